From an optimization exercise on the open Yosys and OpenROAD flow, aimed at small area and a short achievable clock period; shortcuts taken in it are not production practice.
The RTL was checked by simulation tests, not by an equivalence proof against the original design.
The runs stand in the order in which they began. Some may have run side by side, so a run need not build on the results above it, and the first need not be the original design.
Some runs may be left out. An edit can pass the tests and still lose a function that they never use.

`design/flow/config.mk`:
```
export PLATFORM = sky130hd
export DESIGN_NAME = pipeline
export DESIGN_NICKNAME = pipeline
export VERILOG_FILES = /design/flow/design.v
export SDC_FILE = /design/flow/constraint.sdc
export NUM_CORES = 8
export LEC_CHECK = 0
export CAP_MARGIN = 20
export CORE_MARGIN = 2
export CORE_UTILIZATION = 40
export SLEW_MARGIN = 20
```
`design/flow/constraint.sdc`:
```
create_clock -name core_clock -period 7.5 [get_ports {CLK}]
set_input_delay 1.5000 -clock core_clock [delete_from_list [all_inputs] [get_ports {CLK}]]
set_output_delay 1.5000 -clock core_clock [all_outputs]
set_load 0.01 [all_outputs]
```
`design/flow/design.v`:
```
module pipeline (
  input  CLK,
  input  [31:0]counter_in,
  input  [127:0]target_hash,
  input  reset,
  output found,
  output reg [31:0]found_word
);
reg [31:0] word00, word01, word02, word03, word04, word05, word06, word07,
           word08, word09, word10, word11, word12, word13, word14, word15,
           word16, word17, word18, word19, word20, word21, word22, word23,
           word24, word25, word26, word27, word28, word29, word30, word31,
           word32, word33, word34, word35, word36, word37, word38, word39,
           word40, word41, word42, word43, word44, word45, word46, word47,
           word48, word49, word50, word51, word52, word53, word54, word55,
           word56, word57, word58, word59, word60, word61, word62, word63,
           word64;
wire [31:0] counter19;
wire [31:0] counter41;
wire [31:0] counter48;
assign counter19[31:0] = {word18[ 7: 0],word18[15: 8],word18[23:16],word18[31:24]};
assign counter41[31:0] = {word40[ 7: 0],word40[15: 8],word40[23:16],word40[31:24]};
assign counter48[31:0] = {word47[ 7: 0],word47[15: 8],word47[23:16],word47[31:24]};
reg [127:0] hash;
reg hash_equal;
reg [31:0] counter00;
reg [31:0] A00, B00, C00, D00, F00;
reg [31:0] A01, B01, C01, D01, F01;
reg [31:0] A02, B02, C02, D02, F02;
reg [31:0] A03, B03, C03, D03, F03;
reg [31:0] A04, B04, C04, D04, F04;
reg [31:0] A05, B05, C05, D05, F05;
reg [31:0] A06, B06, C06, D06, F06;
reg [31:0] A07, B07, C07, D07, F07;
reg [31:0] A08, B08, C08, D08, F08;
reg [31:0] A09, B09, C09, D09, F09;
reg [31:0] A10, B10, C10, D10, F10;
reg [31:0] A11, B11, C11, D11, F11;
reg [31:0] A12, B12, C12, D12, F12;
reg [31:0] A13, B13, C13, D13, F13;
reg [31:0] A14, B14, C14, D14, F14;
reg [31:0] A15, B15, C15, D15, F15;
reg [31:0] A16, B16, C16, D16, F16;
reg [31:0] A17, B17, C17, D17, F17;
reg [31:0] A18, B18, C18, D18, F18;
reg [31:0] A19, B19, C19, D19, F19;
reg [31:0] A20, B20, C20, D20, F20;
reg [31:0] A21, B21, C21, D21, F21;
reg [31:0] A22, B22, C22, D22, F22;
reg [31:0] A23, B23, C23, D23, F23;
reg [31:0] A24, B24, C24, D24, F24;
reg [31:0] A25, B25, C25, D25, F25;
reg [31:0] A26, B26, C26, D26, F26;
reg [31:0] A27, B27, C27, D27, F27;
reg [31:0] A28, B28, C28, D28, F28;
reg [31:0] A29, B29, C29, D29, F29;
reg [31:0] A30, B30, C30, D30, F30;
reg [31:0] A31, B31, C31, D31, F31;
reg [31:0] A32, B32, C32, D32, F32;
reg [31:0] A33, B33, C33, D33, F33;
reg [31:0] A34, B34, C34, D34, F34;
reg [31:0] A35, B35, C35, D35, F35;
reg [31:0] A36, B36, C36, D36, F36;
reg [31:0] A37, B37, C37, D37, F37;
reg [31:0] A38, B38, C38, D38, F38;
reg [31:0] A39, B39, C39, D39, F39;
reg [31:0] A40, B40, C40, D40, F40;
reg [31:0] A41, B41, C41, D41, F41;
reg [31:0] A42, B42, C42, D42, F42;
reg [31:0] A43, B43, C43, D43, F43;
reg [31:0] A44, B44, C44, D44, F44;
reg [31:0] A45, B45, C45, D45, F45;
reg [31:0] A46, B46, C46, D46, F46;
reg [31:0] A47, B47, C47, D47, F47;
reg [31:0] A48, B48, C48, D48, F48;
reg [31:0] A49, B49, C49, D49, F49;
reg [31:0] A50, B50, C50, D50, F50;
reg [31:0] A51, B51, C51, D51, F51;
reg [31:0] A52, B52, C52, D52, F52;
reg [31:0] A53, B53, C53, D53, F53;
reg [31:0] A54, B54, C54, D54, F54;
reg [31:0] A55, B55, C55, D55, F55;
reg [31:0] A56, B56, C56, D56, F56;
reg [31:0] A57, B57, C57, D57, F57;
reg [31:0] A58, B58, C58, D58, F58;
reg [31:0] A59, B59, C59, D59, F59;
reg [31:0] A60, B60, C60, D60, F60;
reg [31:0] A61, B61, C61, D61, F61;
reg [31:0] A62, B62, C62, D62, F62;
reg [31:0] A63, B63, C63, D63, F63;
localparam AValue = 32'h67452301;
localparam BValue = 32'hefcdab89;
localparam CValue = 32'h98badcfe;
localparam DValue = 32'h10325476;
localparam Stage00Value = 32'hd76aa478;
localparam Stage01Value = 32'he8c7b7d6;
localparam Stage02Value = 32'h242070db;
localparam Stage03Value = 32'hc1bdceee;
localparam Stage04Value = 32'hf57c0faf;
localparam Stage05Value = 32'h4787c62a;
localparam Stage06Value = 32'ha8304613;
localparam Stage07Value = 32'hfd469501;
localparam Stage08Value = 32'h698098d8;
localparam Stage09Value = 32'h8b44f7af;
localparam Stage10Value = 32'hffff5bb1;
localparam Stage11Value = 32'h895cd7be;
localparam Stage12Value = 32'h6b901122;
localparam Stage13Value = 32'hfd987193;
localparam Stage14Value = 32'ha67943ae;
localparam Stage15Value = 32'h49b40821;
localparam Stage16Value = 32'hf61e25e2;
localparam Stage17Value = 32'hc040b340;
localparam Stage18Value = 32'h265e5a51;
localparam Stage19Value = 32'he9b6c7aa;
localparam Stage20Value = 32'hd62f105d;
localparam Stage21Value = 32'h2441453;
localparam Stage22Value = 32'hd8a1e681;
localparam Stage23Value = 32'he7d3fbc8;
localparam Stage24Value = 32'h21e1cde6;
localparam Stage25Value = 32'hc33707f6;
localparam Stage26Value = 32'hf4d50d87;
localparam Stage27Value = 32'h455a14ed;
localparam Stage28Value = 32'ha9e3e905;
localparam Stage29Value = 32'hfcefa3f8;
localparam Stage30Value = 32'h676f02d9;
localparam Stage31Value = 32'h8d2a4c8a;
localparam Stage32Value = 32'hfffa3942;
localparam Stage33Value = 32'h8771f681;
localparam Stage34Value = 32'h6d9d6122;
localparam Stage35Value = 32'hfde5382c;
localparam Stage36Value = 32'ha4beeac4;
localparam Stage37Value = 32'h4bdecfa9;
localparam Stage38Value = 32'hf6bb4b60;
localparam Stage39Value = 32'hbebfbc70;
localparam Stage40Value = 32'h289b7ec6;
localparam Stage41Value = 32'heaa127fa;
localparam Stage42Value = 32'hd4ef3085;
localparam Stage43Value = 32'h4881d05;
localparam Stage44Value = 32'hd9d4d039;
localparam Stage45Value = 32'he6db99e5;
localparam Stage46Value = 32'h1fa27cf8;
localparam Stage47Value = 32'hc4ac5665;
localparam Stage48Value = 32'hf4292244;
localparam Stage49Value = 32'h432aff97;
localparam Stage50Value = 32'hab9423c7;
localparam Stage51Value = 32'hfc93a039;
localparam Stage52Value = 32'h655b59c3;
localparam Stage53Value = 32'h8f0ccc92;
localparam Stage54Value = 32'hffeff47d;
localparam Stage55Value = 32'h85845e51;
localparam Stage56Value = 32'h6fa87e4f;
localparam Stage57Value = 32'hfe2ce6e0;
localparam Stage58Value = 32'ha3014314;
localparam Stage59Value = 32'h4e0811a1;
localparam Stage60Value = 32'hf7537e82;
localparam Stage61Value = 32'hbd3af235;
localparam Stage62Value = 32'h2ad7d2bb;
localparam Stage63Value = 32'heb86d391;
always @(posedge CLK)
begin
  word00 <= counter_in;
  counter00[ 7: 0] = counter_in[31:24];
  counter00[15: 8] = counter_in[23:16];
  counter00[23:16] = counter_in[15: 8];
  counter00[31:24] = counter_in[ 7: 0];
  F00 = ( ( BValue & CValue) | (( ~ BValue) & DValue) ) + AValue + Stage00Value + counter00;
  A00 <= DValue;
  D00 <= CValue;
  C00 <= BValue;
  B00 <= BValue + ( (F00 << 7) | (F00 >> ( 32 - 7 ) ) );
end
always @(posedge CLK)
begin
  word01 <= word00;
  F01 = ( ( B00 & C00) | (( ~ B00) & D00) ) + A00 + Stage01Value;
  A01 <= D00;
  D01 <= C00;
  C01 <= B00;
  B01 <= B00 + ( (F01 << 12) | (F01 >> ( 32 - 12 ) ) );
end
always @(posedge CLK)
begin
  word02 <= word01;
  F02 = ( ( B01 & C01) | (( ~ B01) & D01) ) + A01 + Stage02Value;
  A02 <= D01;
  D02 <= C01;
  C02 <= B01;
  B02 <= B01 + ( (F02 << 17) | (F02 >> ( 32 - 17 ) ) );
end
always @(posedge CLK)
begin
  word03 <= word02;
  F03 = ( ( B02 & C02) | (( ~ B02) & D02) ) + A02 + Stage03Value;
  A03 <= D02;
  D03 <= C02;
  C03 <= B02;
  B03 <= B02 + ( (F03 << 22) | (F03 >> ( 32 - 22 ) ) );
end
always @(posedge CLK)
begin
  word04 <= word03;
  F04 = ( ( B03 & C03) | (( ~ B03) & D03) ) + A03 + Stage04Value;
  A04 <= D03;
  D04 <= C03;
  C04 <= B03;
  B04 <= B03 + ( (F04 << 7) | (F04 >> ( 32 - 7 ) ) );
end
always @(posedge CLK)
begin
  word05 <= word04;
  F05 = ( ( B04 & C04) | (( ~ B04) & D04) ) + A04 + Stage05Value;
  A05 <= D04;
  D05 <= C04;
  C05 <= B04;
  B05 <= B04 + ( (F05 << 12) | (F05 >> ( 32 - 12 ) ) );
end
always @(posedge CLK)
begin
  word06 <= word05;
  F06 = ( ( B05 & C05) | (( ~ B05) & D05) ) + A05 + Stage06Value;
  A06 <= D05;
  D06 <= C05;
  C06 <= B05;
  B06 <= B05 + ( (F06 << 17) | (F06 >> ( 32 - 17 ) ) );
end
always @(posedge CLK)
begin
  word07 <= word06;
  F07 = ( ( B06 & C06) | (( ~ B06) & D06) ) + A06 + Stage07Value;
  A07 <= D06;
  D07 <= C06;
  C07 <= B06;
  B07 <= B06 + ( (F07 << 22) | (F07 >> ( 32 - 22 ) ) );
end
always @(posedge CLK)
begin
  word08 <= word07;
  F08 = ( ( B07 & C07) | (( ~ B07) & D07) ) + A07 + Stage08Value;
  A08 <= D07;
  D08 <= C07;
  C08 <= B07;
  B08 <= B07 + ( (F08 << 7) | (F08 >> ( 32 - 7 ) ) );
end
always @(posedge CLK)
begin
  word09 <= word08;
  F09 = ( ( B08 & C08) | (( ~ B08) & D08) ) + A08 + Stage09Value;
  A09 <= D08;
  D09 <= C08;
  C09 <= B08;
  B09 <= B08 + ( (F09 << 12) | (F09 >> ( 32 - 12 ) ) );
end
always @(posedge CLK)
begin
  word10 <= word09;
  F10 = ( ( B09 & C09) | (( ~ B09) & D09) ) + A09 + Stage10Value;
  A10 <= D09;
  D10 <= C09;
  C10 <= B09;
  B10 <= B09 + ( (F10 << 17) | (F10 >> ( 32 - 17 ) ) );
end
always @(posedge CLK)
begin
  word11 <= word10;
  F11 = ( ( B10 & C10) | (( ~ B10) & D10) ) + A10 + Stage11Value;
  A11 <= D10;
  D11 <= C10;
  C11 <= B10;
  B11 <= B10 + ( (F11 << 22) | (F11 >> ( 32 - 22 ) ) );
end
always @(posedge CLK)
begin
  word12 <= word11;
  F12 = ( ( B11 & C11) | (( ~ B11) & D11) ) + A11 + Stage12Value;
  A12 <= D11;
  D12 <= C11;
  C12 <= B11;
  B12 <= B11 + ( (F12 << 7) | (F12 >> ( 32 - 7 ) ) );
end
always @(posedge CLK)
begin
  word13 <= word12;
  F13 = ( ( B12 & C12) | (( ~ B12) & D12) ) + A12 + Stage13Value;
  A13 <= D12;
  D13 <= C12;
  C13 <= B12;
  B13 <= B12 + ( (F13 << 12) | (F13 >> ( 32 - 12 ) ) );
end
always @(posedge CLK)
begin
  word14 <= word13;
  F14 = ( ( B13 & C13) | (( ~ B13) & D13) ) + A13 + Stage14Value;
  A14 <= D13;
  D14 <= C13;
  C14 <= B13;
  B14 <= B13 + ( (F14 << 17) | (F14 >> ( 32 - 17 ) ) );
end
always @(posedge CLK)
begin
  word15 <= word14;
  F15 = ( ( B14 & C14) | (( ~ B14) & D14) ) + A14 + Stage15Value;
  A15 <= D14;
  D15 <= C14;
  C15 <= B14;
  B15 <= B14 + ( (F15 << 22) | (F15 >> ( 32 - 22 ) ) );
end
always @(posedge CLK)
begin
  word16 <= word15;
  F16 = ( ( D15 & B15) | (( ~ D15) & C15) ) + A15 + Stage16Value;
  A16 <= D15;
  D16 <= C15;
  C16 <= B15;
  B16 <= B15 + ( (F16 << 5) | (F16 >> ( 32 - 5 ) ) );
end
always @(posedge CLK)
begin
  word17 <= word16;
  F17 = ( ( D16 & B16) | (( ~ D16) & C16) ) + A16 + Stage17Value;
  A17 <= D16;
  D17 <= C16;
  C17 <= B16;
  B17 <= B16 + ( (F17 << 9) | (F17 >> ( 32 - 9 ) ) );
end
always @(posedge CLK)
begin
  word18 <= word17;
  F18 = ( ( D17 & B17) | (( ~ D17) & C17) ) + A17 + Stage18Value;
  A18 <= D17;
  D18 <= C17;
  C18 <= B17;
  B18 <= B17 + ( (F18 << 14) | (F18 >> ( 32 - 14 ) ) );
end
always @(posedge CLK)
begin
  word19 <= word18;
  F19 = ( ( D18 & B18) | (( ~ D18) & C18) ) + A18 + Stage19Value + counter19;
  A19 <= D18;
  D19 <= C18;
  C19 <= B18;
  B19 <= B18 + ( (F19 << 20) | (F19 >> ( 32 - 20 ) ) );
end
always @(posedge CLK)
begin
  word20 <= word19;
  F20 = ( ( D19 & B19) | (( ~ D19) & C19) ) + A19 + Stage20Value;
  A20 <= D19;
  D20 <= C19;
  C20 <= B19;
  B20 <= B19 + ( (F20 << 5) | (F20 >> ( 32 - 5 ) ) );
end
always @(posedge CLK)
begin
  word21 <= word20;
  F21 = ( ( D20 & B20) | (( ~ D20) & C20) ) + A20 + Stage21Value;
  A21 <= D20;
  D21 <= C20;
  C21 <= B20;
  B21 <= B20 + ( (F21 << 9) | (F21 >> ( 32 - 9 ) ) );
end
always @(posedge CLK)
begin
  word22 <= word21;
  F22 = ( ( D21 & B21) | (( ~ D21) & C21) ) + A21 + Stage22Value;
  A22 <= D21;
  D22 <= C21;
  C22 <= B21;
  B22 <= B21 + ( (F22 << 14) | (F22 >> ( 32 - 14 ) ) );
end
always @(posedge CLK)
begin
  word23 <= word22;
  F23 = ( ( D22 & B22) | (( ~ D22) & C22) ) + A22 + Stage23Value;
  A23 <= D22;
  D23 <= C22;
  C23 <= B22;
  B23 <= B22 + ( (F23 << 20) | (F23 >> ( 32 - 20 ) ) );
end
always @(posedge CLK)
begin
  word24 <= word23;
  F24 = ( ( D23 & B23) | (( ~ D23) & C23) ) + A23 + Stage24Value;
  A24 <= D23;
  D24 <= C23;
  C24 <= B23;
  B24 <= B23 + ( (F24 << 5) | (F24 >> ( 32 - 5 ) ) );
end
always @(posedge CLK)
begin
  word25 <= word24;
  F25 = ( ( D24 & B24) | (( ~ D24) & C24) ) + A24 + Stage25Value;
  A25 <= D24;
  D25 <= C24;
  C25 <= B24;
  B25 <= B24 + ( (F25 << 9) | (F25 >> ( 32 - 9 ) ) );
end
always @(posedge CLK)
begin
  word26 <= word25;
  F26 = ( ( D25 & B25) | (( ~ D25) & C25) ) + A25 + Stage26Value;
  A26 <= D25;
  D26 <= C25;
  C26 <= B25;
  B26 <= B25 + ( (F26 << 14) | (F26 >> ( 32 - 14 ) ) );
end
always @(posedge CLK)
begin
  word27 <= word26;
  F27 = ( ( D26 & B26) | (( ~ D26) & C26) ) + A26 + Stage27Value;
  A27 <= D26;
  D27 <= C26;
  C27 <= B26;
  B27 <= B26 + ( (F27 << 20) | (F27 >> ( 32 - 20 ) ) );
end
always @(posedge CLK)
begin
  word28 <= word27;
  F28 = ( ( D27 & B27) | (( ~ D27) & C27) ) + A27 + Stage28Value;
  A28 <= D27;
  D28 <= C27;
  C28 <= B27;
  B28 <= B27 + ( (F28 << 5) | (F28 >> ( 32 - 5 ) ) );
end
always @(posedge CLK)
begin
  word29 <= word28;
  F29 = ( ( D28 & B28) | (( ~ D28) & C28) ) + A28 + Stage29Value;
  A29 <= D28;
  D29 <= C28;
  C29 <= B28;
  B29 <= B28 + ( (F29 << 9) | (F29 >> ( 32 - 9 ) ) );
end
always @(posedge CLK)
begin
  word30 <= word29;
  F30 = ( ( D29 & B29) | (( ~ D29) & C29) ) + A29 + Stage30Value;
  A30 <= D29;
  D30 <= C29;
  C30 <= B29;
  B30 <= B29 + ( (F30 << 14) | (F30 >> ( 32 - 14 ) ) );
end
always @(posedge CLK)
begin
  word31 <= word30;
  F31 = ( ( D30 & B30) | (( ~ D30) & C30) ) + A30 + Stage31Value;
  A31 <= D30;
  D31 <= C30;
  C31 <= B30;
  B31 <= B30 + ( (F31 << 20) | (F31 >> ( 32 - 20 ) ) );
end
always @(posedge CLK)
begin
  word32 <= word31;
  F32 = ( ( B31 ^ C31) ^ D31 ) +  A31 + Stage32Value;
  A32 <= D31;
  D32 <= C31;
  C32 <= B31;
  B32 <= B31 + ( (F32 << 4) | (F32 >> ( 32 - 4 ) ) );
end
always @(posedge CLK)
begin
  word33 <= word32;
  F33 = ( ( B32 ^ C32) ^ D32 ) +  A32 + Stage33Value;
  A33 <= D32;
  D33 <= C32;
  C33 <= B32;
  B33 <= B32 + ( (F33 << 11) | (F33 >> ( 32 - 11 ) ) );
end
always @(posedge CLK)
begin
  word34 <= word33;
  F34 = ( ( B33 ^ C33) ^ D33 ) +  A33 + Stage34Value;
  A34 <= D33;
  D34 <= C33;
  C34 <= B33;
  B34 <= B33 + ( (F34 << 16) | (F34 >> ( 32 - 16 ) ) );
end
always @(posedge CLK)
begin
  word35 <= word34;
  F35 = ( ( B34 ^ C34) ^ D34 ) +  A34 + Stage35Value;
  A35 <= D34;
  D35 <= C34;
  C35 <= B34;
  B35 <= B34 + ( (F35 << 23) | (F35 >> ( 32 - 23 ) ) );
end
always @(posedge CLK)
begin
  word36 <= word35;
  F36 = ( ( B35 ^ C35) ^ D35 ) +  A35 + Stage36Value;
  A36 <= D35;
  D36 <= C35;
  C36 <= B35;
  B36 <= B35 + ( (F36 << 4) | (F36 >> ( 32 - 4 ) ) );
end
always @(posedge CLK)
begin
  word37 <= word36;
  F37 = ( ( B36 ^ C36) ^ D36 ) +  A36 + Stage37Value;
  A37 <= D36;
  D37 <= C36;
  C37 <= B36;
  B37 <= B36 + ( (F37 << 11) | (F37 >> ( 32 - 11 ) ) );
end
always @(posedge CLK)
begin
  word38 <= word37;
  F38 = ( ( B37 ^ C37) ^ D37 ) +  A37 + Stage38Value;
  A38 <= D37;
  D38 <= C37;
  C38 <= B37;
  B38 <= B37 + ( (F38 << 16) | (F38 >> ( 32 - 16 ) ) );
end
always @(posedge CLK)
begin
  word39 <= word38;
  F39 = ( ( B38 ^ C38) ^ D38 ) +  A38 + Stage39Value;
  A39 <= D38;
  D39 <= C38;
  C39 <= B38;
  B39 <= B38 + ( (F39 << 23) | (F39 >> ( 32 - 23 ) ) );
end
always @(posedge CLK)
begin
  word40 <= word39;
  F40 = ( ( B39 ^ C39) ^ D39 ) +  A39 + Stage40Value;
  A40 <= D39;
  D40 <= C39;
  C40 <= B39;
  B40 <= B39 + ( (F40 << 4) | (F40 >> ( 32 - 4 ) ) );
end
always @(posedge CLK)
begin
  word41 <= word40;
  F41 = ( ( B40 ^ C40) ^ D40 ) +  A40 + Stage41Value + counter41;
  A41 <= D40;
  D41 <= C40;
  C41 <= B40;
  B41 <= B40 + ( (F41 << 11) | (F41 >> ( 32 - 11 ) ) );
end
always @(posedge CLK)
begin
  word42 <= word41;
  F42 = ( ( B41 ^ C41) ^ D41 ) +  A41 + Stage42Value;
  A42 <= D41;
  D42 <= C41;
  C42 <= B41;
  B42 <= B41 + ( (F42 << 16) | (F42 >> ( 32 - 16 ) ) );
end
always @(posedge CLK)
begin
  word43 <= word42;
  F43 = ( ( B42 ^ C42) ^ D42 ) +  A42 + Stage43Value;
  A43 <= D42;
  D43 <= C42;
  C43 <= B42;
  B43 <= B42 + ( (F43 << 23) | (F43 >> ( 32 - 23 ) ) );
end
always @(posedge CLK)
begin
  word44 <= word43;
  F44 = ( ( B43 ^ C43) ^ D43 ) +  A43 + Stage44Value;
  A44 <= D43;
  D44 <= C43;
  C44 <= B43;
  B44 <= B43 + ( (F44 << 4) | (F44 >> ( 32 - 4 ) ) );
end
always @(posedge CLK)
begin
  word45 <= word44;
  F45 = ( ( B44 ^ C44) ^ D44 ) +  A44 + Stage45Value;
  A45 <= D44;
  D45 <= C44;
  C45 <= B44;
  B45 <= B44 + ( (F45 << 11) | (F45 >> ( 32 - 11 ) ) );
end
always @(posedge CLK)
begin
  word46 <= word45;
  F46 = ( ( B45 ^ C45) ^ D45 ) +  A45 + Stage46Value;
  A46 <= D45;
  D46 <= C45;
  C46 <= B45;
  B46 <= B45 + ( (F46 << 16) | (F46 >> ( 32 - 16 ) ) );
end
always @(posedge CLK)
begin
  word47 <= word46;
  F47 = ( ( B46 ^ C46) ^ D46 ) +  A46 + Stage47Value;
  A47 <= D46;
  D47 <= C46;
  C47 <= B46;
  B47 <= B46 + ( (F47 << 23) | (F47 >> ( 32 - 23 ) ) );
end
always @(posedge CLK)
begin
  word48 <= word47;
  F48 = ( C47 ^ (  B47 | ~ D47 ) ) +  A47 + Stage48Value + counter48;
  A48 <= D47;
  D48 <= C47;
  C48 <= B47;
  B48 <= B47 + ( (F48 << 6) | (F48 >> ( 32 - 6 ) ) );
end
always @(posedge CLK)
begin
  word49 <= word48;
  F49 = ( C48 ^ (  B48 | ~ D48 ) ) +  A48 + Stage49Value;
  A49 <= D48;
  D49 <= C48;
  C49 <= B48;
  B49 <= B48 + ( (F49 << 10) | (F49 >> ( 32 - 10 ) ) );
end
always @(posedge CLK)
begin
  word50 <= word49;
  F50 = ( C49 ^ (  B49 | ~ D49 ) ) +  A49 + Stage50Value;
  A50 <= D49;
  D50 <= C49;
  C50 <= B49;
  B50 <= B49 + ( (F50 << 15) | (F50 >> ( 32 - 15 ) ) );
end
always @(posedge CLK)
begin
  word51 <= word50;
  F51 = ( C50 ^ (  B50 | ~ D50 ) ) +  A50 + Stage51Value;
  A51 <= D50;
  D51 <= C50;
  C51 <= B50;
  B51 <= B50 + ( (F51 << 21) | (F51 >> ( 32 - 21 ) ) );
end
always @(posedge CLK)
begin
  word52 <= word51;
  F52 = ( C51 ^ (  B51 | ~ D51 ) ) +  A51 + Stage52Value;
  A52 <= D51;
  D52 <= C51;
  C52 <= B51;
  B52 <= B51 + ( (F52 << 6) | (F52 >> ( 32 - 6 ) ) );
end
always @(posedge CLK)
begin
  word53 <= word52;
  F53 = ( C52 ^ (  B52 | ~ D52 ) ) +  A52 + Stage53Value;
  A53 <= D52;
  D53 <= C52;
  C53 <= B52;
  B53 <= B52 + ( (F53 << 10) | (F53 >> ( 32 - 10 ) ) );
end
always @(posedge CLK)
begin
  word54 <= word53;
  F54 = ( C53 ^ (  B53 | ~ D53 ) ) +  A53 + Stage54Value;
  A54 <= D53;
  D54 <= C53;
  C54 <= B53;
  B54 <= B53 + ( (F54 << 15) | (F54 >> ( 32 - 15 ) ) );
end
always @(posedge CLK)
begin
  word55 <= word54;
  F55 = ( C54 ^ (  B54 | ~ D54 ) ) +  A54 + Stage55Value;
  A55 <= D54;
  D55 <= C54;
  C55 <= B54;
  B55 <= B54 + ( (F55 << 21) | (F55 >> ( 32 - 21 ) ) );
end
always @(posedge CLK)
begin
  word56 <= word55;
  F56 = ( C55 ^ (  B55 | ~ D55 ) ) +  A55 + Stage56Value;
  A56 <= D55;
  D56 <= C55;
  C56 <= B55;
  B56 <= B55 + ( (F56 << 6) | (F56 >> ( 32 - 6 ) ) );
end
always @(posedge CLK)
begin
  word57 <= word56;
  F57 = ( C56 ^ (  B56 | ~ D56 ) ) +  A56 + Stage57Value;
  A57 <= D56;
  D57 <= C56;
  C57 <= B56;
  B57 <= B56 + ( (F57 << 10) | (F57 >> ( 32 - 10 ) ) );
end
always @(posedge CLK)
begin
  word58 <= word57;
  F58 = ( C57 ^ (  B57 | ~ D57 ) ) +  A57 + Stage58Value;
  A58 <= D57;
  D58 <= C57;
  C58 <= B57;
  B58 <= B57 + ( (F58 << 15) | (F58 >> ( 32 - 15 ) ) );
end
always @(posedge CLK)
begin
  word59 <= word58;
  F59 = ( C58 ^ (  B58 | ~ D58 ) ) +  A58 + Stage59Value;
  A59 <= D58;
  D59 <= C58;
  C59 <= B58;
  B59 <= B58 + ( (F59 << 21) | (F59 >> ( 32 - 21 ) ) );
end
always @(posedge CLK)
begin
  word60 <= word59;
  F60 = ( C59 ^ (  B59 | ~ D59 ) ) +  A59 + Stage60Value;
  A60 <= D59;
  D60 <= C59;
  C60 <= B59;
  B60 <= B59 + ( (F60 << 6) | (F60 >> ( 32 - 6 ) ) );
end
always @(posedge CLK)
begin
  word61 <= word60;
  F61 = ( C60 ^ (  B60 | ~ D60 ) ) +  A60 + Stage61Value;
  A61 <= D60;
  D61 <= C60;
  C61 <= B60;
  B61 <= B60 + ( (F61 << 10) | (F61 >> ( 32 - 10 ) ) );
end
always @(posedge CLK)
begin
  word62 <= word61;
  F62 = ( C61 ^ (  B61 | ~ D61 ) ) +  A61 + Stage62Value;
  A62 <= D61;
  D62 <= C61;
  C62 <= B61;
  B62 <= B61 + ( (F62 << 15) | (F62 >> ( 32 - 15 ) ) );
end
always @(posedge CLK)
begin
  word63 <= word62;
  F63 = ( C62 ^ (  B62 | ~ D62 ) ) +  A62 + Stage63Value;
  A63 <= D62 + AValue;
  D63 <= C62 + DValue;
  C63 <= B62 + CValue;
  B63 <= B62 + BValue + ( (F63 << 21) | (F63 >> ( 32 - 21 ) ) );
end
always @(posedge CLK)
begin
  word64 <= word63;
  hash <= {A63[7:0],A63[15:8],A63[23:16],A63[31:24],
           B63[7:0],B63[15:8],B63[23:16],B63[31:24],
           C63[7:0],C63[15:8],C63[23:16],C63[31:24],
           D63[7:0],D63[15:8],D63[23:16],D63[31:24]
          };
end
always @(posedge CLK)
begin
  found_word <= word64;
  if (reset)
    hash_equal <= 1'h0;
  else
    hash_equal <= ( hash == target_hash);
end
assign found = hash_equal;
endmodule
```
`design/flow/run.sh`:
```
#!/bin/bash
# synth_recipe.tcl (not shown) runs the flow's synth.tcl, then flattens the netlist and writes it again
# the make line also repeats each setting of config.mk as NAME=value (left out here)
make -C /OpenROAD-flow-scripts/flow DESIGN_CONFIG=/design/flow/config.mk WORK_HOME=/design/flow/orfs CLKGATE_MAP_FILE= SYNTH_SCRIPT=/design/flow/synth_recipe.tcl finish
```
==> results of run 1 <==
-- metal layers --
layer	routed length (µm)	vias to the layer above
met1	600300	145300
met5	44	-
met2	675800	8396
met4	70290	8
li1	-	149100
met3	63140	2528
-- logic make-up (layout without fill, tap and decap cells) --
| group | Yosys count | count (layout) |
|---|---|---|
| xor+xnor | 5235 | 5235 |
| buf+inv | 4030 | 7094 |
| compound gates | 8582 | 8582 |
| flops | 10240 | 10240 |
| fa+ha+maj | 5868 | 5868 |
| mux | 944 | 944 |
| simple gates | 7153 | 7153 |
| other cells | 1 | 88 |
-- final timing paths --
kind	startpoint	end	slack, ns
worst max-delay path	D37[1]	B38[31]	0.26
worst min-delay path	word07[4]	word08[4]	0.25
worst max register to register	D37[1]	B38[31]	0.26
worst min register to register	word07[4]	word08[4]	0.25
-- worst register-to-register path, delay by kind of cell, from the launching register on --
family                   cells  cell delay [ns]
AO/OA/AOI/OAI               18             3.65
adder cells (fa/ha/maj)      4             1.22
AND/OR/NAND/NOR              5             1.06
XOR/XNOR                     3             0.42
flip-flops                   1             0.41
buffers and inverters        2             0.38
-- placed cells by master (no fill, tap or decap), drive strengths merged, types with 84 or more instances in the layout --
cell,n
diode,86
o21bai,482
nor2b,699
mux2i,494
dfxtp,10240
ha,5651
a31o,93
nand2,1293
nor3,578
o31ai,144
clkinv,214
and2,172
clkdlybuf4s50,194
nand3,548
or3,179
a21boi,101
buf,928
bufinv,114
inv,4031
xor2,1219
nor2,2087
or2,118
nand4,176
o21a,656
a211oi,301
o21ai,1459
fa,216
a31oi,268
clkbuf,1547
o211ai,137
a21oi,2669
a2111oi,84
and3,246
mux2,450
nand2b,760
a21o,1267
xnor2,4015
-- timing repair --
item                                   4_1_cts  5_1_grt
setup endpoints to repair                   57      279
endpoints found under the hold margin        0        0
pin swaps                                   21      120
setup buffers                                3       29
resized for setup                           76      405
-- Yosys cell counts (all sizes together), types with 548 or more instances --
cell,number
nor2b,699
nand2b,760
xor2,1219
nand2,1293
ha,5651
dfxtp,10240
nor2,2087
a21oi,2669
inv,3980
nand3,548
a21o,1267
o21a,656
xnor2,4015
o21ai,1459
nor3,578
-- final cells by class --
class | instances | share of cell area
Clock buffer | 1547 | 0.06484
Inverter | 3980 | 0.02928
Multi-Input combinational cell | 27780 | 0.4386
Tap cell | 14740 | 0.03616
Timing Repair Buffer | 1122 | 0.01756
Antenna cell | 86 | 0.0004218
Clock inverter | 445 | 0.01127
Sequential cell | 10240 | 0.4018
-- through the flow --
step                      TNS [ns]  worst slack, ns
final                            0           0.2588
after global routing       -0.4669         -0.05683
after CTS                        0         0.001005
after detailed placement    -8.880          -0.6771
after global placement      -15.04          -0.9497
after floorplan                  0           0.5260
==> out/metrics.yaml, run 1 <==
global_routing:
  gr-usage-met2: 0.4282
  gr-usage-all-layers: 0.2444
  grt_pass1_wl_um: 2015000
  grt_max_degree: 18
  busiest_layer: "met2"
  globalRouteOverflowTotal: 0
  antenna_found_initial: 128
  grt_pass1_vias: 304700
  met3_usage: 0.02767
  met1_usage: 0.3037
min_path:
  hold_path.class: "flop to flop"
  min_path_cells: 0
sta:
  min_period_ns: 7.241
  rsz0062_at_grt: "yes"
  final_max_slew_viol_count: 0
  holdWs_ns: 0.2515
  fin_crit_sh: 0.9655
  tightestPinTransition_ns: 1.276
  timing.slew.headroom: 0.1468
  fmax_mhz: 138.1
  hold_violations: 0
  setup_viol: 0
  fin_worst_skew_ns: 0.1061
die:
  core_um2: 1103000
  die_w_um: 1055
  io_pins: 195
  rows: 386
  dieArea_um2: 1113000
  initial_core_util: 0.4006
  die_h_um: 1055
worst_setup_path:
  critPathKind: "flop to flop"
  path_max_fanout: 6
  crit_path_end_kind: "flop"
  crit_family: "compound AO/OA/AOI/OAI gates"
  r2r_cells: 32
  required_ns: 8.61
  max_stage_delay_ns: 0.49
  crit_buf_inv: 2
  crit_slowest_cell: "fa_1"
  arrival_ns: 8.35
  cp.depth: 32
  cp-start-kind: "flop"
cts:
  htree_levels: 7
  root_buffer: "clkbuf_16"
  insertion_delay_ns: 1.28
  path_clk_slew_ns: 0.06
  clock_sinks: 10240
  cts_tree: "yes"
  ctsHoldBuffers: 0
  cts_buffers: 1171
  cts_buffer_depth: 6
drt:
  wire_per_inst_um: 23.51
  drtAntennaViolNets: 0
  viasPerCell: 5.092
  dr.pass1.iters: 8
  drt_iter0_drc: 20420
  vias: 305300
  routed_wl_um: 1410000
  drcViolationCount: 0
synth:
  syn-cell-area_um2: 441900
  synth_compound_gate_area_share: 0.1256
  synth_flop_cell: "dfxtp_1"
  synth_area_per_cell_um2: 10.51
  synth.area.top_cells: "dfxtp_1, ha_1, xnor2_1, inv_1, a21oi_1"
  synth_top_area_share: 0.4640
  synth_seq_area_share: 0.4640
  synthCells: 42050
  yosys.area.top_type: "dfxtp_1"
  yosysWarningCount: 1
  synthAdderAreaFrac: 0.1698
  synth_xor_area_frac: 0.1038
  synthArstFlopShare: 0
  synth_cell_types: 101
  synthSimpleGateAreaFrac: 0.07995
  synth_top_family_by_area: "adder cells"
  synthMuxAreaShare: 0.02266
  synth_edf_count: 0
  ys_seq_elements: 10240
layout:
  final_nets: 50330
  drive_gt1_frac: 0.08500
  multi_input_area_um2: 223800
  num-fill-cells: 102800
  largest_reg_flops: 128
  fin_cells: 59950
  final_util: 0.4625
  regMostFlops: "hash"
  seq_area_um2: 205000
  syn_to_final_growth_pct: 15.47
  final_cell_area_um2: 510200
placed_design:
  portBuffers: 194
  gp_congestion: 0.9720
  place_inst: 57840
  dp_hpwl_um: 1178000
  dpl-instance-area_um2: 468900
status:
  status: "timing/DRC/antenna clean"
flow_run:
  drv_cap: 0
Power of run 1 is not shown: default switching activity piles up to over one toggle a cycle in this logic, so the estimate is an artifact.
==> inputs of run 2 (changes only) <==
==> design/flow/design.v (replaced) <==
module pipeline (
  input  CLK,
  input  [31:0]counter_in,
  input  [127:0]target_hash,
  input  reset,
  output reg found,
  output reg [31:0]found_word
);
reg [31:0] w_m1;
reg [31:0] w_00;
reg [31:0] w_01;
reg [31:0] w_02;
reg [31:0] w_03;
reg [31:0] w_04;
reg [31:0] w_05;
reg [31:0] w_06;
reg [31:0] w_07;
reg [31:0] w_08;
reg [31:0] w_09;
reg [31:0] w_10;
reg [31:0] w_11;
reg [31:0] w_12;
reg [31:0] w_13;
reg [31:0] w_14;
reg [31:0] w_15;
reg [31:0] w_16;
reg [31:0] w_17;
reg [31:0] w_18;
reg [31:0] w_19;
reg [31:0] w_20;
reg [31:0] w_21;
reg [31:0] w_22;
reg [31:0] w_23;
reg [31:0] w_24;
reg [31:0] w_25;
reg [31:0] w_26;
reg [31:0] w_27;
reg [31:0] w_28;
reg [31:0] w_29;
reg [31:0] w_30;
reg [31:0] w_31;
reg [31:0] w_32;
reg [31:0] w_33;
reg [31:0] w_34;
reg [31:0] w_35;
reg [31:0] w_36;
reg [31:0] w_37;
reg [31:0] w_38;
reg [31:0] w_39;
reg [31:0] w_40;
reg [31:0] w_41;
reg [31:0] w_42;
reg [31:0] w_43;
reg [31:0] w_44;
always @(posedge CLK) begin
  w_m1 <= counter_in;
  w_00 <= w_m1;
  w_01 <= w_00;
  w_02 <= w_01;
  w_03 <= w_02;
  w_04 <= w_03;
  w_05 <= w_04;
  w_06 <= w_05;
  w_07 <= w_06;
  w_08 <= w_07;
  w_09 <= w_08;
  w_10 <= w_09;
  w_11 <= w_10;
  w_12 <= w_11;
  w_13 <= w_12;
  w_14 <= w_13;
  w_15 <= w_14;
  w_16 <= w_15;
  w_17 <= w_16;
  w_18 <= w_17;
  w_19 <= w_18;
  w_20 <= w_19;
  w_21 <= w_20;
  w_22 <= w_21;
  w_23 <= w_22;
  w_24 <= w_23;
  w_25 <= w_24;
  w_26 <= w_25;
  w_27 <= w_26;
  w_28 <= w_27;
  w_29 <= w_28;
  w_30 <= w_29;
  w_31 <= w_30;
  w_32 <= w_31;
  w_33 <= w_32;
  w_34 <= w_33;
  w_35 <= w_34;
  w_36 <= w_35;
  w_37 <= w_36;
  w_38 <= w_37;
  w_39 <= w_38;
  w_40 <= w_39;
  w_41 <= w_40;
  w_42 <= w_41;
  w_43 <= w_42;
  w_44 <= w_43;
  found_word <= w_44;
end
function [31:0] bswap(input [31:0] x);
  bswap = {x[7:0], x[15:8], x[23:16], x[31:24]};
endfunction
wire [31:0] f_00 = ((32'hefcdab89 & 32'h98badcfe) | (~32'hefcdab89 & 32'h10325476));
wire [31:0] x_00 = bswap(w_m1) + 32'h3eafc779 + f_00;
wire [31:0] r_00 = {x_00[24:0], x_00[31:25]};
reg  [31:0] b_00;
always @(posedge CLK) b_00 <= 32'hefcdab89 + r_00;
wire [31:0] f_01 = ((b_00 & 32'hefcdab89) | (~b_00 & 32'h98badcfe));
wire [31:0] x_01 = 32'hf8fa0c4c + f_01;
wire [31:0] r_01 = {x_01[19:0], x_01[31:20]};
reg  [31:0] b_01;
always @(posedge CLK) b_01 <= b_00 + r_01;
reg  [31:0] c_01;
always @(posedge CLK) c_01 <= b_00;
wire [31:0] f_02 = ((b_01 & c_01) | (~b_01 & 32'hefcdab89));
wire [31:0] x_02 = 32'hbcdb4dd9 + f_02;
wire [31:0] r_02 = {x_02[14:0], x_02[31:15]};
reg  [31:0] b_02;
always @(posedge CLK) b_02 <= b_01 + r_02;
reg  [31:0] c_02;
always @(posedge CLK) c_02 <= b_01;
reg  [31:0] d_02;
always @(posedge CLK) d_02 <= c_01;
wire [31:0] f_03 = ((b_02 & c_02) | (~b_02 & d_02));
wire [31:0] x_03 = 32'hb18b7a77 + f_03;
wire [31:0] r_03 = {x_03[9:0], x_03[31:10]};
reg  [31:0] b_03;
always @(posedge CLK) b_03 <= b_02 + r_03;
reg  [31:0] ap_03;
always @(posedge CLK) ap_03 <= d_02 + 32'hf57c0faf;
reg  [31:0] c_03;
always @(posedge CLK) c_03 <= b_02;
reg  [31:0] d_03;
always @(posedge CLK) d_03 <= c_02;
wire [31:0] f_04 = ((b_03 & c_03) | (~b_03 & d_03));
wire [31:0] x_04 = ap_03 + f_04;
wire [31:0] r_04 = {x_04[24:0], x_04[31:25]};
reg  [31:0] b_04;
always @(posedge CLK) b_04 <= b_03 + r_04;
reg  [31:0] ap_04;
always @(posedge CLK) ap_04 <= d_03 + 32'h4787c62a;
reg  [31:0] c_04;
always @(posedge CLK) c_04 <= b_03;
reg  [31:0] d_04;
always @(posedge CLK) d_04 <= c_03;
wire [31:0] f_05 = ((b_04 & c_04) | (~b_04 & d_04));
wire [31:0] x_05 = ap_04 + f_05;
wire [31:0] r_05 = {x_05[19:0], x_05[31:20]};
reg  [31:0] b_05;
always @(posedge CLK) b_05 <= b_04 + r_05;
reg  [31:0] ap_05;
always @(posedge CLK) ap_05 <= d_04 + 32'ha8304613;
reg  [31:0] c_05;
always @(posedge CLK) c_05 <= b_04;
reg  [31:0] d_05;
always @(posedge CLK) d_05 <= c_04;
wire [31:0] f_06 = ((b_05 & c_05) | (~b_05 & d_05));
wire [31:0] x_06 = ap_05 + f_06;
wire [31:0] r_06 = {x_06[14:0], x_06[31:15]};
reg  [31:0] b_06;
always @(posedge CLK) b_06 <= b_05 + r_06;
reg  [31:0] ap_06;
always @(posedge CLK) ap_06 <= d_05 + 32'hfd469501;
reg  [31:0] c_06;
always @(posedge CLK) c_06 <= b_05;
reg  [31:0] d_06;
always @(posedge CLK) d_06 <= c_05;
wire [31:0] f_07 = ((b_06 & c_06) | (~b_06 & d_06));
wire [31:0] x_07 = ap_06 + f_07;
wire [31:0] r_07 = {x_07[9:0], x_07[31:10]};
reg  [31:0] b_07;
always @(posedge CLK) b_07 <= b_06 + r_07;
reg  [31:0] ap_07;
always @(posedge CLK) ap_07 <= d_06 + 32'h698098d8;
reg  [31:0] c_07;
always @(posedge CLK) c_07 <= b_06;
reg  [31:0] d_07;
always @(posedge CLK) d_07 <= c_06;
wire [31:0] f_08 = ((b_07 & c_07) | (~b_07 & d_07));
wire [31:0] x_08 = ap_07 + f_08;
wire [31:0] r_08 = {x_08[24:0], x_08[31:25]};
reg  [31:0] b_08;
always @(posedge CLK) b_08 <= b_07 + r_08;
reg  [31:0] ap_08;
always @(posedge CLK) ap_08 <= d_07 + 32'h8b44f7af;
reg  [31:0] c_08;
always @(posedge CLK) c_08 <= b_07;
reg  [31:0] d_08;
always @(posedge CLK) d_08 <= c_07;
wire [31:0] f_09 = ((b_08 & c_08) | (~b_08 & d_08));
wire [31:0] x_09 = ap_08 + f_09;
wire [31:0] r_09 = {x_09[19:0], x_09[31:20]};
reg  [31:0] b_09;
always @(posedge CLK) b_09 <= b_08 + r_09;
reg  [31:0] ap_09;
always @(posedge CLK) ap_09 <= d_08 + 32'hffff5bb1;
reg  [31:0] c_09;
always @(posedge CLK) c_09 <= b_08;
reg  [31:0] d_09;
always @(posedge CLK) d_09 <= c_08;
wire [31:0] f_10 = ((b_09 & c_09) | (~b_09 & d_09));
wire [31:0] x_10 = ap_09 + f_10;
wire [31:0] r_10 = {x_10[14:0], x_10[31:15]};
reg  [31:0] b_10;
always @(posedge CLK) b_10 <= b_09 + r_10;
reg  [31:0] ap_10;
always @(posedge CLK) ap_10 <= d_09 + 32'h895cd7be;
reg  [31:0] c_10;
always @(posedge CLK) c_10 <= b_09;
reg  [31:0] d_10;
always @(posedge CLK) d_10 <= c_09;
wire [31:0] f_11 = ((b_10 & c_10) | (~b_10 & d_10));
wire [31:0] x_11 = ap_10 + f_11;
wire [31:0] r_11 = {x_11[9:0], x_11[31:10]};
reg  [31:0] b_11;
always @(posedge CLK) b_11 <= b_10 + r_11;
reg  [31:0] ap_11;
always @(posedge CLK) ap_11 <= d_10 + 32'h6b901122;
reg  [31:0] c_11;
always @(posedge CLK) c_11 <= b_10;
reg  [31:0] d_11;
always @(posedge CLK) d_11 <= c_10;
wire [31:0] f_12 = ((b_11 & c_11) | (~b_11 & d_11));
wire [31:0] x_12 = ap_11 + f_12;
wire [31:0] r_12 = {x_12[24:0], x_12[31:25]};
reg  [31:0] b_12;
always @(posedge CLK) b_12 <= b_11 + r_12;
reg  [31:0] ap_12;
always @(posedge CLK) ap_12 <= d_11 + 32'hfd987193;
reg  [31:0] c_12;
always @(posedge CLK) c_12 <= b_11;
reg  [31:0] d_12;
always @(posedge CLK) d_12 <= c_11;
wire [31:0] f_13 = ((b_12 & c_12) | (~b_12 & d_12));
wire [31:0] x_13 = ap_12 + f_13;
wire [31:0] r_13 = {x_13[19:0], x_13[31:20]};
reg  [31:0] b_13;
always @(posedge CLK) b_13 <= b_12 + r_13;
reg  [31:0] ap_13;
always @(posedge CLK) ap_13 <= d_12 + 32'ha67943ae;
reg  [31:0] c_13;
always @(posedge CLK) c_13 <= b_12;
reg  [31:0] d_13;
always @(posedge CLK) d_13 <= c_12;
wire [31:0] f_14 = ((b_13 & c_13) | (~b_13 & d_13));
wire [31:0] x_14 = ap_13 + f_14;
wire [31:0] r_14 = {x_14[14:0], x_14[31:15]};
reg  [31:0] b_14;
always @(posedge CLK) b_14 <= b_13 + r_14;
reg  [31:0] ap_14;
always @(posedge CLK) ap_14 <= d_13 + 32'h49b40821;
reg  [31:0] c_14;
always @(posedge CLK) c_14 <= b_13;
reg  [31:0] d_14;
always @(posedge CLK) d_14 <= c_13;
wire [31:0] f_15 = ((b_14 & c_14) | (~b_14 & d_14));
wire [31:0] x_15 = ap_14 + f_15;
wire [31:0] r_15 = {x_15[9:0], x_15[31:10]};
reg  [31:0] b_15;
always @(posedge CLK) b_15 <= b_14 + r_15;
reg  [31:0] ap_15;
always @(posedge CLK) ap_15 <= d_14 + 32'hf61e25e2;
reg  [31:0] c_15;
always @(posedge CLK) c_15 <= b_14;
reg  [31:0] d_15;
always @(posedge CLK) d_15 <= c_14;
wire [31:0] f_16 = ((d_15 & b_15) | (c_15 & ~d_15));
wire [31:0] x_16 = ap_15 + f_16;
wire [31:0] r_16 = {x_16[26:0], x_16[31:27]};
reg  [31:0] b_16;
always @(posedge CLK) b_16 <= b_15 + r_16;
reg  [31:0] ap_16;
always @(posedge CLK) ap_16 <= d_15 + 32'hc040b340;
reg  [31:0] c_16;
always @(posedge CLK) c_16 <= b_15;
reg  [31:0] d_16;
always @(posedge CLK) d_16 <= c_15;
wire [31:0] f_17 = ((d_16 & b_16) | (c_16 & ~d_16));
wire [31:0] x_17 = ap_16 + f_17;
wire [31:0] r_17 = {x_17[22:0], x_17[31:23]};
reg  [31:0] b_17;
always @(posedge CLK) b_17 <= b_16 + r_17;
reg  [31:0] ap_17;
always @(posedge CLK) ap_17 <= d_16 + 32'h265e5a51;
reg  [31:0] c_17;
always @(posedge CLK) c_17 <= b_16;
reg  [31:0] d_17;
always @(posedge CLK) d_17 <= c_16;
wire [31:0] f_18 = ((d_17 & b_17) | (c_17 & ~d_17));
wire [31:0] x_18 = ap_17 + f_18;
wire [31:0] r_18 = {x_18[17:0], x_18[31:18]};
reg  [31:0] b_18;
always @(posedge CLK) b_18 <= b_17 + r_18;
reg  [31:0] ap_18;
always @(posedge CLK) ap_18 <= d_17 + 32'he9b6c7aa + bswap(w_17);
reg  [31:0] c_18;
always @(posedge CLK) c_18 <= b_17;
reg  [31:0] d_18;
always @(posedge CLK) d_18 <= c_17;
wire [31:0] f_19 = ((d_18 & b_18) | (c_18 & ~d_18));
wire [31:0] x_19 = ap_18 + f_19;
wire [31:0] r_19 = {x_19[11:0], x_19[31:12]};
reg  [31:0] b_19;
always @(posedge CLK) b_19 <= b_18 + r_19;
reg  [31:0] ap_19;
always @(posedge CLK) ap_19 <= d_18 + 32'hd62f105d;
reg  [31:0] c_19;
always @(posedge CLK) c_19 <= b_18;
reg  [31:0] d_19;
always @(posedge CLK) d_19 <= c_18;
wire [31:0] f_20 = ((d_19 & b_19) | (c_19 & ~d_19));
wire [31:0] x_20 = ap_19 + f_20;
wire [31:0] r_20 = {x_20[26:0], x_20[31:27]};
reg  [31:0] b_20;
always @(posedge CLK) b_20 <= b_19 + r_20;
reg  [31:0] ap_20;
always @(posedge CLK) ap_20 <= d_19 + 32'h02441453;
reg  [31:0] c_20;
always @(posedge CLK) c_20 <= b_19;
reg  [31:0] d_20;
always @(posedge CLK) d_20 <= c_19;
wire [31:0] f_21 = ((d_20 & b_20) | (c_20 & ~d_20));
wire [31:0] x_21 = ap_20 + f_21;
wire [31:0] r_21 = {x_21[22:0], x_21[31:23]};
reg  [31:0] b_21;
always @(posedge CLK) b_21 <= b_20 + r_21;
reg  [31:0] ap_21;
always @(posedge CLK) ap_21 <= d_20 + 32'hd8a1e681;
reg  [31:0] c_21;
always @(posedge CLK) c_21 <= b_20;
reg  [31:0] d_21;
always @(posedge CLK) d_21 <= c_20;
wire [31:0] f_22 = ((d_21 & b_21) | (c_21 & ~d_21));
wire [31:0] x_22 = ap_21 + f_22;
wire [31:0] r_22 = {x_22[17:0], x_22[31:18]};
reg  [31:0] b_22;
always @(posedge CLK) b_22 <= b_21 + r_22;
reg  [31:0] ap_22;
always @(posedge CLK) ap_22 <= d_21 + 32'he7d3fbc8;
reg  [31:0] c_22;
always @(posedge CLK) c_22 <= b_21;
reg  [31:0] d_22;
always @(posedge CLK) d_22 <= c_21;
wire [31:0] f_23 = ((d_22 & b_22) | (c_22 & ~d_22));
wire [31:0] x_23 = ap_22 + f_23;
wire [31:0] r_23 = {x_23[11:0], x_23[31:12]};
reg  [31:0] b_23;
always @(posedge CLK) b_23 <= b_22 + r_23;
reg  [31:0] ap_23;
always @(posedge CLK) ap_23 <= d_22 + 32'h21e1cde6;
reg  [31:0] c_23;
always @(posedge CLK) c_23 <= b_22;
reg  [31:0] d_23;
always @(posedge CLK) d_23 <= c_22;
wire [31:0] f_24 = ((d_23 & b_23) | (c_23 & ~d_23));
wire [31:0] x_24 = ap_23 + f_24;
wire [31:0] r_24 = {x_24[26:0], x_24[31:27]};
reg  [31:0] b_24;
always @(posedge CLK) b_24 <= b_23 + r_24;
reg  [31:0] ap_24;
always @(posedge CLK) ap_24 <= d_23 + 32'hc33707f6;
reg  [31:0] c_24;
always @(posedge CLK) c_24 <= b_23;
reg  [31:0] d_24;
always @(posedge CLK) d_24 <= c_23;
wire [31:0] f_25 = ((d_24 & b_24) | (c_24 & ~d_24));
wire [31:0] x_25 = ap_24 + f_25;
wire [31:0] r_25 = {x_25[22:0], x_25[31:23]};
reg  [31:0] b_25;
always @(posedge CLK) b_25 <= b_24 + r_25;
reg  [31:0] ap_25;
always @(posedge CLK) ap_25 <= d_24 + 32'hf4d50d87;
reg  [31:0] c_25;
always @(posedge CLK) c_25 <= b_24;
reg  [31:0] d_25;
always @(posedge CLK) d_25 <= c_24;
wire [31:0] f_26 = ((d_25 & b_25) | (c_25 & ~d_25));
wire [31:0] x_26 = ap_25 + f_26;
wire [31:0] r_26 = {x_26[17:0], x_26[31:18]};
reg  [31:0] b_26;
always @(posedge CLK) b_26 <= b_25 + r_26;
reg  [31:0] ap_26;
always @(posedge CLK) ap_26 <= d_25 + 32'h455a14ed;
reg  [31:0] c_26;
always @(posedge CLK) c_26 <= b_25;
reg  [31:0] d_26;
always @(posedge CLK) d_26 <= c_25;
wire [31:0] f_27 = ((d_26 & b_26) | (c_26 & ~d_26));
wire [31:0] x_27 = ap_26 + f_27;
wire [31:0] r_27 = {x_27[11:0], x_27[31:12]};
reg  [31:0] b_27;
always @(posedge CLK) b_27 <= b_26 + r_27;
reg  [31:0] ap_27;
always @(posedge CLK) ap_27 <= d_26 + 32'ha9e3e905;
reg  [31:0] c_27;
always @(posedge CLK) c_27 <= b_26;
reg  [31:0] d_27;
always @(posedge CLK) d_27 <= c_26;
wire [31:0] f_28 = ((d_27 & b_27) | (c_27 & ~d_27));
wire [31:0] x_28 = ap_27 + f_28;
wire [31:0] r_28 = {x_28[26:0], x_28[31:27]};
reg  [31:0] b_28;
always @(posedge CLK) b_28 <= b_27 + r_28;
reg  [31:0] ap_28;
always @(posedge CLK) ap_28 <= d_27 + 32'hfcefa3f8;
reg  [31:0] c_28;
always @(posedge CLK) c_28 <= b_27;
reg  [31:0] d_28;
always @(posedge CLK) d_28 <= c_27;
wire [31:0] f_29 = ((d_28 & b_28) | (c_28 & ~d_28));
wire [31:0] x_29 = ap_28 + f_29;
wire [31:0] r_29 = {x_29[22:0], x_29[31:23]};
reg  [31:0] b_29;
always @(posedge CLK) b_29 <= b_28 + r_29;
reg  [31:0] ap_29;
always @(posedge CLK) ap_29 <= d_28 + 32'h676f02d9;
reg  [31:0] c_29;
always @(posedge CLK) c_29 <= b_28;
reg  [31:0] d_29;
always @(posedge CLK) d_29 <= c_28;
wire [31:0] f_30 = ((d_29 & b_29) | (c_29 & ~d_29));
wire [31:0] x_30 = ap_29 + f_30;
wire [31:0] r_30 = {x_30[17:0], x_30[31:18]};
reg  [31:0] b_30;
always @(posedge CLK) b_30 <= b_29 + r_30;
reg  [31:0] ap_30;
always @(posedge CLK) ap_30 <= d_29 + 32'h8d2a4c8a;
reg  [31:0] c_30;
always @(posedge CLK) c_30 <= b_29;
reg  [31:0] d_30;
always @(posedge CLK) d_30 <= c_29;
wire [31:0] f_31 = ((d_30 & b_30) | (c_30 & ~d_30));
wire [31:0] x_31 = ap_30 + f_31;
wire [31:0] r_31 = {x_31[11:0], x_31[31:12]};
reg  [31:0] b_31;
always @(posedge CLK) b_31 <= b_30 + r_31;
reg  [31:0] ap_31;
always @(posedge CLK) ap_31 <= d_30 + 32'hfffa3942;
reg  [31:0] c_31;
always @(posedge CLK) c_31 <= b_30;
reg  [31:0] d_31;
always @(posedge CLK) d_31 <= c_30;
wire [31:0] f_32 = (b_31 ^ c_31 ^ d_31);
wire [31:0] x_32 = ap_31 + f_32;
wire [31:0] r_32 = {x_32[27:0], x_32[31:28]};
reg  [31:0] b_32;
always @(posedge CLK) b_32 <= b_31 + r_32;
reg  [31:0] ap_32;
always @(posedge CLK) ap_32 <= d_31 + 32'h8771f681;
reg  [31:0] c_32;
always @(posedge CLK) c_32 <= b_31;
reg  [31:0] d_32;
always @(posedge CLK) d_32 <= c_31;
wire [31:0] f_33 = (b_32 ^ c_32 ^ d_32);
wire [31:0] x_33 = ap_32 + f_33;
wire [31:0] r_33 = {x_33[20:0], x_33[31:21]};
reg  [31:0] b_33;
always @(posedge CLK) b_33 <= b_32 + r_33;
reg  [31:0] ap_33;
always @(posedge CLK) ap_33 <= d_32 + 32'h6d9d6122;
reg  [31:0] c_33;
always @(posedge CLK) c_33 <= b_32;
reg  [31:0] d_33;
always @(posedge CLK) d_33 <= c_32;
wire [31:0] f_34 = (b_33 ^ c_33 ^ d_33);
wire [31:0] x_34 = ap_33 + f_34;
wire [31:0] r_34 = {x_34[15:0], x_34[31:16]};
reg  [31:0] b_34;
always @(posedge CLK) b_34 <= b_33 + r_34;
reg  [31:0] ap_34;
always @(posedge CLK) ap_34 <= d_33 + 32'hfde5382c;
reg  [31:0] c_34;
always @(posedge CLK) c_34 <= b_33;
reg  [31:0] d_34;
always @(posedge CLK) d_34 <= c_33;
wire [31:0] f_35 = (b_34 ^ c_34 ^ d_34);
wire [31:0] x_35 = ap_34 + f_35;
wire [31:0] r_35 = {x_35[8:0], x_35[31:9]};
reg  [31:0] b_35;
always @(posedge CLK) b_35 <= b_34 + r_35;
reg  [31:0] ap_35;
always @(posedge CLK) ap_35 <= d_34 + 32'ha4beeac4;
reg  [31:0] c_35;
always @(posedge CLK) c_35 <= b_34;
reg  [31:0] d_35;
always @(posedge CLK) d_35 <= c_34;
wire [31:0] f_36 = (b_35 ^ c_35 ^ d_35);
wire [31:0] x_36 = ap_35 + f_36;
wire [31:0] r_36 = {x_36[27:0], x_36[31:28]};
reg  [31:0] b_36;
always @(posedge CLK) b_36 <= b_35 + r_36;
reg  [31:0] ap_36;
always @(posedge CLK) ap_36 <= d_35 + 32'h4bdecfa9;
reg  [31:0] c_36;
always @(posedge CLK) c_36 <= b_35;
reg  [31:0] d_36;
always @(posedge CLK) d_36 <= c_35;
wire [31:0] f_37 = (b_36 ^ c_36 ^ d_36);
wire [31:0] x_37 = ap_36 + f_37;
wire [31:0] r_37 = {x_37[20:0], x_37[31:21]};
reg  [31:0] b_37;
always @(posedge CLK) b_37 <= b_36 + r_37;
reg  [31:0] ap_37;
always @(posedge CLK) ap_37 <= d_36 + 32'hf6bb4b60;
reg  [31:0] c_37;
always @(posedge CLK) c_37 <= b_36;
reg  [31:0] d_37;
always @(posedge CLK) d_37 <= c_36;
wire [31:0] f_38 = (b_37 ^ c_37 ^ d_37);
wire [31:0] x_38 = ap_37 + f_38;
wire [31:0] r_38 = {x_38[15:0], x_38[31:16]};
reg  [31:0] b_38;
always @(posedge CLK) b_38 <= b_37 + r_38;
reg  [31:0] ap_38;
always @(posedge CLK) ap_38 <= d_37 + 32'hbebfbc70;
reg  [31:0] c_38;
always @(posedge CLK) c_38 <= b_37;
reg  [31:0] d_38;
always @(posedge CLK) d_38 <= c_37;
wire [31:0] f_39 = (b_38 ^ c_38 ^ d_38);
wire [31:0] x_39 = ap_38 + f_39;
wire [31:0] r_39 = {x_39[8:0], x_39[31:9]};
reg  [31:0] b_39;
always @(posedge CLK) b_39 <= b_38 + r_39;
reg  [31:0] ap_39;
always @(posedge CLK) ap_39 <= d_38 + 32'h289b7ec6;
reg  [31:0] c_39;
always @(posedge CLK) c_39 <= b_38;
reg  [31:0] d_39;
always @(posedge CLK) d_39 <= c_38;
wire [31:0] f_40 = (b_39 ^ c_39 ^ d_39);
wire [31:0] x_40 = ap_39 + f_40;
wire [31:0] r_40 = {x_40[27:0], x_40[31:28]};
reg  [31:0] b_40;
always @(posedge CLK) b_40 <= b_39 + r_40;
reg  [31:0] ap_40;
always @(posedge CLK) ap_40 <= d_39 + 32'heaa127fa + bswap(w_39);
reg  [31:0] c_40;
always @(posedge CLK) c_40 <= b_39;
reg  [31:0] d_40;
always @(posedge CLK) d_40 <= c_39;
wire [31:0] f_41 = (b_40 ^ c_40 ^ d_40);
wire [31:0] x_41 = ap_40 + f_41;
wire [31:0] r_41 = {x_41[20:0], x_41[31:21]};
reg  [31:0] b_41;
always @(posedge CLK) b_41 <= b_40 + r_41;
reg  [31:0] ap_41;
always @(posedge CLK) ap_41 <= d_40 + 32'hd4ef3085;
reg  [31:0] c_41;
always @(posedge CLK) c_41 <= b_40;
reg  [31:0] d_41;
always @(posedge CLK) d_41 <= c_40;
wire [31:0] f_42 = (b_41 ^ c_41 ^ d_41);
wire [31:0] x_42 = ap_41 + f_42;
wire [31:0] r_42 = {x_42[15:0], x_42[31:16]};
reg  [31:0] b_42;
always @(posedge CLK) b_42 <= b_41 + r_42;
reg  [31:0] ap_42;
always @(posedge CLK) ap_42 <= d_41 + 32'h04881d05;
reg  [31:0] c_42;
always @(posedge CLK) c_42 <= b_41;
reg  [31:0] d_42;
always @(posedge CLK) d_42 <= c_41;
wire [31:0] f_43 = (b_42 ^ c_42 ^ d_42);
wire [31:0] x_43 = ap_42 + f_43;
wire [31:0] r_43 = {x_43[8:0], x_43[31:9]};
reg  [31:0] b_43;
always @(posedge CLK) b_43 <= b_42 + r_43;
reg  [31:0] ap_43;
always @(posedge CLK) ap_43 <= d_42 + 32'hd9d4d039;
reg  [31:0] c_43;
always @(posedge CLK) c_43 <= b_42;
reg  [31:0] d_43;
always @(posedge CLK) d_43 <= c_42;
wire [31:0] f_44 = (b_43 ^ c_43 ^ d_43);
wire [31:0] x_44 = ap_43 + f_44;
wire [31:0] r_44 = {x_44[27:0], x_44[31:28]};
reg  [31:0] b_44;
always @(posedge CLK) b_44 <= b_43 + r_44;
reg  [31:0] ap_44;
always @(posedge CLK) ap_44 <= d_43 + 32'he6db99e5;
reg  [31:0] c_44;
always @(posedge CLK) c_44 <= b_43;
reg  [31:0] d_44;
always @(posedge CLK) d_44 <= c_43;
reg  [5:0]  cnt;    
reg  [31:0] q0, q1, q2, q3, t21, dq;
wire [4:0]  step = cnt[5:1];
wire busy = (cnt != 6'd44);
always @(posedge CLK)
  if (reset) cnt <= 6'd0;
  else if (busy) cnt <= cnt + 6'd1;
reg  [31:0] ex, kc;
reg  [2:0]  rs;
always @* begin
  case (step)
    5'd0: begin ex = bswap(target_hash[95:64]); kc = 32'h10325478; rs = 3'd0; end
    5'd1: begin ex = bswap(target_hash[63:32]); kc = 32'h67452303; rs = 3'd0; end
    5'd2: begin ex = bswap(target_hash[31:0]); kc = 32'hefcdab8b; rs = 3'd0; end
    5'd3: begin ex = bswap(target_hash[127:96]); kc = 32'h98badd00; rs = 3'd0; end
    5'd4: begin ex = q0 - q1; kc = 32'h14792c70; rs = 3'd4; end
    5'd5: begin ex = q0 - q1; kc = 32'hd5282d46; rs = 3'd3; end
    5'd6: begin ex = q0 - q1; kc = 32'h42c50dcc; rs = 3'd2; end
    5'd7: begin ex = q0 - q1; kc = 32'h08ac817f; rs = 3'd1; end
    5'd8: begin ex = q0 - q1; kc = 32'hb1f7ee60; rs = 3'd4; end
    5'd9: begin ex = q0 - q1; kc = 32'h5cfebced; rs = 3'd3; end
    5'd10: begin ex = q0 - q1; kc = 32'h01d31921; rs = 3'd2; end
    5'd11: begin ex = q0 - q1; kc = 32'h905781b2; rs = 3'd1; end
    5'd12: begin ex = q0 - q1; kc = 32'h7a7ba1b0; rs = 3'd4; end
    5'd13: begin ex = q0 - q1; kc = 32'h00100b84; rs = 3'd3; end
    5'd14: begin ex = q0 - q1; kc = 32'h70f3336f; rs = 3'd2; end
    5'd15: begin ex = q0 - q1; kc = 32'h9aa4a63e; rs = 3'd1; end
    5'd16: begin ex = q0 - q1; kc = 32'h036c5fc8; rs = 3'd4; end
    5'd17: begin ex = q0 - q1; kc = 32'h546bdc3a; rs = 3'd3; end
    5'd18: begin ex = q0 - q1; kc = 32'hbcd5006a; rs = 3'd2; end
    5'd19: begin ex = q0 - q1; kc = 32'h0bd6ddbd; rs = 3'd1; end
    5'd20: begin ex = q0 - q1; kc = 32'h3b53a99c; rs = 3'd5; end
    5'd21: begin ex = q0 - q1; kc = 32'he05d8309; rs = 3'd6; end
    default: begin ex = q0 - q1; kc = 32'h0; rs = 3'd0; end
  endcase
end
always @(posedge CLK)
  if (busy & ~cnt[0]) dq <= ex;
reg  [31:0] rot;
always @*
  case (rs)
    3'd0: rot = dq;
    3'd1: rot = {dq[5:0], dq[31:6]};
    3'd2: rot = {dq[9:0], dq[31:10]};
    3'd3: rot = {dq[14:0], dq[31:15]};
    3'd4: rot = {dq[20:0], dq[31:21]};
    3'd5: rot = {dq[22:0], dq[31:23]};
    3'd6: rot = {dq[15:0], dq[31:16]};
    default: rot = dq;
  endcase
wire usef = (step >= 5'd4) && (step < 5'd20);
wire [31:0] nf = usef ? ~(q2 ^ (q1 | ~q3)) : 32'hffffffff;
wire [31:0] cs_s = rot ^ nf ^ kc;
wire [31:0] cs_c = {(rot[30:0] & nf[30:0]) | (rot[30:0] & kc[30:0]) | (nf[30:0] & kc[30:0]), 1'b0};
wire [31:0] er = cs_s + cs_c;
always @(posedge CLK)
  if (busy & cnt[0]) begin
    q0 <= q1; q1 <= q2; q2 <= q3; q3 <= er;
  end
always @(posedge CLK)
  if (cnt == 6'd42) t21 <= q0 ^ q1;
function eqadd(input [31:0] a, input [31:0] b, input [31:0] k);
  reg [31:0] cy;
  begin
    cy = {(a[30:0] & b[30:0]) | ((a[30:0] | b[30:0]) & ~k[30:0]), 1'b0};
    eqadd = ((a ^ b ^ k) == cy);
  end
endfunction
wire [31:0] x_45 = ap_44 + (b_44 ^ c_44 ^ d_44);
wire c45 = eqadd(b_44, {x_45[20:0], x_45[31:21]}, q0);
wire c46 = eqadd(d_44, q0 ^ b_44 ^ c_44, q3);
wire c47 = eqadd(c_44, t21 ^ b_44, q2);
wire c48 = eqadd(b_44, bswap(w_44), q1);
always @(posedge CLK) found <= c45 & c46 & c47 & c48;
endmodule
--- a/design/flow/config.mk
+++ b/design/flow/config.mk
@@ -5,6 +5,7 @@
 export SDC_FILE = /design/flow/constraint.sdc
 export NUM_CORES = 8
 export LEC_CHECK = 0
+export ABC_AREA = 1
 export CAP_MARGIN = 20
 export CORE_MARGIN = 2
 export CORE_UTILIZATION = 40
==> run 2 against run 1 <==
Net effect:
- core utilization fell by 1.1 points
- worst hold slack improved by 0.025 ns
- clock skew rose by 0.014 ns
- critical path type unchanged
- first-iteration DRC count rose by 22%
- area after synthesis fell by 20%
- design area fell by 22%
- via count fell by 4.1%
- critical endpoint is now b_41[21]
- register-to-register slack improved by 1.4 ns
- global-route usage rose by 8.3 points
- largest cell class unchanged
- sequential share of layout area fell by 3.1 points
==> out/metrics.yaml, run 2 <==
cts:
  root_buffer: "clkbuf_16"
  htree_levels: 6  # -1
  cts_buffers: 768  # -34%
  ctsHoldBuffers: 0  # unchanged
  insertion_delay_ns: 1.22  # -0.06 ns
  cts_resized: 0  # -100%
  clock_sinks: 7271  # -29%
  post_cts_buffers: 0  # -3
  cts_buffer_depth: 4  # -2
  path_clk_slew_ns: 0.06  # about the same
  cts_tree: "yes"
drt:
  wire_per_inst_um: 27.22  # +16%
  viasPerCell: 5.266  # +3.4%
  vias: 292900  # -4.1%
  drt_iter0_drc: 24840  # +22%
  dr.pass1.iters: 12  # +4
  drtAntennaViolNets: 0  # unchanged
  routed_wl_um: 1514000  # +7.4%
  drcViolationCount: 0  # unchanged
sta:
  holdWs_ns: 0.2768  # +0.02534 ns
  setup_viol: 0  # unchanged
  fin_worst_skew_ns: 0.1202  # +0.01413 ns
  min_period_ns: 5.832  # -1.409 ns
  fin_crit_sh: 0.7777  # -0.1878
  rsz0062_at_grt: "no"
  fmax_mhz: 171.5  # +24%
  setup_tns_ns: 0  # unchanged
  final_max_slew_viol_count: 0  # unchanged
  tightestPinTransition_ns: 1.313  # +0.03734 ns
  hold_violations: 0  # unchanged
  timing.slew.headroom: 0.1216  # -0.02520
layout:
  num-fill-cells: 87360  # -15%
  final_cell_mix: "nand2_1, dfxtp_1, inv_1, a21oi_1, xor2_1"
  final_common_cell: "nand2_1"
  syn_to_final_growth_pct: 12.56
  multi_input_area_um2: 186700  # -17%
  seq_area_um2: 147500  # -28%
  drive_gt1_frac: 0.03972  # -0.04528
  final_nets: 46420  # -7.8%
synth:
  synth_flop_cell: "dfxtp_1"
  synthArstFlopShare: 0  # unchanged
  synthMostInstantiatedCell: "nand2_1"
  ys_seq_elements: 7271  # -29%
  synth_edf_count: 192  # +192
  synthTopCellsByCount: "nand2_1, dfxtp_1, inv_1"
  yosys.area.top_type: "dfxtp_1"
  synthCells: 42200  # +0.34%
  synth_cell_types: 76  # -25%
  synth_top_area_share: 0.4013  # -0.06264
  synth.area.top_cells: "dfxtp_1, ha_1, nand2_1, xor2_1, inv_1"
  yosysWarningCount: 1  # unchanged
  syn-cell-area_um2: 353100  # -20%
  synth_seq_area_share: 0.4177  # -0.04631
  synth_area_per_cell_um2: 8.369  # -20%
die:
  dieArea_um2: 890300  # -20%
  io_pins: 195  # unchanged
  core_um2: 881000  # -20%
  die_h_um: 943.6  # -11%
  rows: 345  # -11%
  initial_core_util: 0.4008  # about the same
  die_w_um: 943.6  # -11%
global_routing:
  grt_pass1_vias: 288400  # -5.3%
  antenna_found_initial: 127  # -0.78%
  globalRouteOverflowTotal: 0  # unchanged
  grt_max_degree: 121  # +103
  gr-usage-all-layers: 0.3275  # +0.08315
  grt_pass1_wl_um: 2105000  # +4.5%
placed_design:
  gp_congestion: 1.021  # +5.0%
  portBuffers: 194  # unchanged
  dp_hpwl_um: 1302000  # +11%
worst_setup_path:
  crit_slowest_cell: "a21boi_0"
  cp-start-kind: "flop"
  critical_path.most_common_cell: "a21oi_1"
  crit_family: "compound AO/OA/AOI/OAI gates"
  required_ns: 8.49  # -0.12 ns
  crit_buf_inv: 1  # -1
  path_max_fanout: 5  # -1
  crit_path_end_kind: "flop"
  arrival_ns: 6.82  # -1.53 ns
  cp_cell_sequence: "xnor2_1 > xor2_1 > inv_1 > ha_1 > a21oi_1 > o21ai_0 > a21oi_1 > nand3_1 > a21o_1 > a21boi_1 > xnor2_1 > ha_1 > a31oi_1 > nand2_1 > a21boi_0 > o21ai_0 > a21oi_1 > o21bai_1 > xor2_1"
  max_stage_delay_ns: 0.66  # +0.17 ns
  critPathLaunch: "b_40[13]"
  critPathKind: "flop to flop"
  r2r_start: "b_40[13]"
min_path:
  hold_start: "w_42[11]"
  hold_path.class: "flop to flop"
flow_run:
  drv_cap: 0  # unchanged
status:
  status: "timing/DRC/antenna clean"
## run 2: changes by cell type after synthesis, moves of 972 or more
| cell | delta |
|---|---|
| nand2_1 | +6585 |
| dfxtp_1 | -3162 |
| ha_1 | -2748 |
| xnor2_1 | -2485 |
| xor2_1 | +2031 |
| nor2_1 | +1031 |
| a21oi_1 | +982 |
| a21o_1 | -972 |
## run 2: cell families (layout without fill, tap and decap cells)
group	Yosys count	after routing	share of synthesized area
xor gates and xnor gates	4782	4782	0.1187
adders and majority gates	3148	3148	0.1168
buffers and inverters	5072	6635	0.05397
muxes	258	258	0.008192
and+or+nand+nor	13710	13710	0.1580
AOI/OAI and AO/OA	7956	7956	0.1267
other	1	64	0.00001062
DFF	7271	7271	0.4177
## run 2: area by class of cell
type	instances	share of cell area
multi-input combinational	29850	0.4697
sequential	7271	0.3711
clock buffer	992	0.05362
inverter	4954	0.04679
tap	11800	0.03714
clock inverter	428	0.01509
timing repair buffer	261	0.006208
antenna	62	0.0003904
## run 2: per-layer routing
metal | up-vias | track usage | wire length (µm)
met3 | 2856 | 0.03874 | 76200
met1 | 138600 | 0.3906 | 608500
li1 | 141400 | - | -
met4 | 44 | 0.1912 | 107100
met2 | 10040 | 0.5685 | 722000
met5 | - | 0 | 319
## run 2: worst register-to-register path, stage by stage (launching register included)
cell	delay [ns]
dfxtp_1	0.59
xnor2_1	0.19
xor2_1	0.44
inv_1	0.16
ha_1	0.37
a21oi_1	0.31
o21ai_0	0.18
a21oi_1	0.23
nand3_1	0.27
a21o_1	0.26
a21boi_1	0.33
xnor2_1	0.24
ha_1	0.35
a31oi_1	0.19
nand2_1	0.13
a21boi_0	0.66
o21ai_0	0.28
a21oi_1	0.27
o21bai_1	0.11
xor2_1	0.14
## run 2: final timing paths
check | slack, ns | endpoint | depth (start not counted)
setup / recovery | 1.67 | b_41[21] | 19
hold / removal | 0.28 | w_43[11] | 0
setup reg to reg | 1.67 | b_41[21] | 19
hold reg to reg | 0.28 | w_43[11] | 0
## run 2: through the flow
stage	setup slack [ns]	utilization	cells	cell area (µm²)
2_1_floorplan	0.5529	-	42200	353100
3_3_place_gp	1.489	0.4198	54130	369900
6_report	1.668	0.4511	55620	397500
4_1_cts	1.686	0.4509	55550	397200
5_1_grt	1.355	0.4510	55570	397300
3_5_place_dp	1.741	0.4199	54130	369900
Power of run 2 is left out for the same reason.
==> inputs of run 3 (changes only) <==
--- a/design/flow/config.mk
+++ b/design/flow/config.mk
@@ -8,5 +8,6 @@
 export ABC_AREA = 1
 export CAP_MARGIN = 20
 export CORE_MARGIN = 2
-export CORE_UTILIZATION = 40
+export CORE_UTILIZATION = 55
+export SETUP_SLACK_MARGIN = 3.0
 export SLEW_MARGIN = 20
==> run 3 against run 2 <==
Net effect:
- the layout now fails its checks (antenna rules)
- global-route usage grew 9.0 points
- area after synthesis stayed put
- sequential share of layout area is 1.5 points lower
- count of clock-buffer cells in the layout is 66 lower
==> out/metrics.yaml, run 3 <==
synth:
  synthTopCellsByCount: "nand2_1, dfxtp_1, inv_1"
  synthArstFlopShare: 0  # unchanged
  synth.area.top_cells: "dfxtp_1, ha_1, nand2_1, xor2_1, inv_1"
  synthSimpleGateAreaFrac: 0.1580  # unchanged
  yosys.area.top_type: "dfxtp_1"
  synthAdderAreaFrac: 0.1168  # unchanged
  synth_compound_gate_area_share: 0.1267  # unchanged
  synth_area_per_cell_um2: 8.369  # unchanged
  synth_edf_count: 192  # unchanged
  synth_top_area_share: 0.4013  # unchanged
  synth_xor_area_frac: 0.1187  # unchanged
  synthMuxAreaShare: 0.008192  # unchanged
  synthCells: 42200  # unchanged
  synth_flop_cell: "dfxtp_1"
  synth_seq_area_share: 0.4177  # unchanged
  synth_cell_types: 76  # unchanged
  yosysWarningCount: 1  # unchanged
  synth_top_family_by_area: "simple AND/OR/NAND/NOR gates"
  syn-cell-area_um2: 353100  # unchanged
  synthMostInstantiatedCell: "nand2_1"
  ys_seq_elements: 7271  # unchanged
layout:
  final_nets: 47040  # +1.3%
  drive_gt1_frac: 0.1406  # +0.1009
  final_cell_mix: "nand2_1, dfxtp_1, inv_1, nor2_1, xor2_1"
  syn_to_final_growth_pct: 18.67
  final_common_cell: "nand2_1"
placed_design:
  dp_hpwl_um: 1169000  # -10%
  portBuffers: 194  # unchanged
  gp_congestion: 1.130  # +11%
worst_setup_path:
  max_stage_delay_ns: 0.39  # -0.27 ns
  r2r_cells: 28  # +9
  path_max_fanout: 4  # -1
  critPathKind: "flop to flop"
  r2r_start: "d_35[0]"
  crit_slowest_cell: "fa_2"
  required_ns: 8.52  # +0.03 ns
  r2r-end: "b_36[31]"
  crit_path_end_kind: "flop"
  rrSetupSlack_ns: 2.79  # +1.12 ns
  arrival_ns: 5.73  # -1.09 ns
  cp-start-kind: "flop"
  critical_path.most_common_cell: "inv_1"
die:
  dieArea_um2: 648500  # -27%
  io_pins: 195  # unchanged
  initial_core_util: 0.5514  # +0.1506
  core_um2: 640400  # -27%
  rows: 294  # -15%
  die_h_um: 805.3  # -15%
  die_w_um: 805.3  # -15%
cts:
  root_buffer: "clkbuf_16"
  clock_sinks: 7271  # unchanged
  cts_tree: "yes"
  htree_levels: 6  # unchanged
  path_clk_slew_ns: 0.07  # about the same
  cts_buffers: 729  # -5.1%
  cts_buffer_depth: 4  # unchanged
  insertion_delay_ns: 1.22  # about the same
sta:
  hold_violations: 0  # unchanged
  min_period_ns: 4.708  # -1.124 ns
  fin_crit_sh: 0.6278  # -0.1499
  rsz0062_at_grt: "yes"
  timing.slew.headroom: 0.1130  # -0.008597
  setup_viol: 0  # unchanged
  fmax_mhz: 212.4  # +24%
  fin_worst_skew_ns: 0.08902  # -0.03118 ns
  setup_tns_ns: 0  # unchanged
  final_max_slew_viol_count: 0  # unchanged
  tightestPinTransition_ns: 1.329  # +0.01553 ns
flow_run:
  drv_cap: 0  # unchanged
drt:
  routed_wl_um: 1438000  # -5.0%
  vias: 314900  # +7.5%
  drtAntennaViolNets: 1  # +1
  wire_per_inst_um: 27.10  # -0.43%
  drt_iter0_drc: 37430  # +51%
  viasPerCell: 5.937  # +13%
  drcViolationCount: 0  # unchanged
  dr.pass1.iters: 12  # unchanged
min_path:
  hold_path.class: "flop to flop"
  min_path_cells: 0  # unchanged
  hold_start: "w_15[22]"
  whs_endpoint: "w_16[22]"
global_routing:
  grt_pass1_vias: 298700  # +3.6%
  globalRouteOverflowTotal: 0  # unchanged
  grt_pass1_wl_um: 2004000  # -4.8%
  grt_max_degree: 77  # -36%
  antenna_found_initial: 167  # +31%
  gr-usage-all-layers: 0.4179  # +0.09043
status:
  status: "finished with violations"
  so_faults: "antenna rules"
## run 3: changes by cell type in the layout (fill, tap and decap cells not counted), sizes merged
cell      previous run  this run
inv               5030      5022
diode               62       108
nor2              3126      3127
clkinvlp            64        71
clkbuf             993       930
bufinv              88        90
buf                 66       717
## run 3: worst max path at each step
stage,start,to,slack [ns],cells past startpoint
6_report,d_35[0],b_36[31],2.79,28
5_1_grt,b_35[0],b_36[31],2.76,28
4_1_cts,d_34[0],b_35[24],2.86,24
2_1_floorplan,d_21[0],b_22[30],3.05,26
3_3_place_gp,b_38[13],b_39[28],1.35,18
3_5_place_dp,b_38[13],b_39[26],1.52,20
## run 3: critical path: cells and delay by family, from the launching register on
kind | cells | cell delay, ns
simple gates | 9 | 1.10
compound gates | 8 | 1.32
flops | 1 | 0.35
buf+inv | 5 | 0.41
xor+xnor | 3 | 0.55
fa+ha+maj | 3 | 0.81
## run 3: metrics by stage
stage	cells	setup slack [ns]	hold slack, ns	area [µm²]	util
after CTS	52470	2.864	0.2729	401800	0.6273
after detailed placement	50900	1.518	0.3121	365700	0.5711
final	53040	2.792	0.2721	419000	0.6543
after global placement	50900	1.350	0.3095	365700	0.5710
after floorplan	42200	3.049	0.3096	353100	-
after global routing	52950	2.758	0.2777	418800	0.6539
## run 3: what timing repair did
| item | CTS | global route |
|---|---|---|
| pin swaps | 311 | 826 |
| cloned | 1 | 4 |
| endpoints found under the setup margin | 1001 | 789 |
| hold buffers | 0 | 0 |
| resized for setup | 2033 | 3286 |
| setup buffers | 212 | 460 |
## run 3: layer usage
layer  routed length (µm)  track usage  up-vias
met5                  987            0        -
met4               116700       0.2651      136
met3               159900       0.1167     5397
met2               614900       0.6422    18740
met1               545100       0.5178   148000
li1                     -            -   142600
## run 3: cells by family (layout without fill, tap and decap cells)
family	count (synthesis)	count (layout)
AO/OA/AOI/OAI	7956	7956
XOR/XNOR	4782	4782
flip-flops	7271	7271
adder cells (fa/ha/maj)	3148	3148
AND/OR/NAND/NOR	13710	13710
other	1	110
multiplexers	258	258
buffers and inverters	5072	7224
## run 3: cell type report
| cell class | count | area (µm²) |
|---|---|---|
| Tap cell | 8584 | 10740 |
| Multi-Input combinational cell | 29850 | 206500 |
| Sequential cell | 7271 | 149100 |
| Clock buffer | 926 | 20160 |
| Antenna cell | 108 | 270.3 |
| Fill cell | 52000 | 221400 |
| Timing Repair Buffer | 915 | 7635 |
| Clock inverter | 429 | 6033 |
| Inverter | 4954 | 18640 |
Power of run 3 is left out for the same reason.
==> inputs of run 4 (changes only) <==
--- a/design/flow/config.mk
+++ b/design/flow/config.mk
@@ -9,5 +9,6 @@
 export CAP_MARGIN = 20
 export CORE_MARGIN = 2
 export CORE_UTILIZATION = 55
-export SETUP_SLACK_MARGIN = 3.0
+export CTS_BUF_LIST = sky130_fd_sc_hd__clkbuf_8
+export CTS_CLUSTER_SIZE = 30
 export SLEW_MARGIN = 20
==> run 4 against run 3 <==
Net effect:
- now clean on timing, DRC and antenna
- via count shrank 1.4%
- cell count about the same
- routed wire length shrank 2.0%
- largest cell class unchanged
==> out/metrics.yaml, run 4 <==
status:
  status: "timing/DRC/antenna clean"
drt:
  vias: 310500  # -1.4%
  routed_wl_um: 1409000  # -2.0%
  wire_per_inst_um: 26.55  # -2.0%
  drcViolationCount: 0  # unchanged
  viasPerCell: 5.850  # -1.5%
  drt_iter0_drc: 37690  # +0.70%
  drtAntennaViolNets: 0  # -1
  dr.pass1.iters: 9  # -3
synth:
  synthTopCellsByCount: "nand2_1, dfxtp_1, inv_1"
  synth_area_per_cell_um2: 8.369  # unchanged
  synthCells: 42200  # unchanged
  synth_flop_cell: "dfxtp_1"
  ys_seq_elements: 7271  # unchanged
  synthArstFlopShare: 0  # unchanged
  synth_edf_count: 192  # unchanged
  synth_seq_area_share: 0.4177  # unchanged
  yosys.area.top_type: "dfxtp_1"
  syn-cell-area_um2: 353100  # unchanged
  synth_top_area_share: 0.4013  # unchanged
  yosysWarningCount: 1  # unchanged
  synth.area.top_cells: "dfxtp_1, ha_1, nand2_1, xor2_1, inv_1"
  synth_cell_types: 76  # unchanged
  synthMostInstantiatedCell: "nand2_1"
worst_setup_path:
  arrival_ns: 7.21  # +1.48 ns
  critPathKind: "flop to flop"
  required_ns: 8.61  # +0.09 ns
  cp-start-kind: "flop"
  crit_path_end_kind: "flop"
  path_max_fanout: 13  # +9
sta:
  min_period_ns: 6.096  # +1.388 ns
  hold_violations: 0  # unchanged
  rsz0062_at_grt: "no"
  final_max_slew_viol_count: 0  # unchanged
  timing.slew.headroom: 0.1595  # +0.04656
  setup_viol: 0  # unchanged
  setup_tns_ns: 0  # unchanged
  fmax_mhz: 164.1  # -23%
  fin_crit_sh: 0.8128  # +0.1850
  tightestPinTransition_ns: 1.229  # -0.09981 ns
  fin_worst_skew_ns: 0.1239  # +0.03484 ns
cts:
  path_clk_slew_ns: 0.07  # about the same
  cts_buffer_depth: 5  # +1
  post_cts_buffers: 0  # -100%
  clock_sinks: 7271  # unchanged
  root_buffer: "clkbuf_8"
  insertion_delay_ns: 1.48  # +0.26 ns
  ctsHoldBuffers: 0  # unchanged
  cts_resized: 0  # -100%
  cts_buffers: 1233  # +69%
  htree_levels: 7  # +1
  cts_tree: "yes"
global_routing:
  gr-usage-all-layers: 0.4194  # +0.001452
  grt_pass1_vias: 296800  # -0.63%
  globalRouteOverflowTotal: 0  # unchanged
  antenna_found_initial: 160  # -4.2%
  grt_max_degree: 68  # -12%
  grt_pass1_wl_um: 1997000  # -0.35%
layout:
  final_cell_mix: "nand2_1, dfxtp_1, inv_1, a21oi_1, xor2_1"
  final_nets: 46860  # -0.37%
  syn_to_final_growth_pct: 10.86
  seq_area_um2: 147500  # -1.1%
  drive_gt1_frac: 0.05003  # -0.09061
  multi_input_area_um2: 186700  # -9.6%
  final_common_cell: "nand2_1"
  final_util: 0.6113  # -0.04305
  num-fill-cells: 55430  # +6.6%
die:
  io_pins: 195  # unchanged
  core_um2: 640400  # unchanged
  initial_core_util: 0.5514  # unchanged
  die_h_um: 805.3  # unchanged
  dieArea_um2: 648500  # unchanged
  rows: 294  # unchanged
  die_w_um: 805.3  # unchanged
placed_design:
  gp_congestion: 1.100  # -2.7%
  portBuffers: 194  # unchanged
  dp_hpwl_um: 1175000  # +0.57%
min_path:
  hold_path.class: "flop to flop"
flow_run:
  drv_cap: 0  # unchanged
## run 4: per-layer routing
| layer | wire length (µm) | vias up | GRT usage |
|---|---|---|---|
| li1 | - | 142500 | - |
| met1 | 554700 | 145600 | 0.5264 |
| met2 | 601300 | 17870 | 0.6398 |
| met3 | 144600 | 4495 | 0.1074 |
| met4 | 108400 | 64 | 0.2740 |
| met5 | 428 | - | 0.0005115 |
## run 4: cells by family (layout without fill, tap and decap cells)
kind of cell	Yosys count	count (layout)	share of synthesized area
AO/OA/AOI/OAI	7956	7956	0.1267
XOR/XNOR	4782	4782	0.1187
adder cells (fa/ha/maj)	3148	3148	0.1168
buffers and inverters	5072	7292	0.05397
flip-flops	7271	7271	0.4177
multiplexers	258	258	0.008192
other	1	78	0.00001062
AND/OR/NAND/NOR	13710	13710	0.1580
## run 4: metrics by stage
stage	setup WS, ns	instances	hold WS (ns)	area, µm²
2_1_floorplan	0.5529	42200	0.3096	353100
3_3_place_gp	1.739	50900	0.3095	365700
3_5_place_dp	1.679	50900	0.3121	365700
4_1_cts	1.608	53000	0.2430	391300
5_1_grt	1.136	53020	0.2576	391300
6_report	1.404	53080	0.2671	391500
## run 4: path summary, 6_finish.rpt
path                start  endpoint  slack [ns]  depth (start not counted)
setup / recovery   cnt[2]    q3[27]        1.40                         22
hold / removal    w_03[0]   w_04[0]        0.27                          0
setup reg to reg   cnt[2]    q3[27]        1.40                         22
hold reg to reg   w_03[0]   w_04[0]        0.27                          0
## run 4: worst max-delay path: stages (launching register included)
cell and delay, ns:
dfxtp_1 0.58, inv_1 0.22, nor2_1 0.34, nand2_1 0.23, nand2_1 0.17, nor2_4 0.10, nand2_1 0.08, nor2_2 0.11
buf_4 0.19, a2111oi_0 1.03, fa_1 0.59, inv_1 0.07, ha_1 0.15, inv_1 0.08, fa_1 0.42, o21ai_1 0.36
a21oi_1 0.21, o21ai_0 0.37, nand3_1 0.12, nand2_1 0.12, nand3_1 0.07, nand2_1 0.08, xor2_1 0.06
## run 4: final cells by class
type,count,area share
Timing Repair Buffer,236,0.005766
Clock inverter,607,0.01267
Clock buffer,1495,0.05256
Inverter,4954,0.04750
Antenna cell,76,0.0004858
Tap cell,8584,0.02744
Sequential cell,7271,0.3767
Multi-Input combinational cell,29850,0.4768
Power of run 4 is left out for the same reason.
==> inputs of run 5 (changes only) <==
==> design/flow/config.mk (replaced) <==
export PLATFORM = sky130hd
export DESIGN_NAME = pipeline
export DESIGN_NICKNAME = pipeline
export VERILOG_FILES = /design/flow/design.v
export SDC_FILE = /design/flow/constraint.sdc
export NUM_CORES = 8
export LEC_CHECK = 0
export CAP_MARGIN = 20
export CORE_MARGIN = 2
export CORE_UTILIZATION = 55
export SETUP_SLACK_MARGIN = 4.0
export SLEW_MARGIN = 20
==> run 5 against run 4 <==
Net effect:
- global-route usage shrank 5.1 points
- worst setup slack lost 0.32 ns
- area after synthesis shrank 8.4%
- design area grew 7.3%
- core utilization grew 11 points
- clock skew shrank 0.032 ns
- routed wire length shrank 17%
- register-to-register slack lost 0.32 ns
- first-iteration DRC count shrank 45%
- count of clock-buffer cells in the layout shrank 570
- synthesized cell count shrank 27%
==> out/metrics.yaml, run 5 <==
synth:
  synth_top_area_share: 0.4379  # +0.03662
  synthAdderAreaFrac: 0.1274  # +0.01068
  synth_seq_area_share: 0.4558  # +0.03811
  synth_area_per_cell_um2: 10.44  # +25%
  synthMuxAreaShare: 0.03505  # +0.02686
  synth_cell_types: 104  # +37%
  synth_top_family_by_area: "compound AO/OA/AOI/OAI gates"
  synthCells: 30990  # -27%
  syn-cell-area_um2: 323600  # -8.4%
  synth_xor_area_frac: 0.1304  # +0.01168
  synthMostInstantiatedCell: "dfxtp_1"
  synth_compound_gate_area_share: 0.1417  # +0.01499
  synthArstFlopShare: 0  # unchanged
  synthSimpleGateAreaFrac: 0.09530  # -0.06273
  synth.area.top_cells: "dfxtp_1, ha_1, xnor2_1, a21oi_1, xor2_1"
  yosys.area.top_type: "dfxtp_1"
  synth_flop_cell: "dfxtp_1"
  ys_seq_elements: 7271  # unchanged
  synthTopCellsByCount: "dfxtp_1, xnor2_1, ha_1"
  yosysWarningCount: 1  # unchanged
  synth_edf_count: 192  # unchanged
global_routing:
  grt_max_degree: 70  # +2.9%
  grt_pass1_wl_um: 1629000  # -18%
  gr-usage-all-layers: 0.3686  # -0.05084
  globalRouteOverflowTotal: 0  # unchanged
  antenna_found_initial: 71  # -56%
  grt_pass1_vias: 248200  # -16%
min_path:
  hold_path.class: "flop to flop"
status:
  status: "timing/DRC/antenna clean"
layout:
  drive_gt1_frac: 0.2908  # +0.2408
  final_nets: 38060  # -19%
  num-fill-cells: 41270  # -26%
  syn_to_final_growth_pct: 29.86
  final_common_cell: "dfxtp_1"
  final_cell_mix: "dfxtp_1, xnor2_1, ha_1, buf_4, nor2_1"
worst_setup_path:
  max_stage_delay_ns: 0.38  # -0.65 ns
  path_max_fanout: 5  # -8
  crit_slowest_cell: "a221o_1"
  critPathKind: "flop to flop"
  arrival_ns: 7.39  # +0.18 ns
  crit_path_end_kind: "flop"
  required_ns: 8.47  # -0.14 ns
  cp-start-kind: "flop"
die:
  core_um2: 585700  # -8.5%
  rows: 281  # -4.4%
  io_pins: 195  # unchanged
  initial_core_util: 0.5524  # +0.001067
  die_w_um: 771.0  # -4.3%
  dieArea_um2: 594500  # -8.3%
  die_h_um: 771.0  # -4.3%
cts:
  clock_sinks: 7271  # unchanged
  root_buffer: "clkbuf_16"
  htree_levels: 6  # -1
  cts_buffers: 727  # -41%
  path_clk_slew_ns: 0.06  # about the same
  cts_tree: "yes"
  insertion_delay_ns: 1.17  # -0.31 ns
  ctsHoldBuffers: 0  # unchanged
  cts_buffer_depth: 4  # -1
sta:
  rsz0062_at_grt: "yes"
  tightestPinTransition_ns: 1.069  # -0.1599 ns
  fin_crit_sh: 0.8560  # +0.04327
  fmax_mhz: 155.8  # -5.1%
  setup_tns_ns: 0  # unchanged
  hold_violations: 0  # unchanged
  min_period_ns: 6.420  # +0.3245 ns
  fin_worst_skew_ns: 0.09211  # -0.03175 ns
  setup_viol: 0  # unchanged
  final_max_slew_viol_count: 0  # unchanged
  holdWs_ns: 0.2889  # +0.02182 ns
  timing.slew.headroom: 0.2873  # +0.1278
placed_design:
  dp_hpwl_um: 876700  # -25%
  gp_congestion: 1.009  # -8.3%
  portBuffers: 194  # unchanged
drt:
  dr.pass1.iters: 6  # -3
  wire_per_inst_um: 26.92  # +1.4%
  vias: 254500  # -18%
  drtAntennaViolNets: 0  # unchanged
  drt_iter0_drc: 20820  # -45%
  routed_wl_um: 1163000  # -17%
  viasPerCell: 5.889  # +0.67%
  drcViolationCount: 0  # unchanged
flow_run:
  drv_cap: 0  # unchanged
-- run 5: cell count changes in the layout (fill, tap and decap cells not counted), sizes merged, moves of 1431 or more --
| cell | delta |
|---|---|
| xor2 | -2004 |
| a21oi | -1431 |
| nand2 | -6482 |
| inv | -4084 |
| xnor2 | +2039 |
| buf | +2919 |
-- run 5: final timing paths --
kind | startpoint | to | slack [ns] | depth (start not counted)
max | d_20[0] | b_21[31] | 1.08 | 27
min | c_13[11] | d_14[11] | 0.29 | 0
max reg2reg | d_20[0] | b_21[31] | 1.08 | 27
min reg2reg | c_13[11] | d_14[11] | 0.29 | 0
-- run 5: kinds of logic after synthesis --
logic type               Yosys count
flip-flops                      7271
AND/OR/NAND/NOR                 6415
adder cells (fa/ha/maj)         3149
AO/OA/AOI/OAI                   7118
other                              1
buffers and inverters           1237
XOR/XNOR                        4816
multiplexers                     981
-- run 5: timing repair --
action                                  4_1_cts  5_1_grt
gates cloned                                  7        0
resized for setup                          5336     2338
endpoints found under the setup margin     1560     1473
pin swaps                                  3127     2230
setup buffers                              2013      843
-- run 5: layout make-up --
class | instances | area, µm² | area share
diodes | 58 | 145.1 | 0.0003454
inverters | 1111 | 4219 | 0.01004
repair buffers | 3161 | 27920 | 0.06645
clock buffers | 925 | 20030 | 0.04766
multi-input cells | 22480 | 203500 | 0.4842
flip-flops and latches | 7271 | 148800 | 0.3540
clock inverters | 428 | 5948 | 0.01416
well taps | 7782 | 9737 | 0.02317
-- run 5: critical path, delay by kind of cell (launching register included) --
kind                     cells  cell delay (ns)
AO/OA/AOI/OAI               19             4.21
XOR/XNOR                     2             0.28
adder cells (fa/ha/maj)      3             0.91
buffers and inverters        1             0.16
flip-flops                   1             0.35
multiplexers                 1             0.31
AND/OR/NAND/NOR              1             0.07
-- run 5: per-layer routing --
layer / track usage / vias up / part of all wire
met4: 0.2552 / 24 / 0.086
met1: 0.4551 / 123200 / 0.39
met5: 0 / - / 0.00047
met2: 0.5889 / 10690 / 0.45
li1: - / 117100 / -
met3: 0.06314 / 3494 / 0.072
-- run 5: stage by stage --
step / instance area, µm² / util / cells / setup WS (ns)
after global routing: 420100 / 0.7172 / 43170 / 0.9293
after floorplan: 324900 / - / 30990 / 1.411
after global placement: 336900 / 0.5751 / 38940 / 0.1174
after detailed placement: 336900 / 0.5752 / 38940 / 0.2155
after CTS: 402100 / 0.6866 / 42320 / 1.088
final: 420200 / 0.7174 / 43220 / 1.080
Power of run 5 is left out for the same reason.
==> inputs of run 6 (changes only) <==
==> design/flow/design.v (replaced) <==
module pipeline (
  input  CLK,
  input  [31:0]counter_in,
  input  [127:0]target_hash,
  input  reset,
  output reg found,
  output reg [31:0]found_word
);
function [31:0] bswap(input [31:0] x);
  bswap = {x[7:0], x[15:8], x[23:16], x[31:24]};
endfunction
function eqadd(input [31:0] a, input [31:0] b, input [31:0] k);
  reg [31:0] cy;
  begin
    cy = {(a[30:0] & b[30:0]) | ((a[30:0] | b[30:0]) & ~k[30:0]), 1'b0};
    eqadd = ((a ^ b ^ k) == cy);
  end
endfunction
reg  [4:0]  step;
reg  [1:0]  ph;
reg  [31:0] q0, q1, q2, q3, t21, er;
wire busy = (step != 5'd22);
always @(posedge CLK)
  if (reset) begin step <= 5'd0; ph <= 2'd0; end
  else if (busy) begin
    ph <= (ph == 2'd2) ? 2'd0 : ph + 2'd1;
    if (ph == 2'd2) step <= step + 5'd1;
  end
reg  [31:0] ex, kc;
reg  [2:0]  rs;
always @* begin
  case (step)
    5'd0: begin ex = bswap(target_hash[95:64]); kc = 32'h10325478; rs = 3'd0; end
    5'd1: begin ex = bswap(target_hash[63:32]); kc = 32'h67452303; rs = 3'd0; end
    5'd2: begin ex = bswap(target_hash[31:0]); kc = 32'hefcdab8b; rs = 3'd0; end
    5'd3: begin ex = bswap(target_hash[127:96]); kc = 32'h98badd00; rs = 3'd0; end
    5'd4: begin ex = q0 - q1; kc = 32'h14792c70; rs = 3'd4; end
    5'd5: begin ex = q0 - q1; kc = 32'hd5282d46; rs = 3'd3; end
    5'd6: begin ex = q0 - q1; kc = 32'h42c50dcc; rs = 3'd2; end
    5'd7: begin ex = q0 - q1; kc = 32'h08ac817f; rs = 3'd1; end
    5'd8: begin ex = q0 - q1; kc = 32'hb1f7ee60; rs = 3'd4; end
    5'd9: begin ex = q0 - q1; kc = 32'h5cfebced; rs = 3'd3; end
    5'd10: begin ex = q0 - q1; kc = 32'h01d31921; rs = 3'd2; end
    5'd11: begin ex = q0 - q1; kc = 32'h905781b2; rs = 3'd1; end
    5'd12: begin ex = q0 - q1; kc = 32'h7a7ba1b0; rs = 3'd4; end
    5'd13: begin ex = q0 - q1; kc = 32'h00100b84; rs = 3'd3; end
    5'd14: begin ex = q0 - q1; kc = 32'h70f3336f; rs = 3'd2; end
    5'd15: begin ex = q0 - q1; kc = 32'h9aa4a63e; rs = 3'd1; end
    5'd16: begin ex = q0 - q1; kc = 32'h036c5fc8; rs = 3'd4; end
    5'd17: begin ex = q0 - q1; kc = 32'h546bdc3a; rs = 3'd3; end
    5'd18: begin ex = q0 - q1; kc = 32'hbcd5006a; rs = 3'd2; end
    5'd19: begin ex = q0 - q1; kc = 32'h0bd6ddbd; rs = 3'd1; end
    5'd20: begin ex = q0 - q1; kc = 32'h3b53a99c; rs = 3'd5; end
    5'd21: begin ex = q0 - q1; kc = 32'he05d8309; rs = 3'd6; end
    default: begin ex = q0 - q1; kc = 32'h0; rs = 3'd0; end
  endcase
end
reg  [31:0] rot;
always @*
  case (rs)
    3'd0: rot = er;
    3'd1: rot = {er[5:0], er[31:6]};
    3'd2: rot = {er[9:0], er[31:10]};
    3'd3: rot = {er[14:0], er[31:15]};
    3'd4: rot = {er[20:0], er[31:21]};
    3'd5: rot = {er[22:0], er[31:23]};
    3'd6: rot = {er[15:0], er[31:16]};
    default: rot = er;
  endcase
always @(posedge CLK)
  if (busy & (ph == 2'd0)) er <= ex;
  else if (busy & (ph == 2'd1)) er <= rot;
wire usef = (step >= 5'd4) && (step < 5'd20);
wire [31:0] nf = usef ? ~(q2 ^ (q1 | ~q3)) : 32'hffffffff;
wire [31:0] cs_s = er ^ nf ^ kc;
wire [31:0] cs_c = {(er[30:0] & nf[30:0]) | (er[30:0] & kc[30:0]) | (nf[30:0] & kc[30:0]), 1'b0};
always @(posedge CLK)
  if (busy & (ph == 2'd2)) begin
    q0 <= q1; q1 <= q2; q2 <= q3; q3 <= cs_s + cs_c;
  end
always @(posedge CLK)
  if ((step == 5'd21) & (ph == 2'd0)) t21 <= q0 ^ q1;
reg  [31:0] w_in;
always @(posedge CLK) w_in <= counter_in;
wire [31:0] s001;
add_sk u_s001 (.a(bswap(w_in)), .b(32'hd76aa477), .s(s001));
wire [31:0] x_00 = s001;
wire [31:0] s002;
add_sk u_s002 (.a(32'hefcdab89), .b({x_00[24:0], x_00[31:25]}), .s(s002));
reg  [31:0] b_00;
always @(posedge CLK) b_00 <= s002;
reg  [31:0] w_01;
always @(posedge CLK) w_01 <= w_in;
wire [31:0] f_01 = ((b_00 & 32'hefcdab89) | (~b_00 & 32'h98badcfe));
wire [31:0] s003;
add_sk u_s003 (.a(f_01), .b(32'hf8fa0c4c), .s(s003));
wire [31:0] x_01 = s003;
wire [31:0] s004;
add_sk u_s004 (.a(b_00), .b({x_01[19:0], x_01[31:20]}), .s(s004));
reg  [31:0] b_01;
always @(posedge CLK) b_01 <= s004;
reg  [31:0] c_01;
always @(posedge CLK) c_01 <= b_00;
reg  [31:0] w_02;
always @(posedge CLK) w_02 <= w_01;
wire [31:0] f_02 = ((b_01 & c_01) | (~b_01 & 32'hefcdab89));
wire [31:0] s005;
add_sk u_s005 (.a(f_02), .b(32'hbcdb4dd9), .s(s005));
wire [31:0] x_02 = s005;
wire [31:0] s006;
add_sk u_s006 (.a(b_01), .b({x_02[14:0], x_02[31:15]}), .s(s006));
reg  [31:0] b_02;
always @(posedge CLK) b_02 <= s006;
reg  [31:0] c_02;
always @(posedge CLK) c_02 <= b_01;
reg  [31:0] d_02;
always @(posedge CLK) d_02 <= c_01;
reg  [31:0] w_03;
always @(posedge CLK) w_03 <= w_02;
wire [31:0] f_03 = ((b_02 & c_02) | (~b_02 & d_02));
wire [31:0] s007;
add_sk u_s007 (.a(f_03), .b(32'hb18b7a77), .s(s007));
wire [31:0] x_03 = s007;
wire [31:0] s008;
add_sk u_s008 (.a(b_02), .b({x_03[9:0], x_03[31:10]}), .s(s008));
reg  [31:0] b_03;
always @(posedge CLK) b_03 <= s008;
wire [31:0] s009;
add_sk u_s009 (.a(d_02), .b(32'hf57c0faf), .s(s009));
reg  [31:0] ap_03;
always @(posedge CLK) ap_03 <= s009;
reg  [31:0] c_03;
always @(posedge CLK) c_03 <= b_02;
reg  [31:0] d_03;
always @(posedge CLK) d_03 <= c_02;
reg  [31:0] w_04;
always @(posedge CLK) w_04 <= w_03;
wire [31:0] f_04 = ((b_03 & c_03) | (~b_03 & d_03));
wire [31:0] s010;
add_sk u_s010 (.a(ap_03), .b(f_04), .s(s010));
wire [31:0] x_04 = s010;
wire [31:0] s011;
add_sk u_s011 (.a(b_03), .b({x_04[24:0], x_04[31:25]}), .s(s011));
reg  [31:0] b_04;
always @(posedge CLK) b_04 <= s011;
wire [31:0] s012;
add_sk u_s012 (.a(d_03), .b(32'h4787c62a), .s(s012));
reg  [31:0] ap_04;
always @(posedge CLK) ap_04 <= s012;
reg  [31:0] c_04;
always @(posedge CLK) c_04 <= b_03;
reg  [31:0] d_04;
always @(posedge CLK) d_04 <= c_03;
reg  [31:0] w_05;
always @(posedge CLK) w_05 <= w_04;
wire [31:0] f_05 = ((b_04 & c_04) | (~b_04 & d_04));
wire [31:0] s013;
add_sk u_s013 (.a(ap_04), .b(f_05), .s(s013));
wire [31:0] x_05 = s013;
wire [31:0] s014;
add_sk u_s014 (.a(b_04), .b({x_05[19:0], x_05[31:20]}), .s(s014));
reg  [31:0] b_05;
always @(posedge CLK) b_05 <= s014;
wire [31:0] s015;
add_sk u_s015 (.a(d_04), .b(32'ha8304613), .s(s015));
reg  [31:0] ap_05;
always @(posedge CLK) ap_05 <= s015;
reg  [31:0] c_05;
always @(posedge CLK) c_05 <= b_04;
reg  [31:0] d_05;
always @(posedge CLK) d_05 <= c_04;
reg  [31:0] w_06;
always @(posedge CLK) w_06 <= w_05;
wire [31:0] f_06 = ((b_05 & c_05) | (~b_05 & d_05));
wire [31:0] s016;
add_sk u_s016 (.a(ap_05), .b(f_06), .s(s016));
wire [31:0] x_06 = s016;
wire [31:0] s017;
add_sk u_s017 (.a(b_05), .b({x_06[14:0], x_06[31:15]}), .s(s017));
reg  [31:0] b_06;
always @(posedge CLK) b_06 <= s017;
wire [31:0] s018;
add_sk u_s018 (.a(d_05), .b(32'hfd469501), .s(s018));
reg  [31:0] ap_06;
always @(posedge CLK) ap_06 <= s018;
reg  [31:0] c_06;
always @(posedge CLK) c_06 <= b_05;
reg  [31:0] d_06;
always @(posedge CLK) d_06 <= c_05;
reg  [31:0] w_07;
always @(posedge CLK) w_07 <= w_06;
wire [31:0] f_07 = ((b_06 & c_06) | (~b_06 & d_06));
wire [31:0] s019;
add_sk u_s019 (.a(ap_06), .b(f_07), .s(s019));
wire [31:0] x_07 = s019;
wire [31:0] s020;
add_sk u_s020 (.a(b_06), .b({x_07[9:0], x_07[31:10]}), .s(s020));
reg  [31:0] b_07;
always @(posedge CLK) b_07 <= s020;
wire [31:0] s021;
add_sk u_s021 (.a(d_06), .b(32'h698098d8), .s(s021));
reg  [31:0] ap_07;
always @(posedge CLK) ap_07 <= s021;
reg  [31:0] c_07;
always @(posedge CLK) c_07 <= b_06;
reg  [31:0] d_07;
always @(posedge CLK) d_07 <= c_06;
reg  [31:0] w_08;
always @(posedge CLK) w_08 <= w_07;
wire [31:0] f_08 = ((b_07 & c_07) | (~b_07 & d_07));
wire [31:0] s022;
add_sk u_s022 (.a(ap_07), .b(f_08), .s(s022));
wire [31:0] x_08 = s022;
wire [31:0] s023;
add_sk u_s023 (.a(b_07), .b({x_08[24:0], x_08[31:25]}), .s(s023));
reg  [31:0] b_08;
always @(posedge CLK) b_08 <= s023;
wire [31:0] s024;
add_sk u_s024 (.a(d_07), .b(32'h8b44f7af), .s(s024));
reg  [31:0] ap_08;
always @(posedge CLK) ap_08 <= s024;
reg  [31:0] c_08;
always @(posedge CLK) c_08 <= b_07;
reg  [31:0] d_08;
always @(posedge CLK) d_08 <= c_07;
reg  [31:0] w_09;
always @(posedge CLK) w_09 <= w_08;
wire [31:0] f_09 = ((b_08 & c_08) | (~b_08 & d_08));
wire [31:0] s025;
add_sk u_s025 (.a(ap_08), .b(f_09), .s(s025));
wire [31:0] x_09 = s025;
wire [31:0] s026;
add_sk u_s026 (.a(b_08), .b({x_09[19:0], x_09[31:20]}), .s(s026));
reg  [31:0] b_09;
always @(posedge CLK) b_09 <= s026;
wire [31:0] s027;
add_sk u_s027 (.a(d_08), .b(32'hffff5bb1), .s(s027));
reg  [31:0] ap_09;
always @(posedge CLK) ap_09 <= s027;
reg  [31:0] c_09;
always @(posedge CLK) c_09 <= b_08;
reg  [31:0] d_09;
always @(posedge CLK) d_09 <= c_08;
reg  [31:0] w_10;
always @(posedge CLK) w_10 <= w_09;
wire [31:0] f_10 = ((b_09 & c_09) | (~b_09 & d_09));
wire [31:0] s028;
add_sk u_s028 (.a(ap_09), .b(f_10), .s(s028));
wire [31:0] x_10 = s028;
wire [31:0] s029;
add_sk u_s029 (.a(b_09), .b({x_10[14:0], x_10[31:15]}), .s(s029));
reg  [31:0] b_10;
always @(posedge CLK) b_10 <= s029;
wire [31:0] s030;
add_sk u_s030 (.a(d_09), .b(32'h895cd7be), .s(s030));
reg  [31:0] ap_10;
always @(posedge CLK) ap_10 <= s030;
reg  [31:0] c_10;
always @(posedge CLK) c_10 <= b_09;
reg  [31:0] d_10;
always @(posedge CLK) d_10 <= c_09;
reg  [31:0] w_11;
always @(posedge CLK) w_11 <= w_10;
wire [31:0] f_11 = ((b_10 & c_10) | (~b_10 & d_10));
wire [31:0] s031;
add_sk u_s031 (.a(ap_10), .b(f_11), .s(s031));
wire [31:0] x_11 = s031;
wire [31:0] s032;
add_sk u_s032 (.a(b_10), .b({x_11[9:0], x_11[31:10]}), .s(s032));
reg  [31:0] b_11;
always @(posedge CLK) b_11 <= s032;
wire [31:0] s033;
add_sk u_s033 (.a(d_10), .b(32'h6b901122), .s(s033));
reg  [31:0] ap_11;
always @(posedge CLK) ap_11 <= s033;
reg  [31:0] c_11;
always @(posedge CLK) c_11 <= b_10;
reg  [31:0] d_11;
always @(posedge CLK) d_11 <= c_10;
reg  [31:0] w_12;
always @(posedge CLK) w_12 <= w_11;
wire [31:0] f_12 = ((b_11 & c_11) | (~b_11 & d_11));
wire [31:0] s034;
add_sk u_s034 (.a(ap_11), .b(f_12), .s(s034));
wire [31:0] x_12 = s034;
wire [31:0] s035;
add_sk u_s035 (.a(b_11), .b({x_12[24:0], x_12[31:25]}), .s(s035));
reg  [31:0] b_12;
always @(posedge CLK) b_12 <= s035;
wire [31:0] s036;
add_sk u_s036 (.a(d_11), .b(32'hfd987193), .s(s036));
reg  [31:0] ap_12;
always @(posedge CLK) ap_12 <= s036;
reg  [31:0] c_12;
always @(posedge CLK) c_12 <= b_11;
reg  [31:0] d_12;
always @(posedge CLK) d_12 <= c_11;
reg  [31:0] w_13;
always @(posedge CLK) w_13 <= w_12;
wire [31:0] f_13 = ((b_12 & c_12) | (~b_12 & d_12));
wire [31:0] s037;
add_sk u_s037 (.a(ap_12), .b(f_13), .s(s037));
wire [31:0] x_13 = s037;
wire [31:0] s038;
add_sk u_s038 (.a(b_12), .b({x_13[19:0], x_13[31:20]}), .s(s038));
reg  [31:0] b_13;
always @(posedge CLK) b_13 <= s038;
wire [31:0] s039;
add_sk u_s039 (.a(d_12), .b(32'ha67943ae), .s(s039));
reg  [31:0] ap_13;
always @(posedge CLK) ap_13 <= s039;
reg  [31:0] c_13;
always @(posedge CLK) c_13 <= b_12;
reg  [31:0] d_13;
always @(posedge CLK) d_13 <= c_12;
reg  [31:0] w_14;
always @(posedge CLK) w_14 <= w_13;
wire [31:0] f_14 = ((b_13 & c_13) | (~b_13 & d_13));
wire [31:0] s040;
add_sk u_s040 (.a(ap_13), .b(f_14), .s(s040));
wire [31:0] x_14 = s040;
wire [31:0] s041;
add_sk u_s041 (.a(b_13), .b({x_14[14:0], x_14[31:15]}), .s(s041));
reg  [31:0] b_14;
always @(posedge CLK) b_14 <= s041;
wire [31:0] s042;
add_sk u_s042 (.a(d_13), .b(32'h49b40821), .s(s042));
reg  [31:0] ap_14;
always @(posedge CLK) ap_14 <= s042;
reg  [31:0] c_14;
always @(posedge CLK) c_14 <= b_13;
reg  [31:0] d_14;
always @(posedge CLK) d_14 <= c_13;
reg  [31:0] w_15;
always @(posedge CLK) w_15 <= w_14;
wire [31:0] f_15 = ((b_14 & c_14) | (~b_14 & d_14));
wire [31:0] s043;
add_sk u_s043 (.a(ap_14), .b(f_15), .s(s043));
wire [31:0] x_15 = s043;
wire [31:0] s044;
add_sk u_s044 (.a(b_14), .b({x_15[9:0], x_15[31:10]}), .s(s044));
reg  [31:0] b_15;
always @(posedge CLK) b_15 <= s044;
wire [31:0] s045;
add_sk u_s045 (.a(d_14), .b(32'hf61e25e2), .s(s045));
reg  [31:0] ap_15;
always @(posedge CLK) ap_15 <= s045;
reg  [31:0] c_15;
always @(posedge CLK) c_15 <= b_14;
reg  [31:0] d_15;
always @(posedge CLK) d_15 <= c_14;
reg  [31:0] w_16;
always @(posedge CLK) w_16 <= w_15;
wire [31:0] f_16 = ((d_15 & b_15) | (c_15 & ~d_15));
wire [31:0] s046;
add_sk u_s046 (.a(ap_15), .b(f_16), .s(s046));
wire [31:0] x_16 = s046;
wire [31:0] s047;
add_sk u_s047 (.a(b_15), .b({x_16[26:0], x_16[31:27]}), .s(s047));
reg  [31:0] b_16;
always @(posedge CLK) b_16 <= s047;
wire [31:0] s048;
add_sk u_s048 (.a(d_15), .b(32'hc040b340), .s(s048));
reg  [31:0] ap_16;
always @(posedge CLK) ap_16 <= s048;
reg  [31:0] c_16;
always @(posedge CLK) c_16 <= b_15;
reg  [31:0] d_16;
always @(posedge CLK) d_16 <= c_15;
reg  [31:0] w_17;
always @(posedge CLK) w_17 <= w_16;
wire [31:0] f_17 = ((d_16 & b_16) | (c_16 & ~d_16));
wire [31:0] s049;
add_sk u_s049 (.a(ap_16), .b(f_17), .s(s049));
wire [31:0] x_17 = s049;
wire [31:0] s050;
add_sk u_s050 (.a(b_16), .b({x_17[22:0], x_17[31:23]}), .s(s050));
reg  [31:0] b_17;
always @(posedge CLK) b_17 <= s050;
wire [31:0] s051;
add_sk u_s051 (.a(d_16), .b(32'h265e5a51), .s(s051));
reg  [31:0] ap_17;
always @(posedge CLK) ap_17 <= s051;
reg  [31:0] c_17;
always @(posedge CLK) c_17 <= b_16;
reg  [31:0] d_17;
always @(posedge CLK) d_17 <= c_16;
reg  [31:0] w_18;
always @(posedge CLK) w_18 <= w_17;
wire [31:0] f_18 = ((d_17 & b_17) | (c_17 & ~d_17));
wire [31:0] s052;
add_sk u_s052 (.a(ap_17), .b(f_18), .s(s052));
wire [31:0] x_18 = s052;
wire [31:0] s053;
add_sk u_s053 (.a(b_17), .b({x_18[17:0], x_18[31:18]}), .s(s053));
reg  [31:0] b_18;
always @(posedge CLK) b_18 <= s053;
wire [31:0] s054;
add_sk u_s054 (.a(d_17), .b(32'he9b6c7aa), .s(s054));
wire [31:0] s055;
add_sk u_s055 (.a(s054), .b(bswap(w_18)), .s(s055));
reg  [31:0] ap_18;
always @(posedge CLK) ap_18 <= s055;
reg  [31:0] c_18;
always @(posedge CLK) c_18 <= b_17;
reg  [31:0] d_18;
always @(posedge CLK) d_18 <= c_17;
reg  [31:0] w_19;
always @(posedge CLK) w_19 <= w_18;
wire [31:0] f_19 = ((d_18 & b_18) | (c_18 & ~d_18));
wire [31:0] s056;
add_sk u_s056 (.a(ap_18), .b(f_19), .s(s056));
wire [31:0] x_19 = s056;
wire [31:0] s057;
add_sk u_s057 (.a(b_18), .b({x_19[11:0], x_19[31:12]}), .s(s057));
reg  [31:0] b_19;
always @(posedge CLK) b_19 <= s057;
wire [31:0] s058;
add_sk u_s058 (.a(d_18), .b(32'hd62f105d), .s(s058));
reg  [31:0] ap_19;
always @(posedge CLK) ap_19 <= s058;
reg  [31:0] c_19;
always @(posedge CLK) c_19 <= b_18;
reg  [31:0] d_19;
always @(posedge CLK) d_19 <= c_18;
reg  [31:0] w_20;
always @(posedge CLK) w_20 <= w_19;
wire [31:0] f_20 = ((d_19 & b_19) | (c_19 & ~d_19));
wire [31:0] s059;
add_sk u_s059 (.a(ap_19), .b(f_20), .s(s059));
wire [31:0] x_20 = s059;
wire [31:0] s060;
add_sk u_s060 (.a(b_19), .b({x_20[26:0], x_20[31:27]}), .s(s060));
reg  [31:0] b_20;
always @(posedge CLK) b_20 <= s060;
wire [31:0] s061;
add_sk u_s061 (.a(d_19), .b(32'h02441453), .s(s061));
reg  [31:0] ap_20;
always @(posedge CLK) ap_20 <= s061;
reg  [31:0] c_20;
always @(posedge CLK) c_20 <= b_19;
reg  [31:0] d_20;
always @(posedge CLK) d_20 <= c_19;
reg  [31:0] w_21;
always @(posedge CLK) w_21 <= w_20;
wire [31:0] f_21 = ((d_20 & b_20) | (c_20 & ~d_20));
wire [31:0] s062;
add_sk u_s062 (.a(ap_20), .b(f_21), .s(s062));
wire [31:0] x_21 = s062;
wire [31:0] s063;
add_sk u_s063 (.a(b_20), .b({x_21[22:0], x_21[31:23]}), .s(s063));
reg  [31:0] b_21;
always @(posedge CLK) b_21 <= s063;
wire [31:0] s064;
add_sk u_s064 (.a(d_20), .b(32'hd8a1e681), .s(s064));
reg  [31:0] ap_21;
always @(posedge CLK) ap_21 <= s064;
reg  [31:0] c_21;
always @(posedge CLK) c_21 <= b_20;
reg  [31:0] d_21;
always @(posedge CLK) d_21 <= c_20;
reg  [31:0] w_22;
always @(posedge CLK) w_22 <= w_21;
wire [31:0] f_22 = ((d_21 & b_21) | (c_21 & ~d_21));
wire [31:0] s065;
add_sk u_s065 (.a(ap_21), .b(f_22), .s(s065));
wire [31:0] x_22 = s065;
wire [31:0] s066;
add_sk u_s066 (.a(b_21), .b({x_22[17:0], x_22[31:18]}), .s(s066));
reg  [31:0] b_22;
always @(posedge CLK) b_22 <= s066;
wire [31:0] s067;
add_sk u_s067 (.a(d_21), .b(32'he7d3fbc8), .s(s067));
reg  [31:0] ap_22;
always @(posedge CLK) ap_22 <= s067;
reg  [31:0] c_22;
always @(posedge CLK) c_22 <= b_21;
reg  [31:0] d_22;
always @(posedge CLK) d_22 <= c_21;
reg  [31:0] w_23;
always @(posedge CLK) w_23 <= w_22;
wire [31:0] f_23 = ((d_22 & b_22) | (c_22 & ~d_22));
wire [31:0] s068;
add_sk u_s068 (.a(ap_22), .b(f_23), .s(s068));
wire [31:0] x_23 = s068;
wire [31:0] s069;
add_sk u_s069 (.a(b_22), .b({x_23[11:0], x_23[31:12]}), .s(s069));
reg  [31:0] b_23;
always @(posedge CLK) b_23 <= s069;
wire [31:0] s070;
add_sk u_s070 (.a(d_22), .b(32'h21e1cde6), .s(s070));
reg  [31:0] ap_23;
always @(posedge CLK) ap_23 <= s070;
reg  [31:0] c_23;
always @(posedge CLK) c_23 <= b_22;
reg  [31:0] d_23;
always @(posedge CLK) d_23 <= c_22;
reg  [31:0] w_24;
always @(posedge CLK) w_24 <= w_23;
wire [31:0] f_24 = ((d_23 & b_23) | (c_23 & ~d_23));
wire [31:0] s071;
add_sk u_s071 (.a(ap_23), .b(f_24), .s(s071));
wire [31:0] x_24 = s071;
wire [31:0] s072;
add_sk u_s072 (.a(b_23), .b({x_24[26:0], x_24[31:27]}), .s(s072));
reg  [31:0] b_24;
always @(posedge CLK) b_24 <= s072;
wire [31:0] s073;
add_sk u_s073 (.a(d_23), .b(32'hc33707f6), .s(s073));
reg  [31:0] ap_24;
always @(posedge CLK) ap_24 <= s073;
reg  [31:0] c_24;
always @(posedge CLK) c_24 <= b_23;
reg  [31:0] d_24;
always @(posedge CLK) d_24 <= c_23;
reg  [31:0] w_25;
always @(posedge CLK) w_25 <= w_24;
wire [31:0] f_25 = ((d_24 & b_24) | (c_24 & ~d_24));
wire [31:0] s074;
add_sk u_s074 (.a(ap_24), .b(f_25), .s(s074));
wire [31:0] x_25 = s074;
wire [31:0] s075;
add_sk u_s075 (.a(b_24), .b({x_25[22:0], x_25[31:23]}), .s(s075));
reg  [31:0] b_25;
always @(posedge CLK) b_25 <= s075;
wire [31:0] s076;
add_sk u_s076 (.a(d_24), .b(32'hf4d50d87), .s(s076));
reg  [31:0] ap_25;
always @(posedge CLK) ap_25 <= s076;
reg  [31:0] c_25;
always @(posedge CLK) c_25 <= b_24;
reg  [31:0] d_25;
always @(posedge CLK) d_25 <= c_24;
reg  [31:0] w_26;
always @(posedge CLK) w_26 <= w_25;
wire [31:0] f_26 = ((d_25 & b_25) | (c_25 & ~d_25));
wire [31:0] s077;
add_sk u_s077 (.a(ap_25), .b(f_26), .s(s077));
wire [31:0] x_26 = s077;
wire [31:0] s078;
add_sk u_s078 (.a(b_25), .b({x_26[17:0], x_26[31:18]}), .s(s078));
reg  [31:0] b_26;
always @(posedge CLK) b_26 <= s078;
wire [31:0] s079;
add_sk u_s079 (.a(d_25), .b(32'h455a14ed), .s(s079));
reg  [31:0] ap_26;
always @(posedge CLK) ap_26 <= s079;
reg  [31:0] c_26;
always @(posedge CLK) c_26 <= b_25;
reg  [31:0] d_26;
always @(posedge CLK) d_26 <= c_25;
reg  [31:0] w_27;
always @(posedge CLK) w_27 <= w_26;
wire [31:0] f_27 = ((d_26 & b_26) | (c_26 & ~d_26));
wire [31:0] s080;
add_sk u_s080 (.a(ap_26), .b(f_27), .s(s080));
wire [31:0] x_27 = s080;
wire [31:0] s081;
add_sk u_s081 (.a(b_26), .b({x_27[11:0], x_27[31:12]}), .s(s081));
reg  [31:0] b_27;
always @(posedge CLK) b_27 <= s081;
wire [31:0] s082;
add_sk u_s082 (.a(d_26), .b(32'ha9e3e905), .s(s082));
reg  [31:0] ap_27;
always @(posedge CLK) ap_27 <= s082;
reg  [31:0] c_27;
always @(posedge CLK) c_27 <= b_26;
reg  [31:0] d_27;
always @(posedge CLK) d_27 <= c_26;
reg  [31:0] w_28;
always @(posedge CLK) w_28 <= w_27;
wire [31:0] f_28 = ((d_27 & b_27) | (c_27 & ~d_27));
wire [31:0] s083;
add_sk u_s083 (.a(ap_27), .b(f_28), .s(s083));
wire [31:0] x_28 = s083;
wire [31:0] s084;
add_sk u_s084 (.a(b_27), .b({x_28[26:0], x_28[31:27]}), .s(s084));
reg  [31:0] b_28;
always @(posedge CLK) b_28 <= s084;
wire [31:0] s085;
add_sk u_s085 (.a(d_27), .b(32'hfcefa3f8), .s(s085));
reg  [31:0] ap_28;
always @(posedge CLK) ap_28 <= s085;
reg  [31:0] c_28;
always @(posedge CLK) c_28 <= b_27;
reg  [31:0] d_28;
always @(posedge CLK) d_28 <= c_27;
reg  [31:0] w_29;
always @(posedge CLK) w_29 <= w_28;
wire [31:0] f_29 = ((d_28 & b_28) | (c_28 & ~d_28));
wire [31:0] s086;
add_sk u_s086 (.a(ap_28), .b(f_29), .s(s086));
wire [31:0] x_29 = s086;
wire [31:0] s087;
add_sk u_s087 (.a(b_28), .b({x_29[22:0], x_29[31:23]}), .s(s087));
reg  [31:0] b_29;
always @(posedge CLK) b_29 <= s087;
wire [31:0] s088;
add_sk u_s088 (.a(d_28), .b(32'h676f02d9), .s(s088));
reg  [31:0] ap_29;
always @(posedge CLK) ap_29 <= s088;
reg  [31:0] c_29;
always @(posedge CLK) c_29 <= b_28;
reg  [31:0] d_29;
always @(posedge CLK) d_29 <= c_28;
reg  [31:0] w_30;
always @(posedge CLK) w_30 <= w_29;
wire [31:0] f_30 = ((d_29 & b_29) | (c_29 & ~d_29));
wire [31:0] s089;
add_sk u_s089 (.a(ap_29), .b(f_30), .s(s089));
wire [31:0] x_30 = s089;
wire [31:0] s090;
add_sk u_s090 (.a(b_29), .b({x_30[17:0], x_30[31:18]}), .s(s090));
reg  [31:0] b_30;
always @(posedge CLK) b_30 <= s090;
wire [31:0] s091;
add_sk u_s091 (.a(d_29), .b(32'h8d2a4c8a), .s(s091));
reg  [31:0] ap_30;
always @(posedge CLK) ap_30 <= s091;
reg  [31:0] c_30;
always @(posedge CLK) c_30 <= b_29;
reg  [31:0] d_30;
always @(posedge CLK) d_30 <= c_29;
reg  [31:0] w_31;
always @(posedge CLK) w_31 <= w_30;
wire [31:0] f_31 = ((d_30 & b_30) | (c_30 & ~d_30));
wire [31:0] s092;
add_sk u_s092 (.a(ap_30), .b(f_31), .s(s092));
wire [31:0] x_31 = s092;
wire [31:0] s093;
add_sk u_s093 (.a(b_30), .b({x_31[11:0], x_31[31:12]}), .s(s093));
reg  [31:0] b_31;
always @(posedge CLK) b_31 <= s093;
wire [31:0] s094;
add_sk u_s094 (.a(d_30), .b(32'hfffa3942), .s(s094));
reg  [31:0] ap_31;
always @(posedge CLK) ap_31 <= s094;
reg  [31:0] c_31;
always @(posedge CLK) c_31 <= b_30;
reg  [31:0] d_31;
always @(posedge CLK) d_31 <= c_30;
reg  [31:0] w_32;
always @(posedge CLK) w_32 <= w_31;
wire [31:0] f_32 = (b_31 ^ c_31 ^ d_31);
wire [31:0] s095;
add_sk u_s095 (.a(ap_31), .b(f_32), .s(s095));
wire [31:0] x_32 = s095;
wire [31:0] s096;
add_sk u_s096 (.a(b_31), .b({x_32[27:0], x_32[31:28]}), .s(s096));
reg  [31:0] b_32;
always @(posedge CLK) b_32 <= s096;
wire [31:0] s097;
add_sk u_s097 (.a(d_31), .b(32'h8771f681), .s(s097));
reg  [31:0] ap_32;
always @(posedge CLK) ap_32 <= s097;
reg  [31:0] c_32;
always @(posedge CLK) c_32 <= b_31;
reg  [31:0] d_32;
always @(posedge CLK) d_32 <= c_31;
reg  [31:0] w_33;
always @(posedge CLK) w_33 <= w_32;
wire [31:0] f_33 = (b_32 ^ c_32 ^ d_32);
wire [31:0] s098;
add_sk u_s098 (.a(ap_32), .b(f_33), .s(s098));
wire [31:0] x_33 = s098;
wire [31:0] s099;
add_sk u_s099 (.a(b_32), .b({x_33[20:0], x_33[31:21]}), .s(s099));
reg  [31:0] b_33;
always @(posedge CLK) b_33 <= s099;
wire [31:0] s100;
add_sk u_s100 (.a(d_32), .b(32'h6d9d6122), .s(s100));
reg  [31:0] ap_33;
always @(posedge CLK) ap_33 <= s100;
reg  [31:0] c_33;
always @(posedge CLK) c_33 <= b_32;
reg  [31:0] d_33;
always @(posedge CLK) d_33 <= c_32;
reg  [31:0] w_34;
always @(posedge CLK) w_34 <= w_33;
wire [31:0] f_34 = (b_33 ^ c_33 ^ d_33);
wire [31:0] s101;
add_sk u_s101 (.a(ap_33), .b(f_34), .s(s101));
wire [31:0] x_34 = s101;
wire [31:0] s102;
add_sk u_s102 (.a(b_33), .b({x_34[15:0], x_34[31:16]}), .s(s102));
reg  [31:0] b_34;
always @(posedge CLK) b_34 <= s102;
wire [31:0] s103;
add_sk u_s103 (.a(d_33), .b(32'hfde5382c), .s(s103));
reg  [31:0] ap_34;
always @(posedge CLK) ap_34 <= s103;
reg  [31:0] c_34;
always @(posedge CLK) c_34 <= b_33;
reg  [31:0] d_34;
always @(posedge CLK) d_34 <= c_33;
reg  [31:0] w_35;
always @(posedge CLK) w_35 <= w_34;
wire [31:0] f_35 = (b_34 ^ c_34 ^ d_34);
wire [31:0] s104;
add_sk u_s104 (.a(ap_34), .b(f_35), .s(s104));
wire [31:0] x_35 = s104;
wire [31:0] s105;
add_sk u_s105 (.a(b_34), .b({x_35[8:0], x_35[31:9]}), .s(s105));
reg  [31:0] b_35;
always @(posedge CLK) b_35 <= s105;
wire [31:0] s106;
add_sk u_s106 (.a(d_34), .b(32'ha4beeac4), .s(s106));
reg  [31:0] ap_35;
always @(posedge CLK) ap_35 <= s106;
reg  [31:0] c_35;
always @(posedge CLK) c_35 <= b_34;
reg  [31:0] d_35;
always @(posedge CLK) d_35 <= c_34;
reg  [31:0] w_36;
always @(posedge CLK) w_36 <= w_35;
wire [31:0] f_36 = (b_35 ^ c_35 ^ d_35);
wire [31:0] s107;
add_sk u_s107 (.a(ap_35), .b(f_36), .s(s107));
wire [31:0] x_36 = s107;
wire [31:0] s108;
add_sk u_s108 (.a(b_35), .b({x_36[27:0], x_36[31:28]}), .s(s108));
reg  [31:0] b_36;
always @(posedge CLK) b_36 <= s108;
wire [31:0] s109;
add_sk u_s109 (.a(d_35), .b(32'h4bdecfa9), .s(s109));
reg  [31:0] ap_36;
always @(posedge CLK) ap_36 <= s109;
reg  [31:0] c_36;
always @(posedge CLK) c_36 <= b_35;
reg  [31:0] d_36;
always @(posedge CLK) d_36 <= c_35;
reg  [31:0] w_37;
always @(posedge CLK) w_37 <= w_36;
wire [31:0] f_37 = (b_36 ^ c_36 ^ d_36);
wire [31:0] s110;
add_sk u_s110 (.a(ap_36), .b(f_37), .s(s110));
wire [31:0] x_37 = s110;
wire [31:0] s111;
add_sk u_s111 (.a(b_36), .b({x_37[20:0], x_37[31:21]}), .s(s111));
reg  [31:0] b_37;
always @(posedge CLK) b_37 <= s111;
wire [31:0] s112;
add_sk u_s112 (.a(d_36), .b(32'hf6bb4b60), .s(s112));
reg  [31:0] ap_37;
always @(posedge CLK) ap_37 <= s112;
reg  [31:0] c_37;
always @(posedge CLK) c_37 <= b_36;
reg  [31:0] d_37;
always @(posedge CLK) d_37 <= c_36;
reg  [31:0] w_38;
always @(posedge CLK) w_38 <= w_37;
wire [31:0] f_38 = (b_37 ^ c_37 ^ d_37);
wire [31:0] s113;
add_sk u_s113 (.a(ap_37), .b(f_38), .s(s113));
wire [31:0] x_38 = s113;
wire [31:0] s114;
add_sk u_s114 (.a(b_37), .b({x_38[15:0], x_38[31:16]}), .s(s114));
reg  [31:0] b_38;
always @(posedge CLK) b_38 <= s114;
wire [31:0] s115;
add_sk u_s115 (.a(d_37), .b(32'hbebfbc70), .s(s115));
reg  [31:0] ap_38;
always @(posedge CLK) ap_38 <= s115;
reg  [31:0] c_38;
always @(posedge CLK) c_38 <= b_37;
reg  [31:0] d_38;
always @(posedge CLK) d_38 <= c_37;
reg  [31:0] w_39;
always @(posedge CLK) w_39 <= w_38;
wire [31:0] f_39 = (b_38 ^ c_38 ^ d_38);
wire [31:0] s116;
add_sk u_s116 (.a(ap_38), .b(f_39), .s(s116));
wire [31:0] x_39 = s116;
wire [31:0] s117;
add_sk u_s117 (.a(b_38), .b({x_39[8:0], x_39[31:9]}), .s(s117));
reg  [31:0] b_39;
always @(posedge CLK) b_39 <= s117;
wire [31:0] s118;
add_sk u_s118 (.a(d_38), .b(32'h289b7ec6), .s(s118));
reg  [31:0] ap_39;
always @(posedge CLK) ap_39 <= s118;
reg  [31:0] c_39;
always @(posedge CLK) c_39 <= b_38;
reg  [31:0] d_39;
always @(posedge CLK) d_39 <= c_38;
reg  [31:0] w_40;
always @(posedge CLK) w_40 <= w_39;
wire [31:0] f_40 = (b_39 ^ c_39 ^ d_39);
wire [31:0] s119;
add_sk u_s119 (.a(ap_39), .b(f_40), .s(s119));
wire [31:0] x_40 = s119;
wire [31:0] s120;
add_sk u_s120 (.a(b_39), .b({x_40[27:0], x_40[31:28]}), .s(s120));
reg  [31:0] b_40;
always @(posedge CLK) b_40 <= s120;
wire [31:0] s121;
add_sk u_s121 (.a(d_39), .b(32'heaa127fa), .s(s121));
wire [31:0] s122;
add_sk u_s122 (.a(s121), .b(bswap(w_40)), .s(s122));
reg  [31:0] ap_40;
always @(posedge CLK) ap_40 <= s122;
reg  [31:0] c_40;
always @(posedge CLK) c_40 <= b_39;
reg  [31:0] d_40;
always @(posedge CLK) d_40 <= c_39;
reg  [31:0] w_41;
always @(posedge CLK) w_41 <= w_40;
wire [31:0] f_41 = (b_40 ^ c_40 ^ d_40);
wire [31:0] s123;
add_sk u_s123 (.a(ap_40), .b(f_41), .s(s123));
wire [31:0] x_41 = s123;
wire [31:0] s124;
add_sk u_s124 (.a(b_40), .b({x_41[20:0], x_41[31:21]}), .s(s124));
reg  [31:0] b_41;
always @(posedge CLK) b_41 <= s124;
wire [31:0] s125;
add_sk u_s125 (.a(d_40), .b(32'hd4ef3085), .s(s125));
reg  [31:0] ap_41;
always @(posedge CLK) ap_41 <= s125;
reg  [31:0] c_41;
always @(posedge CLK) c_41 <= b_40;
reg  [31:0] d_41;
always @(posedge CLK) d_41 <= c_40;
reg  [31:0] w_42;
always @(posedge CLK) w_42 <= w_41;
wire [31:0] f_42 = (b_41 ^ c_41 ^ d_41);
wire [31:0] s126;
add_sk u_s126 (.a(ap_41), .b(f_42), .s(s126));
wire [31:0] x_42 = s126;
wire [31:0] s127;
add_sk u_s127 (.a(b_41), .b({x_42[15:0], x_42[31:16]}), .s(s127));
reg  [31:0] b_42;
always @(posedge CLK) b_42 <= s127;
wire [31:0] s128;
add_sk u_s128 (.a(d_41), .b(32'h04881d05), .s(s128));
reg  [31:0] ap_42;
always @(posedge CLK) ap_42 <= s128;
reg  [31:0] c_42;
always @(posedge CLK) c_42 <= b_41;
reg  [31:0] d_42;
always @(posedge CLK) d_42 <= c_41;
reg  [31:0] w_43;
always @(posedge CLK) w_43 <= w_42;
wire [31:0] f_43 = (b_42 ^ c_42 ^ d_42);
wire [31:0] s129;
add_sk u_s129 (.a(ap_42), .b(f_43), .s(s129));
wire [31:0] x_43 = s129;
wire [31:0] s130;
add_sk u_s130 (.a(b_42), .b({x_43[8:0], x_43[31:9]}), .s(s130));
reg  [31:0] b_43;
always @(posedge CLK) b_43 <= s130;
wire [31:0] s131;
add_sk u_s131 (.a(d_42), .b(32'hd9d4d039), .s(s131));
reg  [31:0] ap_43;
always @(posedge CLK) ap_43 <= s131;
reg  [31:0] c_43;
always @(posedge CLK) c_43 <= b_42;
reg  [31:0] d_43;
always @(posedge CLK) d_43 <= c_42;
reg  [31:0] w_44;
always @(posedge CLK) w_44 <= w_43;
wire [31:0] f_44 = (b_43 ^ c_43 ^ d_43);
wire [31:0] s132;
add_sk u_s132 (.a(ap_43), .b(f_44), .s(s132));
wire [31:0] x_44 = s132;
wire [31:0] s133;
add_sk u_s133 (.a(b_43), .b({x_44[27:0], x_44[31:28]}), .s(s133));
reg  [31:0] b_44;
always @(posedge CLK) b_44 <= s133;
wire [31:0] s134;
add_sk u_s134 (.a(d_43), .b(32'he6db99e5), .s(s134));
reg  [31:0] ap_44;
always @(posedge CLK) ap_44 <= s134;
reg  [31:0] c_44;
always @(posedge CLK) c_44 <= b_43;
reg  [31:0] d_44;
always @(posedge CLK) d_44 <= c_43;
reg  [31:0] w_45;
always @(posedge CLK) w_45 <= w_44;
wire [31:0] f_45 = b_44 ^ c_44 ^ d_44;
wire [31:0] s135;
add_sk u_s135 (.a(ap_44), .b(f_45), .s(s135));
reg  [31:0] x_45;
always @(posedge CLK) x_45 <= s135;
reg  [31:0] b44_k;
always @(posedge CLK) b44_k <= b_44;
reg  ok46;
always @(posedge CLK) ok46 <= eqadd(d_44, q0 ^ b_44 ^ c_44, q3);
reg  ok47;
always @(posedge CLK) ok47 <= eqadd(c_44, t21 ^ b_44, q2);
reg  ok48;
always @(posedge CLK) ok48 <= eqadd(b_44, bswap(w_45), q1);
reg  [31:0] w_46;
always @(posedge CLK) w_46 <= w_45;
always @(posedge CLK) found <= eqadd(b44_k, {x_45[20:0], x_45[31:21]}, q0) & ok46 & ok47 & ok48;
always @(posedge CLK) found_word <= w_46;
endmodule
module add_sk (input [31:0] a, input [31:0] b, output [31:0] s);
  wire [31:0] g0 = a & b;
  wire [31:0] p0 = a ^ b;
  wire g_0 = g0[1] | (p0[1] & g0[0]);
  wire g_1 = g0[3] | (p0[3] & g0[2]);
  wire p_1 = p0[3] & p0[2];
  wire g_2 = g0[5] | (p0[5] & g0[4]);
  wire p_2 = p0[5] & p0[4];
  wire g_3 = g0[7] | (p0[7] & g0[6]);
  wire p_3 = p0[7] & p0[6];
  wire g_4 = g0[9] | (p0[9] & g0[8]);
  wire p_4 = p0[9] & p0[8];
  wire g_5 = g0[11] | (p0[11] & g0[10]);
  wire p_5 = p0[11] & p0[10];
  wire g_6 = g0[13] | (p0[13] & g0[12]);
  wire p_6 = p0[13] & p0[12];
  wire g_7 = g0[15] | (p0[15] & g0[14]);
  wire p_7 = p0[15] & p0[14];
  wire g_8 = g0[17] | (p0[17] & g0[16]);
  wire p_8 = p0[17] & p0[16];
  wire g_9 = g0[19] | (p0[19] & g0[18]);
  wire p_9 = p0[19] & p0[18];
  wire g_10 = g0[21] | (p0[21] & g0[20]);
  wire p_10 = p0[21] & p0[20];
  wire g_11 = g0[23] | (p0[23] & g0[22]);
  wire p_11 = p0[23] & p0[22];
  wire g_12 = g0[25] | (p0[25] & g0[24]);
  wire p_12 = p0[25] & p0[24];
  wire g_13 = g0[27] | (p0[27] & g0[26]);
  wire p_13 = p0[27] & p0[26];
  wire g_14 = g0[29] | (p0[29] & g0[28]);
  wire p_14 = p0[29] & p0[28];
  wire g_15 = g0[31] | (p0[31] & g0[30]);
  wire p_15 = p0[31] & p0[30];
  wire g_16 = g0[2] | (p0[2] & g_0);
  wire g_17 = g_1 | (p_1 & g_0);
  wire g_18 = g0[6] | (p0[6] & g_2);
  wire p_18 = p0[6] & p_2;
  wire g_19 = g_3 | (p_3 & g_2);
  wire p_19 = p_3 & p_2;
  wire g_20 = g0[10] | (p0[10] & g_4);
  wire p_20 = p0[10] & p_4;
  wire g_21 = g_5 | (p_5 & g_4);
  wire p_21 = p_5 & p_4;
  wire g_22 = g0[14] | (p0[14] & g_6);
  wire p_22 = p0[14] & p_6;
  wire g_23 = g_7 | (p_7 & g_6);
  wire p_23 = p_7 & p_6;
  wire g_24 = g0[18] | (p0[18] & g_8);
  wire p_24 = p0[18] & p_8;
  wire g_25 = g_9 | (p_9 & g_8);
  wire p_25 = p_9 & p_8;
  wire g_26 = g0[22] | (p0[22] & g_10);
  wire p_26 = p0[22] & p_10;
  wire g_27 = g_11 | (p_11 & g_10);
  wire p_27 = p_11 & p_10;
  wire g_28 = g0[26] | (p0[26] & g_12);
  wire p_28 = p0[26] & p_12;
  wire g_29 = g_13 | (p_13 & g_12);
  wire p_29 = p_13 & p_12;
  wire g_30 = g0[30] | (p0[30] & g_14);
  wire p_30 = p0[30] & p_14;
  wire g_31 = g_15 | (p_15 & g_14);
  wire p_31 = p_15 & p_14;
  wire g_32 = g0[4] | (p0[4] & g_17);
  wire g_33 = g_2 | (p_2 & g_17);
  wire g_34 = g_18 | (p_18 & g_17);
  wire g_35 = g_19 | (p_19 & g_17);
  wire g_36 = g0[12] | (p0[12] & g_21);
  wire p_36 = p0[12] & p_21;
  wire g_37 = g_6 | (p_6 & g_21);
  wire p_37 = p_6 & p_21;
  wire g_38 = g_22 | (p_22 & g_21);
  wire p_38 = p_22 & p_21;
  wire g_39 = g_23 | (p_23 & g_21);
  wire p_39 = p_23 & p_21;
  wire g_40 = g0[20] | (p0[20] & g_25);
  wire p_40 = p0[20] & p_25;
  wire g_41 = g_10 | (p_10 & g_25);
  wire p_41 = p_10 & p_25;
  wire g_42 = g_26 | (p_26 & g_25);
  wire p_42 = p_26 & p_25;
  wire g_43 = g_27 | (p_27 & g_25);
  wire p_43 = p_27 & p_25;
  wire g_44 = g0[28] | (p0[28] & g_29);
  wire p_44 = p0[28] & p_29;
  wire g_45 = g_14 | (p_14 & g_29);
  wire p_45 = p_14 & p_29;
  wire g_46 = g_30 | (p_30 & g_29);
  wire p_46 = p_30 & p_29;
  wire g_47 = g_31 | (p_31 & g_29);
  wire p_47 = p_31 & p_29;
  wire g_48 = g0[8] | (p0[8] & g_35);
  wire g_49 = g_4 | (p_4 & g_35);
  wire g_50 = g_20 | (p_20 & g_35);
  wire g_51 = g_21 | (p_21 & g_35);
  wire g_52 = g_36 | (p_36 & g_35);
  wire g_53 = g_37 | (p_37 & g_35);
  wire g_54 = g_38 | (p_38 & g_35);
  wire g_55 = g_39 | (p_39 & g_35);
  wire g_56 = g0[24] | (p0[24] & g_43);
  wire p_56 = p0[24] & p_43;
  wire g_57 = g_12 | (p_12 & g_43);
  wire p_57 = p_12 & p_43;
  wire g_58 = g_28 | (p_28 & g_43);
  wire p_58 = p_28 & p_43;
  wire g_59 = g_29 | (p_29 & g_43);
  wire p_59 = p_29 & p_43;
  wire g_60 = g_44 | (p_44 & g_43);
  wire p_60 = p_44 & p_43;
  wire g_61 = g_45 | (p_45 & g_43);
  wire p_61 = p_45 & p_43;
  wire g_62 = g_46 | (p_46 & g_43);
  wire p_62 = p_46 & p_43;
  wire g_63 = g_47 | (p_47 & g_43);
  wire p_63 = p_47 & p_43;
  wire g_64 = g0[16] | (p0[16] & g_55);
  wire g_65 = g_8 | (p_8 & g_55);
  wire g_66 = g_24 | (p_24 & g_55);
  wire g_67 = g_25 | (p_25 & g_55);
  wire g_68 = g_40 | (p_40 & g_55);
  wire g_69 = g_41 | (p_41 & g_55);
  wire g_70 = g_42 | (p_42 & g_55);
  wire g_71 = g_43 | (p_43 & g_55);
  wire g_72 = g_56 | (p_56 & g_55);
  wire g_73 = g_57 | (p_57 & g_55);
  wire g_74 = g_58 | (p_58 & g_55);
  wire g_75 = g_59 | (p_59 & g_55);
  wire g_76 = g_60 | (p_60 & g_55);
  wire g_77 = g_61 | (p_61 & g_55);
  wire g_78 = g_62 | (p_62 & g_55);
  wire g_79 = g_63 | (p_63 & g_55);
  wire [31:0] c;
  assign c[0] = 1'b0;
  assign c[1] = g0[0];
  assign c[2] = g_0;
  assign c[3] = g_16;
  assign c[4] = g_17;
  assign c[5] = g_32;
  assign c[6] = g_33;
  assign c[7] = g_34;
  assign c[8] = g_35;
  assign c[9] = g_48;
  assign c[10] = g_49;
  assign c[11] = g_50;
  assign c[12] = g_51;
  assign c[13] = g_52;
  assign c[14] = g_53;
  assign c[15] = g_54;
  assign c[16] = g_55;
  assign c[17] = g_64;
  assign c[18] = g_65;
  assign c[19] = g_66;
  assign c[20] = g_67;
  assign c[21] = g_68;
  assign c[22] = g_69;
  assign c[23] = g_70;
  assign c[24] = g_71;
  assign c[25] = g_72;
  assign c[26] = g_73;
  assign c[27] = g_74;
  assign c[28] = g_75;
  assign c[29] = g_76;
  assign c[30] = g_77;
  assign c[31] = g_78;
  assign s = p0 ^ c;
endmodule
==> design/flow/flow/run.sh (new file) <==
#!/bin/bash
# Layout flow: the standard ORFS flow, with Yosys's full/half-adder
# extraction turned off (the RTL already spells out its adders as prefix
# networks) and more antenna-repair rounds after detailed routing.
set -euo pipefail
bash standard.sh ADDER_MAP_FILE= MAX_REPAIR_ANTENNAS_ITER_DRT=10 finish > standard.log 2>&1
==> design/flow/standard.sh (new file) <==
#!/bin/bash
# synth_recipe.tcl (not shown) runs the flow's synth.tcl, then flattens the netlist and writes it again
# the make line also repeats each setting of config.mk as NAME=value (left out here)
make -C /OpenROAD-flow-scripts/flow DESIGN_CONFIG=/design/flow/config.mk WORK_HOME=/design/flow/orfs CLKGATE_MAP_FILE= SYNTH_SCRIPT=/design/flow/synth_recipe.tcl "${@:-finish}"
--- a/design/flow/config.mk
+++ b/design/flow/config.mk
@@ -5,6 +5,7 @@
 export SDC_FILE = /design/flow/constraint.sdc
 export NUM_CORES = 8
 export LEC_CHECK = 0
+export ABC_AREA = 1
 export CAP_MARGIN = 20
 export CORE_MARGIN = 2
 export CORE_UTILIZATION = 55
removed: design/flow/run.sh
==> run 6 against run 5 <==
Net effect:
- still clean on timing, DRC and antenna
- flip-flop and latch count rose by 100
- routed wire length rose by 15%
- first-iteration DRC count rose by 66%
- critical endpoint is now b_41[21]
==> out/metrics.yaml, run 6 <==
status:
  status: "timing/DRC/antenna clean"
layout:
  drive_gt1_frac: 0.1934  # -0.09746
  multi_input_area_um2: 201900  # -0.76%
  syn_to_final_growth_pct: 21.64
  num-fill-cells: 53910  # +31%
  seq_area_um2: 152100  # +2.2%
  final_nets: 55010  # +45%
  final_common_cell: "nand2_1"
  final_cell_mix: "nand2_1, inv_1, dfxtp_1, nor2_1, nand3_1"
synth:
  synth_flop_cell: "dfxtp_1"
  synth_top_area_share: 0.4030  # -0.03491
  synth_edf_count: 192  # unchanged
  synth_area_per_cell_um2: 6.758  # -35%
  synth.area.top_cells: "dfxtp_1, nand2_1, inv_1, nand3_1, nor2_1"
  synth_seq_area_share: 0.4192  # -0.03655
  syn-cell-area_um2: 356600  # +10%
  ys_seq_elements: 7371  # +1.4%
  synthCells: 52770  # +70%
  yosysWarningCount: 1  # unchanged
  synthTopCellsByCount: "nand2_1, inv_1, dfxtp_1"
  yosys.area.top_type: "dfxtp_1"
  synthArstFlopShare: 0  # unchanged
  synth_cell_types: 94  # -9.6%
  synthMostInstantiatedCell: "nand2_1"
drt:
  met1Wirelength_um: 508200  # +11%
  viasPerCell: 5.442  # -7.6%
  wire_per_inst_um: 20.91  # -22%
  highest_layer: "met5"
  wl_met2_um: 603000  # +16%
  vias: 349300  # +37%
  wl_met3_um: 120900  # +45%
  drtAntennaViolNets: 0  # unchanged
  drcViolationCount: 0  # unchanged
  routed_wl_um: 1342000  # +15%
  drt_iter0_drc: 34620  # +66%
  dr.pass1.iters: 13  # +7
worst_setup_path:
  crit_buf_inv: 1  # unchanged
  path_max_fanout: 8  # +3
  crit_path_end_kind: "flop"
  arrival_ns: 4.66  # -2.73 ns
  required_ns: 8.59  # +0.12 ns
  critPathKind: "flop to flop"
  crit_slowest_cell: "dfxtp_4"
  crit_family: "simple AND/OR/NAND/NOR gates"
  critical_path.most_common_cell: "nand2_1"
  max_stage_delay_ns: 0.36  # -0.02 ns
  cp-start-kind: "flop"
global_routing:
  grt_max_degree: 133  # +90%
  antenna_found_initial: 107  # +51%
  globalRouteOverflowTotal: 0  # unchanged
  gr-usage-all-layers: 0.3751  # +0.006551
  grt_pass1_wl_um: 1874000  # +15%
  grt_pass1_vias: 313000  # +26%
cts:
  path_clk_slew_ns: 0.06  # about the same
  cts_tree: "yes"
  cts_buffer_depth: 4  # unchanged
  clock_sinks: 7371  # +1.4%
  insertion_delay_ns: 1.27  # +0.10 ns
  root_buffer: "clkbuf_16"
  htree_levels: 6  # unchanged
  cts_buffers: 752  # +3.4%
sta:
  tightestPinTransition_ns: 1.213  # +0.1445 ns
  timing.slew.headroom: 0.1910  # -0.09632
  setup_viol: 0  # unchanged
  setup_tns_ns: 0  # unchanged
  final_max_slew_viol_count: 0  # unchanged
  hold_violations: 0  # unchanged
  min_period_ns: 3.571  # -2.849 ns
  fin_worst_skew_ns: 0.1375  # +0.04540 ns
  finalWorstSetupSlack_ns: 3.929  # +2.849 ns
  holdWs_ns: 0.2384  # -0.05050 ns
  fin_crit_sh: 0.4762  # -0.3798
  rsz0062_at_grt: "yes"
  fmax_mhz: 280.0  # +80%
die:
  die_h_um: 809.2  # +4.9%
  io_pins: 195  # unchanged
  initial_core_util: 0.5524  # about the same
  core_um2: 645600  # +10%
  dieArea_um2: 654800  # +10%
  die_w_um: 809.2  # +4.9%
  rows: 295  # +5.0%
flow_run:
  drv_cap: 0  # unchanged
placed_design:
  dp_hpwl_um: 1039000  # +18%
  gp_congestion: 1.043  # +3.4%
  portBuffers: 194  # unchanged
  pre_cts_ws_ns: 2.413  # +2.197 ns
min_path:
  hold_path.class: "flop to flop"
==> run 6: changes by cell type after synthesis, moves of 624 or more <==
cell     before    now
inv_1      1110   7554
a21o_1     1080    180
nor2_1     1960   4696
mux2_2      848      2
nand3_1     517   3864
nand2_1    1402  18787
ha_1       2903      0
xnor2_1    3569    779
xor2_1     1247   1871
==> run 6: routing by layer <==
metal  up-vias  GRT usage
met5         -          0
met4        44     0.2430
met3      4794    0.06855
met2     16670     0.6112
met1    160700     0.4564
li1     167100          -
==> run 6: worst paths after layout <==
kind / startpoint / to / slack [ns] / cells past startpoint
worst max-delay path: b_40[6] / b_41[21] / 3.93 / 27
worst min-delay path: w_37[21] / w_38[21] / 0.24 / 0
worst max register to register: b_40[6] / b_41[21] / 3.93 / 27
worst min register to register: w_37[21] / w_38[21] / 0.24 / 0
==> run 6: what timing repair did <==
| action | CTS | global route |
|---|---|---|
| gates resized for setup | 1802 | 6705 |
| pin swaps | 209 | 1414 |
| hold buffers | 0 | 0 |
| cloned | 30 | 35 |
| buffers inserted | 223 | 972 |
| endpoints found under the setup margin | 1230 | 1352 |
==> run 6: cell families after synthesis <==
group                      Yosys count  share of synthesized area
and+or+nand+nor                  30400                     0.3587
buffers and inverters             7936                    0.08542
DFF                               7371                     0.4192
AOI/OAI and AO/OA                 4356                    0.06963
xor gates and xnor gates          2668                    0.06605
muxes                               28                  0.0007930
adders and majority gates            7                  0.0001965
==> run 6: per-stage QoR <==
step | util | area (µm²) | cells
floorplan | - | 356600 | 52770
global placement | 0.5706 | 368400 | 61450
detailed placement | 0.5707 | 368400 | 61450
CTS | 0.6251 | 403600 | 63110
global route | 0.6717 | 433600 | 64140
finish | 0.6719 | 433700 | 64190
==> run 6: final cells by class <==
cell class / instances / area share
flip-flops and latches: 7371 / 0.3506
repair buffers: 1418 / 0.02854
inverters: 7787 / 0.06774
well taps: 8613 / 0.02485
multi-input cells: 37520 / 0.4655
clock inverters: 427 / 0.01356
clock buffers: 975 / 0.04874
repair inverters: 1 / 0.00002019
diodes: 73 / 0.0004212
Power of run 6 is left out for the same reason.
==> inputs of run 7 (changes only) <==
--- a/design/flow/config.mk
+++ b/design/flow/config.mk
@@ -8,6 +8,7 @@
 export ABC_AREA = 1
 export CAP_MARGIN = 20
 export CORE_MARGIN = 2
-export CORE_UTILIZATION = 55
+export CORE_UTILIZATION = 70
+export PLACE_DENSITY = 0.78
 export SETUP_SLACK_MARGIN = 4.0
 export SLEW_MARGIN = 20
==> run 7 against run 6 <==
Net effect:
- the flow now stops in global routing
- synthesized cell count unchanged
- area after synthesis unchanged
==> out/metrics.yaml, run 7 <==
cts:
  root_buffer: "clkbuf_16"
  cts_buffers: 712  # -5.3%
  ctsHoldBuffers: 0  # unchanged
  htree_levels: 6  # unchanged
  cts_buffer_depth: 4  # unchanged
  clock_sinks: 7371  # unchanged
placed_design:
  place_inst: 59570  # -3.1%
  portBuffers: 194  # unchanged
  dp_hpwl_um: 989300  # -4.8%
  gp_congestion: 1.119  # +7.3%
global_routing:
  gr-usage-all-layers: 0.5941
  grt_max_degree: 75
  grt_pass1_wl_um: 2331000
  grt_pass1_vias: 373800
  globalRouteOverflowTotal: 2828
synth:
  synth_area_per_cell_um2: 6.758  # unchanged
  synth_xor_area_frac: 0.06605  # unchanged
  synth_compound_gate_area_share: 0.06963  # unchanged
  synthCells: 52770  # unchanged
  synth_top_area_share: 0.4030  # unchanged
  syn-cell-area_um2: 356600  # unchanged
  synthTopCellsByCount: "nand2_1, inv_1, dfxtp_1"
  synthAdderAreaFrac: 0.0001965  # unchanged
  synth.area.top_cells: "dfxtp_1, nand2_1, inv_1, nand3_1, nor2_1"
  synthArstFlopShare: 0  # unchanged
  synth_top_family_by_area: "simple AND/OR/NAND/NOR gates"
  yosysWarningCount: 1  # unchanged
  synthSimpleGateAreaFrac: 0.3587  # unchanged
  yosys.area.top_type: "dfxtp_1"
  synth_seq_area_share: 0.4192  # unchanged
  ys_seq_elements: 7371  # unchanged
  synthMostInstantiatedCell: "nand2_1"
  synth_edf_count: 192  # unchanged
  synthMuxAreaShare: 0.0007930  # unchanged
  synth_cell_types: 94  # unchanged
  synth_flop_cell: "dfxtp_1"
status:
  haltStage: "global routing"
  error: "[ERROR GRT-0116] Global routing finished with congestion. Check the congestion regions in the DRC Viewer."
  status: "did not finish"
die:
  die_h_um: 717.7  # -11%
  initial_core_util: 0.7018  # +0.1494
  io_pins: 195  # unchanged
  rows: 262  # -11%
  die_w_um: 717.7  # -11%
-- run 7: kinds of logic after synthesis --
| group | Yosys count |
|---|---|
| AOI/OAI and AO/OA | 4356 |
| DFF | 7371 |
| muxes | 28 |
| adders and majority gates | 7 |
| buffers and inverters | 7936 |
| xor gates and xnor gates | 2668 |
| and+or+nand+nor | 30400 |
-- run 7: what timing repair did --
item | CTS
pin swaps | 202
cloned | 24
setup buffers | 202
gates resized for setup | 1787
endpoints found under the setup margin | 1173
-- run 7: worst max-delay path by stage --
stage	start	to	slack, ns	cells after the start
CTS	d_17[2]	ap_18[29]	3.84	27
detailed placement	step[4]	er[28]	3.18	14
global placement	step[4]	er[30]	2.92	13
floorplan	step[2]	step[4]	2.90	10
-- run 7: layer usage --
metal,track usage,GRT overflow
met1,0.6236,228
met2,0.8184,1637
met3,0.3410,175
met4,0.5415,761
met5,0.1814,27
-- run 7: stage by stage --
step / instance area, µm² / setup slack (ns) / util / hold WS, ns
CTS: 399500 / 3.843 / 0.7862 / 0.2946
floorplan: 356600 / 2.903 / - / 0.3096
global placement: 366000 / 2.922 / 0.7203 / 0.3095
detailed placement: 366000 / 3.185 / 0.7203 / 0.3121
==> inputs of run 8 (changes only) <==
==> design/flow/design.v (replaced) <==
module pipeline (
  input  CLK,
  input  [31:0]counter_in,
  input  [127:0]target_hash,
  input  reset,
  output reg found,
  output reg [31:0]found_word
);
function [31:0] bswap(input [31:0] x);
  bswap = {x[7:0], x[15:8], x[23:16], x[31:24]};
endfunction
function eqadd(input [31:0] a, input [31:0] b, input [31:0] k);
  reg [31:0] cy;
  begin
    cy = {(a[30:0] & b[30:0]) | ((a[30:0] | b[30:0]) & ~k[30:0]), 1'b0};
    eqadd = ((a ^ b ^ k) == cy);
  end
endfunction
reg  [4:0]  step;
reg  [1:0]  ph;
reg  [31:0] q0, q1, q2, q3, t21, er;
wire busy = (step != 5'd22);
always @(posedge CLK)
  if (reset) begin step <= 5'd0; ph <= 2'd0; end
  else if (busy) begin
    ph <= (ph == 2'd2) ? 2'd0 : ph + 2'd1;
    if (ph == 2'd2) step <= step + 5'd1;
  end
reg  [31:0] ex, kc;
reg  [2:0]  rs;
wire [31:0] s001;
add_bk u_s001 (.a(~q0), .b(q1), .s(s001));
wire [31:0] dif = ~s001;   
always @* begin
  case (step)
    5'd0: begin ex = bswap(target_hash[95:64]); kc = 32'h10325478; rs = 3'd0; end
    5'd1: begin ex = bswap(target_hash[63:32]); kc = 32'h67452303; rs = 3'd0; end
    5'd2: begin ex = bswap(target_hash[31:0]); kc = 32'hefcdab8b; rs = 3'd0; end
    5'd3: begin ex = bswap(target_hash[127:96]); kc = 32'h98badd00; rs = 3'd0; end
    5'd4: begin ex = dif; kc = 32'h14792c70; rs = 3'd4; end
    5'd5: begin ex = dif; kc = 32'hd5282d46; rs = 3'd3; end
    5'd6: begin ex = dif; kc = 32'h42c50dcc; rs = 3'd2; end
    5'd7: begin ex = dif; kc = 32'h08ac817f; rs = 3'd1; end
    5'd8: begin ex = dif; kc = 32'hb1f7ee60; rs = 3'd4; end
    5'd9: begin ex = dif; kc = 32'h5cfebced; rs = 3'd3; end
    5'd10: begin ex = dif; kc = 32'h01d31921; rs = 3'd2; end
    5'd11: begin ex = dif; kc = 32'h905781b2; rs = 3'd1; end
    5'd12: begin ex = dif; kc = 32'h7a7ba1b0; rs = 3'd4; end
    5'd13: begin ex = dif; kc = 32'h00100b84; rs = 3'd3; end
    5'd14: begin ex = dif; kc = 32'h70f3336f; rs = 3'd2; end
    5'd15: begin ex = dif; kc = 32'h9aa4a63e; rs = 3'd1; end
    5'd16: begin ex = dif; kc = 32'h036c5fc8; rs = 3'd4; end
    5'd17: begin ex = dif; kc = 32'h546bdc3a; rs = 3'd3; end
    5'd18: begin ex = dif; kc = 32'hbcd5006a; rs = 3'd2; end
    5'd19: begin ex = dif; kc = 32'h0bd6ddbd; rs = 3'd1; end
    5'd20: begin ex = dif; kc = 32'h3b53a99c; rs = 3'd5; end
    5'd21: begin ex = dif; kc = 32'he05d8309; rs = 3'd6; end
    default: begin ex = dif; kc = 32'h0; rs = 3'd0; end
  endcase
end
reg  [31:0] rot;
always @*
  case (rs)
    3'd0: rot = er;
    3'd1: rot = {er[5:0], er[31:6]};
    3'd2: rot = {er[9:0], er[31:10]};
    3'd3: rot = {er[14:0], er[31:15]};
    3'd4: rot = {er[20:0], er[31:21]};
    3'd5: rot = {er[22:0], er[31:23]};
    3'd6: rot = {er[15:0], er[31:16]};
    default: rot = er;
  endcase
always @(posedge CLK)
  if (busy & (ph == 2'd0)) er <= ex;
  else if (busy & (ph == 2'd1)) er <= rot;
wire usef = (step >= 5'd4) && (step < 5'd20);
wire [31:0] nf = usef ? ~(q2 ^ (q1 | ~q3)) : 32'hffffffff;
wire [31:0] cs_s = er ^ nf ^ kc;
wire [31:0] cs_c = {(er[30:0] & nf[30:0]) | (er[30:0] & kc[30:0]) | (nf[30:0] & kc[30:0]), 1'b0};
wire [31:0] s002;
add_bk u_s002 (.a(cs_s), .b(cs_c), .s(s002));
always @(posedge CLK)
  if (busy & (ph == 2'd2)) begin
    q0 <= q1; q1 <= q2; q2 <= q3; q3 <= s002;
  end
always @(posedge CLK)
  if ((step == 5'd21) & (ph == 2'd0)) t21 <= q0 ^ q1;
reg  [31:0] w_in;
always @(posedge CLK) w_in <= counter_in;
wire [31:0] s003;
add_sk u_s003 (.a(bswap(w_in)), .b(32'hd76aa477), .s(s003));
wire [31:0] x_00 = s003;
wire [31:0] s004;
add_sk u_s004 (.a(32'hefcdab89), .b({x_00[24:0], x_00[31:25]}), .s(s004));
reg  [31:0] b_00;
always @(posedge CLK) b_00 <= s004;
reg  [31:0] w_01;
always @(posedge CLK) w_01 <= w_in;
wire [31:0] f_01 = ((b_00 & 32'hefcdab89) | (~b_00 & 32'h98badcfe));
wire [31:0] s005;
add_sk u_s005 (.a(f_01), .b(32'hf8fa0c4c), .s(s005));
wire [31:0] x_01 = s005;
wire [31:0] s006;
add_sk u_s006 (.a(b_00), .b({x_01[19:0], x_01[31:20]}), .s(s006));
reg  [31:0] b_01;
always @(posedge CLK) b_01 <= s006;
reg  [31:0] c_01;
always @(posedge CLK) c_01 <= b_00;
reg  [31:0] w_02;
always @(posedge CLK) w_02 <= w_01;
wire [31:0] f_02 = ((b_01 & c_01) | (~b_01 & 32'hefcdab89));
wire [31:0] s007;
add_sk u_s007 (.a(f_02), .b(32'hbcdb4dd9), .s(s007));
wire [31:0] x_02 = s007;
wire [31:0] s008;
add_sk u_s008 (.a(b_01), .b({x_02[14:0], x_02[31:15]}), .s(s008));
reg  [31:0] b_02;
always @(posedge CLK) b_02 <= s008;
reg  [31:0] c_02;
always @(posedge CLK) c_02 <= b_01;
reg  [31:0] d_02;
always @(posedge CLK) d_02 <= c_01;
reg  [31:0] w_03;
always @(posedge CLK) w_03 <= w_02;
wire [31:0] f_03 = ((b_02 & c_02) | (~b_02 & d_02));
wire [31:0] s009;
add_sk u_s009 (.a(f_03), .b(32'hb18b7a77), .s(s009));
wire [31:0] x_03 = s009;
wire [31:0] s010;
add_sk u_s010 (.a(b_02), .b({x_03[9:0], x_03[31:10]}), .s(s010));
reg  [31:0] b_03;
always @(posedge CLK) b_03 <= s010;
wire [31:0] s011;
add_bk u_s011 (.a(d_02), .b(32'hf57c0faf), .s(s011));
reg  [31:0] ap_03;
always @(posedge CLK) ap_03 <= s011;
reg  [31:0] c_03;
always @(posedge CLK) c_03 <= b_02;
reg  [31:0] d_03;
always @(posedge CLK) d_03 <= c_02;
reg  [31:0] w_04;
always @(posedge CLK) w_04 <= w_03;
wire [31:0] f_04 = ((b_03 & c_03) | (~b_03 & d_03));
wire [31:0] s012;
add_sk u_s012 (.a(ap_03), .b(f_04), .s(s012));
wire [31:0] x_04 = s012;
wire [31:0] s013;
add_sk u_s013 (.a(b_03), .b({x_04[24:0], x_04[31:25]}), .s(s013));
reg  [31:0] b_04;
always @(posedge CLK) b_04 <= s013;
wire [31:0] s014;
add_bk u_s014 (.a(d_03), .b(32'h4787c62a), .s(s014));
reg  [31:0] ap_04;
always @(posedge CLK) ap_04 <= s014;
reg  [31:0] c_04;
always @(posedge CLK) c_04 <= b_03;
reg  [31:0] d_04;
always @(posedge CLK) d_04 <= c_03;
reg  [31:0] w_05;
always @(posedge CLK) w_05 <= w_04;
wire [31:0] f_05 = ((b_04 & c_04) | (~b_04 & d_04));
wire [31:0] s015;
add_sk u_s015 (.a(ap_04), .b(f_05), .s(s015));
wire [31:0] x_05 = s015;
wire [31:0] s016;
add_sk u_s016 (.a(b_04), .b({x_05[19:0], x_05[31:20]}), .s(s016));
reg  [31:0] b_05;
always @(posedge CLK) b_05 <= s016;
wire [31:0] s017;
add_bk u_s017 (.a(d_04), .b(32'ha8304613), .s(s017));
reg  [31:0] ap_05;
always @(posedge CLK) ap_05 <= s017;
reg  [31:0] c_05;
always @(posedge CLK) c_05 <= b_04;
reg  [31:0] d_05;
always @(posedge CLK) d_05 <= c_04;
reg  [31:0] w_06;
always @(posedge CLK) w_06 <= w_05;
wire [31:0] f_06 = ((b_05 & c_05) | (~b_05 & d_05));
wire [31:0] s018;
add_sk u_s018 (.a(ap_05), .b(f_06), .s(s018));
wire [31:0] x_06 = s018;
wire [31:0] s019;
add_sk u_s019 (.a(b_05), .b({x_06[14:0], x_06[31:15]}), .s(s019));
reg  [31:0] b_06;
always @(posedge CLK) b_06 <= s019;
wire [31:0] s020;
add_bk u_s020 (.a(d_05), .b(32'hfd469501), .s(s020));
reg  [31:0] ap_06;
always @(posedge CLK) ap_06 <= s020;
reg  [31:0] c_06;
always @(posedge CLK) c_06 <= b_05;
reg  [31:0] d_06;
always @(posedge CLK) d_06 <= c_05;
reg  [31:0] w_07;
always @(posedge CLK) w_07 <= w_06;
wire [31:0] f_07 = ((b_06 & c_06) | (~b_06 & d_06));
wire [31:0] s021;
add_sk u_s021 (.a(ap_06), .b(f_07), .s(s021));
wire [31:0] x_07 = s021;
wire [31:0] s022;
add_sk u_s022 (.a(b_06), .b({x_07[9:0], x_07[31:10]}), .s(s022));
reg  [31:0] b_07;
always @(posedge CLK) b_07 <= s022;
wire [31:0] s023;
add_bk u_s023 (.a(d_06), .b(32'h698098d8), .s(s023));
reg  [31:0] ap_07;
always @(posedge CLK) ap_07 <= s023;
reg  [31:0] c_07;
always @(posedge CLK) c_07 <= b_06;
reg  [31:0] d_07;
always @(posedge CLK) d_07 <= c_06;
reg  [31:0] w_08;
always @(posedge CLK) w_08 <= w_07;
wire [31:0] f_08 = ((b_07 & c_07) | (~b_07 & d_07));
wire [31:0] s024;
add_sk u_s024 (.a(ap_07), .b(f_08), .s(s024));
wire [31:0] x_08 = s024;
wire [31:0] s025;
add_sk u_s025 (.a(b_07), .b({x_08[24:0], x_08[31:25]}), .s(s025));
reg  [31:0] b_08;
always @(posedge CLK) b_08 <= s025;
wire [31:0] s026;
add_bk u_s026 (.a(d_07), .b(32'h8b44f7af), .s(s026));
reg  [31:0] ap_08;
always @(posedge CLK) ap_08 <= s026;
reg  [31:0] c_08;
always @(posedge CLK) c_08 <= b_07;
reg  [31:0] d_08;
always @(posedge CLK) d_08 <= c_07;
reg  [31:0] w_09;
always @(posedge CLK) w_09 <= w_08;
wire [31:0] f_09 = ((b_08 & c_08) | (~b_08 & d_08));
wire [31:0] s027;
add_sk u_s027 (.a(ap_08), .b(f_09), .s(s027));
wire [31:0] x_09 = s027;
wire [31:0] s028;
add_sk u_s028 (.a(b_08), .b({x_09[19:0], x_09[31:20]}), .s(s028));
reg  [31:0] b_09;
always @(posedge CLK) b_09 <= s028;
wire [31:0] s029;
add_bk u_s029 (.a(d_08), .b(32'hffff5bb1), .s(s029));
reg  [31:0] ap_09;
always @(posedge CLK) ap_09 <= s029;
reg  [31:0] c_09;
always @(posedge CLK) c_09 <= b_08;
reg  [31:0] d_09;
always @(posedge CLK) d_09 <= c_08;
reg  [31:0] w_10;
always @(posedge CLK) w_10 <= w_09;
wire [31:0] f_10 = ((b_09 & c_09) | (~b_09 & d_09));
wire [31:0] s030;
add_sk u_s030 (.a(ap_09), .b(f_10), .s(s030));
wire [31:0] x_10 = s030;
wire [31:0] s031;
add_sk u_s031 (.a(b_09), .b({x_10[14:0], x_10[31:15]}), .s(s031));
reg  [31:0] b_10;
always @(posedge CLK) b_10 <= s031;
wire [31:0] s032;
add_bk u_s032 (.a(d_09), .b(32'h895cd7be), .s(s032));
reg  [31:0] ap_10;
always @(posedge CLK) ap_10 <= s032;
reg  [31:0] c_10;
always @(posedge CLK) c_10 <= b_09;
reg  [31:0] d_10;
always @(posedge CLK) d_10 <= c_09;
reg  [31:0] w_11;
always @(posedge CLK) w_11 <= w_10;
wire [31:0] f_11 = ((b_10 & c_10) | (~b_10 & d_10));
wire [31:0] s033;
add_sk u_s033 (.a(ap_10), .b(f_11), .s(s033));
wire [31:0] x_11 = s033;
wire [31:0] s034;
add_sk u_s034 (.a(b_10), .b({x_11[9:0], x_11[31:10]}), .s(s034));
reg  [31:0] b_11;
always @(posedge CLK) b_11 <= s034;
wire [31:0] s035;
add_bk u_s035 (.a(d_10), .b(32'h6b901122), .s(s035));
reg  [31:0] ap_11;
always @(posedge CLK) ap_11 <= s035;
reg  [31:0] c_11;
always @(posedge CLK) c_11 <= b_10;
reg  [31:0] d_11;
always @(posedge CLK) d_11 <= c_10;
reg  [31:0] w_12;
always @(posedge CLK) w_12 <= w_11;
wire [31:0] f_12 = ((b_11 & c_11) | (~b_11 & d_11));
wire [31:0] s036;
add_sk u_s036 (.a(ap_11), .b(f_12), .s(s036));
wire [31:0] x_12 = s036;
wire [31:0] s037;
add_sk u_s037 (.a(b_11), .b({x_12[24:0], x_12[31:25]}), .s(s037));
reg  [31:0] b_12;
always @(posedge CLK) b_12 <= s037;
wire [31:0] s038;
add_bk u_s038 (.a(d_11), .b(32'hfd987193), .s(s038));
reg  [31:0] ap_12;
always @(posedge CLK) ap_12 <= s038;
reg  [31:0] c_12;
always @(posedge CLK) c_12 <= b_11;
reg  [31:0] d_12;
always @(posedge CLK) d_12 <= c_11;
reg  [31:0] w_13;
always @(posedge CLK) w_13 <= w_12;
wire [31:0] f_13 = ((b_12 & c_12) | (~b_12 & d_12));
wire [31:0] s039;
add_sk u_s039 (.a(ap_12), .b(f_13), .s(s039));
wire [31:0] x_13 = s039;
wire [31:0] s040;
add_sk u_s040 (.a(b_12), .b({x_13[19:0], x_13[31:20]}), .s(s040));
reg  [31:0] b_13;
always @(posedge CLK) b_13 <= s040;
wire [31:0] s041;
add_bk u_s041 (.a(d_12), .b(32'ha67943ae), .s(s041));
reg  [31:0] ap_13;
always @(posedge CLK) ap_13 <= s041;
reg  [31:0] c_13;
always @(posedge CLK) c_13 <= b_12;
reg  [31:0] d_13;
always @(posedge CLK) d_13 <= c_12;
reg  [31:0] w_14;
always @(posedge CLK) w_14 <= w_13;
wire [31:0] f_14 = ((b_13 & c_13) | (~b_13 & d_13));
wire [31:0] s042;
add_sk u_s042 (.a(ap_13), .b(f_14), .s(s042));
wire [31:0] x_14 = s042;
wire [31:0] s043;
add_sk u_s043 (.a(b_13), .b({x_14[14:0], x_14[31:15]}), .s(s043));
reg  [31:0] b_14;
always @(posedge CLK) b_14 <= s043;
wire [31:0] s044;
add_bk u_s044 (.a(d_13), .b(32'h49b40821), .s(s044));
reg  [31:0] ap_14;
always @(posedge CLK) ap_14 <= s044;
reg  [31:0] c_14;
always @(posedge CLK) c_14 <= b_13;
reg  [31:0] d_14;
always @(posedge CLK) d_14 <= c_13;
reg  [31:0] w_15;
always @(posedge CLK) w_15 <= w_14;
wire [31:0] f_15 = ((b_14 & c_14) | (~b_14 & d_14));
wire [31:0] s045;
add_sk u_s045 (.a(ap_14), .b(f_15), .s(s045));
wire [31:0] x_15 = s045;
wire [31:0] s046;
add_sk u_s046 (.a(b_14), .b({x_15[9:0], x_15[31:10]}), .s(s046));
reg  [31:0] b_15;
always @(posedge CLK) b_15 <= s046;
wire [31:0] s047;
add_bk u_s047 (.a(d_14), .b(32'hf61e25e2), .s(s047));
reg  [31:0] ap_15;
always @(posedge CLK) ap_15 <= s047;
reg  [31:0] c_15;
always @(posedge CLK) c_15 <= b_14;
reg  [31:0] d_15;
always @(posedge CLK) d_15 <= c_14;
reg  [31:0] w_16;
always @(posedge CLK) w_16 <= w_15;
wire [31:0] f_16 = ((d_15 & b_15) | (c_15 & ~d_15));
wire [31:0] s048;
add_sk u_s048 (.a(ap_15), .b(f_16), .s(s048));
wire [31:0] x_16 = s048;
wire [31:0] s049;
add_sk u_s049 (.a(b_15), .b({x_16[26:0], x_16[31:27]}), .s(s049));
reg  [31:0] b_16;
always @(posedge CLK) b_16 <= s049;
wire [31:0] s050;
add_bk u_s050 (.a(d_15), .b(32'hc040b340), .s(s050));
reg  [31:0] ap_16;
always @(posedge CLK) ap_16 <= s050;
reg  [31:0] c_16;
always @(posedge CLK) c_16 <= b_15;
reg  [31:0] d_16;
always @(posedge CLK) d_16 <= c_15;
reg  [31:0] w_17;
always @(posedge CLK) w_17 <= w_16;
wire [31:0] f_17 = ((d_16 & b_16) | (c_16 & ~d_16));
wire [31:0] s051;
add_sk u_s051 (.a(ap_16), .b(f_17), .s(s051));
wire [31:0] x_17 = s051;
wire [31:0] s052;
add_sk u_s052 (.a(b_16), .b({x_17[22:0], x_17[31:23]}), .s(s052));
reg  [31:0] b_17;
always @(posedge CLK) b_17 <= s052;
wire [31:0] s053;
add_bk u_s053 (.a(d_16), .b(32'h265e5a51), .s(s053));
reg  [31:0] ap_17;
always @(posedge CLK) ap_17 <= s053;
reg  [31:0] c_17;
always @(posedge CLK) c_17 <= b_16;
reg  [31:0] d_17;
always @(posedge CLK) d_17 <= c_16;
reg  [31:0] w_18;
always @(posedge CLK) w_18 <= w_17;
wire [31:0] f_18 = ((d_17 & b_17) | (c_17 & ~d_17));
wire [31:0] s054;
add_sk u_s054 (.a(ap_17), .b(f_18), .s(s054));
wire [31:0] x_18 = s054;
wire [31:0] s055;
add_sk u_s055 (.a(b_17), .b({x_18[17:0], x_18[31:18]}), .s(s055));
reg  [31:0] b_18;
always @(posedge CLK) b_18 <= s055;
wire [31:0] s056;
add_bk u_s056 (.a(d_17), .b(32'he9b6c7aa), .s(s056));
wire [31:0] s057;
add_sk u_s057 (.a(s056), .b(bswap(w_18)), .s(s057));
reg  [31:0] ap_18;
always @(posedge CLK) ap_18 <= s057;
reg  [31:0] c_18;
always @(posedge CLK) c_18 <= b_17;
reg  [31:0] d_18;
always @(posedge CLK) d_18 <= c_17;
reg  [31:0] w_19;
always @(posedge CLK) w_19 <= w_18;
wire [31:0] f_19 = ((d_18 & b_18) | (c_18 & ~d_18));
wire [31:0] s058;
add_sk u_s058 (.a(ap_18), .b(f_19), .s(s058));
wire [31:0] x_19 = s058;
wire [31:0] s059;
add_sk u_s059 (.a(b_18), .b({x_19[11:0], x_19[31:12]}), .s(s059));
reg  [31:0] b_19;
always @(posedge CLK) b_19 <= s059;
wire [31:0] s060;
add_bk u_s060 (.a(d_18), .b(32'hd62f105d), .s(s060));
reg  [31:0] ap_19;
always @(posedge CLK) ap_19 <= s060;
reg  [31:0] c_19;
always @(posedge CLK) c_19 <= b_18;
reg  [31:0] d_19;
always @(posedge CLK) d_19 <= c_18;
reg  [31:0] w_20;
always @(posedge CLK) w_20 <= w_19;
wire [31:0] f_20 = ((d_19 & b_19) | (c_19 & ~d_19));
wire [31:0] s061;
add_sk u_s061 (.a(ap_19), .b(f_20), .s(s061));
wire [31:0] x_20 = s061;
wire [31:0] s062;
add_sk u_s062 (.a(b_19), .b({x_20[26:0], x_20[31:27]}), .s(s062));
reg  [31:0] b_20;
always @(posedge CLK) b_20 <= s062;
wire [31:0] s063;
add_bk u_s063 (.a(d_19), .b(32'h02441453), .s(s063));
reg  [31:0] ap_20;
always @(posedge CLK) ap_20 <= s063;
reg  [31:0] c_20;
always @(posedge CLK) c_20 <= b_19;
reg  [31:0] d_20;
always @(posedge CLK) d_20 <= c_19;
reg  [31:0] w_21;
always @(posedge CLK) w_21 <= w_20;
wire [31:0] f_21 = ((d_20 & b_20) | (c_20 & ~d_20));
wire [31:0] s064;
add_sk u_s064 (.a(ap_20), .b(f_21), .s(s064));
wire [31:0] x_21 = s064;
wire [31:0] s065;
add_sk u_s065 (.a(b_20), .b({x_21[22:0], x_21[31:23]}), .s(s065));
reg  [31:0] b_21;
always @(posedge CLK) b_21 <= s065;
wire [31:0] s066;
add_bk u_s066 (.a(d_20), .b(32'hd8a1e681), .s(s066));
reg  [31:0] ap_21;
always @(posedge CLK) ap_21 <= s066;
reg  [31:0] c_21;
always @(posedge CLK) c_21 <= b_20;
reg  [31:0] d_21;
always @(posedge CLK) d_21 <= c_20;
reg  [31:0] w_22;
always @(posedge CLK) w_22 <= w_21;
wire [31:0] f_22 = ((d_21 & b_21) | (c_21 & ~d_21));
wire [31:0] s067;
add_sk u_s067 (.a(ap_21), .b(f_22), .s(s067));
wire [31:0] x_22 = s067;
wire [31:0] s068;
add_sk u_s068 (.a(b_21), .b({x_22[17:0], x_22[31:18]}), .s(s068));
reg  [31:0] b_22;
always @(posedge CLK) b_22 <= s068;
wire [31:0] s069;
add_bk u_s069 (.a(d_21), .b(32'he7d3fbc8), .s(s069));
reg  [31:0] ap_22;
always @(posedge CLK) ap_22 <= s069;
reg  [31:0] c_22;
always @(posedge CLK) c_22 <= b_21;
reg  [31:0] d_22;
always @(posedge CLK) d_22 <= c_21;
reg  [31:0] w_23;
always @(posedge CLK) w_23 <= w_22;
wire [31:0] f_23 = ((d_22 & b_22) | (c_22 & ~d_22));
wire [31:0] s070;
add_sk u_s070 (.a(ap_22), .b(f_23), .s(s070));
wire [31:0] x_23 = s070;
wire [31:0] s071;
add_sk u_s071 (.a(b_22), .b({x_23[11:0], x_23[31:12]}), .s(s071));
reg  [31:0] b_23;
always @(posedge CLK) b_23 <= s071;
wire [31:0] s072;
add_bk u_s072 (.a(d_22), .b(32'h21e1cde6), .s(s072));
reg  [31:0] ap_23;
always @(posedge CLK) ap_23 <= s072;
reg  [31:0] c_23;
always @(posedge CLK) c_23 <= b_22;
reg  [31:0] d_23;
always @(posedge CLK) d_23 <= c_22;
reg  [31:0] w_24;
always @(posedge CLK) w_24 <= w_23;
wire [31:0] f_24 = ((d_23 & b_23) | (c_23 & ~d_23));
wire [31:0] s073;
add_sk u_s073 (.a(ap_23), .b(f_24), .s(s073));
wire [31:0] x_24 = s073;
wire [31:0] s074;
add_sk u_s074 (.a(b_23), .b({x_24[26:0], x_24[31:27]}), .s(s074));
reg  [31:0] b_24;
always @(posedge CLK) b_24 <= s074;
wire [31:0] s075;
add_bk u_s075 (.a(d_23), .b(32'hc33707f6), .s(s075));
reg  [31:0] ap_24;
always @(posedge CLK) ap_24 <= s075;
reg  [31:0] c_24;
always @(posedge CLK) c_24 <= b_23;
reg  [31:0] d_24;
always @(posedge CLK) d_24 <= c_23;
reg  [31:0] w_25;
always @(posedge CLK) w_25 <= w_24;
wire [31:0] f_25 = ((d_24 & b_24) | (c_24 & ~d_24));
wire [31:0] s076;
add_sk u_s076 (.a(ap_24), .b(f_25), .s(s076));
wire [31:0] x_25 = s076;
wire [31:0] s077;
add_sk u_s077 (.a(b_24), .b({x_25[22:0], x_25[31:23]}), .s(s077));
reg  [31:0] b_25;
always @(posedge CLK) b_25 <= s077;
wire [31:0] s078;
add_bk u_s078 (.a(d_24), .b(32'hf4d50d87), .s(s078));
reg  [31:0] ap_25;
always @(posedge CLK) ap_25 <= s078;
reg  [31:0] c_25;
always @(posedge CLK) c_25 <= b_24;
reg  [31:0] d_25;
always @(posedge CLK) d_25 <= c_24;
reg  [31:0] w_26;
always @(posedge CLK) w_26 <= w_25;
wire [31:0] f_26 = ((d_25 & b_25) | (c_25 & ~d_25));
wire [31:0] s079;
add_sk u_s079 (.a(ap_25), .b(f_26), .s(s079));
wire [31:0] x_26 = s079;
wire [31:0] s080;
add_sk u_s080 (.a(b_25), .b({x_26[17:0], x_26[31:18]}), .s(s080));
reg  [31:0] b_26;
always @(posedge CLK) b_26 <= s080;
wire [31:0] s081;
add_bk u_s081 (.a(d_25), .b(32'h455a14ed), .s(s081));
reg  [31:0] ap_26;
always @(posedge CLK) ap_26 <= s081;
reg  [31:0] c_26;
always @(posedge CLK) c_26 <= b_25;
reg  [31:0] d_26;
always @(posedge CLK) d_26 <= c_25;
reg  [31:0] w_27;
always @(posedge CLK) w_27 <= w_26;
wire [31:0] f_27 = ((d_26 & b_26) | (c_26 & ~d_26));
wire [31:0] s082;
add_sk u_s082 (.a(ap_26), .b(f_27), .s(s082));
wire [31:0] x_27 = s082;
wire [31:0] s083;
add_sk u_s083 (.a(b_26), .b({x_27[11:0], x_27[31:12]}), .s(s083));
reg  [31:0] b_27;
always @(posedge CLK) b_27 <= s083;
wire [31:0] s084;
add_bk u_s084 (.a(d_26), .b(32'ha9e3e905), .s(s084));
reg  [31:0] ap_27;
always @(posedge CLK) ap_27 <= s084;
reg  [31:0] c_27;
always @(posedge CLK) c_27 <= b_26;
reg  [31:0] d_27;
always @(posedge CLK) d_27 <= c_26;
reg  [31:0] w_28;
always @(posedge CLK) w_28 <= w_27;
wire [31:0] f_28 = ((d_27 & b_27) | (c_27 & ~d_27));
wire [31:0] s085;
add_sk u_s085 (.a(ap_27), .b(f_28), .s(s085));
wire [31:0] x_28 = s085;
wire [31:0] s086;
add_sk u_s086 (.a(b_27), .b({x_28[26:0], x_28[31:27]}), .s(s086));
reg  [31:0] b_28;
always @(posedge CLK) b_28 <= s086;
wire [31:0] s087;
add_bk u_s087 (.a(d_27), .b(32'hfcefa3f8), .s(s087));
reg  [31:0] ap_28;
always @(posedge CLK) ap_28 <= s087;
reg  [31:0] c_28;
always @(posedge CLK) c_28 <= b_27;
reg  [31:0] d_28;
always @(posedge CLK) d_28 <= c_27;
reg  [31:0] w_29;
always @(posedge CLK) w_29 <= w_28;
wire [31:0] f_29 = ((d_28 & b_28) | (c_28 & ~d_28));
wire [31:0] s088;
add_sk u_s088 (.a(ap_28), .b(f_29), .s(s088));
wire [31:0] x_29 = s088;
wire [31:0] s089;
add_sk u_s089 (.a(b_28), .b({x_29[22:0], x_29[31:23]}), .s(s089));
reg  [31:0] b_29;
always @(posedge CLK) b_29 <= s089;
wire [31:0] s090;
add_bk u_s090 (.a(d_28), .b(32'h676f02d9), .s(s090));
reg  [31:0] ap_29;
always @(posedge CLK) ap_29 <= s090;
reg  [31:0] c_29;
always @(posedge CLK) c_29 <= b_28;
reg  [31:0] d_29;
always @(posedge CLK) d_29 <= c_28;
reg  [31:0] w_30;
always @(posedge CLK) w_30 <= w_29;
wire [31:0] f_30 = ((d_29 & b_29) | (c_29 & ~d_29));
wire [31:0] s091;
add_sk u_s091 (.a(ap_29), .b(f_30), .s(s091));
wire [31:0] x_30 = s091;
wire [31:0] s092;
add_sk u_s092 (.a(b_29), .b({x_30[17:0], x_30[31:18]}), .s(s092));
reg  [31:0] b_30;
always @(posedge CLK) b_30 <= s092;
wire [31:0] s093;
add_bk u_s093 (.a(d_29), .b(32'h8d2a4c8a), .s(s093));
reg  [31:0] ap_30;
always @(posedge CLK) ap_30 <= s093;
reg  [31:0] c_30;
always @(posedge CLK) c_30 <= b_29;
reg  [31:0] d_30;
always @(posedge CLK) d_30 <= c_29;
reg  [31:0] w_31;
always @(posedge CLK) w_31 <= w_30;
wire [31:0] f_31 = ((d_30 & b_30) | (c_30 & ~d_30));
wire [31:0] s094;
add_sk u_s094 (.a(ap_30), .b(f_31), .s(s094));
wire [31:0] x_31 = s094;
wire [31:0] s095;
add_sk u_s095 (.a(b_30), .b({x_31[11:0], x_31[31:12]}), .s(s095));
reg  [31:0] b_31;
always @(posedge CLK) b_31 <= s095;
wire [31:0] s096;
add_bk u_s096 (.a(d_30), .b(32'hfffa3942), .s(s096));
reg  [31:0] ap_31;
always @(posedge CLK) ap_31 <= s096;
reg  [31:0] c_31;
always @(posedge CLK) c_31 <= b_30;
reg  [31:0] d_31;
always @(posedge CLK) d_31 <= c_30;
reg  [31:0] w_32;
always @(posedge CLK) w_32 <= w_31;
wire [31:0] f_32 = (b_31 ^ c_31 ^ d_31);
wire [31:0] s097;
add_sk u_s097 (.a(ap_31), .b(f_32), .s(s097));
wire [31:0] x_32 = s097;
wire [31:0] s098;
add_sk u_s098 (.a(b_31), .b({x_32[27:0], x_32[31:28]}), .s(s098));
reg  [31:0] b_32;
always @(posedge CLK) b_32 <= s098;
wire [31:0] s099;
add_bk u_s099 (.a(d_31), .b(32'h8771f681), .s(s099));
reg  [31:0] ap_32;
always @(posedge CLK) ap_32 <= s099;
reg  [31:0] c_32;
always @(posedge CLK) c_32 <= b_31;
reg  [31:0] d_32;
always @(posedge CLK) d_32 <= c_31;
reg  [31:0] w_33;
always @(posedge CLK) w_33 <= w_32;
wire [31:0] f_33 = (b_32 ^ c_32 ^ d_32);
wire [31:0] s100;
add_sk u_s100 (.a(ap_32), .b(f_33), .s(s100));
wire [31:0] x_33 = s100;
wire [31:0] s101;
add_sk u_s101 (.a(b_32), .b({x_33[20:0], x_33[31:21]}), .s(s101));
reg  [31:0] b_33;
always @(posedge CLK) b_33 <= s101;
wire [31:0] s102;
add_bk u_s102 (.a(d_32), .b(32'h6d9d6122), .s(s102));
reg  [31:0] ap_33;
always @(posedge CLK) ap_33 <= s102;
reg  [31:0] c_33;
always @(posedge CLK) c_33 <= b_32;
reg  [31:0] d_33;
always @(posedge CLK) d_33 <= c_32;
reg  [31:0] w_34;
always @(posedge CLK) w_34 <= w_33;
wire [31:0] f_34 = (b_33 ^ c_33 ^ d_33);
wire [31:0] s103;
add_sk u_s103 (.a(ap_33), .b(f_34), .s(s103));
wire [31:0] x_34 = s103;
wire [31:0] s104;
add_sk u_s104 (.a(b_33), .b({x_34[15:0], x_34[31:16]}), .s(s104));
reg  [31:0] b_34;
always @(posedge CLK) b_34 <= s104;
wire [31:0] s105;
add_bk u_s105 (.a(d_33), .b(32'hfde5382c), .s(s105));
reg  [31:0] ap_34;
always @(posedge CLK) ap_34 <= s105;
reg  [31:0] c_34;
always @(posedge CLK) c_34 <= b_33;
reg  [31:0] d_34;
always @(posedge CLK) d_34 <= c_33;
reg  [31:0] w_35;
always @(posedge CLK) w_35 <= w_34;
wire [31:0] f_35 = (b_34 ^ c_34 ^ d_34);
wire [31:0] s106;
add_sk u_s106 (.a(ap_34), .b(f_35), .s(s106));
wire [31:0] x_35 = s106;
wire [31:0] s107;
add_sk u_s107 (.a(b_34), .b({x_35[8:0], x_35[31:9]}), .s(s107));
reg  [31:0] b_35;
always @(posedge CLK) b_35 <= s107;
wire [31:0] s108;
add_bk u_s108 (.a(d_34), .b(32'ha4beeac4), .s(s108));
reg  [31:0] ap_35;
always @(posedge CLK) ap_35 <= s108;
reg  [31:0] c_35;
always @(posedge CLK) c_35 <= b_34;
reg  [31:0] d_35;
always @(posedge CLK) d_35 <= c_34;
reg  [31:0] w_36;
always @(posedge CLK) w_36 <= w_35;
wire [31:0] f_36 = (b_35 ^ c_35 ^ d_35);
wire [31:0] s109;
add_sk u_s109 (.a(ap_35), .b(f_36), .s(s109));
wire [31:0] x_36 = s109;
wire [31:0] s110;
add_sk u_s110 (.a(b_35), .b({x_36[27:0], x_36[31:28]}), .s(s110));
reg  [31:0] b_36;
always @(posedge CLK) b_36 <= s110;
wire [31:0] s111;
add_bk u_s111 (.a(d_35), .b(32'h4bdecfa9), .s(s111));
reg  [31:0] ap_36;
always @(posedge CLK) ap_36 <= s111;
reg  [31:0] c_36;
always @(posedge CLK) c_36 <= b_35;
reg  [31:0] d_36;
always @(posedge CLK) d_36 <= c_35;
reg  [31:0] w_37;
always @(posedge CLK) w_37 <= w_36;
wire [31:0] f_37 = (b_36 ^ c_36 ^ d_36);
wire [31:0] s112;
add_sk u_s112 (.a(ap_36), .b(f_37), .s(s112));
wire [31:0] x_37 = s112;
wire [31:0] s113;
add_sk u_s113 (.a(b_36), .b({x_37[20:0], x_37[31:21]}), .s(s113));
reg  [31:0] b_37;
always @(posedge CLK) b_37 <= s113;
wire [31:0] s114;
add_bk u_s114 (.a(d_36), .b(32'hf6bb4b60), .s(s114));
reg  [31:0] ap_37;
always @(posedge CLK) ap_37 <= s114;
reg  [31:0] c_37;
always @(posedge CLK) c_37 <= b_36;
reg  [31:0] d_37;
always @(posedge CLK) d_37 <= c_36;
reg  [31:0] w_38;
always @(posedge CLK) w_38 <= w_37;
wire [31:0] f_38 = (b_37 ^ c_37 ^ d_37);
wire [31:0] s115;
add_sk u_s115 (.a(ap_37), .b(f_38), .s(s115));
wire [31:0] x_38 = s115;
wire [31:0] s116;
add_sk u_s116 (.a(b_37), .b({x_38[15:0], x_38[31:16]}), .s(s116));
reg  [31:0] b_38;
always @(posedge CLK) b_38 <= s116;
wire [31:0] s117;
add_bk u_s117 (.a(d_37), .b(32'hbebfbc70), .s(s117));
reg  [31:0] ap_38;
always @(posedge CLK) ap_38 <= s117;
reg  [31:0] c_38;
always @(posedge CLK) c_38 <= b_37;
reg  [31:0] d_38;
always @(posedge CLK) d_38 <= c_37;
reg  [31:0] w_39;
always @(posedge CLK) w_39 <= w_38;
wire [31:0] f_39 = (b_38 ^ c_38 ^ d_38);
wire [31:0] s118;
add_sk u_s118 (.a(ap_38), .b(f_39), .s(s118));
wire [31:0] x_39 = s118;
wire [31:0] s119;
add_sk u_s119 (.a(b_38), .b({x_39[8:0], x_39[31:9]}), .s(s119));
reg  [31:0] b_39;
always @(posedge CLK) b_39 <= s119;
wire [31:0] s120;
add_bk u_s120 (.a(d_38), .b(32'h289b7ec6), .s(s120));
reg  [31:0] ap_39;
always @(posedge CLK) ap_39 <= s120;
reg  [31:0] c_39;
always @(posedge CLK) c_39 <= b_38;
reg  [31:0] d_39;
always @(posedge CLK) d_39 <= c_38;
reg  [31:0] w_40;
always @(posedge CLK) w_40 <= w_39;
wire [31:0] f_40 = (b_39 ^ c_39 ^ d_39);
wire [31:0] s121;
add_sk u_s121 (.a(ap_39), .b(f_40), .s(s121));
wire [31:0] x_40 = s121;
wire [31:0] s122;
add_sk u_s122 (.a(b_39), .b({x_40[27:0], x_40[31:28]}), .s(s122));
reg  [31:0] b_40;
always @(posedge CLK) b_40 <= s122;
wire [31:0] s123;
add_bk u_s123 (.a(d_39), .b(32'heaa127fa), .s(s123));
wire [31:0] s124;
add_sk u_s124 (.a(s123), .b(bswap(w_40)), .s(s124));
reg  [31:0] ap_40;
always @(posedge CLK) ap_40 <= s124;
reg  [31:0] c_40;
always @(posedge CLK) c_40 <= b_39;
reg  [31:0] d_40;
always @(posedge CLK) d_40 <= c_39;
reg  [31:0] w_41;
always @(posedge CLK) w_41 <= w_40;
wire [31:0] f_41 = (b_40 ^ c_40 ^ d_40);
wire [31:0] s125;
add_sk u_s125 (.a(ap_40), .b(f_41), .s(s125));
wire [31:0] x_41 = s125;
wire [31:0] s126;
add_sk u_s126 (.a(b_40), .b({x_41[20:0], x_41[31:21]}), .s(s126));
reg  [31:0] b_41;
always @(posedge CLK) b_41 <= s126;
wire [31:0] s127;
add_bk u_s127 (.a(d_40), .b(32'hd4ef3085), .s(s127));
reg  [31:0] ap_41;
always @(posedge CLK) ap_41 <= s127;
reg  [31:0] c_41;
always @(posedge CLK) c_41 <= b_40;
reg  [31:0] d_41;
always @(posedge CLK) d_41 <= c_40;
reg  [31:0] w_42;
always @(posedge CLK) w_42 <= w_41;
wire [31:0] f_42 = (b_41 ^ c_41 ^ d_41);
wire [31:0] s128;
add_sk u_s128 (.a(ap_41), .b(f_42), .s(s128));
wire [31:0] x_42 = s128;
wire [31:0] s129;
add_sk u_s129 (.a(b_41), .b({x_42[15:0], x_42[31:16]}), .s(s129));
reg  [31:0] b_42;
always @(posedge CLK) b_42 <= s129;
wire [31:0] s130;
add_bk u_s130 (.a(d_41), .b(32'h04881d05), .s(s130));
reg  [31:0] ap_42;
always @(posedge CLK) ap_42 <= s130;
reg  [31:0] c_42;
always @(posedge CLK) c_42 <= b_41;
reg  [31:0] d_42;
always @(posedge CLK) d_42 <= c_41;
reg  [31:0] w_43;
always @(posedge CLK) w_43 <= w_42;
wire [31:0] f_43 = (b_42 ^ c_42 ^ d_42);
wire [31:0] s131;
add_sk u_s131 (.a(ap_42), .b(f_43), .s(s131));
wire [31:0] x_43 = s131;
wire [31:0] s132;
add_sk u_s132 (.a(b_42), .b({x_43[8:0], x_43[31:9]}), .s(s132));
reg  [31:0] b_43;
always @(posedge CLK) b_43 <= s132;
wire [31:0] s133;
add_bk u_s133 (.a(d_42), .b(32'hd9d4d039), .s(s133));
reg  [31:0] ap_43;
always @(posedge CLK) ap_43 <= s133;
reg  [31:0] c_43;
always @(posedge CLK) c_43 <= b_42;
reg  [31:0] d_43;
always @(posedge CLK) d_43 <= c_42;
reg  [31:0] w_44;
always @(posedge CLK) w_44 <= w_43;
wire [31:0] f_44 = (b_43 ^ c_43 ^ d_43);
wire [31:0] s134;
add_sk u_s134 (.a(ap_43), .b(f_44), .s(s134));
wire [31:0] x_44 = s134;
wire [31:0] s135;
add_sk u_s135 (.a(b_43), .b({x_44[27:0], x_44[31:28]}), .s(s135));
reg  [31:0] b_44;
always @(posedge CLK) b_44 <= s135;
wire [31:0] s136;
add_bk u_s136 (.a(d_43), .b(32'he6db99e5), .s(s136));
reg  [31:0] ap_44;
always @(posedge CLK) ap_44 <= s136;
reg  [31:0] c_44;
always @(posedge CLK) c_44 <= b_43;
reg  [31:0] d_44;
always @(posedge CLK) d_44 <= c_43;
reg  [31:0] w_45;
always @(posedge CLK) w_45 <= w_44;
wire [31:0] f_45 = b_44 ^ c_44 ^ d_44;
wire [31:0] s137;
add_bk u_s137 (.a(ap_44), .b(f_45), .s(s137));
reg  [31:0] x_45;
always @(posedge CLK) x_45 <= s137;
reg  [31:0] b44_k;
always @(posedge CLK) b44_k <= b_44;
reg  ok46;
always @(posedge CLK) ok46 <= eqadd(d_44, q0 ^ b_44 ^ c_44, q3);
reg  ok47;
always @(posedge CLK) ok47 <= eqadd(c_44, t21 ^ b_44, q2);
reg  ok48;
always @(posedge CLK) ok48 <= eqadd(b_44, bswap(w_45), q1);
reg  [31:0] w_46;
always @(posedge CLK) w_46 <= w_45;
always @(posedge CLK) found <= eqadd(b44_k, {x_45[20:0], x_45[31:21]}, q0) & ok46 & ok47 & ok48;
always @(posedge CLK) found_word <= w_46;
endmodule
module add_bk (input [31:0] a, input [31:0] b, output [31:0] s);
  wire [31:0] g0 = a & b;
  wire [31:0] p0 = a ^ b;
  wire g_0 = g0[1] | (p0[1] & g0[0]);
  wire g_1 = g0[3] | (p0[3] & g0[2]);
  wire p_1 = p0[3] & p0[2];
  wire g_2 = g0[5] | (p0[5] & g0[4]);
  wire p_2 = p0[5] & p0[4];
  wire g_3 = g0[7] | (p0[7] & g0[6]);
  wire p_3 = p0[7] & p0[6];
  wire g_4 = g0[9] | (p0[9] & g0[8]);
  wire p_4 = p0[9] & p0[8];
  wire g_5 = g0[11] | (p0[11] & g0[10]);
  wire p_5 = p0[11] & p0[10];
  wire g_6 = g0[13] | (p0[13] & g0[12]);
  wire p_6 = p0[13] & p0[12];
  wire g_7 = g0[15] | (p0[15] & g0[14]);
  wire p_7 = p0[15] & p0[14];
  wire g_8 = g0[17] | (p0[17] & g0[16]);
  wire p_8 = p0[17] & p0[16];
  wire g_9 = g0[19] | (p0[19] & g0[18]);
  wire p_9 = p0[19] & p0[18];
  wire g_10 = g0[21] | (p0[21] & g0[20]);
  wire p_10 = p0[21] & p0[20];
  wire g_11 = g0[23] | (p0[23] & g0[22]);
  wire p_11 = p0[23] & p0[22];
  wire g_12 = g0[25] | (p0[25] & g0[24]);
  wire p_12 = p0[25] & p0[24];
  wire g_13 = g0[27] | (p0[27] & g0[26]);
  wire p_13 = p0[27] & p0[26];
  wire g_14 = g0[29] | (p0[29] & g0[28]);
  wire p_14 = p0[29] & p0[28];
  wire g_15 = g0[31] | (p0[31] & g0[30]);
  wire p_15 = p0[31] & p0[30];
  wire g_16 = g_1 | (p_1 & g_0);
  wire g_17 = g_3 | (p_3 & g_2);
  wire p_17 = p_3 & p_2;
  wire g_18 = g_5 | (p_5 & g_4);
  wire p_18 = p_5 & p_4;
  wire g_19 = g_7 | (p_7 & g_6);
  wire p_19 = p_7 & p_6;
  wire g_20 = g_9 | (p_9 & g_8);
  wire p_20 = p_9 & p_8;
  wire g_21 = g_11 | (p_11 & g_10);
  wire p_21 = p_11 & p_10;
  wire g_22 = g_13 | (p_13 & g_12);
  wire p_22 = p_13 & p_12;
  wire g_23 = g_15 | (p_15 & g_14);
  wire p_23 = p_15 & p_14;
  wire g_24 = g_17 | (p_17 & g_16);
  wire g_25 = g_19 | (p_19 & g_18);
  wire p_25 = p_19 & p_18;
  wire g_26 = g_21 | (p_21 & g_20);
  wire p_26 = p_21 & p_20;
  wire g_27 = g_23 | (p_23 & g_22);
  wire p_27 = p_23 & p_22;
  wire g_28 = g_25 | (p_25 & g_24);
  wire g_29 = g_27 | (p_27 & g_26);
  wire p_29 = p_27 & p_26;
  wire g_30 = g_29 | (p_29 & g_28);
  wire g_31 = g_26 | (p_26 & g_28);
  wire g_32 = g_18 | (p_18 & g_24);
  wire g_33 = g_20 | (p_20 & g_28);
  wire g_34 = g_22 | (p_22 & g_31);
  wire g_35 = g_2 | (p_2 & g_16);
  wire g_36 = g_4 | (p_4 & g_24);
  wire g_37 = g_6 | (p_6 & g_32);
  wire g_38 = g_8 | (p_8 & g_28);
  wire g_39 = g_10 | (p_10 & g_33);
  wire g_40 = g_12 | (p_12 & g_31);
  wire g_41 = g_14 | (p_14 & g_34);
  wire g_42 = g0[2] | (p0[2] & g_0);
  wire g_43 = g0[4] | (p0[4] & g_16);
  wire g_44 = g0[6] | (p0[6] & g_35);
  wire g_45 = g0[8] | (p0[8] & g_24);
  wire g_46 = g0[10] | (p0[10] & g_36);
  wire g_47 = g0[12] | (p0[12] & g_32);
  wire g_48 = g0[14] | (p0[14] & g_37);
  wire g_49 = g0[16] | (p0[16] & g_28);
  wire g_50 = g0[18] | (p0[18] & g_38);
  wire g_51 = g0[20] | (p0[20] & g_33);
  wire g_52 = g0[22] | (p0[22] & g_39);
  wire g_53 = g0[24] | (p0[24] & g_31);
  wire g_54 = g0[26] | (p0[26] & g_40);
  wire g_55 = g0[28] | (p0[28] & g_34);
  wire g_56 = g0[30] | (p0[30] & g_41);
  wire [31:0] c;
  assign c[0] = 1'b0;
  assign c[1] = g0[0];
  assign c[2] = g_0;
  assign c[3] = g_42;
  assign c[4] = g_16;
  assign c[5] = g_43;
  assign c[6] = g_35;
  assign c[7] = g_44;
  assign c[8] = g_24;
  assign c[9] = g_45;
  assign c[10] = g_36;
  assign c[11] = g_46;
  assign c[12] = g_32;
  assign c[13] = g_47;
  assign c[14] = g_37;
  assign c[15] = g_48;
  assign c[16] = g_28;
  assign c[17] = g_49;
  assign c[18] = g_38;
  assign c[19] = g_50;
  assign c[20] = g_33;
  assign c[21] = g_51;
  assign c[22] = g_39;
  assign c[23] = g_52;
  assign c[24] = g_31;
  assign c[25] = g_53;
  assign c[26] = g_40;
  assign c[27] = g_54;
  assign c[28] = g_34;
  assign c[29] = g_55;
  assign c[30] = g_41;
  assign c[31] = g_56;
  assign s = p0 ^ c;
endmodule
module add_sk (input [31:0] a, input [31:0] b, output [31:0] s);
  wire [31:0] g0 = a & b;
  wire [31:0] p0 = a ^ b;
  wire g_0 = g0[1] | (p0[1] & g0[0]);
  wire g_1 = g0[3] | (p0[3] & g0[2]);
  wire p_1 = p0[3] & p0[2];
  wire g_2 = g0[5] | (p0[5] & g0[4]);
  wire p_2 = p0[5] & p0[4];
  wire g_3 = g0[7] | (p0[7] & g0[6]);
  wire p_3 = p0[7] & p0[6];
  wire g_4 = g0[9] | (p0[9] & g0[8]);
  wire p_4 = p0[9] & p0[8];
  wire g_5 = g0[11] | (p0[11] & g0[10]);
  wire p_5 = p0[11] & p0[10];
  wire g_6 = g0[13] | (p0[13] & g0[12]);
  wire p_6 = p0[13] & p0[12];
  wire g_7 = g0[15] | (p0[15] & g0[14]);
  wire p_7 = p0[15] & p0[14];
  wire g_8 = g0[17] | (p0[17] & g0[16]);
  wire p_8 = p0[17] & p0[16];
  wire g_9 = g0[19] | (p0[19] & g0[18]);
  wire p_9 = p0[19] & p0[18];
  wire g_10 = g0[21] | (p0[21] & g0[20]);
  wire p_10 = p0[21] & p0[20];
  wire g_11 = g0[23] | (p0[23] & g0[22]);
  wire p_11 = p0[23] & p0[22];
  wire g_12 = g0[25] | (p0[25] & g0[24]);
  wire p_12 = p0[25] & p0[24];
  wire g_13 = g0[27] | (p0[27] & g0[26]);
  wire p_13 = p0[27] & p0[26];
  wire g_14 = g0[29] | (p0[29] & g0[28]);
  wire p_14 = p0[29] & p0[28];
  wire g_15 = g0[31] | (p0[31] & g0[30]);
  wire p_15 = p0[31] & p0[30];
  wire g_16 = g0[2] | (p0[2] & g_0);
  wire g_17 = g_1 | (p_1 & g_0);
  wire g_18 = g0[6] | (p0[6] & g_2);
  wire p_18 = p0[6] & p_2;
  wire g_19 = g_3 | (p_3 & g_2);
  wire p_19 = p_3 & p_2;
  wire g_20 = g0[10] | (p0[10] & g_4);
  wire p_20 = p0[10] & p_4;
  wire g_21 = g_5 | (p_5 & g_4);
  wire p_21 = p_5 & p_4;
  wire g_22 = g0[14] | (p0[14] & g_6);
  wire p_22 = p0[14] & p_6;
  wire g_23 = g_7 | (p_7 & g_6);
  wire p_23 = p_7 & p_6;
  wire g_24 = g0[18] | (p0[18] & g_8);
  wire p_24 = p0[18] & p_8;
  wire g_25 = g_9 | (p_9 & g_8);
  wire p_25 = p_9 & p_8;
  wire g_26 = g0[22] | (p0[22] & g_10);
  wire p_26 = p0[22] & p_10;
  wire g_27 = g_11 | (p_11 & g_10);
  wire p_27 = p_11 & p_10;
  wire g_28 = g0[26] | (p0[26] & g_12);
  wire p_28 = p0[26] & p_12;
  wire g_29 = g_13 | (p_13 & g_12);
  wire p_29 = p_13 & p_12;
  wire g_30 = g0[30] | (p0[30] & g_14);
  wire p_30 = p0[30] & p_14;
  wire g_31 = g_15 | (p_15 & g_14);
  wire p_31 = p_15 & p_14;
  wire g_32 = g0[4] | (p0[4] & g_17);
  wire g_33 = g_2 | (p_2 & g_17);
  wire g_34 = g_18 | (p_18 & g_17);
  wire g_35 = g_19 | (p_19 & g_17);
  wire g_36 = g0[12] | (p0[12] & g_21);
  wire p_36 = p0[12] & p_21;
  wire g_37 = g_6 | (p_6 & g_21);
  wire p_37 = p_6 & p_21;
  wire g_38 = g_22 | (p_22 & g_21);
  wire p_38 = p_22 & p_21;
  wire g_39 = g_23 | (p_23 & g_21);
  wire p_39 = p_23 & p_21;
  wire g_40 = g0[20] | (p0[20] & g_25);
  wire p_40 = p0[20] & p_25;
  wire g_41 = g_10 | (p_10 & g_25);
  wire p_41 = p_10 & p_25;
  wire g_42 = g_26 | (p_26 & g_25);
  wire p_42 = p_26 & p_25;
  wire g_43 = g_27 | (p_27 & g_25);
  wire p_43 = p_27 & p_25;
  wire g_44 = g0[28] | (p0[28] & g_29);
  wire p_44 = p0[28] & p_29;
  wire g_45 = g_14 | (p_14 & g_29);
  wire p_45 = p_14 & p_29;
  wire g_46 = g_30 | (p_30 & g_29);
  wire p_46 = p_30 & p_29;
  wire g_47 = g_31 | (p_31 & g_29);
  wire p_47 = p_31 & p_29;
  wire g_48 = g0[8] | (p0[8] & g_35);
  wire g_49 = g_4 | (p_4 & g_35);
  wire g_50 = g_20 | (p_20 & g_35);
  wire g_51 = g_21 | (p_21 & g_35);
  wire g_52 = g_36 | (p_36 & g_35);
  wire g_53 = g_37 | (p_37 & g_35);
  wire g_54 = g_38 | (p_38 & g_35);
  wire g_55 = g_39 | (p_39 & g_35);
  wire g_56 = g0[24] | (p0[24] & g_43);
  wire p_56 = p0[24] & p_43;
  wire g_57 = g_12 | (p_12 & g_43);
  wire p_57 = p_12 & p_43;
  wire g_58 = g_28 | (p_28 & g_43);
  wire p_58 = p_28 & p_43;
  wire g_59 = g_29 | (p_29 & g_43);
  wire p_59 = p_29 & p_43;
  wire g_60 = g_44 | (p_44 & g_43);
  wire p_60 = p_44 & p_43;
  wire g_61 = g_45 | (p_45 & g_43);
  wire p_61 = p_45 & p_43;
  wire g_62 = g_46 | (p_46 & g_43);
  wire p_62 = p_46 & p_43;
  wire g_63 = g_47 | (p_47 & g_43);
  wire p_63 = p_47 & p_43;
  wire g_64 = g0[16] | (p0[16] & g_55);
  wire g_65 = g_8 | (p_8 & g_55);
  wire g_66 = g_24 | (p_24 & g_55);
  wire g_67 = g_25 | (p_25 & g_55);
  wire g_68 = g_40 | (p_40 & g_55);
  wire g_69 = g_41 | (p_41 & g_55);
  wire g_70 = g_42 | (p_42 & g_55);
  wire g_71 = g_43 | (p_43 & g_55);
  wire g_72 = g_56 | (p_56 & g_55);
  wire g_73 = g_57 | (p_57 & g_55);
  wire g_74 = g_58 | (p_58 & g_55);
  wire g_75 = g_59 | (p_59 & g_55);
  wire g_76 = g_60 | (p_60 & g_55);
  wire g_77 = g_61 | (p_61 & g_55);
  wire g_78 = g_62 | (p_62 & g_55);
  wire g_79 = g_63 | (p_63 & g_55);
  wire [31:0] c;
  assign c[0] = 1'b0;
  assign c[1] = g0[0];
  assign c[2] = g_0;
  assign c[3] = g_16;
  assign c[4] = g_17;
  assign c[5] = g_32;
  assign c[6] = g_33;
  assign c[7] = g_34;
  assign c[8] = g_35;
  assign c[9] = g_48;
  assign c[10] = g_49;
  assign c[11] = g_50;
  assign c[12] = g_51;
  assign c[13] = g_52;
  assign c[14] = g_53;
  assign c[15] = g_54;
  assign c[16] = g_55;
  assign c[17] = g_64;
  assign c[18] = g_65;
  assign c[19] = g_66;
  assign c[20] = g_67;
  assign c[21] = g_68;
  assign c[22] = g_69;
  assign c[23] = g_70;
  assign c[24] = g_71;
  assign c[25] = g_72;
  assign c[26] = g_73;
  assign c[27] = g_74;
  assign c[28] = g_75;
  assign c[29] = g_76;
  assign c[30] = g_77;
  assign c[31] = g_78;
  assign s = p0 ^ c;
endmodule
--- a/design/flow/config.mk
+++ b/design/flow/config.mk
@@ -8,7 +8,6 @@
 export ABC_AREA = 1
 export CAP_MARGIN = 20
 export CORE_MARGIN = 2
-export CORE_UTILIZATION = 70
-export PLACE_DENSITY = 0.78
+export CORE_UTILIZATION = 55
 export SETUP_SLACK_MARGIN = 4.0
 export SLEW_MARGIN = 20
==> run 8 against run 7 <==
Net effect:
- now clean on timing, DRC and antenna
- synthesized cell count decreased by 1.3%
- area after synthesis decreased by 0.80%
==> out/metrics.yaml, run 8 <==
status:
  status: "timing/DRC/antenna clean"
synth:
  ys_seq_elements: 7371  # unchanged
  synth_seq_area_share: 0.4226  # +0.003378
  synth_flop_cell: "dfxtp_1"
  synthCells: 52060  # -1.3%
  synth_top_area_share: 0.4063  # +0.003248
  synthTopCellsByCount: "nand2_1, inv_1, dfxtp_1"
  synthArstFlopShare: 0  # unchanged
  synth_cell_types: 90  # -4.3%
  syn-cell-area_um2: 353700  # -0.80%
  synth.area.top_cells: "dfxtp_1, nand2_1, inv_1, nand3_1, xor2_1"
  synth_area_per_cell_um2: 6.794  # +0.54%
  synthMostInstantiatedCell: "nand2_1"
  yosysWarningCount: 1  # unchanged
  synth_edf_count: 192  # unchanged
  yosys.area.top_type: "dfxtp_1"
cts:
  htree_levels: 6  # unchanged
  cts_buffers: 742  # +4.2%
  ctsHoldBuffers: 0  # unchanged
  cts_tree: "yes"
  clock_sinks: 7371  # unchanged
  cts_buffer_depth: 4  # unchanged
  insertion_delay_ns: 1.23
  path_clk_slew_ns: 0.08
  root_buffer: "clkbuf_16"
layout:
  final_nets: 54180
  drive_gt1_frac: 0.1785
  num-fill-cells: 54050
  final_common_cell: "nand2_1"
  syn_to_final_growth_pct: 20.22
  final_cell_mix: "nand2_1, inv_1, dfxtp_1, nand3_1, nor2_1"
sta:
  fmax_mhz: 252.8
  finalWorstSetupSlack_ns: 3.544
  timing.slew.headroom: 0.2621
  setup_tns_ns: 0
  hold_violations: 0
  rsz0062_at_grt: "yes"
  setup_viol: 0
  min_period_ns: 3.956
  holdWs_ns: 0.2960
  final_max_slew_viol_count: 0
  tightestPinTransition_ns: 1.105
  fin_crit_sh: 0.5274
  fin_worst_skew_ns: 0.1163
drt:
  drtAntennaViolNets: 0
  drt_iter0_drc: 34810
  vias: 345400
  drcViolationCount: 0
  viasPerCell: 5.454
  wire_per_inst_um: 21.27
  routed_wl_um: 1347000
  dr.pass1.iters: 11
min_path:
  hold_start: "w_08[5]"
  min_path_cells: 0
  hold_path.class: "flop to flop"
placed_design:
  dp_hpwl_um: 1039000  # +5.1%
  portBuffers: 194  # unchanged
  gp_congestion: 1.041  # -7.0%
  pre_cts_ws_ns: 2.832  # -0.3531 ns
die:
  dieArea_um2: 649600
  rows: 294  # +12%
  die_w_um: 806.0  # +12%
  initial_core_util: 0.5520  # -0.1498
  io_pins: 195  # unchanged
  die_h_um: 806.0  # +12%
  core_um2: 640800
worst_setup_path:
  required_ns: 8.60
  critPathLaunch: "b_18[24]"
  crit_path_end_kind: "flop"
  r2r_cells: 21
  arrival_ns: 5.06
  critPathKind: "flop to flop"
  path_max_fanout: 8
  r2r_start: "b_18[24]"
  cp-start-kind: "flop"
global_routing:
  gr-usage-all-layers: 0.3790
  grt_max_degree: 80
  globalRouteOverflowTotal: 0
  grt_pass1_wl_um: 1869000
  antenna_found_initial: 113
  grt_pass1_vias: 312300
flow_run:
  drv_cap: 0
==> run 8: changes by cell type after synthesis, sizes merged, moves of 48 or more <==
| cell | delta |
|---|---|
| a21boi | +70 |
| a21o | +85 |
| a21oi | -159 |
| and2 | -48 |
| inv | -308 |
| nand2 | +171 |
| nor2 | -490 |
==> run 8: area by class of cell <==
class                      instances  area, µm²  area share
inverter                        7487      28260     0.06645
tap                             8584      10740     0.02526
timing repair inverter             2      25.02  0.00005885
clock inverter                   417       6021     0.01416
antenna                           98      245.2   0.0005767
sequential                      7371     152100      0.3577
clock buffer                     957      20700     0.04867
multi-input combinational      37140     196200      0.4613
timing repair buffer            1275      11000     0.02587
==> run 8: path summary, 6_finish.rpt <==
check	to	slack (ns)
hold / removal	w_09[5]	0.30
setup / recovery	b_19[31]	3.54
hold reg to reg	w_09[5]	0.30
setup reg to reg	b_19[31]	3.54
==> run 8: per-stage QoR <==
stage,area (µm²),instances,util
after floorplan,353800,52060,-
after global placement,365400,60720,0.5703
after detailed placement,365400,60720,0.5703
after CTS,398400,62300,0.6217
after global routing,425100,63280,0.6634
final,425200,63330,0.6636
==> run 8: kinds of logic after synthesis <==
family / count (synthesis) / share of synthesized area
muxes: 34 / 0.0009727
adders and majority gates: 1 / 0.00002830
and+or+nand+nor: 30010 / 0.3555
DFF: 7371 / 0.4226
buffers and inverters: 7627 / 0.08285
AOI/OAI and AO/OA: 4386 / 0.07206
xor gates and xnor gates: 2638 / 0.06600
==> run 8: routing by layer <==
metal	vias up	global-route usage	wire, µm	share of wire
li1	165000	-	-	-
met1	158200	0.4427	499000	0.37
met2	16660	0.6242	608400	0.45
met3	5504	0.06430	113700	0.084
met4	60	0.2867	125900	0.093
met5	-	0	437	0.00032
==> run 8: critical path, stage by stage, from the launching register on <==
cell	delay [ns]
dfxtp_1	0.38
inv_1	0.19
nand2_1	0.10
o21ai_2	0.19
or2_4	0.21
nand2_1	0.12
nor2_4	0.16
inv_1	0.11
nor2_1	0.61
nand3_2	0.21
nand3b_1	0.18
nand2_1	0.08
nand2_1	0.10
nand2_1	0.12
nor2_1	0.17
nand2_1	0.13
a21oi_2	0.19
nor2_4	0.09
nand2_8	0.12
nand2_1	0.10
nand3b_1	0.15
nand2_2	0.11
==> run 8: timing repair <==
| item | 4_1_cts | 5_1_grt |
|---|---|---|
| setup buffers | 176 | 881 |
| setup endpoints to repair | 1199 | 1371 |
| cloned | 25 | 56 |
| resized for setup | 1550 | 6089 |
| pin swaps | 168 | 1171 |
| hold endpoints to repair | 0 | 0 |
Power of run 8 is left out for the same reason.
==> inputs of run 9 (changes only) <==
==> design/flow/flow/run.sh (replaced) <==
#!/bin/bash
# Layout flow: the standard ORFS flow, with Yosys's full/half-adder
# extraction turned off (the RTL already spells out its adders as prefix
# networks), larger clock-tree sink clusters without dummy loads, and more
# antenna-repair rounds after detailed routing.
set -euo pipefail
bash standard.sh ADDER_MAP_FILE= MAX_REPAIR_ANTENNAS_ITER_DRT=10 \
  "CTS_ARGS=-sink_clustering_enable -repair_clock_nets -dont_use_dummy_load -sink_clustering_size 24 -sink_clustering_max_diameter 80" \
  finish > standard.log 2>&1
==> run 9 against run 8 <==
Net effect:
- worst hold slack lost 0.015 ns
- die area is the same
- highest routed layer unchanged
- clock skew up 0.0031 ns
- register-to-register slack better by 0.30 ns
- flip-flop and latch count stayed put
- first-iteration DRC count decreased by 6.4%
- core utilization decreased by 2.6 points
- via count is 2.0% lower
- global-route usage fell by 0.89 points
- area after synthesis unchanged
- still clean
- worst setup slack gained 0.30 ns
==> out/metrics.yaml, run 9 <==
cts:
  htree_levels: 5  # -1
  root_buffer: "clkbuf_16"
  path_clk_slew_ns: 0.09  # about the same
  clock_sinks: 7371  # unchanged
  insertion_delay_ns: 1.16  # -0.07 ns
  cts_buffers: 428  # -42%
  cts_buffer_depth: 4  # unchanged
  ctsHoldBuffers: 0  # unchanged
  cts_tree: "yes"
layout:
  final_nets: 53840  # -0.63%
  final_cell_mix: "nand2_1, inv_1, dfxtp_1, nand3_1, nor2_1"
  fin_cells: 62330  # -1.6%
  multi_input_area_um2: 195600  # -0.30%
  final_cell_area_um2: 408400  # -4.0%
  syn_to_final_growth_pct: 15.45
  num-fill-cells: 56520  # +4.6%
  final_common_cell: "nand2_1"
  final_util: 0.6373  # -0.02633
  drive_gt1_frac: 0.1631  # -0.01535
  seq_area_um2: 152200  # about the same
sta:
  tightestPinTransition_ns: 1.080  # -0.02504 ns
  timing.slew.headroom: 0.2789  # +0.01672
  hold_violations: 0  # unchanged
  final_max_slew_viol_count: 0  # unchanged
  setup_viol: 0  # unchanged
  min_period_ns: 3.660  # -0.2953 ns
  fmax_mhz: 273.2  # +8.1%
  rsz0062_at_grt: "yes"
  setup_tns_ns: 0  # unchanged
  fin_crit_sh: 0.4880  # -0.03937
  fin_worst_skew_ns: 0.1194  # +0.003123 ns
drt:
  dr.pass1.iters: 9  # -2
  viasPerCell: 5.433  # -0.39%
  drt_iter0_drc: 32600  # -6.4%
  wire_per_inst_um: 21.01  # -1.2%
  drtAntennaViolNets: 0  # unchanged
  vias: 338600  # -2.0%
  routed_wl_um: 1310000  # -2.8%
  drcViolationCount: 0  # unchanged
worst_setup_path:
  crit_slowest_cell: "o21ai_0"
  cp_cell_sequence: "inv_1 > nand2_1 > o21ai_2 > or2_2 > nand2_2 > o21ai_1 > a21oi_2 > nand2_4 > nand3_1 > nand2_1 > xor2_2 > or2_2 > nand2_1 > nand2_1 > o21ai_0 > inv_1 > nand2_1 > a21oi_2 > nand2_1 > nand2_1 > nand2_1"
  arrival_ns: 4.71  # -0.35 ns
  required_ns: 8.55  # -0.05 ns
  crit_buf_inv: 2  # unchanged
  crit_family: "simple AND/OR/NAND/NOR gates"
  max_stage_delay_ns: 0.54  # -0.07 ns
  critical_path.most_common_cell: "nand2_1"
  path_max_fanout: 7  # -1
  critPathKind: "flop to flop"
  crit_path_end_kind: "flop"
  cp-start-kind: "flop"
synth:
  synthCells: 52060  # unchanged
  yosysWarningCount: 1  # unchanged
  synth_compound_gate_area_share: 0.07206  # unchanged
  synth_top_area_share: 0.4063  # unchanged
  synthMostInstantiatedCell: "nand2_1"
  syn-cell-area_um2: 353700  # unchanged
  synth_edf_count: 192  # unchanged
  synthArstFlopShare: 0  # unchanged
  synth_seq_area_share: 0.4226  # unchanged
  synthMuxAreaShare: 0.0009727  # unchanged
  synthTopCellsByCount: "nand2_1, inv_1, dfxtp_1"
  yosys.area.top_type: "dfxtp_1"
  ys_seq_elements: 7371  # unchanged
  synthSimpleGateAreaFrac: 0.3555  # unchanged
  synth_xor_area_frac: 0.06600  # unchanged
  synth.area.top_cells: "dfxtp_1, nand2_1, inv_1, nand3_1, xor2_1"
  synth_flop_cell: "dfxtp_1"
  synth_top_family_by_area: "simple AND/OR/NAND/NOR gates"
  synth_cell_types: 90  # unchanged
  synthAdderAreaFrac: 0.00002830  # unchanged
  synth_area_per_cell_um2: 6.794  # unchanged
placed_design:
  dp_hpwl_um: 1039000  # unchanged
  place_inst: 60720  # unchanged
  portBuffers: 194  # unchanged
  dpl-instance-area_um2: 365400  # unchanged
  gp_congestion: 1.041  # unchanged
flow_run:
  drv_cap: 0  # unchanged
global_routing:
  globalRouteOverflowTotal: 0  # unchanged
  antenna_found_initial: 102  # -9.7%
  gr-usage-all-layers: 0.3701  # -0.008873
  grt_pass1_wl_um: 1823000  # -2.4%
  grt_pass1_vias: 303800  # -2.7%
  grt_max_degree: 80  # unchanged
die:
  die_h_um: 806.0  # unchanged
  dieArea_um2: 649600  # unchanged
  rows: 294  # unchanged
  initial_core_util: 0.5520  # unchanged
  io_pins: 195  # unchanged
  core_um2: 640800  # unchanged
  die_w_um: 806.0  # unchanged
min_path:
  hold_path.class: "flop to flop"
status:
  status: "timing/DRC/antenna clean"
[run 9: cell families (layout without fill, tap and decap cells)]
kind of cell | Yosys count | count (layout)
compound gates | 4386 | 4386
flops | 7371 | 7371
mux | 34 | 34
other cells | 0 | 75
xor+xnor | 2638 | 2638
buf+inv | 7627 | 9162
simple gates | 30010 | 30080
fa+ha+maj | 1 | 1
[run 9: area by class of cell]
type | count | share of cell area
antenna | 75 | 0.0004596
timing repair inverter | 2 | 0.00006128
sequential | 7371 | 0.3727
clock buffer | 428 | 0.02623
inverter | 7487 | 0.06909
multi-input combinational | 37140 | 0.4789
tap | 8584 | 0.02630
timing repair buffer | 1245 | 0.02621
[run 9: per-stage QoR]
| step | setup slack (ns) | hold WS [ns] |
|---|---|---|
| after floorplan | 3.838 | 0.3096 |
| after global placement | 2.611 | 0.3095 |
| after detailed placement | 2.832 | 0.3121 |
| after CTS | 3.970 | 0.2751 |
| after global routing | 3.553 | 0.2738 |
| final | 3.840 | 0.2812 |
[run 9: per-layer routing]
| layer | vias to the layer above | wire, µm | track usage |
|---|---|---|---|
| li1 | 163600 | - | - |
| met1 | 155500 | 494200 | 0.4386 |
| met2 | 14990 | 595200 | 0.6140 |
| met3 | 4572 | 102900 | 0.05472 |
| met4 | 48 | 117100 | 0.2677 |
| met5 | - | 302 | 0 |
[run 9: path summary, 6_finish.rpt]
check                               from       end  slack [ns]  cells past startpoint
worst min-delay path            w_08[21]  w_09[21]        0.28                      0
worst max register to register   b_18[5]  b_19[31]        3.84                     21
worst max-delay path             b_18[5]  b_19[31]        3.84                     21
worst min register to register  w_08[21]  w_09[21]        0.28                      0
[run 9: timing repair]
action / 4_1_cts / 5_1_grt
endpoints found under the setup margin: 1172 / 1395
pin swaps: 142 / 1168
buffers inserted: 150 / 877
hold endpoints to repair: 0 / 0
gates cloned: 20 / 61
gates resized for setup: 1476 / 5983
Power of run 9 is left out for the same reason.
==> inputs of run 10 (changes only) <==
==> design/flow/design.v: back to that of run 6 <==
==> run 10 against run 9 <==
Net effect:
- synthesized cell count rose by 1.3%
- worst setup slack improved by 0.099 ns
- largest cell class unchanged
- routed wire length rose by 0.16%
- highest routed layer unchanged
- design area rose by 2.5%
- cell count rose by 1.5%
- global-route usage fell by 0.29 points
==> out/metrics.yaml, run 10 <==
die:
  io_pins: 195  # unchanged
  die_h_um: 809.2  # +0.40%
  dieArea_um2: 654800  # +0.80%
  die_w_um: 809.2  # +0.40%
  initial_core_util: 0.5524  # about the same
  core_um2: 645600  # +0.74%
  rows: 295  # +0.34%
layout:
  final_nets: 54770  # +1.7%
  seq_area_um2: 152300  # about the same
  multi_input_area_um2: 202000  # +3.3%
  drive_gt1_frac: 0.1840  # +0.02082
  num-fill-cells: 56040  # -0.86%
  syn_to_final_growth_pct: 17.42
  final_cell_mix: "nand2_1, inv_1, dfxtp_1, nor2_1, nand3_1"
  final_common_cell: "nand2_1"
drt:
  routed_wl_um: 1312000  # +0.16%
  wire_per_inst_um: 20.73  # -1.3%
  vias: 343400  # +1.4%
  viasPerCell: 5.427  # -0.11%
  drtAntennaViolNets: 0  # unchanged
  dr.pass1.iters: 16  # +7
  drt_iter0_drc: 33810  # +3.7%
  drcViolationCount: 0  # unchanged
global_routing:
  grt_pass1_wl_um: 1831000  # +0.43%
  grt_max_degree: 133  # +66%
  grt_pass1_vias: 304800  # +0.32%
  antenna_found_initial: 109  # +6.9%
  gr-usage-all-layers: 0.3672  # -0.002921
  globalRouteOverflowTotal: 0  # unchanged
synth:
  synthMuxAreaShare: 0.0007930  # -0.0001797
  ys_seq_elements: 7371  # unchanged
  synth_xor_area_frac: 0.06605  # about the same
  yosys.area.top_type: "dfxtp_1"
  synthAdderAreaFrac: 0.0001965  # +0.0001682
  synth_cell_types: 94  # +4.4%
  synth.area.top_cells: "dfxtp_1, nand2_1, inv_1, nand3_1, nor2_1"
  syn-cell-area_um2: 356600  # +0.81%
  synthCells: 52770  # +1.3%
  synth_seq_area_share: 0.4192  # -0.003378
  yosysWarningCount: 1  # unchanged
  synth_area_per_cell_um2: 6.758  # -0.54%
  synth_top_area_share: 0.4030  # -0.003248
  synth_flop_cell: "dfxtp_1"
  synth_edf_count: 192  # unchanged
  synth_top_family_by_area: "simple AND/OR/NAND/NOR gates"
  synth_compound_gate_area_share: 0.06963  # -0.002432
  synthSimpleGateAreaFrac: 0.3587  # +0.003201
  synthTopCellsByCount: "nand2_1, inv_1, dfxtp_1"
  synthMostInstantiatedCell: "nand2_1"
  synthArstFlopShare: 0  # unchanged
sta:
  fmax_mhz: 280.8  # +2.8%
  hold_violations: 0  # unchanged
  fin_worst_skew_ns: 0.1716  # +0.05221 ns
  holdWs_ns: 0.2545  # -0.02677 ns
  fin_crit_sh: 0.4748  # -0.01326
  setup_viol: 0  # unchanged
  setup_tns_ns: 0  # unchanged
  timing.slew.headroom: 0.2366  # -0.04221
  tightestPinTransition_ns: 1.145  # +0.06480 ns
  min_period_ns: 3.561  # -0.09944 ns
  final_max_slew_viol_count: 0  # unchanged
  rsz0062_at_grt: "yes"
worst_setup_path:
  path_max_fanout: 8  # +1
  cp-start-kind: "flop"
  critPathKind: "flop to flop"
  crit_slowest_cell: "dfxtp_4"
  required_ns: 8.47  # -0.08 ns
  critical_path.most_common_cell: "nand2_1"
  crit_path_end_kind: "flop"
  arrival_ns: 4.53  # -0.18 ns
  max_stage_delay_ns: 0.43  # -0.11 ns
cts:
  cts_buffer_depth: 4  # unchanged
  insertion_delay_ns: 1.15  # about the same
  root_buffer: "clkbuf_16"
  ctsHoldBuffers: 0  # unchanged
  path_clk_slew_ns: 0.10  # about the same
  clock_sinks: 7371  # unchanged
  htree_levels: 5  # unchanged
  cts_buffers: 441  # +3.0%
  cts_tree: "yes"
status:
  status: "timing/DRC/antenna clean"
min_path:
  hold_path.class: "flop to flop"
placed_design:
  portBuffers: 194  # unchanged
  gp_congestion: 1.043  # +0.16%
  dp_hpwl_um: 1039000  # about the same
flow_run:
  drv_cap: 0  # unchanged
-- run 10: cell types whose count changed after synthesis, moves of 42 or more --
| cell | before | now |
|---|---|---|
| nand2_1 | 19000 | 18787 |
| a21boi_0 | 345 | 264 |
| o21ai_1 | 252 | 313 |
| nor2_1 | 4239 | 4696 |
| nand3_1 | 3906 | 3864 |
| inv_1 | 7335 | 7554 |
| inv_2 | 140 | 229 |
| a21oi_1 | 1469 | 1630 |
| and2_1 | 52 | 97 |
| or2_2 | 741 | 699 |
| o21ai_0 | 1338 | 1283 |
| a21o_1 | 266 | 180 |
-- run 10: final timing paths --
kind	start	to	slack, ns	cells past startpoint
min reg2reg	c_14[30]	d_15[30]	0.25	0
min	c_14[30]	d_15[30]	0.25	0
max reg2reg	b_38[18]	b_39[20]	3.94	26
max	b_38[18]	b_39[20]	3.94	26
-- run 10: layout make-up --
cell class                 count  share of cell area
antenna                       61           0.0003646
clock buffer                 441             0.02636
inverter                    7787             0.07020
multi-input combinational  37520              0.4825
sequential                  7371              0.3639
tap                         8613             0.02574
timing repair buffer        1484             0.03091
timing repair inverter         1          0.00007172
-- run 10: routing by layer --
| metal | vias to the layer above | track usage | routed length (µm) |
|---|---|---|---|
| li1 | 165900 | - | - |
| met1 | 158100 | 0.4524 | 502500 |
| met2 | 15100 | 0.6002 | 589200 |
| met3 | 4180 | 0.06363 | 116500 |
| met4 | 50 | 0.2247 | 102900 |
| met5 | - | 0 | 483 |
-- run 10: metrics by stage --
stage,cells,utilization,setup WS (ns),cell area (µm²)
5_1_grt,63230,0.6484,3.756,418600
2_1_floorplan,52770,-,2.903,356600
6_report,63280,0.6486,3.939,418700
3_3_place_gp,61450,0.5706,2.425,368400
4_1_cts,62150,0.6004,3.961,387600
3_5_place_dp,61450,0.5707,2.413,368400
-- run 10: cell families (layout without fill, tap and decap cells) --
logic type	Yosys count	in the layout
multiplexers	28	28
AO/OA/AOI/OAI	4356	4357
XOR/XNOR	2668	2668
buffers and inverters	7936	9713
other	0	61
flip-flops	7371	7371
AND/OR/NAND/NOR	30400	30460
adder cells (fa/ha/maj)	7	7
-- run 10: timing repair --
| action | 4_1_cts | 5_1_grt |
|---|---|---|
| setup buffers | 233 | 1026 |
| gates cloned | 27 | 38 |
| resized for setup | 1768 | 6953 |
| endpoints found under the setup margin | 1232 | 1354 |
| pin swaps | 195 | 1485 |
-- run 10: worst max-delay path, delay by kind of cell (launching register included) --
kind / cells / cell delay (ns)
AOI/OAI and AO/OA: 1 / 0.17
buffers and inverters: 4 / 0.44
DFF: 1 / 0.43
and+or+nand+nor: 21 / 2.33
Power of run 10 is left out for the same reason.
==> inputs of run 11 (changes only) <==
==> design/flow/design.v: back to that of run 8 <==
--- a/design/flow/config.mk
+++ b/design/flow/config.mk
@@ -9,5 +9,5 @@
 export CAP_MARGIN = 20
 export CORE_MARGIN = 2
 export CORE_UTILIZATION = 55
-export SETUP_SLACK_MARGIN = 4.0
+export SETUP_SLACK_MARGIN = 3.6
 export SLEW_MARGIN = 20
==> run 11 against run 10 <==
Net effect:
- register-to-register slack got worse by 0.30 ns
- critical path type unchanged
- sequential share of layout area increased by 2.8 points
- still clean on timing, DRC and antenna
- critical path depth decreased by 3
- synthesized cell count decreased by 1.3%
==> out/metrics.yaml, run 11 <==
layout:
  final_nets: 52920  # -3.4%
  final_common_cell: "nand2_1"
  fin_cells: 61410  # -3.0%
  final_cell_mix: "nand2_1, inv_1, dfxtp_1, nor2_1, nand3_1"
  drive_gt1_frac: 0.06860  # -0.1154
  syn_to_final_growth_pct: 8.220
  final_cell_area_um2: 382800  # -8.6%
  num-fill-cells: 59470  # +6.1%
drt:
  vias: 327900  # -4.5%
  routed_wl_um: 1245000  # -5.1%
  drtAntennaViolNets: 0  # unchanged
  viasPerCell: 5.339  # -1.6%
  drcViolationCount: 0  # unchanged
  dr.pass1.iters: 14  # -2
  wire_per_inst_um: 20.27  # -2.2%
  drt_iter0_drc: 31430  # -7.0%
status:
  status: "timing/DRC/antenna clean"
die:
  initial_core_util: 0.5520  # about the same
  io_pins: 195  # unchanged
  dieArea_um2: 649600  # -0.80%
  die_h_um: 806.0  # -0.40%
  die_w_um: 806.0  # -0.40%
  core_um2: 640800  # -0.74%
  rows: 294  # -0.34%
global_routing:
  globalRouteOverflowTotal: 0  # unchanged
  grt_pass1_vias: 295500  # -3.0%
  gr-usage-all-layers: 0.3613  # -0.005868
  grt_pass1_wl_um: 1777000  # -2.9%
  grt_max_degree: 67  # -50%
  antenna_found_initial: 110  # +0.92%
sta:
  tightestPinTransition_ns: 1.097  # -0.04779 ns
  hold_violations: 0  # unchanged
  setup_tns_ns: 0  # unchanged
  final_max_slew_viol_count: 0  # unchanged
  fin_crit_sh: 0.5145  # +0.03972
  rsz0062_at_grt: "yes"
  timing.slew.headroom: 0.2632  # +0.02660
  min_period_ns: 3.859  # +0.2979 ns
  setup_viol: 0  # unchanged
  holdWs_ns: 0.2701  # +0.01567 ns
  fmax_mhz: 259.1  # -7.7%
  fin_worst_skew_ns: 0.1565  # -0.01516 ns
worst_setup_path:
  r2r-end: "b_41[18]"
  critPathKind: "flop to flop"
  required_ns: 8.44  # -0.03 ns
  crit_path_end_kind: "flop"
  arrival_ns: 4.80  # +0.27 ns
  crit_end: "b_41[18]"
  rrSetupSlack_ns: 3.64  # -0.30 ns
  critPathLaunch: "b_40[10]"
  path_max_fanout: 16  # +8
  r2r_start: "b_40[10]"
  r2r_cells: 23  # -12%
  cp-start-kind: "flop"
synth:
  ys_seq_elements: 7371  # unchanged
  synth_flop_cell: "dfxtp_1"
  synthTopCellsByCount: "nand2_1, inv_1, dfxtp_1"
  synth.area.top_cells: "dfxtp_1, nand2_1, inv_1, nand3_1, xor2_1"
  syn-cell-area_um2: 353700  # -0.80%
  synth_top_area_share: 0.4063  # +0.003248
  synthCells: 52060  # -1.3%
  yosys.area.top_type: "dfxtp_1"
  synth_seq_area_share: 0.4226  # +0.003378
  synthArstFlopShare: 0  # unchanged
  synthMostInstantiatedCell: "nand2_1"
  synth_edf_count: 192  # unchanged
  yosysWarningCount: 1  # unchanged
  synth_cell_types: 90  # -4.3%
  synth_area_per_cell_um2: 6.794  # +0.54%
cts:
  cts_buffers: 430  # -2.5%
  cts_buffer_depth: 4  # unchanged
  cts_tree: "yes"
  insertion_delay_ns: 1.16  # about the same
  path_clk_slew_ns: 0.10  # about the same
  ctsHoldBuffers: 0  # unchanged
  clock_sinks: 7371  # unchanged
  root_buffer: "clkbuf_16"
  htree_levels: 5  # unchanged
placed_design:
  gp_congestion: 1.048  # +0.49%
  portBuffers: 194  # unchanged
  dpl-instance-area_um2: 365400  # -0.81%
  dp_hpwl_um: 1029000  # -0.95%
  place_inst: 60730  # -1.2%
flow_run:
  drv_cap: 0  # unchanged
min_path:
  hold_path.class: "flop to flop"
-- run 11: cell types whose count changed after synthesis, moves of 41 or more --
cell,previous run,this run
nor2_1,4696,4239
nand3_1,3864,3906
a21oi_1,1630,1469
a21boi_0,264,345
or2_2,699,741
nand2_1,18787,19000
inv_1,7554,7335
a21o_1,180,266
inv_2,229,140
o21ai_0,1283,1338
and2_1,97,52
o21ai_1,313,252
nand4_1,171,130
-- run 11: worst min path at each step --
stage                         from              to  slack, ns  cells past startpoint
after floorplan            w_46[0]   found_word[0]       0.31                      0
after global placement    w_43[20]        w_44[20]       0.31                      0
after detailed placement  w_46[26]  found_word[26]       0.31                      0
after CTS                  w_23[9]         w_24[9]       0.26                      0
after global routing       w_23[9]         w_24[9]       0.26                      0
final                      c_38[6]         d_39[6]       0.27                      0
-- run 11: logic make-up after synthesis --
| family | share of synthesized area |
|---|---|
| xor gates and xnor gates | 0.06600 |
| DFF | 0.4226 |
| buffers and inverters | 0.08285 |
| AOI/OAI and AO/OA | 0.07206 |
| muxes | 0.0009727 |
| and+or+nand+nor | 0.3555 |
| adders and majority gates | 0.00002830 |
-- run 11: cell type report --
type / count / area (µm²) / area share
Sequential cell: 7371 / 150000 / 0.3920
Inverter: 7487 / 28140 / 0.07350
Timing Repair Buffer: 379 / 3571 / 0.009328
Antenna cell: 69 / 172.7 / 0.0004511
Clock buffer: 430 / 10760 / 0.02811
Multi-Input combinational cell: 37090 / 179400 / 0.4686
Tap cell: 8584 / 10740 / 0.02806
-- run 11: stage by stage --
stage               setup slack, ns    util
floorplan                     3.770       -
global placement              2.924  0.5703
detailed placement            2.977  0.5703
CTS                           3.550  0.5881
global route                  3.452  0.5973
finish                        3.641  0.5974
-- run 11: per-layer routing --
| metal | wire length [µm] | share of wire | up-vias | global-route usage |
|---|---|---|---|---|
| met3 | 106600 | 0.086 | 3373 | 0.06076 |
| met4 | 90560 | 0.073 | 36 | 0.2184 |
| met5 | 258 | 0.00021 | - | 0 |
| met1 | 499300 | 0.40 | 149500 | 0.4539 |
| li1 | - | - | 161600 | - |
| met2 | 548100 | 0.44 | 13380 | 0.5828 |
-- run 11: worst max-delay path, stage by stage (launching register included) --
cell and delay [ns]:
dfxtp_2 0.47, nor2_1 0.09, o21ai_0 0.22, nand3_1 0.12, nand2_1 0.22, nor2_1 0.10
nand2_1 0.08, nand2_2 0.11, a21oi_4 0.31, nand2_4 0.14, nand2_1 0.12, nand2_1 0.06
nand2_1 0.19, nand3_1 0.15, o21ai_2 0.23, nand2_1 0.09, nand2_2 0.11, nand2_1 0.10
nand2_4 0.15, nand2_2 0.11, nand2_8 0.16, nand2_1 0.12, nand3_1 0.09, nand2_1 0.09
-- run 11: repair_timing --
| action | 4_1_cts | 5_1_grt |
|---|---|---|
| endpoints found under the setup margin | 476 | 1094 |
| resized for setup | 163 | 1383 |
| buffers inserted | 11 | 147 |
| pin swaps | 7 | 119 |
| cloned | 0 | 22 |
Power of run 11 is left out for the same reason.
==> inputs of run 12 (changes only) <==
--- a/design/flow/config.mk
+++ b/design/flow/config.mk
@@ -9,5 +9,6 @@
 export CAP_MARGIN = 20
 export CORE_MARGIN = 2
 export CORE_UTILIZATION = 55
-export SETUP_SLACK_MARGIN = 3.6
+export PLACE_DENSITY = 0.68
+export SETUP_SLACK_MARGIN = 4.0
 export SLEW_MARGIN = 20
==> run 12 against run 11 <==
Net effect:
- global-route usage increased by 1.8 points
- worst setup slack improved by 0.26 ns
- non-clock buffer count increased by 935
- routed wire length increased by 7.3%
- synthesized cell count unchanged
- first-iteration DRC count grew 8.1%
- cell count rose by 1.7%
- fmax increased by 7.1%
- count of clock-buffer cells in the layout decreased by 5
- core utilization is 4.5 points higher
- critical endpoint is now b_22[20]
==> out/metrics.yaml, run 12 <==
worst_setup_path:
  cp_cell_sequence: "o21ai_2 > nand2_1 > nand2_2 > inv_1 > nand2_2 > o21ai_2 > a21oi_4 > buf_12 > nand2_8 > nand3_1 > nand3b_1 > nand2_2 > nor2_1 > inv_1 > nand2_1 > nor2_2 > nand2_1 > nor2_4 > nand2_8 > nand2_8 > nand2_1 > nand3b_1 > nand2_1"
  crit_end: "b_22[20]"
  path_max_fanout: 8  # -8
  max_stage_delay_ns: 0.40  # -0.07 ns
  critPathLaunch: "c_21[14]"
  r2r-end: "b_22[20]"
  r2r_start: "c_21[14]"
  critPathKind: "flop to flop"
  critical_path.most_common_cell: "nand2_1"
  cp-start-kind: "flop"
  r2r_cells: 23  # unchanged
  rrSetupSlack_ns: 3.90  # +0.26 ns
  required_ns: 8.42  # -0.02 ns
  crit_path_end_kind: "flop"
  arrival_ns: 4.52  # -0.28 ns
  crit_slowest_cell: "o21ai_2"
status:
  status: "timing/DRC/antenna clean"
die:
  rows: 294  # unchanged
  io_pins: 195  # unchanged
  die_h_um: 806.0  # unchanged
  die_w_um: 806.0  # unchanged
  dieArea_um2: 649600  # unchanged
  initial_core_util: 0.5520  # unchanged
  core_um2: 640800  # unchanged
placed_design:
  portBuffers: 194  # unchanged
  gp_congestion: 1.075  # +2.6%
  dp_hpwl_um: 1065000  # +3.5%
sta:
  fin_crit_sh: 0.4802  # -0.03432
  fmax_mhz: 277.7  # +7.1%
  rsz0062_at_grt: "yes"
  setup_viol: 0  # unchanged
  hold_violations: 0  # unchanged
  tightestPinTransition_ns: 1.268  # +0.1706 ns
  fin_worst_skew_ns: 0.1055  # -0.05094 ns
  setup_tns_ns: 0  # unchanged
  final_max_slew_viol_count: 0  # unchanged
  timing.slew.headroom: 0.1536  # -0.1096
  min_period_ns: 3.601  # -0.2574 ns
global_routing:
  antenna_found_initial: 115  # +4.5%
  grt_max_degree: 131  # +96%
  globalRouteOverflowTotal: 0  # unchanged
  gr-usage-all-layers: 0.3795  # +0.01818
  grt_pass1_vias: 303800  # +2.8%
  grt_pass1_wl_um: 1860000  # +4.6%
synth:
  synth_top_area_share: 0.4063  # unchanged
  synth_edf_count: 192  # unchanged
  synth_flop_cell: "dfxtp_1"
  yosys.area.top_type: "dfxtp_1"
  synth_cell_types: 90  # unchanged
  synthMostInstantiatedCell: "nand2_1"
  synth_seq_area_share: 0.4226  # unchanged
  synth.area.top_cells: "dfxtp_1, nand2_1, inv_1, nand3_1, xor2_1"
  yosysWarningCount: 1  # unchanged
  syn-cell-area_um2: 353700  # unchanged
  ys_seq_elements: 7371  # unchanged
  synthTopCellsByCount: "nand2_1, inv_1, dfxtp_1"
  synthArstFlopShare: 0  # unchanged
  synth_area_per_cell_um2: 6.794  # unchanged
  synthCells: 52060  # unchanged
cts:
  path_clk_slew_ns: 0.09  # about the same
  clock_sinks: 7371  # unchanged
  htree_levels: 5  # unchanged
  cts_buffer_depth: 4  # unchanged
  root_buffer: "clkbuf_16"
  cts_buffers: 425  # -1.2%
  ctsHoldBuffers: 0  # unchanged
  cts_tree: "yes"
  insertion_delay_ns: 1.16  # about the same
drt:
  wire_per_inst_um: 21.40  # +5.5%
  routed_wl_um: 1336000  # +7.3%
  drt_iter0_drc: 33980  # +8.1%
  drcViolationCount: 0  # unchanged
  vias: 340000  # +3.7%
  dr.pass1.iters: 9  # -5
  viasPerCell: 5.446  # +2.0%
  drtAntennaViolNets: 0  # unchanged
layout:
  drive_gt1_frac: 0.1733  # +0.1047
  final_cell_mix: "nand2_1, inv_1, dfxtp_1, nand3_1, nor2_1"
  final_common_cell: "nand2_1"
  final_nets: 53900  # +1.9%
  syn_to_final_growth_pct: 16.40
min_path:
  hold_path.class: "flop to flop"
flow_run:
  drv_cap: 0  # unchanged
-- run 12: critical path: cells and delay by family (launching register included) --
family / cells / cell delay, ns
simple gates: 17 / 2.01
compound gates: 3 / 0.72
flops: 1 / 0.36
buf+inv: 3 / 0.29
-- run 12: cell families (layout without fill, tap and decap cells) --
kind of cell / after synthesis / in the layout / synth area share
XOR/XNOR: 2638 / 2638 / 0.06600
AND/OR/NAND/NOR: 30010 / 30080 / 0.3555
buffers and inverters: 7627 / 9229 / 0.08285
other: 0 / 108 / 0
AO/OA/AOI/OAI: 4386 / 4386 / 0.07206
flip-flops: 7371 / 7371 / 0.4226
multiplexers: 34 / 34 / 0.0009727
adder cells (fa/ha/maj): 1 / 1 / 0.00002830
-- run 12: how the worst min path moves through the flow --
stage | startpoint | endpoint | cells after the start
final | w_10[26] | w_11[26] | 0
after global routing | w_10[26] | w_11[26] | 0
after CTS | w_10[26] | w_11[26] | 0
after detailed placement | w_02[9] | w_03[9] | 0
after global placement | w_14[31] | w_15[31] | 0
after floorplan | w_46[0] | found_word[0] | 0
-- run 12: final cells by class --
class                           count  area (µm²)
Timing Repair Buffer             1314       11510
Multi-Input combinational cell  37140      197700
Clock buffer                      425       10640
Tap cell                         8584       10740
Sequential cell                  7371      152600
Fill cell                       56460      229100
Antenna cell                      108       270.3
Timing Repair inverter              3       33.78
Inverter                         7487       28260
-- run 12: repair_timing --
item	4_1_cts	5_1_grt
endpoints found under the setup margin	1269	1378
pin swaps	185	1244
setup buffers	174	924
gates cloned	27	54
gates resized for setup	1834	6463
-- run 12: metrics by stage --
stage | area [µm²] | util | cells | worst slack, ns | hold WS [ns]
final | 411700 | 0.6425 | 62430 | 3.899 | 0.2474
after detailed placement | 365400 | 0.5703 | 60720 | 3.052 | 0.3121
after CTS | 383400 | 0.5983 | 61350 | 3.939 | 0.2209
after global placement | 365400 | 0.5703 | 60720 | 2.952 | 0.3097
after global routing | 411600 | 0.6424 | 62380 | 3.785 | 0.2368
after floorplan | 353800 | - | 52060 | 3.838 | 0.3096
-- run 12: metal layers --
layer / vias up / wire length, µm / GRT usage
li1: 163800 / - / -
met1: 156400 / 513300 / 0.4674
met2: 15590 / 590100 / 0.6093
met3: 4225 / 118900 / 0.06670
met4: 40 / 113300 / 0.2553
met5: - / 259 / 0
Power of run 12 is left out for the same reason.
==> inputs of run 13 (changes only) <==
--- a/design/flow/config.mk
+++ b/design/flow/config.mk
@@ -9,6 +9,5 @@
 export CAP_MARGIN = 20
 export CORE_MARGIN = 2
 export CORE_UTILIZATION = 55
-export PLACE_DENSITY = 0.68
-export SETUP_SLACK_MARGIN = 4.0
+export SETUP_SLACK_MARGIN = 3.2
 export SLEW_MARGIN = 20
==> run 13 against run 12 <==
Net effect:
- synthesized cell count stayed put
- largest cell class unchanged
- flip-flop and latch count stayed put
- critical endpoint is now b_42[28]
- worst hold slack better by 0.016 ns
- count of clock-buffer cells in the layout is 1 lower
- global-route usage is 1.3 points lower
==> out/metrics.yaml, run 13 <==
synth:
  ys_seq_elements: 7371  # unchanged
  synthArstFlopShare: 0  # unchanged
  synthMuxAreaShare: 0.0009727  # unchanged
  synthMostInstantiatedCell: "nand2_1"
  syn-cell-area_um2: 353700  # unchanged
  synth_cell_types: 90  # unchanged
  synthTopCellsByCount: "nand2_1, inv_1, dfxtp_1"
  synth.area.top_cells: "dfxtp_1, nand2_1, inv_1, nand3_1, xor2_1"
  synth_top_area_share: 0.4063  # unchanged
  synthSimpleGateAreaFrac: 0.3555  # unchanged
  synth_compound_gate_area_share: 0.07206  # unchanged
  synth_area_per_cell_um2: 6.794  # unchanged
  synth_edf_count: 192  # unchanged
  synth_seq_area_share: 0.4226  # unchanged
  synthAdderAreaFrac: 0.00002830  # unchanged
  synth_top_family_by_area: "simple AND/OR/NAND/NOR gates"
  yosys.area.top_type: "dfxtp_1"
  synth_xor_area_frac: 0.06600  # unchanged
  synth_flop_cell: "dfxtp_1"
  synthCells: 52060  # unchanged
  yosysWarningCount: 1  # unchanged
drt:
  viasPerCell: 5.327  # -2.2%
  drtAntennaViolNets: 0  # unchanged
  drt_iter0_drc: 29890  # -12%
  dr.pass1.iters: 14  # +5
  wire_per_inst_um: 20.29  # -5.2%
  drcViolationCount: 0  # unchanged
  routed_wl_um: 1243000  # -7.0%
  vias: 326300  # -4.0%
worst_setup_path:
  crit_path_end_kind: "flop"
  required_ns: 8.44  # +0.02 ns
  arrival_ns: 5.13  # +0.61 ns
  max_stage_delay_ns: 0.54  # +0.14 ns
  cp_cell_sequence: "inv_1 > nand2_1 > nand2_1 > nand2_1 > a21oi_1 > inv_1 > nand2_1 > xnor2_1 > inv_1 > or2_2 > nand2_1 > nand2_1 > a31oi_1 > nor2_1 > nor2_1 > inv_1 > a21oi_1 > nand2_1 > nand2_1 > nand2_1"
  path_max_fanout: 6  # -2
  critPathKind: "flop to flop"
  critPathLaunch: "b_41[1]"
  cp-start-kind: "flop"
  critical_path.most_common_cell: "nand2_1"
  r2r_start: "b_41[1]"
  crit_slowest_cell: "a31oi_1"
cts:
  cts_tree: "yes"
  insertion_delay_ns: 1.17  # about the same
  clock_sinks: 7371  # unchanged
  htree_levels: 5  # unchanged
  root_buffer: "clkbuf_16"
  cts_buffer_depth: 4  # unchanged
  ctsHoldBuffers: 0  # unchanged
  cts_buffers: 424  # -0.24%
  path_clk_slew_ns: 0.09  # about the same
die:
  rows: 294  # unchanged
  die_h_um: 806.0  # unchanged
  die_w_um: 806.0  # unchanged
  core_um2: 640800  # unchanged
  dieArea_um2: 649600  # unchanged
  initial_core_util: 0.5520  # unchanged
  io_pins: 195  # unchanged
layout:
  final_nets: 52740  # -2.2%
  final_cell_mix: "nand2_1, inv_1, dfxtp_1, nor2_1, nand3_1"
  num-fill-cells: 59830  # +6.0%
  final_common_cell: "nand2_1"
  syn_to_final_growth_pct: 6.605
  multi_input_area_um2: 175600  # -11%
  seq_area_um2: 149600  # -2.0%
  drive_gt1_frac: 0.04751  # -0.1258
sta:
  fmax_mhz: 238.5  # -14%
  setup_viol: 0  # unchanged
  min_period_ns: 4.194  # +0.5922 ns
  timing.slew.headroom: 0.1924  # +0.03882
  rsz0062_at_grt: "no"
  fin_crit_sh: 0.5592  # +0.07896
  tightestPinTransition_ns: 1.181  # -0.08703 ns
  setup_tns_ns: 0  # unchanged
  final_max_slew_viol_count: 0  # unchanged
  fin_worst_skew_ns: 0.1365  # +0.03091 ns
  hold_violations: 0  # unchanged
min_path:
  hold_start: "w_32[28]"
  hold_path.class: "flop to flop"
flow_run:
  drv_cap: 0  # unchanged
global_routing:
  antenna_found_initial: 89  # -23%
  gr-usage-all-layers: 0.3661  # -0.01338
  grt_max_degree: 72  # -45%
  grt_pass1_wl_um: 1804000  # -3.0%
  globalRouteOverflowTotal: 0  # unchanged
  grt_pass1_vias: 300100  # -1.2%
placed_design:
  dp_hpwl_um: 1038000  # -2.5%
  gp_congestion: 1.028  # -4.4%
  portBuffers: 194  # unchanged
status:
  status: "timing/DRC/antenna clean"
## run 13: per-layer routing
layer | GRT usage | wire (µm) | up-vias
met5 | 0 | 215 | -
met2 | 0.6114 | 565400 | 13080
met4 | 0.2525 | 104300 | 32
met3 | 0.05033 | 90410 | 3672
met1 | 0.4377 | 482200 | 148200
li1 | - | - | 161300
## run 13: path summary, 6_finish.rpt
| check | to | slack (ns) | cells after the start |
|---|---|---|---|
| max | b_42[28] | 3.31 | 20 |
| min | w_33[28] | 0.26 | 0 |
| min reg2reg | w_33[28] | 0.26 | 0 |
| max reg2reg | b_42[28] | 3.31 | 20 |
## run 13: kinds of logic after synthesis
kind of cell | after synthesis
AO/OA/AOI/OAI | 4386
XOR/XNOR | 2638
adder cells (fa/ha/maj) | 1
AND/OR/NAND/NOR | 30010
multiplexers | 34
buffers and inverters | 7627
flip-flops | 7371
## run 13: final cells by class
type / count / share of cell area
multi-input cells: 37070 / 0.4657
clock buffers: 424 / 0.02814
inverters: 7487 / 0.07460
flip-flops and latches: 7371 / 0.3966
well taps: 8584 / 0.02848
diodes: 84 / 0.0005574
repair buffers: 231 / 0.005939
## run 13: worst max-delay path: cells and delay by family (launching register included)
family	cells	cell delay (ns)
AO/OA/AOI/OAI	3	0.94
XOR/XNOR	1	0.42
buffers and inverters	4	0.51
flip-flops	1	0.39
AND/OR/NAND/NOR	12	1.77
## run 13: stage by stage
| step | util | instance area (µm²) | setup WS [ns] | hold slack, ns | std cells |
|---|---|---|---|---|---|
| final | 0.5885 | 377100 | 3.306 | 0.2629 | 61250 |
| after global routing | 0.5883 | 377000 | 3.176 | 0.2374 | 61200 |
| after CTS | 0.5870 | 376100 | 3.200 | 0.2410 | 61150 |
| after detailed placement | 0.5702 | 365400 | 2.630 | 0.3121 | 60720 |
| after global placement | 0.5702 | 365400 | 2.470 | 0.3095 | 60720 |
| after floorplan | - | 353700 | 3.566 | 0.3096 | 52060 |
## run 13: what timing repair did
action | in CTS | in global routing
setup buffers | 3 | 14
endpoints found under the setup margin | 32 | 508
cloned | 1 | 0
pin swaps | 3 | 13
gates resized for setup | 18 | 209
Power of run 13 is left out for the same reason.
==> inputs of run 14 (changes only) <==
--- a/design/flow/design.v
+++ b/design/flow/design.v
@@ -884,21 +884,9 @@
 always @(posedge CLK) w_45 <= w_44;
 wire [31:0] f_45 = b_44 ^ c_44 ^ d_44;
 wire [31:0] s137;
-add_bk u_s137 (.a(ap_44), .b(f_45), .s(s137));
-reg  [31:0] x_45;
-always @(posedge CLK) x_45 <= s137;
-reg  [31:0] b44_k;
-always @(posedge CLK) b44_k <= b_44;
-reg  ok46;
-always @(posedge CLK) ok46 <= eqadd(d_44, q0 ^ b_44 ^ c_44, q3);
-reg  ok47;
-always @(posedge CLK) ok47 <= eqadd(c_44, t21 ^ b_44, q2);
-reg  ok48;
-always @(posedge CLK) ok48 <= eqadd(b_44, bswap(w_45), q1);
-reg  [31:0] w_46;
-always @(posedge CLK) w_46 <= w_45;
-always @(posedge CLK) found <= eqadd(b44_k, {x_45[20:0], x_45[31:21]}, q0) & ok46 & ok47 & ok48;
-always @(posedge CLK) found_word <= w_46;
+add_sk u_s137 (.a(ap_44), .b(f_45), .s(s137));
+always @(posedge CLK) found <= eqadd(b_44, {s137[20:0], s137[31:21]}, q0) & eqadd(d_44, q0 ^ b_44 ^ c_44, q3) & eqadd(c_44, t21 ^ b_44, q2) & eqadd(b_44, bswap(w_45), q1);
+always @(posedge CLK) found_word <= w_45;
 endmodule
 module add_bk (input [31:0] a, input [31:0] b, output [31:0] s);
   wire [31:0] g0 = a & b;
--- a/design/flow/config.mk
+++ b/design/flow/config.mk
@@ -9,5 +9,6 @@
 export CAP_MARGIN = 20
 export CORE_MARGIN = 2
 export CORE_UTILIZATION = 55
-export SETUP_SLACK_MARGIN = 3.2
+export PLACE_DENSITY = 0.68
+export SETUP_SLACK_MARGIN = 3.6
 export SLEW_MARGIN = 20
==> run 14 against run 13 <==
Net effect:
- still clean on timing, DRC and antenna
- core utilization grew 0.88 points
- via count rose by 1.7%
- design area grew 1.4%
- synthesized cell count grew 0.92%
- fmax rose by 8.4%
- worst setup slack better by 0.32 ns
- register-to-register slack improved by 0.32 ns
- cell count grew 1.2%
==> out/metrics.yaml, run 14 <==
die:
  dieArea_um2: 648400  # -0.18%
  initial_core_util: 0.5513  # -0.0007086
  core_um2: 640400  # about the same
  io_pins: 195  # unchanged
  die_w_um: 805.2  # about the same
  rows: 294  # unchanged
  die_h_um: 805.2  # about the same
cts:
  ctsHoldBuffers: 0  # unchanged
  clock_sinks: 7272  # -1.3%
  cts_buffers: 431  # +1.7%
  path_clk_slew_ns: 0.09  # about the same
  root_buffer: "clkbuf_16"
  insertion_delay_ns: 1.16  # about the same
  cts_tree: "yes"
  htree_levels: 5  # unchanged
  cts_buffer_depth: 4  # unchanged
worst_setup_path:
  required_ns: 8.48  # +0.04 ns
  r2r_start: "b_44[25]"
  critPathKind: "flop to flop"
  cp_cell_sequence: "or2_2 > nand2_2 > xor2_4 > xor2_2 > nand4_1 > nor2_2 > nand2_1 > nor2_2 > nand2_2 > nor2_4 > nand3_4 > nor2_2 > nand3_1 > nor2_1 > nand4_1 > nor2_2 > nand4_1 > nor2_1"
  cp-start-kind: "flop"
  rrSetupSlack_ns: 3.63  # +0.32 ns
  path_max_fanout: 7  # +1
  arrival_ns: 4.85  # -0.28 ns
  critPathLaunch: "b_44[25]"
  critical_path.most_common_cell: "nor2_2"
  crit_path_end_kind: "flop"
  crit_slowest_cell: "dfxtp_4"
  r2r_cells: 18  # -10%
  max_stage_delay_ns: 0.43  # -0.11 ns
  r2r-end: "found"
placed_design:
  gp_congestion: 1.082  # +5.2%
  dp_hpwl_um: 1092000  # +5.2%
  portBuffers: 194  # unchanged
sta:
  tightestPinTransition_ns: 1.285  # +0.1046 ns
  fin_crit_sh: 0.5159  # -0.04329
  fin_worst_skew_ns: 0.1443  # +0.007879 ns
  setup_viol: 0  # unchanged
  timing.slew.headroom: 0.1419  # -0.05053
  hold_violations: 0  # unchanged
  min_period_ns: 3.869  # -0.3247 ns
  fmax_mhz: 258.5  # +8.4%
  setup_tns_ns: 0  # unchanged
  final_max_slew_viol_count: 0  # unchanged
  rsz0062_at_grt: "yes"
synth:
  synthMostInstantiatedCell: "nand2_1"
  synth_seq_area_share: 0.4178  # -0.004827
  synth_cell_types: 87  # -3.3%
  synthCells: 52540  # +0.92%
  yosys.area.top_type: "dfxtp_1"
  synth_flop_cell: "dfxtp_1"
  ys_seq_elements: 7272  # -1.3%
  synthArstFlopShare: 0  # unchanged
  yosysWarningCount: 1  # unchanged
  synthTopCellsByCount: "nand2_1, inv_1, dfxtp_1"
  synth_area_per_cell_um2: 6.720  # -1.1%
  syn-cell-area_um2: 353100  # -0.19%
  synth_edf_count: 192  # unchanged
  synth.area.top_cells: "dfxtp_1, nand2_1, inv_1, nand3_1, xor2_1"
  synth_top_area_share: 0.4014  # -0.004857
global_routing:
  gr-usage-all-layers: 0.3838  # +0.01770
  grt_pass1_vias: 304300  # +1.4%
  globalRouteOverflowTotal: 0  # unchanged
  met3_usage: 0.05425  # +0.003917
  busiest_layer: "met2"
  antenna_found_initial: 124  # +39%
  grt_max_degree: 64  # -11%
  met1_usage: 0.4129  # -0.02479
  grt_pass1_wl_um: 1863000  # +3.3%
  gr-usage-met2: 0.6510  # +0.03964
drt:
  drt_iter0_drc: 30830  # +3.2%
  wire_per_inst_um: 21.13  # +4.1%
  dr.pass1.iters: 15  # +1
  drcViolationCount: 0  # unchanged
  vias: 331800  # +1.7%
  viasPerCell: 5.354  # +0.51%
  routed_wl_um: 1309000  # +5.4%
  drtAntennaViolNets: 0  # unchanged
min_path:
  hold_start: "w_14[2]"
  whs_endpoint: "w_15[2]"
  min_path_cells: 0  # unchanged
  hold_path.class: "flop to flop"
layout:
  drive_gt1_frac: 0.06679  # +0.01928
  final_common_cell: "nand2_1"
  final_cell_mix: "nand2_1, inv_1, dfxtp_1, nor2_1, nand3_1"
  syn_to_final_growth_pct: 8.342
  final_nets: 53360  # +1.2%
status:
  status: "timing/DRC/antenna clean"
flow_run:
  drv_cap: 0  # unchanged
-- run 14: how the worst max path moves through the flow --
stage | to | slack, ns | depth (start not counted)
3_3_place_gp | found | 2.87 | 18
4_1_cts | found | 3.27 | 18
6_report | found | 3.63 | 18
3_5_place_dp | found | 2.87 | 18
5_1_grt | b_16[31] | 3.47 | 26
2_1_floorplan | er[0] | 3.83 | 10
-- run 14: repair_timing --
action	in CTS	in global routing
endpoints found under the setup margin	437	1102
hold endpoints to repair	0	0
pin swaps	2	129
gates cloned	1	19
buffers inserted	3	134
resized for setup	154	1467
-- run 14: kinds of logic after synthesis --
family,share of synthesized area
compound gates,0.06975
mux,0.001141
fa+ha+maj,0.0001169
buf+inv,0.08435
simple gates,0.3621
xor+xnor,0.06472
flops,0.4178
-- run 14: worst max-delay path, delay by kind of cell (launching register included) --
kind                      cells  cell delay (ns)
DFF                           1             0.43
and+or+nand+nor              16             2.84
xor gates and xnor gates      2             0.47
-- run 14: final cells by class --
cell class,instances,area [µm²]
Clock buffer,431,10790
Multi-Input combinational cell,37520,180300
Tap cell,8584,10740
Timing Repair inverter,1,5.005
Sequential cell,7272,148200
Antenna cell,197,493.0
Fill cell,59640,257900
Timing Repair Buffer,372,3463
Inverter,7601,28570
-- run 14: per-stage QoR --
step / area (µm²) / instances / hold WS (ns) / utilization / setup WS [ns]
4_1_cts: 376200 / 61620 / 0.2472 / 0.5874 / 3.268
5_1_grt: 382400 / 61920 / 0.2630 / 0.5971 / 3.474
3_5_place_dp: 364800 / 61190 / 0.3121 / 0.5697 / 2.870
3_3_place_gp: 364800 / 61190 / 0.3096 / 0.5697 / 2.865
6_report: 382500 / 61980 / 0.2587 / 0.5973 / 3.631
2_1_floorplan: 353100 / 52540 / 0.3096 / - / 3.831
-- run 14: routing by layer --
metal | routed length [µm] | part of all wire
met3 | 91230 | 0.070
met5 | 232 | 0.00018
met2 | 602300 | 0.46
met1 | 464700 | 0.35
met4 | 150800 | 0.12
Power of run 14 is left out for the same reason.
==> inputs of run 15 (changes only) <==
--- a/design/flow/flow/run.sh
+++ b/design/flow/flow/run.sh
@@ -4,6 +4,6 @@
 # networks), larger clock-tree sink clusters without dummy loads, and more
 # antenna-repair rounds after detailed routing.
 set -euo pipefail
-bash standard.sh ADDER_MAP_FILE= MAX_REPAIR_ANTENNAS_ITER_DRT=10 \
+bash standard.sh ADDER_MAP_FILE= MAX_REPAIR_ANTENNAS_ITER_DRT=10 ENABLE_RESISTANCE_AWARE=1 \
   "CTS_ARGS=-sink_clustering_enable -repair_clock_nets -dont_use_dummy_load -sink_clustering_size 24 -sink_clustering_max_diameter 80" \
   finish > standard.log 2>&1
==> run 15 against run 14 <==
Net effect:
- via count about the same
- fmax decreased by 1.1%
- non-clock buffer count decreased by 6
==> out/metrics.yaml, run 15 <==
synth:
  synthMostInstantiatedCell: "nand2_1"
  synth_cell_types: 87  # unchanged
  syn-cell-area_um2: 353100  # unchanged
  synth_flop_cell: "dfxtp_1"
  synthArstFlopShare: 0  # unchanged
  synth_seq_area_share: 0.4178  # unchanged
  synth_edf_count: 192  # unchanged
  synth_area_per_cell_um2: 6.720  # unchanged
  synth_top_area_share: 0.4014  # unchanged
  synthTopCellsByCount: "nand2_1, inv_1, dfxtp_1"
  yosys.area.top_type: "dfxtp_1"
  yosysWarningCount: 1  # unchanged
  synthCells: 52540  # unchanged
  ys_seq_elements: 7272  # unchanged
  synth.area.top_cells: "dfxtp_1, nand2_1, inv_1, nand3_1, xor2_1"
die:
  initial_core_util: 0.5513  # unchanged
  dieArea_um2: 648400  # unchanged
  die_w_um: 805.2  # unchanged
  die_h_um: 805.2  # unchanged
  rows: 294  # unchanged
  core_um2: 640400  # unchanged
  io_pins: 195  # unchanged
global_routing:
  grt_pass1_vias: 304400  # +0.018%
  gr-usage-all-layers: 0.3834  # -0.0003866
  grt_pass1_wl_um: 1862000  # -0.10%
  grt_max_degree: 64  # unchanged
  antenna_found_initial: 120  # -3.2%
  globalRouteOverflowTotal: 0  # unchanged
drt:
  drcViolationCount: 0  # unchanged
  wire_per_inst_um: 21.12  # about the same
  dr.pass1.iters: 12  # -3
  routed_wl_um: 1309000  # about the same
  drt_iter0_drc: 31180  # +1.1%
  vias: 332000  # +0.052%
  viasPerCell: 5.358  # about the same
  drtAntennaViolNets: 0  # unchanged
layout:
  final_cell_mix: "nand2_1, inv_1, dfxtp_1, nor2_1, nand3_1"
  num-fill-cells: 59620  # -0.025%
  fin_cells: 61970  # -0.0097%
  syn_to_final_growth_pct: 8.295  # about the same
  final_common_cell: "nand2_1"
  final_cell_area_um2: 382400  # about the same
  multi_input_area_um2: 180300  # about the same
  final_util: 0.5970  # about the same
  seq_area_um2: 148100  # about the same
  final_nets: 53360  # -0.0094%
  drive_gt1_frac: 0.06646  # -0.0003321
sta:
  hold_violations: 0  # unchanged
  setup_viol: 0  # unchanged
  setup_tns_ns: 0  # unchanged
  min_period_ns: 3.914  # +0.04487 ns
  fin_crit_sh: 0.5218  # +0.005983
  fin_worst_skew_ns: 0.1296  # -0.01477 ns
  tightestPinTransition_ns: 1.290  # +0.004697 ns
  rsz0062_at_grt: "yes"
  fmax_mhz: 255.5  # -1.1%
  final_max_slew_viol_count: 0  # unchanged
  timing.slew.headroom: 0.1388  # -0.003136
cts:
  cts_tree: "yes"
  clock_sinks: 7272  # unchanged
  htree_levels: 5  # unchanged
  ctsHoldBuffers: 0  # unchanged
  root_buffer: "clkbuf_16"
  cts_buffer_depth: 4  # unchanged
  cts_buffers: 431  # unchanged
  insertion_delay_ns: 1.15  # about the same
  path_clk_slew_ns: 0.09  # about the same
placed_design:
  place_inst: 61190  # unchanged
  gp_congestion: 1.082  # unchanged
  portBuffers: 194  # unchanged
  dpl-instance-area_um2: 364800  # unchanged
  dp_hpwl_um: 1092000  # unchanged
worst_setup_path:
  path_max_fanout: 18  # +11
  cp-start-kind: "flop"
  critPathKind: "flop to flop"
  required_ns: 8.27  # -0.21 ns
  arrival_ns: 4.69  # -0.16 ns
  crit_path_end_kind: "flop"
min_path:
  hold_path.class: "flop to flop"
flow_run:
  drv_cap: 0  # unchanged
status:
  status: "timing/DRC/antenna clean"
## run 15: area by class of cell
type | instances | share of cell area
diodes | 196 | 0.001283
multi-input cells | 37520 | 0.4714
flip-flops and latches | 7272 | 0.3875
inverters | 7601 | 0.07470
well taps | 8584 | 0.02809
repair buffers | 366 | 0.008812
clock buffers | 431 | 0.02821
repair inverters | 1 | 0.00001309
## run 15: per-stage QoR
step / hold WS, ns / setup WS, ns
after detailed placement: 0.3121 / 2.870
after floorplan: 0.3096 / 3.831
after global routing: 0.2483 / 3.480
after CTS: 0.2472 / 3.268
after global placement: 0.3096 / 2.865
final: 0.2538 / 3.586
## run 15: what timing repair did
action,4_1_cts,5_1_grt
pin swaps,2,120
endpoints found under the hold margin,0,0
gates resized for setup,154,1444
buffers inserted,3,128
cloned,1,20
setup endpoints to repair,437,1103
## run 15: metal layers
layer	share of wire	vias to the layer above	GRT usage
met5	0.00016	-	0
met4	0.11	32	0.3566
met3	0.070	4506	0.05441
met2	0.46	14210	0.6516
met1	0.35	150200	0.4119
li1	-	163000	-
## run 15: final timing paths
kind | start | end | slack (ns) | depth (start not counted)
worst max register to register | step[0] | er[15] | 3.59 | 9
worst max-delay path | step[0] | er[15] | 3.59 | 9
worst min register to register | w_43[1] | w_44[1] | 0.25 | 0
worst min-delay path | w_43[1] | w_44[1] | 0.25 | 0
## run 15: kinds of logic (layout without fill, tap and decap cells)
| family | after synthesis | count (layout) | synth area share |
|---|---|---|---|
| AOI/OAI and AO/OA | 4288 | 4288 | 0.06975 |
| DFF | 7272 | 7272 | 0.4178 |
| other | 0 | 196 | 0 |
| muxes | 40 | 40 | 0.001141 |
| xor gates and xnor gates | 2591 | 2591 | 0.06472 |
| buffers and inverters | 7769 | 8399 | 0.08435 |
| and+or+nand+nor | 30580 | 30600 | 0.3621 |
| adders and majority gates | 4 | 4 | 0.0001169 |
## run 15: worst max-delay path, stage by stage (launching register included)
cell and delay, ns:
dfxtp_2 0.41, inv_1 0.10, nand2_1 0.14, nor2_4 0.08, nand2_2 0.16, inv_1 0.39, buf_4 0.38, a221oi_1 0.95
a21boi_0 0.85, o22ai_1 0.13
Power of run 15 is left out for the same reason.
==> inputs of run 16 (changes only) <==
--- a/design/flow/design.v
+++ b/design/flow/design.v
@@ -790,103 +790,87 @@
 always @(posedge CLK) d_39 <= c_38;
 reg  [31:0] w_40;
 always @(posedge CLK) w_40 <= w_39;
-wire [31:0] f_40 = (b_39 ^ c_39 ^ d_39);
+wire [31:0] wsy = bswap(w_40);
 wire [31:0] s121;
-add_sk u_s121 (.a(ap_39), .b(f_40), .s(s121));
-wire [31:0] x_40 = s121;
+add_sk u_s121 (.a(~q1), .b(wsy), .s(s121));
+wire [31:0] y44_n = ~s121;
+wire [31:0] t43 = t21 ^ y44_n;
 wire [31:0] s122;
-add_sk u_s122 (.a(b_39), .b({x_40[27:0], x_40[31:28]}), .s(s122));
-reg  [31:0] b_40;
-always @(posedge CLK) b_40 <= s122;
+add_sk u_s122 (.a(~q2), .b(t43), .s(s122));
+reg  [31:0] y43_b;
+always @(posedge CLK) y43_b <= ~s122;
+reg  [31:0] y44_b;
+always @(posedge CLK) y44_b <= y44_n;
+wire [31:0] f_40 = (b_39 ^ c_39 ^ d_39);
 wire [31:0] s123;
-add_bk u_s123 (.a(d_39), .b(32'heaa127fa), .s(s123));
+add_sk u_s123 (.a(ap_39), .b(f_40), .s(s123));
+wire [31:0] x_40 = s123;
 wire [31:0] s124;
-add_sk u_s124 (.a(s123), .b(bswap(w_40)), .s(s124));
+add_sk u_s124 (.a(b_39), .b({x_40[27:0], x_40[31:28]}), .s(s124));
+reg  [31:0] b_40;
+always @(posedge CLK) b_40 <= s124;
+wire [31:0] s125;
+add_bk u_s125 (.a(d_39), .b(32'heaa127fa), .s(s125));
+wire [31:0] s126;
+add_sk u_s126 (.a(s125), .b(bswap(w_40)), .s(s126));
 reg  [31:0] ap_40;
-always @(posedge CLK) ap_40 <= s124;
+always @(posedge CLK) ap_40 <= s126;
 reg  [31:0] c_40;
 always @(posedge CLK) c_40 <= b_39;
 reg  [31:0] d_40;
 always @(posedge CLK) d_40 <= c_39;
 reg  [31:0] w_41;
 always @(posedge CLK) w_41 <= w_40;
+wire [31:0] t42 = q0 ^ y44_b ^ y43_b;
+wire [31:0] s127;
+add_bk u_s127 (.a(~q3), .b(t42), .s(s127));
+reg  [31:0] y42_c;
+always @(posedge CLK) y42_c <= ~s127;
+reg  [31:0] y43_c;
+always @(posedge CLK) y43_c <= y43_b;
+reg  [31:0] y44_c;
+always @(posedge CLK) y44_c <= y44_b;
 wire [31:0] f_41 = (b_40 ^ c_40 ^ d_40);
-wire [31:0] s125;
-add_sk u_s125 (.a(ap_40), .b(f_41), .s(s125));
-wire [31:0] x_41 = s125;
-wire [31:0] s126;
-add_sk u_s126 (.a(b_40), .b({x_41[20:0], x_41[31:21]}), .s(s126));
+wire [31:0] s128;
+add_sk u_s128 (.a(ap_40), .b(f_41), .s(s128));
+wire [31:0] x_41 = s128;
+wire [31:0] s129;
+add_sk u_s129 (.a(b_40), .b({x_41[20:0], x_41[31:21]}), .s(s129));
 reg  [31:0] b_41;
-always @(posedge CLK) b_41 <= s126;
-wire [31:0] s127;
-add_bk u_s127 (.a(d_40), .b(32'hd4ef3085), .s(s127));
+always @(posedge CLK) b_41 <= s129;
+wire [31:0] s130;
+add_bk u_s130 (.a(d_40), .b(32'hd4ef3085), .s(s130));
 reg  [31:0] ap_41;
-always @(posedge CLK) ap_41 <= s127;
+always @(posedge CLK) ap_41 <= s130;
 reg  [31:0] c_41;
 always @(posedge CLK) c_41 <= b_40;
 reg  [31:0] d_41;
 always @(posedge CLK) d_41 <= c_40;
 reg  [31:0] w_42;
 always @(posedge CLK) w_42 <= w_41;
-wire [31:0] f_42 = (b_41 ^ c_41 ^ d_41);
-wire [31:0] s128;
-add_sk u_s128 (.a(ap_41), .b(f_42), .s(s128));
-wire [31:0] x_42 = s128;
-wire [31:0] s129;
-add_sk u_s129 (.a(b_41), .b({x_42[15:0], x_42[31:16]}), .s(s129));
-reg  [31:0] b_42;
-always @(posedge CLK) b_42 <= s129;
-wire [31:0] s130;
-add_bk u_s130 (.a(d_41), .b(32'h04881d05), .s(s130));
-reg  [31:0] ap_42;
-always @(posedge CLK) ap_42 <= s130;
-reg  [31:0] c_42;
-always @(posedge CLK) c_42 <= b_41;
-reg  [31:0] d_42;
-always @(posedge CLK) d_42 <= c_41;
-reg  [31:0] w_43;
-always @(posedge CLK) w_43 <= w_42;
-wire [31:0] f_43 = (b_42 ^ c_42 ^ d_42);
+wire [31:0] f_42 = b_41 ^ c_41 ^ d_41;
 wire [31:0] s131;
-add_sk u_s131 (.a(ap_42), .b(f_43), .s(s131));
-wire [31:0] x_43 = s131;
+add_sk u_s131 (.a(ap_41), .b(f_42), .s(s131));
+wire [31:0] f_43 = y42_c ^ b_41 ^ c_41;
+wire [31:0] k_43 = 32'h04881d05;
+wire [31:0] ss_43 = d_41 ^ f_43 ^ k_43;
+wire [31:0] sc_43 = {(d_41[30:0] & f_43[30:0]) | (d_41[30:0] & k_43[30:0]) | (f_43[30:0] & k_43[30:0]), 1'b0};
 wire [31:0] s132;
-add_sk u_s132 (.a(b_42), .b({x_43[8:0], x_43[31:9]}), .s(s132));
-reg  [31:0] b_43;
-always @(posedge CLK) b_43 <= s132;
+add_sk u_s132 (.a(ss_43), .b(sc_43), .s(s132));
+wire [31:0] f_44 = y43_c ^ y42_c ^ b_41;
+wire [31:0] k_44 = 32'hd9d4d039;
+wire [31:0] ss_44 = c_41 ^ f_44 ^ k_44;
+wire [31:0] sc_44 = {(c_41[30:0] & f_44[30:0]) | (c_41[30:0] & k_44[30:0]) | (f_44[30:0] & k_44[30:0]), 1'b0};
 wire [31:0] s133;
-add_bk u_s133 (.a(d_42), .b(32'hd9d4d039), .s(s133));
-reg  [31:0] ap_43;
-always @(posedge CLK) ap_43 <= s133;
-reg  [31:0] c_43;
-always @(posedge CLK) c_43 <= b_42;
-reg  [31:0] d_43;
-always @(posedge CLK) d_43 <= c_42;
-reg  [31:0] w_44;
-always @(posedge CLK) w_44 <= w_43;
-wire [31:0] f_44 = (b_43 ^ c_43 ^ d_43);
+add_sk u_s133 (.a(ss_44), .b(sc_44), .s(s133));
+wire [31:0] f_45 = y44_c ^ y43_c ^ y42_c;
+wire [31:0] k_45 = 32'he6db99e5;
+wire [31:0] ss_45 = b_41 ^ f_45 ^ k_45;
+wire [31:0] sc_45 = {(b_41[30:0] & f_45[30:0]) | (b_41[30:0] & k_45[30:0]) | (f_45[30:0] & k_45[30:0]), 1'b0};
 wire [31:0] s134;
-add_sk u_s134 (.a(ap_43), .b(f_44), .s(s134));
-wire [31:0] x_44 = s134;
-wire [31:0] s135;
-add_sk u_s135 (.a(b_43), .b({x_44[27:0], x_44[31:28]}), .s(s135));
-reg  [31:0] b_44;
-always @(posedge CLK) b_44 <= s135;
-wire [31:0] s136;
-add_bk u_s136 (.a(d_43), .b(32'he6db99e5), .s(s136));
-reg  [31:0] ap_44;
-always @(posedge CLK) ap_44 <= s136;
-reg  [31:0] c_44;
-always @(posedge CLK) c_44 <= b_43;
-reg  [31:0] d_44;
-always @(posedge CLK) d_44 <= c_43;
-reg  [31:0] w_45;
-always @(posedge CLK) w_45 <= w_44;
-wire [31:0] f_45 = b_44 ^ c_44 ^ d_44;
-wire [31:0] s137;
-add_sk u_s137 (.a(ap_44), .b(f_45), .s(s137));
-always @(posedge CLK) found <= eqadd(b_44, {s137[20:0], s137[31:21]}, q0) & eqadd(d_44, q0 ^ b_44 ^ c_44, q3) & eqadd(c_44, t21 ^ b_44, q2) & eqadd(b_44, bswap(w_45), q1);
-always @(posedge CLK) found_word <= w_45;
+add_sk u_s134 (.a(ss_45), .b(sc_45), .s(s134));
+always @(posedge CLK) found <= eqadd(b_41, {s131[15:0], s131[31:16]}, y42_c) & eqadd(y42_c, {s132[8:0], s132[31:9]}, y43_c) & eqadd(y43_c, {s133[27:0], s133[31:28]}, y44_c) & eqadd(y44_c, {s134[20:0], s134[31:21]}, q0);
+always @(posedge CLK) found_word <= w_42;
 endmodule
 module add_bk (input [31:0] a, input [31:0] b, output [31:0] s);
   wire [31:0] g0 = a & b;
==> run 16 against run 15 <==
Net effect:
- global-route usage about the same
- core utilization up 0.90 points
- fmax down 0.96%
- critical path type unchanged
- register-to-register slack worse by 0.04 ns
- critical endpoint is now found
- sequential share of layout area down 0.94 points
- via count down 2.1%
- routed wire length down 2.5%
- flip-flop and latch count down 320
- cell count down 3.4%
- worst setup slack worse by 0.038 ns
- area after synthesis down 3.0%
==> out/metrics.yaml, run 16 <==
sta:
  setup_viol: 0  # unchanged
  holdWs_ns: 0.2458  # -0.007917 ns
  timing.slew.headroom: 0.07617  # -0.06260
  setup_tns_ns: 0  # unchanged
  final_max_slew_viol_count: 0  # unchanged
  finalWorstSetupSlack_ns: 3.548  # -0.03812 ns
  tightestPinTransition_ns: 1.371  # +0.08118 ns
  min_period_ns: 3.952  # +0.03812 ns
  fin_worst_skew_ns: 0.1150  # -0.01458 ns
  rsz0062_at_grt: "yes"
  fmax_mhz: 253.0  # -0.96%
  hold_violations: 0  # unchanged
  fin_crit_sh: 0.5269  # +0.005083
synth:
  synthAdderAreaFrac: 0.00006209  # -0.00005485
  synthTopCellsByCount: "nand2_1, inv_1, dfxtp_1"
  synth_edf_count: 192  # unchanged
  synth_xor_area_frac: 0.06960  # +0.004876
  synth_compound_gate_area_share: 0.06847  # -0.001281
  syn-cell-area_um2: 342600  # -3.0%
  synth_top_area_share: 0.3951  # -0.006380
  synth_flop_cell: "dfxtp_1"
  yosysWarningCount: 1  # unchanged
  synthMostInstantiatedCell: "nand2_1"
  synthSimpleGateAreaFrac: 0.3636  # +0.001436
  synthCells: 50640  # -3.6%
  synth_seq_area_share: 0.4119  # -0.005879
  synth.area.top_cells: "dfxtp_1, nand2_1, inv_1, nand3_1, xor2_1"
  synth_top_family_by_area: "simple AND/OR/NAND/NOR gates"
  ys_seq_elements: 6952  # -4.4%
  synth_area_per_cell_um2: 6.764  # +0.66%
  yosys.area.top_type: "dfxtp_1"
  synth_cell_types: 99  # +14%
  synthMuxAreaShare: 0.002604  # +0.001463
  synthArstFlopShare: 0  # unchanged
drt:
  dr.pass1.iters: 11  # -1
  routed_wl_um: 1276000  # -2.5%
  drcViolationCount: 0  # unchanged
  vias: 325000  # -2.1%
  drt_iter0_drc: 34130  # +9.5%
  drtAntennaViolNets: 0  # unchanged
  viasPerCell: 5.430  # +1.3%
  wire_per_inst_um: 21.33  # +1.0%
global_routing:
  gr-usage-all-layers: 0.3836  # about the same
  globalRouteOverflowTotal: 0  # unchanged
  grt_pass1_vias: 293600  # -3.5%
  grt_max_degree: 57  # -11%
  grt_pass1_wl_um: 1809000  # -2.8%
  antenna_found_initial: 127  # +5.8%
die:
  die_h_um: 793.2  # -1.5%
  initial_core_util: 0.5524  # +0.001087
  dieArea_um2: 629200  # -3.0%
  io_pins: 195  # unchanged
  core_um2: 620100  # -3.2%
  die_w_um: 793.2  # -1.5%
  rows: 289  # -1.7%
cts:
  cts_buffer_depth: 4  # unchanged
  root_buffer: "clkbuf_16"
  path_clk_slew_ns: 0.09  # about the same
  ctsHoldBuffers: 0  # unchanged
  cts_buffers: 407  # -5.6%
  insertion_delay_ns: 1.12  # -0.03 ns
  cts_tree: "yes"
  clock_sinks: 6952  # -4.4%
  htree_levels: 5  # unchanged
layout:
  fin_cells: 59850  # -3.4%
  syn_to_final_growth_pct: 9.716
  final_common_cell: "nand2_1"
  final_cell_mix: "nand2_1, inv_1, dfxtp_1, nor2_1, nand3_1"
  final_nets: 51620  # -3.3%
  drive_gt1_frac: 0.09504  # +0.02858
  num-fill-cells: 56650  # -5.0%
worst_setup_path:
  max_stage_delay_ns: 0.63  # -0.32 ns
  cp-start-kind: "flop"
  critPathKind: "flop to flop"
  crit_slowest_cell: "xor2_1"
  r2r-end: "found"
  path_max_fanout: 4  # -14
  critical_path.most_common_cell: "nand2_1"
  r2r_cells: 22  # +13
  rrSetupSlack_ns: 3.55  # -0.04 ns
  required_ns: 8.50  # +0.23 ns
  cp_cell_sequence: "xnor2_1 > xor2_1 > nor2_1 > inv_1 > nand2_1 > nor2_1 > nand2_1 > nor2_1 > nand3_1 > nand2_1 > nand2_1 > nand2_1 > nand3_1 > nand2_1 > nand2_1 > nand2_1 > nand3_1 > nor2_2 > nand3_1 > nor2_4 > nand3_1 > nor2_1"
  r2r_start: "c_41[29]"
  arrival_ns: 4.96  # +0.27 ns
  crit_path_end_kind: "flop"
placed_design:
  pre_cts_ws_ns: 2.026  # -0.8444 ns
  dp_hpwl_um: 1060000  # -2.9%
  place_inst: 59040  # -3.5%
  portBuffers: 194  # unchanged
  gp_congestion: 1.070  # -1.1%
min_path:
  hold_path.class: "flop to flop"
  whs_endpoint: "w_34[9]"
  min_path_cells: 0  # unchanged
  hold_start: "w_33[9]"
flow_run:
  drv_cap: 0  # unchanged
status:
  status: "timing/DRC/antenna clean"
-- run 16: cell count changes after synthesis, moves of 50 or more --
cell,before,now
nand2_1,19517,18312
mux2i_1,38,88
nor2_2,135,233
a21o_1,251,182
inv_1,7473,7132
dfxtp_1,7080,6760
xnor2_1,764,896
a21oi_1,1447,1361
nand3_2,73,145
nor2_1,4204,4064
inv_2,121,181
nand3_1,4035,3888
nand2_2,457,612
-- run 16: logic make-up after synthesis --
family | count (synthesis)
AOI/OAI and AO/OA | 4066
xor gates and xnor gates | 2697
and+or+nand+nor | 29370
DFF | 6952
adders and majority gates | 2
buffers and inverters | 7467
muxes | 89
-- run 16: worst max path at each step --
stage | startpoint | to | slack [ns]
floorplan | step[3] | er[0] | 3.83
global placement | y42_c[5] | found | 1.93
detailed placement | y42_c[5] | found | 2.03
CTS | b_41[17] | found | 3.47
global route | y44_c[10] | found | 3.42
finish | c_41[29] | found | 3.55
-- run 16: stage by stage --
step | util | cell area (µm²)
2_1_floorplan | - | 342600
3_3_place_gp | 0.5710 | 354100
3_5_place_dp | 0.5710 | 354100
4_1_cts | 0.5911 | 366600
5_1_grt | 0.6059 | 375700
6_report | 0.6061 | 375800
-- run 16: cell type report --
class | count | area (µm²) | share of cell area
Tap cell | 8293 | 10380 | 0.02761
Timing Repair Buffer | 515 | 4669 | 0.01242
Inverter | 7326 | 27590 | 0.07340
Clock buffer | 407 | 10180 | 0.02710
Sequential cell | 6952 | 142100 | 0.3781
Multi-Input combinational cell | 36250 | 180700 | 0.4807
Antenna cell | 105 | 262.8 | 0.0006991
-- run 16: what timing repair did --
item                                    CTS  global route
setup buffers                            42           227
cloned                                    2            26
endpoints found under the setup margin  532          1037
gates resized for setup                 558          2058
pin swaps                                24           240
-- run 16: worst max-delay path, delay by kind of cell, from the launching register on --
family	cells	cell delay (ns)
flops	1	0.43
buf+inv	1	0.08
simple gates	19	2.25
xor+xnor	2	1.14
-- run 16: metal layers --
| metal | track usage | share of wire | vias to the layer above |
|---|---|---|---|
| li1 | - | - | 157600 |
| met1 | 0.4896 | 0.40 | 149000 |
| met2 | 0.6078 | 0.44 | 15000 |
| met3 | 0.06836 | 0.093 | 3371 |
| met4 | 0.2292 | 0.072 | 32 |
| met5 | 0.0002269 | 0.00016 | - |
Power of run 16 is left out for the same reason.
==> inputs of run 17 (changes only) <==
--- a/design/flow/flow/run.sh
+++ b/design/flow/flow/run.sh
@@ -5,5 +5,5 @@
 # antenna-repair rounds after detailed routing.
 set -euo pipefail
 bash standard.sh ADDER_MAP_FILE= MAX_REPAIR_ANTENNAS_ITER_DRT=10 ENABLE_RESISTANCE_AWARE=1 \
-  "CTS_ARGS=-sink_clustering_enable -repair_clock_nets -dont_use_dummy_load -sink_clustering_size 24 -sink_clustering_max_diameter 80" \
+  "CTS_ARGS=-sink_clustering_enable -repair_clock_nets -dont_use_dummy_load -sink_clustering_size 28 -sink_clustering_max_diameter 90" \
   finish > standard.log 2>&1
--- a/design/flow/config.mk
+++ b/design/flow/config.mk
@@ -8,7 +8,7 @@
 export ABC_AREA = 1
 export CAP_MARGIN = 20
 export CORE_MARGIN = 2
-export CORE_UTILIZATION = 55
-export PLACE_DENSITY = 0.68
+export CORE_UTILIZATION = 60
+export PLACE_DENSITY = 0.7
 export SETUP_SLACK_MARGIN = 3.6
 export SLEW_MARGIN = 20
==> run 17 against run 16 <==
Net effect:
- global-route usage is 3.0 points higher
- routed wire length up 0.29%
- worst hold slack gained 0.024 ns
- flip-flop and latch count unchanged
- cell count down 1.2%
- sequential share of layout area is 0.12 points higher
- critical path depth shrank 5
- register-to-register slack lost 0.03 ns
- design area decreased by 0.33%
- area after synthesis unchanged
- first-iteration DRC count up 21%
- critical path type unchanged
- critical endpoint unchanged
- largest cell class unchanged
==> out/metrics.yaml, run 17 <==
status:
  status: "timing/DRC/antenna clean"
die:
  core_um2: 568700  # -8.3%
  dieArea_um2: 577000  # -8.3%
  rows: 277  # -4.2%
  io_pins: 195  # unchanged
  initial_core_util: 0.6023  # +0.04992
  die_w_um: 759.6  # -4.2%
  die_h_um: 759.6  # -4.2%
cts:
  root_buffer: "clkbuf_16"
  ctsHoldBuffers: 0  # unchanged
  cts_buffer_depth: 4  # unchanged
  cts_buffers: 316  # -22%
  path_clk_slew_ns: 0.11  # +0.02 ns
  insertion_delay_ns: 1.10  # -0.02 ns
  clock_sinks: 6952  # unchanged
  htree_levels: 5  # unchanged
  cts_tree: "yes"
placed_design:
  place_inst: 58280  # -1.3%
  gp_congestion: 1.111  # +3.8%
  portBuffers: 194  # unchanged
  dp_hpwl_um: 1046000  # -1.4%
worst_setup_path:
  critPathKind: "flop to flop"
  max_stage_delay_ns: 0.74  # +0.11 ns
  arrival_ns: 4.90  # -0.06 ns
  cp_cell_sequence: "xnor2_1 > or2_2 > nand3_1 > nand2_1 > nand2_1 > o21ai_0 > a31oi_1 > nand3_1 > nand2_1 > xor2_1 > a21oi_2 > nand3_1 > nor2_2 > nand3_1 > nor2_4 > nand3_1 > nor2_1"
  r2r_cells: 17  # -23%
  cp-start-kind: "flop"
  critical_path.most_common_cell: "nand3_1"
  crit_path_end_kind: "flop"
  path_max_fanout: 4  # unchanged
  crit_slowest_cell: "o21ai_0"
  required_ns: 8.41  # -0.09 ns
synth:
  synthMostInstantiatedCell: "nand2_1"
  synthCells: 50640  # unchanged
  yosys.area.top_type: "dfxtp_1"
  ys_seq_elements: 6952  # unchanged
  synth_edf_count: 192  # unchanged
  synth_cell_types: 99  # unchanged
  synth_area_per_cell_um2: 6.764  # unchanged
  synth.area.top_cells: "dfxtp_1, nand2_1, inv_1, nand3_1, xor2_1"
  synth_flop_cell: "dfxtp_1"
  syn-cell-area_um2: 342600  # unchanged
  synthTopCellsByCount: "nand2_1, inv_1, dfxtp_1"
  synthArstFlopShare: 0  # unchanged
  yosysWarningCount: 1  # unchanged
  synth_top_area_share: 0.3951  # unchanged
  synth_seq_area_share: 0.4119  # unchanged
sta:
  fin_crit_sh: 0.5313  # +0.004345
  setup_viol: 0  # unchanged
  rsz0062_at_grt: "yes"
  tightestPinTransition_ns: 1.276  # -0.09554 ns
  setup_tns_ns: 0  # unchanged
  fin_worst_skew_ns: 0.1470  # +0.03205 ns
  holdWs_ns: 0.2697  # +0.02388 ns
  fmax_mhz: 251.0  # -0.82%
  timing.slew.headroom: 0.1464  # +0.07021
  final_max_slew_viol_count: 0  # unchanged
  hold_violations: 0  # unchanged
  min_period_ns: 3.985  # +0.03259 ns
layout:
  fin_cells: 59110  # -1.2%
  syn_to_final_growth_pct: 9.355
  drive_gt1_frac: 0.09783  # +0.002789
  num-fill-cells: 48290  # -15%
  final_nets: 51620  # +0.0097%
  final_cell_mix: "nand2_1, inv_1, dfxtp_1, nor2_1, nand3_1"
  final_common_cell: "nand2_1"
drt:
  drtAntennaViolNets: 0  # unchanged
  wl_met3_um: 144900  # +22%
  viasPerCell: 5.624  # +3.6%
  routed_wl_um: 1280000  # +0.29%
  drt_iter0_drc: 41160  # +21%
  vias: 332400  # +2.3%
  wire_per_inst_um: 21.66  # +1.5%
  dr.pass1.iters: 13  # +2
  wl_met2_um: 547900  # -1.5%
  met1Wirelength_um: 491000  # -3.8%
  highest_layer: "met5"
  drcViolationCount: 0  # unchanged
global_routing:
  grt_max_degree: 94  # +65%
  antenna_found_initial: 120  # -5.5%
  globalRouteOverflowTotal: 0  # unchanged
  grt_pass1_wl_um: 1814000  # +0.30%
  gr-usage-all-layers: 0.4139  # +0.03024
  grt_pass1_vias: 301400  # +2.7%
min_path:
  min_path_cells: 0  # unchanged
  hold_path.class: "flop to flop"
flow_run:
  drv_cap: 0  # unchanged
## run 17: worst max-delay path: cells and delay by family (launching register included)
kind / cells / cell delay (ns)
xor gates and xnor gates: 2 / 0.40
AOI/OAI and AO/OA: 3 / 1.13
DFF: 1 / 0.41
and+or+nand+nor: 12 / 1.93
## run 17: logic make-up (layout without fill, tap and decap cells)
logic type	Yosys count	after routing	share of synthesized area
AOI/OAI and AO/OA	4066	4066	0.06847
DFF	6952	6952	0.4119
adders and majority gates	2	2	0.00006209
muxes	89	89	0.002604
and+or+nand+nor	29370	29400	0.3636
xor gates and xnor gates	2697	2697	0.06960
buffers and inverters	7467	8248	0.08380
other	0	119	0
## run 17: repair_timing
item,CTS,global route
pin swaps,34,270
setup endpoints to repair,643,1084
buffers inserted,44,313
endpoints found under the hold margin,0,0
gates cloned,0,34
gates resized for setup,564,2300
## run 17: path summary, 6_finish.rpt
path	startpoint	endpoint	slack, ns
max	c_41[20]	found	3.52
min	w_20[25]	w_21[25]	0.27
max reg2reg	c_41[20]	found	3.52
min reg2reg	w_20[25]	w_21[25]	0.27
## run 17: area by class of cell
| cell class | instances | area, µm² | area share |
|---|---|---|---|
| clock buffer | 316 | 7908 | 0.02111 |
| inverter | 7326 | 27590 | 0.07364 |
| antenna | 119 | 297.8 | 0.0007949 |
| tap | 7533 | 9425 | 0.02516 |
| sequential | 6952 | 142100 | 0.3793 |
| multi-input combinational | 36260 | 181800 | 0.4852 |
| timing repair buffer | 606 | 5538 | 0.01478 |
## run 17: per-stage QoR
| step | util | setup WS, ns | area, µm² |
|---|---|---|---|
| 2_1_floorplan | - | 3.831 | 342600 |
| 3_3_place_gp | 0.6210 | 2.006 | 353200 |
| 3_5_place_dp | 0.6210 | 2.029 | 353200 |
| 4_1_cts | 0.6392 | 3.410 | 363600 |
| 5_1_grt | 0.6585 | 3.361 | 374500 |
| 6_report | 0.6587 | 3.515 | 374600 |
## run 17: routing by layer
layer	global-route usage	up-vias
li1	-	157600
met1	0.5204	151700
met2	0.6427	18600
met3	0.09679	4443
met4	0.2586	58
met5	0	-
Power of run 17 is left out for the same reason.
==> inputs of run 18 (changes only) <==
--- a/design/flow/flow/run.sh
+++ b/design/flow/flow/run.sh
@@ -5,5 +5,5 @@
 # antenna-repair rounds after detailed routing.
 set -euo pipefail
 bash standard.sh ADDER_MAP_FILE= MAX_REPAIR_ANTENNAS_ITER_DRT=10 ENABLE_RESISTANCE_AWARE=1 \
-  "CTS_ARGS=-sink_clustering_enable -repair_clock_nets -dont_use_dummy_load -sink_clustering_size 28 -sink_clustering_max_diameter 90" \
+  "CTS_ARGS=-sink_clustering_enable -repair_clock_nets -dont_use_dummy_load -sink_clustering_size 24 -sink_clustering_max_diameter 80" \
   finish > standard.log 2>&1
--- a/design/flow/config.mk
+++ b/design/flow/config.mk
@@ -8,7 +8,7 @@
 export ABC_AREA = 1
 export CAP_MARGIN = 20
 export CORE_MARGIN = 2
-export CORE_UTILIZATION = 60
-export PLACE_DENSITY = 0.7
-export SETUP_SLACK_MARGIN = 3.6
+export CORE_UTILIZATION = 55
+export PLACE_DENSITY = 0.68
+export SETUP_SLACK_MARGIN = 3.9
 export SLEW_MARGIN = 20
==> run 18 against run 17 <==
Net effect:
- still clean on timing, DRC and antenna
- non-clock buffer count up 990
- cell count up 3.2%
- synthesized cell count unchanged
- via count up 1.9%
- worst setup slack better by 0.16 ns
- count of clock-buffer cells in the layout up 87
- first-iteration DRC count down 1.0%
- fmax up 4.1%
- design area up 8.2%
- die area up 9.0%
- routed wire length up 5.8%
- flip-flop and latch count unchanged
- critical endpoint is now b_12[30]
- largest cell class unchanged
- highest routed layer unchanged
==> out/metrics.yaml, run 18 <==
placed_design:
  dpl-instance-area_um2: 354100  # +0.25%
  dp_hpwl_um: 1070000  # +2.4%
  gp_congestion: 1.082  # -2.6%
  place_inst: 59040  # +1.3%
  portBuffers: 194  # unchanged
synth:
  synthMuxAreaShare: 0.002604  # unchanged
  synthAdderAreaFrac: 0.00006209  # unchanged
  synth_top_family_by_area: "simple AND/OR/NAND/NOR gates"
  synth_flop_cell: "dfxtp_1"
  yosys.area.top_type: "dfxtp_1"
  synthSimpleGateAreaFrac: 0.3636  # unchanged
  synthCells: 50640  # unchanged
  synthMostInstantiatedCell: "nand2_1"
  synth_cell_types: 99  # unchanged
  synth_xor_area_frac: 0.06960  # unchanged
  synthArstFlopShare: 0  # unchanged
  syn-cell-area_um2: 342600  # unchanged
  synth_seq_area_share: 0.4119  # unchanged
  synth_edf_count: 192  # unchanged
  ys_seq_elements: 6952  # unchanged
  synth_top_area_share: 0.3951  # unchanged
  synth.area.top_cells: "dfxtp_1, nand2_1, inv_1, nand3_1, xor2_1"
  yosysWarningCount: 1  # unchanged
  synth_area_per_cell_um2: 6.764  # unchanged
  synthTopCellsByCount: "nand2_1, inv_1, dfxtp_1"
  synth_compound_gate_area_share: 0.06847  # unchanged
drt:
  drcViolationCount: 0  # unchanged
  dr.pass1.iters: 14  # +1
  drtAntennaViolNets: 0  # unchanged
  vias: 338700  # +1.9%
  wire_per_inst_um: 22.21  # +2.6%
  viasPerCell: 5.553  # -1.3%
  drt_iter0_drc: 40740  # -1.0%
  routed_wl_um: 1355000  # +5.8%
cts:
  cts_buffer_depth: 4  # unchanged
  root_buffer: "clkbuf_16"
  clock_sinks: 6952  # unchanged
  cts_buffers: 403  # +28%
  cts_tree: "yes"
  insertion_delay_ns: 1.13  # +0.03 ns
  htree_levels: 5  # unchanged
  path_clk_slew_ns: 0.09  # -0.02 ns
sta:
  tightestPinTransition_ns: 1.379  # +0.1037 ns
  rsz0062_at_grt: "yes"
  fin_crit_sh: 0.5102  # -0.02106
  final_max_slew_viol_count: 0  # unchanged
  fmax_mhz: 261.3  # +4.1%
  hold_violations: 0  # unchanged
  fin_worst_skew_ns: 0.1252  # -0.02183 ns
  min_period_ns: 3.827  # -0.1579 ns
  setup_tns_ns: 0  # unchanged
  timing.slew.headroom: 0.08041  # -0.06597
  setup_viol: 0  # unchanged
die:
  initial_core_util: 0.5524  # -0.04992
  dieArea_um2: 629200  # +9.0%
  core_um2: 620100  # +9.0%
  die_h_um: 793.2  # +4.4%
  rows: 289  # +4.3%
  die_w_um: 793.2  # +4.4%
  io_pins: 195  # unchanged
worst_setup_path:
  cp-start-kind: "flop"
  arrival_ns: 4.82  # -0.08 ns
  critPathLaunch: "b_11[2]"
  path_max_fanout: 8  # +4
  crit_end: "b_12[30]"
  rrSetupSlack_ns: 3.67  # +0.16 ns
  crit_path_end_kind: "flop"
  r2r_start: "b_11[2]"
  r2r-end: "b_12[30]"
  critPathKind: "flop to flop"
  required_ns: 8.49  # +0.08 ns
  r2r_cells: 26  # +9
global_routing:
  gr-usage-all-layers: 0.3923  # -0.02162
  antenna_found_initial: 104  # -13%
  grt_pass1_wl_um: 1848000  # +1.9%
  globalRouteOverflowTotal: 0  # unchanged
  grt_pass1_vias: 299200  # -0.70%
  grt_max_degree: 77  # -18%
layout:
  fin_cells: 60990  # +3.2%
  drive_gt1_frac: 0.1933  # +0.09550
  final_cell_area_um2: 405400  # +8.2%
  final_util: 0.6537  # -0.005009
  final_nets: 52740  # +2.2%
  final_common_cell: "nand2_1"
  syn_to_final_growth_pct: 18.33
  num-fill-cells: 52350  # +8.4%
  final_cell_mix: "nand2_1, inv_1, dfxtp_1, nand3_1, nor2_1"
min_path:
  hold_path.class: "flop to flop"
flow_run:
  drv_cap: 0  # unchanged
status:
  status: "timing/DRC/antenna clean"
## run 18: cell types whose count changed in the layout (fill, tap and decap cells not counted), moves of 400 or more
cell	previous run	this run
buf_4	362	1237
dfxtp_1	6192	5470
dfxtp_2	459	859
nand2_1	17861	16327
nand2_2	897	2070
nor2_1	3802	3269
## run 18: final cells by class
cell class                      instances  area (µm²)  share of cell area
Multi-Input combinational cell      36300      199100              0.4912
Antenna cell                          127       317.8           0.0007840
Clock buffer                          403       10080             0.02488
Inverter                             7326       27690             0.06830
Timing Repair Buffer                 1596       13970             0.03448
Tap cell                             8293       10380             0.02560
Sequential cell                      6952      143800              0.3547
## run 18: worst max-delay path, cell delays in order, from the launching register on
cell	delay, ns
dfxtp_2	0.33
buf_6	0.13
clkinvlp_4	0.17
or2_1	0.27
o21ai_2	0.08
xor2_1	0.21
inv_1	0.08
nand2_2	0.09
nand2_1	0.07
nand2_2	0.11
nand2_4	0.07
nand3_4	0.10
nand2_8	0.08
nand3_1	0.14
nand2_1	0.08
xnor2_1	0.14
nand2_1	0.14
nand2_1	0.11
nor2_1	0.25
nand2_1	0.20
inv_1	0.20
nand2_4	0.16
nor3_4	0.18
nand2_4	0.07
nand2_1	0.06
nand2_1	0.04
nand2_1	0.11
## run 18: worst min-delay path by stage
stage               startpoint        endpoint  slack, ns  cells after the start
floorplan              w_42[0]   found_word[0]       0.31                      0
global placement      w_21[11]        w_22[11]       0.31                      0
detailed placement    w_42[11]  found_word[11]       0.31                      0
CTS                    c_26[9]         d_27[9]       0.29                      0
global route          b_21[31]        c_22[31]       0.27                      0
finish                 w_41[8]         w_42[8]       0.25                      0
## run 18: cell families (layout without fill, tap and decap cells)
family / after synthesis / after routing
adder cells (fa/ha/maj): 2 / 2
other: 0 / 127
AND/OR/NAND/NOR: 29370 / 29440
flip-flops: 6952 / 6952
multiplexers: 89 / 89
XOR/XNOR: 2697 / 2697
AO/OA/AOI/OAI: 4066 / 4066
buffers and inverters: 7467 / 9325
## run 18: what timing repair did
action / CTS / global route
buffers inserted: 274 / 1077
cloned: 26 / 49
hold buffers: 0 / 0
resized for setup: 2184 / 6450
setup endpoints to repair: 1135 / 1286
pin swaps: 238 / 1479
## run 18: per-layer routing
| metal | wire (µm) | share of wire | up-vias | GRT usage |
|---|---|---|---|---|
| li1 | - | - | 160000 | - |
| met1 | 528300 | 0.39 | 156300 | 0.5018 |
| met2 | 598900 | 0.44 | 18000 | 0.6177 |
| met3 | 133500 | 0.099 | 4298 | 0.07568 |
| met4 | 93470 | 0.069 | 32 | 0.2302 |
| met5 | 487 | 0.00036 | - | 0 |
## run 18: per-stage QoR
| stage | hold slack, ns | worst slack, ns |
|---|---|---|
| 2_1_floorplan | 0.3096 | 3.871 |
| 3_3_place_gp | 0.3095 | 2.118 |
| 3_5_place_dp | 0.3121 | 2.183 |
| 4_1_cts | 0.2866 | 3.740 |
| 5_1_grt | 0.2694 | 3.526 |
| 6_report | 0.2461 | 3.673 |
Power of run 18 is left out for the same reason.
==> inputs of run 19 (changes only) <==
==> design/flow/design.v: back to that of run 14 <==
--- a/design/flow/config.mk
+++ b/design/flow/config.mk
@@ -10,5 +10,5 @@
 export CORE_MARGIN = 2
 export CORE_UTILIZATION = 55
 export PLACE_DENSITY = 0.68
-export SETUP_SLACK_MARGIN = 3.9
+export SETUP_SLACK_MARGIN = 3.8
 export SLEW_MARGIN = 20
==> run 19 against run 18 <==
Net effect:
- worst setup slack improved by 0.094 ns
- highest routed layer unchanged
- register-to-register slack improved by 0.09 ns
- first-iteration DRC count fell by 22%
- fmax rose by 2.5%
- non-clock buffer count fell by 938
- critical path depth fell by 6
- count of clock-buffer cells in the layout rose by 28
- routed wire length fell by 2.3%
==> out/metrics.yaml, run 19 <==
flow_run:
  drv_cap: 0  # unchanged
synth:
  synth_flop_cell: "dfxtp_1"
  ys_seq_elements: 7272  # +4.6%
  synth_area_per_cell_um2: 6.720  # -0.65%
  synth.area.top_cells: "dfxtp_1, nand2_1, inv_1, nand3_1, xor2_1"
  synth_xor_area_frac: 0.06472  # -0.004876
  synth_top_area_share: 0.4014  # +0.006380
  yosysWarningCount: 1  # unchanged
  synth_edf_count: 192  # unchanged
  synthCells: 52540  # +3.7%
  synthAdderAreaFrac: 0.0001169  # +0.00005485
  synthArstFlopShare: 0  # unchanged
  synth_top_family_by_area: "simple AND/OR/NAND/NOR gates"
  synth_seq_area_share: 0.4178  # +0.005879
  synthMostInstantiatedCell: "nand2_1"
  synth_cell_types: 87  # -12%
  synthTopCellsByCount: "nand2_1, inv_1, dfxtp_1"
  synthMuxAreaShare: 0.001141  # -0.001463
  yosys.area.top_type: "dfxtp_1"
  synth_compound_gate_area_share: 0.06975  # +0.001281
  syn-cell-area_um2: 353100  # +3.1%
  synthSimpleGateAreaFrac: 0.3621  # -0.001436
global_routing:
  grt_pass1_vias: 305100  # +2.0%
  antenna_found_initial: 113  # +8.7%
  grt_pass1_wl_um: 1866000  # +0.96%
  globalRouteOverflowTotal: 0  # unchanged
  grt_max_degree: 64  # -17%
  gr-usage-all-layers: 0.3844  # -0.007918
placed_design:
  portBuffers: 194  # unchanged
  pre_cts_ws_ns: 2.870  # +0.6875 ns
  gp_congestion: 1.082  # about the same
  dp_hpwl_um: 1092000  # +2.0%
  place_inst: 61190  # +3.6%
drt:
  drt_iter0_drc: 31940  # -22%
  vias: 335200  # -1.0%
  highest_layer: "met5"
  met1Wirelength_um: 468100  # -11%
  dr.pass1.iters: 10  # -4
  drcViolationCount: 0  # unchanged
  drtAntennaViolNets: 0  # unchanged
  wl_met2_um: 616700  # +3.0%
  routed_wl_um: 1323000  # -2.3%
  wire_per_inst_um: 21.25  # -4.3%
  viasPerCell: 5.383  # -3.1%
  wl_met3_um: 92760  # -31%
worst_setup_path:
  cp-start-kind: "flop"
  r2r-end: "found"
  arrival_ns: 4.72  # -0.10 ns
  required_ns: 8.49  # about the same
  r2r_start: "b_44[19]"
  r2r_cells: 20  # -23%
  crit_buf_inv: 1  # -3
  crit_path_end_kind: "flop"
  max_stage_delay_ns: 0.48  # +0.15 ns
  crit_family: "simple AND/OR/NAND/NOR gates"
  rrSetupSlack_ns: 3.77  # +0.09 ns
  crit_slowest_cell: "dfxtp_4"
  path_max_fanout: 6  # -2
  critPathKind: "flop to flop"
  cp_cell_sequence: "inv_1 > nand2_1 > nand2_1 > xor2_1 > xor2_1 > nor2_1 > nand4_1 > nor2_2 > nand2_1 > nor2_2 > nand2_2 > nor2_4 > nand3_4 > nor2_2 > nand3_1 > nor2_1 > nand4_1 > nor2_2 > nand4_1 > nor2_1"
  critical_path.most_common_cell: "nor2_2"
die:
  rows: 294  # +1.7%
  die_w_um: 805.2  # +1.5%
  dieArea_um2: 648400  # +3.1%
  initial_core_util: 0.5513  # -0.001087
  core_um2: 640400  # +3.3%
  die_h_um: 805.2  # +1.5%
  io_pins: 195  # unchanged
cts:
  htree_levels: 5  # unchanged
  cts_buffer_depth: 4  # unchanged
  path_clk_slew_ns: 0.10  # about the same
  cts_tree: "yes"
  clock_sinks: 7272  # +4.6%
  insertion_delay_ns: 1.16  # +0.03 ns
  cts_buffers: 431  # +6.9%
  root_buffer: "clkbuf_16"
sta:
  min_period_ns: 3.733  # -0.09358 ns
  fin_worst_skew_ns: 0.1435  # +0.01826 ns
  finalWorstSetupSlack_ns: 3.767  # +0.09358 ns
  setup_viol: 0  # unchanged
  rsz0062_at_grt: "yes"
  timing.slew.headroom: 0.1288  # +0.04843
  hold_violations: 0  # unchanged
  tightestPinTransition_ns: 1.307  # -0.07265 ns
  fmax_mhz: 267.9  # +2.5%
  final_max_slew_viol_count: 0  # unchanged
  fin_crit_sh: 0.4977  # -0.01248
  setup_tns_ns: 0  # unchanged
min_path:
  hold_path.class: "flop to flop"
  hold_start: "b_25[0]"
  min_path_cells: 0  # unchanged
  whs_endpoint: "c_26[0]"
layout:
  final_nets: 53670  # +1.8%
  syn_to_final_growth_pct: 10.71
  fin_cells: 62270  # +2.1%
  seq_area_um2: 149100  # +3.7%
  num-fill-cells: 58820  # +12%
  multi_input_area_um2: 185400  # -6.9%
  drive_gt1_frac: 0.09906  # -0.09427
  final_common_cell: "nand2_1"
  final_cell_mix: "nand2_1, inv_1, dfxtp_1, nand3_1, nor2_1"
status:
  status: "timing/DRC/antenna clean"
-- run 19: changes by cell type after synthesis, moves of 50 or more --
cell | before | now
nand2_1 | 18312 | 19517
mux2i_1 | 88 | 38
nand3_1 | 3888 | 4035
xnor2_1 | 896 | 764
nand2_2 | 612 | 457
a21o_1 | 182 | 251
nor2_2 | 233 | 135
dfxtp_1 | 6760 | 7080
nor2_1 | 4064 | 4204
inv_1 | 7132 | 7473
a21oi_1 | 1361 | 1447
inv_2 | 181 | 121
nand3_2 | 145 | 73
-- run 19: logic make-up after synthesis --
group                      after synthesis
AOI/OAI and AO/OA                     4288
xor gates and xnor gates              2591
adders and majority gates                4
buffers and inverters                 7769
DFF                                   7272
muxes                                   40
and+or+nand+nor                      30580
-- run 19: layout make-up --
| class | count | area share |
|---|---|---|
| well taps | 8584 | 0.02748 |
| diodes | 188 | 0.001204 |
| clock buffers | 431 | 0.02759 |
| flip-flops and latches | 7272 | 0.3814 |
| multi-input cells | 37540 | 0.4742 |
| repair inverters | 2 | 0.00004161 |
| repair buffers | 658 | 0.01494 |
| inverters | 7601 | 0.07313 |
-- run 19: worst max path at each step --
stage | slack, ns | from | to | depth (start not counted)
2_1_floorplan | 3.83 | step[3] | er[0] | 10
3_3_place_gp | 2.87 | b_44[25] | found | 18
3_5_place_dp | 2.87 | b_44[25] | found | 18
4_1_cts | 3.61 | b_44[31] | found | 17
5_1_grt | 3.63 | b_38[6] | b_39[26] | 29
6_report | 3.77 | b_44[19] | found | 20
-- run 19: metrics by stage --
step / cell area, µm² / util / hold WS, ns
after CTS: 377800 / 0.5899 / 0.2472
after global placement: 364800 / 0.5697 / 0.3096
after global routing: 390800 / 0.6101 / 0.2483
after detailed placement: 364800 / 0.5697 / 0.3121
final: 390900 / 0.6104 / 0.2526
after floorplan: 353100 / - / 0.3096
-- run 19: what timing repair did --
item	in CTS	in global routing
gates resized for setup	615	3039
setup endpoints to repair	884	1307
hold endpoints to repair	0	0
hold buffers	0	0
cloned	6	33
setup buffers	37	387
pin swaps	35	393
-- run 19: per-layer routing --
layer  global-route usage  vias to the layer above
li1                     -                   163600
met1               0.4124                   152200
met2               0.6540                    14640
met3              0.05518                     4653
met4               0.3561                       30
met5                    0                        -
Power of run 19 is left out for the same reason.
==> inputs of run 20 (changes only) <==
==> design/flow/design.v: back to that of run 16 <==
==> run 20 against run 19 <==
Net effect:
- still clean on timing, DRC and antenna
- worst setup slack got worse by 0.070 ns
- core utilization increased by 1.9 points
- global-route usage increased by 0.10 points
- clock skew decreased by 0.028 ns
- fmax decreased by 1.8%
- die area decreased by 3.0%
- count of clock-buffer cells in the layout decreased by 24
- cell count decreased by 3.0%
- flip-flop and latch count decreased by 320
- critical endpoint unchanged
==> out/metrics.yaml, run 20 <==
layout:
  final_nets: 52160  # -2.8%
  final_cell_mix: "nand2_1, inv_1, dfxtp_1, nand3_1, nor2_1"
  syn_to_final_growth_pct: 13.89
  multi_input_area_um2: 189500  # +2.2%
  drive_gt1_frac: 0.1435  # +0.04441
  final_common_cell: "nand2_1"
  num-fill-cells: 54930  # -6.6%
  seq_area_um2: 143100  # -4.0%
status:
  status: "timing/DRC/antenna clean"
die:
  io_pins: 195  # unchanged
  core_um2: 620100  # -3.2%
  rows: 289  # -1.7%
  initial_core_util: 0.5524  # +0.001087
  die_h_um: 793.2  # -1.5%
  die_w_um: 793.2  # -1.5%
  dieArea_um2: 629200  # -3.0%
worst_setup_path:
  path_max_fanout: 4  # -2
  crit_slowest_cell: "dfxtp_2"
  required_ns: 8.51  # +0.02 ns
  arrival_ns: 4.81  # +0.09 ns
  crit_path_end_kind: "flop"
  critical_path.most_common_cell: "nand2_1"
  critPathKind: "flop to flop"
  max_stage_delay_ns: 0.36  # -0.12 ns
  cp-start-kind: "flop"
drt:
  wire_per_inst_um: 21.65  # +1.9%
  routed_wl_um: 1308000  # -1.2%
  viasPerCell: 5.479  # +1.8%
  vias: 331000  # -1.3%
  drt_iter0_drc: 36900  # +16%
  drcViolationCount: 0  # unchanged
  drtAntennaViolNets: 0  # unchanged
  dr.pass1.iters: 15  # +5
synth:
  synthArstFlopShare: 0  # unchanged
  synth_cell_types: 99  # +14%
  synth_top_area_share: 0.3951  # -0.006380
  synth_area_per_cell_um2: 6.764  # +0.66%
  yosys.area.top_type: "dfxtp_1"
  synth_flop_cell: "dfxtp_1"
  synth_seq_area_share: 0.4119  # -0.005879
  yosysWarningCount: 1  # unchanged
  syn-cell-area_um2: 342600  # -3.0%
  synthMostInstantiatedCell: "nand2_1"
  synth_edf_count: 192  # unchanged
  synthTopCellsByCount: "nand2_1, inv_1, dfxtp_1"
  synthCells: 50640  # -3.6%
  synth.area.top_cells: "dfxtp_1, nand2_1, inv_1, nand3_1, xor2_1"
  ys_seq_elements: 6952  # -4.4%
placed_design:
  portBuffers: 194  # unchanged
  dp_hpwl_um: 1060000  # -2.9%
  gp_congestion: 1.070  # -1.1%
cts:
  ctsHoldBuffers: 0  # unchanged
  cts_tree: "yes"
  root_buffer: "clkbuf_16"
  cts_buffers: 407  # -5.6%
  cts_buffer_depth: 4  # unchanged
  path_clk_slew_ns: 0.09  # about the same
  insertion_delay_ns: 1.13  # -0.03 ns
  htree_levels: 5  # unchanged
  clock_sinks: 6952  # -4.4%
sta:
  fmax_mhz: 263.0  # -1.8%
  rsz0062_at_grt: "yes"
  setup_tns_ns: 0  # unchanged
  setup_viol: 0  # unchanged
  fin_crit_sh: 0.5070  # +0.009292
  fin_worst_skew_ns: 0.1157  # -0.02775 ns
  timing.slew.headroom: 0.08391  # -0.04493
  tightestPinTransition_ns: 1.360  # +0.05303 ns
  hold_violations: 0  # unchanged
  min_period_ns: 3.803  # +0.06969 ns
  holdWs_ns: 0.2480  # -0.004649 ns
  final_max_slew_viol_count: 0  # unchanged
global_routing:
  grt_pass1_wl_um: 1817000  # -2.6%
  globalRouteOverflowTotal: 0  # unchanged
  antenna_found_initial: 127  # +12%
  met1_usage: 0.4898  # +0.07741
  grt_pass1_vias: 295100  # -3.3%
  busiest_layer: "met2"
  grt_max_degree: 57  # -11%
  gr-usage-met2: 0.6085  # -0.04544
  met3_usage: 0.07144  # +0.01626
  gr-usage-all-layers: 0.3854  # +0.001020
min_path:
  hold_path.class: "flop to flop"
flow_run:
  drv_cap: 0  # unchanged
## run 20: changes by cell type in the layout (fill, tap and decap cells not counted), sizes merged, moves of 72 or more
cell   previous run  this run
diode           188       115
nand2         20048     19059
xnor2           770       898
dfxtp          7080      6760
nand3          4112      4040
or2            1007       930
inv            7588      7283
buf             462       832
## run 20: kinds of logic (layout without fill, tap and decap cells)
family,after synthesis,count (layout),synth area share
other,0,115,0
XOR/XNOR,2697,2697,0.06960
AO/OA/AOI/OAI,4066,4067,0.06847
buffers and inverters,7467,8763,0.08380
multiplexers,89,89,0.002604
flip-flops,6952,6952,0.4119
AND/OR/NAND/NOR,29370,29430,0.3636
adder cells (fa/ha/maj),2,2,0.00006209
## run 20: worst max-delay path: cells and delay by family (launching register included)
family | cells | cell delay [ns]
DFF | 1 | 0.36
buffers and inverters | 2 | 0.33
and+or+nand+nor | 26 | 2.98
## run 20: what timing repair did
action	CTS	global route
gates resized for setup	1256	4305
endpoints found under the setup margin	915	1220
buffers inserted	101	680
pin swaps	80	764
gates cloned	8	53
## run 20: layer usage
layer,vias to the layer above,part of all wire
li1,158800,-
met1,152000,0.39
met3,3671,0.096
met2,16450,0.44
met5,-,0.00020
met4,36,0.071
## run 20: worst paths after layout
check	from	endpoint	slack (ns)	cells after the start
setup / recovery	y44_c[8]	found	3.70	28
setup reg to reg	y44_c[8]	found	3.70	28
hold / removal	w_33[9]	w_34[9]	0.25	0
hold reg to reg	w_33[9]	w_34[9]	0.25	0
## run 20: layout make-up
class | count | share of cell area
clock buffers | 407 | 0.02611
diodes | 115 | 0.0007376
inverters | 7326 | 0.07086
multi-input cells | 36280 | 0.4857
flip-flops and latches | 6952 | 0.3667
repair buffers | 1030 | 0.02324
well taps | 8293 | 0.02660
## run 20: metrics by stage
| stage | std cells | setup slack (ns) | instance area (µm²) | util |
|---|---|---|---|---|
| after floorplan | 50640 | 3.831 | 342600 | - |
| after global placement | 59040 | 1.934 | 354100 | 0.5710 |
| after detailed placement | 59040 | 2.026 | 354100 | 0.5710 |
| after CTS | 59560 | 3.642 | 369600 | 0.5959 |
| after global routing | 60340 | 3.583 | 390000 | 0.6289 |
| final | 60410 | 3.697 | 390100 | 0.6291 |
Power of run 20 is left out for the same reason.
==> inputs of run 21 (changes only) <==
==> design/flow/design.v: back to that of run 14 <==
--- a/design/flow/config.mk
+++ b/design/flow/config.mk
@@ -10,5 +10,5 @@
 export CORE_MARGIN = 2
 export CORE_UTILIZATION = 55
 export PLACE_DENSITY = 0.68
-export SETUP_SLACK_MARGIN = 3.8
+export SETUP_SLACK_MARGIN = 3.7
 export SLEW_MARGIN = 20
==> run 21 against run 20 <==
Net effect:
- critical path depth decreased by 19
- flip-flop and latch count up 320
- area after synthesis increased by 3.1%
- worst setup slack worse by 0.035 ns
- still clean
- non-clock buffer count down 561
- core utilization down 2.7 points
- fmax down 0.92%
- first-iteration DRC count is 14% lower
- critical endpoint is now er[15]
- global-route usage fell by 0.14 points
==> out/metrics.yaml, run 21 <==
die:
  dieArea_um2: 648400  # +3.1%
  initial_core_util: 0.5513  # -0.001087
  rows: 294  # +1.7%
  core_um2: 640400  # +3.3%
  die_h_um: 805.2  # +1.5%
  die_w_um: 805.2  # +1.5%
  io_pins: 195  # unchanged
cts:
  cts_tree: "yes"
  ctsHoldBuffers: 0  # unchanged
  cts_buffer_depth: 4  # unchanged
  htree_levels: 5  # unchanged
  cts_buffers: 431  # +5.9%
  insertion_delay_ns: 1.16  # +0.03 ns
  path_clk_slew_ns: 0.09  # about the same
  clock_sinks: 7272  # +4.6%
  root_buffer: "clkbuf_16"
drt:
  vias: 333500  # +0.75%
  viasPerCell: 5.370  # -2.0%
  drt_iter0_drc: 31590  # -14%
  wire_per_inst_um: 21.20  # -2.1%
  dr.pass1.iters: 13  # -2
  routed_wl_um: 1316000  # +0.65%
  drtAntennaViolNets: 0  # unchanged
  drcViolationCount: 0  # unchanged
sta:
  fin_worst_skew_ns: 0.1366  # +0.02086 ns
  final_max_slew_viol_count: 0  # unchanged
  timing.slew.headroom: 0.08677  # +0.002864
  tightestPinTransition_ns: 1.368  # +0.008203 ns
  min_period_ns: 3.838  # +0.03526 ns
  fin_crit_sh: 0.5117  # +0.004701
  setup_tns_ns: 0  # unchanged
  fmax_mhz: 260.6  # -0.92%
  rsz0062_at_grt: "yes"
  hold_violations: 0  # unchanged
  setup_viol: 0  # unchanged
layout:
  final_util: 0.6023  # -0.02685
  final_cell_mix: "nand2_1, inv_1, dfxtp_1, nor2_1, nand3_1"
  syn_to_final_growth_pct: 9.241
  drive_gt1_frac: 0.07930  # -0.06417
  final_common_cell: "nand2_1"
  fin_cells: 62090  # +2.8%
  final_nets: 53470  # +2.5%
  multi_input_area_um2: 182400  # -3.8%
  num-fill-cells: 59310  # +8.0%
  seq_area_um2: 148500  # +3.8%
worst_setup_path:
  required_ns: 8.28  # -0.23 ns
  arrival_ns: 4.62  # -0.19 ns
  critPathKind: "flop to flop"
  critical_path.most_common_cell: "inv_1"
  cp_cell_sequence: "inv_1 > nand2_1 > nor2_4 > nand2_2 > inv_1 > buf_4 > a221oi_1 > a21boi_1 > o22ai_1"
  cp.depth: 9  # -68%
  crit_buf_inv: 3  # +1
  crit_path_end_kind: "flop"
  r2r_cells: 9  # -68%
  path_max_fanout: 18  # +14
  max_stage_delay_ns: 1.07  # +0.71 ns
  crit_slowest_cell: "a221oi_1"
  cp-start-kind: "flop"
  crit_family: "compound AO/OA/AOI/OAI gates"
placed_design:
  dp_hpwl_um: 1092000  # +3.0%
  portBuffers: 194  # unchanged
  gp_congestion: 1.082  # +1.1%
  place_inst: 61190  # +3.6%
global_routing:
  grt_pass1_wl_um: 1864000  # +2.6%
  grt_pass1_vias: 304500  # +3.2%
  globalRouteOverflowTotal: 0  # unchanged
  gr-usage-all-layers: 0.3839  # -0.001435
  grt_max_degree: 64  # +12%
  antenna_found_initial: 111  # -13%
synth:
  synthTopCellsByCount: "nand2_1, inv_1, dfxtp_1"
  synthCells: 52540  # +3.7%
  synth_flop_cell: "dfxtp_1"
  synth_edf_count: 192  # unchanged
  synth_seq_area_share: 0.4178  # +0.005879
  synth_cell_types: 87  # -12%
  synthArstFlopShare: 0  # unchanged
  synth.area.top_cells: "dfxtp_1, nand2_1, inv_1, nand3_1, xor2_1"
  ys_seq_elements: 7272  # +4.6%
  yosys.area.top_type: "dfxtp_1"
  synth_top_area_share: 0.4014  # +0.006380
  yosysWarningCount: 1  # unchanged
  syn-cell-area_um2: 353100  # +3.1%
  synth_area_per_cell_um2: 6.720  # -0.65%
  synthMostInstantiatedCell: "nand2_1"
min_path:
  min_path_cells: 0  # unchanged
  hold_path.class: "flop to flop"
flow_run:
  drv_cap: 0  # unchanged
status:
  status: "timing/DRC/antenna clean"
-- run 21: cell types whose count changed after synthesis, sizes merged, moves of 27 or more --
| cell | delta |
|---|---|
| xnor2 | -128 |
| dfxtp | +320 |
| a21boi | +42 |
| or2 | +77 |
| xor2 | +27 |
| nand2 | +1007 |
| nand3 | +73 |
| a21oi | +61 |
| mux2i | -50 |
| a21o | +61 |
| inv | +281 |
| o21ai | +53 |
-- run 21: worst reg2reg max path, cell delays in order (launching register included) --
cell and delay, ns:
dfxtp_2 0.43, inv_1 0.11, nand2_1 0.15, nor2_4 0.08
nand2_2 0.16, inv_1 0.39, buf_4 0.41, a221oi_1 1.08
a21boi_1 0.63, o22ai_1 0.13
-- run 21: area by class of cell --
type                            instances  share of cell area
Antenna cell                          207            0.001343
Clock buffer                          431             0.02796
Inverter                             7601             0.07409
Multi-Input combinational cell      37530              0.4728
Sequential cell                      7272              0.3851
Tap cell                             8584             0.02785
Timing Repair Buffer                  469             0.01083
Timing Repair inverter                  2          0.00004217
-- run 21: per-layer routing --
| metal | part of all wire | vias up | GRT usage |
|---|---|---|---|
| met3 | 0.070 | 4558 | 0.05513 |
| met2 | 0.46 | 14370 | 0.6529 |
| met1 | 0.35 | 151300 | 0.4122 |
| met5 | 0.00015 | - | 0 |
| li1 | - | 163200 | - |
| met4 | 0.11 | 32 | 0.3557 |
-- run 21: metrics by stage --
stage	instance area, µm²	setup WS, ns	hold slack, ns
floorplan	353100	3.831	0.3096
global placement	364800	2.865	0.3096
detailed placement	364800	2.870	0.3121
CTS	376800	3.465	0.2472
global route	385500	3.564	0.2483
finish	385700	3.662	0.2512
-- run 21: cells by family (layout without fill, tap and decap cells) --
logic type,count (synthesis),after routing,synth area share
AOI/OAI and AO/OA,4288,4288,0.06975
xor gates and xnor gates,2591,2591,0.06472
adders and majority gates,4,4,0.0001169
buffers and inverters,7769,8503,0.08435
DFF,7272,7272,0.4178
muxes,40,40,0.001141
other,0,207,0
and+or+nand+nor,30580,30600,0.3621
-- run 21: path summary, 6_finish.rpt --
path              to  slack (ns)    start
min reg2reg  w_44[1]        0.25  w_43[1]
max           er[15]        3.66  step[0]
max reg2reg   er[15]        3.66  step[0]
min          w_44[1]        0.25  w_43[1]
-- run 21: what timing repair did --
item | in CTS | in global routing
endpoints found under the setup margin | 668 | 1227
pin swaps | 13 | 203
resized for setup | 326 | 2090
setup buffers | 14 | 219
gates cloned | 3 | 27
Power of run 21 is left out for the same reason.
==> inputs of run 22 (changes only) <==
--- a/design/flow/flow/run.sh
+++ b/design/flow/flow/run.sh
@@ -5,5 +5,5 @@
 # antenna-repair rounds after detailed routing.
 set -euo pipefail
 bash standard.sh ADDER_MAP_FILE= MAX_REPAIR_ANTENNAS_ITER_DRT=10 ENABLE_RESISTANCE_AWARE=1 \
-  "CTS_ARGS=-sink_clustering_enable -repair_clock_nets -dont_use_dummy_load -sink_clustering_size 24 -sink_clustering_max_diameter 80" \
+  "CTS_ARGS=-sink_clustering_enable -repair_clock_nets -dont_use_dummy_load -sink_clustering_size 20 -sink_clustering_max_diameter 70" \
   finish > standard.log 2>&1
==> run 22 against run 21 <==
Net effect:
- still clean
- sequential share of layout area is 0.32 points lower
- synthesized cell count stayed put
- cell count is 0.26% higher
- die area stayed put
- worst setup slack better by 0.041 ns
- core utilization is 0.46 points higher
- fmax is 1.1% higher
- critical path depth is 11 higher
- flip-flop and latch count stayed put
- worst hold slack better by 0.048 ns
- clock skew is 0.033 ns lower
==> out/metrics.yaml, run 22 <==
status:
  status: "timing/DRC/antenna clean"
sta:
  min_period_ns: 3.797  # -0.04058 ns
  tightestPinTransition_ns: 1.292  # -0.07624 ns
  fmax_mhz: 263.3  # +1.1%
  hold_violations: 0  # unchanged
  timing.slew.headroom: 0.1377  # +0.05089
  final_max_slew_viol_count: 0  # unchanged
  fin_worst_skew_ns: 0.1031  # -0.03348 ns
  setup_viol: 0  # unchanged
  fin_crit_sh: 0.5063  # -0.005411
  setup_tns_ns: 0  # unchanged
  rsz0062_at_grt: "yes"
synth:
  synth_area_per_cell_um2: 6.720  # unchanged
  synth_flop_cell: "dfxtp_1"
  synthArstFlopShare: 0  # unchanged
  synthCells: 52540  # unchanged
  synth_edf_count: 192  # unchanged
  syn-cell-area_um2: 353100  # unchanged
  synthMostInstantiatedCell: "nand2_1"
  synth_top_area_share: 0.4014  # unchanged
  yosys.area.top_type: "dfxtp_1"
  synth.area.top_cells: "dfxtp_1, nand2_1, inv_1, nand3_1, xor2_1"
  synth_seq_area_share: 0.4178  # unchanged
  synthTopCellsByCount: "nand2_1, inv_1, dfxtp_1"
  yosysWarningCount: 1  # unchanged
  ys_seq_elements: 7272  # unchanged
  synth_cell_types: 87  # unchanged
layout:
  syn_to_final_growth_pct: 10.07
  final_cell_mix: "nand2_1, inv_1, dfxtp_1, nor2_1, nand3_1"
  final_nets: 53590  # +0.24%
  drive_gt1_frac: 0.08042  # +0.001122
  final_common_cell: "nand2_1"
  final_cell_area_um2: 388600  # +0.76%
cts:
  cts_buffers: 546  # +27%
  path_clk_slew_ns: 0.08  # about the same
  insertion_delay_ns: 1.16  # about the same
  cts_tree: "yes"
  root_buffer: "clkbuf_16"
  clock_sinks: 7272  # unchanged
  cts_buffer_depth: 4  # unchanged
  htree_levels: 6  # +1
  ctsHoldBuffers: 0  # unchanged
worst_setup_path:
  arrival_ns: 4.83  # +0.21 ns
  crit_path_end_kind: "flop"
  critPathKind: "flop to flop"
  path_max_fanout: 5  # -13
  required_ns: 8.53  # +0.25 ns
  cp-start-kind: "flop"
global_routing:
  antenna_found_initial: 126  # +14%
  gr-usage-all-layers: 0.3854  # +0.001487
  grt_max_degree: 64  # unchanged
  grt_pass1_wl_um: 1872000  # +0.43%
  grt_pass1_vias: 306600  # +0.68%
  globalRouteOverflowTotal: 0  # unchanged
placed_design:
  dpl-instance-area_um2: 364800  # unchanged
  portBuffers: 194  # unchanged
  dp_hpwl_um: 1092000  # unchanged
  gp_congestion: 1.082  # unchanged
drt:
  drt_iter0_drc: 31700  # +0.37%
  drcViolationCount: 0  # unchanged
  dr.pass1.iters: 13  # unchanged
  vias: 334700  # +0.37%
  viasPerCell: 5.376  # +0.11%
  wire_per_inst_um: 21.20  # about the same
  drtAntennaViolNets: 0  # unchanged
  routed_wl_um: 1320000  # +0.27%
die:
  initial_core_util: 0.5513  # unchanged
  dieArea_um2: 648400  # unchanged
  rows: 294  # unchanged
  core_um2: 640400  # unchanged
  die_w_um: 805.2  # unchanged
  io_pins: 195  # unchanged
  die_h_um: 805.2  # unchanged
flow_run:
  drv_cap: 0  # unchanged
min_path:
  hold_path.class: "flop to flop"
-- run 22: cell counts after synthesis --
Identical to the previous run, type by type.
-- run 22: routing by layer --
| layer | routed length [µm] | part of all wire | up-vias | global-route usage |
|---|---|---|---|---|
| met1 | 464200 | 0.35 | 151600 | 0.4118 |
| met5 | 256 | 0.00019 | - | 0.0003654 |
| met2 | 610400 | 0.46 | 14700 | 0.6536 |
| met3 | 95770 | 0.073 | 4863 | 0.05947 |
| met4 | 149100 | 0.11 | 32 | 0.3594 |
| li1 | - | - | 163500 | - |
-- run 22: path summary, 6_finish.rpt --
check | from | endpoint | slack [ns] | depth (start not counted)
max | b_44[18] | found | 3.70 | 20
max reg2reg | b_44[18] | found | 3.70 | 20
min | w_05[7] | w_06[7] | 0.30 | 0
min reg2reg | w_05[7] | w_06[7] | 0.30 | 0
-- run 22: worst max-delay path: stages, from the launching register on --
cell and delay, ns:
dfxtp_2 0.50, inv_1 0.12, nand2_1 0.10, nand2_1 0.07
xor2_1 0.15, xor2_1 0.15, nor2_1 0.26, nand4_1 0.30
nor2_2 0.27, nand2_1 0.09, nor2_2 0.17, nand2_2 0.10
nor2_4 0.14, nand3_4 0.09, nor2_2 0.10, nand3_1 0.09
nor2_1 0.13, nand4_1 0.33, nor2_2 0.27, nand4_1 0.11
nor2_1 0.14
-- run 22: metrics by stage --
stage / utilization / hold WS, ns / cells / worst slack [ns]
2_1_floorplan: - / 0.3096 / 52540 / 3.831
5_1_grt: 0.6066 / 0.2795 / 62200 / 3.549
3_5_place_dp: 0.5697 / 0.3121 / 61190 / 2.870
4_1_cts: 0.5928 / 0.2837 / 61750 / 3.507
3_3_place_gp: 0.5697 / 0.3096 / 61190 / 2.865
6_report: 0.6068 / 0.2989 / 62250 / 3.703
-- run 22: kinds of logic after synthesis --
family          Yosys count  share of synthesized area
simple gates          30580                     0.3621
buf+inv                7769                    0.08435
flops                  7272                     0.4178
compound gates         4288                    0.06975
xor+xnor               2591                    0.06472
mux                      40                   0.001141
fa+ha+maj                 4                  0.0001169
-- run 22: what timing repair did --
| item | in CTS | in global routing |
|---|---|---|
| pin swaps | 11 | 196 |
| endpoints found under the setup margin | 684 | 1212 |
| gates cloned | 1 | 25 |
| hold endpoints to repair | 0 | 0 |
| gates resized for setup | 327 | 1990 |
| setup buffers | 10 | 240 |
-- run 22: cell type report --
type / instances / area (µm²)
Timing Repair Buffer: 484 / 4471
Tap cell: 8584 / 10740
Sequential cell: 7272 / 148400
Multi-Input combinational cell: 37520 / 182100
Antenna cell: 239 / 598.1
Inverter: 7601 / 28570
Clock buffer: 546 / 13660
Fill cell: 58990 / 251800
Timing Repair inverter: 2 / 16.27
Power of run 22 is left out for the same reason.
==> inputs of run 23 (changes only) <==
--- a/design/flow/flow/run.sh
+++ b/design/flow/flow/run.sh
@@ -5,5 +5,5 @@
 # antenna-repair rounds after detailed routing.
 set -euo pipefail
 bash standard.sh ADDER_MAP_FILE= MAX_REPAIR_ANTENNAS_ITER_DRT=10 ENABLE_RESISTANCE_AWARE=1 \
-  "CTS_ARGS=-sink_clustering_enable -repair_clock_nets -dont_use_dummy_load -sink_clustering_size 20 -sink_clustering_max_diameter 70" \
+  "CTS_ARGS=-sink_clustering_enable -repair_clock_nets -dont_use_dummy_load -sink_clustering_size 24 -sink_clustering_max_diameter 80" \
   finish > standard.log 2>&1
--- a/design/flow/config.mk
+++ b/design/flow/config.mk
@@ -10,5 +10,5 @@
 export CORE_MARGIN = 2
 export CORE_UTILIZATION = 55
 export PLACE_DENSITY = 0.68
-export SETUP_SLACK_MARGIN = 3.7
+export SETUP_SLACK_MARGIN = 3.75
 export SLEW_MARGIN = 20
==> run 23 against run 22 <==
Net effect:
- cell count is 0.11% lower
- fmax hardly changed
- design area shrank 0.15%
- area after synthesis stayed put
- worst setup slack gained 0.0019 ns
- register-to-register slack about the same
- critical path type unchanged
- critical endpoint is now er[15]
- largest cell class unchanged
==> out/metrics.yaml, run 23 <==
worst_setup_path:
  r2r-end: "er[15]"
  r2r_cells: 9  # -55%
  required_ns: 8.28  # -0.25 ns
  crit_path_end_kind: "flop"
  r2r_start: "step[0]"
  critPathLaunch: "step[0]"
  arrival_ns: 4.58  # -0.25 ns
  critPathKind: "flop to flop"
  cp-start-kind: "flop"
  rrSetupSlack_ns: 3.70  # about the same
  path_max_fanout: 18  # +13
drt:
  drtAntennaViolNets: 0  # unchanged
  drt_iter0_drc: 31890  # +0.58%
  drcViolationCount: 0  # unchanged
  dr.pass1.iters: 14  # +1
  wire_per_inst_um: 21.23  # +0.13%
  routed_wl_um: 1320000  # about the same
  vias: 334300  # -0.12%
  viasPerCell: 5.376  # about the same
synth:
  ys_seq_elements: 7272  # unchanged
  synth_area_per_cell_um2: 6.720  # unchanged
  yosys.area.top_type: "dfxtp_1"
  synth_seq_area_share: 0.4178  # unchanged
  synthArstFlopShare: 0  # unchanged
  synthTopCellsByCount: "nand2_1, inv_1, dfxtp_1"
  yosysWarningCount: 1  # unchanged
  synthMostInstantiatedCell: "nand2_1"
  syn-cell-area_um2: 353100  # unchanged
  synth_cell_types: 87  # unchanged
  synth_edf_count: 192  # unchanged
  synth_flop_cell: "dfxtp_1"
  synth_top_area_share: 0.4014  # unchanged
  synth.area.top_cells: "dfxtp_1, nand2_1, inv_1, nand3_1, xor2_1"
  synthCells: 52540  # unchanged
die:
  dieArea_um2: 648400  # unchanged
  io_pins: 195  # unchanged
  rows: 294  # unchanged
  die_h_um: 805.2  # unchanged
  die_w_um: 805.2  # unchanged
  initial_core_util: 0.5513  # unchanged
  core_um2: 640400  # unchanged
placed_design:
  dp_hpwl_um: 1092000  # unchanged
  portBuffers: 194  # unchanged
  gp_congestion: 1.082  # unchanged
  dpl-instance-area_um2: 364800  # unchanged
cts:
  cts_buffer_depth: 4  # unchanged
  path_clk_slew_ns: 0.09  # about the same
  clock_sinks: 7272  # unchanged
  root_buffer: "clkbuf_16"
  cts_tree: "yes"
  cts_buffers: 431  # -21%
  insertion_delay_ns: 1.16  # about the same
  htree_levels: 5  # -1
min_path:
  hold_path.class: "flop to flop"
  whs_endpoint: "c_26[0]"
  hold_start: "b_25[0]"
  min_path_cells: 0  # unchanged
sta:
  fin_worst_skew_ns: 0.1338  # +0.03072 ns
  fin_crit_sh: 0.5061  # about the same
  tightestPinTransition_ns: 1.337  # +0.04557 ns
  setup_tns_ns: 0  # unchanged
  fmax_mhz: 263.5  # about the same
  min_period_ns: 3.796  # -0.001900 ns
  timing.slew.headroom: 0.1085  # -0.02920
  final_max_slew_viol_count: 0  # unchanged
  hold_violations: 0  # unchanged
  rsz0062_at_grt: "yes"
  setup_viol: 0  # unchanged
global_routing:
  antenna_found_initial: 114  # -9.5%
  globalRouteOverflowTotal: 0  # unchanged
  grt_max_degree: 64  # unchanged
  grt_pass1_wl_um: 1865000  # -0.36%
  gr-usage-all-layers: 0.3842  # -0.001185
  grt_pass1_vias: 305000  # -0.54%
flow_run:
  drv_cap: 0  # unchanged
layout:
  drive_gt1_frac: 0.08792  # +0.007500
  final_cell_area_um2: 388100  # -0.15%
  final_cell_mix: "nand2_1, inv_1, dfxtp_1, nand3_1, nor2_1"
  final_nets: 53560  # -0.058%
  final_common_cell: "nand2_1"
  syn_to_final_growth_pct: 9.910
status:
  status: "timing/DRC/antenna clean"
[run 23: changes by cell type in the layout (fill, tap and decap cells not counted), moves of 52 or more]
cell       change
buf_4         +70
dfxtp_1      -190
nand2_1       -96
dfxtp_2      +144
clkbuf_16    -115
nand2_2       +52
[run 23: area by class of cell]
| class | count | area (µm²) |
|---|---|---|
| diodes | 200 | 500.5 |
| flip-flops and latches | 7272 | 148800 |
| fillers | 59100 | 252400 |
| multi-input cells | 37540 | 183700 |
| clock buffers | 431 | 10790 |
| repair buffers | 555 | 4994 |
| repair inverters | 2 | 16.27 |
| well taps | 8584 | 10740 |
| inverters | 7601 | 28580 |
[run 23: per-layer routing]
layer  up-vias  part of all wire  global-route usage
li1     163400                 -                   -
met5         -           0.00017                   0
met4        36              0.11              0.3570
met1    151700              0.35              0.4130
met2     14560              0.47              0.6529
met3      4616             0.070             0.05456
[run 23: repair_timing]
action	in CTS	in global routing
gates cloned	5	34
hold buffers	0	0
gates resized for setup	464	2476
setup endpoints to repair	770	1271
buffers inserted	22	299
hold endpoints to repair	0	0
pin swaps	19	284
[run 23: worst max-delay path by stage]
| stage | cells after the start | end | slack [ns] |
|---|---|---|---|
| 2_1_floorplan | 10 | er[0] | 3.83 |
| 3_3_place_gp | 18 | found | 2.87 |
| 3_5_place_dp | 18 | found | 2.87 |
| 4_1_cts | 18 | found | 3.56 |
| 5_1_grt | 26 | b_39[18] | 3.62 |
| 6_report | 9 | er[15] | 3.70 |
[run 23: logic make-up (layout without fill, tap and decap cells)]
group | Yosys count | count (layout) | share of synthesized area
buffers and inverters | 7769 | 8589 | 0.08435
AND/OR/NAND/NOR | 30580 | 30610 | 0.3621
multiplexers | 40 | 40 | 0.001141
other | 0 | 200 | 0
flip-flops | 7272 | 7272 | 0.4178
XOR/XNOR | 2591 | 2591 | 0.06472
adder cells (fa/ha/maj) | 4 | 4 | 0.0001169
AO/OA/AOI/OAI | 4288 | 4288 | 0.06975
[run 23: through the flow]
step,utilization,std cells,setup WS [ns],hold slack [ns]
2_1_floorplan,-,52540,3.831,0.3096
3_3_place_gp,0.5697,61190,2.865,0.3096
3_5_place_dp,0.5697,61190,2.870,0.3121
4_1_cts,0.5890,61650,3.556,0.2472
5_1_grt,0.6057,62110,3.617,0.2483
6_report,0.6059,62180,3.704,0.2518
[run 23: critical path, cell delays in order, from the launching register on]
cell and delay, ns:
dfxtp_4 0.40, inv_1 0.08, nand2_1 0.14, nor2_4 0.08, nand2_2 0.16, inv_1 0.39, buf_4 0.38, a221oi_1 1.09
a21boi_1 0.63, o22ai_1 0.13
Power of run 23 is left out for the same reason.

-- separate check: timing with driven ports --
In the flow no input, the clock included, has a driving cell. The finished layouts below were timed again as built, in two steps.
Step 1 sets driving cells, clkbuf_16 on the clock port and buf_2 on the other inputs (assumed; they add their load-dependent delay and slew).
Step 2 times the ports against the registers' clock, not the clock port: input delays grow and output delays shrink by t, the midpoint of the rising clock arrivals with the driver on.
Three values: no drivers, after step 1, after step 2; two values: the first two.
run | t, ns | setup WS [ns] | worst register clock-pin slew, ns
run 1 | 1.361 | 0.259 / 0.259 / 0.259 | 0.08 / 0.08
run 2 | 1.316 | 1.668 / 1.668 / 1.668 | 0.08 / 0.08
run 3 | 1.316 | 2.792 / 2.792 / 2.792 | 0.07 / 0.07
run 4 | 1.566 | 1.404 / 1.404 / 1.404 | 0.08 / 0.08
run 5 | 1.263 | 1.080 / 1.080 / 1.080 | 0.08 / 0.08
run 6 | 1.342 | 3.929 / 3.922 / 3.915 | 0.08 / 0.08
run 8 | 1.335 | 3.544 / 3.544 / 3.544 | 0.08 / 0.08
run 9 | 1.259 | 3.840 / 3.840 / 3.607 | 0.10 / 0.10
run 10 | 1.228 | 3.939 / 3.920 / 3.939 | 0.11 / 0.11
run 11 | 1.235 | 3.641 / 3.641 / 3.577 | 0.10 / 0.10
run 12 | 1.250 | 3.899 / 3.899 / 3.576 | 0.10 / 0.10
run 13 | 1.246 | 3.306 / 3.306 / 3.306 | 0.11 / 0.11
run 14 | 1.233 | 3.631 / 3.514 / 3.292 | 0.10 / 0.10
run 15 | 1.240 | 3.586 / 3.528 / 3.184 | 0.10 / 0.10
run 16 | 1.236 | 3.548 / 3.521 / 3.150 | 0.10 / 0.10
run 17 | 1.193 | 3.515 / 3.515 / 3.168 | 0.12 / 0.12
run 18 | 1.226 | 3.673 / 3.673 / 3.345 | 0.11 / 0.11
run 19 | 1.247 | 3.767 / 3.718 / 3.512 | 0.11 / 0.11
run 20 | 1.239 | 3.697 / 3.564 / 3.098 | 0.11 / 0.11
run 21 | 1.245 | 3.662 / 3.558 / 3.284 | 0.10 / 0.10
run 22 | 1.276 | 3.703 / 3.611 / 3.435 | 0.09 / 0.09
run 23 | 1.250 | 3.704 / 3.592 / 3.266 | 0.10 / 0.10
For run 20, which loses most, drivers alone change the setup slack by -0.133 ns; drivers and shift together by -0.599 ns.
